This is an optimization exercise on Yosys and OpenROAD, whose aim is small area, not a production implementation. RTL that was checked went through simulation tests only; none was proved equivalent to the original. Order is by start time. A run may have started before the one above it ended, and the first run may already hold edits. Not every run is shown, and edits may drop behaviour that the tests do not exercise. Function not checked in runs 1 to 4 and 11 to 13: the RTL went through the layout flow alone.

[design/flow/run.sh]
#!/bin/bash
# synth_recipe.tcl (not shown) runs the flow's synth.tcl, then flattens the netlist and writes it again
# the make line also repeats each setting of config.mk as NAME=value (left out here)
make -C /OpenROAD-flow-scripts/flow DESIGN_CONFIG=/design/flow/config.mk WORK_HOME=/design/flow/orfs CLKGATE_MAP_FILE= SYNTH_SCRIPT=/design/flow/synth_recipe.tcl finish
[design/flow/config.mk]
export PLATFORM = sky130hd
export DESIGN_NAME = fir
export DESIGN_NICKNAME = fir
export VERILOG_FILES = /design/flow/design.v
export SDC_FILE = /design/flow/constraint.sdc
export NUM_CORES = 4
export LEC_CHECK = 0
export CAP_MARGIN = 20
export CORE_MARGIN = 2
export CORE_UTILIZATION = 40
export SLEW_MARGIN = 20
[design/flow/constraint.sdc]
create_clock -name core_clock -period 6.0 [get_ports {clk}]
set_input_delay 1.2000 -clock core_clock [delete_from_list [all_inputs] [get_ports {clk}]]
set_output_delay 1.2000 -clock core_clock [all_outputs]
set_load 0.01 [all_outputs]
[design/flow/design.v]
`timescale 1ms / 1us
module fix_mult ( clk,rst_n,in_a,in_b,y_out );  
  input clk,rst_n;
  input [15:0]   in_a,in_b;  
  output[31:0]   y_out;      
  reg[31:0]   y_out;          
  reg[15:0]   x1,x2,x3,x4;    
  reg         x5;             
  reg[29:0]   x6;             
  reg[31:0]   x7;             
 always@ (posedge clk )
	 begin
		if(!rst_n )               
			begin
			x1<=16'b0;
			x2<=16'b0;
			x3<=16'b0;
			x4<=16'b0;
			x5<=1'b0;
			x6<=30'b0;
			x7<=32'b0;
			y_out<=32'b0;
			end
		else
			 begin
			 x1<=in_a;              
			 x2<=in_b;
			 x3<=(x1[15]==0)?x1:{x1[15],~x1[14:0]+1'b1};      
			 x4<=(x2[15]==0)?x2:{x2[15],~x2[14:0]+1'b1};      
			 x5<=x3[15]^x4[15];                               
			 x6<=x3[14:0]*x4[14:0];                           
			 x7<={x5,x6,1'b0};                                
			 y_out<=(x7[31]==0)?x7:{x7[31],~x7[30:0]+1'b1};   
			 end
	 end
endmodule
`timescale 1ms / 1us
module fir(
	out,
	x,
	clk,
	rest
	);                  
output[34:0] out;
input rest;
input[15:0] x;                               
input clk;
reg  signed [15:0] x1,x2,x3,x4,x5,x6,x7,x8;  
reg  signed [15:0] s1,s2,s3,s4;              
wire signed [31:0] y1,y2,y3,y4,y5,y6,y7,y8;  
reg signed  [34:0] out;                      
reg signed  [33:0] out1,out2;                
  parameter [15:0] coeff1 = 16'd5;           
  parameter [15:0] coeff2 = 16'd60; 
  parameter [15:0] coeff3 = 16'd257; 
  parameter [15:0] coeff4 = 16'd476; 
  parameter [15:0] coeff5 = 16'd476; 
  parameter [15:0] coeff6 = 16'd257; 
  parameter [15:0] coeff7 = 16'd60; 
  parameter [15:0] coeff8 = 16'd5; 
always@(posedge clk)
      if(!rest)                             
		begin
		    x1<=16'd0;
			  x2<=16'd0;
			  x3<=16'd0;
			  x4<=16'd0;
			  x5<=16'd0;
			  x6<=16'd0;
			  x7<=16'd0;
			  x8<=16'd0;
			  s1<=16'd0;
			  s2<=16'd0;
        s3<=16'd0;
        s4<=16'd0;
        out1<=34'd0;
        out2<=34'd0;
        out<=35'd0;
		end
		else
      begin                   
           x1  <=  x;                      
           x2  <=  x1;
           x3  <=  x2;
           x4  <=  x3;
           x5  <=  x4;
           x6  <=  x5;
           x7  <=  x6;
           x8  <=  x7;
           s1  <=x1+x8;                   
           s2  <=x2+x7;
           s3  <=x3+x6;
           s4  <=x4+x5;
			     out1   <=  y1+y2;
           out2   <=  y3+y4;
           out    <= out1+out2;
      end
		fix_mult mult1(.clk(clk),.rst_n(rest),.in_a(coeff1),.in_b(s1),.y_out(y1));   
		fix_mult mult2(.clk(clk),.rst_n(rest),.in_a(coeff2),.in_b(s2),.y_out(y2));
		fix_mult mult3(.clk(clk),.rst_n(rest),.in_a(coeff3),.in_b(s3),.y_out(y3));
		fix_mult mult4(.clk(clk),.rst_n(rest),.in_a(coeff4),.in_b(s4),.y_out(y4));   
endmodule
==> key figures, run 1 <==
Floorplanning
  • Die area: 91,700 um^2
  • IO Pins: 53
  • Die Ht: 303 um
  • Core area: 88,500 um^2
  • Die width: 303 um
  • Initial Util: 40.4%
  • Standard-cell rows: 109

Min path
  • Min-delay worst type: reg -> reg

Timing
  • Setup TNS: 0 ps
  • Final setup viols: 0
  • Final Max Tran Viols: 0
  • Worst-Margin Slew: 1000 ps
  • Hold Vio Cnt, Final: 0
  • Achievable Freq: 178 MHz
  • Slew HR: 32.7%
  • Fin crit share: 93.6%
  • Worst Skew: 22.6 ps
  • RSZ-0062 raised after global routing: false
  • Min cycle time layout: 5620 ps

Worst setup path
  • Setup crit start: mult4.x4[4]
  • Startpoint types: flip-flop
  • Cell mode on critical path: inv_1
  • Worst reg2reg path startpoint: mult4.x4[4]
  • FF-to-FF End: mult4.x6[25]
  • Kind of end point of the critical path: flip-flop
  • Stages on the worst setup path: 24
  • Buf/Inv on CP: 5
  • Crit path max-delay family: adder cells
  • Crit path required time: 6540 ps
  • Critical path class: reg -> reg
  • Max incr delay on CP: 540 ps
  • Critical-path top delay cell: fa_1
  • Peak fanout along the critical path: 6
  • CP endpoint: mult4.x6[25]
  • Reg-to-reg setup timing slack: 380 ps
  • Critical Path AT: 6160 ps
  • CP cell instances: xor2_1, nand2_1, inv_1, ha_1, or2_2, inv_1, fa_1, inv_1, ha_1, ha_1, inv_1, fa_1, fa_1, inv_1, ha_1, or2_2, nand2_1, o21ai_0, a31o_2, a21oi_2, o31ai_1, a221o_1, a31oi_1, mux2i_1
  • Reg2Reg Depth: 24

Yosys
  • Primary FF master, synth: dfxtp_1
  • Synth warn: 2
  • Post-Synthesis Cells: 3,719
  • Synth cell types: 69
  • Post-synth EDFFs: 0
  • Synth Cell Area: 35,700 um^2
  • Async SR Flop Fraction: 0%
  • Register area share after synthesis: 40.9%
  • Syn_area_per_cell: 9.61 um^2
  • Yosys reg bits: 730

Finish
  • Final net count: 4,262
  • Area of the multi-input gates: 19,800 um^2
  • Area grow syn2layout: 11.9%
  • FILL cells: 8,512
  • Reg area: 14,600 um^2
  • Antenna cells: 0
  • Ratio of cells with drive above 1 in the final layout: 4.39%

Drt
  • Wl on met1: 32,600 um
  • Via Count: 23,400
  • Met3 wire len: 1650 um
  • Drt pass-1 iters: 23
  • Initial DRC count: 885
  • WL met2: 30,700 um
  • DR top layer: met4
  • Final ANT Viol Nets: 0
  • # DRC: 0
  • Drt wl/cell: 13.4 um
  • Vias per Instance: 4.71
  • Final WL: 66,400 um

Placement
  • Placer Congestion: 0.817
  • # port buffers: 51
  • DP HPWL: 50,500 um

Clock tree
  • Clock root cell: clkbuf_16
  • Skew-Pair Late Insertion Delay: 620 ps
  • Clock sinks: 730
  • Htree depth: 3
  • CTS tree: done
  • Clock-pin slew on the worst setup and hold paths: 60 ps
  • Total CTS buffers: 77
  • Clock Tree Buf Depth: 3

Global route
  • First-pass GRT wire length: 112,000 um
  • Largest net degree at the start of global routing: 240
  • Number of global-route vias before repair: 22,700
  • Initial antenna violation count: 0
  • Remaining Overflow, GRT: 0
  • All-Layer GR Usage: 14.7%

Outcome
  • Status: finished clean

Run
  • Max-Cap Viols: 0
==> per-layer routing <==
layer  vias to the layer above  global-route usage, %
li1                      12500                      -
met1                     10600                   19.3
met2                       238                   25.1
met3                        99                   2.31
met4                         0                   3.92
met5                         -                      0
==> logic make-up (layout without fill, tap and decap cells) <==
family,count (synthesis),count (layout),share of synthesized area (%)
XOR/XNOR,288,288,7.06
adder cells (fa/ha/maj),506,506,19.3
buffers and inverters,351,434,3.70
multiplexers,17,17,0.476
AND/OR/NAND/NOR,1234,1234,17.9
flip-flops,730,730,40.9
AO/OA/AOI/OAI,592,592,10.7
other,1,1,0.0105
==> cell usage in the layout, fill, tap and decap left out, drive strengths merged, types with 9 or more instances in the layout <==
cell type,n
or3,21
clkbuf,112
mux2i,17
xnor2,124
nand4,13
nor3,53
a21oi,153
a21boi,18
o21ai,132
o41ai,17
fa,76
a211oi,12
clkinv,16
a31oi,33
nand2,184
o21a,22
ha,430
or2,17
o31ai,41
nand3,33
or4,22
xor2,164
clkdlybuf4s50,50
a41oi,9
o21bai,22
inv,237
dfxtp,730
nor2b,36
nor2,339
and3,40
and2,421
o31a,17
nand2b,32
a21o,75
==> worst register-to-register path: cells and delay by family (launching register included) <==
kind | cells | cell delay [ps]
xor+xnor | 1 | 160
compound gates | 6 | 1340
fa+ha+maj | 7 | 2310
buf+inv | 5 | 330
flops | 1 | 360
mux | 1 | 210
simple gates | 4 | 850
==> flip-flops by register name, summed over array words and instances (netlist names), 20 cells and up <==
signal / cells
mult3.x7: 25
mult3.y_out: 31
mult2.x7: 23
mult1.x7: 21
mult2.y_out: 29
out: 34
mult2.x6: 22
mult3.x6: 24
mult1.x6: 20
mult1.y_out: 31
mult4.y_out: 29
mult4.x7: 26
out1: 32
out2: 32
mult4.x6: 25
==> repair_timing <==
item	CTS	global route
setup endpoints to repair	0	4
gates resized for setup	0	3
setup buffers	0	0
endpoints found under the hold margin	0	0
hold buffers	0	0
==> final cells by class <==
class                   count  share of cell area (%)
multi-input cells        2638                    49.5
flip-flops and latches    730                    36.5
clock buffers             112                    5.55
well taps                1165                    3.64
inverters                 235                    2.22
repair buffers             56                    1.45
clock inverters            31                    1.09
==> worst min-delay path by stage <==
stage / from / end / slack [ps] / cells past startpoint
floorplan: mult3.x4[14] / mult3.x6[23] / 410 / 2
global placement: mult4.x6[2] / mult4.x7[3] / 410 / 1
detailed placement: s2[13] / mult2.x2[13] / 420 / 1
CTS: s4[7] / mult4.x2[7] / 420 / 1
global route: s4[7] / mult4.x2[7] / 440 / 1
finish: s4[7] / mult4.x2[7] / 420 / 1
==> synthesized netlist by cell type (21+ instances only) <==
| master | count | area share, % |
|---|---|---|
| dfxtp_1 | 730 | 41 |
| ha_1 | 430 | 15 |
| and2_1 | 421 | 7.4 |
| nor2_1 | 339 | 3.6 |
| inv_1 | 234 | 2.5 |
| nand2_1 | 184 | 1.9 |
| xor2_1 | 164 | 4.0 |
| a21oi_1 | 153 | 2.1 |
| o21ai_0 | 131 | 1.8 |
| xnor2_1 | 124 | 3.0 |
| clkbuf_1 | 114 | 1.2 |
| fa_1 | 76 | 4.3 |
| a21o_1 | 75 | 1.6 |
| nor3_1 | 53 | 0.74 |
| o31ai_1 | 41 | 0.86 |
| and3_1 | 40 | 0.70 |
| nor2b_1 | 36 | 0.63 |
| a31oi_1 | 33 | 0.58 |
| nand3_1 | 33 | 0.46 |
| nand2b_1 | 31 | 0.54 |
| o21a_1 | 22 | 0.46 |
| o21bai_1 | 22 | 0.46 |
| or3_1 | 21 | 0.37 |
==> per-stage QoR <==
step           util (%)  hold slack [ps]  worst slack (ps)  instances  instance area, um^2
6_report           45.2              425               381       4967                40000
2_1_floorplan         -              410               223       3719                35700
5_1_grt            45.2              438              49.2       4967                40000
3_5_place_dp       42.2              417               181       4824                37300
4_1_cts            45.2              424               164       4967                40000
3_3_place_gp       42.2              414               308       4824                37300
Power of run 1 is not shown: the default activity estimate is doubtful for this run.
==> run 2, diff against run 1 <==
==> design/flow/design.v (replaced) <==
module fix_mult (s0, s1, s2, s3, l);
input  [15:0] s0, s1, s2, s3;
output [25:0] l;
wire w0 = s0[2] ^ s0[0] ^ ~s1[0];
wire w1 = (s0[2] & s0[0]) | (s0[2] & ~s1[0]) | (s0[0] & ~s1[0]);
wire w2 = s2[2] ^ ~s3[0] ^ w0;
wire w3 = (s2[2] & ~s3[0]) | (s2[2] & w0) | (~s3[0] & w0);
wire w4 = ~(s0[3] ^ s0[1]);
wire w5 = s0[3] | s0[1];
wire w6 = w4 ^ ~s1[1] ^ s2[3];
wire w7 = (w4 & ~s1[1]) | (w4 & s2[3]) | (~s1[1] & s2[3]);
wire w8 = ~s3[1] ^ w1 ^ w6;
wire w9 = (~s3[1] & w1) | (~s3[1] & w6) | (w1 & w6);
wire w10 = s0[4] ^ s0[2] ^ w5;
wire w11 = (s0[4] & s0[2]) | (s0[4] & w5) | (s0[2] & w5);
wire w12 = w10 ^ ~s1[2] ^ s2[4];
wire w13 = (w10 & ~s1[2]) | (w10 & s2[4]) | (~s1[2] & s2[4]);
wire w14 = ~s3[2] ^ w7 ^ w12;
wire w15 = (~s3[2] & w7) | (~s3[2] & w12) | (w7 & w12);
wire w16 = ~(s0[5] ^ s0[3]);
wire w17 = s0[5] | s0[3];
wire w18 = w16 ^ w11 ^ ~s1[3];
wire w19 = (w16 & w11) | (w16 & ~s1[3]) | (w11 & ~s1[3]);
wire w20 = s2[5] ^ ~s3[0] ^ ~s3[3];
wire w21 = (s2[5] & ~s3[0]) | (s2[5] & ~s3[3]) | (~s3[0] & ~s3[3]);
wire w22 = w13 ^ w18 ^ w20;
wire w23 = (w13 & w18) | (w13 & w20) | (w18 & w20);
wire w24 = s0[6] ^ s0[4] ^ w17;
wire w25 = (s0[6] & s0[4]) | (s0[6] & w17) | (s0[4] & w17);
wire w26 = w24 ^ s1[0] ^ ~s1[4];
wire w27 = (w24 & s1[0]) | (w24 & ~s1[4]) | (s1[0] & ~s1[4]);
wire w28 = s2[6] ^ ~s3[1] ^ ~s3[4];
wire w29 = (s2[6] & ~s3[1]) | (s2[6] & ~s3[4]) | (~s3[1] & ~s3[4]);
wire w30 = w19 ^ w21 ^ w26;
wire w31 = (w19 & w21) | (w19 & w26) | (w21 & w26);
wire w32 = w28 ^ w23 ^ w30;
wire w33 = (w28 & w23) | (w28 & w30) | (w23 & w30);
wire w34 = s0[7] ^ s0[5] ^ w25;
wire w35 = (s0[7] & s0[5]) | (s0[7] & w25) | (s0[5] & w25);
wire w36 = w34 ^ s1[1] ^ ~s1[5];
wire w37 = (w34 & s1[1]) | (w34 & ~s1[5]) | (s1[1] & ~s1[5]);
wire w38 = s2[7] ^ ~s3[2] ^ ~s3[5];
wire w39 = (s2[7] & ~s3[2]) | (s2[7] & ~s3[5]) | (~s3[2] & ~s3[5]);
wire w40 = w27 ^ w29 ^ w36;
wire w41 = (w27 & w29) | (w27 & w36) | (w29 & w36);
wire w42 = w38 ^ w31 ^ w40;
wire w43 = (w38 & w31) | (w38 & w40) | (w31 & w40);
wire w44 = s0[8] ^ s0[6] ^ w35;
wire w45 = (s0[8] & s0[6]) | (s0[8] & w35) | (s0[6] & w35);
wire w46 = s1[2] ^ ~s1[6] ^ s2[8];
wire w47 = (s1[2] & ~s1[6]) | (s1[2] & s2[8]) | (~s1[6] & s2[8]);
wire w48 = s2[0] ^ ~s3[3] ^ ~s3[6];
wire w49 = (s2[0] & ~s3[3]) | (s2[0] & ~s3[6]) | (~s3[3] & ~s3[6]);
wire w50 = w44 ^ w37 ^ w39;
wire w51 = (w44 & w37) | (w44 & w39) | (w37 & w39);
wire w52 = w46 ^ w48 ^ w41;
wire w53 = (w46 & w48) | (w46 & w41) | (w48 & w41);
wire w54 = w50 ^ w43 ^ w52;
wire w55 = (w50 & w43) | (w50 & w52) | (w43 & w52);
wire w56 = s0[9] ^ s0[7] ^ s1[3];
wire w57 = (s0[9] & s0[7]) | (s0[9] & s1[3]) | (s0[7] & s1[3]);
wire w58 = ~s1[7] ^ s2[9] ^ s2[1];
wire w59 = (~s1[7] & s2[9]) | (~s1[7] & s2[1]) | (s2[9] & s2[1]);
wire w60 = s3[0] ^ ~s3[4] ^ ~s3[7];
wire w61 = (s3[0] & ~s3[4]) | (s3[0] & ~s3[7]) | (~s3[4] & ~s3[7]);
wire w62 = w45 ^ w47 ^ w49;
wire w63 = (w45 & w47) | (w45 & w49) | (w47 & w49);
wire w64 = w56 ^ w58 ^ w60;
wire w65 = (w56 & w58) | (w56 & w60) | (w58 & w60);
wire w66 = w51 ^ w62 ^ w64;
wire w67 = (w51 & w62) | (w51 & w64) | (w62 & w64);
wire w68 = w53 ^ w66 ^ w55;
wire w69 = (w53 & w66) | (w53 & w55) | (w66 & w55);
wire w70 = s0[10] ^ s0[8] ^ s1[4];
wire w71 = (s0[10] & s0[8]) | (s0[10] & s1[4]) | (s0[8] & s1[4]);
wire w72 = ~s1[8] ^ s2[10] ^ s2[2];
wire w73 = (~s1[8] & s2[10]) | (~s1[8] & s2[2]) | (s2[10] & s2[2]);
wire w74 = s3[1] ^ ~s3[5] ^ ~s3[8];
wire w75 = (s3[1] & ~s3[5]) | (s3[1] & ~s3[8]) | (~s3[5] & ~s3[8]);
wire w76 = w57 ^ w59 ^ w61;
wire w77 = (w57 & w59) | (w57 & w61) | (w59 & w61);
wire w78 = w70 ^ w72 ^ w74;
wire w79 = (w70 & w72) | (w70 & w74) | (w72 & w74);
wire w80 = w63 ^ w65 ^ w76;
wire w81 = (w63 & w65) | (w63 & w76) | (w65 & w76);
wire w82 = w78 ^ w67 ^ w80;
wire w83 = (w78 & w67) | (w78 & w80) | (w67 & w80);
wire w84 = s0[11] ^ s0[9] ^ s1[5];
wire w85 = (s0[11] & s0[9]) | (s0[11] & s1[5]) | (s0[9] & s1[5]);
wire w86 = ~s1[9] ^ s2[11] ^ s2[3];
wire w87 = (~s1[9] & s2[11]) | (~s1[9] & s2[3]) | (s2[11] & s2[3]);
wire w88 = s3[2] ^ ~s3[6] ^ ~s3[9];
wire w89 = (s3[2] & ~s3[6]) | (s3[2] & ~s3[9]) | (~s3[6] & ~s3[9]);
wire w90 = w71 ^ w73 ^ w75;
wire w91 = (w71 & w73) | (w71 & w75) | (w73 & w75);
wire w92 = w84 ^ w86 ^ w88;
wire w93 = (w84 & w86) | (w84 & w88) | (w86 & w88);
wire w94 = w77 ^ w79 ^ w90;
wire w95 = (w77 & w79) | (w77 & w90) | (w79 & w90);
wire w96 = w92 ^ w81 ^ w94;
wire w97 = (w92 & w81) | (w92 & w94) | (w81 & w94);
wire w98 = s0[12] ^ s0[10] ^ s1[6];
wire w99 = (s0[12] & s0[10]) | (s0[12] & s1[6]) | (s0[10] & s1[6]);
wire w100 = ~s1[10] ^ s2[12] ^ s2[4];
wire w101 = (~s1[10] & s2[12]) | (~s1[10] & s2[4]) | (s2[12] & s2[4]);
wire w102 = s3[3] ^ ~s3[7] ^ ~s3[10];
wire w103 = (s3[3] & ~s3[7]) | (s3[3] & ~s3[10]) | (~s3[7] & ~s3[10]);
wire w104 = w85 ^ w87 ^ w89;
wire w105 = (w85 & w87) | (w85 & w89) | (w87 & w89);
wire w106 = w98 ^ w100 ^ w102;
wire w107 = (w98 & w100) | (w98 & w102) | (w100 & w102);
wire w108 = w91 ^ w93 ^ w104;
wire w109 = (w91 & w93) | (w91 & w104) | (w93 & w104);
wire w110 = w106 ^ w95 ^ w108;
wire w111 = (w106 & w95) | (w106 & w108) | (w95 & w108);
wire w112 = s0[13] ^ s0[11] ^ s1[7];
wire w113 = (s0[13] & s0[11]) | (s0[13] & s1[7]) | (s0[11] & s1[7]);
wire w114 = ~s1[11] ^ s2[13] ^ s2[5];
wire w115 = (~s1[11] & s2[13]) | (~s1[11] & s2[5]) | (s2[13] & s2[5]);
wire w116 = s3[4] ^ ~s3[8] ^ ~s3[11];
wire w117 = (s3[4] & ~s3[8]) | (s3[4] & ~s3[11]) | (~s3[8] & ~s3[11]);
wire w118 = w99 ^ w101 ^ w103;
wire w119 = (w99 & w101) | (w99 & w103) | (w101 & w103);
wire w120 = w112 ^ w114 ^ w116;
wire w121 = (w112 & w114) | (w112 & w116) | (w114 & w116);
wire w122 = w105 ^ w107 ^ w118;
wire w123 = (w105 & w107) | (w105 & w118) | (w107 & w118);
wire w124 = w120 ^ w109 ^ w122;
wire w125 = (w120 & w109) | (w120 & w122) | (w109 & w122);
wire w126 = s0[14] ^ s0[12] ^ s1[8];
wire w127 = (s0[14] & s0[12]) | (s0[14] & s1[8]) | (s0[12] & s1[8]);
wire w128 = ~s1[12] ^ s2[14] ^ s2[6];
wire w129 = (~s1[12] & s2[14]) | (~s1[12] & s2[6]) | (s2[14] & s2[6]);
wire w130 = s3[5] ^ ~s3[9] ^ ~s3[12];
wire w131 = (s3[5] & ~s3[9]) | (s3[5] & ~s3[12]) | (~s3[9] & ~s3[12]);
wire w132 = w113 ^ w115 ^ w117;
wire w133 = (w113 & w115) | (w113 & w117) | (w115 & w117);
wire w134 = w126 ^ w128 ^ w130;
wire w135 = (w126 & w128) | (w126 & w130) | (w128 & w130);
wire w136 = w119 ^ w121 ^ w132;
wire w137 = (w119 & w121) | (w119 & w132) | (w121 & w132);
wire w138 = w134 ^ w123 ^ w136;
wire w139 = (w134 & w123) | (w134 & w136) | (w123 & w136);
wire w140 = ~s0[15] ^ s0[13] ^ s1[9];
wire w141 = (~s0[15] & s0[13]) | (~s0[15] & s1[9]) | (s0[13] & s1[9]);
wire w142 = ~s1[13] ^ s2[7] ^ s3[6];
wire w143 = (~s1[13] & s2[7]) | (~s1[13] & s3[6]) | (s2[7] & s3[6]);
wire w144 = ~s3[10] ^ ~s3[13] ^ ~s2[15];
wire w145 = (~s3[10] & ~s3[13]) | (~s3[10] & ~s2[15]) | (~s3[13] & ~s2[15]);
wire w146 = w127 ^ w129 ^ w131;
wire w147 = (w127 & w129) | (w127 & w131) | (w129 & w131);
wire w148 = w140 ^ w142 ^ w133;
wire w149 = (w140 & w142) | (w140 & w133) | (w142 & w133);
wire w150 = w135 ^ w144 ^ w146;
wire w151 = (w135 & w144) | (w135 & w146) | (w144 & w146);
wire w152 = w137 ^ w148 ^ w150;
wire w153 = (w137 & w148) | (w137 & w150) | (w148 & w150);
wire w154 = ~(s0[14] ^ s1[10]);
wire w155 = s0[14] | s1[10];
wire w156 = ~s1[14] ^ s2[8] ^ s3[7];
wire w157 = (~s1[14] & s2[8]) | (~s1[14] & s3[7]) | (s2[8] & s3[7]);
wire w158 = ~s3[11] ^ ~s3[14] ^ w141;
wire w159 = (~s3[11] & ~s3[14]) | (~s3[11] & w141) | (~s3[14] & w141);
wire w160 = w143 ^ w154 ^ w156;
wire w161 = (w143 & w154) | (w143 & w156) | (w154 & w156);
wire w162 = w145 ^ w147 ^ w158;
wire w163 = (w145 & w147) | (w145 & w158) | (w147 & w158);
wire w164 = w160 ^ w149 ^ w151;
wire w165 = (w160 & w149) | (w160 & w151) | (w149 & w151);
wire w166 = w162 ^ w153 ^ w164;
wire w167 = (w162 & w153) | (w162 & w164) | (w153 & w164);
wire w168 = ~s0[15] ^ s1[11] ^ s2[9];
wire w169 = (~s0[15] & s1[11]) | (~s0[15] & s2[9]) | (s1[11] & s2[9]);
wire w170 = s3[8] ^ ~s3[12] ^ s1[15];
wire w171 = (s3[8] & ~s3[12]) | (s3[8] & s1[15]) | (~s3[12] & s1[15]);
wire w172 = s3[15] ^ w155 ^ w157;
wire w173 = (s3[15] & w155) | (s3[15] & w157) | (w155 & w157);
wire w174 = w168 ^ w159 ^ w161;
wire w175 = (w168 & w159) | (w168 & w161) | (w159 & w161);
wire w176 = w170 ^ w172 ^ w163;
wire w177 = (w170 & w172) | (w170 & w163) | (w172 & w163);
wire w178 = w174 ^ w165 ^ w176;
wire w179 = (w174 & w165) | (w174 & w176) | (w165 & w176);
wire w180 = s1[12] ^ s2[10] ^ s3[9];
wire w181 = (s1[12] & s2[10]) | (s1[12] & s3[9]) | (s2[10] & s3[9]);
wire w182 = ~s3[13] ^ w169 ^ w180;
wire w183 = (~s3[13] & w169) | (~s3[13] & w180) | (w169 & w180);
wire w184 = w171 ^ w173 ^ w182;
wire w185 = (w171 & w173) | (w171 & w182) | (w173 & w182);
wire w186 = w175 ^ w184 ^ w177;
wire w187 = (w175 & w184) | (w175 & w177) | (w184 & w177);
wire w188 = ~(s1[13] ^ s2[11]);
wire w189 = s1[13] | s2[11];
wire w190 = s3[10] ^ ~s3[14] ^ w181;
wire w191 = (s3[10] & ~s3[14]) | (s3[10] & w181) | (~s3[14] & w181);
wire w192 = w188 ^ w183 ^ w190;
wire w193 = (w188 & w183) | (w188 & w190) | (w183 & w190);
wire w194 = w185 ^ w192 ^ w187;
wire w195 = (w185 & w192) | (w185 & w187) | (w192 & w187);
wire w196 = s1[14] ^ s2[12] ^ s3[11];
wire w197 = (s1[14] & s2[12]) | (s1[14] & s3[11]) | (s2[12] & s3[11]);
wire w198 = s3[15] ^ w189 ^ w196;
wire w199 = (s3[15] & w189) | (s3[15] & w196) | (w189 & w196);
wire w200 = w191 ^ w198 ^ w193;
wire w201 = (w191 & w198) | (w191 & w193) | (w198 & w193);
wire w202 = s2[13] ^ s3[12] ^ ~s1[15];
wire w203 = (s2[13] & s3[12]) | (s2[13] & ~s1[15]) | (s3[12] & ~s1[15]);
wire w204 = w197 ^ w199 ^ w202;
wire w205 = (w197 & w199) | (w197 & w202) | (w199 & w202);
wire w206 = ~(s2[14] ^ s3[13]);
wire w207 = s2[14] | s3[13];
wire w208 = w206 ^ w203 ^ w205;
wire w209 = (w206 & w203) | (w206 & w205) | (w203 & w205);
wire w210 = s3[14] ^ ~s2[15] ^ w207;
wire w211 = (s3[14] & ~s2[15]) | (s3[14] & w207) | (~s2[15] & w207);
wire [25:0] cpa_a = {1'b1, ~s3[15], w209, w208, w201, w195, w194, w179, w167, w166, w139, w125, w111, w97, w83, w69, w68, w54, w33, w32, w15, w9, w3, w2, s0[1], s0[0]};
wire [25:0] cpa_b = {1'b0, w211, w210, 1'b0, w204, w200, 1'b0, w186, w178, 1'b0, w152, w138, w124, w110, w96, w82, 1'b0, 1'b0, w42, 1'b0, w22, w14, w8, 1'b0, s2[1], s2[0]};
assign l = cpa_a + cpa_b;
endmodule
module fir(
	out,
	x,
	clk,
	rest
	);
output [34:0] out;
input         rest;
input  [15:0] x;
input         clk;
reg  [15:0] r0, r1, r2, r3, r4, r5, r6, r7, r8, r9, r10, r11, r12, r13;
reg  [15:0] p;           
reg  [3:0]  n;           
reg  [25:0] l;           
reg  [2:0]  q;           
wire [3:0] hi = {4{l[25]}} - {1'b0, q};
assign out = {hi, {4{l[25]}}, l, 1'b0};
wire v6  = rest && n > 4'd6;
wire v13p = rest && n > 4'd13;
wire v8  = n > 4'd8;
wire v9  = n > 4'd9;
wire v10 = n > 4'd10;
wire v11 = n > 4'd11;
wire v12 = n > 4'd12;
wire v13 = n > 4'd13;
wire [15:0] m6  = r6  & {16{v6}};
wire [15:0] m13p = r13 & {16{v13p}};
wire [15:0] m8  = r8  & {16{v8}};
wire [15:0] m9  = r9  & {16{v9}};
wire [15:0] m10 = r10 & {16{v10}};
wire [15:0] m11 = r11 & {16{v11}};
wire [15:0] m12 = r12 & {16{v12}};
wire [15:0] m13 = r13 & {16{v13}};
wire [15:0] t1 = m8 + m13;
wire [15:0] t2 = m9 + m12;
wire [15:0] t3 = m10 + m11;
wire [15:0] pn = m6 + m13p;
wire z1 = t1[15] & ~|t1[14:0];
wire z2 = t2[15] & ~|t2[14:0];
wire z3 = t3[15] & ~|t3[14:0];
wire z0 = p[15] & ~|p[14:0];
wire [15:0] s0 = {p[15] & ~z0, p[14:0]};
wire [15:0] s1 = {t1[15] & ~z1, t1[14:0]};
wire [15:0] s2 = {t2[15] & ~z2, t2[14:0]};
wire [15:0] s3 = {t3[15] & ~z3, t3[14:0]};
wire [2:0] qn = z0 + z1 + z2 + z3;
wire [25:0] ln;
fix_mult core (.s0(s0), .s1(s1), .s2(s2), .s3(s3), .l(ln));
always @(posedge clk) begin
	r0  <= x;
	r1  <= r0;
	r2  <= r1;
	r3  <= r2;
	r4  <= r3;
	r5  <= r4;
	r6  <= r5;
	r7  <= r6;
	r8  <= r7;
	r9  <= r8;
	r10 <= r9;
	r11 <= r10;
	r12 <= r11;
	r13 <= r12;
	p   <= pn;
	l   <= ln & {26{rest}};
	q   <= qn & {3{rest}};
	if (!rest)
		n <= 4'd0;
	else if (n != 4'd14)
		n <= n + 4'd1;
end
endmodule
==> run 2 against run 1 <==
Against the previous run:
- now fails the layout checks on negative setup slack
- global-route usage rose by 3.6 points
- critical path depth up 6
- synthesized cell count is 66% lower
- worst hold slack got worse by 130 ps
- non-clock buffer count is 212 higher
- setup slack got worse by 590 ps
- critical endpoint is now l[24]
- largest cell class unchanged
- highest routed layer unchanged
==> key figures, run 2 <==
Yosys
  • Syn_area_per_cell: 10.5 um^2
  • Register area share after synthesis: 41.0%
  • Yosys reg bits: 273
  • Synth top area share: 41.0%
  • Post-synth EDFFs: 0
  • Synth warn: 1
  • Post-Synthesis Cells: 1,269
  • Dominant cells by area after synthesis: dfxtp_1, fa_1, ha_1
  • Most frequent cell after synthesis: dfxtp_1
  • Async SR Flop Fraction: 0%
  • Primary FF master, synth: dfxtp_1
  • Commonest cells in the netlist: dfxtp_1, inv_1, fa_1
  • Synth cell types: 77
  • Synth Cell Area: 13,300 um^2
  • Area leader, netlist: dfxtp_1

Timing
  • Slew HR: 59.9%
  • Achievable Freq: 161 MHz
  • Worst Skew: 33.9 ps
  • Final worst slack: -208 ps
  • Final Max Tran Viols: 0
  • Min cycle time layout: 6210 ps
  • Final setup viols: 11
  • RSZ-0062 raised after global routing: true
  • Fin crit share: 103%
  • Setup TNS: -1310 ps
  • Worst-Margin Slew: 592 ps
  • Hold Vio Cnt, Final: 0

Drt
  • Initial DRC count: 325
  • Drt wl/cell: 15.7 um
  • Final ANT Viol Nets: 0
  • Drt pass-1 iters: 7
  • Via Count: 9,556
  • # DRC: 0
  • Final WL: 31,600 um
  • Vias per Instance: 4.75

Clock tree
  • Clock sinks: 273
  • Cts hold-fix bufs: 0
  • CTS tree: done
  • Htree depth: 1
  • Clock root cell: clkbuf_16
  • Total CTS buffers: 29
  • Clock Tree Buf Depth: 3
  • Clock-pin slew on the worst setup and hold paths: 60 ps
  • Skew-Pair Late Insertion Delay: 580 ps

Finish
  • Biggest register: l
  • Area grow syn2layout: 34.6%
  • Post-Route Utilization: 54.8%
  • FILL cells: 2,858
  • Max FFs per register: 26
  • Final net count: 1,766
  • Most frequent cells in the layout: dfxtp_1, buf_4, inv_1
  • Final Non-Filler Cells: 2,013
  • Commonest non-fill, non-tap cell in the layout: dfxtp_1
  • Ratio of cells with drive above 1 in the final layout: 27.8%

Placement
  • Post-place setup slack: -390 ps
  • Placer Congestion: 0.853
  • Placed cell count: 1,924
  • DP HPWL: 24,300 um
  • # port buffers: 51

Floorplanning
  • Core area: 32,700 um^2
  • Die width: 186 um
  • IO Pins: 53
  • Initial Util: 40.7%
  • Standard-cell rows: 66
  • Die Ht: 186 um
  • Die area: 34,800 um^2

Outcome
  • Status: finished with violations
  • Layout Check Fails: negative setup slack

Worst setup path
  • FF-to-FF End: l[24]
  • Critical-path top delay cell: fa_1
  • Critical path class: reg -> reg
  • Cell mode on critical path: buf_4
  • Kind of end point of the critical path: flip-flop
  • Reg2Reg Depth: 30
  • Critical Path AT: 6660 ps
  • Reg-to-reg setup timing slack: -210 ps
  • Crit path required time: 6450 ps
  • Max incr delay on CP: 530 ps
  • Worst reg2reg path startpoint: n[1]
  • Startpoint types: flip-flop
  • Peak fanout along the critical path: 5

Global route
  • Number of global-route vias before repair: 10,200
  • First-pass GRT wire length: 51,000 um
  • Remaining Overflow, GRT: 0
  • All-Layer GR Usage: 18.3%
  • Initial antenna violation count: 1
  • Largest net degree at the start of global routing: 28

Min path
  • Hold path depth: 0
  • Min-Delay Startpoint: r4[6]
  • Hold Path End: r5[6]
  • Min-delay worst type: reg -> reg

Run
  • Max-Cap Viols: 0
[run 2: cell count changes after synthesis, sizes merged, moves of 32 or more]
cell	delta
dfxtp	-457
ha	-337
and2	-323
nor2	-266
nand2	-143
xor2	-135
a21oi	-115
o21ai	-101
clkbuf	-98
xnor2	-82
a21o	-62
inv	-62
o31ai	-36
fa	+32
[run 2: cell families (layout without fill, tap and decap cells)]
| logic type | count (synthesis) | after routing | synth area share [%] |
|---|---|---|---|
| compound gates | 157 | 157 | 8.06 |
| xor+xnor | 71 | 71 | 4.72 |
| fa+ha+maj | 201 | 201 | 25.0 |
| buf+inv | 195 | 496 | 5.64 |
| flops | 273 | 273 | 41.0 |
| mux | 3 | 3 | 0.225 |
| other cells | 1 | 2 | 0.0281 |
| simple gates | 368 | 368 | 15.3 |
[run 2: metal layers]
metal  up-vias  wire, um  track usage, %
li1       4710         -               -
met1      4617     13700            22.4
met2       169     15500            32.6
met3        60      1200            2.37
met4         0      1130            7.42
met5         -         0               0
[run 2: area by class of cell]
type                       count  area (um^2)  area share, %
timing repair buffer         268         2190           12.2
inverter                     174          663           3.70
tap                          442          553           3.08
clock inverter                16          188           1.05
antenna                        1         2.50         0.0140
sequential                   273         5470           30.5
multi-input combinational    801         8040           44.8
clock buffer                  38          831           4.63
[run 2: worst max-delay path: cells and delay by family, from the launching register on]
kind / cells / cell delay (ps)
AOI/OAI and AO/OA: 5 / 1060
DFF: 1 / 370
adders and majority gates: 6 / 2010
xor gates and xnor gates: 2 / 230
and+or+nand+nor: 8 / 1390
buffers and inverters: 9 / 1000
[run 2: how the worst max path moves through the flow]
stage,from,to,cells past startpoint
2_1_floorplan,n[1],l[22],26
3_3_place_gp,n[1],l[24],27
3_5_place_dp,n[1],l[24],27
4_1_cts,n[0],l[24],26
5_1_grt,n[1],l[21],28
6_report,n[1],l[24],30
[run 2: stage by stage]
step | hold WS (ps) | cell area (um^2)
6_report | 293 | 17900
5_1_grt | 326 | 17900
4_1_cts | 321 | 17600
3_5_place_dp | 312 | 15800
3_3_place_gp | 310 | 15800
2_1_floorplan | 310 | 13400
[run 2: timing repair]
action                                  in CTS  in global routing
gates cloned                                 1                  0
gates resized for setup                    115                 61
pin swaps                                   64                 56
endpoints found under the setup margin      12                 13
buffers inserted                            27                  7
Power of run 2 is not shown: the default activity estimate is doubtful for this run.
==> run 3, diff against run 2 <==
==> design/flow/design.v (replaced) <==
module fix_mult (s0, s1, s2, s3, lo, hi, c);
input  [15:0] s0, s1, s2, s3;
output [12:0] lo;
output [12:0] hi;
output c;
wire w0, w1;
fa u1 (.a(s0[2]), .b(s0[0]), .c(s2[2]), .s(w0), .co(w1));
wire w2 = ~w0;
wire w3, w4;
fa u2 (.a(s1[0]), .b(s3[0]), .c(w2), .s(w3), .co(w4));
wire w5 = s0[3] ^ s0[1];
wire w6 = s0[3] | s0[1];
wire w7, w8;
fa u3 (.a(w5), .b(s1[1]), .c(s3[1]), .s(w7), .co(w8));
wire w9 = ~w7;
wire w10, w11;
fa u4 (.a(s2[3]), .b(w1), .c(w9), .s(w10), .co(w11));
wire w12, w13;
fa u5 (.a(s0[4]), .b(s0[2]), .c(w6), .s(w12), .co(w13));
wire w14 = ~s1[2];
wire w15, w16;
fa u6 (.a(w12), .b(w14), .c(s2[4]), .s(w15), .co(w16));
wire w17 = ~w15;
wire w18, w19;
fa u7 (.a(s3[2]), .b(w8), .c(w17), .s(w18), .co(w19));
wire w20 = s0[5] ^ s0[3];
wire w21 = s0[5] | s0[3];
wire w22, w23;
fa u8 (.a(w20), .b(s1[3]), .c(s3[0]), .s(w22), .co(w23));
wire w24 = ~s3[3];
wire w25, w26;
fa u9 (.a(w13), .b(s2[5]), .c(w24), .s(w25), .co(w26));
wire w27 = ~w22;
wire w28, w29;
fa u10 (.a(w27), .b(w16), .c(w25), .s(w28), .co(w29));
wire w30, w31;
fa u11 (.a(s0[6]), .b(s0[4]), .c(w21), .s(w30), .co(w31));
wire w32, w33;
fa u12 (.a(w30), .b(s1[0]), .c(s2[6]), .s(w32), .co(w33));
wire w34, w35;
fa u13 (.a(s1[4]), .b(s3[1]), .c(s3[4]), .s(w34), .co(w35));
wire w36 = ~w32;
wire w37, w38;
fa u14 (.a(w23), .b(w36), .c(w34), .s(w37), .co(w38));
wire w39 = ~w37;
wire w40, w41;
fa u15 (.a(w26), .b(w39), .c(w29), .s(w40), .co(w41));
wire w42, w43;
fa u16 (.a(s0[7]), .b(s0[5]), .c(w31), .s(w42), .co(w43));
wire w44, w45;
fa u17 (.a(w42), .b(s1[1]), .c(s2[7]), .s(w44), .co(w45));
wire w46, w47;
fa u18 (.a(s1[5]), .b(s3[2]), .c(s3[5]), .s(w46), .co(w47));
wire w48 = ~w35;
wire w49, w50;
fa u19 (.a(w33), .b(w48), .c(w44), .s(w49), .co(w50));
wire w51 = ~w49;
wire w52, w53;
fa u20 (.a(w46), .b(w38), .c(w51), .s(w52), .co(w53));
wire w54, w55;
fa u21 (.a(s0[8]), .b(s0[6]), .c(w43), .s(w54), .co(w55));
wire w56, w57;
fa u22 (.a(w54), .b(s1[2]), .c(s2[8]), .s(w56), .co(w57));
wire w58, w59;
fa u23 (.a(s1[6]), .b(s3[3]), .c(s3[6]), .s(w58), .co(w59));
wire w60, w61;
fa u24 (.a(s2[0]), .b(w45), .c(w56), .s(w60), .co(w61));
wire w62 = ~w60;
wire w63, w64;
fa u25 (.a(w47), .b(w58), .c(w62), .s(w63), .co(w64));
wire w65 = ~w50;
wire w66, w67;
fa u26 (.a(w65), .b(w63), .c(w53), .s(w66), .co(w67));
wire w68, w69;
fa u27 (.a(s0[9]), .b(s0[7]), .c(w55), .s(w68), .co(w69));
wire w70, w71;
fa u28 (.a(s1[3]), .b(s2[9]), .c(s2[1]), .s(w70), .co(w71));
wire w72, w73;
fa u29 (.a(s1[7]), .b(s3[4]), .c(s3[7]), .s(w72), .co(w73));
wire w74, w75;
fa u30 (.a(s3[0]), .b(w68), .c(w57), .s(w74), .co(w75));
wire w76 = ~w70;
wire w77, w78;
fa u31 (.a(w59), .b(w76), .c(w72), .s(w77), .co(w78));
wire w79 = ~w77;
wire w80, w81;
fa u32 (.a(w61), .b(w74), .c(w79), .s(w80), .co(w81));
wire w82 = ~w80;
wire w83, w84;
fa u33 (.a(w64), .b(w82), .c(w67), .s(w83), .co(w84));
wire w85, w86;
fa u34 (.a(s0[10]), .b(s0[8]), .c(s1[4]), .s(w85), .co(w86));
wire w87, w88;
fa u35 (.a(s2[10]), .b(s2[2]), .c(s3[1]), .s(w87), .co(w88));
wire w89, w90;
fa u36 (.a(s1[8]), .b(s3[5]), .c(s3[8]), .s(w89), .co(w90));
wire w91, w92;
fa u37 (.a(w69), .b(w71), .c(w85), .s(w91), .co(w92));
wire w93 = ~w87;
wire w94, w95;
fa u38 (.a(w73), .b(w93), .c(w89), .s(w94), .co(w95));
wire w96 = ~w78;
wire w97, w98;
fa u39 (.a(w75), .b(w91), .c(w96), .s(w97), .co(w98));
wire w99 = ~w94;
wire w100, w101;
fa u40 (.a(w99), .b(w81), .c(w97), .s(w100), .co(w101));
wire w102, w103;
fa u41 (.a(s0[11]), .b(s0[9]), .c(s1[5]), .s(w102), .co(w103));
wire w104, w105;
fa u42 (.a(s2[11]), .b(s2[3]), .c(s3[2]), .s(w104), .co(w105));
wire w106, w107;
fa u43 (.a(s1[9]), .b(s3[6]), .c(s3[9]), .s(w106), .co(w107));
wire w108, w109;
fa u44 (.a(w86), .b(w88), .c(w102), .s(w108), .co(w109));
wire w110 = ~w104;
wire w111, w112;
fa u45 (.a(w90), .b(w110), .c(w106), .s(w111), .co(w112));
wire w113 = ~w95;
wire w114, w115;
fa u46 (.a(w92), .b(w108), .c(w113), .s(w114), .co(w115));
wire w116 = ~w111;
wire w117, w118;
fa u47 (.a(w116), .b(w98), .c(w114), .s(w117), .co(w118));
wire w119, w120;
fa u48 (.a(s0[12]), .b(s0[10]), .c(s1[6]), .s(w119), .co(w120));
wire w121, w122;
fa u49 (.a(s2[12]), .b(s2[4]), .c(s3[3]), .s(w121), .co(w122));
wire w123, w124;
fa u50 (.a(s1[10]), .b(s3[7]), .c(s3[10]), .s(w123), .co(w124));
wire w125, w126;
fa u51 (.a(w103), .b(w105), .c(w119), .s(w125), .co(w126));
wire w127 = ~w121;
wire w128, w129;
fa u52 (.a(w107), .b(w127), .c(w123), .s(w128), .co(w129));
wire w130 = ~w112;
wire w131, w132;
fa u53 (.a(w109), .b(w125), .c(w130), .s(w131), .co(w132));
wire w133 = ~w128;
wire w134, w135;
fa u54 (.a(w133), .b(w115), .c(w131), .s(w134), .co(w135));
wire w136, w137;
fa u55 (.a(s0[13]), .b(s0[11]), .c(s1[7]), .s(w136), .co(w137));
wire w138, w139;
fa u56 (.a(s2[13]), .b(s2[5]), .c(s3[4]), .s(w138), .co(w139));
wire w140, w141;
fa u57 (.a(s1[11]), .b(s3[8]), .c(s3[11]), .s(w140), .co(w141));
wire w142, w143;
fa u58 (.a(w120), .b(w122), .c(w136), .s(w142), .co(w143));
wire w144 = ~w138;
wire w145, w146;
fa u59 (.a(w124), .b(w144), .c(w140), .s(w145), .co(w146));
wire w147 = ~w129;
wire w148, w149;
fa u60 (.a(w126), .b(w142), .c(w147), .s(w148), .co(w149));
wire w150 = ~w145;
wire w151, w152;
fa u61 (.a(w150), .b(w132), .c(w148), .s(w151), .co(w152));
wire w153, w154;
fa u62 (.a(s0[14]), .b(s0[12]), .c(s1[8]), .s(w153), .co(w154));
wire w155, w156;
fa u63 (.a(s2[14]), .b(s2[6]), .c(s3[5]), .s(w155), .co(w156));
wire w157, w158;
fa u64 (.a(s1[12]), .b(s3[9]), .c(s3[12]), .s(w157), .co(w158));
wire w159, w160;
fa u65 (.a(w137), .b(w139), .c(w153), .s(w159), .co(w160));
wire w161 = ~w155;
wire w162, w163;
fa u66 (.a(w141), .b(w161), .c(w157), .s(w162), .co(w163));
wire w164 = ~w146;
wire w165, w166;
fa u67 (.a(w143), .b(w159), .c(w164), .s(w165), .co(w166));
wire w167 = ~w162;
wire w168, w169;
fa u68 (.a(w167), .b(w149), .c(w165), .s(w168), .co(w169));
wire w170, w171;
fa u69 (.a(s0[13]), .b(s1[9]), .c(s2[7]), .s(w170), .co(w171));
wire w172, w173;
fa u70 (.a(s0[15]), .b(s1[13]), .c(s3[10]), .s(w172), .co(w173));
wire w174, w175;
fa u71 (.a(s3[6]), .b(w154), .c(w156), .s(w174), .co(w175));
wire w176, w177;
fa u72 (.a(s3[13]), .b(w158), .c(w172), .s(w176), .co(w177));
wire w178, w179;
fa u73 (.a(w170), .b(w160), .c(w174), .s(w178), .co(w179));
wire w180, w181;
fa u74 (.a(s2[15]), .b(w176), .c(w163), .s(w180), .co(w181));
wire w182 = ~w180;
wire w183, w184;
fa u75 (.a(w178), .b(w182), .c(w166), .s(w183), .co(w184));
wire w185 = s0[14] ^ s1[10];
wire w186 = s0[14] | s1[10];
wire w187, w188;
fa u76 (.a(s1[14]), .b(s3[11]), .c(s3[14]), .s(w187), .co(w188));
wire w189, w190;
fa u77 (.a(s2[8]), .b(s3[7]), .c(w171), .s(w189), .co(w190));
wire w191, w192;
fa u78 (.a(w173), .b(w185), .c(w187), .s(w191), .co(w192));
wire w193 = ~w177;
wire w194, w195;
fa u79 (.a(w175), .b(w193), .c(w189), .s(w194), .co(w195));
wire w196 = ~w179;
wire w197, w198;
fa u80 (.a(w191), .b(w196), .c(w181), .s(w197), .co(w198));
wire w199 = ~w197;
wire w200, w201;
fa u81 (.a(w194), .b(w199), .c(w184), .s(w200), .co(w201));
wire w202, w203;
fa u82 (.a(s1[11]), .b(s2[9]), .c(s3[8]), .s(w202), .co(w203));
wire w204 = ~w186;
wire w205, w206;
fa u83 (.a(s0[15]), .b(s3[12]), .c(w204), .s(w205), .co(w206));
wire w207, w208;
fa u84 (.a(w202), .b(s1[15]), .c(s3[15]), .s(w207), .co(w208));
wire w209, w210;
fa u85 (.a(w188), .b(w205), .c(w192), .s(w209), .co(w210));
wire w211, w212;
fa u86 (.a(w190), .b(w207), .c(w195), .s(w211), .co(w212));
wire w213 = ~w211;
wire w214, w215;
fa u87 (.a(w209), .b(w213), .c(w198), .s(w214), .co(w215));
wire w216, w217;
fa u88 (.a(s1[12]), .b(s2[10]), .c(s3[9]), .s(w216), .co(w217));
wire w218 = ~s3[13];
wire w219, w220;
fa u89 (.a(w218), .b(w203), .c(w216), .s(w219), .co(w220));
wire w221 = ~w206;
wire w222, w223;
fa u90 (.a(w221), .b(w208), .c(w219), .s(w222), .co(w223));
wire w224 = ~w210;
wire w225, w226;
fa u91 (.a(w224), .b(w222), .c(w212), .s(w225), .co(w226));
wire w227 = s1[13] ^ s2[11];
wire w228 = s1[13] | s2[11];
wire w229 = ~s3[14];
wire w230, w231;
fa u92 (.a(s3[10]), .b(w229), .c(w217), .s(w230), .co(w231));
wire w232 = ~w227;
wire w233, w234;
fa u93 (.a(w232), .b(w220), .c(w230), .s(w233), .co(w234));
wire w235, w236;
fa u94 (.a(w223), .b(w233), .c(w226), .s(w235), .co(w236));
wire w237, w238;
fa u95 (.a(s1[14]), .b(s2[12]), .c(s3[11]), .s(w237), .co(w238));
wire w239, w240;
fa u96 (.a(w228), .b(w237), .c(s3[15]), .s(w239), .co(w240));
wire w241, w242;
fa u97 (.a(w231), .b(w239), .c(w234), .s(w241), .co(w242));
wire w243, w244;
fa u98 (.a(s2[13]), .b(s3[12]), .c(w238), .s(w243), .co(w244));
wire w245 = ~s1[15];
wire w246, w247;
fa u99 (.a(w245), .b(w243), .c(w240), .s(w246), .co(w247));
wire w248 = s2[14] ^ s3[13];
wire w249 = s2[14] | s3[13];
wire w250 = ~w248;
wire w251, w252;
fa u100 (.a(w250), .b(w244), .c(w247), .s(w251), .co(w252));
wire w253 = ~s2[15];
wire w254, w255;
fa u101 (.a(s3[14]), .b(w249), .c(w253), .s(w254), .co(w255));
wire cpl_p0 = s0[0] ^ s2[0];
wire cpl_g0 = s0[0] & s2[0];
wire cpl_p1 = s0[1] ^ s2[1];
wire cpl_g1 = s0[1] & s2[1];
wire cpl_p2 = ~w3 ^ 1'b0;
wire cpl_g2 = ~w3 & 1'b0;
wire cpl_p3 = ~w4 ^ w10;
wire cpl_g3 = ~w4 & w10;
wire cpl_p4 = w11 ^ ~w18;
wire cpl_g4 = w11 & ~w18;
wire cpl_p5 = ~w19 ^ w28;
wire cpl_g5 = ~w19 & w28;
wire cpl_p6 = w40 ^ 1'b0;
wire cpl_g6 = w40 & 1'b0;
wire cpl_p7 = w41 ^ ~w52;
wire cpl_g7 = w41 & ~w52;
wire cpl_p8 = ~w66 ^ 1'b0;
wire cpl_g8 = ~w66 & 1'b0;
wire cpl_p9 = ~w83 ^ 1'b0;
wire cpl_g9 = ~w83 & 1'b0;
wire cpl_p10 = ~w84 ^ w100;
wire cpl_g10 = ~w84 & w100;
wire cpl_p11 = w101 ^ w117;
wire cpl_g11 = w101 & w117;
wire cpl_p12 = w118 ^ w134;
wire cpl_g12 = w118 & w134;
wire cpl_G1 = cpl_g1 | (cpl_p1 & cpl_g0);
wire cpl_G2 = cpl_g3 | (cpl_p3 & cpl_g2);
wire cpl_P2 = cpl_p3 & cpl_p2;
wire cpl_G3 = cpl_g5 | (cpl_p5 & cpl_g4);
wire cpl_P3 = cpl_p5 & cpl_p4;
wire cpl_G4 = cpl_g7 | (cpl_p7 & cpl_g6);
wire cpl_P4 = cpl_p7 & cpl_p6;
wire cpl_G5 = cpl_g9 | (cpl_p9 & cpl_g8);
wire cpl_P5 = cpl_p9 & cpl_p8;
wire cpl_G6 = cpl_g11 | (cpl_p11 & cpl_g10);
wire cpl_P6 = cpl_p11 & cpl_p10;
wire cpl_G7 = cpl_G2 | (cpl_P2 & cpl_G1);
wire cpl_G8 = cpl_G4 | (cpl_P4 & cpl_G3);
wire cpl_P8 = cpl_P4 & cpl_P3;
wire cpl_G9 = cpl_G6 | (cpl_P6 & cpl_G5);
wire cpl_P9 = cpl_P6 & cpl_P5;
wire cpl_G10 = cpl_G8 | (cpl_P8 & cpl_G7);
wire cpl_G11 = cpl_G9 | (cpl_P9 & cpl_G10);
wire cpl_G12 = cpl_G3 | (cpl_P3 & cpl_G7);
wire cpl_G13 = cpl_G5 | (cpl_P5 & cpl_G10);
wire cpl_G14 = cpl_g2 | (cpl_p2 & cpl_G1);
wire cpl_G15 = cpl_g4 | (cpl_p4 & cpl_G7);
wire cpl_G16 = cpl_g6 | (cpl_p6 & cpl_G12);
wire cpl_G17 = cpl_g8 | (cpl_p8 & cpl_G10);
wire cpl_G18 = cpl_g10 | (cpl_p10 & cpl_G13);
wire cpl_G19 = cpl_g12 | (cpl_p12 & cpl_G11);
wire [12:0] cpl = {cpl_p12 ^ cpl_G11, cpl_p11 ^ cpl_G18, cpl_p10 ^ cpl_G13, cpl_p9 ^ cpl_G17, cpl_p8 ^ cpl_G10, cpl_p7 ^ cpl_G16, cpl_p6 ^ cpl_G12, cpl_p5 ^ cpl_G15, cpl_p4 ^ cpl_G7, cpl_p3 ^ cpl_G14, cpl_p2 ^ cpl_G1, cpl_p1 ^ cpl_g0, cpl_p0};
wire cpl_co = cpl_G19;
wire cph_p0 = w135 ^ w151;
wire cph_g0 = w135 & w151;
wire cph_p1 = w152 ^ w168;
wire cph_g1 = w152 & w168;
wire cph_p2 = w169 ^ w183;
wire cph_g2 = w169 & w183;
wire cph_p3 = w200 ^ 1'b0;
wire cph_g3 = w200 & 1'b0;
wire cph_p4 = w201 ^ ~w214;
wire cph_g4 = w201 & ~w214;
wire cph_p5 = ~w215 ^ w225;
wire cph_g5 = ~w215 & w225;
wire cph_p6 = w235 ^ 1'b0;
wire cph_g6 = w235 & 1'b0;
wire cph_p7 = w236 ^ w241;
wire cph_g7 = w236 & w241;
wire cph_p8 = w242 ^ w246;
wire cph_g8 = w242 & w246;
wire cph_p9 = w251 ^ 1'b0;
wire cph_g9 = w251 & 1'b0;
wire cph_p10 = w252 ^ w254;
wire cph_g10 = w252 & w254;
wire cph_p11 = ~s3[15] ^ w255;
wire cph_g11 = ~s3[15] & w255;
wire cph_p12 = 1'b1 ^ 1'b0;
wire cph_g12 = 1'b1 & 1'b0;
wire cph_G1 = cph_g1 | (cph_p1 & cph_g0);
wire cph_G2 = cph_g3 | (cph_p3 & cph_g2);
wire cph_P2 = cph_p3 & cph_p2;
wire cph_G3 = cph_g5 | (cph_p5 & cph_g4);
wire cph_P3 = cph_p5 & cph_p4;
wire cph_G4 = cph_g7 | (cph_p7 & cph_g6);
wire cph_P4 = cph_p7 & cph_p6;
wire cph_G5 = cph_g9 | (cph_p9 & cph_g8);
wire cph_P5 = cph_p9 & cph_p8;
wire cph_G6 = cph_g11 | (cph_p11 & cph_g10);
wire cph_P6 = cph_p11 & cph_p10;
wire cph_G7 = cph_G2 | (cph_P2 & cph_G1);
wire cph_G8 = cph_G4 | (cph_P4 & cph_G3);
wire cph_P8 = cph_P4 & cph_P3;
wire cph_G9 = cph_G6 | (cph_P6 & cph_G5);
wire cph_P9 = cph_P6 & cph_P5;
wire cph_G10 = cph_G8 | (cph_P8 & cph_G7);
wire cph_G11 = cph_G9 | (cph_P9 & cph_G10);
wire cph_G12 = cph_G3 | (cph_P3 & cph_G7);
wire cph_G13 = cph_G5 | (cph_P5 & cph_G10);
wire cph_G14 = cph_g2 | (cph_p2 & cph_G1);
wire cph_G15 = cph_g4 | (cph_p4 & cph_G7);
wire cph_G16 = cph_g6 | (cph_p6 & cph_G12);
wire cph_G17 = cph_g8 | (cph_p8 & cph_G10);
wire cph_G18 = cph_g10 | (cph_p10 & cph_G13);
wire cph_G19 = cph_g12 | (cph_p12 & cph_G11);
wire [12:0] cph = {cph_p12 ^ cph_G11, cph_p11 ^ cph_G18, cph_p10 ^ cph_G13, cph_p9 ^ cph_G17, cph_p8 ^ cph_G10, cph_p7 ^ cph_G16, cph_p6 ^ cph_G12, cph_p5 ^ cph_G15, cph_p4 ^ cph_G7, cph_p3 ^ cph_G14, cph_p2 ^ cph_G1, cph_p1 ^ cph_g0, cph_p0};
wire cph_co = cph_G19;
assign lo = cpl;
assign hi = cph;
assign c = cpl_co;
endmodule
module fa (a, b, c, s, co);
input  a, b, c;
output s, co;
assign s  = a ^ b ^ c;
assign co = (a & b) | (a & c) | (b & c);
endmodule
module fir(
	out,
	x,
	clk,
	rest
	);
output [34:0] out;
input         rest;
input  [15:0] x;
input         clk;
reg  [15:0] r0, r1, r2, r3, r4, r5, r6, r7, r8, r9, r10, r11, r12, r13;
reg  [15:0] p;
reg  [2:0]  n;           
reg         z;           
reg  [2:0]  q;           
reg  [12:0] llo;
reg  [12:0] lhi;        
reg         lc;
wire [25:0] l = {lhi + {12'd0, lc}, llo};
wire [3:0] hi = {4{l[25]}} - {1'b0, q};
assign out = {hi, {4{l[25]}}, l, 1'b0} & {35{~z}};
wire [15:0] d7  = (rest && n == 3'd7) ? r6 : 16'd0;
wire [15:0] d14 = rest ? r13 : 16'd0;
wire t1_p0 = r8[0] ^ r13[0];
wire t1_g0 = r8[0] & r13[0];
wire t1_p1 = r8[1] ^ r13[1];
wire t1_g1 = r8[1] & r13[1];
wire t1_p2 = r8[2] ^ r13[2];
wire t1_g2 = r8[2] & r13[2];
wire t1_p3 = r8[3] ^ r13[3];
wire t1_g3 = r8[3] & r13[3];
wire t1_p4 = r8[4] ^ r13[4];
wire t1_g4 = r8[4] & r13[4];
wire t1_p5 = r8[5] ^ r13[5];
wire t1_g5 = r8[5] & r13[5];
wire t1_p6 = r8[6] ^ r13[6];
wire t1_g6 = r8[6] & r13[6];
wire t1_p7 = r8[7] ^ r13[7];
wire t1_g7 = r8[7] & r13[7];
wire t1_p8 = r8[8] ^ r13[8];
wire t1_g8 = r8[8] & r13[8];
wire t1_p9 = r8[9] ^ r13[9];
wire t1_g9 = r8[9] & r13[9];
wire t1_p10 = r8[10] ^ r13[10];
wire t1_g10 = r8[10] & r13[10];
wire t1_p11 = r8[11] ^ r13[11];
wire t1_g11 = r8[11] & r13[11];
wire t1_p12 = r8[12] ^ r13[12];
wire t1_g12 = r8[12] & r13[12];
wire t1_p13 = r8[13] ^ r13[13];
wire t1_g13 = r8[13] & r13[13];
wire t1_p14 = r8[14] ^ r13[14];
wire t1_g14 = r8[14] & r13[14];
wire t1_p15 = r8[15] ^ r13[15];
wire t1_g15 = r8[15] & r13[15];
wire t1_G1 = t1_g1 | (t1_p1 & t1_g0);
wire t1_G2 = t1_g3 | (t1_p3 & t1_g2);
wire t1_P2 = t1_p3 & t1_p2;
wire t1_G3 = t1_g5 | (t1_p5 & t1_g4);
wire t1_P3 = t1_p5 & t1_p4;
wire t1_G4 = t1_g7 | (t1_p7 & t1_g6);
wire t1_P4 = t1_p7 & t1_p6;
wire t1_G5 = t1_g9 | (t1_p9 & t1_g8);
wire t1_P5 = t1_p9 & t1_p8;
wire t1_G6 = t1_g11 | (t1_p11 & t1_g10);
wire t1_P6 = t1_p11 & t1_p10;
wire t1_G7 = t1_g13 | (t1_p13 & t1_g12);
wire t1_P7 = t1_p13 & t1_p12;
wire t1_G8 = t1_g15 | (t1_p15 & t1_g14);
wire t1_P8 = t1_p15 & t1_p14;
wire t1_G9 = t1_G2 | (t1_P2 & t1_G1);
wire t1_G10 = t1_G4 | (t1_P4 & t1_G3);
wire t1_P10 = t1_P4 & t1_P3;
wire t1_G11 = t1_G6 | (t1_P6 & t1_G5);
wire t1_P11 = t1_P6 & t1_P5;
wire t1_G12 = t1_G8 | (t1_P8 & t1_G7);
wire t1_P12 = t1_P8 & t1_P7;
wire t1_G13 = t1_G10 | (t1_P10 & t1_G9);
wire t1_G14 = t1_G12 | (t1_P12 & t1_G11);
wire t1_P14 = t1_P12 & t1_P11;
wire t1_G15 = t1_G14 | (t1_P14 & t1_G13);
wire t1_G16 = t1_G11 | (t1_P11 & t1_G13);
wire t1_G17 = t1_G3 | (t1_P3 & t1_G9);
wire t1_G18 = t1_G5 | (t1_P5 & t1_G13);
wire t1_G19 = t1_G7 | (t1_P7 & t1_G16);
wire t1_G20 = t1_g2 | (t1_p2 & t1_G1);
wire t1_G21 = t1_g4 | (t1_p4 & t1_G9);
wire t1_G22 = t1_g6 | (t1_p6 & t1_G17);
wire t1_G23 = t1_g8 | (t1_p8 & t1_G13);
wire t1_G24 = t1_g10 | (t1_p10 & t1_G18);
wire t1_G25 = t1_g12 | (t1_p12 & t1_G16);
wire t1_G26 = t1_g14 | (t1_p14 & t1_G19);
wire [15:0] t1 = {t1_p15 ^ t1_G26, t1_p14 ^ t1_G19, t1_p13 ^ t1_G25, t1_p12 ^ t1_G16, t1_p11 ^ t1_G24, t1_p10 ^ t1_G18, t1_p9 ^ t1_G23, t1_p8 ^ t1_G13, t1_p7 ^ t1_G22, t1_p6 ^ t1_G17, t1_p5 ^ t1_G21, t1_p4 ^ t1_G9, t1_p3 ^ t1_G20, t1_p2 ^ t1_G1, t1_p1 ^ t1_g0, t1_p0};
wire t1_co = t1_G15;
wire t2_p0 = r9[0] ^ r12[0];
wire t2_g0 = r9[0] & r12[0];
wire t2_p1 = r9[1] ^ r12[1];
wire t2_g1 = r9[1] & r12[1];
wire t2_p2 = r9[2] ^ r12[2];
wire t2_g2 = r9[2] & r12[2];
wire t2_p3 = r9[3] ^ r12[3];
wire t2_g3 = r9[3] & r12[3];
wire t2_p4 = r9[4] ^ r12[4];
wire t2_g4 = r9[4] & r12[4];
wire t2_p5 = r9[5] ^ r12[5];
wire t2_g5 = r9[5] & r12[5];
wire t2_p6 = r9[6] ^ r12[6];
wire t2_g6 = r9[6] & r12[6];
wire t2_p7 = r9[7] ^ r12[7];
wire t2_g7 = r9[7] & r12[7];
wire t2_p8 = r9[8] ^ r12[8];
wire t2_g8 = r9[8] & r12[8];
wire t2_p9 = r9[9] ^ r12[9];
wire t2_g9 = r9[9] & r12[9];
wire t2_p10 = r9[10] ^ r12[10];
wire t2_g10 = r9[10] & r12[10];
wire t2_p11 = r9[11] ^ r12[11];
wire t2_g11 = r9[11] & r12[11];
wire t2_p12 = r9[12] ^ r12[12];
wire t2_g12 = r9[12] & r12[12];
wire t2_p13 = r9[13] ^ r12[13];
wire t2_g13 = r9[13] & r12[13];
wire t2_p14 = r9[14] ^ r12[14];
wire t2_g14 = r9[14] & r12[14];
wire t2_p15 = r9[15] ^ r12[15];
wire t2_g15 = r9[15] & r12[15];
wire t2_G1 = t2_g1 | (t2_p1 & t2_g0);
wire t2_G2 = t2_g3 | (t2_p3 & t2_g2);
wire t2_P2 = t2_p3 & t2_p2;
wire t2_G3 = t2_g5 | (t2_p5 & t2_g4);
wire t2_P3 = t2_p5 & t2_p4;
wire t2_G4 = t2_g7 | (t2_p7 & t2_g6);
wire t2_P4 = t2_p7 & t2_p6;
wire t2_G5 = t2_g9 | (t2_p9 & t2_g8);
wire t2_P5 = t2_p9 & t2_p8;
wire t2_G6 = t2_g11 | (t2_p11 & t2_g10);
wire t2_P6 = t2_p11 & t2_p10;
wire t2_G7 = t2_g13 | (t2_p13 & t2_g12);
wire t2_P7 = t2_p13 & t2_p12;
wire t2_G8 = t2_g15 | (t2_p15 & t2_g14);
wire t2_P8 = t2_p15 & t2_p14;
wire t2_G9 = t2_G2 | (t2_P2 & t2_G1);
wire t2_G10 = t2_G4 | (t2_P4 & t2_G3);
wire t2_P10 = t2_P4 & t2_P3;
wire t2_G11 = t2_G6 | (t2_P6 & t2_G5);
wire t2_P11 = t2_P6 & t2_P5;
wire t2_G12 = t2_G8 | (t2_P8 & t2_G7);
wire t2_P12 = t2_P8 & t2_P7;
wire t2_G13 = t2_G10 | (t2_P10 & t2_G9);
wire t2_G14 = t2_G12 | (t2_P12 & t2_G11);
wire t2_P14 = t2_P12 & t2_P11;
wire t2_G15 = t2_G14 | (t2_P14 & t2_G13);
wire t2_G16 = t2_G11 | (t2_P11 & t2_G13);
wire t2_G17 = t2_G3 | (t2_P3 & t2_G9);
wire t2_G18 = t2_G5 | (t2_P5 & t2_G13);
wire t2_G19 = t2_G7 | (t2_P7 & t2_G16);
wire t2_G20 = t2_g2 | (t2_p2 & t2_G1);
wire t2_G21 = t2_g4 | (t2_p4 & t2_G9);
wire t2_G22 = t2_g6 | (t2_p6 & t2_G17);
wire t2_G23 = t2_g8 | (t2_p8 & t2_G13);
wire t2_G24 = t2_g10 | (t2_p10 & t2_G18);
wire t2_G25 = t2_g12 | (t2_p12 & t2_G16);
wire t2_G26 = t2_g14 | (t2_p14 & t2_G19);
wire [15:0] t2 = {t2_p15 ^ t2_G26, t2_p14 ^ t2_G19, t2_p13 ^ t2_G25, t2_p12 ^ t2_G16, t2_p11 ^ t2_G24, t2_p10 ^ t2_G18, t2_p9 ^ t2_G23, t2_p8 ^ t2_G13, t2_p7 ^ t2_G22, t2_p6 ^ t2_G17, t2_p5 ^ t2_G21, t2_p4 ^ t2_G9, t2_p3 ^ t2_G20, t2_p2 ^ t2_G1, t2_p1 ^ t2_g0, t2_p0};
wire t2_co = t2_G15;
wire t3_p0 = r10[0] ^ r11[0];
wire t3_g0 = r10[0] & r11[0];
wire t3_p1 = r10[1] ^ r11[1];
wire t3_g1 = r10[1] & r11[1];
wire t3_p2 = r10[2] ^ r11[2];
wire t3_g2 = r10[2] & r11[2];
wire t3_p3 = r10[3] ^ r11[3];
wire t3_g3 = r10[3] & r11[3];
wire t3_p4 = r10[4] ^ r11[4];
wire t3_g4 = r10[4] & r11[4];
wire t3_p5 = r10[5] ^ r11[5];
wire t3_g5 = r10[5] & r11[5];
wire t3_p6 = r10[6] ^ r11[6];
wire t3_g6 = r10[6] & r11[6];
wire t3_p7 = r10[7] ^ r11[7];
wire t3_g7 = r10[7] & r11[7];
wire t3_p8 = r10[8] ^ r11[8];
wire t3_g8 = r10[8] & r11[8];
wire t3_p9 = r10[9] ^ r11[9];
wire t3_g9 = r10[9] & r11[9];
wire t3_p10 = r10[10] ^ r11[10];
wire t3_g10 = r10[10] & r11[10];
wire t3_p11 = r10[11] ^ r11[11];
wire t3_g11 = r10[11] & r11[11];
wire t3_p12 = r10[12] ^ r11[12];
wire t3_g12 = r10[12] & r11[12];
wire t3_p13 = r10[13] ^ r11[13];
wire t3_g13 = r10[13] & r11[13];
wire t3_p14 = r10[14] ^ r11[14];
wire t3_g14 = r10[14] & r11[14];
wire t3_p15 = r10[15] ^ r11[15];
wire t3_g15 = r10[15] & r11[15];
wire t3_G1 = t3_g1 | (t3_p1 & t3_g0);
wire t3_G2 = t3_g3 | (t3_p3 & t3_g2);
wire t3_P2 = t3_p3 & t3_p2;
wire t3_G3 = t3_g5 | (t3_p5 & t3_g4);
wire t3_P3 = t3_p5 & t3_p4;
wire t3_G4 = t3_g7 | (t3_p7 & t3_g6);
wire t3_P4 = t3_p7 & t3_p6;
wire t3_G5 = t3_g9 | (t3_p9 & t3_g8);
wire t3_P5 = t3_p9 & t3_p8;
wire t3_G6 = t3_g11 | (t3_p11 & t3_g10);
wire t3_P6 = t3_p11 & t3_p10;
wire t3_G7 = t3_g13 | (t3_p13 & t3_g12);
wire t3_P7 = t3_p13 & t3_p12;
wire t3_G8 = t3_g15 | (t3_p15 & t3_g14);
wire t3_P8 = t3_p15 & t3_p14;
wire t3_G9 = t3_G2 | (t3_P2 & t3_G1);
wire t3_G10 = t3_G4 | (t3_P4 & t3_G3);
wire t3_P10 = t3_P4 & t3_P3;
wire t3_G11 = t3_G6 | (t3_P6 & t3_G5);
wire t3_P11 = t3_P6 & t3_P5;
wire t3_G12 = t3_G8 | (t3_P8 & t3_G7);
wire t3_P12 = t3_P8 & t3_P7;
wire t3_G13 = t3_G10 | (t3_P10 & t3_G9);
wire t3_G14 = t3_G12 | (t3_P12 & t3_G11);
wire t3_P14 = t3_P12 & t3_P11;
wire t3_G15 = t3_G14 | (t3_P14 & t3_G13);
wire t3_G16 = t3_G11 | (t3_P11 & t3_G13);
wire t3_G17 = t3_G3 | (t3_P3 & t3_G9);
wire t3_G18 = t3_G5 | (t3_P5 & t3_G13);
wire t3_G19 = t3_G7 | (t3_P7 & t3_G16);
wire t3_G20 = t3_g2 | (t3_p2 & t3_G1);
wire t3_G21 = t3_g4 | (t3_p4 & t3_G9);
wire t3_G22 = t3_g6 | (t3_p6 & t3_G17);
wire t3_G23 = t3_g8 | (t3_p8 & t3_G13);
wire t3_G24 = t3_g10 | (t3_p10 & t3_G18);
wire t3_G25 = t3_g12 | (t3_p12 & t3_G16);
wire t3_G26 = t3_g14 | (t3_p14 & t3_G19);
wire [15:0] t3 = {t3_p15 ^ t3_G26, t3_p14 ^ t3_G19, t3_p13 ^ t3_G25, t3_p12 ^ t3_G16, t3_p11 ^ t3_G24, t3_p10 ^ t3_G18, t3_p9 ^ t3_G23, t3_p8 ^ t3_G13, t3_p7 ^ t3_G22, t3_p6 ^ t3_G17, t3_p5 ^ t3_G21, t3_p4 ^ t3_G9, t3_p3 ^ t3_G20, t3_p2 ^ t3_G1, t3_p1 ^ t3_g0, t3_p0};
wire t3_co = t3_G15;
wire pn_p0 = d7[0] ^ d14[0];
wire pn_g0 = d7[0] & d14[0];
wire pn_p1 = d7[1] ^ d14[1];
wire pn_g1 = d7[1] & d14[1];
wire pn_p2 = d7[2] ^ d14[2];
wire pn_g2 = d7[2] & d14[2];
wire pn_p3 = d7[3] ^ d14[3];
wire pn_g3 = d7[3] & d14[3];
wire pn_p4 = d7[4] ^ d14[4];
wire pn_g4 = d7[4] & d14[4];
wire pn_p5 = d7[5] ^ d14[5];
wire pn_g5 = d7[5] & d14[5];
wire pn_p6 = d7[6] ^ d14[6];
wire pn_g6 = d7[6] & d14[6];
wire pn_p7 = d7[7] ^ d14[7];
wire pn_g7 = d7[7] & d14[7];
wire pn_p8 = d7[8] ^ d14[8];
wire pn_g8 = d7[8] & d14[8];
wire pn_p9 = d7[9] ^ d14[9];
wire pn_g9 = d7[9] & d14[9];
wire pn_p10 = d7[10] ^ d14[10];
wire pn_g10 = d7[10] & d14[10];
wire pn_p11 = d7[11] ^ d14[11];
wire pn_g11 = d7[11] & d14[11];
wire pn_p12 = d7[12] ^ d14[12];
wire pn_g12 = d7[12] & d14[12];
wire pn_p13 = d7[13] ^ d14[13];
wire pn_g13 = d7[13] & d14[13];
wire pn_p14 = d7[14] ^ d14[14];
wire pn_g14 = d7[14] & d14[14];
wire pn_p15 = d7[15] ^ d14[15];
wire pn_g15 = d7[15] & d14[15];
wire pn_G1 = pn_g1 | (pn_p1 & pn_g0);
wire pn_G2 = pn_g3 | (pn_p3 & pn_g2);
wire pn_P2 = pn_p3 & pn_p2;
wire pn_G3 = pn_g5 | (pn_p5 & pn_g4);
wire pn_P3 = pn_p5 & pn_p4;
wire pn_G4 = pn_g7 | (pn_p7 & pn_g6);
wire pn_P4 = pn_p7 & pn_p6;
wire pn_G5 = pn_g9 | (pn_p9 & pn_g8);
wire pn_P5 = pn_p9 & pn_p8;
wire pn_G6 = pn_g11 | (pn_p11 & pn_g10);
wire pn_P6 = pn_p11 & pn_p10;
wire pn_G7 = pn_g13 | (pn_p13 & pn_g12);
wire pn_P7 = pn_p13 & pn_p12;
wire pn_G8 = pn_g15 | (pn_p15 & pn_g14);
wire pn_P8 = pn_p15 & pn_p14;
wire pn_G9 = pn_G2 | (pn_P2 & pn_G1);
wire pn_G10 = pn_G4 | (pn_P4 & pn_G3);
wire pn_P10 = pn_P4 & pn_P3;
wire pn_G11 = pn_G6 | (pn_P6 & pn_G5);
wire pn_P11 = pn_P6 & pn_P5;
wire pn_G12 = pn_G8 | (pn_P8 & pn_G7);
wire pn_P12 = pn_P8 & pn_P7;
wire pn_G13 = pn_G10 | (pn_P10 & pn_G9);
wire pn_G14 = pn_G12 | (pn_P12 & pn_G11);
wire pn_P14 = pn_P12 & pn_P11;
wire pn_G15 = pn_G14 | (pn_P14 & pn_G13);
wire pn_G16 = pn_G11 | (pn_P11 & pn_G13);
wire pn_G17 = pn_G3 | (pn_P3 & pn_G9);
wire pn_G18 = pn_G5 | (pn_P5 & pn_G13);
wire pn_G19 = pn_G7 | (pn_P7 & pn_G16);
wire pn_G20 = pn_g2 | (pn_p2 & pn_G1);
wire pn_G21 = pn_g4 | (pn_p4 & pn_G9);
wire pn_G22 = pn_g6 | (pn_p6 & pn_G17);
wire pn_G23 = pn_g8 | (pn_p8 & pn_G13);
wire pn_G24 = pn_g10 | (pn_p10 & pn_G18);
wire pn_G25 = pn_g12 | (pn_p12 & pn_G16);
wire pn_G26 = pn_g14 | (pn_p14 & pn_G19);
wire [15:0] pn = {pn_p15 ^ pn_G26, pn_p14 ^ pn_G19, pn_p13 ^ pn_G25, pn_p12 ^ pn_G16, pn_p11 ^ pn_G24, pn_p10 ^ pn_G18, pn_p9 ^ pn_G23, pn_p8 ^ pn_G13, pn_p7 ^ pn_G22, pn_p6 ^ pn_G17, pn_p5 ^ pn_G21, pn_p4 ^ pn_G9, pn_p3 ^ pn_G20, pn_p2 ^ pn_G1, pn_p1 ^ pn_g0, pn_p0};
wire pn_co = pn_G15;
wire z0 = p[15]  & ~|p[14:0];
wire z1 = t1[15] & ~|t1[14:0];
wire z2 = t2[15] & ~|t2[14:0];
wire z3 = t3[15] & ~|t3[14:0];
wire [15:0] s0 = {p[15]  & ~z0, p[14:0]};
wire [15:0] s1 = {t1[15] & ~z1, t1[14:0]};
wire [15:0] s2 = {t2[15] & ~z2, t2[14:0]};
wire [15:0] s3 = {t3[15] & ~z3, t3[14:0]};
wire [2:0] qn = z0 + z1 + z2 + z3;
wire [12:0] lon;
wire [12:0] hin;
wire cn;
fix_mult core (.s0(s0), .s1(s1), .s2(s2), .s3(s3), .lo(lon), .hi(hin), .c(cn));
always @(posedge clk) begin
	r0  <= x;
	r1  <= r0;
	r2  <= r1;
	r3  <= r2;
	r4  <= r3;
	r5  <= r4;
	r6  <= r5;
	r7  <= d7;
	r8  <= rest ? r7  : 16'd0;
	r9  <= rest ? r8  : 16'd0;
	r10 <= rest ? r9  : 16'd0;
	r11 <= rest ? r10 : 16'd0;
	r12 <= rest ? r11 : 16'd0;
	r13 <= rest ? r12 : 16'd0;
	p   <= pn;
	z   <= ~rest;
	q   <= qn;
	llo <= lon;
	lhi <= hin;
	lc  <= cn;
	if (!rest)
		n <= 3'd0;
	else if (n != 3'd7)
		n <= n + 3'd1;
end
endmodule
--- a/design/flow/config.mk
+++ b/design/flow/config.mk
@@ -9,3 +9,6 @@
 export CORE_MARGIN = 2
-export CORE_UTILIZATION = 40
+export CORE_UTILIZATION = 65
+export CTS_BUF_LIST = sky130_fd_sc_hd__clkbuf_4
 export SLEW_MARGIN = 20
+export SYNTH_HIERARCHICAL = 1
+export SYNTH_MINIMUM_KEEP_SIZE = 0
==> run 3 against run 2 <==
Against the previous run:
- the layout still fails its checks (negative setup slack)
- final cell count down 26%
- synthesized cell count down 18%
- worst hold slack better by 24 ps
- die area down 42%
- setup slack better by 120 ps
- global-route usage up 7.1 points
- design area down 18%
- first-iteration DRC count up 4.6%
- wire length down 23%
- critical endpoint is now lhi[11]
==> key figures, run 3 <==
Outcome
  • Status: finished with violations
  • Layout Check Fails: negative setup slack

Yosys
  • Post-synth EDFFs: 0
  • Adder-Cell Fraction of Synth Area: 31.7%
  • Post-synthesis mux area share: 0.161%
  • Post-Synth Simple-Gate Area: 11.0%
  • Post-Synthesis Cells: 1,043
  • Synth Cell Area: 12,400 um^2
  • Most frequent cell after synthesis: dfxtp_1
  • Yosys reg bits: 274
  • Async SR Flop Fraction: 0%
  • Synth warn: 7
  • Main combinational cell family by area after synthesis: adder cells
  • Register area share after synthesis: 44.1%
  • Primary FF master, synth: dfxtp_1
  • Dominant cells by area after synthesis: dfxtp_1, fa_1, ha_1
  • Synth top area share: 44.1%
  • Synth cell types: 47
  • XOR/XNOR Fraction of Synth Area: 3.80%
  • Syn_area_per_cell: 11.9 um^2
  • Synth Area in Compound Gates: 4.29%
  • Area leader, netlist: dfxtp_1
  • Commonest cells in the netlist: dfxtp_1, fa_1, inv_1

Finish
  • Area grow syn2layout: 18.3%
  • Commonest non-fill, non-tap cell in the layout: dfxtp_1
  • Final net count: 1,461
  • FILL cells: 1,229
  • Final Non-Filler Cells: 1,487
  • Antenna cells: 0
  • Ratio of cells with drive above 1 in the final layout: 18.8%
  • Most frequent cells in the layout: dfxtp_1, inv_1, fa_1

Global route
  • Initial antenna violation count: 0
  • All-Layer GR Usage: 25.4%
  • Number of global-route vias before repair: 8,161
  • First-pass GRT wire length: 39,400 um
  • Remaining Overflow, GRT: 0
  • Largest net degree at the start of global routing: 96

Placement
  • DP HPWL: 18,000 um
  • Placed cell count: 1,361
  • Placer Congestion: 0.925
  • # port buffers: 51

Clock tree
  • Htree depth: 3
  • Total CTS buffers: 68
  • Clock-pin slew on the worst setup and hold paths: 70 ps
  • Cts hold-fix bufs: 0
  • CTS tree: done
  • Skew-Pair Late Insertion Delay: 680 ps
  • Clock root cell: clkbuf_4
  • Clock Tree Buf Depth: 3
  • Clock sinks: 274

Timing
  • Final worst slack: -88.5 ps
  • Slew HR: 45.1%
  • Worst Skew: 56.8 ps
  • Final Max Tran Viols: 0
  • Min cycle time layout: 6090 ps
  • Worst-Margin Slew: 822 ps
  • RSZ-0062 raised after global routing: true
  • Hold Vio Cnt, Final: 0
  • Achievable Freq: 164 MHz
  • Fin crit share: 101%
  • Final setup viols: 4

Drt
  • Drt wl/cell: 16.3 um
  • Via Count: 7,602
  • Initial DRC count: 340
  • Final WL: 24,200 um
  • Final ANT Viol Nets: 0
  • Vias per Instance: 5.11
  • Drt pass-1 iters: 4
  • # DRC: 0

Floorplanning
  • Initial Util: 66.5%
  • Standard-cell rows: 50
  • Die width: 142 um
  • Core area: 18,700 um^2
  • IO Pins: 53
  • Die Ht: 142 um
  • Die area: 20,200 um^2

Min path
  • Min-delay worst type: reg -> reg

Worst setup path
  • Critical Path AT: 6600 ps
  • Startpoint types: flip-flop
  • Crit path required time: 6510 ps
  • Kind of end point of the critical path: flip-flop
  • Critical path class: reg -> reg
  • Peak fanout along the critical path: 4

Run
  • Max-Cap Viols: 0
run 3: cell count changes in the layout (fill, tap and decap cells not counted), moves of 13 or more:
cell / change
fa_1: +38
nor3_1: -14
ha_4: -20
clkbuf_4: +93
xnor2_1: -13
buf_4: -130
inv_1: -37
clkbuf_16: -30
nand2_1: -15
and3_1: -23
run 3: worst max-delay path, stage by stage (launching register included):
cell,delay [ps]
dfxtp_1,310
ha_2,190
fa_2,390
a211oi_2,210
o21a_1,170
a21o_1,180
o21ai_2,80
o31a_1,310
fa_2,520
fa_2,380
fa_2,360
fa_2,410
fa_2,520
inv_1,50
fa_1,400
inv_2,80
ha_4,220
a2111oi_4,360
o31ai_2,130
and2_4,160
fa_2,330
xor2_1,170
run 3: path summary, 6_finish.rpt:
path	startpoint	endpoint	slack (ps)	cells after the start
min reg2reg	r2[3]	r3[3]	320	0
max	r9[0]	lhi[11]	-90	21
min	r2[3]	r3[3]	320	0
max reg2reg	r9[0]	lhi[11]	-90	21
run 3: repair_timing:
action | CTS | global route
endpoints found under the setup margin | 4 | 9
resized for setup | 26 | 14
setup buffers | 15 | 2
pin swaps | 19 | 17
run 3: logic make-up (layout without fill, tap and decap cells):
| logic type | count (synthesis) | after routing |
|---|---|---|
| xor gates and xnor gates | 54 | 54 |
| muxes | 2 | 2 |
| DFF | 274 | 274 |
| adders and majority gates | 229 | 229 |
| other | 1 | 1 |
| buffers and inverters | 152 | 362 |
| and+or+nand+nor | 250 | 250 |
| AOI/OAI and AO/OA | 81 | 81 |
run 3: layout make-up:
| cell class | instances | area, um^2 | share of cell area (%) |
|---|---|---|---|
| timing repair buffer | 127 | 1090 | 7.39 |
| inverter | 126 | 473 | 3.21 |
| clock inverter | 16 | 133 | 0.902 |
| tap | 234 | 293 | 1.99 |
| sequential | 274 | 5490 | 37.3 |
| multi-input combinational | 617 | 6540 | 44.5 |
| clock buffer | 93 | 698 | 4.75 |
run 3: through the flow:
| stage | setup TNS [ps] | setup slack (ps) | util (%) | instance area (um^2) | hold slack [ps] |
|---|---|---|---|---|---|
| after floorplan | 0 | 0.883 | - | 12500 | 310 |
| after detailed placement | -867 | -280 | 72.8 | 13600 | 312 |
| after global routing | -1320 | -313 | 78.6 | 14700 | 311 |
| after global placement | -536 | -225 | 72.8 | 13600 | 310 |
| after CTS | -221 | -82.7 | 78.3 | 14600 | 308 |
| final | -184 | -88.5 | 78.6 | 14700 | 317 |
run 3: layer usage:
metal	GRT usage, %	vias to the layer above	wire length (um)
met4	8.96	0	556
met2	43.9	205	12000
met3	6.80	48	1390
li1	-	3674	-
met1	31.0	3675	10300
met5	0	-	0
run 3: per-module statistics from Yosys (local to each module, per instance):
module / cells / flops+latches / cell area [um^2] / copies in the design
fir: 793 / 274 / 9350 / 1
fix_mult: 149 / 0 / 1060 / 1
fa: 1 / 0 / 20.0 / 101
Power of run 3 is not shown: the default activity estimate is doubtful for this run.
==> run 4, diff against run 3 <==
--- a/design/flow/config.mk
+++ b/design/flow/config.mk
@@ -9,4 +9,3 @@
 export CORE_MARGIN = 2
-export CORE_UTILIZATION = 65
-export CTS_BUF_LIST = sky130_fd_sc_hd__clkbuf_4
+export CORE_UTILIZATION = 40
 export SLEW_MARGIN = 20
==> run 4 against run 3 <==
Against the previous run:
- still fails the layout checks on negative setup slack
- final cell count up 7.5%
- clock skew down 42 ps
- synthesized cell count is the same
- non-clock buffer count is 5 higher
- synthesized area did not move
- clock-buffer cell count down 51
- worst hold slack improved by 5.1 ps
- critical endpoint unchanged
- highest routed layer unchanged
==> key figures, run 4 <==
Worst setup path
  • Critical path class: reg -> reg
  • Startpoint types: flip-flop
  • CP cell instances: ha_4, fa_2, a21o_1, a21oi_2, o21a_1, o21ai_2, a211o_1, fa_2, xnor2_4, inv_2, fa_1, fa_1, fa_2, fa_2, inv_2, fa_2, ha_4, a2111oi_4, o31ai_2, and2_1, fa_2, xor2_1
  • Kind of end point of the critical path: flip-flop
  • Max incr delay on CP: 530 ps
  • Critical Path AT: 6530 ps
  • Crit path required time: 6450 ps
  • Critical-path top delay cell: fa_2
  • Peak fanout along the critical path: 2
  • Cell mode on critical path: fa_2

Floorplanning
  • Die Ht: 180 um
  • Initial Util: 40.6%
  • Die area: 32,500 um^2
  • Die width: 180 um
  • Core area: 30,600 um^2
  • IO Pins: 53
  • Standard-cell rows: 64

Yosys
  • Post-Synthesis Cells: 1,043
  • Synth Cell Area: 12,400 um^2
  • Yosys reg bits: 274
  • Post-synth EDFFs: 0
  • Async SR Flop Fraction: 0%
  • Area leader, netlist: dfxtp_1
  • Syn_area_per_cell: 11.9 um^2
  • Commonest cells in the netlist: dfxtp_1, fa_1, inv_1
  • Main combinational cell family by area after synthesis: adder cells
  • Post-Synth Simple-Gate Area: 11.0%
  • Most frequent cell after synthesis: dfxtp_1
  • Register area share after synthesis: 44.1%
  • Adder-Cell Fraction of Synth Area: 31.7%
  • Synth cell types: 47
  • Synth Area in Compound Gates: 4.29%
  • Dominant cells by area after synthesis: dfxtp_1, fa_1, ha_1
  • Post-synthesis mux area share: 0.161%
  • Synth top area share: 44.1%
  • Synth warn: 7
  • XOR/XNOR Fraction of Synth Area: 3.80%
  • Primary FF master, synth: dfxtp_1

Finish
  • Antenna cells: 0
  • Final net count: 1,427
  • Post-Route Utilization: 49.6%
  • Final Non-Filler Cells: 1,599
  • Ratio of cells with drive above 1 in the final layout: 16.0%
  • Commonest non-fill, non-tap cell in the layout: dfxtp_1
  • Area grow syn2layout: 22.1%
  • Most frequent cells in the layout: dfxtp_1, inv_1, fa_1

Run
  • Max-Cap Viols: 0

Drt
  • Vias per Instance: 4.51
  • Via Count: 7,208
  • Drt pass-1 iters: 4
  • Final WL: 23,500 um
  • Initial DRC count: 306
  • # DRC: 0
  • Final ANT Viol Nets: 0
  • Drt wl/cell: 14.7 um

Placement
  • # port buffers: 51
  • Placed cell count: 1,526
  • Post-place setup slack: -360 ps
  • DP HPWL: 18,400 um
  • Placer Congestion: 0.858

Global route
  • Number of global-route vias before repair: 7,547
  • All-Layer GR Usage: 15.0%
  • Largest net degree at the start of global routing: 78
  • Remaining Overflow, GRT: 0
  • First-pass GRT wire length: 39,000 um
  • Initial antenna violation count: 0

Timing
  • Hold Vio Cnt, Final: 0
  • RSZ-0062 raised after global routing: true
  • Worst Skew: 15.2 ps
  • Min cycle time layout: 6080 ps
  • Final setup viols: 4
  • Final Max Tran Viols: 0
  • Worst-Margin Slew: 684 ps
  • Slew HR: 54.2%
  • Setup TNS: -181 ps
  • Final worst slack: -79.0 ps
  • Achievable Freq: 165 MHz
  • Fin crit share: 101%

Clock tree
  • Skew-Pair Late Insertion Delay: 560 ps
  • Clock-pin slew on the worst setup and hold paths: 60 ps
  • Clock Tree Buf Depth: 3
  • Clock sinks: 274
  • Clock root cell: clkbuf_16
  • Total CTS buffers: 29
  • Htree depth: 1
  • CTS tree: done
  • Cts hold-fix bufs: 0

Outcome
  • Status: finished with violations
  • Layout Check Fails: negative setup slack

Min path
  • Min-delay worst type: reg -> reg
[run 4: cell count changes in the layout (fill, tap and decap cells not counted), moves of 3 or more]
cell | before | now
clkbuf_4 | 93 | 0
clkbuf_8 | 0 | 9
clkinv_1 | 9 | 0
clkbuf_16 | 0 | 29
buf_4 | 73 | 81
clkinv_2 | 1 | 4
buf_6 | 3 | 0
clkbuf_1 | 0 | 4
[run 4: repair_timing]
action,in CTS,in global routing
endpoints found under the hold margin,0,0
buffers inserted,17,2
cloned,0,0
endpoints found under the setup margin,4,7
resized for setup,26,18
pin swaps,23,11
[run 4: final cells by class]
cell class / count / area [um^2]
Clock buffer: 42 / 865
Clock inverter: 12 / 161
Fill cell: 2769 / 15400
Inverter: 126 / 473
Multi-Input combinational cell: 617 / 6590
Sequential cell: 274 / 5490
Tap cell: 396 / 495
Timing Repair Buffer: 132 / 1110
[run 4: layer usage]
layer / part of all wire (%) / global-route usage (%) / up-vias
li1: - / - / 3579
met1: 46 / 20.0 / 3422
met2: 45 / 24.8 / 151
met3: 4.8 / 2.53 / 56
met4: 4.0 / 5.03 / 0
met5: 0 / 0 / -
[run 4: final timing paths]
| kind | endpoint | cells past startpoint | slack [ps] | startpoint |
|---|---|---|---|---|
| worst min register to register | r3[2] | 0 | 320 | r2[2] |
| worst min-delay path | r3[2] | 0 | 320 | r2[2] |
| worst max-delay path | lhi[11] | 22 | -80 | r8[0] |
| worst max register to register | lhi[11] | 22 | -80 | r8[0] |
[run 4: critical path: cells and delay by family (launching register included)]
| kind | cells | cell delay, ps |
|---|---|---|
| adders and majority gates | 10 | 3650 |
| AOI/OAI and AO/OA | 7 | 1350 |
| DFF | 1 | 340 |
| xor gates and xnor gates | 2 | 340 |
| and+or+nand+nor | 1 | 180 |
| buffers and inverters | 2 | 110 |
[run 4: kinds of logic (layout without fill, tap and decap cells)]
family	count (synthesis)	in the layout
xor gates and xnor gates	54	54
other	1	1
buffers and inverters	152	312
muxes	2	2
DFF	274	274
AOI/OAI and AO/OA	81	81
adders and majority gates	229	229
and+or+nand+nor	250	250
[run 4: Yosys stat by module, one instance, submodules excluded]
module    cells inside  copies in the design  cell area (um^2)
fix_mult           149                     1              1060
fir                793                     1              9350
fa                   1                   101              20.0
[run 4: through the flow]
stage / cell area, um^2 / hold slack [ps]
final: 15200 / 322
after global routing: 15200 / 327
after CTS: 15100 / 324
after detailed placement: 13800 / 312
after global placement: 13800 / 310
after floorplan: 12500 / 310
Power of run 4 is not shown: the default activity estimate is doubtful for this run.
==> run 5, diff against run 4 <==
==> design/flow/design.v (replaced) <==
module fix_mult (s0, s1, s2, s3, z0, z1, z2, z3, a, b);
input  [15:0] s0, s1, s2, s3;
input  z0, z1, z2, z3;
output [25:0] a;
output [25:0] b;
wire w0 = ~s0[2];
wire w1, w2;
fa u1 (.a(w0), .b(s1[0]), .c(s3[0]), .s(w1), .co(w2));
wire w3 = ~w1;
wire w4, w5;
fa u2 (.a(s0[0]), .b(w3), .c(s2[2]), .s(w4), .co(w5));
wire w6 = s0[3] ^ s0[1];
wire w7 = s0[3] | s0[1];
wire w8, w9;
fa u3 (.a(w6), .b(w2), .c(s1[1]), .s(w8), .co(w9));
wire w10 = ~s2[3];
wire w11, w12;
fa u4 (.a(s3[1]), .b(w10), .c(w8), .s(w11), .co(w12));
wire w13, w14;
fa u5 (.a(s0[4]), .b(s0[2]), .c(w7), .s(w13), .co(w14));
wire w15 = ~w13;
wire w16, w17;
fa u6 (.a(w15), .b(s1[2]), .c(s3[2]), .s(w16), .co(w17));
wire w18 = ~s2[4];
wire w19, w20;
fa u7 (.a(w18), .b(w9), .c(w16), .s(w19), .co(w20));
wire w21 = s0[5] ^ s0[3];
wire w22 = s0[5] | s0[3];
wire w23 = ~w14;
wire w24, w25;
fa u8 (.a(s3[0]), .b(w21), .c(w23), .s(w24), .co(w25));
wire w26, w27;
fa u9 (.a(s1[3]), .b(s3[3]), .c(w24), .s(w26), .co(w27));
wire w28 = ~s2[5];
wire w29, w30;
fa u10 (.a(w28), .b(w17), .c(w26), .s(w29), .co(w30));
wire w31, w32;
fa u11 (.a(s0[6]), .b(s0[4]), .c(w22), .s(w31), .co(w32));
wire w33 = ~s3[1];
wire w34, w35;
fa u12 (.a(s1[0]), .b(w31), .c(w33), .s(w34), .co(w35));
wire w36, w37;
fa u13 (.a(w25), .b(s1[4]), .c(s3[4]), .s(w36), .co(w37));
wire w38 = ~s2[6];
wire w39, w40;
fa u14 (.a(w38), .b(w27), .c(w36), .s(w39), .co(w40));
wire w41 = ~w34;
wire w42, w43;
fa u15 (.a(w41), .b(w30), .c(w39), .s(w42), .co(w43));
wire w44, w45;
fa u16 (.a(s0[7]), .b(s0[5]), .c(w32), .s(w44), .co(w45));
wire w46 = ~s3[2];
wire w47, w48;
fa u17 (.a(s1[1]), .b(w46), .c(w44), .s(w47), .co(w48));
wire w49 = ~w35;
wire w50, w51;
fa u18 (.a(s1[5]), .b(s3[5]), .c(w49), .s(w50), .co(w51));
wire w52 = ~w37;
wire w53, w54;
fa u19 (.a(s2[7]), .b(w52), .c(w47), .s(w53), .co(w54));
wire w55 = ~w53;
wire w56, w57;
fa u20 (.a(w50), .b(w40), .c(w55), .s(w56), .co(w57));
wire w58, w59;
fa u21 (.a(s0[8]), .b(s0[6]), .c(s2[0]), .s(w58), .co(w59));
wire w60, w61;
fa u22 (.a(w58), .b(s1[2]), .c(w45), .s(w60), .co(w61));
wire w62, w63;
fa u23 (.a(s3[3]), .b(s1[6]), .c(s3[6]), .s(w62), .co(w63));
wire w64, w65;
fa u24 (.a(w48), .b(w60), .c(s2[8]), .s(w64), .co(w65));
wire w66 = ~w51;
wire w67, w68;
fa u25 (.a(w66), .b(w54), .c(w64), .s(w67), .co(w68));
wire w69 = ~w67;
wire w70, w71;
fa u26 (.a(w62), .b(w69), .c(w57), .s(w70), .co(w71));
wire w72, w73;
fa u27 (.a(s0[9]), .b(s0[7]), .c(s3[0]), .s(w72), .co(w73));
wire w74, w75;
fa u28 (.a(w59), .b(w72), .c(s2[1]), .s(w74), .co(w75));
wire w76 = ~s3[4];
wire w77, w78;
fa u29 (.a(s1[3]), .b(w76), .c(w74), .s(w77), .co(w78));
wire w79 = ~w61;
wire w80, w81;
fa u30 (.a(w79), .b(s1[7]), .c(s3[7]), .s(w80), .co(w81));
wire w82 = ~w63;
wire w83, w84;
fa u31 (.a(s2[9]), .b(w82), .c(w77), .s(w83), .co(w84));
wire w85 = ~w80;
wire w86, w87;
fa u32 (.a(w65), .b(w85), .c(w83), .s(w86), .co(w87));
wire w88 = ~w71;
wire w89, w90;
fa u33 (.a(w68), .b(w86), .c(w88), .s(w89), .co(w90));
wire w91, w92;
fa u34 (.a(s0[10]), .b(s0[8]), .c(w73), .s(w91), .co(w92));
wire w93, w94;
fa u35 (.a(s3[1]), .b(s2[2]), .c(s1[4]), .s(w93), .co(w94));
wire w95 = ~s3[5];
wire w96, w97;
fa u36 (.a(w91), .b(w75), .c(w95), .s(w96), .co(w97));
wire w98 = ~w93;
wire w99, w100;
fa u37 (.a(s1[8]), .b(s3[8]), .c(w98), .s(w99), .co(w100));
wire w101, w102;
fa u38 (.a(w78), .b(s2[10]), .c(w96), .s(w101), .co(w102));
wire w103 = ~w81;
wire w104, w105;
fa u39 (.a(w103), .b(w84), .c(w101), .s(w104), .co(w105));
wire w106 = ~w99;
wire w107, w108;
fa u40 (.a(w106), .b(w87), .c(w104), .s(w107), .co(w108));
wire w109, w110;
fa u41 (.a(s0[11]), .b(s0[9]), .c(s3[2]), .s(w109), .co(w110));
wire w111, w112;
fa u42 (.a(s2[3]), .b(w92), .c(s1[5]), .s(w111), .co(w112));
wire w113 = ~s3[6];
wire w114, w115;
fa u43 (.a(w113), .b(w109), .c(w94), .s(w114), .co(w115));
wire w116 = ~s1[9];
wire w117, w118;
fa u44 (.a(w116), .b(w97), .c(w111), .s(w117), .co(w118));
wire w119 = ~s3[9];
wire w120, w121;
fa u45 (.a(w119), .b(s2[11]), .c(w114), .s(w120), .co(w121));
wire w122 = ~w100;
wire w123, w124;
fa u46 (.a(w122), .b(w102), .c(w117), .s(w123), .co(w124));
wire w125, w126;
fa u47 (.a(w120), .b(w105), .c(w123), .s(w125), .co(w126));
wire w127, w128;
fa u48 (.a(s0[12]), .b(s0[10]), .c(s3[3]), .s(w127), .co(w128));
wire w129, w130;
fa u49 (.a(s2[4]), .b(w110), .c(s1[6]), .s(w129), .co(w130));
wire w131 = ~s3[7];
wire w132, w133;
fa u50 (.a(w131), .b(w127), .c(w112), .s(w132), .co(w133));
wire w134 = ~w129;
wire w135, w136;
fa u51 (.a(s1[10]), .b(s3[10]), .c(w134), .s(w135), .co(w136));
wire w137, w138;
fa u52 (.a(w115), .b(s2[12]), .c(w132), .s(w137), .co(w138));
wire w139 = ~w135;
wire w140, w141;
fa u53 (.a(w118), .b(w139), .c(w121), .s(w140), .co(w141));
wire w142, w143;
fa u54 (.a(w137), .b(w124), .c(w140), .s(w142), .co(w143));
wire w144, w145;
fa u55 (.a(s0[13]), .b(s0[11]), .c(s3[4]), .s(w144), .co(w145));
wire w146, w147;
fa u56 (.a(s2[5]), .b(w128), .c(s1[7]), .s(w146), .co(w147));
wire w148 = ~s3[8];
wire w149, w150;
fa u57 (.a(w148), .b(w144), .c(w130), .s(w149), .co(w150));
wire w151 = ~s1[11];
wire w152, w153;
fa u58 (.a(w151), .b(w146), .c(s2[13]), .s(w152), .co(w153));
wire w154 = ~s3[11];
wire w155, w156;
fa u59 (.a(w154), .b(w133), .c(w149), .s(w155), .co(w156));
wire w157 = ~w136;
wire w158, w159;
fa u60 (.a(w157), .b(w152), .c(w138), .s(w158), .co(w159));
wire w160, w161;
fa u61 (.a(w155), .b(w141), .c(w158), .s(w160), .co(w161));
wire w162, w163;
fa u62 (.a(s0[14]), .b(s0[12]), .c(s3[5]), .s(w162), .co(w163));
wire w164, w165;
fa u63 (.a(s2[6]), .b(w145), .c(s1[8]), .s(w164), .co(w165));
wire w166 = ~s3[9];
wire w167, w168;
fa u64 (.a(w166), .b(w162), .c(w147), .s(w167), .co(w168));
wire w169 = ~s2[14];
wire w170, w171;
fa u65 (.a(s1[12]), .b(w169), .c(s3[12]), .s(w170), .co(w171));
wire w172, w173;
fa u66 (.a(w164), .b(w150), .c(w167), .s(w172), .co(w173));
wire w174 = ~w170;
wire w175, w176;
fa u67 (.a(w153), .b(w174), .c(w156), .s(w175), .co(w176));
wire w177, w178;
fa u68 (.a(w172), .b(w159), .c(w175), .s(w177), .co(w178));
wire w179 = ~s0[15];
wire w180, w181;
fa u69 (.a(w179), .b(s0[13]), .c(z0), .s(w180), .co(w181));
wire w182, w183;
fa u70 (.a(w180), .b(s3[6]), .c(s2[7]), .s(w182), .co(w183));
wire w184 = ~s3[10];
wire w185, w186;
fa u71 (.a(w163), .b(s1[9]), .c(w184), .s(w185), .co(w186));
wire w187 = ~w182;
wire w188, w189;
fa u72 (.a(w187), .b(s1[13]), .c(s3[13]), .s(w188), .co(w189));
wire w190 = ~s2[15];
wire w191, w192;
fa u73 (.a(w165), .b(w190), .c(w168), .s(w191), .co(w192));
wire w193 = ~w185;
wire w194, w195;
fa u74 (.a(w193), .b(w171), .c(w188), .s(w194), .co(w195));
wire w196, w197;
fa u75 (.a(w173), .b(w191), .c(w176), .s(w196), .co(w197));
wire w198, w199;
fa u76 (.a(z2), .b(w178), .c(w196), .s(w198), .co(w199));
wire w200 = s0[14] ^ w181;
wire w201 = s0[14] | w181;
wire w202 = ~w200;
wire w203, w204;
fa u77 (.a(w202), .b(s3[7]), .c(s2[8]), .s(w203), .co(w204));
wire w205, w206;
fa u78 (.a(s3[11]), .b(s1[14]), .c(s3[14]), .s(w205), .co(w206));
wire w207, w208;
fa u79 (.a(s1[10]), .b(w183), .c(w203), .s(w207), .co(w208));
wire w209 = ~w186;
wire w210, w211;
fa u80 (.a(w209), .b(w189), .c(w205), .s(w210), .co(w211));
wire w212 = ~w207;
wire w213, w214;
fa u81 (.a(w212), .b(w195), .c(w210), .s(w213), .co(w214));
wire w215 = ~w213;
wire w216, w217;
fa u82 (.a(w192), .b(w215), .c(w197), .s(w216), .co(w217));
wire w218 = ~s0[15];
wire w219, w220;
fa u83 (.a(w218), .b(z0), .c(w201), .s(w219), .co(w220));
wire w221, w222;
fa u84 (.a(s3[8]), .b(w219), .c(s2[9]), .s(w221), .co(w222));
wire w223 = ~s3[12];
wire w224, w225;
fa u85 (.a(s1[11]), .b(w223), .c(w204), .s(w224), .co(w225));
wire w226, w227;
fa u86 (.a(s1[15]), .b(s3[15]), .c(w221), .s(w226), .co(w227));
wire w228 = ~w206;
wire w229, w230;
fa u87 (.a(w228), .b(w208), .c(w224), .s(w229), .co(w230));
wire w231 = ~w211;
wire w232, w233;
fa u88 (.a(w226), .b(w231), .c(w229), .s(w232), .co(w233));
wire w234, w235;
fa u89 (.a(z1), .b(z3), .c(w214), .s(w234), .co(w235));
wire w236 = ~w234;
wire w237, w238;
fa u90 (.a(w232), .b(w236), .c(w217), .s(w237), .co(w238));
wire w239 = w220 ^ s3[9];
wire w240 = w220 | s3[9];
wire w241 = ~s3[13];
wire w242, w243;
fa u91 (.a(s2[10]), .b(s1[12]), .c(w241), .s(w242), .co(w243));
wire w244 = ~w239;
wire w245, w246;
fa u92 (.a(w222), .b(w244), .c(w225), .s(w245), .co(w246));
wire w247, w248;
fa u93 (.a(w242), .b(w227), .c(w230), .s(w247), .co(w248));
wire w249, w250;
fa u94 (.a(w245), .b(w233), .c(w247), .s(w249), .co(w250));
wire w251 = ~w235;
wire w252, w253;
fa u95 (.a(w251), .b(w249), .c(w238), .s(w252), .co(w253));
wire w254, w255;
fa u96 (.a(s3[10]), .b(s2[11]), .c(w240), .s(w254), .co(w255));
wire w256 = ~s3[14];
wire w257, w258;
fa u97 (.a(s1[13]), .b(w256), .c(w254), .s(w257), .co(w258));
wire w259, w260;
fa u98 (.a(w243), .b(w246), .c(w257), .s(w259), .co(w260));
wire w261, w262;
fa u99 (.a(w248), .b(w259), .c(w250), .s(w261), .co(w262));
wire w263 = s3[11] ^ s1[14];
wire w264 = s3[11] | s1[14];
wire w265, w266;
fa u100 (.a(s2[12]), .b(s3[15]), .c(w255), .s(w265), .co(w266));
wire w267 = ~w263;
wire w268, w269;
fa u101 (.a(w267), .b(w258), .c(w265), .s(w268), .co(w269));
wire w270 = ~z3;
wire w271, w272;
fa u102 (.a(w270), .b(w260), .c(w268), .s(w271), .co(w272));
wire w273 = s2[13] ^ s3[12];
wire w274 = s2[13] | s3[12];
wire w275 = ~w264;
wire w276, w277;
fa u103 (.a(s1[15]), .b(w275), .c(w273), .s(w276), .co(w277));
wire w278 = ~w276;
wire w279, w280;
fa u104 (.a(w266), .b(w278), .c(z1), .s(w279), .co(w280));
wire w281, w282;
fa u105 (.a(w269), .b(w279), .c(w272), .s(w281), .co(w282));
wire w283, w284;
fa u106 (.a(s2[14]), .b(s3[13]), .c(w274), .s(w283), .co(w284));
wire w285 = ~w277;
wire w286, w287;
fa u107 (.a(w283), .b(w285), .c(w280), .s(w286), .co(w287));
wire w288 = ~s2[15];
wire w289, w290;
fa u108 (.a(s3[14]), .b(w288), .c(w284), .s(w289), .co(w290));
wire w291, w292;
fa u109 (.a(z2), .b(w289), .c(w287), .s(w291), .co(w292));
wire w293 = ~s3[15];
wire w294, w295;
fa u110 (.a(w293), .b(w290), .c(z3), .s(w294), .co(w295));
wire cp0_p0 = s0[0] ^ s2[0];
wire cp0_g0 = s0[0] & s2[0];
wire cp0_p1 = s0[1] ^ s2[1];
wire cp0_g1 = s0[1] & s2[1];
wire cp0_p2 = w4 ^ 1'b0;
wire cp0_g2 = w4 & 1'b0;
wire cp0_p3 = w5 ^ ~w11;
wire cp0_g3 = w5 & ~w11;
wire cp0_p4 = ~w12 ^ ~w19;
wire cp0_g4 = ~w12 & ~w19;
wire cp0_p5 = ~w20 ^ ~w29;
wire cp0_g5 = ~w20 & ~w29;
wire cp0_p6 = ~w42 ^ 1'b0;
wire cp0_g6 = ~w42 & 1'b0;
wire cp0_p7 = ~w43 ^ ~w56;
wire cp0_g7 = ~w43 & ~w56;
wire cp0_p8 = ~w70 ^ 1'b0;
wire cp0_g8 = ~w70 & 1'b0;
wire cp0_G1 = cp0_g1 | (cp0_p1 & cp0_g0);
wire cp0_G2 = cp0_g3 | (cp0_p3 & cp0_g2);
wire cp0_P2 = cp0_p3 & cp0_p2;
wire cp0_G3 = cp0_g5 | (cp0_p5 & cp0_g4);
wire cp0_P3 = cp0_p5 & cp0_p4;
wire cp0_G4 = cp0_g7 | (cp0_p7 & cp0_g6);
wire cp0_P4 = cp0_p7 & cp0_p6;
wire cp0_G5 = cp0_G2 | (cp0_P2 & cp0_G1);
wire cp0_G6 = cp0_G4 | (cp0_P4 & cp0_G3);
wire cp0_P6 = cp0_P4 & cp0_P3;
wire cp0_G7 = cp0_G6 | (cp0_P6 & cp0_G5);
wire cp0_G8 = cp0_G3 | (cp0_P3 & cp0_G5);
wire cp0_G9 = cp0_g2 | (cp0_p2 & cp0_G1);
wire cp0_G10 = cp0_g4 | (cp0_p4 & cp0_G5);
wire cp0_G11 = cp0_g6 | (cp0_p6 & cp0_G8);
wire cp0_G12 = cp0_g8 | (cp0_p8 & cp0_G7);
wire [8:0] cp0 = {cp0_p8 ^ cp0_G7, cp0_p7 ^ cp0_G11, cp0_p6 ^ cp0_G8, cp0_p5 ^ cp0_G10, cp0_p4 ^ cp0_G5, cp0_p3 ^ cp0_G9, cp0_p2 ^ cp0_G1, cp0_p1 ^ cp0_g0, cp0_p0};
wire cp0_co = cp0_G12;
wire cp1_p0 = w89 ^ 1'b0;
wire cp1_g0 = w89 & 1'b0;
wire cp1_p1 = w90 ^ w107;
wire cp1_g1 = w90 & w107;
wire cp1_p2 = w108 ^ w125;
wire cp1_g2 = w108 & w125;
wire cp1_p3 = w126 ^ w142;
wire cp1_g3 = w126 & w142;
wire cp1_p4 = w143 ^ w160;
wire cp1_g4 = w143 & w160;
wire cp1_p5 = w161 ^ w177;
wire cp1_g5 = w161 & w177;
wire cp1_p6 = ~w194 ^ w198;
wire cp1_g6 = ~w194 & w198;
wire cp1_p7 = w199 ^ w216;
wire cp1_g7 = w199 & w216;
wire cp1_G1 = cp1_g1 | (cp1_p1 & cp1_g0);
wire cp1_G2 = cp1_g3 | (cp1_p3 & cp1_g2);
wire cp1_P2 = cp1_p3 & cp1_p2;
wire cp1_G3 = cp1_g5 | (cp1_p5 & cp1_g4);
wire cp1_P3 = cp1_p5 & cp1_p4;
wire cp1_G4 = cp1_g7 | (cp1_p7 & cp1_g6);
wire cp1_P4 = cp1_p7 & cp1_p6;
wire cp1_G5 = cp1_G2 | (cp1_P2 & cp1_G1);
wire cp1_G6 = cp1_G4 | (cp1_P4 & cp1_G3);
wire cp1_P6 = cp1_P4 & cp1_P3;
wire cp1_G7 = cp1_G6 | (cp1_P6 & cp1_G5);
wire cp1_G8 = cp1_G3 | (cp1_P3 & cp1_G5);
wire cp1_G9 = cp1_g2 | (cp1_p2 & cp1_G1);
wire cp1_G10 = cp1_g4 | (cp1_p4 & cp1_G5);
wire cp1_G11 = cp1_g6 | (cp1_p6 & cp1_G8);
wire [7:0] cp1 = {cp1_p7 ^ cp1_G11, cp1_p6 ^ cp1_G8, cp1_p5 ^ cp1_G10, cp1_p4 ^ cp1_G5, cp1_p3 ^ cp1_G9, cp1_p2 ^ cp1_G1, cp1_p1 ^ cp1_g0, cp1_p0};
wire cp1_co = cp1_G7;
assign a = {1'b1, w292, w291, w282, w281, w262, w253, w252, w237, cp1[7], cp1[6], cp1[5], cp1[4], cp1[3], cp1[2], cp1[1], cp1[0], cp0[8], cp0[7], cp0[6], cp0[5], cp0[4], cp0[3], cp0[2], cp0[1], cp0[0]};
assign b = {w295, w294, 1'b0, w286, 1'b0, w271, w261, 1'b0, cp1_co, 1'b0, 1'b0, 1'b0, 1'b0, 1'b0, 1'b0, 1'b0, cp0_co, 1'b0, 1'b0, 1'b0, 1'b0, 1'b0, 1'b0, 1'b0, 1'b0, 1'b0};
endmodule
module fa (a, b, c, s, co);
input  a, b, c;
output s, co;
assign s  = a ^ b ^ c;
assign co = (a & b) | (a & c) | (b & c);
endmodule
module fir(
	out,
	x,
	clk,
	rest
	);
output [34:0] out;
input         rest;
input  [15:0] x;
input         clk;
reg  [15:0] r0, r1, r2, r3, r4, r5, r6, r7, r8, r9, r10, r11, r12, r13;
reg  [15:0] p;
reg  [2:0]  n;           
reg         z;           
reg  [2:0]  q;           
reg  [24:0] ra;
reg  [6:0] rb;
wire [25:0] l = {1'b1, ra[24], ra[23], ra[22], ra[21], ra[20], ra[19], ra[18], ra[17], ra[16], ra[15], ra[14], ra[13], ra[12], ra[11], ra[10], ra[9], ra[8], ra[7], ra[6], ra[5], ra[4], ra[3], ra[2], ra[1], ra[0]}
              + {rb[6], rb[5], 1'b0, rb[4], 1'b0, rb[3], rb[2], 1'b0, rb[1], 1'b0, 1'b0, 1'b0, 1'b0, 1'b0, 1'b0, 1'b0, rb[0], 1'b0, 1'b0, 1'b0, 1'b0, 1'b0, 1'b0, 1'b0, 1'b0, 1'b0};
wire [3:0] hi = {4{l[25]}} - {1'b0, q};
assign out = {hi, {4{l[25]}}, l, 1'b0} & {35{~z}};
wire [15:0] d7  = (rest && n == 3'd7) ? r6 : 16'd0;
wire [15:0] d14 = rest ? ~r13 : 16'd0;
wire t1_p0 = r8[0] ^ ~r13[0];
wire t1_g0 = r8[0] & ~r13[0];
wire t1_p1 = r8[1] ^ ~r13[1];
wire t1_g1 = r8[1] & ~r13[1];
wire t1_p2 = r8[2] ^ ~r13[2];
wire t1_g2 = r8[2] & ~r13[2];
wire t1_p3 = r8[3] ^ ~r13[3];
wire t1_g3 = r8[3] & ~r13[3];
wire t1_p4 = r8[4] ^ ~r13[4];
wire t1_g4 = r8[4] & ~r13[4];
wire t1_p5 = r8[5] ^ ~r13[5];
wire t1_g5 = r8[5] & ~r13[5];
wire t1_p6 = r8[6] ^ ~r13[6];
wire t1_g6 = r8[6] & ~r13[6];
wire t1_p7 = r8[7] ^ ~r13[7];
wire t1_g7 = r8[7] & ~r13[7];
wire t1_p8 = r8[8] ^ ~r13[8];
wire t1_g8 = r8[8] & ~r13[8];
wire t1_p9 = r8[9] ^ ~r13[9];
wire t1_g9 = r8[9] & ~r13[9];
wire t1_p10 = r8[10] ^ ~r13[10];
wire t1_g10 = r8[10] & ~r13[10];
wire t1_p11 = r8[11] ^ ~r13[11];
wire t1_g11 = r8[11] & ~r13[11];
wire t1_p12 = r8[12] ^ ~r13[12];
wire t1_g12 = r8[12] & ~r13[12];
wire t1_p13 = r8[13] ^ ~r13[13];
wire t1_g13 = r8[13] & ~r13[13];
wire t1_p14 = r8[14] ^ ~r13[14];
wire t1_g14 = r8[14] & ~r13[14];
wire t1_p15 = r8[15] ^ ~r13[15];
wire t1_g15 = r8[15] & ~r13[15];
wire t1_G1 = t1_g1 | (t1_p1 & t1_g0);
wire t1_G2 = t1_g3 | (t1_p3 & t1_g2);
wire t1_P2 = t1_p3 & t1_p2;
wire t1_G3 = t1_g5 | (t1_p5 & t1_g4);
wire t1_P3 = t1_p5 & t1_p4;
wire t1_G4 = t1_g7 | (t1_p7 & t1_g6);
wire t1_P4 = t1_p7 & t1_p6;
wire t1_G5 = t1_g9 | (t1_p9 & t1_g8);
wire t1_P5 = t1_p9 & t1_p8;
wire t1_G6 = t1_g11 | (t1_p11 & t1_g10);
wire t1_P6 = t1_p11 & t1_p10;
wire t1_G7 = t1_g13 | (t1_p13 & t1_g12);
wire t1_P7 = t1_p13 & t1_p12;
wire t1_G8 = t1_g15 | (t1_p15 & t1_g14);
wire t1_P8 = t1_p15 & t1_p14;
wire t1_G9 = t1_G2 | (t1_P2 & t1_G1);
wire t1_G10 = t1_G4 | (t1_P4 & t1_G3);
wire t1_P10 = t1_P4 & t1_P3;
wire t1_G11 = t1_G6 | (t1_P6 & t1_G5);
wire t1_P11 = t1_P6 & t1_P5;
wire t1_G12 = t1_G8 | (t1_P8 & t1_G7);
wire t1_P12 = t1_P8 & t1_P7;
wire t1_G13 = t1_G10 | (t1_P10 & t1_G9);
wire t1_G14 = t1_G12 | (t1_P12 & t1_G11);
wire t1_P14 = t1_P12 & t1_P11;
wire t1_G15 = t1_G14 | (t1_P14 & t1_G13);
wire t1_G16 = t1_G11 | (t1_P11 & t1_G13);
wire t1_G17 = t1_G3 | (t1_P3 & t1_G9);
wire t1_G18 = t1_G5 | (t1_P5 & t1_G13);
wire t1_G19 = t1_G7 | (t1_P7 & t1_G16);
wire t1_G20 = t1_g2 | (t1_p2 & t1_G1);
wire t1_G21 = t1_g4 | (t1_p4 & t1_G9);
wire t1_G22 = t1_g6 | (t1_p6 & t1_G17);
wire t1_G23 = t1_g8 | (t1_p8 & t1_G13);
wire t1_G24 = t1_g10 | (t1_p10 & t1_G18);
wire t1_G25 = t1_g12 | (t1_p12 & t1_G16);
wire t1_G26 = t1_g14 | (t1_p14 & t1_G19);
wire [15:0] t1 = {t1_p15 ^ t1_G26, t1_p14 ^ t1_G19, t1_p13 ^ t1_G25, t1_p12 ^ t1_G16, t1_p11 ^ t1_G24, t1_p10 ^ t1_G18, t1_p9 ^ t1_G23, t1_p8 ^ t1_G13, t1_p7 ^ t1_G22, t1_p6 ^ t1_G17, t1_p5 ^ t1_G21, t1_p4 ^ t1_G9, t1_p3 ^ t1_G20, t1_p2 ^ t1_G1, t1_p1 ^ t1_g0, t1_p0};
wire t1_co = t1_G15;
wire t2_p0 = ~r9[0] ^ r12[0];
wire t2_g0 = ~r9[0] & r12[0];
wire t2_p1 = ~r9[1] ^ r12[1];
wire t2_g1 = ~r9[1] & r12[1];
wire t2_p2 = ~r9[2] ^ r12[2];
wire t2_g2 = ~r9[2] & r12[2];
wire t2_p3 = ~r9[3] ^ r12[3];
wire t2_g3 = ~r9[3] & r12[3];
wire t2_p4 = ~r9[4] ^ r12[4];
wire t2_g4 = ~r9[4] & r12[4];
wire t2_p5 = ~r9[5] ^ r12[5];
wire t2_g5 = ~r9[5] & r12[5];
wire t2_p6 = ~r9[6] ^ r12[6];
wire t2_g6 = ~r9[6] & r12[6];
wire t2_p7 = ~r9[7] ^ r12[7];
wire t2_g7 = ~r9[7] & r12[7];
wire t2_p8 = ~r9[8] ^ r12[8];
wire t2_g8 = ~r9[8] & r12[8];
wire t2_p9 = ~r9[9] ^ r12[9];
wire t2_g9 = ~r9[9] & r12[9];
wire t2_p10 = ~r9[10] ^ r12[10];
wire t2_g10 = ~r9[10] & r12[10];
wire t2_p11 = ~r9[11] ^ r12[11];
wire t2_g11 = ~r9[11] & r12[11];
wire t2_p12 = ~r9[12] ^ r12[12];
wire t2_g12 = ~r9[12] & r12[12];
wire t2_p13 = ~r9[13] ^ r12[13];
wire t2_g13 = ~r9[13] & r12[13];
wire t2_p14 = ~r9[14] ^ r12[14];
wire t2_g14 = ~r9[14] & r12[14];
wire t2_p15 = ~r9[15] ^ r12[15];
wire t2_g15 = ~r9[15] & r12[15];
wire t2_G1 = t2_g1 | (t2_p1 & t2_g0);
wire t2_G2 = t2_g3 | (t2_p3 & t2_g2);
wire t2_P2 = t2_p3 & t2_p2;
wire t2_G3 = t2_g5 | (t2_p5 & t2_g4);
wire t2_P3 = t2_p5 & t2_p4;
wire t2_G4 = t2_g7 | (t2_p7 & t2_g6);
wire t2_P4 = t2_p7 & t2_p6;
wire t2_G5 = t2_g9 | (t2_p9 & t2_g8);
wire t2_P5 = t2_p9 & t2_p8;
wire t2_G6 = t2_g11 | (t2_p11 & t2_g10);
wire t2_P6 = t2_p11 & t2_p10;
wire t2_G7 = t2_g13 | (t2_p13 & t2_g12);
wire t2_P7 = t2_p13 & t2_p12;
wire t2_G8 = t2_g15 | (t2_p15 & t2_g14);
wire t2_P8 = t2_p15 & t2_p14;
wire t2_G9 = t2_G2 | (t2_P2 & t2_G1);
wire t2_G10 = t2_G4 | (t2_P4 & t2_G3);
wire t2_P10 = t2_P4 & t2_P3;
wire t2_G11 = t2_G6 | (t2_P6 & t2_G5);
wire t2_P11 = t2_P6 & t2_P5;
wire t2_G12 = t2_G8 | (t2_P8 & t2_G7);
wire t2_P12 = t2_P8 & t2_P7;
wire t2_G13 = t2_G10 | (t2_P10 & t2_G9);
wire t2_G14 = t2_G12 | (t2_P12 & t2_G11);
wire t2_P14 = t2_P12 & t2_P11;
wire t2_G15 = t2_G14 | (t2_P14 & t2_G13);
wire t2_G16 = t2_G11 | (t2_P11 & t2_G13);
wire t2_G17 = t2_G3 | (t2_P3 & t2_G9);
wire t2_G18 = t2_G5 | (t2_P5 & t2_G13);
wire t2_G19 = t2_G7 | (t2_P7 & t2_G16);
wire t2_G20 = t2_g2 | (t2_p2 & t2_G1);
wire t2_G21 = t2_g4 | (t2_p4 & t2_G9);
wire t2_G22 = t2_g6 | (t2_p6 & t2_G17);
wire t2_G23 = t2_g8 | (t2_p8 & t2_G13);
wire t2_G24 = t2_g10 | (t2_p10 & t2_G18);
wire t2_G25 = t2_g12 | (t2_p12 & t2_G16);
wire t2_G26 = t2_g14 | (t2_p14 & t2_G19);
wire [15:0] t2 = {t2_p15 ^ t2_G26, t2_p14 ^ t2_G19, t2_p13 ^ t2_G25, t2_p12 ^ t2_G16, t2_p11 ^ t2_G24, t2_p10 ^ t2_G18, t2_p9 ^ t2_G23, t2_p8 ^ t2_G13, t2_p7 ^ t2_G22, t2_p6 ^ t2_G17, t2_p5 ^ t2_G21, t2_p4 ^ t2_G9, t2_p3 ^ t2_G20, t2_p2 ^ t2_G1, t2_p1 ^ t2_g0, t2_p0};
wire t2_co = t2_G15;
wire t3_p0 = r10[0] ^ ~r11[0];
wire t3_g0 = r10[0] & ~r11[0];
wire t3_p1 = r10[1] ^ ~r11[1];
wire t3_g1 = r10[1] & ~r11[1];
wire t3_p2 = r10[2] ^ ~r11[2];
wire t3_g2 = r10[2] & ~r11[2];
wire t3_p3 = r10[3] ^ ~r11[3];
wire t3_g3 = r10[3] & ~r11[3];
wire t3_p4 = r10[4] ^ ~r11[4];
wire t3_g4 = r10[4] & ~r11[4];
wire t3_p5 = r10[5] ^ ~r11[5];
wire t3_g5 = r10[5] & ~r11[5];
wire t3_p6 = r10[6] ^ ~r11[6];
wire t3_g6 = r10[6] & ~r11[6];
wire t3_p7 = r10[7] ^ ~r11[7];
wire t3_g7 = r10[7] & ~r11[7];
wire t3_p8 = r10[8] ^ ~r11[8];
wire t3_g8 = r10[8] & ~r11[8];
wire t3_p9 = r10[9] ^ ~r11[9];
wire t3_g9 = r10[9] & ~r11[9];
wire t3_p10 = r10[10] ^ ~r11[10];
wire t3_g10 = r10[10] & ~r11[10];
wire t3_p11 = r10[11] ^ ~r11[11];
wire t3_g11 = r10[11] & ~r11[11];
wire t3_p12 = r10[12] ^ ~r11[12];
wire t3_g12 = r10[12] & ~r11[12];
wire t3_p13 = r10[13] ^ ~r11[13];
wire t3_g13 = r10[13] & ~r11[13];
wire t3_p14 = r10[14] ^ ~r11[14];
wire t3_g14 = r10[14] & ~r11[14];
wire t3_p15 = r10[15] ^ ~r11[15];
wire t3_g15 = r10[15] & ~r11[15];
wire t3_G1 = t3_g1 | (t3_p1 & t3_g0);
wire t3_G2 = t3_g3 | (t3_p3 & t3_g2);
wire t3_P2 = t3_p3 & t3_p2;
wire t3_G3 = t3_g5 | (t3_p5 & t3_g4);
wire t3_P3 = t3_p5 & t3_p4;
wire t3_G4 = t3_g7 | (t3_p7 & t3_g6);
wire t3_P4 = t3_p7 & t3_p6;
wire t3_G5 = t3_g9 | (t3_p9 & t3_g8);
wire t3_P5 = t3_p9 & t3_p8;
wire t3_G6 = t3_g11 | (t3_p11 & t3_g10);
wire t3_P6 = t3_p11 & t3_p10;
wire t3_G7 = t3_g13 | (t3_p13 & t3_g12);
wire t3_P7 = t3_p13 & t3_p12;
wire t3_G8 = t3_g15 | (t3_p15 & t3_g14);
wire t3_P8 = t3_p15 & t3_p14;
wire t3_G9 = t3_G2 | (t3_P2 & t3_G1);
wire t3_G10 = t3_G4 | (t3_P4 & t3_G3);
wire t3_P10 = t3_P4 & t3_P3;
wire t3_G11 = t3_G6 | (t3_P6 & t3_G5);
wire t3_P11 = t3_P6 & t3_P5;
wire t3_G12 = t3_G8 | (t3_P8 & t3_G7);
wire t3_P12 = t3_P8 & t3_P7;
wire t3_G13 = t3_G10 | (t3_P10 & t3_G9);
wire t3_G14 = t3_G12 | (t3_P12 & t3_G11);
wire t3_P14 = t3_P12 & t3_P11;
wire t3_G15 = t3_G14 | (t3_P14 & t3_G13);
wire t3_G16 = t3_G11 | (t3_P11 & t3_G13);
wire t3_G17 = t3_G3 | (t3_P3 & t3_G9);
wire t3_G18 = t3_G5 | (t3_P5 & t3_G13);
wire t3_G19 = t3_G7 | (t3_P7 & t3_G16);
wire t3_G20 = t3_g2 | (t3_p2 & t3_G1);
wire t3_G21 = t3_g4 | (t3_p4 & t3_G9);
wire t3_G22 = t3_g6 | (t3_p6 & t3_G17);
wire t3_G23 = t3_g8 | (t3_p8 & t3_G13);
wire t3_G24 = t3_g10 | (t3_p10 & t3_G18);
wire t3_G25 = t3_g12 | (t3_p12 & t3_G16);
wire t3_G26 = t3_g14 | (t3_p14 & t3_G19);
wire [15:0] t3 = {t3_p15 ^ t3_G26, t3_p14 ^ t3_G19, t3_p13 ^ t3_G25, t3_p12 ^ t3_G16, t3_p11 ^ t3_G24, t3_p10 ^ t3_G18, t3_p9 ^ t3_G23, t3_p8 ^ t3_G13, t3_p7 ^ t3_G22, t3_p6 ^ t3_G17, t3_p5 ^ t3_G21, t3_p4 ^ t3_G9, t3_p3 ^ t3_G20, t3_p2 ^ t3_G1, t3_p1 ^ t3_g0, t3_p0};
wire t3_co = t3_G15;
wire pn_p0 = d7[0] ^ d14[0];
wire pn_g0 = d7[0] & d14[0];
wire pn_p1 = d7[1] ^ d14[1];
wire pn_g1 = d7[1] & d14[1];
wire pn_p2 = d7[2] ^ d14[2];
wire pn_g2 = d7[2] & d14[2];
wire pn_p3 = d7[3] ^ d14[3];
wire pn_g3 = d7[3] & d14[3];
wire pn_p4 = d7[4] ^ d14[4];
wire pn_g4 = d7[4] & d14[4];
wire pn_p5 = d7[5] ^ d14[5];
wire pn_g5 = d7[5] & d14[5];
wire pn_p6 = d7[6] ^ d14[6];
wire pn_g6 = d7[6] & d14[6];
wire pn_p7 = d7[7] ^ d14[7];
wire pn_g7 = d7[7] & d14[7];
wire pn_p8 = d7[8] ^ d14[8];
wire pn_g8 = d7[8] & d14[8];
wire pn_p9 = d7[9] ^ d14[9];
wire pn_g9 = d7[9] & d14[9];
wire pn_p10 = d7[10] ^ d14[10];
wire pn_g10 = d7[10] & d14[10];
wire pn_p11 = d7[11] ^ d14[11];
wire pn_g11 = d7[11] & d14[11];
wire pn_p12 = d7[12] ^ d14[12];
wire pn_g12 = d7[12] & d14[12];
wire pn_p13 = d7[13] ^ d14[13];
wire pn_g13 = d7[13] & d14[13];
wire pn_p14 = d7[14] ^ d14[14];
wire pn_g14 = d7[14] & d14[14];
wire pn_p15 = d7[15] ^ d14[15];
wire pn_g15 = d7[15] & d14[15];
wire pn_G1 = pn_g1 | (pn_p1 & pn_g0);
wire pn_G2 = pn_g3 | (pn_p3 & pn_g2);
wire pn_P2 = pn_p3 & pn_p2;
wire pn_G3 = pn_g5 | (pn_p5 & pn_g4);
wire pn_P3 = pn_p5 & pn_p4;
wire pn_G4 = pn_g7 | (pn_p7 & pn_g6);
wire pn_P4 = pn_p7 & pn_p6;
wire pn_G5 = pn_g9 | (pn_p9 & pn_g8);
wire pn_P5 = pn_p9 & pn_p8;
wire pn_G6 = pn_g11 | (pn_p11 & pn_g10);
wire pn_P6 = pn_p11 & pn_p10;
wire pn_G7 = pn_g13 | (pn_p13 & pn_g12);
wire pn_P7 = pn_p13 & pn_p12;
wire pn_G8 = pn_g15 | (pn_p15 & pn_g14);
wire pn_P8 = pn_p15 & pn_p14;
wire pn_G9 = pn_G2 | (pn_P2 & pn_G1);
wire pn_G10 = pn_G4 | (pn_P4 & pn_G3);
wire pn_P10 = pn_P4 & pn_P3;
wire pn_G11 = pn_G6 | (pn_P6 & pn_G5);
wire pn_P11 = pn_P6 & pn_P5;
wire pn_G12 = pn_G8 | (pn_P8 & pn_G7);
wire pn_P12 = pn_P8 & pn_P7;
wire pn_G13 = pn_G10 | (pn_P10 & pn_G9);
wire pn_G14 = pn_G12 | (pn_P12 & pn_G11);
wire pn_P14 = pn_P12 & pn_P11;
wire pn_G15 = pn_G14 | (pn_P14 & pn_G13);
wire pn_G16 = pn_G11 | (pn_P11 & pn_G13);
wire pn_G17 = pn_G3 | (pn_P3 & pn_G9);
wire pn_G18 = pn_G5 | (pn_P5 & pn_G13);
wire pn_G19 = pn_G7 | (pn_P7 & pn_G16);
wire pn_G20 = pn_g2 | (pn_p2 & pn_G1);
wire pn_G21 = pn_g4 | (pn_p4 & pn_G9);
wire pn_G22 = pn_g6 | (pn_p6 & pn_G17);
wire pn_G23 = pn_g8 | (pn_p8 & pn_G13);
wire pn_G24 = pn_g10 | (pn_p10 & pn_G18);
wire pn_G25 = pn_g12 | (pn_p12 & pn_G16);
wire pn_G26 = pn_g14 | (pn_p14 & pn_G19);
wire [15:0] pn = {pn_p15 ^ pn_G26, pn_p14 ^ pn_G19, pn_p13 ^ pn_G25, pn_p12 ^ pn_G16, pn_p11 ^ pn_G24, pn_p10 ^ pn_G18, pn_p9 ^ pn_G23, pn_p8 ^ pn_G13, pn_p7 ^ pn_G22, pn_p6 ^ pn_G17, pn_p5 ^ pn_G21, pn_p4 ^ pn_G9, pn_p3 ^ pn_G20, pn_p2 ^ pn_G1, pn_p1 ^ pn_g0, pn_p0};
wire pn_co = pn_G15;
wire z0 = p[15]  & ~|p[14:0];
wire z1 = t1[15] & ~|t1[14:0];
wire z2 = t2[15] & ~|t2[14:0];
wire z3 = t3[15] & ~|t3[14:0];
wire [2:0] qn = z0 + z1 + z2 + z3;
wire [25:0] an, bn;
fix_mult core (.s0(p), .s1(t1), .s2(t2), .s3(t3), .z0(z0), .z1(z1), .z2(z2), .z3(z3), .a(an), .b(bn));
always @(posedge clk) begin
	r0  <= x;
	r1  <= r0;
	r2  <= r1;
	r3  <= r2;
	r4  <= r3;
	r5  <= r4;
	r6  <= r5;
	r7  <= ~d7;
	r8  <= rest ? ~r7  : 16'd0;
	r9  <= ~(rest ? r8  : 16'd0);
	r10 <= rest ? ~r9  : 16'd0;
	r11 <= ~(rest ? r10 : 16'd0);
	r12 <= rest ? ~r11 : 16'd0;
	r13 <= ~(rest ? r12 : 16'd0);
	p   <= pn;
	z   <= ~rest;
	q   <= qn;
	ra  <= {an[24], an[23], an[22], an[21], an[20], an[19], an[18], an[17], an[16], an[15], an[14], an[13], an[12], an[11], an[10], an[9], an[8], an[7], an[6], an[5], an[4], an[3], an[2], an[1], an[0]};
	rb  <= {bn[25], bn[24], bn[22], bn[20], bn[19], bn[17], bn[9]};
	if (!rest)
		n <= 3'd0;
	else if (n != 3'd7)
		n <= n + 3'd1;
end
endmodule
--- a/design/flow/config.mk
+++ b/design/flow/config.mk
@@ -9,3 +9,3 @@
 export CORE_MARGIN = 2
-export CORE_UTILIZATION = 40
+export CORE_UTILIZATION = 65
 export SLEW_MARGIN = 20
==> run 5 against run 4 <==
Against the previous run:
- the run now finishes clean
- die area is 35% lower
- synthesized area is 4.1% higher
- maximum frequency is 6.7% higher
- sequential share of layout area is 2.1 points higher
- core utilization is 25 points higher
- setup slack better by 380 ps
==> key figures, run 5 <==
Timing
  • Final hold slack: 322 ps
  • Final worst slack: 303 ps
  • Setup TNS: 0 ps
  • Slew HR: 58.1%
  • Final setup viols: 0
  • Worst Skew: 9.86 ps
  • Hold Vio Cnt, Final: 0
  • Achievable Freq: 176 MHz
  • Fin crit share: 95.0%
  • Final Max Tran Viols: 0
  • Min cycle time layout: 5700 ps
  • RSZ-0062 raised after global routing: false
  • Worst-Margin Slew: 624 ps

Finish
  • Biggest register: ra
  • Area grow syn2layout: 12.8%
  • Final net count: 1,486
  • Antenna cells: 0
  • Design Area, Final: 14,600 um^2
  • Most frequent cells in the layout: dfxtp_1, inv_1, fa_1
  • Commonest non-fill, non-tap cell in the layout: dfxtp_1
  • Ratio of cells with drive above 1 in the final layout: 6.63%
  • Max FFs per register: 25
  • FILL cells: 1,388

Placement
  • Post-place setup slack: 359 ps
  • # port buffers: 51
  • Dpl cell area: 13,700 um^2
  • DP HPWL: 20,000 um
  • Placer Congestion: 0.913

Worst setup path
  • Crit path max-delay family: adder cells
  • Critical path class: reg -> reg
  • Max incr delay on CP: 570 ps
  • Critical-path top delay cell: fa_1
  • Peak fanout along the critical path: 4
  • Cell mode on critical path: fa_1
  • Reg2Reg Depth: 18
  • Crit path required time: 6410 ps
  • Startpoint types: flip-flop
  • Critical Path AT: 6110 ps
  • Buf/Inv on CP: 4
  • CP cell instances: inv_1, ha_1, inv_1, fa_1, nor2b_1, o21ai_0, and2_1, o21ai_0, fa_1, fa_1, inv_1, fa_1, fa_1, fa_1, fa_1, inv_1, fa_1, fa_1
  • Kind of end point of the critical path: flip-flop
  • Stages on the worst setup path: 18

Drt
  • Final WL: 26,100 um
  • Drt pass-1 iters: 4
  • # DRC: 0
  • Initial DRC count: 335
  • Final ANT Viol Nets: 0
  • Drt wl/cell: 17.2 um
  • Via Count: 7,727
  • Vias per Instance: 5.09

Global route
  • Remaining Overflow, GRT: 0
  • GRT busiest layer: met2
  • M3 GR Usage: 3.74%
  • All-Layer GR Usage: 26.0%
  • Number of global-route vias before repair: 8,475
  • Met1 usage: 32.8%
  • M2 GR Usage: 45.6%
  • Largest net degree at the start of global routing: 53
  • First-pass GRT wire length: 42,900 um
  • Initial antenna violation count: 0

Run
  • Max-Cap Viols: 0

Clock tree
  • Clock-pin slew on the worst setup and hold paths: 70 ps
  • Skew-Pair Late Insertion Delay: 540 ps
  • Cts repair resizes: 0
  • CTS tree: done
  • Total CTS buffers: 27
  • Cts hold-fix bufs: 0
  • Clock Tree Buf Depth: 3
  • Number of post-CTS setup repair buffers: 0
  • Clock root cell: clkbuf_16
  • Htree depth: 1
  • Clock sinks: 279

Yosys
  • Syn_area_per_cell: 11.0 um^2
  • Post-Synthesis Cells: 1,173
  • Synth Cell Area: 12,900 um^2
  • Synth warn: 7

Floorplanning
  • Die Ht: 145 um
  • Initial Util: 66.3%
  • Die area: 21,100 um^2
  • IO Pins: 53
  • Core area: 19,500 um^2
  • Die width: 145 um
  • Standard-cell rows: 51

Outcome
  • Status: finished clean

Min path
  • Min-delay worst type: reg -> reg
  • Hold path depth: 0
-- run 5: changes by cell type in the layout (fill, tap and decap cells not counted), moves of 8 or more --
cell / previous run / this run
and2_1: 93 / 4
inv_1: 123 / 204
nand2_1: 22 / 89
buf_4: 81 / 20
nor2_1: 53 / 105
fa_1: 122 / 149
fa_2: 22 / 0
and3_1: 14 / 6
-- run 5: final timing paths --
| path | from | slack, ps | end |
|---|---|---|---|
| min reg2reg | r4[4] | 320 | r5[4] |
| max | r11[0] | 300 | ra[18] |
| min | r4[4] | 320 | r5[4] |
| max reg2reg | r11[0] | 300 | ra[18] |
-- run 5: worst reg2reg max path: stages, from the launching register on --
cell,delay (ps)
dfxtp_1,320
inv_1,60
ha_1,130
inv_1,50
fa_1,400
nor2b_1,130
o21ai_0,120
and2_1,200
o21ai_0,250
fa_1,540
fa_1,570
inv_1,70
fa_1,450
fa_1,500
fa_1,400
fa_1,490
inv_1,50
fa_1,410
fa_1,430
-- run 5: stage by stage --
step | instances | utilization (%)
CTS | 1517 | 74.8
floorplan | 1173 | -
global placement | 1468 | 70.1
finish | 1517 | 74.8
global route | 1517 | 74.8
detailed placement | 1468 | 70.1
-- run 5: cell type report --
type / instances / area [um^2] / area share, %
Tap cell: 265 / 332 / 2.27
Timing Repair Buffer: 71 / 656 / 4.49
Clock inverter: 13 / 145 / 0.994
Clock buffer: 36 / 769 / 5.27
Multi-Input combinational cell: 648 / 6340 / 43.4
Sequential cell: 279 / 5590 / 38.3
Inverter: 205 / 769 / 5.27
-- run 5: layer usage --
layer	vias up	share of wire (%)
met5	-	0
met2	175	49
li1	3709	-
met1	3770	43
met4	0	4.0
met3	73	4.0
Power of run 5 is not shown: the default activity estimate is doubtful for this run.
==> run 6, diff against run 5 <==
==> design/flow/design.v (replaced) <==
module fix_mult (s0, s1, s2, s3, z0, z1, z2, z3, a, b);
input  [15:0] s0, s1, s2, s3;
input  z0, z1, z2, z3;
output [25:0] a;
output [25:0] b;
wire [15:0] ns0 = ~s0;
wire nz0 = ~z0;
wire [15:0] ns1 = ~s1;
wire nz1 = ~z1;
wire [15:0] ns2 = ~s2;
wire nz2 = ~z2;
wire [15:0] ns3 = ~s3;
wire nz3 = ~z3;
wire w0, w1;
fa u1 (.a(s0[2]), .b(s0[0]), .c(ns1[0]), .s(w0), .co(w1));
wire w2, w3;
fa u2 (.a(ns3[0]), .b(w0), .c(s2[2]), .s(w2), .co(w3));
wire w4 = s0[3] ^ s0[1];
wire w5 = s0[3] | s0[1];
wire w6, w7;
fa u3 (.a(w1), .b(ns1[1]), .c(ns3[1]), .s(w6), .co(w7));
wire w8 = ~w4;
wire w9, w10;
fa u4 (.a(w8), .b(s2[3]), .c(w3), .s(w9), .co(w10));
wire w11, w12;
fa u5 (.a(s0[4]), .b(s0[2]), .c(w5), .s(w11), .co(w12));
wire w13, w14;
fa u6 (.a(w11), .b(ns1[2]), .c(ns3[2]), .s(w13), .co(w14));
wire w15, w16;
fa u7 (.a(s2[4]), .b(w7), .c(w13), .s(w15), .co(w16));
wire w17 = s0[5] ^ s0[3];
wire w18 = s0[5] | s0[3];
wire w19 = ~w17;
wire w20, w21;
fa u8 (.a(ns3[0]), .b(w19), .c(w12), .s(w20), .co(w21));
wire w22, w23;
fa u9 (.a(w20), .b(ns1[3]), .c(ns3[3]), .s(w22), .co(w23));
wire w24, w25;
fa u10 (.a(s2[5]), .b(w14), .c(w22), .s(w24), .co(w25));
wire w26, w27;
fa u11 (.a(s0[6]), .b(s0[4]), .c(w18), .s(w26), .co(w27));
wire w28, w29;
fa u12 (.a(s1[0]), .b(w26), .c(ns3[1]), .s(w28), .co(w29));
wire w30, w31;
fa u13 (.a(w21), .b(ns1[4]), .c(ns3[4]), .s(w30), .co(w31));
wire w32, w33;
fa u14 (.a(s2[6]), .b(w28), .c(w23), .s(w32), .co(w33));
wire w34, w35;
fa u15 (.a(w30), .b(w25), .c(w32), .s(w34), .co(w35));
wire w36, w37;
fa u16 (.a(s0[7]), .b(s0[5]), .c(w27), .s(w36), .co(w37));
wire w38, w39;
fa u17 (.a(s1[1]), .b(ns3[2]), .c(w36), .s(w38), .co(w39));
wire w40, w41;
fa u18 (.a(w29), .b(ns1[5]), .c(ns3[5]), .s(w40), .co(w41));
wire w42, w43;
fa u19 (.a(s2[7]), .b(w38), .c(w31), .s(w42), .co(w43));
wire w44, w45;
fa u20 (.a(w40), .b(w33), .c(w42), .s(w44), .co(w45));
wire w46, w47;
fa u21 (.a(s0[8]), .b(s0[6]), .c(s2[0]), .s(w46), .co(w47));
wire w48, w49;
fa u22 (.a(w46), .b(s1[2]), .c(w37), .s(w48), .co(w49));
wire w50, w51;
fa u23 (.a(ns3[3]), .b(ns1[6]), .c(ns3[6]), .s(w50), .co(w51));
wire w52, w53;
fa u24 (.a(w39), .b(w48), .c(s2[8]), .s(w52), .co(w53));
wire w54, w55;
fa u25 (.a(w41), .b(w50), .c(w43), .s(w54), .co(w55));
wire w56, w57;
fa u26 (.a(w52), .b(w45), .c(w54), .s(w56), .co(w57));
wire w58, w59;
fa u27 (.a(s0[9]), .b(s0[7]), .c(s3[0]), .s(w58), .co(w59));
wire w60, w61;
fa u28 (.a(w47), .b(w58), .c(s2[1]), .s(w60), .co(w61));
wire w62, w63;
fa u29 (.a(s1[3]), .b(ns3[4]), .c(w60), .s(w62), .co(w63));
wire w64, w65;
fa u30 (.a(w49), .b(ns1[7]), .c(ns3[7]), .s(w64), .co(w65));
wire w66, w67;
fa u31 (.a(s2[9]), .b(w62), .c(w51), .s(w66), .co(w67));
wire w68, w69;
fa u32 (.a(w53), .b(w64), .c(w66), .s(w68), .co(w69));
wire w70, w71;
fa u33 (.a(w55), .b(w68), .c(w57), .s(w70), .co(w71));
wire w72, w73;
fa u34 (.a(s0[10]), .b(s0[8]), .c(w59), .s(w72), .co(w73));
wire w74, w75;
fa u35 (.a(s3[1]), .b(s2[2]), .c(s1[4]), .s(w74), .co(w75));
wire w76, w77;
fa u36 (.a(w72), .b(w61), .c(ns3[5]), .s(w76), .co(w77));
wire w78, w79;
fa u37 (.a(w74), .b(ns1[8]), .c(ns3[8]), .s(w78), .co(w79));
wire w80, w81;
fa u38 (.a(w63), .b(s2[10]), .c(w76), .s(w80), .co(w81));
wire w82, w83;
fa u39 (.a(w65), .b(w78), .c(w67), .s(w82), .co(w83));
wire w84, w85;
fa u40 (.a(w80), .b(w69), .c(w82), .s(w84), .co(w85));
wire w86, w87;
fa u41 (.a(s0[11]), .b(s0[9]), .c(s3[2]), .s(w86), .co(w87));
wire w88, w89;
fa u42 (.a(s2[3]), .b(w73), .c(s1[5]), .s(w88), .co(w89));
wire w90, w91;
fa u43 (.a(w86), .b(ns3[6]), .c(w75), .s(w90), .co(w91));
wire w92, w93;
fa u44 (.a(w88), .b(w77), .c(ns1[9]), .s(w92), .co(w93));
wire w94, w95;
fa u45 (.a(ns3[9]), .b(s2[11]), .c(w90), .s(w94), .co(w95));
wire w96, w97;
fa u46 (.a(w79), .b(w81), .c(w92), .s(w96), .co(w97));
wire w98, w99;
fa u47 (.a(w94), .b(w83), .c(w96), .s(w98), .co(w99));
wire w100, w101;
fa u48 (.a(s0[12]), .b(s0[10]), .c(s3[3]), .s(w100), .co(w101));
wire w102, w103;
fa u49 (.a(s2[4]), .b(w87), .c(s1[6]), .s(w102), .co(w103));
wire w104, w105;
fa u50 (.a(w100), .b(ns3[7]), .c(w89), .s(w104), .co(w105));
wire w106, w107;
fa u51 (.a(w102), .b(ns1[10]), .c(ns3[10]), .s(w106), .co(w107));
wire w108, w109;
fa u52 (.a(w91), .b(s2[12]), .c(w104), .s(w108), .co(w109));
wire w110, w111;
fa u53 (.a(w93), .b(w106), .c(w95), .s(w110), .co(w111));
wire w112, w113;
fa u54 (.a(w108), .b(w97), .c(w110), .s(w112), .co(w113));
wire w114, w115;
fa u55 (.a(s0[13]), .b(s0[11]), .c(s3[4]), .s(w114), .co(w115));
wire w116, w117;
fa u56 (.a(s2[5]), .b(w101), .c(s1[7]), .s(w116), .co(w117));
wire w118, w119;
fa u57 (.a(w114), .b(ns3[8]), .c(w103), .s(w118), .co(w119));
wire w120, w121;
fa u58 (.a(w116), .b(s2[13]), .c(ns1[11]), .s(w120), .co(w121));
wire w122, w123;
fa u59 (.a(ns3[11]), .b(w105), .c(w118), .s(w122), .co(w123));
wire w124, w125;
fa u60 (.a(w107), .b(w120), .c(w109), .s(w124), .co(w125));
wire w126, w127;
fa u61 (.a(w122), .b(w111), .c(w124), .s(w126), .co(w127));
wire w128, w129;
fa u62 (.a(s0[14]), .b(s0[12]), .c(s3[5]), .s(w128), .co(w129));
wire w130, w131;
fa u63 (.a(s2[6]), .b(w115), .c(s1[8]), .s(w130), .co(w131));
wire w132, w133;
fa u64 (.a(w128), .b(ns3[9]), .c(w117), .s(w132), .co(w133));
wire w134, w135;
fa u65 (.a(s2[14]), .b(w130), .c(ns1[12]), .s(w134), .co(w135));
wire w136, w137;
fa u66 (.a(ns3[12]), .b(w119), .c(w132), .s(w136), .co(w137));
wire w138, w139;
fa u67 (.a(w121), .b(w134), .c(w123), .s(w138), .co(w139));
wire w140, w141;
fa u68 (.a(w136), .b(w125), .c(w138), .s(w140), .co(w141));
wire w142, w143;
fa u69 (.a(s0[13]), .b(ns0[15]), .c(z0), .s(w142), .co(w143));
wire w144, w145;
fa u70 (.a(w142), .b(s3[6]), .c(s2[7]), .s(w144), .co(w145));
wire w146, w147;
fa u71 (.a(w129), .b(s1[9]), .c(ns3[10]), .s(w146), .co(w147));
wire w148, w149;
fa u72 (.a(w144), .b(w131), .c(ns1[13]), .s(w148), .co(w149));
wire w150, w151;
fa u73 (.a(ns3[13]), .b(ns2[15]), .c(w133), .s(w150), .co(w151));
wire w152, w153;
fa u74 (.a(w146), .b(w135), .c(w148), .s(w152), .co(w153));
wire w154, w155;
fa u75 (.a(w137), .b(w150), .c(w152), .s(w154), .co(w155));
wire w156, w157;
fa u76 (.a(w139), .b(z2), .c(w154), .s(w156), .co(w157));
wire w158 = s0[14] ^ w143;
wire w159 = s0[14] | w143;
wire w160 = ~w158;
wire w161, w162;
fa u77 (.a(w160), .b(s3[7]), .c(s2[8]), .s(w161), .co(w162));
wire w163, w164;
fa u78 (.a(s1[10]), .b(w145), .c(ns3[11]), .s(w163), .co(w164));
wire w165, w166;
fa u79 (.a(w161), .b(ns1[14]), .c(ns3[14]), .s(w165), .co(w166));
wire w167, w168;
fa u80 (.a(w147), .b(w163), .c(w149), .s(w167), .co(w168));
wire w169, w170;
fa u81 (.a(w165), .b(w151), .c(w153), .s(w169), .co(w170));
wire w171, w172;
fa u82 (.a(w167), .b(w155), .c(w169), .s(w171), .co(w172));
wire w173, w174;
fa u83 (.a(ns0[15]), .b(z0), .c(w159), .s(w173), .co(w174));
wire w175, w176;
fa u84 (.a(s3[8]), .b(w173), .c(s2[9]), .s(w175), .co(w176));
wire w177, w178;
fa u85 (.a(s1[11]), .b(w162), .c(ns3[12]), .s(w177), .co(w178));
wire w179, w180;
fa u86 (.a(s1[15]), .b(s3[15]), .c(w175), .s(w179), .co(w180));
wire w181, w182;
fa u87 (.a(w164), .b(w166), .c(w177), .s(w181), .co(w182));
wire w183, w184;
fa u88 (.a(w179), .b(w168), .c(w181), .s(w183), .co(w184));
wire w185, w186;
fa u89 (.a(nz1), .b(nz3), .c(w170), .s(w185), .co(w186));
wire w187, w188;
fa u90 (.a(w183), .b(w172), .c(w185), .s(w187), .co(w188));
wire w189 = w174 ^ s3[9];
wire w190 = w174 | s3[9];
wire w191, w192;
fa u91 (.a(s2[10]), .b(s1[12]), .c(ns3[13]), .s(w191), .co(w192));
wire w193 = ~w189;
wire w194, w195;
fa u92 (.a(w176), .b(w193), .c(w178), .s(w194), .co(w195));
wire w196, w197;
fa u93 (.a(w191), .b(w180), .c(w182), .s(w196), .co(w197));
wire w198, w199;
fa u94 (.a(w194), .b(w184), .c(w196), .s(w198), .co(w199));
wire w200, w201;
fa u95 (.a(w186), .b(w198), .c(w188), .s(w200), .co(w201));
wire w202, w203;
fa u96 (.a(s3[10]), .b(s2[11]), .c(w190), .s(w202), .co(w203));
wire w204, w205;
fa u97 (.a(s1[13]), .b(ns3[14]), .c(w202), .s(w204), .co(w205));
wire w206, w207;
fa u98 (.a(w192), .b(w195), .c(w204), .s(w206), .co(w207));
wire w208, w209;
fa u99 (.a(w197), .b(w206), .c(w199), .s(w208), .co(w209));
wire w210 = s3[11] ^ s1[14];
wire w211 = s3[11] | s1[14];
wire w212, w213;
fa u100 (.a(s2[12]), .b(s3[15]), .c(w203), .s(w212), .co(w213));
wire w214 = ~w210;
wire w215, w216;
fa u101 (.a(w214), .b(w205), .c(w212), .s(w215), .co(w216));
wire w217, w218;
fa u102 (.a(nz3), .b(w207), .c(w215), .s(w217), .co(w218));
wire w219 = s2[13] ^ s3[12];
wire w220 = s2[13] | s3[12];
wire w221 = ~w219;
wire w222, w223;
fa u103 (.a(ns1[15]), .b(w211), .c(w221), .s(w222), .co(w223));
wire w224, w225;
fa u104 (.a(w213), .b(w222), .c(z1), .s(w224), .co(w225));
wire w226, w227;
fa u105 (.a(w216), .b(w224), .c(w218), .s(w226), .co(w227));
wire w228, w229;
fa u106 (.a(s2[14]), .b(s3[13]), .c(w220), .s(w228), .co(w229));
wire w230, w231;
fa u107 (.a(w228), .b(w223), .c(w225), .s(w230), .co(w231));
wire w232, w233;
fa u108 (.a(s3[14]), .b(ns2[15]), .c(w229), .s(w232), .co(w233));
wire w234, w235;
fa u109 (.a(z2), .b(w232), .c(w231), .s(w234), .co(w235));
wire w236, w237;
fa u110 (.a(ns3[15]), .b(w233), .c(z3), .s(w236), .co(w237));
wire cp0_p0 = s0[0] ^ s2[0];
wire cp0_g0 = s0[0] & s2[0];
wire cp0_p1 = s0[1] ^ s2[1];
wire cp0_g1 = s0[1] & s2[1];
wire cp0_p2 = w2 ^ 1'b0;
wire cp0_g2 = w2 & 1'b0;
wire cp0_p3 = w6 ^ w9;
wire cp0_g3 = w6 & w9;
wire cp0_p4 = w10 ^ w15;
wire cp0_g4 = w10 & w15;
wire cp0_p5 = w16 ^ w24;
wire cp0_g5 = w16 & w24;
wire cp0_p6 = w34 ^ 1'b0;
wire cp0_g6 = w34 & 1'b0;
wire cp0_p7 = w35 ^ w44;
wire cp0_g7 = w35 & w44;
wire cp0_p8 = w56 ^ 1'b0;
wire cp0_g8 = w56 & 1'b0;
wire cp0_G1 = cp0_g1 | (cp0_p1 & cp0_g0);
wire cp0_G2 = cp0_g3 | (cp0_p3 & cp0_g2);
wire cp0_P2 = cp0_p3 & cp0_p2;
wire cp0_G3 = cp0_g5 | (cp0_p5 & cp0_g4);
wire cp0_P3 = cp0_p5 & cp0_p4;
wire cp0_G4 = cp0_g7 | (cp0_p7 & cp0_g6);
wire cp0_P4 = cp0_p7 & cp0_p6;
wire cp0_G5 = cp0_G2 | (cp0_P2 & cp0_G1);
wire cp0_G6 = cp0_G4 | (cp0_P4 & cp0_G3);
wire cp0_P6 = cp0_P4 & cp0_P3;
wire cp0_G7 = cp0_G6 | (cp0_P6 & cp0_G5);
wire cp0_G8 = cp0_G3 | (cp0_P3 & cp0_G5);
wire cp0_G9 = cp0_g2 | (cp0_p2 & cp0_G1);
wire cp0_G10 = cp0_g4 | (cp0_p4 & cp0_G5);
wire cp0_G11 = cp0_g6 | (cp0_p6 & cp0_G8);
wire cp0_G12 = cp0_g8 | (cp0_p8 & cp0_G7);
wire [8:0] cp0 = {cp0_p8 ^ cp0_G7, cp0_p7 ^ cp0_G11, cp0_p6 ^ cp0_G8, cp0_p5 ^ cp0_G10, cp0_p4 ^ cp0_G5, cp0_p3 ^ cp0_G9, cp0_p2 ^ cp0_G1, cp0_p1 ^ cp0_g0, cp0_p0};
wire cp0_co = cp0_G12;
wire cp1_p0 = w70 ^ 1'b0;
wire cp1_g0 = w70 & 1'b0;
wire cp1_p1 = w71 ^ w84;
wire cp1_g1 = w71 & w84;
wire cp1_p2 = w85 ^ w98;
wire cp1_g2 = w85 & w98;
wire cp1_p3 = w99 ^ w112;
wire cp1_g3 = w99 & w112;
wire cp1_p4 = w113 ^ w126;
wire cp1_g4 = w113 & w126;
wire cp1_p5 = w127 ^ w140;
wire cp1_g5 = w127 & w140;
wire cp1_p6 = w141 ^ w156;
wire cp1_g6 = w141 & w156;
wire cp1_p7 = w157 ^ w171;
wire cp1_g7 = w157 & w171;
wire cp1_G1 = cp1_g1 | (cp1_p1 & cp1_g0);
wire cp1_G2 = cp1_g3 | (cp1_p3 & cp1_g2);
wire cp1_P2 = cp1_p3 & cp1_p2;
wire cp1_G3 = cp1_g5 | (cp1_p5 & cp1_g4);
wire cp1_P3 = cp1_p5 & cp1_p4;
wire cp1_G4 = cp1_g7 | (cp1_p7 & cp1_g6);
wire cp1_P4 = cp1_p7 & cp1_p6;
wire cp1_G5 = cp1_G2 | (cp1_P2 & cp1_G1);
wire cp1_G6 = cp1_G4 | (cp1_P4 & cp1_G3);
wire cp1_P6 = cp1_P4 & cp1_P3;
wire cp1_G7 = cp1_G6 | (cp1_P6 & cp1_G5);
wire cp1_G8 = cp1_G3 | (cp1_P3 & cp1_G5);
wire cp1_G9 = cp1_g2 | (cp1_p2 & cp1_G1);
wire cp1_G10 = cp1_g4 | (cp1_p4 & cp1_G5);
wire cp1_G11 = cp1_g6 | (cp1_p6 & cp1_G8);
wire [7:0] cp1 = {cp1_p7 ^ cp1_G11, cp1_p6 ^ cp1_G8, cp1_p5 ^ cp1_G10, cp1_p4 ^ cp1_G5, cp1_p3 ^ cp1_G9, cp1_p2 ^ cp1_G1, cp1_p1 ^ cp1_g0, cp1_p0};
wire cp1_co = cp1_G7;
assign a = {1'b1, w235, w234, w227, w226, w209, w201, w200, w187, cp1[7], cp1[6], cp1[5], cp1[4], cp1[3], cp1[2], cp1[1], cp1[0], cp0[8], cp0[7], cp0[6], cp0[5], cp0[4], cp0[3], cp0[2], cp0[1], cp0[0]};
assign b = {w237, w236, 1'b0, w230, 1'b0, w217, w208, 1'b0, cp1_co, 1'b0, 1'b0, 1'b0, 1'b0, 1'b0, 1'b0, 1'b0, cp0_co, 1'b0, 1'b0, 1'b0, 1'b0, 1'b0, 1'b0, 1'b0, 1'b0, 1'b0};
endmodule
module fa (a, b, c, s, co);
input  a, b, c;
output s, co;
assign s  = a ^ b ^ c;
assign co = (a & b) | (a & c) | (b & c);
endmodule
module fir(
	out,
	x,
	clk,
	rest
	);
output [34:0] out;
input         rest;
input  [15:0] x;
input         clk;
reg  [15:0] r0, r1, r2, r3, r4, r5, r6, r7, r8, r9, r10, r11, r12, r13;
reg  [15:0] p;
reg  [2:0]  n;           
reg         z;           
reg  [2:0]  q;           
reg  [24:0] ra;
reg  [6:0] rb;
wire [25:0] l = {1'b1, ra[24], ra[23], ra[22], ra[21], ra[20], ra[19], ra[18], ra[17], ra[16], ra[15], ra[14], ra[13], ra[12], ra[11], ra[10], ra[9], ra[8], ra[7], ra[6], ra[5], ra[4], ra[3], ra[2], ra[1], ra[0]}
              + {rb[6], rb[5], 1'b0, rb[4], 1'b0, rb[3], rb[2], 1'b0, rb[1], 1'b0, 1'b0, 1'b0, 1'b0, 1'b0, 1'b0, 1'b0, rb[0], 1'b0, 1'b0, 1'b0, 1'b0, 1'b0, 1'b0, 1'b0, 1'b0, 1'b0};
wire [3:0] hi = {4{l[25]}} - {1'b0, q};
assign out = {hi, {4{l[25]}}, l, 1'b0} & {35{~z}};
wire [15:0] d7  = (rest && n == 3'd7) ? r6 : 16'd0;
wire [15:0] d14 = rest ? r13 : 16'd0;
wire t1_p0 = r8[0] ^ r13[0];
wire t1_g0 = r8[0] & r13[0];
wire t1_p1 = r8[1] ^ r13[1];
wire t1_g1 = r8[1] & r13[1];
wire t1_p2 = r8[2] ^ r13[2];
wire t1_g2 = r8[2] & r13[2];
wire t1_p3 = r8[3] ^ r13[3];
wire t1_g3 = r8[3] & r13[3];
wire t1_p4 = r8[4] ^ r13[4];
wire t1_g4 = r8[4] & r13[4];
wire t1_p5 = r8[5] ^ r13[5];
wire t1_g5 = r8[5] & r13[5];
wire t1_p6 = r8[6] ^ r13[6];
wire t1_g6 = r8[6] & r13[6];
wire t1_p7 = r8[7] ^ r13[7];
wire t1_g7 = r8[7] & r13[7];
wire t1_p8 = r8[8] ^ r13[8];
wire t1_g8 = r8[8] & r13[8];
wire t1_p9 = r8[9] ^ r13[9];
wire t1_g9 = r8[9] & r13[9];
wire t1_p10 = r8[10] ^ r13[10];
wire t1_g10 = r8[10] & r13[10];
wire t1_p11 = r8[11] ^ r13[11];
wire t1_g11 = r8[11] & r13[11];
wire t1_p12 = r8[12] ^ r13[12];
wire t1_g12 = r8[12] & r13[12];
wire t1_p13 = r8[13] ^ r13[13];
wire t1_g13 = r8[13] & r13[13];
wire t1_p14 = r8[14] ^ r13[14];
wire t1_g14 = r8[14] & r13[14];
wire t1_p15 = r8[15] ^ r13[15];
wire t1_g15 = r8[15] & r13[15];
wire t1_G1 = t1_g1 | (t1_p1 & t1_g0);
wire t1_G2 = t1_g3 | (t1_p3 & t1_g2);
wire t1_P2 = t1_p3 & t1_p2;
wire t1_G3 = t1_g5 | (t1_p5 & t1_g4);
wire t1_P3 = t1_p5 & t1_p4;
wire t1_G4 = t1_g7 | (t1_p7 & t1_g6);
wire t1_P4 = t1_p7 & t1_p6;
wire t1_G5 = t1_g9 | (t1_p9 & t1_g8);
wire t1_P5 = t1_p9 & t1_p8;
wire t1_G6 = t1_g11 | (t1_p11 & t1_g10);
wire t1_P6 = t1_p11 & t1_p10;
wire t1_G7 = t1_g13 | (t1_p13 & t1_g12);
wire t1_P7 = t1_p13 & t1_p12;
wire t1_G8 = t1_g15 | (t1_p15 & t1_g14);
wire t1_P8 = t1_p15 & t1_p14;
wire t1_G9 = t1_G2 | (t1_P2 & t1_G1);
wire t1_G10 = t1_G4 | (t1_P4 & t1_G3);
wire t1_P10 = t1_P4 & t1_P3;
wire t1_G11 = t1_G6 | (t1_P6 & t1_G5);
wire t1_P11 = t1_P6 & t1_P5;
wire t1_G12 = t1_G8 | (t1_P8 & t1_G7);
wire t1_P12 = t1_P8 & t1_P7;
wire t1_G13 = t1_G10 | (t1_P10 & t1_G9);
wire t1_G14 = t1_G12 | (t1_P12 & t1_G11);
wire t1_P14 = t1_P12 & t1_P11;
wire t1_G15 = t1_G14 | (t1_P14 & t1_G13);
wire t1_G16 = t1_G11 | (t1_P11 & t1_G13);
wire t1_G17 = t1_G3 | (t1_P3 & t1_G9);
wire t1_G18 = t1_G5 | (t1_P5 & t1_G13);
wire t1_G19 = t1_G7 | (t1_P7 & t1_G16);
wire t1_G20 = t1_g2 | (t1_p2 & t1_G1);
wire t1_G21 = t1_g4 | (t1_p4 & t1_G9);
wire t1_G22 = t1_g6 | (t1_p6 & t1_G17);
wire t1_G23 = t1_g8 | (t1_p8 & t1_G13);
wire t1_G24 = t1_g10 | (t1_p10 & t1_G18);
wire t1_G25 = t1_g12 | (t1_p12 & t1_G16);
wire t1_G26 = t1_g14 | (t1_p14 & t1_G19);
wire [15:0] t1 = {t1_p15 ^ t1_G26, t1_p14 ^ t1_G19, t1_p13 ^ t1_G25, t1_p12 ^ t1_G16, t1_p11 ^ t1_G24, t1_p10 ^ t1_G18, t1_p9 ^ t1_G23, t1_p8 ^ t1_G13, t1_p7 ^ t1_G22, t1_p6 ^ t1_G17, t1_p5 ^ t1_G21, t1_p4 ^ t1_G9, t1_p3 ^ t1_G20, t1_p2 ^ t1_G1, t1_p1 ^ t1_g0, t1_p0};
wire t1_co = t1_G15;
wire t2n_x0 = r9[0] ^ r12[0];
wire t2n_s0 = t2n_x0 ^ 1'b1;
wire t2n_g0 = (r9[0] & r12[0]) | (t2n_x0 & 1'b1);
wire t2n_p0 = 1'b0;
wire t2n_p1 = r9[1] ^ r12[1];
wire t2n_g1 = r9[1] & r12[1];
wire t2n_p2 = r9[2] ^ r12[2];
wire t2n_g2 = r9[2] & r12[2];
wire t2n_p3 = r9[3] ^ r12[3];
wire t2n_g3 = r9[3] & r12[3];
wire t2n_p4 = r9[4] ^ r12[4];
wire t2n_g4 = r9[4] & r12[4];
wire t2n_p5 = r9[5] ^ r12[5];
wire t2n_g5 = r9[5] & r12[5];
wire t2n_p6 = r9[6] ^ r12[6];
wire t2n_g6 = r9[6] & r12[6];
wire t2n_p7 = r9[7] ^ r12[7];
wire t2n_g7 = r9[7] & r12[7];
wire t2n_p8 = r9[8] ^ r12[8];
wire t2n_g8 = r9[8] & r12[8];
wire t2n_p9 = r9[9] ^ r12[9];
wire t2n_g9 = r9[9] & r12[9];
wire t2n_p10 = r9[10] ^ r12[10];
wire t2n_g10 = r9[10] & r12[10];
wire t2n_p11 = r9[11] ^ r12[11];
wire t2n_g11 = r9[11] & r12[11];
wire t2n_p12 = r9[12] ^ r12[12];
wire t2n_g12 = r9[12] & r12[12];
wire t2n_p13 = r9[13] ^ r12[13];
wire t2n_g13 = r9[13] & r12[13];
wire t2n_p14 = r9[14] ^ r12[14];
wire t2n_g14 = r9[14] & r12[14];
wire t2n_p15 = r9[15] ^ r12[15];
wire t2n_g15 = r9[15] & r12[15];
wire t2n_G1 = t2n_g1 | (t2n_p1 & t2n_g0);
wire t2n_G2 = t2n_g3 | (t2n_p3 & t2n_g2);
wire t2n_P2 = t2n_p3 & t2n_p2;
wire t2n_G3 = t2n_g5 | (t2n_p5 & t2n_g4);
wire t2n_P3 = t2n_p5 & t2n_p4;
wire t2n_G4 = t2n_g7 | (t2n_p7 & t2n_g6);
wire t2n_P4 = t2n_p7 & t2n_p6;
wire t2n_G5 = t2n_g9 | (t2n_p9 & t2n_g8);
wire t2n_P5 = t2n_p9 & t2n_p8;
wire t2n_G6 = t2n_g11 | (t2n_p11 & t2n_g10);
wire t2n_P6 = t2n_p11 & t2n_p10;
wire t2n_G7 = t2n_g13 | (t2n_p13 & t2n_g12);
wire t2n_P7 = t2n_p13 & t2n_p12;
wire t2n_G8 = t2n_g15 | (t2n_p15 & t2n_g14);
wire t2n_P8 = t2n_p15 & t2n_p14;
wire t2n_G9 = t2n_G2 | (t2n_P2 & t2n_G1);
wire t2n_G10 = t2n_G4 | (t2n_P4 & t2n_G3);
wire t2n_P10 = t2n_P4 & t2n_P3;
wire t2n_G11 = t2n_G6 | (t2n_P6 & t2n_G5);
wire t2n_P11 = t2n_P6 & t2n_P5;
wire t2n_G12 = t2n_G8 | (t2n_P8 & t2n_G7);
wire t2n_P12 = t2n_P8 & t2n_P7;
wire t2n_G13 = t2n_G10 | (t2n_P10 & t2n_G9);
wire t2n_G14 = t2n_G12 | (t2n_P12 & t2n_G11);
wire t2n_P14 = t2n_P12 & t2n_P11;
wire t2n_G15 = t2n_G14 | (t2n_P14 & t2n_G13);
wire t2n_G16 = t2n_G11 | (t2n_P11 & t2n_G13);
wire t2n_G17 = t2n_G3 | (t2n_P3 & t2n_G9);
wire t2n_G18 = t2n_G5 | (t2n_P5 & t2n_G13);
wire t2n_G19 = t2n_G7 | (t2n_P7 & t2n_G16);
wire t2n_G20 = t2n_g2 | (t2n_p2 & t2n_G1);
wire t2n_G21 = t2n_g4 | (t2n_p4 & t2n_G9);
wire t2n_G22 = t2n_g6 | (t2n_p6 & t2n_G17);
wire t2n_G23 = t2n_g8 | (t2n_p8 & t2n_G13);
wire t2n_G24 = t2n_g10 | (t2n_p10 & t2n_G18);
wire t2n_G25 = t2n_g12 | (t2n_p12 & t2n_G16);
wire t2n_G26 = t2n_g14 | (t2n_p14 & t2n_G19);
wire [15:0] t2n = {t2n_p15 ^ t2n_G26, t2n_p14 ^ t2n_G19, t2n_p13 ^ t2n_G25, t2n_p12 ^ t2n_G16, t2n_p11 ^ t2n_G24, t2n_p10 ^ t2n_G18, t2n_p9 ^ t2n_G23, t2n_p8 ^ t2n_G13, t2n_p7 ^ t2n_G22, t2n_p6 ^ t2n_G17, t2n_p5 ^ t2n_G21, t2n_p4 ^ t2n_G9, t2n_p3 ^ t2n_G20, t2n_p2 ^ t2n_G1, t2n_p1 ^ t2n_g0, t2n_s0};
wire t2n_co = t2n_G15;
wire t3_p0 = r10[0] ^ r11[0];
wire t3_g0 = r10[0] & r11[0];
wire t3_p1 = r10[1] ^ r11[1];
wire t3_g1 = r10[1] & r11[1];
wire t3_p2 = r10[2] ^ r11[2];
wire t3_g2 = r10[2] & r11[2];
wire t3_p3 = r10[3] ^ r11[3];
wire t3_g3 = r10[3] & r11[3];
wire t3_p4 = r10[4] ^ r11[4];
wire t3_g4 = r10[4] & r11[4];
wire t3_p5 = r10[5] ^ r11[5];
wire t3_g5 = r10[5] & r11[5];
wire t3_p6 = r10[6] ^ r11[6];
wire t3_g6 = r10[6] & r11[6];
wire t3_p7 = r10[7] ^ r11[7];
wire t3_g7 = r10[7] & r11[7];
wire t3_p8 = r10[8] ^ r11[8];
wire t3_g8 = r10[8] & r11[8];
wire t3_p9 = r10[9] ^ r11[9];
wire t3_g9 = r10[9] & r11[9];
wire t3_p10 = r10[10] ^ r11[10];
wire t3_g10 = r10[10] & r11[10];
wire t3_p11 = r10[11] ^ r11[11];
wire t3_g11 = r10[11] & r11[11];
wire t3_p12 = r10[12] ^ r11[12];
wire t3_g12 = r10[12] & r11[12];
wire t3_p13 = r10[13] ^ r11[13];
wire t3_g13 = r10[13] & r11[13];
wire t3_p14 = r10[14] ^ r11[14];
wire t3_g14 = r10[14] & r11[14];
wire t3_p15 = r10[15] ^ r11[15];
wire t3_g15 = r10[15] & r11[15];
wire t3_G1 = t3_g1 | (t3_p1 & t3_g0);
wire t3_G2 = t3_g3 | (t3_p3 & t3_g2);
wire t3_P2 = t3_p3 & t3_p2;
wire t3_G3 = t3_g5 | (t3_p5 & t3_g4);
wire t3_P3 = t3_p5 & t3_p4;
wire t3_G4 = t3_g7 | (t3_p7 & t3_g6);
wire t3_P4 = t3_p7 & t3_p6;
wire t3_G5 = t3_g9 | (t3_p9 & t3_g8);
wire t3_P5 = t3_p9 & t3_p8;
wire t3_G6 = t3_g11 | (t3_p11 & t3_g10);
wire t3_P6 = t3_p11 & t3_p10;
wire t3_G7 = t3_g13 | (t3_p13 & t3_g12);
wire t3_P7 = t3_p13 & t3_p12;
wire t3_G8 = t3_g15 | (t3_p15 & t3_g14);
wire t3_P8 = t3_p15 & t3_p14;
wire t3_G9 = t3_G2 | (t3_P2 & t3_G1);
wire t3_G10 = t3_G4 | (t3_P4 & t3_G3);
wire t3_P10 = t3_P4 & t3_P3;
wire t3_G11 = t3_G6 | (t3_P6 & t3_G5);
wire t3_P11 = t3_P6 & t3_P5;
wire t3_G12 = t3_G8 | (t3_P8 & t3_G7);
wire t3_P12 = t3_P8 & t3_P7;
wire t3_G13 = t3_G10 | (t3_P10 & t3_G9);
wire t3_G14 = t3_G12 | (t3_P12 & t3_G11);
wire t3_P14 = t3_P12 & t3_P11;
wire t3_G15 = t3_G14 | (t3_P14 & t3_G13);
wire t3_G16 = t3_G11 | (t3_P11 & t3_G13);
wire t3_G17 = t3_G3 | (t3_P3 & t3_G9);
wire t3_G18 = t3_G5 | (t3_P5 & t3_G13);
wire t3_G19 = t3_G7 | (t3_P7 & t3_G16);
wire t3_G20 = t3_g2 | (t3_p2 & t3_G1);
wire t3_G21 = t3_g4 | (t3_p4 & t3_G9);
wire t3_G22 = t3_g6 | (t3_p6 & t3_G17);
wire t3_G23 = t3_g8 | (t3_p8 & t3_G13);
wire t3_G24 = t3_g10 | (t3_p10 & t3_G18);
wire t3_G25 = t3_g12 | (t3_p12 & t3_G16);
wire t3_G26 = t3_g14 | (t3_p14 & t3_G19);
wire [15:0] t3 = {t3_p15 ^ t3_G26, t3_p14 ^ t3_G19, t3_p13 ^ t3_G25, t3_p12 ^ t3_G16, t3_p11 ^ t3_G24, t3_p10 ^ t3_G18, t3_p9 ^ t3_G23, t3_p8 ^ t3_G13, t3_p7 ^ t3_G22, t3_p6 ^ t3_G17, t3_p5 ^ t3_G21, t3_p4 ^ t3_G9, t3_p3 ^ t3_G20, t3_p2 ^ t3_G1, t3_p1 ^ t3_g0, t3_p0};
wire t3_co = t3_G15;
wire pn_p0 = d7[0] ^ d14[0];
wire pn_g0 = d7[0] & d14[0];
wire pn_p1 = d7[1] ^ d14[1];
wire pn_g1 = d7[1] & d14[1];
wire pn_p2 = d7[2] ^ d14[2];
wire pn_g2 = d7[2] & d14[2];
wire pn_p3 = d7[3] ^ d14[3];
wire pn_g3 = d7[3] & d14[3];
wire pn_p4 = d7[4] ^ d14[4];
wire pn_g4 = d7[4] & d14[4];
wire pn_p5 = d7[5] ^ d14[5];
wire pn_g5 = d7[5] & d14[5];
wire pn_p6 = d7[6] ^ d14[6];
wire pn_g6 = d7[6] & d14[6];
wire pn_p7 = d7[7] ^ d14[7];
wire pn_g7 = d7[7] & d14[7];
wire pn_p8 = d7[8] ^ d14[8];
wire pn_g8 = d7[8] & d14[8];
wire pn_p9 = d7[9] ^ d14[9];
wire pn_g9 = d7[9] & d14[9];
wire pn_p10 = d7[10] ^ d14[10];
wire pn_g10 = d7[10] & d14[10];
wire pn_p11 = d7[11] ^ d14[11];
wire pn_g11 = d7[11] & d14[11];
wire pn_p12 = d7[12] ^ d14[12];
wire pn_g12 = d7[12] & d14[12];
wire pn_p13 = d7[13] ^ d14[13];
wire pn_g13 = d7[13] & d14[13];
wire pn_p14 = d7[14] ^ d14[14];
wire pn_g14 = d7[14] & d14[14];
wire pn_p15 = d7[15] ^ d14[15];
wire pn_g15 = d7[15] & d14[15];
wire pn_G1 = pn_g1 | (pn_p1 & pn_g0);
wire pn_G2 = pn_g3 | (pn_p3 & pn_g2);
wire pn_P2 = pn_p3 & pn_p2;
wire pn_G3 = pn_g5 | (pn_p5 & pn_g4);
wire pn_P3 = pn_p5 & pn_p4;
wire pn_G4 = pn_g7 | (pn_p7 & pn_g6);
wire pn_P4 = pn_p7 & pn_p6;
wire pn_G5 = pn_g9 | (pn_p9 & pn_g8);
wire pn_P5 = pn_p9 & pn_p8;
wire pn_G6 = pn_g11 | (pn_p11 & pn_g10);
wire pn_P6 = pn_p11 & pn_p10;
wire pn_G7 = pn_g13 | (pn_p13 & pn_g12);
wire pn_P7 = pn_p13 & pn_p12;
wire pn_G8 = pn_g15 | (pn_p15 & pn_g14);
wire pn_P8 = pn_p15 & pn_p14;
wire pn_G9 = pn_G2 | (pn_P2 & pn_G1);
wire pn_G10 = pn_G4 | (pn_P4 & pn_G3);
wire pn_P10 = pn_P4 & pn_P3;
wire pn_G11 = pn_G6 | (pn_P6 & pn_G5);
wire pn_P11 = pn_P6 & pn_P5;
wire pn_G12 = pn_G8 | (pn_P8 & pn_G7);
wire pn_P12 = pn_P8 & pn_P7;
wire pn_G13 = pn_G10 | (pn_P10 & pn_G9);
wire pn_G14 = pn_G12 | (pn_P12 & pn_G11);
wire pn_P14 = pn_P12 & pn_P11;
wire pn_G15 = pn_G14 | (pn_P14 & pn_G13);
wire pn_G16 = pn_G11 | (pn_P11 & pn_G13);
wire pn_G17 = pn_G3 | (pn_P3 & pn_G9);
wire pn_G18 = pn_G5 | (pn_P5 & pn_G13);
wire pn_G19 = pn_G7 | (pn_P7 & pn_G16);
wire pn_G20 = pn_g2 | (pn_p2 & pn_G1);
wire pn_G21 = pn_g4 | (pn_p4 & pn_G9);
wire pn_G22 = pn_g6 | (pn_p6 & pn_G17);
wire pn_G23 = pn_g8 | (pn_p8 & pn_G13);
wire pn_G24 = pn_g10 | (pn_p10 & pn_G18);
wire pn_G25 = pn_g12 | (pn_p12 & pn_G16);
wire pn_G26 = pn_g14 | (pn_p14 & pn_G19);
wire [15:0] pn = {pn_p15 ^ pn_G26, pn_p14 ^ pn_G19, pn_p13 ^ pn_G25, pn_p12 ^ pn_G16, pn_p11 ^ pn_G24, pn_p10 ^ pn_G18, pn_p9 ^ pn_G23, pn_p8 ^ pn_G13, pn_p7 ^ pn_G22, pn_p6 ^ pn_G17, pn_p5 ^ pn_G21, pn_p4 ^ pn_G9, pn_p3 ^ pn_G20, pn_p2 ^ pn_G1, pn_p1 ^ pn_g0, pn_p0};
wire pn_co = pn_G15;
wire [15:0] t2 = ~t2n;    
wire z0 = p[15]  & ~|p[14:0];
wire z1 = t1[15] & ~|t1[14:0];
wire z2 = t2[15] & ~|t2[14:0];
wire z3 = t3[15] & ~|t3[14:0];
wire [2:0] qn = z0 + z1 + z2 + z3;
wire [25:0] an, bn;
fix_mult core (.s0(p), .s1(t1), .s2(t2), .s3(t3), .z0(z0), .z1(z1), .z2(z2), .z3(z3), .a(an), .b(bn));
always @(posedge clk) begin
	r0  <= x;
	r1  <= r0;
	r2  <= r1;
	r3  <= r2;
	r4  <= r3;
	r5  <= r4;
	r6  <= r5;
	r7  <= ~d7;
	r8  <= rest ? ~r7  : 16'd0;
	r9  <= ~(rest ? r8  : 16'd0);
	r10 <= rest ? ~r9  : 16'd0;
	r11 <= rest ? r10  : 16'd0;
	r12 <= ~(rest ? r11 : 16'd0);
	r13 <= rest ? ~r12 : 16'd0;
	p   <= pn;
	z   <= ~rest;
	q   <= qn;
	ra  <= {an[24], an[23], an[22], an[21], an[20], an[19], an[18], an[17], an[16], an[15], an[14], an[13], an[12], an[11], an[10], an[9], an[8], an[7], an[6], an[5], an[4], an[3], an[2], an[1], an[0]};
	rb  <= {bn[25], bn[24], bn[22], bn[20], bn[19], bn[17], bn[9]};
	if (!rest)
		n <= 3'd0;
	else if (n != 3'd7)
		n <= n + 3'd1;
end
endmodule
--- a/design/flow/config.mk
+++ b/design/flow/config.mk
@@ -10,2 +10,5 @@
 export CORE_UTILIZATION = 65
+export CTS_BUF_LIST = sky130_fd_sc_hd__clkbuf_8
+export CTS_CLUSTER_DIAMETER = 150
+export CTS_CLUSTER_SIZE = 16
 export SLEW_MARGIN = 20
==> run 6 against run 5 <==
Against the previous run:
- still clean on timing, DRC and antenna
- global-route usage is 2.8 points lower
- synthesized cell count is 7.0% lower
- critical path depth stayed put
- register-to-register slack better by 97 ps
- clock-buffer cell count is 15 lower
- final cell count is 7.6% lower
- core utilization is 3.9 points lower
- clock skew is 18 ps higher
- non-clock buffer count is 7 lower
- critical path type unchanged
- highest routed layer unchanged
==> key figures, run 6 <==
Outcome
  • Status: finished clean

Placement
  • # port buffers: 51
  • DP HPWL: 18,100 um
  • Placer Congestion: 0.957

Clock tree
  • Cts hold-fix bufs: 0
  • Cts repair resizes: 0
  • Htree depth: 1
  • Total CTS buffers: 21
  • CTS tree: done
  • Clock Tree Buf Depth: 3
  • Clock root cell: clkbuf_8
  • Number of post-CTS setup repair buffers: 0
  • Skew-Pair Late Insertion Delay: 530 ps
  • Clock-pin slew on the worst setup and hold paths: 100 ps
  • Clock sinks: 279

Timing
  • Setup TNS: 0 ps
  • Hold Vio Cnt, Final: 0
  • RSZ-0062 raised after global routing: false
  • Worst Skew: 28.1 ps
  • Min cycle time layout: 5600 ps
  • Slew HR: 57.6%
  • Fin crit share: 93.3%
  • Final setup viols: 0
  • Achievable Freq: 179 MHz
  • Worst-Margin Slew: 631 ps
  • Final Max Tran Viols: 0

Drt
  • Vias per Instance: 5.00
  • Drt pass-1 iters: 4
  • Via Count: 6,998
  • Final ANT Viol Nets: 0
  • Final WL: 22,300 um
  • Initial DRC count: 324
  • # DRC: 0
  • Drt wl/cell: 15.9 um

Worst setup path
  • Startpoint types: flip-flop
  • Peak fanout along the critical path: 4
  • Critical path class: reg -> reg
  • Reg-to-reg setup timing slack: 400 ps
  • Reg2Reg Depth: 18
  • FF-to-FF End: ra[15]
  • Worst reg2reg path startpoint: r12[0]
  • Kind of end point of the critical path: flip-flop
  • Crit path required time: 6480 ps
  • Critical Path AT: 6080 ps

Global route
  • Number of global-route vias before repair: 7,344
  • M3 GR Usage: 2.97%
  • M2 GR Usage: 39.7%
  • First-pass GRT wire length: 36,700 um
  • Largest net degree at the start of global routing: 51
  • Remaining Overflow, GRT: 0
  • Initial antenna violation count: 0
  • GRT busiest layer: met2
  • All-Layer GR Usage: 23.1%
  • Met1 usage: 30.8%

Floorplanning
  • Die Ht: 144 um
  • Die area: 20,700 um^2
  • Core area: 19,300 um^2
  • IO Pins: 53
  • Die width: 144 um
  • Standard-cell rows: 51
  • Initial Util: 65.7%

Run
  • Max-Cap Viols: 0

Finish
  • Max FFs per register: 25
  • Post-Route Utilization: 70.8%
  • Commonest non-fill, non-tap cell in the layout: dfxtp_1
  • Most frequent cells in the layout: dfxtp_1, fa_1, inv_1
  • Area grow syn2layout: 7.83%
  • Antenna cells: 0
  • Final net count: 1,391
  • Ratio of cells with drive above 1 in the final layout: 4.40%
  • FILL cells: 1,425
  • Biggest register: ra

Yosys
  • Syn_area_per_cell: 11.6 um^2
  • Post-Synthesis Cells: 1,091
  • Synth warn: 7
  • Synth Cell Area: 12,700 um^2

Min path
  • Hold Path End: r1[12]
  • Hold path depth: 0
  • Min-delay worst type: reg -> reg
  • Min-Delay Startpoint: r0[12]
[run 6: final cells by class]
type	instances	area, um^2	area share [%]
Clock buffer	21	289	2.11
Clock inverter	1	11.3	0.0822
Inverter	146	548	4.00
Multi-Input combinational cell	625	6330	46.2
Sequential cell	279	5590	40.8
Tap cell	265	332	2.42
Timing Repair Buffer	64	603	4.40
[run 6: stage by stage]
stage	hold slack [ps]	cells	instance area, um^2	setup slack, ps
final	316	1401	13700	400
after floorplan	310	1091	12700	628
after CTS	316	1401	13700	411
after global routing	327	1401	13700	95.7
after global placement	310	1379	13400	477
after detailed placement	312	1379	13400	416
[run 6: worst max-delay path by stage]
stage / from / to / slack [ps]
after floorplan: r10[0] / ra[18] / 630
after global placement: r9[0] / ra[18] / 480
after detailed placement: r10[0] / ra[15] / 420
after CTS: r12[0] / ra[18] / 410
after global routing: r10[0] / ra[16] / 100
final: r12[0] / ra[15] / 400
[run 6: layer usage]
| layer | wire, um | vias to the layer above |
|---|---|---|
| met5 | 0 | - |
| met4 | 530 | 0 |
| met3 | 1080 | 35 |
| met2 | 10900 | 140 |
| met1 | 9820 | 3350 |
| li1 | - | 3473 |
[run 6: critical path, cell delays in order (launching register included)]
cell and delay (ps):
dfxtp_1 350, inv_1 50, ha_1 180, fa_1 410
nor2b_1 120, o21ai_0 120, a21oi_1 290, a311o_1 340
a21boi_0 160, fa_1 400, xor2_1 450, fa_1 540
fa_1 440, fa_1 470, ha_1 340, a21o_1 210
o21ba_2 230, fa_1 400, inv_1 60
Power of run 6 is not shown: the default activity estimate is doubtful for this run.
==> run 7, diff against run 6 <==
--- a/design/flow/config.mk
+++ b/design/flow/config.mk
@@ -9,3 +9,3 @@
 export CORE_MARGIN = 2
-export CORE_UTILIZATION = 65
+export CORE_UTILIZATION = 78
 export CTS_BUF_LIST = sky130_fd_sc_hd__clkbuf_8
==> run 7 against run 6 <==
Against the previous run:
- via count up 14%
- non-clock buffer count down 1
- largest cell class unchanged
- clock-buffer cell count unchanged
- synthesized area unchanged
- core utilization up 15 points
- flip-flop and latch count unchanged
==> key figures, run 7 <==
Outcome
  • Status: finished clean

Worst setup path
  • Setup crit start: r8[0]
  • Critical path class: reg -> reg
  • Critical Path AT: 6120 ps
  • Reg-to-reg setup timing slack: 290 ps
  • Peak fanout along the critical path: 3
  • Crit path required time: 6410 ps
  • Worst reg2reg path startpoint: r8[0]
  • Startpoint types: flip-flop
  • Kind of end point of the critical path: flip-flop

Timing
  • Achievable Freq: 175 MHz
  • Final setup viols: 0
  • Hold Vio Cnt, Final: 0
  • Final Max Tran Viols: 0
  • Worst Skew: 16.9 ps
  • Min cycle time layout: 5710 ps
  • RSZ-0062 raised after global routing: false
  • Setup TNS: 0 ps
  • Slew HR: 30.4%
  • Worst-Margin Slew: 1040 ps
  • Fin crit share: 95.2%

Floorplanning
  • IO Pins: 53
  • Standard-cell rows: 46
  • Die Ht: 132 um
  • Die area: 17,300 um^2
  • Die width: 132 um
  • Initial Util: 80.0%
  • Core area: 15,900 um^2

Finish
  • Biggest register: ra
  • Commonest non-fill, non-tap cell in the layout: dfxtp_1
  • Area grow syn2layout: 7.32%
  • Area of the multi-input gates: 6330 um^2
  • Final net count: 1,390
  • Max FFs per register: 25
  • Antenna cells: 0
  • FILL cells: 741
  • Reg area: 5590 um^2
  • Most frequent cells in the layout: dfxtp_1, fa_1, inv_1
  • Ratio of cells with drive above 1 in the final layout: 4.41%

Drt
  • Final WL: 29,700 um
  • Initial DRC count: 703
  • Via Count: 7,946
  • Drt pass-1 iters: 6
  • # DRC: 0
  • Final ANT Viol Nets: 0
  • Vias per Instance: 5.88
  • Drt wl/cell: 22.0 um

Placement
  • DP HPWL: 21,700 um
  • Placer Congestion: 0.961
  • # port buffers: 51

Run
  • Max-Cap Viols: 0

Clock tree
  • Clock-pin slew on the worst setup and hold paths: 100 ps
  • Htree depth: 1
  • Clock Tree Buf Depth: 3
  • CTS tree: done
  • Clock sinks: 279
  • Total CTS buffers: 21
  • Skew-Pair Late Insertion Delay: 530 ps
  • Clock root cell: clkbuf_8

Yosys
  • Synth Cell Area: 12,700 um^2
  • Post-Synthesis Cells: 1,091
  • Syn_area_per_cell: 11.6 um^2
  • Synth warn: 7

Global route
  • First-pass GRT wire length: 46,600 um
  • All-Layer GR Usage: 35.2%
  • Remaining Overflow, GRT: 0
  • Largest net degree at the start of global routing: 58
  • Number of global-route vias before repair: 8,622
  • Initial antenna violation count: 0

Min path
  • Min-Delay Startpoint: r2[4]
  • Min-delay worst type: reg -> reg
[run 7: critical path, cell delays in order, from the launching register on]
cell and delay (ps):
dfxtp_1 330, ha_1 200, fa_1 410, a21o_1 190, a21oi_2 290, o21a_1 260, o21ai_0 170, fa_1 640
fa_1 470, fa_1 440, fa_1 490, fa_1 400, fa_1 430, fa_1 440, fa_1 440
[run 7: final timing paths]
kind / to / cells after the start
worst max-delay path: ra[18] / 14
worst min-delay path: r3[4] / 0
worst max register to register: ra[18] / 14
worst min register to register: r3[4] / 0
[run 7: layout make-up]
type / count / area share, %
clock buffer: 21 / 2.12
clock inverter: 1 / 0.0826
inverter: 146 / 4.02
multi-input combinational: 625 / 46.5
sequential: 279 / 41.0
tap: 216 / 1.98
timing repair buffer: 63 / 4.37
[run 7: per-layer routing]
| metal | wire (um) | track usage [%] | vias up |
|---|---|---|---|
| li1 | - | - | 3478 |
| met1 | 11300 | 42.7 | 3896 |
| met2 | 14900 | 62.4 | 431 |
| met3 | 1870 | 4.67 | 141 |
| met4 | 1710 | 17.0 | 0 |
| met5 | 0 | 0 | - |
[run 7: per-stage QoR]
stage               hold slack, ps  util (%)  instance area, um^2  setup WS [ps]  std cells
floorplan                      310         -                12700            628       1091
finish                         315      85.8                13600            286       1351
global placement               310      83.9                13300            495       1329
detailed placement             312      83.9                13300            338       1329
CTS                            322      85.8                13600            225       1351
global route                   316      85.8                13600           19.3       1351
[run 7: repair_timing]
action,in CTS,in global routing
hold buffers,0,0
setup buffers,0,0
resized for setup,0,1
setup endpoints to repair,0,3
Power of run 7 is not shown: the default activity estimate is doubtful for this run.
==> run 8, diff against run 7 <==
==> design/flow/flow/run.sh (new file) <==
#!/bin/bash
# Own flow: the standard layout (standard.sh, all steps), except that the
# port buffers that global placement inserts (one per input and output port,
# as in the standard flow) are the library's smallest buffer, buf_1.
set -e
export BUFFER_PORTS_ARGS="-buffer_cell sky130_fd_sc_hd__buf_1"
bash standard.sh > standard.log 2>&1
==> design/flow/standard.sh (new file) <==
#!/bin/bash
# synth_recipe.tcl (not shown) runs the flow's synth.tcl, then flattens the netlist and writes it again
# the make line also repeats each setting of config.mk as NAME=value (left out here)
make -C /OpenROAD-flow-scripts/flow DESIGN_CONFIG=/design/flow/config.mk WORK_HOME=/design/flow/orfs CLKGATE_MAP_FILE= SYNTH_SCRIPT=/design/flow/synth_recipe.tcl "${@:-finish}"
--- a/design/flow/config.mk
+++ b/design/flow/config.mk
@@ -9,3 +9,3 @@
 export CORE_MARGIN = 2
-export CORE_UTILIZATION = 78
+export CORE_UTILIZATION = 65
 export CTS_BUF_LIST = sky130_fd_sc_hd__clkbuf_8
removed: design/flow/run.sh
==> run 8 against run 7 <==
Against the previous run:
- synthesized area unchanged
- wire length down 24%
- synthesized cell count unchanged
- clock skew about the same
==> key figures, run 8 <==
Clock tree
  • Skew-Pair Late Insertion Delay: 530 ps
  • Clock Tree Buf Depth: 3
  • Clock root cell: clkbuf_8
  • Clock sinks: 279
  • CTS tree: done
  • Number of post-CTS setup repair buffers: 0
  • Htree depth: 1
  • Clock-pin slew on the worst setup and hold paths: 100 ps
  • Cts repair resizes: 0
  • Cts hold-fix bufs: 0
  • Total CTS buffers: 21

Yosys
  • Syn_area_per_cell: 11.6 um^2
  • Post-Synthesis Cells: 1,091
  • Synth Cell Area: 12,700 um^2
  • Synth warn: 7

Floorplanning
  • Core area: 19,300 um^2
  • Die width: 144 um
  • IO Pins: 53
  • Initial Util: 65.7%
  • Die area: 20,700 um^2
  • Standard-cell rows: 51
  • Die Ht: 144 um

Timing
  • Fin crit share: 94.1%
  • Hold Vio Cnt, Final: 0
  • Final setup viols: 0
  • Setup TNS: 0 ps
  • Final Max Tran Viols: 0
  • Slew HR: 58.6%
  • Worst Skew: 16.7 ps
  • RSZ-0062 raised after global routing: false
  • Worst-Margin Slew: 617 ps
  • Min cycle time layout: 5650 ps
  • Achievable Freq: 177 MHz

Worst setup path
  • Critical-path top delay cell: fa_1
  • Cell mode on critical path: fa_1
  • Peak fanout along the critical path: 4
  • Critical Path AT: 6120 ps
  • CP cell instances: inv_1, ha_1, fa_1, nor2b_1, o21ai_0, and2_1, fa_1, fa_1, fa_1, fa_1, fa_1, fa_1, ha_1, a21o_1, o21ba_2, fa_1, inv_1
  • Reg2Reg Depth: 17
  • Critical path class: reg -> reg
  • Startpoint types: flip-flop
  • Reg-to-reg setup timing slack: 350 ps
  • Setup crit start: r12[0]
  • Crit path required time: 6470 ps
  • Worst reg2reg path startpoint: r12[0]
  • Max incr delay on CP: 560 ps
  • Kind of end point of the critical path: flip-flop
  • FF-to-FF End: ra[15]

Placement
  • Placer Congestion: 0.921
  • # port buffers: 51
  • Placed cell count: 1,379
  • DP HPWL: 18,200 um

Finish
  • Final net count: 1,391
  • Biggest register: ra
  • Ratio of cells with drive above 1 in the final layout: 4.40%
  • Max FFs per register: 25
  • Commonest non-fill, non-tap cell in the layout: dfxtp_1
  • Area grow syn2layout: 5.37%
  • Post-Route Utilization: 69.2%
  • Final Non-Filler Cells: 1,401
  • Antenna cells: 0
  • Most frequent cells in the layout: dfxtp_1, fa_1, inv_1

Global route
  • Number of global-route vias before repair: 7,262
  • Initial antenna violation count: 0
  • Largest net degree at the start of global routing: 52
  • First-pass GRT wire length: 36,100 um
  • All-Layer GR Usage: 23.0%
  • Remaining Overflow, GRT: 0

Drt
  • DR top layer: met4
  • Vias per Instance: 5.03
  • Final WL: 22,600 um
  • Drt pass-1 iters: 5
  • WL met2: 10,800 um
  • Initial DRC count: 307
  • Drt wl/cell: 16.1 um
  • Met3 wire len: 798 um
  • Via Count: 7,042
  • # DRC: 0
  • Wl on met1: 10,400 um
  • Final ANT Viol Nets: 0

Min path
  • Min-delay worst type: reg -> reg
  • Hold path depth: 0
  • Min-Delay Startpoint: r4[8]
  • Hold Path End: r5[8]

Run
  • Max-Cap Viols: 0

Outcome
  • Status: finished clean
==> run 8: area by class of cell <==
| class | count | area [um^2] |
|---|---|---|
| Multi-Input combinational cell | 625 | 6330 |
| Fill cell | 1491 | 5950 |
| Tap cell | 265 | 332 |
| Timing Repair Buffer | 64 | 290 |
| Clock buffer | 21 | 289 |
| Clock inverter | 1 | 11.3 |
| Inverter | 146 | 548 |
| Sequential cell | 279 | 5590 |
==> run 8: metal layers <==
layer  GRT usage (%)  up-vias
li1                -     3467
met1            30.5     3421
met2            39.6      125
met3            3.07       29
met4            7.02        0
met5               0        -
==> run 8: metrics by stage <==
stage,worst slack [ps],cell area [um^2],hold slack (ps)
2_1_floorplan,628,12700,310
3_3_place_gp,451,13100,310
3_5_place_dp,407,13100,312
4_1_cts,389,13400,325
5_1_grt,102,13400,331
6_report,354,13400,321
==> run 8: how the worst max path moves through the flow <==
stage | end | cells past startpoint
after floorplan | ra[18] | 15
after detailed placement | ra[15] | 17
after global placement | ra[18] | 17
final | ra[15] | 17
after CTS | ra[15] | 17
after global routing | ra[16] | 18
==> run 8: worst max-delay path, delay by kind of cell (launching register included) <==
kind                       cells  cell delay, ps
AOI/OAI and AO/OA              3             570
adders and majority gates     10            4240
buffers and inverters          2             110
DFF                            1             350
and+or+nand+nor                2             320
Power of run 8 is not shown: the default activity estimate is doubtful for this run.
==> run 9, diff against run 8 <==
--- a/design/flow/design.v
+++ b/design/flow/design.v
@@ -1,2 +1,3 @@
-module fix_mult (s0, s1, s2, s3, z0, z1, z2, z3, a, b);
+module fix_mult (s0, s1, s2, s3, z0, z1, z2, z3, a, b, c);
+output c;          
 input  [15:0] s0, s1, s2, s3;
@@ -269,2 +270,14 @@
 wire cp0_g8 = w56 & 1'b0;
+wire cp0_p9 = w70 ^ 1'b0;
+wire cp0_g9 = w70 & 1'b0;
+wire cp0_p10 = w71 ^ w84;
+wire cp0_g10 = w71 & w84;
+wire cp0_p11 = w85 ^ w98;
+wire cp0_g11 = w85 & w98;
+wire cp0_p12 = w99 ^ w112;
+wire cp0_g12 = w99 & w112;
+wire cp0_p13 = w113 ^ w126;
+wire cp0_g13 = w113 & w126;
+wire cp0_p14 = w127 ^ w140;
+wire cp0_g14 = w127 & w140;
 wire cp0_G1 = cp0_g1 | (cp0_p1 & cp0_g0);
@@ -276,48 +289,37 @@
 wire cp0_P4 = cp0_p7 & cp0_p6;
-wire cp0_G5 = cp0_G2 | (cp0_P2 & cp0_G1);
-wire cp0_G6 = cp0_G4 | (cp0_P4 & cp0_G3);
-wire cp0_P6 = cp0_P4 & cp0_P3;
-wire cp0_G7 = cp0_G6 | (cp0_P6 & cp0_G5);
-wire cp0_G8 = cp0_G3 | (cp0_P3 & cp0_G5);
-wire cp0_G9 = cp0_g2 | (cp0_p2 & cp0_G1);
-wire cp0_G10 = cp0_g4 | (cp0_p4 & cp0_G5);
-wire cp0_G11 = cp0_g6 | (cp0_p6 & cp0_G8);
-wire cp0_G12 = cp0_g8 | (cp0_p8 & cp0_G7);
-wire [8:0] cp0 = {cp0_p8 ^ cp0_G7, cp0_p7 ^ cp0_G11, cp0_p6 ^ cp0_G8, cp0_p5 ^ cp0_G10, cp0_p4 ^ cp0_G5, cp0_p3 ^ cp0_G9, cp0_p2 ^ cp0_G1, cp0_p1 ^ cp0_g0, cp0_p0};
-wire cp0_co = cp0_G12;
-wire cp1_p0 = w70 ^ 1'b0;
-wire cp1_g0 = w70 & 1'b0;
-wire cp1_p1 = w71 ^ w84;
-wire cp1_g1 = w71 & w84;
-wire cp1_p2 = w85 ^ w98;
-wire cp1_g2 = w85 & w98;
-wire cp1_p3 = w99 ^ w112;
-wire cp1_g3 = w99 & w112;
-wire cp1_p4 = w113 ^ w126;
-wire cp1_g4 = w113 & w126;
-wire cp1_p5 = w127 ^ w140;
-wire cp1_g5 = w127 & w140;
-wire cp1_p6 = w141 ^ w156;
-wire cp1_g6 = w141 & w156;
-wire cp1_p7 = w157 ^ w171;
-wire cp1_g7 = w157 & w171;
-wire cp1_G1 = cp1_g1 | (cp1_p1 & cp1_g0);
-wire cp1_G2 = cp1_g3 | (cp1_p3 & cp1_g2);
-wire cp1_P2 = cp1_p3 & cp1_p2;
-wire cp1_G3 = cp1_g5 | (cp1_p5 & cp1_g4);
-wire cp1_P3 = cp1_p5 & cp1_p4;
-wire cp1_G4 = cp1_g7 | (cp1_p7 & cp1_g6);
-wire cp1_P4 = cp1_p7 & cp1_p6;
-wire cp1_G5 = cp1_G2 | (cp1_P2 & cp1_G1);
-wire cp1_G6 = cp1_G4 | (cp1_P4 & cp1_G3);
-wire cp1_P6 = cp1_P4 & cp1_P3;
-wire cp1_G7 = cp1_G6 | (cp1_P6 & cp1_G5);
-wire cp1_G8 = cp1_G3 | (cp1_P3 & cp1_G5);
-wire cp1_G9 = cp1_g2 | (cp1_p2 & cp1_G1);
-wire cp1_G10 = cp1_g4 | (cp1_p4 & cp1_G5);
-wire cp1_G11 = cp1_g6 | (cp1_p6 & cp1_G8);
-wire [7:0] cp1 = {cp1_p7 ^ cp1_G11, cp1_p6 ^ cp1_G8, cp1_p5 ^ cp1_G10, cp1_p4 ^ cp1_G5, cp1_p3 ^ cp1_G9, cp1_p2 ^ cp1_G1, cp1_p1 ^ cp1_g0, cp1_p0};
-wire cp1_co = cp1_G7;
-assign a = {1'b1, w235, w234, w227, w226, w209, w201, w200, w187, cp1[7], cp1[6], cp1[5], cp1[4], cp1[3], cp1[2], cp1[1], cp1[0], cp0[8], cp0[7], cp0[6], cp0[5], cp0[4], cp0[3], cp0[2], cp0[1], cp0[0]};
-assign b = {w237, w236, 1'b0, w230, 1'b0, w217, w208, 1'b0, cp1_co, 1'b0, 1'b0, 1'b0, 1'b0, 1'b0, 1'b0, 1'b0, cp0_co, 1'b0, 1'b0, 1'b0, 1'b0, 1'b0, 1'b0, 1'b0, 1'b0, 1'b0};
+wire cp0_G5 = cp0_g9 | (cp0_p9 & cp0_g8);
+wire cp0_P5 = cp0_p9 & cp0_p8;
+wire cp0_G6 = cp0_g11 | (cp0_p11 & cp0_g10);
+wire cp0_P6 = cp0_p11 & cp0_p10;
+wire cp0_G7 = cp0_g13 | (cp0_p13 & cp0_g12);
+wire cp0_P7 = cp0_p13 & cp0_p12;
+wire cp0_G8 = cp0_G2 | (cp0_P2 & cp0_G1);
+wire cp0_G9 = cp0_G4 | (cp0_P4 & cp0_G3);
+wire cp0_P9 = cp0_P4 & cp0_P3;
+wire cp0_G10 = cp0_G6 | (cp0_P6 & cp0_G5);
+wire cp0_P10 = cp0_P6 & cp0_P5;
+wire cp0_G11 = cp0_G9 | (cp0_P9 & cp0_G8);
+wire cp0_G12 = cp0_G10 | (cp0_P10 & cp0_G11);
+wire cp0_G13 = cp0_G3 | (cp0_P3 & cp0_G8);
+wire cp0_G14 = cp0_G5 | (cp0_P5 & cp0_G11);
+wire cp0_G15 = cp0_G7 | (cp0_P7 & cp0_G12);
+wire cp0_fs2, cp0_G16;
+fa cp0_f2 (.a(w2), .b(1'b0), .c(cp0_G1), .s(cp0_fs2), .co(cp0_G16));
+wire cp0_fs4, cp0_G17;
+fa cp0_f4 (.a(w10), .b(w15), .c(cp0_G8), .s(cp0_fs4), .co(cp0_G17));
+wire cp0_fs6, cp0_G18;
+fa cp0_f6 (.a(w34), .b(1'b0), .c(cp0_G13), .s(cp0_fs6), .co(cp0_G18));
+wire cp0_fs8, cp0_G19;
+fa cp0_f8 (.a(w56), .b(1'b0), .c(cp0_G11), .s(cp0_fs8), .co(cp0_G19));
+wire cp0_fs10, cp0_G20;
+fa cp0_f10 (.a(w71), .b(w84), .c(cp0_G14), .s(cp0_fs10), .co(cp0_G20));
+wire cp0_fs12, cp0_G21;
+fa cp0_f12 (.a(w99), .b(w112), .c(cp0_G12), .s(cp0_fs12), .co(cp0_G21));
+wire cp0_fs14, cp0_G22;
+fa cp0_f14 (.a(w127), .b(w140), .c(cp0_G15), .s(cp0_fs14), .co(cp0_G22));
+wire [14:0] cp0 = {cp0_fs14, cp0_p13 ^ cp0_G21, cp0_fs12, cp0_p11 ^ cp0_G20, cp0_fs10, cp0_p9 ^ cp0_G19, cp0_fs8, cp0_p7 ^ cp0_G18, cp0_fs6, cp0_p5 ^ cp0_G17, cp0_fs4, cp0_p3 ^ cp0_G16, cp0_fs2, cp0_p1 ^ cp0_g0, cp0_p0};
+wire cp0_co = cp0_G22;
+assign a = {1'b1, w235, w234, w227, w226, w209, w201, w200, w187, w157, w141, cp0[14], cp0[13], cp0[12], cp0[11], cp0[10], cp0[9], cp0[8], cp0[7], cp0[6], cp0[5], cp0[4], cp0[3], cp0[2], cp0[1], cp0[0]};
+assign b = {w237, w236, 1'b0, w230, 1'b0, w217, w208, 1'b0, 1'b0, w171, w156, 1'b0, 1'b0, 1'b0, 1'b0, 1'b0, 1'b0, 1'b0, 1'b0, 1'b0, 1'b0, 1'b0, 1'b0, 1'b0, 1'b0, 1'b0};
+assign c = cp0_co;
 endmodule
@@ -346,4 +348,6 @@
 reg  [6:0] rb;
+reg         rc;
 wire [25:0] l = {1'b1, ra[24], ra[23], ra[22], ra[21], ra[20], ra[19], ra[18], ra[17], ra[16], ra[15], ra[14], ra[13], ra[12], ra[11], ra[10], ra[9], ra[8], ra[7], ra[6], ra[5], ra[4], ra[3], ra[2], ra[1], ra[0]}
-              + {rb[6], rb[5], 1'b0, rb[4], 1'b0, rb[3], rb[2], 1'b0, rb[1], 1'b0, 1'b0, 1'b0, 1'b0, 1'b0, 1'b0, 1'b0, rb[0], 1'b0, 1'b0, 1'b0, 1'b0, 1'b0, 1'b0, 1'b0, 1'b0, 1'b0};
+              + {rb[6], rb[5], 1'b0, rb[4], 1'b0, rb[3], rb[2], 1'b0, 1'b0, rb[1], rb[0], 1'b0, 1'b0, 1'b0, 1'b0, 1'b0, 1'b0, 1'b0, 1'b0, 1'b0, 1'b0, 1'b0, 1'b0, 1'b0, 1'b0, 1'b0}
+              + {rc, 15'd0};
 wire [3:0] hi = {4{l[25]}} - {1'b0, q};
@@ -414,10 +418,17 @@
 wire t1_G19 = t1_G7 | (t1_P7 & t1_G16);
-wire t1_G20 = t1_g2 | (t1_p2 & t1_G1);
-wire t1_G21 = t1_g4 | (t1_p4 & t1_G9);
-wire t1_G22 = t1_g6 | (t1_p6 & t1_G17);
-wire t1_G23 = t1_g8 | (t1_p8 & t1_G13);
-wire t1_G24 = t1_g10 | (t1_p10 & t1_G18);
-wire t1_G25 = t1_g12 | (t1_p12 & t1_G16);
-wire t1_G26 = t1_g14 | (t1_p14 & t1_G19);
-wire [15:0] t1 = {t1_p15 ^ t1_G26, t1_p14 ^ t1_G19, t1_p13 ^ t1_G25, t1_p12 ^ t1_G16, t1_p11 ^ t1_G24, t1_p10 ^ t1_G18, t1_p9 ^ t1_G23, t1_p8 ^ t1_G13, t1_p7 ^ t1_G22, t1_p6 ^ t1_G17, t1_p5 ^ t1_G21, t1_p4 ^ t1_G9, t1_p3 ^ t1_G20, t1_p2 ^ t1_G1, t1_p1 ^ t1_g0, t1_p0};
+wire t1_fs2, t1_G20;
+fa t1_f2 (.a(r8[2]), .b(r13[2]), .c(t1_G1), .s(t1_fs2), .co(t1_G20));
+wire t1_fs4, t1_G21;
+fa t1_f4 (.a(r8[4]), .b(r13[4]), .c(t1_G9), .s(t1_fs4), .co(t1_G21));
+wire t1_fs6, t1_G22;
+fa t1_f6 (.a(r8[6]), .b(r13[6]), .c(t1_G17), .s(t1_fs6), .co(t1_G22));
+wire t1_fs8, t1_G23;
+fa t1_f8 (.a(r8[8]), .b(r13[8]), .c(t1_G13), .s(t1_fs8), .co(t1_G23));
+wire t1_fs10, t1_G24;
+fa t1_f10 (.a(r8[10]), .b(r13[10]), .c(t1_G18), .s(t1_fs10), .co(t1_G24));
+wire t1_fs12, t1_G25;
+fa t1_f12 (.a(r8[12]), .b(r13[12]), .c(t1_G16), .s(t1_fs12), .co(t1_G25));
+wire t1_fs14, t1_G26;
+fa t1_f14 (.a(r8[14]), .b(r13[14]), .c(t1_G19), .s(t1_fs14), .co(t1_G26));
+wire [15:0] t1 = {t1_p15 ^ t1_G26, t1_fs14, t1_p13 ^ t1_G25, t1_fs12, t1_p11 ^ t1_G24, t1_fs10, t1_p9 ^ t1_G23, t1_fs8, t1_p7 ^ t1_G22, t1_fs6, t1_p5 ^ t1_G21, t1_fs4, t1_p3 ^ t1_G20, t1_fs2, t1_p1 ^ t1_g0, t1_p0};
 wire t1_co = t1_G15;
@@ -487,10 +498,17 @@
 wire t2n_G19 = t2n_G7 | (t2n_P7 & t2n_G16);
-wire t2n_G20 = t2n_g2 | (t2n_p2 & t2n_G1);
-wire t2n_G21 = t2n_g4 | (t2n_p4 & t2n_G9);
-wire t2n_G22 = t2n_g6 | (t2n_p6 & t2n_G17);
-wire t2n_G23 = t2n_g8 | (t2n_p8 & t2n_G13);
-wire t2n_G24 = t2n_g10 | (t2n_p10 & t2n_G18);
-wire t2n_G25 = t2n_g12 | (t2n_p12 & t2n_G16);
-wire t2n_G26 = t2n_g14 | (t2n_p14 & t2n_G19);
-wire [15:0] t2n = {t2n_p15 ^ t2n_G26, t2n_p14 ^ t2n_G19, t2n_p13 ^ t2n_G25, t2n_p12 ^ t2n_G16, t2n_p11 ^ t2n_G24, t2n_p10 ^ t2n_G18, t2n_p9 ^ t2n_G23, t2n_p8 ^ t2n_G13, t2n_p7 ^ t2n_G22, t2n_p6 ^ t2n_G17, t2n_p5 ^ t2n_G21, t2n_p4 ^ t2n_G9, t2n_p3 ^ t2n_G20, t2n_p2 ^ t2n_G1, t2n_p1 ^ t2n_g0, t2n_s0};
+wire t2n_fs2, t2n_G20;
+fa t2n_f2 (.a(r9[2]), .b(r12[2]), .c(t2n_G1), .s(t2n_fs2), .co(t2n_G20));
+wire t2n_fs4, t2n_G21;
+fa t2n_f4 (.a(r9[4]), .b(r12[4]), .c(t2n_G9), .s(t2n_fs4), .co(t2n_G21));
+wire t2n_fs6, t2n_G22;
+fa t2n_f6 (.a(r9[6]), .b(r12[6]), .c(t2n_G17), .s(t2n_fs6), .co(t2n_G22));
+wire t2n_fs8, t2n_G23;
+fa t2n_f8 (.a(r9[8]), .b(r12[8]), .c(t2n_G13), .s(t2n_fs8), .co(t2n_G23));
+wire t2n_fs10, t2n_G24;
+fa t2n_f10 (.a(r9[10]), .b(r12[10]), .c(t2n_G18), .s(t2n_fs10), .co(t2n_G24));
+wire t2n_fs12, t2n_G25;
+fa t2n_f12 (.a(r9[12]), .b(r12[12]), .c(t2n_G16), .s(t2n_fs12), .co(t2n_G25));
+wire t2n_fs14, t2n_G26;
+fa t2n_f14 (.a(r9[14]), .b(r12[14]), .c(t2n_G19), .s(t2n_fs14), .co(t2n_G26));
+wire [15:0] t2n = {t2n_p15 ^ t2n_G26, t2n_fs14, t2n_p13 ^ t2n_G25, t2n_fs12, t2n_p11 ^ t2n_G24, t2n_fs10, t2n_p9 ^ t2n_G23, t2n_fs8, t2n_p7 ^ t2n_G22, t2n_fs6, t2n_p5 ^ t2n_G21, t2n_fs4, t2n_p3 ^ t2n_G20, t2n_fs2, t2n_p1 ^ t2n_g0, t2n_s0};
 wire t2n_co = t2n_G15;
@@ -558,10 +576,17 @@
 wire t3_G19 = t3_G7 | (t3_P7 & t3_G16);
-wire t3_G20 = t3_g2 | (t3_p2 & t3_G1);
-wire t3_G21 = t3_g4 | (t3_p4 & t3_G9);
-wire t3_G22 = t3_g6 | (t3_p6 & t3_G17);
-wire t3_G23 = t3_g8 | (t3_p8 & t3_G13);
-wire t3_G24 = t3_g10 | (t3_p10 & t3_G18);
-wire t3_G25 = t3_g12 | (t3_p12 & t3_G16);
-wire t3_G26 = t3_g14 | (t3_p14 & t3_G19);
-wire [15:0] t3 = {t3_p15 ^ t3_G26, t3_p14 ^ t3_G19, t3_p13 ^ t3_G25, t3_p12 ^ t3_G16, t3_p11 ^ t3_G24, t3_p10 ^ t3_G18, t3_p9 ^ t3_G23, t3_p8 ^ t3_G13, t3_p7 ^ t3_G22, t3_p6 ^ t3_G17, t3_p5 ^ t3_G21, t3_p4 ^ t3_G9, t3_p3 ^ t3_G20, t3_p2 ^ t3_G1, t3_p1 ^ t3_g0, t3_p0};
+wire t3_fs2, t3_G20;
+fa t3_f2 (.a(r10[2]), .b(r11[2]), .c(t3_G1), .s(t3_fs2), .co(t3_G20));
+wire t3_fs4, t3_G21;
+fa t3_f4 (.a(r10[4]), .b(r11[4]), .c(t3_G9), .s(t3_fs4), .co(t3_G21));
+wire t3_fs6, t3_G22;
+fa t3_f6 (.a(r10[6]), .b(r11[6]), .c(t3_G17), .s(t3_fs6), .co(t3_G22));
+wire t3_fs8, t3_G23;
+fa t3_f8 (.a(r10[8]), .b(r11[8]), .c(t3_G13), .s(t3_fs8), .co(t3_G23));
+wire t3_fs10, t3_G24;
+fa t3_f10 (.a(r10[10]), .b(r11[10]), .c(t3_G18), .s(t3_fs10), .co(t3_G24));
+wire t3_fs12, t3_G25;
+fa t3_f12 (.a(r10[12]), .b(r11[12]), .c(t3_G16), .s(t3_fs12), .co(t3_G25));
+wire t3_fs14, t3_G26;
+fa t3_f14 (.a(r10[14]), .b(r11[14]), .c(t3_G19), .s(t3_fs14), .co(t3_G26));
+wire [15:0] t3 = {t3_p15 ^ t3_G26, t3_fs14, t3_p13 ^ t3_G25, t3_fs12, t3_p11 ^ t3_G24, t3_fs10, t3_p9 ^ t3_G23, t3_fs8, t3_p7 ^ t3_G22, t3_fs6, t3_p5 ^ t3_G21, t3_fs4, t3_p3 ^ t3_G20, t3_fs2, t3_p1 ^ t3_g0, t3_p0};
 wire t3_co = t3_G15;
@@ -629,10 +654,17 @@
 wire pn_G19 = pn_G7 | (pn_P7 & pn_G16);
-wire pn_G20 = pn_g2 | (pn_p2 & pn_G1);
-wire pn_G21 = pn_g4 | (pn_p4 & pn_G9);
-wire pn_G22 = pn_g6 | (pn_p6 & pn_G17);
-wire pn_G23 = pn_g8 | (pn_p8 & pn_G13);
-wire pn_G24 = pn_g10 | (pn_p10 & pn_G18);
-wire pn_G25 = pn_g12 | (pn_p12 & pn_G16);
-wire pn_G26 = pn_g14 | (pn_p14 & pn_G19);
-wire [15:0] pn = {pn_p15 ^ pn_G26, pn_p14 ^ pn_G19, pn_p13 ^ pn_G25, pn_p12 ^ pn_G16, pn_p11 ^ pn_G24, pn_p10 ^ pn_G18, pn_p9 ^ pn_G23, pn_p8 ^ pn_G13, pn_p7 ^ pn_G22, pn_p6 ^ pn_G17, pn_p5 ^ pn_G21, pn_p4 ^ pn_G9, pn_p3 ^ pn_G20, pn_p2 ^ pn_G1, pn_p1 ^ pn_g0, pn_p0};
+wire pn_fs2, pn_G20;
+fa pn_f2 (.a(d7[2]), .b(d14[2]), .c(pn_G1), .s(pn_fs2), .co(pn_G20));
+wire pn_fs4, pn_G21;
+fa pn_f4 (.a(d7[4]), .b(d14[4]), .c(pn_G9), .s(pn_fs4), .co(pn_G21));
+wire pn_fs6, pn_G22;
+fa pn_f6 (.a(d7[6]), .b(d14[6]), .c(pn_G17), .s(pn_fs6), .co(pn_G22));
+wire pn_fs8, pn_G23;
+fa pn_f8 (.a(d7[8]), .b(d14[8]), .c(pn_G13), .s(pn_fs8), .co(pn_G23));
+wire pn_fs10, pn_G24;
+fa pn_f10 (.a(d7[10]), .b(d14[10]), .c(pn_G18), .s(pn_fs10), .co(pn_G24));
+wire pn_fs12, pn_G25;
+fa pn_f12 (.a(d7[12]), .b(d14[12]), .c(pn_G16), .s(pn_fs12), .co(pn_G25));
+wire pn_fs14, pn_G26;
+fa pn_f14 (.a(d7[14]), .b(d14[14]), .c(pn_G19), .s(pn_fs14), .co(pn_G26));
+wire [15:0] pn = {pn_p15 ^ pn_G26, pn_fs14, pn_p13 ^ pn_G25, pn_fs12, pn_p11 ^ pn_G24, pn_fs10, pn_p9 ^ pn_G23, pn_fs8, pn_p7 ^ pn_G22, pn_fs6, pn_p5 ^ pn_G21, pn_fs4, pn_p3 ^ pn_G20, pn_fs2, pn_p1 ^ pn_g0, pn_p0};
 wire pn_co = pn_G15;
@@ -645,3 +677,4 @@
 wire [25:0] an, bn;
-fix_mult core (.s0(p), .s1(t1), .s2(t2), .s3(t3), .z0(z0), .z1(z1), .z2(z2), .z3(z3), .a(an), .b(bn));
+wire cn;
+fix_mult core (.s0(p), .s1(t1), .s2(t2), .s3(t3), .z0(z0), .z1(z1), .z2(z2), .z3(z3), .a(an), .b(bn), .c(cn));
 always @(posedge clk) begin
@@ -665,3 +698,4 @@
 	ra  <= {an[24], an[23], an[22], an[21], an[20], an[19], an[18], an[17], an[16], an[15], an[14], an[13], an[12], an[11], an[10], an[9], an[8], an[7], an[6], an[5], an[4], an[3], an[2], an[1], an[0]};
-	rb  <= {bn[25], bn[24], bn[22], bn[20], bn[19], bn[17], bn[9]};
+	rb  <= {bn[25], bn[24], bn[22], bn[20], bn[19], bn[16], bn[15]};
+	rc  <= cn;
 	if (!rest)
==> run 9 against run 8 <==
Against the previous run:
- wire length is 2.8% lower
- global-route usage is 0.24 points lower
- non-clock buffer count is 1 lower
- via count is 4.8% lower
- maximum frequency is 1.6% higher
- sequential share of layout area is 0.63 points higher
- core utilization is 0.82 points higher
- design area is 1.1% lower
- die area is 0.78% lower
- register-to-register slack better by 90 ps
- clock-buffer cell count stayed put
- critical endpoint is now ra[18]
==> key figures, run 9 <==
Clock tree
  • Total CTS buffers: 21
  • Clock-pin slew on the worst setup and hold paths: 100 ps
  • Cts hold-fix bufs: 0
  • Clock root cell: clkbuf_8
  • Htree depth: 1
  • CTS tree: done
  • Clock Tree Buf Depth: 3
  • Cts repair resizes: 0
  • Skew-Pair Late Insertion Delay: 560 ps
  • Number of post-CTS setup repair buffers: 0
  • Clock sinks: 280

Worst setup path
  • Critical Path AT: 6000 ps
  • Cell mode on critical path: fa_1
  • Reg2Reg Depth: 16
  • CP cell instances: inv_1, ha_1, inv_1, fa_1, a21o_1, nand2_1, o21ai_0, fa_1, xnor2_1, fa_1, fa_1, fa_1, fa_1, fa_1, fa_1, fa_1
  • Peak fanout along the critical path: 3
  • Max incr delay on CP: 570 ps
  • Worst reg2reg path startpoint: r12[0]
  • Startpoint types: flip-flop
  • FF-to-FF End: ra[18]
  • Setup crit start: r12[0]
  • Critical-path top delay cell: fa_1
  • Crit path required time: 6440 ps
  • CP endpoint: ra[18]
  • Critical path class: reg -> reg
  • Kind of end point of the critical path: flip-flop
  • Reg-to-reg setup timing slack: 440 ps

Outcome
  • Status: finished clean

Global route
  • Remaining Overflow, GRT: 0
  • Number of global-route vias before repair: 7,031
  • Initial antenna violation count: 0
  • All-Layer GR Usage: 22.7%
  • Largest net degree at the start of global routing: 54
  • First-pass GRT wire length: 35,800 um

Placement
  • # port buffers: 51
  • Placer Congestion: 0.946
  • DP HPWL: 17,600 um

Finish
  • Max FFs per register: 25
  • Ratio of cells with drive above 1 in the final layout: 5.23%
  • Most frequent cells in the layout: dfxtp_1, fa_1, inv_1
  • Biggest register: ra
  • Antenna cells: 0
  • FILL cells: 1,420
  • Area grow syn2layout: 5.01%
  • Final net count: 1,327
  • Commonest non-fill, non-tap cell in the layout: dfxtp_1

Timing
  • Worst-Margin Slew: 994 ps
  • Setup TNS: 0 ps
  • RSZ-0062 raised after global routing: false
  • Achievable Freq: 180 MHz
  • Fin crit share: 92.7%
  • Hold Vio Cnt, Final: 0
  • Final setup viols: 0
  • Worst Skew: 20.9 ps
  • Min cycle time layout: 5560 ps
  • Slew HR: 33.7%
  • Final Max Tran Viols: 0

Floorplanning
  • Core area: 18,900 um^2
  • Die Ht: 143 um
  • Die width: 143 um
  • IO Pins: 53
  • Die area: 20,500 um^2
  • Initial Util: 66.7%
  • Standard-cell rows: 50

Drt
  • Drt pass-1 iters: 4
  • Vias per Instance: 5.04
  • Initial DRC count: 285
  • # DRC: 0
  • Final WL: 22,000 um
  • Drt wl/cell: 16.5 um
  • Via Count: 6,706
  • Final ANT Viol Nets: 0

Yosys
  • Post-Synthesis Cells: 1,030
  • Synth warn: 7
  • Synth Cell Area: 12,600 um^2
  • Syn_area_per_cell: 12.2 um^2

Min path
  • Min-delay worst type: reg -> reg

Run
  • Max-Cap Viols: 0
run 9: metrics by stage:
step           worst slack [ps]  util, %  cell area, um^2  hold slack [ps]  instances
2_1_floorplan               638        -            12600              310       1032
3_3_place_gp                520     68.4            12900              310       1308
3_5_place_dp                470     68.4            12900              312       1308
4_1_cts                     460     70.0            13200              315       1331
5_1_grt                     207     70.0            13200              311       1331
6_report                    440     70.0            13200              314       1331
run 9: area by class of cell:
cell class / instances / area (um^2) / area share, %
Inverter: 108 / 405 / 3.06
Timing Repair Buffer: 63 / 283 / 2.14
Clock inverter: 2 / 16.3 / 0.123
Multi-Input combinational cell: 597 / 6310 / 47.7
Sequential cell: 280 / 5610 / 42.4
Tap cell: 260 / 325 / 2.46
Clock buffer: 21 / 289 / 2.18
run 9: routing by layer:
layer | up-vias | part of all wire (%) | track usage, %
li1 | 3286 | - | -
met1 | 3269 | 47 | 31.5
met2 | 115 | 47 | 38.0
met3 | 36 | 3.1 | 3.19
met4 | 0 | 2.7 | 6.35
met5 | - | 0 | 0
run 9: how the worst min path moves through the flow:
stage          startpoint    end  slack [ps]  depth (start not counted)
6_report            r3[1]  r4[1]         310                          0
5_1_grt             r3[1]  r4[1]         310                          0
4_1_cts             r3[1]  r4[1]         310                          0
3_5_place_dp        r2[0]  r3[0]         310                          0
3_3_place_gp        r4[0]  r5[0]         310                          0
2_1_floorplan       r0[0]  r1[0]         310                          0
run 9: critical path: cells and delay by family (launching register included):
| kind | cells | cell delay [ps] |
|---|---|---|
| AO/OA/AOI/OAI | 2 | 420 |
| AND/OR/NAND/NOR | 1 | 90 |
| XOR/XNOR | 1 | 330 |
| buffers and inverters | 2 | 90 |
| adder cells (fa/ha/maj) | 10 | 4170 |
| flip-flops | 1 | 320 |
Power of run 9 is not shown: the default activity estimate is doubtful for this run.
==> run 10, diff against run 9 <==
==> design/flow/run.sh (new file) <==
#!/bin/bash
# synth_recipe.tcl (not shown) runs the flow's synth.tcl, then flattens the netlist and writes it again
# the make line also repeats each setting of config.mk as NAME=value (left out here)
make -C /OpenROAD-flow-scripts/flow DESIGN_CONFIG=/design/flow/config.mk WORK_HOME=/design/flow/orfs CLKGATE_MAP_FILE= SYNTH_SCRIPT=/design/flow/synth_recipe.tcl finish
removed: design/flow/flow/run.sh
removed: design/flow/standard.sh
==> run 10 against run 9 <==
Against the previous run:
- global-route usage up 0.56 points
- non-clock buffer count fell by 2
- still clean
- synthesized area unchanged
- register-to-register slack about the same
- core utilization grew 1.5 points
==> key figures, run 10 <==
Worst setup path
  • Peak fanout along the critical path: 3
  • Cell mode on critical path: fa_1
  • Crit path required time: 6430 ps
  • CP cell instances: ha_1, inv_1, fa_1, nor2b_1, o21ai_0, o21ai_0, a31o_2, fa_1, fa_1, fa_1, fa_1, fa_1, fa_1, fa_1, fa_1
  • Worst reg2reg path startpoint: r8[0]
  • Reg2Reg Depth: 15
  • Crit path max-delay family: adder cells
  • Startpoint types: flip-flop
  • Setup crit start: r8[0]
  • Max incr delay on CP: 540 ps
  • Critical path class: reg -> reg
  • Reg-to-reg setup timing slack: 440 ps
  • FF-to-FF End: ra[18]
  • Critical-path top delay cell: fa_1
  • Kind of end point of the critical path: flip-flop
  • Stages on the worst setup path: 15
  • Buf/Inv on CP: 1
  • Critical Path AT: 5990 ps
  • CP endpoint: ra[18]

Drt
  • Drt wl/cell: 16.7 um
  • Final ANT Viol Nets: 0
  • Vias per Instance: 5.15
  • Initial DRC count: 280
  • DR top layer: met4
  • WL met2: 10,600 um
  • Final WL: 22,200 um
  • Drt pass-1 iters: 4
  • Met3 wire len: 943 um
  • # DRC: 0
  • Wl on met1: 10,100 um
  • Via Count: 6,839

Floorplanning
  • Standard-cell rows: 50
  • Core area: 18,900 um^2
  • Die area: 20,500 um^2
  • Die Ht: 143 um
  • Initial Util: 66.7%
  • Die width: 143 um
  • IO Pins: 53

Finish
  • Max FFs per register: 25
  • Ratio of cells with drive above 1 in the final layout: 4.96%
  • Most frequent cells in the layout: dfxtp_1, fa_1, inv_1
  • Commonest non-fill, non-tap cell in the layout: dfxtp_1
  • Final Non-Filler Cells: 1,328
  • Antenna cells: 0
  • Biggest register: ra
  • FILL cells: 1,379
  • Area grow syn2layout: 7.32%
  • Final net count: 1,325

Global route
  • Remaining Overflow, GRT: 0
  • All-Layer GR Usage: 23.3%
  • Number of global-route vias before repair: 7,249
  • First-pass GRT wire length: 36,600 um
  • Largest net degree at the start of global routing: 54
  • Initial antenna violation count: 0

Timing
  • Min cycle time layout: 5560 ps
  • Slew HR: 32.2%
  • RSZ-0062 raised after global routing: false
  • Worst Skew: 27.0 ps
  • Hold Vio Cnt, Final: 0
  • Worst-Margin Slew: 1020 ps
  • Final Max Tran Viols: 0
  • Fin crit share: 92.6%
  • Final setup viols: 0
  • Achievable Freq: 180 MHz
  • Setup TNS: 0 ps

Clock tree
  • Clock root cell: clkbuf_8
  • Clock-pin slew on the worst setup and hold paths: 100 ps
  • Cts repair resizes: 0
  • Number of post-CTS setup repair buffers: 0
  • Clock sinks: 280
  • Clock Tree Buf Depth: 3
  • Cts hold-fix bufs: 0
  • Skew-Pair Late Insertion Delay: 540 ps
  • Total CTS buffers: 21
  • CTS tree: done
  • Htree depth: 1

Yosys
  • Syn_area_per_cell: 12.2 um^2
  • Post-Synthesis Cells: 1,030
  • Synth warn: 7
  • Synth Cell Area: 12,600 um^2

Run
  • Max-Cap Viols: 0

Placement
  • Placed cell count: 1,306
  • # port buffers: 51
  • DP HPWL: 17,700 um
  • Placer Congestion: 0.916

Outcome
  • Status: finished clean

Min path
  • Min-delay worst type: reg -> reg
==> run 10: worst min-delay path by stage <==
stage | start | endpoint | slack [ps] | cells after the start
finish | r4[4] | r5[4] | 320 | 0
global route | r0[7] | r1[7] | 320 | 0
CTS | r0[7] | r1[7] | 320 | 0
detailed placement | r4[4] | r5[4] | 310 | 0
global placement | r3[0] | r4[0] | 310 | 0
floorplan | r0[0] | r1[0] | 310 | 0
==> run 10: cell type report <==
type	count	area, um^2	area share, %
inverter	108	405	3.00
clock buffer	21	289	2.14
timing repair buffer	61	581	4.29
clock inverter	1	8.76	0.0648
multi-input combinational	597	6310	46.7
sequential	280	5610	41.4
tap	260	325	2.41
==> run 10: routing by layer <==
layer	vias up	GRT usage [%]
li1	3282	-
met1	3387	31.2
met2	138	39.3
met3	32	3.79
met4	0	7.48
met5	-	0
==> run 10: metrics by stage <==
step / setup WS, ps / util [%] / area, um^2 / hold WS [ps]
floorplan: 638 / - / 12600 / 310
global placement: 528 / 70.0 / 13200 / 310
global route: 116 / 71.6 / 13500 / 321
detailed placement: 428 / 70.0 / 13200 / 312
finish: 441 / 71.6 / 13500 / 316
CTS: 440 / 71.6 / 13500 / 318
Power of run 10 is not shown: the default activity estimate is doubtful for this run.
==> run 11, diff against run 10 <==
--- a/design/flow/design.v
+++ b/design/flow/design.v
@@ -1,3 +1,2 @@
-module fix_mult (s0, s1, s2, s3, z0, z1, z2, z3, a, b, c);
-output c;          
+module fix_mult (s0, s1, s2, s3, z0, z1, z2, z3, a, b);
 input  [15:0] s0, s1, s2, s3;
@@ -282,2 +281,6 @@
 wire cp0_g14 = w127 & w140;
+wire cp0_p15 = w141 ^ w156;
+wire cp0_g15 = w141 & w156;
+wire cp0_p16 = w157 ^ w171;
+wire cp0_g16 = w157 & w171;
 wire cp0_G1 = cp0_g1 | (cp0_p1 & cp0_g0);
@@ -295,31 +298,39 @@
 wire cp0_P7 = cp0_p13 & cp0_p12;
-wire cp0_G8 = cp0_G2 | (cp0_P2 & cp0_G1);
-wire cp0_G9 = cp0_G4 | (cp0_P4 & cp0_G3);
-wire cp0_P9 = cp0_P4 & cp0_P3;
-wire cp0_G10 = cp0_G6 | (cp0_P6 & cp0_G5);
-wire cp0_P10 = cp0_P6 & cp0_P5;
-wire cp0_G11 = cp0_G9 | (cp0_P9 & cp0_G8);
-wire cp0_G12 = cp0_G10 | (cp0_P10 & cp0_G11);
-wire cp0_G13 = cp0_G3 | (cp0_P3 & cp0_G8);
-wire cp0_G14 = cp0_G5 | (cp0_P5 & cp0_G11);
-wire cp0_G15 = cp0_G7 | (cp0_P7 & cp0_G12);
-wire cp0_fs2, cp0_G16;
-fa cp0_f2 (.a(w2), .b(1'b0), .c(cp0_G1), .s(cp0_fs2), .co(cp0_G16));
-wire cp0_fs4, cp0_G17;
-fa cp0_f4 (.a(w10), .b(w15), .c(cp0_G8), .s(cp0_fs4), .co(cp0_G17));
-wire cp0_fs6, cp0_G18;
-fa cp0_f6 (.a(w34), .b(1'b0), .c(cp0_G13), .s(cp0_fs6), .co(cp0_G18));
-wire cp0_fs8, cp0_G19;
-fa cp0_f8 (.a(w56), .b(1'b0), .c(cp0_G11), .s(cp0_fs8), .co(cp0_G19));
-wire cp0_fs10, cp0_G20;
-fa cp0_f10 (.a(w71), .b(w84), .c(cp0_G14), .s(cp0_fs10), .co(cp0_G20));
-wire cp0_fs12, cp0_G21;
-fa cp0_f12 (.a(w99), .b(w112), .c(cp0_G12), .s(cp0_fs12), .co(cp0_G21));
-wire cp0_fs14, cp0_G22;
-fa cp0_f14 (.a(w127), .b(w140), .c(cp0_G15), .s(cp0_fs14), .co(cp0_G22));
-wire [14:0] cp0 = {cp0_fs14, cp0_p13 ^ cp0_G21, cp0_fs12, cp0_p11 ^ cp0_G20, cp0_fs10, cp0_p9 ^ cp0_G19, cp0_fs8, cp0_p7 ^ cp0_G18, cp0_fs6, cp0_p5 ^ cp0_G17, cp0_fs4, cp0_p3 ^ cp0_G16, cp0_fs2, cp0_p1 ^ cp0_g0, cp0_p0};
-wire cp0_co = cp0_G22;
-assign a = {1'b1, w235, w234, w227, w226, w209, w201, w200, w187, w157, w141, cp0[14], cp0[13], cp0[12], cp0[11], cp0[10], cp0[9], cp0[8], cp0[7], cp0[6], cp0[5], cp0[4], cp0[3], cp0[2], cp0[1], cp0[0]};
-assign b = {w237, w236, 1'b0, w230, 1'b0, w217, w208, 1'b0, 1'b0, w171, w156, 1'b0, 1'b0, 1'b0, 1'b0, 1'b0, 1'b0, 1'b0, 1'b0, 1'b0, 1'b0, 1'b0, 1'b0, 1'b0, 1'b0, 1'b0};
-assign c = cp0_co;
+wire cp0_G8 = cp0_g15 | (cp0_p15 & cp0_g14);
+wire cp0_P8 = cp0_p15 & cp0_p14;
+wire cp0_G9 = cp0_G2 | (cp0_P2 & cp0_G1);
+wire cp0_G10 = cp0_G4 | (cp0_P4 & cp0_G3);
+wire cp0_P10 = cp0_P4 & cp0_P3;
+wire cp0_G11 = cp0_G6 | (cp0_P6 & cp0_G5);
+wire cp0_P11 = cp0_P6 & cp0_P5;
+wire cp0_G12 = cp0_G8 | (cp0_P8 & cp0_G7);
+wire cp0_P12 = cp0_P8 & cp0_P7;
+wire cp0_G13 = cp0_G10 | (cp0_P10 & cp0_G9);
+wire cp0_G14 = cp0_G12 | (cp0_P12 & cp0_G11);
+wire cp0_P14 = cp0_P12 & cp0_P11;
+wire cp0_G15 = cp0_G14 | (cp0_P14 & cp0_G13);
+wire cp0_G16 = cp0_G11 | (cp0_P11 & cp0_G13);
+wire cp0_G17 = cp0_G3 | (cp0_P3 & cp0_G9);
+wire cp0_G18 = cp0_G5 | (cp0_P5 & cp0_G13);
+wire cp0_G19 = cp0_G7 | (cp0_P7 & cp0_G16);
+wire cp0_fs2, cp0_G20;
+fa cp0_f2 (.a(w2), .b(1'b0), .c(cp0_G1), .s(cp0_fs2), .co(cp0_G20));
+wire cp0_fs4, cp0_G21;
+fa cp0_f4 (.a(w10), .b(w15), .c(cp0_G9), .s(cp0_fs4), .co(cp0_G21));
+wire cp0_fs6, cp0_G22;
+fa cp0_f6 (.a(w34), .b(1'b0), .c(cp0_G17), .s(cp0_fs6), .co(cp0_G22));
+wire cp0_fs8, cp0_G23;
+fa cp0_f8 (.a(w56), .b(1'b0), .c(cp0_G13), .s(cp0_fs8), .co(cp0_G23));
+wire cp0_fs10, cp0_G24;
+fa cp0_f10 (.a(w71), .b(w84), .c(cp0_G18), .s(cp0_fs10), .co(cp0_G24));
+wire cp0_fs12, cp0_G25;
+fa cp0_f12 (.a(w99), .b(w112), .c(cp0_G16), .s(cp0_fs12), .co(cp0_G25));
+wire cp0_fs14, cp0_G26;
+fa cp0_f14 (.a(w127), .b(w140), .c(cp0_G19), .s(cp0_fs14), .co(cp0_G26));
+wire cp0_fs16, cp0_G27;
+fa cp0_f16 (.a(w157), .b(w171), .c(cp0_G15), .s(cp0_fs16), .co(cp0_G27));
+wire [16:0] cp0 = {cp0_fs16, cp0_p15 ^ cp0_G26, cp0_fs14, cp0_p13 ^ cp0_G25, cp0_fs12, cp0_p11 ^ cp0_G24, cp0_fs10, cp0_p9 ^ cp0_G23, cp0_fs8, cp0_p7 ^ cp0_G22, cp0_fs6, cp0_p5 ^ cp0_G21, cp0_fs4, cp0_p3 ^ cp0_G20, cp0_fs2, cp0_p1 ^ cp0_g0, cp0_p0};
+wire cp0_co = cp0_G27;
+assign a = {1'b1, w235, w234, w227, w226, w209, w201, w200, w187, cp0[16], cp0[15], cp0[14], cp0[13], cp0[12], cp0[11], cp0[10], cp0[9], cp0[8], cp0[7], cp0[6], cp0[5], cp0[4], cp0[3], cp0[2], cp0[1], cp0[0]};
+assign b = {w237, w236, 1'b0, w230, 1'b0, w217, w208, 1'b0, cp0_co, 1'b0, 1'b0, 1'b0, 1'b0, 1'b0, 1'b0, 1'b0, 1'b0, 1'b0, 1'b0, 1'b0, 1'b0, 1'b0, 1'b0, 1'b0, 1'b0, 1'b0};
 endmodule
@@ -347,7 +358,5 @@
 reg  [24:0] ra;
-reg  [6:0] rb;
-reg         rc;
+reg  [5:0] rb;
 wire [25:0] l = {1'b1, ra[24], ra[23], ra[22], ra[21], ra[20], ra[19], ra[18], ra[17], ra[16], ra[15], ra[14], ra[13], ra[12], ra[11], ra[10], ra[9], ra[8], ra[7], ra[6], ra[5], ra[4], ra[3], ra[2], ra[1], ra[0]}
-              + {rb[6], rb[5], 1'b0, rb[4], 1'b0, rb[3], rb[2], 1'b0, 1'b0, rb[1], rb[0], 1'b0, 1'b0, 1'b0, 1'b0, 1'b0, 1'b0, 1'b0, 1'b0, 1'b0, 1'b0, 1'b0, 1'b0, 1'b0, 1'b0, 1'b0}
-              + {rc, 15'd0};
+              + {rb[5], rb[4], 1'b0, rb[3], 1'b0, rb[2], rb[1], 1'b0, rb[0], 1'b0, 1'b0, 1'b0, 1'b0, 1'b0, 1'b0, 1'b0, 1'b0, 1'b0, 1'b0, 1'b0, 1'b0, 1'b0, 1'b0, 1'b0, 1'b0, 1'b0};
 wire [3:0] hi = {4{l[25]}} - {1'b0, q};
@@ -677,4 +686,3 @@
 wire [25:0] an, bn;
-wire cn;
-fix_mult core (.s0(p), .s1(t1), .s2(t2), .s3(t3), .z0(z0), .z1(z1), .z2(z2), .z3(z3), .a(an), .b(bn), .c(cn));
+fix_mult core (.s0(p), .s1(t1), .s2(t2), .s3(t3), .z0(z0), .z1(z1), .z2(z2), .z3(z3), .a(an), .b(bn));
 always @(posedge clk) begin
@@ -698,4 +706,3 @@
 	ra  <= {an[24], an[23], an[22], an[21], an[20], an[19], an[18], an[17], an[16], an[15], an[14], an[13], an[12], an[11], an[10], an[9], an[8], an[7], an[6], an[5], an[4], an[3], an[2], an[1], an[0]};
-	rb  <= {bn[25], bn[24], bn[22], bn[20], bn[19], bn[16], bn[15]};
-	rc  <= cn;
+	rb  <= {bn[25], bn[24], bn[22], bn[20], bn[19], bn[17]};
 	if (!rest)
==> design/flow/flow/run.sh (new file) <==
#!/bin/bash
# Own flow: the standard layout (standard.sh, all steps), except that the
# port buffers that global placement inserts (one per input and output port,
# as in the standard flow) are the library's smallest buffer, buf_1.
set -e
export BUFFER_PORTS_ARGS="-buffer_cell sky130_fd_sc_hd__buf_1"
bash standard.sh > standard.log 2>&1
==> design/flow/standard.sh (new file) <==
#!/bin/bash
# synth_recipe.tcl (not shown) runs the flow's synth.tcl, then flattens the netlist and writes it again
# the make line also repeats each setting of config.mk as NAME=value (left out here)
make -C /OpenROAD-flow-scripts/flow DESIGN_CONFIG=/design/flow/config.mk WORK_HOME=/design/flow/orfs CLKGATE_MAP_FILE= SYNTH_SCRIPT=/design/flow/synth_recipe.tcl "${@:-finish}"
removed: design/flow/run.sh
==> run 11 against run 10 <==
Against the previous run:
- via count is 0.57% lower
- worst hold slack better by 2.2 ps
- non-clock buffer count is 6 higher
- synthesized area is 0.91% lower
- clock-buffer cell count stayed put
- synthesized cell count is 0.19% lower
- wire length is 0.51% lower
- final cell count is 1.5% lower
- die area is 0.89% lower
- register-to-register slack worse by 220 ps
- critical path depth is 4 higher
- largest cell class unchanged
==> key figures, run 11 <==
Outcome
  • Status: finished clean

Placement
  • DP HPWL: 17,600 um
  • Dpl cell area: 12,800 um^2
  • # port buffers: 51
  • Placer Congestion: 0.942
  • Post-place setup slack: 53.9 ps

Global route
  • First-pass GRT wire length: 36,100 um
  • Number of global-route vias before repair: 7,067
  • Initial antenna violation count: 0
  • Largest net degree at the start of global routing: 58
  • Remaining Overflow, GRT: 0
  • All-Layer GR Usage: 23.1%

Finish
  • Area grow syn2layout: 5.43%
  • Most frequent cells in the layout: dfxtp_1, fa_1, inv_1
  • Ratio of cells with drive above 1 in the final layout: 5.59%
  • Final net count: 1,328
  • Antenna cells: 0
  • Design Area, Final: 13,200 um^2
  • FILL cells: 1,395
  • Commonest non-fill, non-tap cell in the layout: dfxtp_1
  • Biggest register: ra
  • Max FFs per register: 25

Clock tree
  • Htree depth: 1
  • Clock-pin slew on the worst setup and hold paths: 100 ps
  • Clock sinks: 278
  • Total CTS buffers: 21
  • Clock root cell: clkbuf_8
  • CTS tree: done
  • Clock Tree Buf Depth: 3
  • Skew-Pair Late Insertion Delay: 530 ps
  • Cts hold-fix bufs: 0

Timing
  • Final worst slack: 222 ps
  • Final Max Tran Viols: 0
  • Slew HR: 34.3%
  • Setup TNS: 0 ps
  • Achievable Freq: 173 MHz
  • Fin crit share: 96.3%
  • Worst Skew: 15.6 ps
  • Final hold slack: 318 ps
  • Hold Vio Cnt, Final: 0
  • Min cycle time layout: 5780 ps
  • Worst-Margin Slew: 984 ps
  • Final setup viols: 0
  • RSZ-0062 raised after global routing: false

Worst setup path
  • Worst reg2reg path startpoint: r12[0]
  • Reg2Reg Depth: 19
  • Peak fanout along the critical path: 2
  • Critical Path AT: 6210 ps
  • Reg-to-reg setup timing slack: 220 ps
  • Critical path class: reg -> reg
  • Kind of end point of the critical path: flip-flop
  • FF-to-FF End: ra[15]
  • Startpoint types: flip-flop
  • Crit path required time: 6430 ps

Floorplanning
  • IO Pins: 53
  • Die area: 20,300 um^2
  • Die Ht: 143 um
  • Core area: 18,800 um^2
  • Die width: 143 um
  • Initial Util: 66.5%
  • Standard-cell rows: 50

Drt
  • Via Count: 6,800
  • Drt wl/cell: 16.9 um
  • Final WL: 22,100 um
  • Vias per Instance: 5.20
  • # DRC: 0
  • Drt pass-1 iters: 4
  • Final ANT Viol Nets: 0
  • Initial DRC count: 310

Min path
  • Hold path depth: 0
  • Min-Delay Startpoint: r3[3]
  • Hold Path End: r4[3]
  • Min-delay worst type: reg -> reg

Yosys
  • Syn_area_per_cell: 12.1 um^2
  • Post-Synthesis Cells: 1,028
  • Synth Cell Area: 12,500 um^2
  • Synth warn: 7

Run
  • Max-Cap Viols: 0
==> run 11: how the worst max path moves through the flow <==
stage	start	endpoint	slack (ps)	depth (start not counted)
final	r12[0]	ra[15]	220	19
after CTS	r12[0]	ra[16]	60	19
after global placement	r9[0]	ra[16]	170	19
after floorplan	r9[0]	ra[16]	320	20
after detailed placement	r12[0]	ra[16]	50	19
after global routing	r9[0]	ra[16]	10	19
==> run 11: layout make-up <==
| cell class | instances | area (um^2) | area share, % |
|---|---|---|---|
| Clock buffer | 21 | 289 | 2.20 |
| Clock inverter | 1 | 11.3 | 0.0855 |
| Inverter | 113 | 424 | 3.22 |
| Multi-Input combinational cell | 594 | 6270 | 47.6 |
| Sequential cell | 278 | 5570 | 42.3 |
| Tap cell | 234 | 293 | 2.22 |
| Timing Repair Buffer | 67 | 313 | 2.38 |
==> run 11: critical path, cell delays in order (launching register included) <==
cell	delay, ps
dfxtp_1	330
inv_1	50
ha_1	150
inv_1	50
fa_1	400
a21o_1	170
nand2_1	100
nand2b_1	80
fa_1	550
inv_1	140
fa_1	520
fa_1	580
fa_1	440
fa_1	500
ha_1	320
and3_1	210
a311o_1	360
a21o_1	190
fa_1	380
xor2_1	150
==> run 11: stage by stage <==
step | std cells | utilization [%]
6_report | 1308 | 70.1
5_1_grt | 1308 | 70.1
3_5_place_dp | 1285 | 68.3
2_1_floorplan | 1030 | -
3_3_place_gp | 1285 | 68.3
4_1_cts | 1307 | 69.9
==> run 11: routing by layer <==
metal	GRT usage (%)	wire, um	vias up
met2	38.0	10200	142
met4	7.76	740	0
met1	31.8	10200	3309
li1	-	-	3307
met3	3.63	959	42
met5	0	0	-
==> run 11: repair_timing <==
action | 4_1_cts | 5_1_grt
buffers inserted | 0 | 1
endpoints found under the hold margin | 0 | 0
gates resized for setup | 0 | 9
setup endpoints to repair | 0 | 3
Power of run 11 is not shown: the default activity estimate is doubtful for this run.
==> run 12, diff against run 11 <==
--- a/design/flow/design.v
+++ b/design/flow/design.v
@@ -1,2 +1,3 @@
-module fix_mult (s0, s1, s2, s3, z0, z1, z2, z3, a, b);
+module fix_mult (s0, s1, s2, s3, z0, z1, z2, z3, a, b, c);
+output c;          
 input  [15:0] s0, s1, s2, s3;
@@ -281,6 +282,2 @@
 wire cp0_g14 = w127 & w140;
-wire cp0_p15 = w141 ^ w156;
-wire cp0_g15 = w141 & w156;
-wire cp0_p16 = w157 ^ w171;
-wire cp0_g16 = w157 & w171;
 wire cp0_G1 = cp0_g1 | (cp0_p1 & cp0_g0);
@@ -298,39 +295,31 @@
 wire cp0_P7 = cp0_p13 & cp0_p12;
-wire cp0_G8 = cp0_g15 | (cp0_p15 & cp0_g14);
-wire cp0_P8 = cp0_p15 & cp0_p14;
-wire cp0_G9 = cp0_G2 | (cp0_P2 & cp0_G1);
-wire cp0_G10 = cp0_G4 | (cp0_P4 & cp0_G3);
-wire cp0_P10 = cp0_P4 & cp0_P3;
-wire cp0_G11 = cp0_G6 | (cp0_P6 & cp0_G5);
-wire cp0_P11 = cp0_P6 & cp0_P5;
-wire cp0_G12 = cp0_G8 | (cp0_P8 & cp0_G7);
-wire cp0_P12 = cp0_P8 & cp0_P7;
-wire cp0_G13 = cp0_G10 | (cp0_P10 & cp0_G9);
-wire cp0_G14 = cp0_G12 | (cp0_P12 & cp0_G11);
-wire cp0_P14 = cp0_P12 & cp0_P11;
-wire cp0_G15 = cp0_G14 | (cp0_P14 & cp0_G13);
-wire cp0_G16 = cp0_G11 | (cp0_P11 & cp0_G13);
-wire cp0_G17 = cp0_G3 | (cp0_P3 & cp0_G9);
-wire cp0_G18 = cp0_G5 | (cp0_P5 & cp0_G13);
-wire cp0_G19 = cp0_G7 | (cp0_P7 & cp0_G16);
-wire cp0_fs2, cp0_G20;
-fa cp0_f2 (.a(w2), .b(1'b0), .c(cp0_G1), .s(cp0_fs2), .co(cp0_G20));
-wire cp0_fs4, cp0_G21;
-fa cp0_f4 (.a(w10), .b(w15), .c(cp0_G9), .s(cp0_fs4), .co(cp0_G21));
-wire cp0_fs6, cp0_G22;
-fa cp0_f6 (.a(w34), .b(1'b0), .c(cp0_G17), .s(cp0_fs6), .co(cp0_G22));
-wire cp0_fs8, cp0_G23;
-fa cp0_f8 (.a(w56), .b(1'b0), .c(cp0_G13), .s(cp0_fs8), .co(cp0_G23));
-wire cp0_fs10, cp0_G24;
-fa cp0_f10 (.a(w71), .b(w84), .c(cp0_G18), .s(cp0_fs10), .co(cp0_G24));
-wire cp0_fs12, cp0_G25;
-fa cp0_f12 (.a(w99), .b(w112), .c(cp0_G16), .s(cp0_fs12), .co(cp0_G25));
-wire cp0_fs14, cp0_G26;
-fa cp0_f14 (.a(w127), .b(w140), .c(cp0_G19), .s(cp0_fs14), .co(cp0_G26));
-wire cp0_fs16, cp0_G27;
-fa cp0_f16 (.a(w157), .b(w171), .c(cp0_G15), .s(cp0_fs16), .co(cp0_G27));
-wire [16:0] cp0 = {cp0_fs16, cp0_p15 ^ cp0_G26, cp0_fs14, cp0_p13 ^ cp0_G25, cp0_fs12, cp0_p11 ^ cp0_G24, cp0_fs10, cp0_p9 ^ cp0_G23, cp0_fs8, cp0_p7 ^ cp0_G22, cp0_fs6, cp0_p5 ^ cp0_G21, cp0_fs4, cp0_p3 ^ cp0_G20, cp0_fs2, cp0_p1 ^ cp0_g0, cp0_p0};
-wire cp0_co = cp0_G27;
-assign a = {1'b1, w235, w234, w227, w226, w209, w201, w200, w187, cp0[16], cp0[15], cp0[14], cp0[13], cp0[12], cp0[11], cp0[10], cp0[9], cp0[8], cp0[7], cp0[6], cp0[5], cp0[4], cp0[3], cp0[2], cp0[1], cp0[0]};
-assign b = {w237, w236, 1'b0, w230, 1'b0, w217, w208, 1'b0, cp0_co, 1'b0, 1'b0, 1'b0, 1'b0, 1'b0, 1'b0, 1'b0, 1'b0, 1'b0, 1'b0, 1'b0, 1'b0, 1'b0, 1'b0, 1'b0, 1'b0, 1'b0};
+wire cp0_G8 = cp0_G2 | (cp0_P2 & cp0_G1);
+wire cp0_G9 = cp0_G4 | (cp0_P4 & cp0_G3);
+wire cp0_P9 = cp0_P4 & cp0_P3;
+wire cp0_G10 = cp0_G6 | (cp0_P6 & cp0_G5);
+wire cp0_P10 = cp0_P6 & cp0_P5;
+wire cp0_G11 = cp0_G9 | (cp0_P9 & cp0_G8);
+wire cp0_G12 = cp0_G10 | (cp0_P10 & cp0_G11);
+wire cp0_G13 = cp0_G3 | (cp0_P3 & cp0_G8);
+wire cp0_G14 = cp0_G5 | (cp0_P5 & cp0_G11);
+wire cp0_G15 = cp0_G7 | (cp0_P7 & cp0_G12);
+wire cp0_fs2, cp0_G16;
+fa cp0_f2 (.a(w2), .b(1'b0), .c(cp0_G1), .s(cp0_fs2), .co(cp0_G16));
+wire cp0_fs4, cp0_G17;
+fa cp0_f4 (.a(w10), .b(w15), .c(cp0_G8), .s(cp0_fs4), .co(cp0_G17));
+wire cp0_fs6, cp0_G18;
+fa cp0_f6 (.a(w34), .b(1'b0), .c(cp0_G13), .s(cp0_fs6), .co(cp0_G18));
+wire cp0_fs8, cp0_G19;
+fa cp0_f8 (.a(w56), .b(1'b0), .c(cp0_G11), .s(cp0_fs8), .co(cp0_G19));
+wire cp0_fs10, cp0_G20;
+fa cp0_f10 (.a(w71), .b(w84), .c(cp0_G14), .s(cp0_fs10), .co(cp0_G20));
+wire cp0_fs12, cp0_G21;
+fa cp0_f12 (.a(w99), .b(w112), .c(cp0_G12), .s(cp0_fs12), .co(cp0_G21));
+wire cp0_fs14, cp0_G22;
+fa cp0_f14 (.a(w127), .b(w140), .c(cp0_G15), .s(cp0_fs14), .co(cp0_G22));
+wire [14:0] cp0 = {cp0_fs14, cp0_p13 ^ cp0_G21, cp0_fs12, cp0_p11 ^ cp0_G20, cp0_fs10, cp0_p9 ^ cp0_G19, cp0_fs8, cp0_p7 ^ cp0_G18, cp0_fs6, cp0_p5 ^ cp0_G17, cp0_fs4, cp0_p3 ^ cp0_G16, cp0_fs2, cp0_p1 ^ cp0_g0, cp0_p0};
+wire cp0_co = cp0_G22;
+assign a = {1'b1, w235, w234, w227, w226, w209, w201, w200, w187, w157, w141, cp0[14], cp0[13], cp0[12], cp0[11], cp0[10], cp0[9], cp0[8], cp0[7], cp0[6], cp0[5], cp0[4], cp0[3], cp0[2], cp0[1], cp0[0]};
+assign b = {w237, w236, 1'b0, w230, 1'b0, w217, w208, 1'b0, 1'b0, w171, w156, 1'b0, 1'b0, 1'b0, 1'b0, 1'b0, 1'b0, 1'b0, 1'b0, 1'b0, 1'b0, 1'b0, 1'b0, 1'b0, 1'b0, 1'b0};
+assign c = cp0_co;
 endmodule
@@ -358,5 +347,7 @@
 reg  [24:0] ra;
-reg  [5:0] rb;
+reg  [6:0] rb;
+reg         rc;
 wire [25:0] l = {1'b1, ra[24], ra[23], ra[22], ra[21], ra[20], ra[19], ra[18], ra[17], ra[16], ra[15], ra[14], ra[13], ra[12], ra[11], ra[10], ra[9], ra[8], ra[7], ra[6], ra[5], ra[4], ra[3], ra[2], ra[1], ra[0]}
-              + {rb[5], rb[4], 1'b0, rb[3], 1'b0, rb[2], rb[1], 1'b0, rb[0], 1'b0, 1'b0, 1'b0, 1'b0, 1'b0, 1'b0, 1'b0, 1'b0, 1'b0, 1'b0, 1'b0, 1'b0, 1'b0, 1'b0, 1'b0, 1'b0, 1'b0};
+              + {rb[6], rb[5], 1'b0, rb[4], 1'b0, rb[3], rb[2], 1'b0, 1'b0, rb[1], rb[0], 1'b0, 1'b0, 1'b0, 1'b0, 1'b0, 1'b0, 1'b0, 1'b0, 1'b0, 1'b0, 1'b0, 1'b0, 1'b0, 1'b0, 1'b0}
+              + {rc, 15'd0};
 wire [3:0] hi = {4{l[25]}} - {1'b0, q};
@@ -364,239 +355,241 @@
 wire [15:0] d7  = (rest && n == 3'd7) ? r6 : 16'd0;
-wire [15:0] d14 = rest ? r13 : 16'd0;
-wire t1_p0 = r8[0] ^ r13[0];
-wire t1_g0 = r8[0] & r13[0];
-wire t1_p1 = r8[1] ^ r13[1];
-wire t1_g1 = r8[1] & r13[1];
-wire t1_p2 = r8[2] ^ r13[2];
-wire t1_g2 = r8[2] & r13[2];
-wire t1_p3 = r8[3] ^ r13[3];
-wire t1_g3 = r8[3] & r13[3];
-wire t1_p4 = r8[4] ^ r13[4];
-wire t1_g4 = r8[4] & r13[4];
-wire t1_p5 = r8[5] ^ r13[5];
-wire t1_g5 = r8[5] & r13[5];
-wire t1_p6 = r8[6] ^ r13[6];
-wire t1_g6 = r8[6] & r13[6];
-wire t1_p7 = r8[7] ^ r13[7];
-wire t1_g7 = r8[7] & r13[7];
-wire t1_p8 = r8[8] ^ r13[8];
-wire t1_g8 = r8[8] & r13[8];
-wire t1_p9 = r8[9] ^ r13[9];
-wire t1_g9 = r8[9] & r13[9];
-wire t1_p10 = r8[10] ^ r13[10];
-wire t1_g10 = r8[10] & r13[10];
-wire t1_p11 = r8[11] ^ r13[11];
-wire t1_g11 = r8[11] & r13[11];
-wire t1_p12 = r8[12] ^ r13[12];
-wire t1_g12 = r8[12] & r13[12];
-wire t1_p13 = r8[13] ^ r13[13];
-wire t1_g13 = r8[13] & r13[13];
-wire t1_p14 = r8[14] ^ r13[14];
-wire t1_g14 = r8[14] & r13[14];
-wire t1_p15 = r8[15] ^ r13[15];
-wire t1_g15 = r8[15] & r13[15];
-wire t1_G1 = t1_g1 | (t1_p1 & t1_g0);
-wire t1_G2 = t1_g3 | (t1_p3 & t1_g2);
-wire t1_P2 = t1_p3 & t1_p2;
-wire t1_G3 = t1_g5 | (t1_p5 & t1_g4);
-wire t1_P3 = t1_p5 & t1_p4;
-wire t1_G4 = t1_g7 | (t1_p7 & t1_g6);
-wire t1_P4 = t1_p7 & t1_p6;
-wire t1_G5 = t1_g9 | (t1_p9 & t1_g8);
-wire t1_P5 = t1_p9 & t1_p8;
-wire t1_G6 = t1_g11 | (t1_p11 & t1_g10);
-wire t1_P6 = t1_p11 & t1_p10;
-wire t1_G7 = t1_g13 | (t1_p13 & t1_g12);
-wire t1_P7 = t1_p13 & t1_p12;
-wire t1_G8 = t1_g15 | (t1_p15 & t1_g14);
-wire t1_P8 = t1_p15 & t1_p14;
-wire t1_G9 = t1_G2 | (t1_P2 & t1_G1);
-wire t1_G10 = t1_G4 | (t1_P4 & t1_G3);
-wire t1_P10 = t1_P4 & t1_P3;
-wire t1_G11 = t1_G6 | (t1_P6 & t1_G5);
-wire t1_P11 = t1_P6 & t1_P5;
-wire t1_G12 = t1_G8 | (t1_P8 & t1_G7);
-wire t1_P12 = t1_P8 & t1_P7;
-wire t1_G13 = t1_G10 | (t1_P10 & t1_G9);
-wire t1_G14 = t1_G12 | (t1_P12 & t1_G11);
-wire t1_P14 = t1_P12 & t1_P11;
-wire t1_G15 = t1_G14 | (t1_P14 & t1_G13);
-wire t1_G16 = t1_G11 | (t1_P11 & t1_G13);
-wire t1_G17 = t1_G3 | (t1_P3 & t1_G9);
-wire t1_G18 = t1_G5 | (t1_P5 & t1_G13);
-wire t1_G19 = t1_G7 | (t1_P7 & t1_G16);
-wire t1_fs2, t1_G20;
-fa t1_f2 (.a(r8[2]), .b(r13[2]), .c(t1_G1), .s(t1_fs2), .co(t1_G20));
-wire t1_fs4, t1_G21;
-fa t1_f4 (.a(r8[4]), .b(r13[4]), .c(t1_G9), .s(t1_fs4), .co(t1_G21));
-wire t1_fs6, t1_G22;
-fa t1_f6 (.a(r8[6]), .b(r13[6]), .c(t1_G17), .s(t1_fs6), .co(t1_G22));
-wire t1_fs8, t1_G23;
-fa t1_f8 (.a(r8[8]), .b(r13[8]), .c(t1_G13), .s(t1_fs8), .co(t1_G23));
-wire t1_fs10, t1_G24;
-fa t1_f10 (.a(r8[10]), .b(r13[10]), .c(t1_G18), .s(t1_fs10), .co(t1_G24));
-wire t1_fs12, t1_G25;
-fa t1_f12 (.a(r8[12]), .b(r13[12]), .c(t1_G16), .s(t1_fs12), .co(t1_G25));
-wire t1_fs14, t1_G26;
-fa t1_f14 (.a(r8[14]), .b(r13[14]), .c(t1_G19), .s(t1_fs14), .co(t1_G26));
-wire [15:0] t1 = {t1_p15 ^ t1_G26, t1_fs14, t1_p13 ^ t1_G25, t1_fs12, t1_p11 ^ t1_G24, t1_fs10, t1_p9 ^ t1_G23, t1_fs8, t1_p7 ^ t1_G22, t1_fs6, t1_p5 ^ t1_G21, t1_fs4, t1_p3 ^ t1_G20, t1_fs2, t1_p1 ^ t1_g0, t1_p0};
-wire t1_co = t1_G15;
-wire t2n_x0 = r9[0] ^ r12[0];
-wire t2n_s0 = t2n_x0 ^ 1'b1;
-wire t2n_g0 = (r9[0] & r12[0]) | (t2n_x0 & 1'b1);
-wire t2n_p0 = 1'b0;
-wire t2n_p1 = r9[1] ^ r12[1];
-wire t2n_g1 = r9[1] & r12[1];
-wire t2n_p2 = r9[2] ^ r12[2];
-wire t2n_g2 = r9[2] & r12[2];
-wire t2n_p3 = r9[3] ^ r12[3];
-wire t2n_g3 = r9[3] & r12[3];
-wire t2n_p4 = r9[4] ^ r12[4];
-wire t2n_g4 = r9[4] & r12[4];
-wire t2n_p5 = r9[5] ^ r12[5];
-wire t2n_g5 = r9[5] & r12[5];
-wire t2n_p6 = r9[6] ^ r12[6];
-wire t2n_g6 = r9[6] & r12[6];
-wire t2n_p7 = r9[7] ^ r12[7];
-wire t2n_g7 = r9[7] & r12[7];
-wire t2n_p8 = r9[8] ^ r12[8];
-wire t2n_g8 = r9[8] & r12[8];
-wire t2n_p9 = r9[9] ^ r12[9];
-wire t2n_g9 = r9[9] & r12[9];
-wire t2n_p10 = r9[10] ^ r12[10];
-wire t2n_g10 = r9[10] & r12[10];
-wire t2n_p11 = r9[11] ^ r12[11];
-wire t2n_g11 = r9[11] & r12[11];
-wire t2n_p12 = r9[12] ^ r12[12];
-wire t2n_g12 = r9[12] & r12[12];
-wire t2n_p13 = r9[13] ^ r12[13];
-wire t2n_g13 = r9[13] & r12[13];
-wire t2n_p14 = r9[14] ^ r12[14];
-wire t2n_g14 = r9[14] & r12[14];
-wire t2n_p15 = r9[15] ^ r12[15];
-wire t2n_g15 = r9[15] & r12[15];
-wire t2n_G1 = t2n_g1 | (t2n_p1 & t2n_g0);
-wire t2n_G2 = t2n_g3 | (t2n_p3 & t2n_g2);
-wire t2n_P2 = t2n_p3 & t2n_p2;
-wire t2n_G3 = t2n_g5 | (t2n_p5 & t2n_g4);
-wire t2n_P3 = t2n_p5 & t2n_p4;
-wire t2n_G4 = t2n_g7 | (t2n_p7 & t2n_g6);
-wire t2n_P4 = t2n_p7 & t2n_p6;
-wire t2n_G5 = t2n_g9 | (t2n_p9 & t2n_g8);
-wire t2n_P5 = t2n_p9 & t2n_p8;
-wire t2n_G6 = t2n_g11 | (t2n_p11 & t2n_g10);
-wire t2n_P6 = t2n_p11 & t2n_p10;
-wire t2n_G7 = t2n_g13 | (t2n_p13 & t2n_g12);
-wire t2n_P7 = t2n_p13 & t2n_p12;
-wire t2n_G8 = t2n_g15 | (t2n_p15 & t2n_g14);
-wire t2n_P8 = t2n_p15 & t2n_p14;
-wire t2n_G9 = t2n_G2 | (t2n_P2 & t2n_G1);
-wire t2n_G10 = t2n_G4 | (t2n_P4 & t2n_G3);
-wire t2n_P10 = t2n_P4 & t2n_P3;
-wire t2n_G11 = t2n_G6 | (t2n_P6 & t2n_G5);
-wire t2n_P11 = t2n_P6 & t2n_P5;
-wire t2n_G12 = t2n_G8 | (t2n_P8 & t2n_G7);
-wire t2n_P12 = t2n_P8 & t2n_P7;
-wire t2n_G13 = t2n_G10 | (t2n_P10 & t2n_G9);
-wire t2n_G14 = t2n_G12 | (t2n_P12 & t2n_G11);
-wire t2n_P14 = t2n_P12 & t2n_P11;
-wire t2n_G15 = t2n_G14 | (t2n_P14 & t2n_G13);
-wire t2n_G16 = t2n_G11 | (t2n_P11 & t2n_G13);
-wire t2n_G17 = t2n_G3 | (t2n_P3 & t2n_G9);
-wire t2n_G18 = t2n_G5 | (t2n_P5 & t2n_G13);
-wire t2n_G19 = t2n_G7 | (t2n_P7 & t2n_G16);
-wire t2n_fs2, t2n_G20;
-fa t2n_f2 (.a(r9[2]), .b(r12[2]), .c(t2n_G1), .s(t2n_fs2), .co(t2n_G20));
-wire t2n_fs4, t2n_G21;
-fa t2n_f4 (.a(r9[4]), .b(r12[4]), .c(t2n_G9), .s(t2n_fs4), .co(t2n_G21));
-wire t2n_fs6, t2n_G22;
-fa t2n_f6 (.a(r9[6]), .b(r12[6]), .c(t2n_G17), .s(t2n_fs6), .co(t2n_G22));
-wire t2n_fs8, t2n_G23;
-fa t2n_f8 (.a(r9[8]), .b(r12[8]), .c(t2n_G13), .s(t2n_fs8), .co(t2n_G23));
-wire t2n_fs10, t2n_G24;
-fa t2n_f10 (.a(r9[10]), .b(r12[10]), .c(t2n_G18), .s(t2n_fs10), .co(t2n_G24));
-wire t2n_fs12, t2n_G25;
-fa t2n_f12 (.a(r9[12]), .b(r12[12]), .c(t2n_G16), .s(t2n_fs12), .co(t2n_G25));
-wire t2n_fs14, t2n_G26;
-fa t2n_f14 (.a(r9[14]), .b(r12[14]), .c(t2n_G19), .s(t2n_fs14), .co(t2n_G26));
-wire [15:0] t2n = {t2n_p15 ^ t2n_G26, t2n_fs14, t2n_p13 ^ t2n_G25, t2n_fs12, t2n_p11 ^ t2n_G24, t2n_fs10, t2n_p9 ^ t2n_G23, t2n_fs8, t2n_p7 ^ t2n_G22, t2n_fs6, t2n_p5 ^ t2n_G21, t2n_fs4, t2n_p3 ^ t2n_G20, t2n_fs2, t2n_p1 ^ t2n_g0, t2n_s0};
-wire t2n_co = t2n_G15;
-wire t3_p0 = r10[0] ^ r11[0];
-wire t3_g0 = r10[0] & r11[0];
-wire t3_p1 = r10[1] ^ r11[1];
-wire t3_g1 = r10[1] & r11[1];
-wire t3_p2 = r10[2] ^ r11[2];
-wire t3_g2 = r10[2] & r11[2];
-wire t3_p3 = r10[3] ^ r11[3];
-wire t3_g3 = r10[3] & r11[3];
-wire t3_p4 = r10[4] ^ r11[4];
-wire t3_g4 = r10[4] & r11[4];
-wire t3_p5 = r10[5] ^ r11[5];
-wire t3_g5 = r10[5] & r11[5];
-wire t3_p6 = r10[6] ^ r11[6];
-wire t3_g6 = r10[6] & r11[6];
-wire t3_p7 = r10[7] ^ r11[7];
-wire t3_g7 = r10[7] & r11[7];
-wire t3_p8 = r10[8] ^ r11[8];
-wire t3_g8 = r10[8] & r11[8];
-wire t3_p9 = r10[9] ^ r11[9];
-wire t3_g9 = r10[9] & r11[9];
-wire t3_p10 = r10[10] ^ r11[10];
-wire t3_g10 = r10[10] & r11[10];
-wire t3_p11 = r10[11] ^ r11[11];
-wire t3_g11 = r10[11] & r11[11];
-wire t3_p12 = r10[12] ^ r11[12];
-wire t3_g12 = r10[12] & r11[12];
-wire t3_p13 = r10[13] ^ r11[13];
-wire t3_g13 = r10[13] & r11[13];
-wire t3_p14 = r10[14] ^ r11[14];
-wire t3_g14 = r10[14] & r11[14];
-wire t3_p15 = r10[15] ^ r11[15];
-wire t3_g15 = r10[15] & r11[15];
-wire t3_G1 = t3_g1 | (t3_p1 & t3_g0);
-wire t3_G2 = t3_g3 | (t3_p3 & t3_g2);
-wire t3_P2 = t3_p3 & t3_p2;
-wire t3_G3 = t3_g5 | (t3_p5 & t3_g4);
-wire t3_P3 = t3_p5 & t3_p4;
-wire t3_G4 = t3_g7 | (t3_p7 & t3_g6);
-wire t3_P4 = t3_p7 & t3_p6;
-wire t3_G5 = t3_g9 | (t3_p9 & t3_g8);
-wire t3_P5 = t3_p9 & t3_p8;
-wire t3_G6 = t3_g11 | (t3_p11 & t3_g10);
-wire t3_P6 = t3_p11 & t3_p10;
-wire t3_G7 = t3_g13 | (t3_p13 & t3_g12);
-wire t3_P7 = t3_p13 & t3_p12;
-wire t3_G8 = t3_g15 | (t3_p15 & t3_g14);
-wire t3_P8 = t3_p15 & t3_p14;
-wire t3_G9 = t3_G2 | (t3_P2 & t3_G1);
-wire t3_G10 = t3_G4 | (t3_P4 & t3_G3);
-wire t3_P10 = t3_P4 & t3_P3;
-wire t3_G11 = t3_G6 | (t3_P6 & t3_G5);
-wire t3_P11 = t3_P6 & t3_P5;
-wire t3_G12 = t3_G8 | (t3_P8 & t3_G7);
-wire t3_P12 = t3_P8 & t3_P7;
-wire t3_G13 = t3_G10 | (t3_P10 & t3_G9);
-wire t3_G14 = t3_G12 | (t3_P12 & t3_G11);
-wire t3_P14 = t3_P12 & t3_P11;
-wire t3_G15 = t3_G14 | (t3_P14 & t3_G13);
-wire t3_G16 = t3_G11 | (t3_P11 & t3_G13);
-wire t3_G17 = t3_G3 | (t3_P3 & t3_G9);
-wire t3_G18 = t3_G5 | (t3_P5 & t3_G13);
-wire t3_G19 = t3_G7 | (t3_P7 & t3_G16);
-wire t3_fs2, t3_G20;
-fa t3_f2 (.a(r10[2]), .b(r11[2]), .c(t3_G1), .s(t3_fs2), .co(t3_G20));
-wire t3_fs4, t3_G21;
-fa t3_f4 (.a(r10[4]), .b(r11[4]), .c(t3_G9), .s(t3_fs4), .co(t3_G21));
-wire t3_fs6, t3_G22;
-fa t3_f6 (.a(r10[6]), .b(r11[6]), .c(t3_G17), .s(t3_fs6), .co(t3_G22));
-wire t3_fs8, t3_G23;
-fa t3_f8 (.a(r10[8]), .b(r11[8]), .c(t3_G13), .s(t3_fs8), .co(t3_G23));
-wire t3_fs10, t3_G24;
-fa t3_f10 (.a(r10[10]), .b(r11[10]), .c(t3_G18), .s(t3_fs10), .co(t3_G24));
-wire t3_fs12, t3_G25;
-fa t3_f12 (.a(r10[12]), .b(r11[12]), .c(t3_G16), .s(t3_fs12), .co(t3_G25));
-wire t3_fs14, t3_G26;
-fa t3_f14 (.a(r10[14]), .b(r11[14]), .c(t3_G19), .s(t3_fs14), .co(t3_G26));
-wire [15:0] t3 = {t3_p15 ^ t3_G26, t3_fs14, t3_p13 ^ t3_G25, t3_fs12, t3_p11 ^ t3_G24, t3_fs10, t3_p9 ^ t3_G23, t3_fs8, t3_p7 ^ t3_G22, t3_fs6, t3_p5 ^ t3_G21, t3_fs4, t3_p3 ^ t3_G20, t3_fs2, t3_p1 ^ t3_g0, t3_p0};
-wire t3_co = t3_G15;
+wire [15:0] d14 = rest ? ~r13 : 16'd0;
+wire t1n_x0 = r8[0] ^ r13[0];
+wire t1n_s0 = t1n_x0 ^ 1'b1;
+wire t1n_g0 = (r8[0] & r13[0]) | (t1n_x0 & 1'b1);
+wire t1n_p0 = 1'b0;
+wire t1n_p1 = r8[1] ^ r13[1];
+wire t1n_g1 = r8[1] & r13[1];
+wire t1n_p2 = r8[2] ^ r13[2];
+wire t1n_g2 = r8[2] & r13[2];
+wire t1n_p3 = r8[3] ^ r13[3];
+wire t1n_g3 = r8[3] & r13[3];
+wire t1n_p4 = r8[4] ^ r13[4];
+wire t1n_g4 = r8[4] & r13[4];
+wire t1n_p5 = r8[5] ^ r13[5];
+wire t1n_g5 = r8[5] & r13[5];
+wire t1n_p6 = r8[6] ^ r13[6];
+wire t1n_g6 = r8[6] & r13[6];
+wire t1n_p7 = r8[7] ^ r13[7];
+wire t1n_g7 = r8[7] & r13[7];
+wire t1n_p8 = r8[8] ^ r13[8];
+wire t1n_g8 = r8[8] & r13[8];
+wire t1n_p9 = r8[9] ^ r13[9];
+wire t1n_g9 = r8[9] & r13[9];
+wire t1n_p10 = r8[10] ^ r13[10];
+wire t1n_g10 = r8[10] & r13[10];
+wire t1n_p11 = r8[11] ^ r13[11];
+wire t1n_g11 = r8[11] & r13[11];
+wire t1n_p12 = r8[12] ^ r13[12];
+wire t1n_g12 = r8[12] & r13[12];
+wire t1n_p13 = r8[13] ^ r13[13];
+wire t1n_g13 = r8[13] & r13[13];
+wire t1n_p14 = r8[14] ^ r13[14];
+wire t1n_g14 = r8[14] & r13[14];
+wire t1n_p15 = r8[15] ^ r13[15];
+wire t1n_g15 = r8[15] & r13[15];
+wire t1n_G1 = t1n_g1 | (t1n_p1 & t1n_g0);
+wire t1n_G2 = t1n_g3 | (t1n_p3 & t1n_g2);
+wire t1n_P2 = t1n_p3 & t1n_p2;
+wire t1n_G3 = t1n_g5 | (t1n_p5 & t1n_g4);
+wire t1n_P3 = t1n_p5 & t1n_p4;
+wire t1n_G4 = t1n_g7 | (t1n_p7 & t1n_g6);
+wire t1n_P4 = t1n_p7 & t1n_p6;
+wire t1n_G5 = t1n_g9 | (t1n_p9 & t1n_g8);
+wire t1n_P5 = t1n_p9 & t1n_p8;
+wire t1n_G6 = t1n_g11 | (t1n_p11 & t1n_g10);
+wire t1n_P6 = t1n_p11 & t1n_p10;
+wire t1n_G7 = t1n_g13 | (t1n_p13 & t1n_g12);
+wire t1n_P7 = t1n_p13 & t1n_p12;
+wire t1n_G8 = t1n_g15 | (t1n_p15 & t1n_g14);
+wire t1n_P8 = t1n_p15 & t1n_p14;
+wire t1n_G9 = t1n_G2 | (t1n_P2 & t1n_G1);
+wire t1n_G10 = t1n_G4 | (t1n_P4 & t1n_G3);
+wire t1n_P10 = t1n_P4 & t1n_P3;
+wire t1n_G11 = t1n_G6 | (t1n_P6 & t1n_G5);
+wire t1n_P11 = t1n_P6 & t1n_P5;
+wire t1n_G12 = t1n_G8 | (t1n_P8 & t1n_G7);
+wire t1n_P12 = t1n_P8 & t1n_P7;
+wire t1n_G13 = t1n_G10 | (t1n_P10 & t1n_G9);
+wire t1n_G14 = t1n_G12 | (t1n_P12 & t1n_G11);
+wire t1n_P14 = t1n_P12 & t1n_P11;
+wire t1n_G15 = t1n_G14 | (t1n_P14 & t1n_G13);
+wire t1n_G16 = t1n_G11 | (t1n_P11 & t1n_G13);
+wire t1n_G17 = t1n_G3 | (t1n_P3 & t1n_G9);
+wire t1n_G18 = t1n_G5 | (t1n_P5 & t1n_G13);
+wire t1n_G19 = t1n_G7 | (t1n_P7 & t1n_G16);
+wire t1n_fs2, t1n_G20;
+fa t1n_f2 (.a(r8[2]), .b(r13[2]), .c(t1n_G1), .s(t1n_fs2), .co(t1n_G20));
+wire t1n_fs4, t1n_G21;
+fa t1n_f4 (.a(r8[4]), .b(r13[4]), .c(t1n_G9), .s(t1n_fs4), .co(t1n_G21));
+wire t1n_fs6, t1n_G22;
+fa t1n_f6 (.a(r8[6]), .b(r13[6]), .c(t1n_G17), .s(t1n_fs6), .co(t1n_G22));
+wire t1n_fs8, t1n_G23;
+fa t1n_f8 (.a(r8[8]), .b(r13[8]), .c(t1n_G13), .s(t1n_fs8), .co(t1n_G23));
+wire t1n_fs10, t1n_G24;
+fa t1n_f10 (.a(r8[10]), .b(r13[10]), .c(t1n_G18), .s(t1n_fs10), .co(t1n_G24));
+wire t1n_fs12, t1n_G25;
+fa t1n_f12 (.a(r8[12]), .b(r13[12]), .c(t1n_G16), .s(t1n_fs12), .co(t1n_G25));
+wire t1n_fs14, t1n_G26;
+fa t1n_f14 (.a(r8[14]), .b(r13[14]), .c(t1n_G19), .s(t1n_fs14), .co(t1n_G26));
+wire [15:0] t1n = {t1n_p15 ^ t1n_G26, t1n_fs14, t1n_p13 ^ t1n_G25, t1n_fs12, t1n_p11 ^ t1n_G24, t1n_fs10, t1n_p9 ^ t1n_G23, t1n_fs8, t1n_p7 ^ t1n_G22, t1n_fs6, t1n_p5 ^ t1n_G21, t1n_fs4, t1n_p3 ^ t1n_G20, t1n_fs2, t1n_p1 ^ t1n_g0, t1n_s0};
+wire t1n_co = t1n_G15;
+wire t2_p0 = r9[0] ^ r12[0];
+wire t2_g0 = r9[0] & r12[0];
+wire t2_p1 = r9[1] ^ r12[1];
+wire t2_g1 = r9[1] & r12[1];
+wire t2_p2 = r9[2] ^ r12[2];
+wire t2_g2 = r9[2] & r12[2];
+wire t2_p3 = r9[3] ^ r12[3];
+wire t2_g3 = r9[3] & r12[3];
+wire t2_p4 = r9[4] ^ r12[4];
+wire t2_g4 = r9[4] & r12[4];
+wire t2_p5 = r9[5] ^ r12[5];
+wire t2_g5 = r9[5] & r12[5];
+wire t2_p6 = r9[6] ^ r12[6];
+wire t2_g6 = r9[6] & r12[6];
+wire t2_p7 = r9[7] ^ r12[7];
+wire t2_g7 = r9[7] & r12[7];
+wire t2_p8 = r9[8] ^ r12[8];
+wire t2_g8 = r9[8] & r12[8];
+wire t2_p9 = r9[9] ^ r12[9];
+wire t2_g9 = r9[9] & r12[9];
+wire t2_p10 = r9[10] ^ r12[10];
+wire t2_g10 = r9[10] & r12[10];
+wire t2_p11 = r9[11] ^ r12[11];
+wire t2_g11 = r9[11] & r12[11];
+wire t2_p12 = r9[12] ^ r12[12];
+wire t2_g12 = r9[12] & r12[12];
+wire t2_p13 = r9[13] ^ r12[13];
+wire t2_g13 = r9[13] & r12[13];
+wire t2_p14 = r9[14] ^ r12[14];
+wire t2_g14 = r9[14] & r12[14];
+wire t2_p15 = r9[15] ^ r12[15];
+wire t2_g15 = r9[15] & r12[15];
+wire t2_G1 = t2_g1 | (t2_p1 & t2_g0);
+wire t2_G2 = t2_g3 | (t2_p3 & t2_g2);
+wire t2_P2 = t2_p3 & t2_p2;
+wire t2_G3 = t2_g5 | (t2_p5 & t2_g4);
+wire t2_P3 = t2_p5 & t2_p4;
+wire t2_G4 = t2_g7 | (t2_p7 & t2_g6);
+wire t2_P4 = t2_p7 & t2_p6;
+wire t2_G5 = t2_g9 | (t2_p9 & t2_g8);
+wire t2_P5 = t2_p9 & t2_p8;
+wire t2_G6 = t2_g11 | (t2_p11 & t2_g10);
+wire t2_P6 = t2_p11 & t2_p10;
+wire t2_G7 = t2_g13 | (t2_p13 & t2_g12);
+wire t2_P7 = t2_p13 & t2_p12;
+wire t2_G8 = t2_g15 | (t2_p15 & t2_g14);
+wire t2_P8 = t2_p15 & t2_p14;
+wire t2_G9 = t2_G2 | (t2_P2 & t2_G1);
+wire t2_G10 = t2_G4 | (t2_P4 & t2_G3);
+wire t2_P10 = t2_P4 & t2_P3;
+wire t2_G11 = t2_G6 | (t2_P6 & t2_G5);
+wire t2_P11 = t2_P6 & t2_P5;
+wire t2_G12 = t2_G8 | (t2_P8 & t2_G7);
+wire t2_P12 = t2_P8 & t2_P7;
+wire t2_G13 = t2_G10 | (t2_P10 & t2_G9);
+wire t2_G14 = t2_G12 | (t2_P12 & t2_G11);
+wire t2_P14 = t2_P12 & t2_P11;
+wire t2_G15 = t2_G14 | (t2_P14 & t2_G13);
+wire t2_G16 = t2_G11 | (t2_P11 & t2_G13);
+wire t2_G17 = t2_G3 | (t2_P3 & t2_G9);
+wire t2_G18 = t2_G5 | (t2_P5 & t2_G13);
+wire t2_G19 = t2_G7 | (t2_P7 & t2_G16);
+wire t2_fs2, t2_G20;
+fa t2_f2 (.a(r9[2]), .b(r12[2]), .c(t2_G1), .s(t2_fs2), .co(t2_G20));
+wire t2_fs4, t2_G21;
+fa t2_f4 (.a(r9[4]), .b(r12[4]), .c(t2_G9), .s(t2_fs4), .co(t2_G21));
+wire t2_fs6, t2_G22;
+fa t2_f6 (.a(r9[6]), .b(r12[6]), .c(t2_G17), .s(t2_fs6), .co(t2_G22));
+wire t2_fs8, t2_G23;
+fa t2_f8 (.a(r9[8]), .b(r12[8]), .c(t2_G13), .s(t2_fs8), .co(t2_G23));
+wire t2_fs10, t2_G24;
+fa t2_f10 (.a(r9[10]), .b(r12[10]), .c(t2_G18), .s(t2_fs10), .co(t2_G24));
+wire t2_fs12, t2_G25;
+fa t2_f12 (.a(r9[12]), .b(r12[12]), .c(t2_G16), .s(t2_fs12), .co(t2_G25));
+wire t2_fs14, t2_G26;
+fa t2_f14 (.a(r9[14]), .b(r12[14]), .c(t2_G19), .s(t2_fs14), .co(t2_G26));
+wire [15:0] t2 = {t2_p15 ^ t2_G26, t2_fs14, t2_p13 ^ t2_G25, t2_fs12, t2_p11 ^ t2_G24, t2_fs10, t2_p9 ^ t2_G23, t2_fs8, t2_p7 ^ t2_G22, t2_fs6, t2_p5 ^ t2_G21, t2_fs4, t2_p3 ^ t2_G20, t2_fs2, t2_p1 ^ t2_g0, t2_p0};
+wire t2_co = t2_G15;
+wire t3n_x0 = r10[0] ^ r11[0];
+wire t3n_s0 = t3n_x0 ^ 1'b1;
+wire t3n_g0 = (r10[0] & r11[0]) | (t3n_x0 & 1'b1);
+wire t3n_p0 = 1'b0;
+wire t3n_p1 = r10[1] ^ r11[1];
+wire t3n_g1 = r10[1] & r11[1];
+wire t3n_p2 = r10[2] ^ r11[2];
+wire t3n_g2 = r10[2] & r11[2];
+wire t3n_p3 = r10[3] ^ r11[3];
+wire t3n_g3 = r10[3] & r11[3];
+wire t3n_p4 = r10[4] ^ r11[4];
+wire t3n_g4 = r10[4] & r11[4];
+wire t3n_p5 = r10[5] ^ r11[5];
+wire t3n_g5 = r10[5] & r11[5];
+wire t3n_p6 = r10[6] ^ r11[6];
+wire t3n_g6 = r10[6] & r11[6];
+wire t3n_p7 = r10[7] ^ r11[7];
+wire t3n_g7 = r10[7] & r11[7];
+wire t3n_p8 = r10[8] ^ r11[8];
+wire t3n_g8 = r10[8] & r11[8];
+wire t3n_p9 = r10[9] ^ r11[9];
+wire t3n_g9 = r10[9] & r11[9];
+wire t3n_p10 = r10[10] ^ r11[10];
+wire t3n_g10 = r10[10] & r11[10];
+wire t3n_p11 = r10[11] ^ r11[11];
+wire t3n_g11 = r10[11] & r11[11];
+wire t3n_p12 = r10[12] ^ r11[12];
+wire t3n_g12 = r10[12] & r11[12];
+wire t3n_p13 = r10[13] ^ r11[13];
+wire t3n_g13 = r10[13] & r11[13];
+wire t3n_p14 = r10[14] ^ r11[14];
+wire t3n_g14 = r10[14] & r11[14];
+wire t3n_p15 = r10[15] ^ r11[15];
+wire t3n_g15 = r10[15] & r11[15];
+wire t3n_G1 = t3n_g1 | (t3n_p1 & t3n_g0);
+wire t3n_G2 = t3n_g3 | (t3n_p3 & t3n_g2);
+wire t3n_P2 = t3n_p3 & t3n_p2;
+wire t3n_G3 = t3n_g5 | (t3n_p5 & t3n_g4);
+wire t3n_P3 = t3n_p5 & t3n_p4;
+wire t3n_G4 = t3n_g7 | (t3n_p7 & t3n_g6);
+wire t3n_P4 = t3n_p7 & t3n_p6;
+wire t3n_G5 = t3n_g9 | (t3n_p9 & t3n_g8);
+wire t3n_P5 = t3n_p9 & t3n_p8;
+wire t3n_G6 = t3n_g11 | (t3n_p11 & t3n_g10);
+wire t3n_P6 = t3n_p11 & t3n_p10;
+wire t3n_G7 = t3n_g13 | (t3n_p13 & t3n_g12);
+wire t3n_P7 = t3n_p13 & t3n_p12;
+wire t3n_G8 = t3n_g15 | (t3n_p15 & t3n_g14);
+wire t3n_P8 = t3n_p15 & t3n_p14;
+wire t3n_G9 = t3n_G2 | (t3n_P2 & t3n_G1);
+wire t3n_G10 = t3n_G4 | (t3n_P4 & t3n_G3);
+wire t3n_P10 = t3n_P4 & t3n_P3;
+wire t3n_G11 = t3n_G6 | (t3n_P6 & t3n_G5);
+wire t3n_P11 = t3n_P6 & t3n_P5;
+wire t3n_G12 = t3n_G8 | (t3n_P8 & t3n_G7);
+wire t3n_P12 = t3n_P8 & t3n_P7;
+wire t3n_G13 = t3n_G10 | (t3n_P10 & t3n_G9);
+wire t3n_G14 = t3n_G12 | (t3n_P12 & t3n_G11);
+wire t3n_P14 = t3n_P12 & t3n_P11;
+wire t3n_G15 = t3n_G14 | (t3n_P14 & t3n_G13);
+wire t3n_G16 = t3n_G11 | (t3n_P11 & t3n_G13);
+wire t3n_G17 = t3n_G3 | (t3n_P3 & t3n_G9);
+wire t3n_G18 = t3n_G5 | (t3n_P5 & t3n_G13);
+wire t3n_G19 = t3n_G7 | (t3n_P7 & t3n_G16);
+wire t3n_fs2, t3n_G20;
+fa t3n_f2 (.a(r10[2]), .b(r11[2]), .c(t3n_G1), .s(t3n_fs2), .co(t3n_G20));
+wire t3n_fs4, t3n_G21;
+fa t3n_f4 (.a(r10[4]), .b(r11[4]), .c(t3n_G9), .s(t3n_fs4), .co(t3n_G21));
+wire t3n_fs6, t3n_G22;
+fa t3n_f6 (.a(r10[6]), .b(r11[6]), .c(t3n_G17), .s(t3n_fs6), .co(t3n_G22));
+wire t3n_fs8, t3n_G23;
+fa t3n_f8 (.a(r10[8]), .b(r11[8]), .c(t3n_G13), .s(t3n_fs8), .co(t3n_G23));
+wire t3n_fs10, t3n_G24;
+fa t3n_f10 (.a(r10[10]), .b(r11[10]), .c(t3n_G18), .s(t3n_fs10), .co(t3n_G24));
+wire t3n_fs12, t3n_G25;
+fa t3n_f12 (.a(r10[12]), .b(r11[12]), .c(t3n_G16), .s(t3n_fs12), .co(t3n_G25));
+wire t3n_fs14, t3n_G26;
+fa t3n_f14 (.a(r10[14]), .b(r11[14]), .c(t3n_G19), .s(t3n_fs14), .co(t3n_G26));
+wire [15:0] t3n = {t3n_p15 ^ t3n_G26, t3n_fs14, t3n_p13 ^ t3n_G25, t3n_fs12, t3n_p11 ^ t3n_G24, t3n_fs10, t3n_p9 ^ t3n_G23, t3n_fs8, t3n_p7 ^ t3n_G22, t3n_fs6, t3n_p5 ^ t3n_G21, t3n_fs4, t3n_p3 ^ t3n_G20, t3n_fs2, t3n_p1 ^ t3n_g0, t3n_s0};
+wire t3n_co = t3n_G15;
 wire pn_p0 = d7[0] ^ d14[0];
@@ -679,3 +672,4 @@
 wire pn_co = pn_G15;
-wire [15:0] t2 = ~t2n;    
+wire [15:0] t1 = ~t1n;    
+wire [15:0] t3 = ~t3n;    
 wire z0 = p[15]  & ~|p[14:0];
@@ -686,3 +680,4 @@
 wire [25:0] an, bn;
-fix_mult core (.s0(p), .s1(t1), .s2(t2), .s3(t3), .z0(z0), .z1(z1), .z2(z2), .z3(z3), .a(an), .b(bn));
+wire cn;
+fix_mult core (.s0(p), .s1(t1), .s2(t2), .s3(t3), .z0(z0), .z1(z1), .z2(z2), .z3(z3), .a(an), .b(bn), .c(cn));
 always @(posedge clk) begin
@@ -695,9 +690,9 @@
 	r6  <= r5;
-	r7  <= ~d7;
-	r8  <= rest ? ~r7  : 16'd0;
-	r9  <= ~(rest ? r8  : 16'd0);
-	r10 <= rest ? ~r9  : 16'd0;
-	r11 <= rest ? r10  : 16'd0;
-	r12 <= ~(rest ? r11 : 16'd0);
-	r13 <= rest ? ~r12 : 16'd0;
+	r7  <= d7;
+	r8  <= ~(rest ? r7  : 16'd0);
+	r9  <= rest ? ~r8  : 16'd0;
+	r10 <= ~(rest ? r9  : 16'd0);
+	r11 <= ~(rest ? ~r10 : 16'd0);
+	r12 <= rest ? ~r11 : 16'd0;
+	r13 <= ~(rest ? r12 : 16'd0);
 	p   <= pn;
@@ -706,3 +701,4 @@
 	ra  <= {an[24], an[23], an[22], an[21], an[20], an[19], an[18], an[17], an[16], an[15], an[14], an[13], an[12], an[11], an[10], an[9], an[8], an[7], an[6], an[5], an[4], an[3], an[2], an[1], an[0]};
-	rb  <= {bn[25], bn[24], bn[22], bn[20], bn[19], bn[17]};
+	rb  <= {bn[25], bn[24], bn[22], bn[20], bn[19], bn[16], bn[15]};
+	rc  <= cn;
 	if (!rest)
==> run 12 against run 11 <==
Against the previous run:
- still clean
- die area is 0.54% higher
- via count is 0.28% lower
- core utilization is 0.31 points lower
- sequential share of layout area is 0.35 points higher
- first-iteration DRC count is 0.32% higher
- wire length is 1.2% lower
- critical endpoint is now ra[18]
==> key figures, run 12 <==
Global route
  • Number of global-route vias before repair: 7,203
  • Initial antenna violation count: 0
  • Remaining Overflow, GRT: 0
  • M3 GR Usage: 3.12%
  • All-Layer GR Usage: 22.9%
  • First-pass GRT wire length: 36,000 um
  • GRT busiest layer: met2
  • Largest net degree at the start of global routing: 66
  • M2 GR Usage: 38.7%
  • Met1 usage: 30.9%

Finish
  • Most frequent cells in the layout: dfxtp_1, fa_1, inv_1
  • Post-Route Utilization: 69.8%
  • Commonest non-fill, non-tap cell in the layout: dfxtp_1
  • Area grow syn2layout: 4.73%
  • Ratio of cells with drive above 1 in the final layout: 4.79%
  • FILL cells: 1,393
  • Final net count: 1,322
  • Max FFs per register: 25
  • Biggest register: ra
  • Antenna cells: 0

Drt
  • Final ANT Viol Nets: 0
  • Via Count: 6,781
  • Initial DRC count: 311
  • Drt pass-1 iters: 5
  • # DRC: 0
  • Vias per Instance: 5.12
  • Drt wl/cell: 16.5 um
  • Final WL: 21,800 um

Worst setup path
  • Cell mode on critical path: fa_1
  • Crit path required time: 6400 ps
  • Max incr delay on CP: 570 ps
  • Startpoint types: flip-flop
  • Critical Path AT: 6030 ps
  • Crit path max-delay family: adder cells
  • Reg2Reg Depth: 15
  • CP cell instances: ha_1, inv_1, fa_1, nor2b_1, o21ai_0, o21ai_0, fa_1, xor2_1, fa_1, fa_1, fa_1, fa_1, fa_1, fa_1, fa_1
  • Critical-path top delay cell: fa_1
  • Critical path class: reg -> reg
  • Kind of end point of the critical path: flip-flop
  • Buf/Inv on CP: 1
  • Peak fanout along the critical path: 3
  • Stages on the worst setup path: 15
  • Reg-to-reg setup timing slack: 370 ps

Min path
  • Hold path depth: 0
  • Min-delay worst type: reg -> reg

Placement
  • Placer Congestion: 0.931
  • # port buffers: 51
  • DP HPWL: 17,500 um

Timing
  • Worst Skew: 25.8 ps
  • Final setup viols: 0
  • Worst-Margin Slew: 759 ps
  • Achievable Freq: 178 MHz
  • RSZ-0062 raised after global routing: false
  • Setup TNS: 0 ps
  • Hold Vio Cnt, Final: 0
  • Final hold slack: 316 ps
  • Fin crit share: 93.8%
  • Final Max Tran Viols: 0
  • Slew HR: 49.0%
  • Min cycle time layout: 5630 ps

Clock tree
  • Cts repair resizes: 0
  • Htree depth: 1
  • Clock sinks: 280
  • Cts hold-fix bufs: 0
  • Number of post-CTS setup repair buffers: 0
  • CTS tree: done
  • Clock root cell: clkbuf_8
  • Clock Tree Buf Depth: 3
  • Skew-Pair Late Insertion Delay: 530 ps
  • Total CTS buffers: 21
  • Clock-pin slew on the worst setup and hold paths: 100 ps

Yosys
  • Post-Synthesis Cells: 1,030
  • Synth warn: 7
  • Syn_area_per_cell: 12.2 um^2
  • Synth Cell Area: 12,600 um^2

Floorplanning
  • IO Pins: 53
  • Die area: 20,400 um^2
  • Die Ht: 143 um
  • Core area: 18,800 um^2
  • Initial Util: 66.7%
  • Standard-cell rows: 50
  • Die width: 143 um

Outcome
  • Status: finished clean

Run
  • Max-Cap Viols: 0
[run 12: final timing paths]
| path | from | end |
|---|---|---|
| max reg2reg | r12[0] | ra[18] |
| min | r3[2] | r4[2] |
| max | r12[0] | ra[18] |
| min reg2reg | r3[2] | r4[2] |
[run 12: through the flow]
step                area (um^2)  setup slack, ps  instances
finish                    13200              372       1325
CTS                       13200              405       1325
floorplan                 12600              606       1032
global route              13200             20.0       1325
global placement          12900              487       1303
detailed placement        12900              430       1303
[run 12: cell type report]
type | instances | area (um^2) | share of cell area [%]
sequential | 280 | 5610 | 42.6
clock buffer | 21 | 289 | 2.20
clock inverter | 1 | 8.76 | 0.0666
multi-input combinational | 597 | 6260 | 47.6
inverter | 106 | 398 | 3.03
timing repair buffer | 60 | 260 | 1.98
tap | 260 | 325 | 2.47
[run 12: per-layer routing]
layer  vias to the layer above  routed length (um)  share of wire [%]
met5                         -                   0                  0
met4                         0                 614                2.8
met3                        47                1090                5.0
met2                       167               10400                 48
met1                      3290                9730                 45
li1                       3277                   -                  -
Power of run 12 is not shown: the default activity estimate is doubtful for this run.
==> run 13, diff against run 12 <==
--- a/design/flow/design.v
+++ b/design/flow/design.v
@@ -14,2 +14,8 @@
 wire nz3 = ~z3;
+wire qs0p = ~s0[15] | z0;    
+wire qs1p = ~s1[15] | z1;    
+wire qs1n = s1[15] & ~z1;    
+wire qs2p = ~s2[15] | z2;    
+wire qs3p = ~s3[15] | z3;    
+wire qs3n = s3[15] & ~z3;    
 wire w0, w1;
@@ -157,97 +163,76 @@
 wire w142, w143;
-fa u69 (.a(s0[13]), .b(ns0[15]), .c(z0), .s(w142), .co(w143));
+fa u69 (.a(s0[13]), .b(qs0p), .c(s3[6]), .s(w142), .co(w143));
 wire w144, w145;
-fa u70 (.a(w142), .b(s3[6]), .c(s2[7]), .s(w144), .co(w145));
+fa u70 (.a(s2[7]), .b(w129), .c(s1[9]), .s(w144), .co(w145));
 wire w146, w147;
-fa u71 (.a(w129), .b(s1[9]), .c(ns3[10]), .s(w146), .co(w147));
+fa u71 (.a(w142), .b(ns3[10]), .c(w131), .s(w146), .co(w147));
 wire w148, w149;
-fa u72 (.a(w144), .b(w131), .c(ns1[13]), .s(w148), .co(w149));
+fa u72 (.a(ns1[13]), .b(ns3[13]), .c(w144), .s(w148), .co(w149));
 wire w150, w151;
-fa u73 (.a(ns3[13]), .b(ns2[15]), .c(w133), .s(w150), .co(w151));
+fa u73 (.a(w133), .b(w146), .c(w135), .s(w150), .co(w151));
 wire w152, w153;
-fa u74 (.a(w146), .b(w135), .c(w148), .s(w152), .co(w153));
+fa u74 (.a(w148), .b(w137), .c(w150), .s(w152), .co(w153));
 wire w154, w155;
-fa u75 (.a(w137), .b(w150), .c(w152), .s(w154), .co(w155));
-wire w156, w157;
-fa u76 (.a(w139), .b(z2), .c(w154), .s(w156), .co(w157));
-wire w158 = s0[14] ^ w143;
-wire w159 = s0[14] | w143;
-wire w160 = ~w158;
-wire w161, w162;
-fa u77 (.a(w160), .b(s3[7]), .c(s2[8]), .s(w161), .co(w162));
+fa u75 (.a(w139), .b(qs2p), .c(w152), .s(w154), .co(w155));
+wire w156 = s0[14] ^ s3[7];
+wire w157 = s0[14] | s3[7];
+wire w158, w159;
+fa u76 (.a(s2[8]), .b(w143), .c(s1[10]), .s(w158), .co(w159));
+wire w160, w161;
+fa u77 (.a(ns3[11]), .b(ns1[14]), .c(ns3[14]), .s(w160), .co(w161));
+wire w162 = ~w156;
 wire w163, w164;
-fa u78 (.a(s1[10]), .b(w145), .c(ns3[11]), .s(w163), .co(w164));
+fa u78 (.a(w162), .b(w145), .c(w158), .s(w163), .co(w164));
 wire w165, w166;
-fa u79 (.a(w161), .b(ns1[14]), .c(ns3[14]), .s(w165), .co(w166));
+fa u79 (.a(w147), .b(w160), .c(w149), .s(w165), .co(w166));
 wire w167, w168;
-fa u80 (.a(w147), .b(w163), .c(w149), .s(w167), .co(w168));
+fa u80 (.a(w163), .b(w151), .c(w165), .s(w167), .co(w168));
 wire w169, w170;
-fa u81 (.a(w165), .b(w151), .c(w153), .s(w169), .co(w170));
+fa u81 (.a(w153), .b(w167), .c(w155), .s(w169), .co(w170));
 wire w171, w172;
-fa u82 (.a(w167), .b(w155), .c(w169), .s(w171), .co(w172));
+fa u82 (.a(qs0p), .b(s3[8]), .c(s2[9]), .s(w171), .co(w172));
 wire w173, w174;
-fa u83 (.a(ns0[15]), .b(z0), .c(w159), .s(w173), .co(w174));
+fa u83 (.a(w157), .b(s1[11]), .c(ns3[12]), .s(w173), .co(w174));
 wire w175, w176;
-fa u84 (.a(s3[8]), .b(w173), .c(s2[9]), .s(w175), .co(w176));
+fa u84 (.a(w171), .b(w159), .c(w161), .s(w175), .co(w176));
 wire w177, w178;
-fa u85 (.a(s1[11]), .b(w162), .c(ns3[12]), .s(w177), .co(w178));
+fa u85 (.a(w173), .b(w164), .c(w175), .s(w177), .co(w178));
 wire w179, w180;
-fa u86 (.a(s1[15]), .b(s3[15]), .c(w175), .s(w179), .co(w180));
+fa u86 (.a(w166), .b(qs1n), .c(qs3n), .s(w179), .co(w180));
 wire w181, w182;
-fa u87 (.a(w164), .b(w166), .c(w177), .s(w181), .co(w182));
+fa u87 (.a(w177), .b(w168), .c(w179), .s(w181), .co(w182));
 wire w183, w184;
-fa u88 (.a(w179), .b(w168), .c(w181), .s(w183), .co(w184));
+fa u88 (.a(s3[9]), .b(s2[10]), .c(s1[12]), .s(w183), .co(w184));
 wire w185, w186;
-fa u89 (.a(nz1), .b(nz3), .c(w170), .s(w185), .co(w186));
+fa u89 (.a(ns3[13]), .b(w172), .c(w183), .s(w185), .co(w186));
 wire w187, w188;
-fa u90 (.a(w183), .b(w172), .c(w185), .s(w187), .co(w188));
-wire w189 = w174 ^ s3[9];
-wire w190 = w174 | s3[9];
-wire w191, w192;
-fa u91 (.a(s2[10]), .b(s1[12]), .c(ns3[13]), .s(w191), .co(w192));
-wire w193 = ~w189;
-wire w194, w195;
-fa u92 (.a(w176), .b(w193), .c(w178), .s(w194), .co(w195));
+fa u90 (.a(w174), .b(w176), .c(w185), .s(w187), .co(w188));
+wire w189, w190;
+fa u91 (.a(w178), .b(w187), .c(w180), .s(w189), .co(w190));
+wire w191 = s3[10] ^ s2[11];
+wire w192 = s3[10] | s2[11];
+wire w193, w194;
+fa u92 (.a(s1[13]), .b(ns3[14]), .c(w184), .s(w193), .co(w194));
+wire w195 = ~w191;
 wire w196, w197;
-fa u93 (.a(w191), .b(w180), .c(w182), .s(w196), .co(w197));
+fa u93 (.a(w195), .b(w186), .c(w193), .s(w196), .co(w197));
 wire w198, w199;
-fa u94 (.a(w194), .b(w184), .c(w196), .s(w198), .co(w199));
+fa u94 (.a(w188), .b(w196), .c(w190), .s(w198), .co(w199));
 wire w200, w201;
-fa u95 (.a(w186), .b(w198), .c(w188), .s(w200), .co(w201));
+fa u95 (.a(s3[11]), .b(s1[14]), .c(s2[12]), .s(w200), .co(w201));
 wire w202, w203;
-fa u96 (.a(s3[10]), .b(s2[11]), .c(w190), .s(w202), .co(w203));
+fa u96 (.a(w192), .b(w200), .c(w194), .s(w202), .co(w203));
 wire w204, w205;
-fa u97 (.a(s1[13]), .b(ns3[14]), .c(w202), .s(w204), .co(w205));
+fa u97 (.a(w197), .b(w202), .c(qs3n), .s(w204), .co(w205));
 wire w206, w207;
-fa u98 (.a(w192), .b(w195), .c(w204), .s(w206), .co(w207));
+fa u98 (.a(s2[13]), .b(s3[12]), .c(w201), .s(w206), .co(w207));
 wire w208, w209;
-fa u99 (.a(w197), .b(w206), .c(w199), .s(w208), .co(w209));
-wire w210 = s3[11] ^ s1[14];
-wire w211 = s3[11] | s1[14];
-wire w212, w213;
-fa u100 (.a(s2[12]), .b(s3[15]), .c(w203), .s(w212), .co(w213));
-wire w214 = ~w210;
+fa u99 (.a(w206), .b(w203), .c(qs1p), .s(w208), .co(w209));
+wire w210 = s2[14] ^ s3[13];
+wire w211 = s2[14] | s3[13];
+wire w212 = ~w210;
+wire w213, w214;
+fa u100 (.a(w212), .b(w207), .c(w209), .s(w213), .co(w214));
 wire w215, w216;
-fa u101 (.a(w214), .b(w205), .c(w212), .s(w215), .co(w216));
-wire w217, w218;
-fa u102 (.a(nz3), .b(w207), .c(w215), .s(w217), .co(w218));
-wire w219 = s2[13] ^ s3[12];
-wire w220 = s2[13] | s3[12];
-wire w221 = ~w219;
-wire w222, w223;
-fa u103 (.a(ns1[15]), .b(w211), .c(w221), .s(w222), .co(w223));
-wire w224, w225;
-fa u104 (.a(w213), .b(w222), .c(z1), .s(w224), .co(w225));
-wire w226, w227;
-fa u105 (.a(w216), .b(w224), .c(w218), .s(w226), .co(w227));
-wire w228, w229;
-fa u106 (.a(s2[14]), .b(s3[13]), .c(w220), .s(w228), .co(w229));
-wire w230, w231;
-fa u107 (.a(w228), .b(w223), .c(w225), .s(w230), .co(w231));
-wire w232, w233;
-fa u108 (.a(s3[14]), .b(ns2[15]), .c(w229), .s(w232), .co(w233));
-wire w234, w235;
-fa u109 (.a(z2), .b(w232), .c(w231), .s(w234), .co(w235));
-wire w236, w237;
-fa u110 (.a(ns3[15]), .b(w233), .c(z3), .s(w236), .co(w237));
+fa u101 (.a(s3[14]), .b(w211), .c(qs2p), .s(w215), .co(w216));
 wire cp0_p0 = s0[0] ^ s2[0];
@@ -282,2 +267,6 @@
 wire cp0_g14 = w127 & w140;
+wire cp0_p15 = w141 ^ w154;
+wire cp0_g15 = w141 & w154;
+wire cp0_p16 = w169 ^ 1'b0;
+wire cp0_g16 = w169 & 1'b0;
 wire cp0_G1 = cp0_g1 | (cp0_p1 & cp0_g0);
@@ -295,30 +284,39 @@
 wire cp0_P7 = cp0_p13 & cp0_p12;
-wire cp0_G8 = cp0_G2 | (cp0_P2 & cp0_G1);
-wire cp0_G9 = cp0_G4 | (cp0_P4 & cp0_G3);
-wire cp0_P9 = cp0_P4 & cp0_P3;
-wire cp0_G10 = cp0_G6 | (cp0_P6 & cp0_G5);
-wire cp0_P10 = cp0_P6 & cp0_P5;
-wire cp0_G11 = cp0_G9 | (cp0_P9 & cp0_G8);
-wire cp0_G12 = cp0_G10 | (cp0_P10 & cp0_G11);
-wire cp0_G13 = cp0_G3 | (cp0_P3 & cp0_G8);
-wire cp0_G14 = cp0_G5 | (cp0_P5 & cp0_G11);
-wire cp0_G15 = cp0_G7 | (cp0_P7 & cp0_G12);
-wire cp0_fs2, cp0_G16;
-fa cp0_f2 (.a(w2), .b(1'b0), .c(cp0_G1), .s(cp0_fs2), .co(cp0_G16));
-wire cp0_fs4, cp0_G17;
-fa cp0_f4 (.a(w10), .b(w15), .c(cp0_G8), .s(cp0_fs4), .co(cp0_G17));
-wire cp0_fs6, cp0_G18;
-fa cp0_f6 (.a(w34), .b(1'b0), .c(cp0_G13), .s(cp0_fs6), .co(cp0_G18));
-wire cp0_fs8, cp0_G19;
-fa cp0_f8 (.a(w56), .b(1'b0), .c(cp0_G11), .s(cp0_fs8), .co(cp0_G19));
-wire cp0_fs10, cp0_G20;
-fa cp0_f10 (.a(w71), .b(w84), .c(cp0_G14), .s(cp0_fs10), .co(cp0_G20));
-wire cp0_fs12, cp0_G21;
-fa cp0_f12 (.a(w99), .b(w112), .c(cp0_G12), .s(cp0_fs12), .co(cp0_G21));
-wire cp0_fs14, cp0_G22;
-fa cp0_f14 (.a(w127), .b(w140), .c(cp0_G15), .s(cp0_fs14), .co(cp0_G22));
-wire [14:0] cp0 = {cp0_fs14, cp0_p13 ^ cp0_G21, cp0_fs12, cp0_p11 ^ cp0_G20, cp0_fs10, cp0_p9 ^ cp0_G19, cp0_fs8, cp0_p7 ^ cp0_G18, cp0_fs6, cp0_p5 ^ cp0_G17, cp0_fs4, cp0_p3 ^ cp0_G16, cp0_fs2, cp0_p1 ^ cp0_g0, cp0_p0};
-wire cp0_co = cp0_G22;
-assign a = {1'b1, w235, w234, w227, w226, w209, w201, w200, w187, w157, w141, cp0[14], cp0[13], cp0[12], cp0[11], cp0[10], cp0[9], cp0[8], cp0[7], cp0[6], cp0[5], cp0[4], cp0[3], cp0[2], cp0[1], cp0[0]};
-assign b = {w237, w236, 1'b0, w230, 1'b0, w217, w208, 1'b0, 1'b0, w171, w156, 1'b0, 1'b0, 1'b0, 1'b0, 1'b0, 1'b0, 1'b0, 1'b0, 1'b0, 1'b0, 1'b0, 1'b0, 1'b0, 1'b0, 1'b0};
+wire cp0_G8 = cp0_g15 | (cp0_p15 & cp0_g14);
+wire cp0_P8 = cp0_p15 & cp0_p14;
+wire cp0_G9 = cp0_G2 | (cp0_P2 & cp0_G1);
+wire cp0_G10 = cp0_G4 | (cp0_P4 & cp0_G3);
+wire cp0_P10 = cp0_P4 & cp0_P3;
+wire cp0_G11 = cp0_G6 | (cp0_P6 & cp0_G5);
+wire cp0_P11 = cp0_P6 & cp0_P5;
+wire cp0_G12 = cp0_G8 | (cp0_P8 & cp0_G7);
+wire cp0_P12 = cp0_P8 & cp0_P7;
+wire cp0_G13 = cp0_G10 | (cp0_P10 & cp0_G9);
+wire cp0_G14 = cp0_G12 | (cp0_P12 & cp0_G11);
+wire cp0_P14 = cp0_P12 & cp0_P11;
+wire cp0_G15 = cp0_G14 | (cp0_P14 & cp0_G13);
+wire cp0_G16 = cp0_G11 | (cp0_P11 & cp0_G13);
+wire cp0_G17 = cp0_G3 | (cp0_P3 & cp0_G9);
+wire cp0_G18 = cp0_G5 | (cp0_P5 & cp0_G13);
+wire cp0_G19 = cp0_G7 | (cp0_P7 & cp0_G16);
+wire cp0_fs2, cp0_G20;
+fa cp0_f2 (.a(w2), .b(1'b0), .c(cp0_G1), .s(cp0_fs2), .co(cp0_G20));
+wire cp0_fs4, cp0_G21;
+fa cp0_f4 (.a(w10), .b(w15), .c(cp0_G9), .s(cp0_fs4), .co(cp0_G21));
+wire cp0_fs6, cp0_G22;
+fa cp0_f6 (.a(w34), .b(1'b0), .c(cp0_G17), .s(cp0_fs6), .co(cp0_G22));
+wire cp0_fs8, cp0_G23;
+fa cp0_f8 (.a(w56), .b(1'b0), .c(cp0_G13), .s(cp0_fs8), .co(cp0_G23));
+wire cp0_fs10, cp0_G24;
+fa cp0_f10 (.a(w71), .b(w84), .c(cp0_G18), .s(cp0_fs10), .co(cp0_G24));
+wire cp0_fs12, cp0_G25;
+fa cp0_f12 (.a(w99), .b(w112), .c(cp0_G16), .s(cp0_fs12), .co(cp0_G25));
+wire cp0_fs14, cp0_G26;
+fa cp0_f14 (.a(w127), .b(w140), .c(cp0_G19), .s(cp0_fs14), .co(cp0_G26));
+wire cp0_fs16, cp0_G27;
+fa cp0_f16 (.a(w169), .b(1'b0), .c(cp0_G15), .s(cp0_fs16), .co(cp0_G27));
+wire [16:0] cp0 = {cp0_fs16, cp0_p15 ^ cp0_G26, cp0_fs14, cp0_p13 ^ cp0_G25, cp0_fs12, cp0_p11 ^ cp0_G24, cp0_fs10, cp0_p9 ^ cp0_G23, cp0_fs8, cp0_p7 ^ cp0_G22, cp0_fs6, cp0_p5 ^ cp0_G21, cp0_fs4, cp0_p3 ^ cp0_G20, cp0_fs2, cp0_p1 ^ cp0_g0, cp0_p0};
+wire cp0_co = cp0_G27;
+assign a = {1'b1, qs3p, w214, w213, w205, w199, w198, w182, w170, cp0[16], cp0[15], cp0[14], cp0[13], cp0[12], cp0[11], cp0[10], cp0[9], cp0[8], cp0[7], cp0[6], cp0[5], cp0[4], cp0[3], cp0[2], cp0[1], cp0[0]};
+assign b = {1'b0, w216, w215, 1'b0, w208, w204, 1'b0, w189, w181, 1'b0, 1'b0, 1'b0, 1'b0, 1'b0, 1'b0, 1'b0, 1'b0, 1'b0, 1'b0, 1'b0, 1'b0, 1'b0, 1'b0, 1'b0, 1'b0, 1'b0};
 assign c = cp0_co;
@@ -347,7 +345,7 @@
 reg  [24:0] ra;
-reg  [6:0] rb;
+reg  [5:0] rb;
 reg         rc;
 wire [25:0] l = {1'b1, ra[24], ra[23], ra[22], ra[21], ra[20], ra[19], ra[18], ra[17], ra[16], ra[15], ra[14], ra[13], ra[12], ra[11], ra[10], ra[9], ra[8], ra[7], ra[6], ra[5], ra[4], ra[3], ra[2], ra[1], ra[0]}
-              + {rb[6], rb[5], 1'b0, rb[4], 1'b0, rb[3], rb[2], 1'b0, 1'b0, rb[1], rb[0], 1'b0, 1'b0, 1'b0, 1'b0, 1'b0, 1'b0, 1'b0, 1'b0, 1'b0, 1'b0, 1'b0, 1'b0, 1'b0, 1'b0, 1'b0}
-              + {rc, 15'd0};
+              + {1'b0, rb[5], rb[4], 1'b0, rb[3], rb[2], 1'b0, rb[1], rb[0], 1'b0, 1'b0, 1'b0, 1'b0, 1'b0, 1'b0, 1'b0, 1'b0, 1'b0, 1'b0, 1'b0, 1'b0, 1'b0, 1'b0, 1'b0, 1'b0, 1'b0}
+              + {rc, 17'd0};
 wire [3:0] hi = {4{l[25]}} - {1'b0, q};
@@ -701,3 +699,3 @@
 	ra  <= {an[24], an[23], an[22], an[21], an[20], an[19], an[18], an[17], an[16], an[15], an[14], an[13], an[12], an[11], an[10], an[9], an[8], an[7], an[6], an[5], an[4], an[3], an[2], an[1], an[0]};
-	rb  <= {bn[25], bn[24], bn[22], bn[20], bn[19], bn[16], bn[15]};
+	rb  <= {bn[24], bn[23], bn[21], bn[20], bn[18], bn[17]};
 	rc  <= cn;
==> run 13 against run 12 <==
Against the previous run:
- flip-flop and latch count down 1
- core utilization is 0.14 points higher
- highest routed layer unchanged
- still clean on timing, DRC and antenna
- synthesized cell count shrank 1.6%
==> key figures, run 13 <==
Worst setup path
  • Max incr delay on CP: 560 ps
  • CP cell instances: inv_1, ha_1, inv_1, fa_1, a21o_1, nand2_1, nand2b_1, fa_1, xnor2_1, fa_1, fa_1, fa_1, fa_1, ha_1, a21oi_1, a21oi_2, a2111oi_2, nor2_1, fa_1, xor2_1
  • Critical path class: reg -> reg
  • Critical-path top delay cell: fa_1
  • Peak fanout along the critical path: 4
  • Critical Path AT: 6250 ps
  • Cell mode on critical path: fa_1
  • Startpoint types: flip-flop
  • Kind of end point of the critical path: flip-flop
  • Crit path required time: 6450 ps

Clock tree
  • Skew-Pair Late Insertion Delay: 560 ps
  • Clock root cell: clkbuf_8
  • Clock Tree Buf Depth: 3
  • Htree depth: 1
  • Clock sinks: 279
  • Cts hold-fix bufs: 0
  • Clock-pin slew on the worst setup and hold paths: 100 ps
  • Total CTS buffers: 21
  • CTS tree: done

Drt
  • Drt wl/cell: 16.6 um
  • Final ANT Viol Nets: 0
  • Final WL: 21,500 um
  • Via Count: 6,660
  • Vias per Instance: 5.15
  • # DRC: 0
  • Initial DRC count: 327
  • Drt pass-1 iters: 4

Min path
  • Min-delay worst type: reg -> reg

Timing
  • RSZ-0062 raised after global routing: false
  • Final setup viols: 0
  • Setup TNS: 0 ps
  • Fin crit share: 96.6%
  • Worst-Margin Slew: 967 ps
  • Achievable Freq: 172 MHz
  • Final hold slack: 314 ps
  • Worst Skew: 28.8 ps
  • Final Max Tran Viols: 0
  • Min cycle time layout: 5800 ps
  • Slew HR: 35.4%
  • Hold Vio Cnt, Final: 0

Global route
  • First-pass GRT wire length: 35,500 um
  • Number of global-route vias before repair: 6,903
  • Remaining Overflow, GRT: 0
  • Initial antenna violation count: 0
  • Largest net degree at the start of global routing: 74
  • All-Layer GR Usage: 22.7%

Finish
  • Commonest non-fill, non-tap cell in the layout: dfxtp_1
  • Antenna cells: 0
  • Biggest register: ra
  • Ratio of cells with drive above 1 in the final layout: 7.65%
  • Final net count: 1,308
  • Area of the multi-input gates: 6210 um^2
  • FILL cells: 1,399
  • Area grow syn2layout: 5.65%
  • Max FFs per register: 25
  • Most frequent cells in the layout: dfxtp_1, fa_1, inv_1
  • Reg area: 5590 um^2

Floorplanning
  • Standard-cell rows: 50
  • Die area: 20,200 um^2
  • Initial Util: 66.2%
  • Die width: 142 um
  • Core area: 18,700 um^2
  • Die Ht: 142 um
  • IO Pins: 53

Placement
  • Placer Congestion: 0.967
  • DP HPWL: 17,100 um
  • # port buffers: 51

Yosys
  • Synth Cell Area: 12,400 um^2
  • Syn_area_per_cell: 12.2 um^2
  • Synth warn: 7
  • Post-Synthesis Cells: 1,014

Run
  • Max-Cap Viols: 0

Outcome
  • Status: finished clean
[run 13: final cells by class]
class | count | area share, %
tap | 234 | 2.24
timing repair buffer | 66 | 2.33
multi-input combinational | 588 | 47.5
clock buffer | 21 | 2.21
clock inverter | 2 | 0.143
inverter | 103 | 2.95
sequential | 279 | 42.7
[run 13: timing repair]
action | CTS | global route
setup endpoints to repair | 0 | 4
setup buffers | 0 | 2
hold endpoints to repair | 0 | 0
resized for setup | 0 | 20
[run 13: worst max-delay path, delay by kind of cell, from the launching register on]
| family | cells | cell delay [ps] |
|---|---|---|
| adders and majority gates | 9 | 3620 |
| AOI/OAI and AO/OA | 4 | 860 |
| xor gates and xnor gates | 2 | 520 |
| DFF | 1 | 320 |
| and+or+nand+nor | 3 | 290 |
| buffers and inverters | 2 | 100 |
[run 13: per-stage QoR]
stage | instance area, um^2 | util, % | instances | setup slack (ps)
final | 13100 | 70.0 | 1293 | 203
after global routing | 13100 | 70.0 | 1293 | 4.51
after CTS | 13000 | 69.6 | 1291 | 107
after detailed placement | 12700 | 67.9 | 1268 | 142
after global placement | 12700 | 67.9 | 1268 | 222
after floorplan | 12400 | - | 1017 | 383
[run 13: final timing paths]
check | endpoint | from | depth (start not counted) | slack (ps)
min reg2reg | r1[6] | r0[6] | 0 | 310
max | ra[15] | r8[0] | 20 | 200
max reg2reg | ra[15] | r8[0] | 20 | 200
min | r1[6] | r0[6] | 0 | 310
[run 13: layer usage]
layer | vias to the layer above | GRT usage (%) | wire (um)
met5 | - | 0 | 0
met4 | 0 | 5.79 | 461
met3 | 26 | 3.53 | 972
met1 | 3225 | 31.6 | 9910
li1 | 3263 | - | -
met2 | 146 | 37.8 | 10200
Power of run 13 is not shown: the default activity estimate is doubtful for this run.
==> run 14, diff against run 13 <==
--- a/design/flow/design.v
+++ b/design/flow/design.v
@@ -267,6 +267,2 @@
 wire cp0_g14 = w127 & w140;
-wire cp0_p15 = w141 ^ w154;
-wire cp0_g15 = w141 & w154;
-wire cp0_p16 = w169 ^ 1'b0;
-wire cp0_g16 = w169 & 1'b0;
 wire cp0_G1 = cp0_g1 | (cp0_p1 & cp0_g0);
@@ -284,39 +280,30 @@
 wire cp0_P7 = cp0_p13 & cp0_p12;
-wire cp0_G8 = cp0_g15 | (cp0_p15 & cp0_g14);
-wire cp0_P8 = cp0_p15 & cp0_p14;
-wire cp0_G9 = cp0_G2 | (cp0_P2 & cp0_G1);
-wire cp0_G10 = cp0_G4 | (cp0_P4 & cp0_G3);
-wire cp0_P10 = cp0_P4 & cp0_P3;
-wire cp0_G11 = cp0_G6 | (cp0_P6 & cp0_G5);
-wire cp0_P11 = cp0_P6 & cp0_P5;
-wire cp0_G12 = cp0_G8 | (cp0_P8 & cp0_G7);
-wire cp0_P12 = cp0_P8 & cp0_P7;
-wire cp0_G13 = cp0_G10 | (cp0_P10 & cp0_G9);
-wire cp0_G14 = cp0_G12 | (cp0_P12 & cp0_G11);
-wire cp0_P14 = cp0_P12 & cp0_P11;
-wire cp0_G15 = cp0_G14 | (cp0_P14 & cp0_G13);
-wire cp0_G16 = cp0_G11 | (cp0_P11 & cp0_G13);
-wire cp0_G17 = cp0_G3 | (cp0_P3 & cp0_G9);
-wire cp0_G18 = cp0_G5 | (cp0_P5 & cp0_G13);
-wire cp0_G19 = cp0_G7 | (cp0_P7 & cp0_G16);
-wire cp0_fs2, cp0_G20;
-fa cp0_f2 (.a(w2), .b(1'b0), .c(cp0_G1), .s(cp0_fs2), .co(cp0_G20));
-wire cp0_fs4, cp0_G21;
-fa cp0_f4 (.a(w10), .b(w15), .c(cp0_G9), .s(cp0_fs4), .co(cp0_G21));
-wire cp0_fs6, cp0_G22;
-fa cp0_f6 (.a(w34), .b(1'b0), .c(cp0_G17), .s(cp0_fs6), .co(cp0_G22));
-wire cp0_fs8, cp0_G23;
-fa cp0_f8 (.a(w56), .b(1'b0), .c(cp0_G13), .s(cp0_fs8), .co(cp0_G23));
-wire cp0_fs10, cp0_G24;
-fa cp0_f10 (.a(w71), .b(w84), .c(cp0_G18), .s(cp0_fs10), .co(cp0_G24));
-wire cp0_fs12, cp0_G25;
-fa cp0_f12 (.a(w99), .b(w112), .c(cp0_G16), .s(cp0_fs12), .co(cp0_G25));
-wire cp0_fs14, cp0_G26;
-fa cp0_f14 (.a(w127), .b(w140), .c(cp0_G19), .s(cp0_fs14), .co(cp0_G26));
-wire cp0_fs16, cp0_G27;
-fa cp0_f16 (.a(w169), .b(1'b0), .c(cp0_G15), .s(cp0_fs16), .co(cp0_G27));
-wire [16:0] cp0 = {cp0_fs16, cp0_p15 ^ cp0_G26, cp0_fs14, cp0_p13 ^ cp0_G25, cp0_fs12, cp0_p11 ^ cp0_G24, cp0_fs10, cp0_p9 ^ cp0_G23, cp0_fs8, cp0_p7 ^ cp0_G22, cp0_fs6, cp0_p5 ^ cp0_G21, cp0_fs4, cp0_p3 ^ cp0_G20, cp0_fs2, cp0_p1 ^ cp0_g0, cp0_p0};
-wire cp0_co = cp0_G27;
-assign a = {1'b1, qs3p, w214, w213, w205, w199, w198, w182, w170, cp0[16], cp0[15], cp0[14], cp0[13], cp0[12], cp0[11], cp0[10], cp0[9], cp0[8], cp0[7], cp0[6], cp0[5], cp0[4], cp0[3], cp0[2], cp0[1], cp0[0]};
-assign b = {1'b0, w216, w215, 1'b0, w208, w204, 1'b0, w189, w181, 1'b0, 1'b0, 1'b0, 1'b0, 1'b0, 1'b0, 1'b0, 1'b0, 1'b0, 1'b0, 1'b0, 1'b0, 1'b0, 1'b0, 1'b0, 1'b0, 1'b0};
+wire cp0_G8 = cp0_G2 | (cp0_P2 & cp0_G1);
+wire cp0_G9 = cp0_G4 | (cp0_P4 & cp0_G3);
+wire cp0_P9 = cp0_P4 & cp0_P3;
+wire cp0_G10 = cp0_G6 | (cp0_P6 & cp0_G5);
+wire cp0_P10 = cp0_P6 & cp0_P5;
+wire cp0_G11 = cp0_G9 | (cp0_P9 & cp0_G8);
+wire cp0_G12 = cp0_G10 | (cp0_P10 & cp0_G11);
+wire cp0_G13 = cp0_G3 | (cp0_P3 & cp0_G8);
+wire cp0_G14 = cp0_G5 | (cp0_P5 & cp0_G11);
+wire cp0_G15 = cp0_G7 | (cp0_P7 & cp0_G12);
+wire cp0_fs2, cp0_G16;
+fa cp0_f2 (.a(w2), .b(1'b0), .c(cp0_G1), .s(cp0_fs2), .co(cp0_G16));
+wire cp0_fs4, cp0_G17;
+fa cp0_f4 (.a(w10), .b(w15), .c(cp0_G8), .s(cp0_fs4), .co(cp0_G17));
+wire cp0_fs6, cp0_G18;
+fa cp0_f6 (.a(w34), .b(1'b0), .c(cp0_G13), .s(cp0_fs6), .co(cp0_G18));
+wire cp0_fs8, cp0_G19;
+fa cp0_f8 (.a(w56), .b(1'b0), .c(cp0_G11), .s(cp0_fs8), .co(cp0_G19));
+wire cp0_fs10, cp0_G20;
+fa cp0_f10 (.a(w71), .b(w84), .c(cp0_G14), .s(cp0_fs10), .co(cp0_G20));
+wire cp0_fs12, cp0_G21;
+fa cp0_f12 (.a(w99), .b(w112), .c(cp0_G12), .s(cp0_fs12), .co(cp0_G21));
+wire cp0_fs14, cp0_G22;
+fa cp0_f14 (.a(w127), .b(w140), .c(cp0_G15), .s(cp0_fs14), .co(cp0_G22));
+wire [14:0] cp0 = {cp0_fs14, cp0_p13 ^ cp0_G21, cp0_fs12, cp0_p11 ^ cp0_G20, cp0_fs10, cp0_p9 ^ cp0_G19, cp0_fs8, cp0_p7 ^ cp0_G18, cp0_fs6, cp0_p5 ^ cp0_G17, cp0_fs4, cp0_p3 ^ cp0_G16, cp0_fs2, cp0_p1 ^ cp0_g0, cp0_p0};
+wire cp0_co = cp0_G22;
+assign a = {1'b1, qs3p, w214, w213, w205, w199, w198, w182, w170, w169, w141, cp0[14], cp0[13], cp0[12], cp0[11], cp0[10], cp0[9], cp0[8], cp0[7], cp0[6], cp0[5], cp0[4], cp0[3], cp0[2], cp0[1], cp0[0]};
+assign b = {1'b0, w216, w215, 1'b0, w208, w204, 1'b0, w189, w181, 1'b0, w154, 1'b0, 1'b0, 1'b0, 1'b0, 1'b0, 1'b0, 1'b0, 1'b0, 1'b0, 1'b0, 1'b0, 1'b0, 1'b0, 1'b0, 1'b0};
 assign c = cp0_co;
@@ -345,7 +332,7 @@
 reg  [24:0] ra;
-reg  [5:0] rb;
+reg  [6:0] rb;
 reg         rc;
 wire [25:0] l = {1'b1, ra[24], ra[23], ra[22], ra[21], ra[20], ra[19], ra[18], ra[17], ra[16], ra[15], ra[14], ra[13], ra[12], ra[11], ra[10], ra[9], ra[8], ra[7], ra[6], ra[5], ra[4], ra[3], ra[2], ra[1], ra[0]}
-              + {1'b0, rb[5], rb[4], 1'b0, rb[3], rb[2], 1'b0, rb[1], rb[0], 1'b0, 1'b0, 1'b0, 1'b0, 1'b0, 1'b0, 1'b0, 1'b0, 1'b0, 1'b0, 1'b0, 1'b0, 1'b0, 1'b0, 1'b0, 1'b0, 1'b0}
-              + {rc, 17'd0};
+              + {1'b0, rb[6], rb[5], 1'b0, rb[4], rb[3], 1'b0, rb[2], rb[1], 1'b0, rb[0], 1'b0, 1'b0, 1'b0, 1'b0, 1'b0, 1'b0, 1'b0, 1'b0, 1'b0, 1'b0, 1'b0, 1'b0, 1'b0, 1'b0, 1'b0}
+              + {rc, 15'd0};
 wire [3:0] hi = {4{l[25]}} - {1'b0, q};
@@ -699,3 +686,3 @@
 	ra  <= {an[24], an[23], an[22], an[21], an[20], an[19], an[18], an[17], an[16], an[15], an[14], an[13], an[12], an[11], an[10], an[9], an[8], an[7], an[6], an[5], an[4], an[3], an[2], an[1], an[0]};
-	rb  <= {bn[24], bn[23], bn[21], bn[20], bn[18], bn[17]};
+	rb  <= {bn[24], bn[23], bn[21], bn[20], bn[18], bn[17], bn[15]};
 	rc  <= cn;
==> run 14 against run 13 <==
Against the previous run:
- sequential share of layout area grew 0.51 points
- core utilization fell by 0.58 points
- global-route usage rose by 0.22 points
- maximum frequency rose by 1.4%
- critical endpoint is now ra[14]
==> key figures, run 14 <==
Worst setup path
  • Max incr delay on CP: 540 ps
  • CP endpoint: ra[14]
  • Setup crit start: r8[0]
  • Buf/Inv on CP: 3
  • Critical path class: reg -> reg
  • FF-to-FF End: ra[14]
  • Cell mode on critical path: fa_1
  • Worst reg2reg path startpoint: r8[0]
  • Crit path required time: 6420 ps
  • Peak fanout along the critical path: 4
  • Reg2Reg Depth: 18
  • Critical Path AT: 6140 ps
  • Kind of end point of the critical path: flip-flop
  • Reg-to-reg setup timing slack: 280 ps
  • Critical-path top delay cell: fa_1
  • Crit path max-delay family: adder cells
  • CP cell instances: inv_1, ha_1, inv_1, fa_1, a21o_1, a41oi_1, o221ai_1, a31o_2, fa_1, xnor2_1, inv_1, fa_1, fa_1, fa_1, ha_1, nor2_1, a311oi_2, fa_1
  • Stages on the worst setup path: 18
  • Startpoint types: flip-flop

Clock tree
  • Cts repair resizes: 0
  • Clock-pin slew on the worst setup and hold paths: 110 ps
  • Total CTS buffers: 21
  • Cts hold-fix bufs: 0
  • Number of post-CTS setup repair buffers: 0
  • Clock sinks: 280
  • Clock root cell: clkbuf_8
  • Skew-Pair Late Insertion Delay: 530 ps
  • Htree depth: 1
  • Clock Tree Buf Depth: 3
  • CTS tree: done

Global route
  • First-pass GRT wire length: 36,100 um
  • Initial antenna violation count: 0
  • All-Layer GR Usage: 22.9%
  • Largest net degree at the start of global routing: 70
  • Number of global-route vias before repair: 7,215
  • Remaining Overflow, GRT: 0

Placement
  • Placer Congestion: 0.914
  • Post-place setup slack: 288 ps
  • DP HPWL: 17,300 um
  • # port buffers: 51

Floorplanning
  • Die width: 142 um
  • Die area: 20,200 um^2
  • Standard-cell rows: 50
  • Core area: 18,700 um^2
  • Initial Util: 66.4%
  • IO Pins: 53
  • Die Ht: 142 um

Yosys
  • Post-Synthesis Cells: 1,029
  • Synth Cell Area: 12,400 um^2
  • Synth warn: 7
  • Syn_area_per_cell: 12.1 um^2

Finish
  • Final net count: 1,312
  • Biggest register: ra
  • Ratio of cells with drive above 1 in the final layout: 4.23%
  • Max FFs per register: 25
  • Most frequent cells in the layout: dfxtp_1, fa_1, inv_1
  • Antenna cells: 0
  • Post-Route Utilization: 69.4%
  • Area grow syn2layout: 4.46%
  • Commonest non-fill, non-tap cell in the layout: dfxtp_1

Drt
  • # DRC: 0
  • Vias per Instance: 5.31
  • Drt wl/cell: 16.6 um
  • Final WL: 21,600 um
  • Via Count: 6,885
  • Final ANT Viol Nets: 0
  • Drt pass-1 iters: 5
  • Initial DRC count: 381

Timing
  • Fin crit share: 95.3%
  • Worst Skew: 22.4 ps
  • Achievable Freq: 175 MHz
  • Hold Vio Cnt, Final: 0
  • Final setup viols: 0
  • Slew HR: 51.5%
  • RSZ-0062 raised after global routing: false
  • Final hold slack: 322 ps
  • Final Max Tran Viols: 0
  • Final worst slack: 282 ps
  • Setup TNS: 0 ps
  • Min cycle time layout: 5720 ps
  • Worst-Margin Slew: 728 ps

Run
  • Max-Cap Viols: 0

Outcome
  • Status: finished clean

Min path
  • Min-delay worst type: reg -> reg
run 14: final cells by class:
| type | count | area, um^2 |
|---|---|---|
| clock inverter | 1 | 8.76 |
| timing repair buffer | 59 | 253 |
| multi-input combinational | 603 | 6160 |
| sequential | 280 | 5610 |
| inverter | 99 | 372 |
| fill | 1420 | 5720 |
| tap | 234 | 293 |
| clock buffer | 21 | 289 |
run 14: worst min path at each step:
| stage | slack (ps) | start | cells past startpoint | end |
|---|---|---|---|---|
| after floorplan | 310 | r0[0] | 0 | r1[0] |
| after global placement | 310 | r5[12] | 0 | r6[12] |
| after detailed placement | 310 | r2[10] | 0 | r3[10] |
| after CTS | 320 | r3[0] | 0 | r4[0] |
| after global routing | 330 | r3[2] | 0 | r4[2] |
| final | 320 | r3[0] | 0 | r4[0] |
run 14: routing by layer:
| metal | track usage, % | vias up | share of wire, % |
|---|---|---|---|
| li1 | - | 3295 | - |
| met1 | 31.2 | 3373 | 45 |
| met2 | 38.8 | 178 | 47 |
| met3 | 3.53 | 39 | 5.2 |
| met4 | 6.42 | 0 | 2.2 |
| met5 | 0 | - | 0 |
run 14: per-stage QoR:
step	instance area, um^2	cells
6_report	13000	1297
3_5_place_dp	12700	1275
3_3_place_gp	12700	1275
5_1_grt	13000	1297
4_1_cts	13000	1297
2_1_floorplan	12400	1031
Power of run 14 is not shown: the default activity estimate is doubtful for this run.
==> run 15, diff against run 14 <==
--- a/design/flow/config.mk
+++ b/design/flow/config.mk
@@ -9,3 +9,3 @@
 export CORE_MARGIN = 2
-export CORE_UTILIZATION = 65
+export CORE_UTILIZATION = 55
 export CTS_BUF_LIST = sky130_fd_sc_hd__clkbuf_8
==> run 15 against run 14 <==
Against the previous run:
- core utilization down 10 points
- clock-buffer cell count unchanged
- global-route usage down 3.6 points
- non-clock buffer count up 2
- largest cell class unchanged
==> key figures, run 15 <==
Floorplanning
  • Standard-cell rows: 54
  • Initial Util: 56.4%
  • Core area: 22,000 um^2
  • Die width: 154 um
  • Die area: 23,800 um^2
  • IO Pins: 53
  • Die Ht: 154 um

Drt
  • WL met2: 10,000 um
  • Final ANT Viol Nets: 0
  • DR top layer: met4
  • Wl on met1: 10,300 um
  • Initial DRC count: 295
  • # DRC: 0
  • Final WL: 21,800 um
  • Drt pass-1 iters: 4
  • Drt wl/cell: 16.2 um
  • Met3 wire len: 923 um
  • Vias per Instance: 4.97
  • Via Count: 6,694

Finish
  • Most frequent cells in the layout: dfxtp_1, fa_1, inv_1
  • Area grow syn2layout: 5.17%
  • Max FFs per register: 25
  • Reg area: 5610 um^2
  • FILL cells: 1,896
  • Final Non-Filler Cells: 1,346
  • Commonest non-fill, non-tap cell in the layout: dfxtp_1
  • Ratio of cells with drive above 1 in the final layout: 4.60%
  • Area of the multi-input gates: 6170 um^2
  • Antenna cells: 0
  • Final net count: 1,314
  • Biggest register: ra

Clock tree
  • Total CTS buffers: 21
  • CTS tree: done
  • Htree depth: 1
  • Skew-Pair Late Insertion Delay: 570 ps
  • Clock-pin slew on the worst setup and hold paths: 100 ps
  • Clock sinks: 280
  • Clock root cell: clkbuf_8
  • Clock Tree Buf Depth: 3

Timing
  • Min cycle time layout: 5690 ps
  • RSZ-0062 raised after global routing: false
  • Fin crit share: 94.8%
  • Setup TNS: 0 ps
  • Slew HR: 55.1%
  • Hold Vio Cnt, Final: 0
  • Worst-Margin Slew: 673 ps
  • Final setup viols: 0
  • Worst Skew: 34.8 ps
  • Final hold slack: 310 ps
  • Final Max Tran Viols: 0
  • Achievable Freq: 176 MHz

Worst setup path
  • Critical path class: reg -> reg
  • CP cell instances: inv_1, ha_1, inv_1, fa_1, a21o_1, a41oi_1, o221ai_1, a31o_2, fa_1, xnor2_1, inv_1, fa_1, fa_1, fa_1, ha_1, nor2_1, a311oi_2, fa_1
  • Startpoint types: flip-flop
  • Kind of end point of the critical path: flip-flop
  • Reg-to-reg setup timing slack: 310 ps
  • Crit path required time: 6440 ps
  • Peak fanout along the critical path: 4
  • Critical Path AT: 6130 ps
  • Crit path max-delay family: adder cells
  • Buf/Inv on CP: 3
  • Critical-path top delay cell: fa_1
  • Cell mode on critical path: fa_1
  • Max incr delay on CP: 540 ps

Global route
  • Remaining Overflow, GRT: 0
  • All-Layer GR Usage: 19.3%
  • First-pass GRT wire length: 36,300 um
  • Initial antenna violation count: 0
  • Largest net degree at the start of global routing: 57
  • Number of global-route vias before repair: 7,018

Yosys
  • Post-Synthesis Cells: 1,029
  • Synth warn: 7
  • Synth Cell Area: 12,400 um^2
  • Syn_area_per_cell: 12.1 um^2

Run
  • Max-Cap Viols: 0

Placement
  • # port buffers: 51
  • Placer Congestion: 0.919
  • Placed cell count: 1,323
  • DP HPWL: 17,100 um

Outcome
  • Status: finished clean

Min path
  • Min-delay worst type: reg -> reg
run 15: changes by cell type in the layout (fill, tap and decap cells not counted), sizes merged:
cell,before,now
buf,58,60
clkinvlp,0,1
run 15: per-layer routing:
layer / vias to the layer above / track usage [%]
met3: 33 / 2.94
met1: 3232 / 26.5
met4: 0 / 4.76
met2: 129 / 32.5
met5: - / 0
li1: 3300 / -
run 15: final timing paths:
path          from  endpoint  cells after the start
max          r8[0]    ra[14]                     18
min          r5[7]     r6[7]                      0
max reg2reg  r8[0]    ra[14]                     18
min reg2reg  r5[7]     r6[7]                      0
run 15: final cells by class:
cell class / instances / share of cell area [%]
Multi-Input combinational cell: 603 / 47.2
Sequential cell: 280 / 42.9
Inverter: 99 / 2.84
Tap cell: 280 / 2.68
Clock buffer: 21 / 2.21
Timing Repair Buffer: 61 / 2.05
Clock inverter: 2 / 0.124
run 15: what timing repair did:
item | in CTS | in global routing
hold endpoints to repair | 0 | 0
endpoints found under the setup margin | 0 | 1
hold buffers | 0 | 0
resized for setup | 0 | 1
buffers inserted | 0 | 0
run 15: worst reg2reg max path: cells and delay by family (launching register included):
family                   cells  cell delay, ps
AO/OA/AOI/OAI                5            1430
XOR/XNOR                     1             430
adder cells (fa/ha/maj)      8            3120
buffers and inverters        3             230
flip-flops                   1             320
AND/OR/NAND/NOR              1              60
run 15: through the flow:
step           util (%)  setup WS, ps  cell area [um^2]
2_1_floorplan         -           695             12400
3_3_place_gp       57.9           347             12800
3_5_place_dp       57.9           269             12800
4_1_cts            59.3           277             13100
5_1_grt            59.3          7.89             13100
6_report           59.3           310             13100
Power of run 15 is not shown: the default activity estimate is doubtful for this run.
==> run 16, diff against run 15 <==
--- a/design/flow/config.mk
+++ b/design/flow/config.mk
@@ -9,3 +9,3 @@
 export CORE_MARGIN = 2
-export CORE_UTILIZATION = 55
+export CORE_UTILIZATION = 78
 export CTS_BUF_LIST = sky130_fd_sc_hd__clkbuf_8
==> run 16 against run 15 <==
Against the previous run:
- synthesized area is the same
- global-route usage grew 11 points
- design area shrank 0.67%
- clock-buffer cell count is the same
- via count grew 5.7%
- setup slack gained 33 ps
- die area shrank 29%
- final cell count shrank 4.8%
- register-to-register slack gained 30 ps
- maximum frequency grew 0.58%
- synthesized cell count is the same
- non-clock buffer count is the same
- highest routed layer unchanged
==> key figures, run 16 <==
Finish
  • Max FFs per register: 25
  • Biggest register: ra
  • Final net count: 1,314
  • Antenna cells: 0
  • Commonest non-fill, non-tap cell in the layout: dfxtp_1
  • Ratio of cells with drive above 1 in the final layout: 4.41%
  • Most frequent cells in the layout: dfxtp_1, fa_1, inv_1
  • Area grow syn2layout: 4.46%

Clock tree
  • Number of post-CTS setup repair buffers: 0
  • Clock Tree Buf Depth: 3
  • Htree depth: 1
  • Clock-pin slew on the worst setup and hold paths: 100 ps
  • Total CTS buffers: 21
  • Cts hold-fix bufs: 0
  • Clock root cell: clkbuf_8
  • Clock sinks: 280
  • Skew-Pair Late Insertion Delay: 530 ps
  • Cts repair resizes: 0
  • CTS tree: done

Placement
  • DP HPWL: 18,700 um
  • Placer Congestion: 0.943
  • # port buffers: 51

Global route
  • Met1 usage: 38.5%
  • Initial antenna violation count: 0
  • Number of global-route vias before repair: 7,597
  • Remaining Overflow, GRT: 0
  • M2 GR Usage: 52.9%
  • Largest net degree at the start of global routing: 69
  • All-Layer GR Usage: 29.9%
  • GRT busiest layer: met2
  • First-pass GRT wire length: 38,500 um
  • M3 GR Usage: 4.88%

Yosys
  • Syn_area_per_cell: 12.1 um^2
  • Post-Synthesis Cells: 1,029
  • Synth Cell Area: 12,400 um^2
  • Synth warn: 7

Outcome
  • Status: finished clean

Worst setup path
  • Critical Path AT: 6090 ps
  • Startpoint types: flip-flop
  • Cell mode on critical path: fa_1
  • Max incr delay on CP: 540 ps
  • CP cell instances: inv_1, ha_1, inv_1, fa_1, a21o_1, a41oi_1, o221ai_1, a31o_2, fa_1, xnor2_1, inv_1, fa_1, fa_1, fa_1, ha_1, nor2_1, a311oi_2, fa_1
  • Critical path class: reg -> reg
  • Peak fanout along the critical path: 4
  • Buf/Inv on CP: 3
  • Crit path required time: 6430 ps
  • Reg-to-reg setup timing slack: 340 ps
  • Kind of end point of the critical path: flip-flop
  • Crit path max-delay family: adder cells
  • Critical-path top delay cell: fa_1

Floorplanning
  • Standard-cell rows: 46
  • Initial Util: 79.1%
  • Die width: 130 um
  • Die area: 17,000 um^2
  • Die Ht: 130 um
  • IO Pins: 53
  • Core area: 15,700 um^2

Timing
  • Hold Vio Cnt, Final: 0
  • Fin crit share: 94.3%
  • Worst Skew: 35.4 ps
  • Achievable Freq: 177 MHz
  • Worst-Margin Slew: 750 ps
  • Slew HR: 50.0%
  • RSZ-0062 raised after global routing: false
  • Final Max Tran Viols: 0
  • Setup TNS: 0 ps
  • Final setup viols: 0
  • Min cycle time layout: 5660 ps

Run
  • Max-Cap Viols: 0

Drt
  • Initial DRC count: 434
  • Final WL: 24,200 um
  • Final ANT Viol Nets: 0
  • # DRC: 0
  • Drt pass-1 iters: 5
  • Via Count: 7,073
  • Vias per Instance: 5.52
  • Drt wl/cell: 18.9 um

Min path
  • Min-delay worst type: reg -> reg
run 16: cell type report:
cell class	count	area, um^2
multi-input cells	603	6160
flip-flops and latches	280	5610
fillers	849	2730
inverters	99	372
clock buffers	21	289
repair buffers	61	275
well taps	216	270
clock inverters	1	8.76
run 16: worst register-to-register path, cell delays in order (launching register included):
cell and delay [ps]:
dfxtp_1 330, inv_1 60, ha_1 130, inv_1 40, fa_1 400, a21o_1 220, a41oi_1 300, o221ai_1 310
a31o_2 340, fa_1 370, xnor2_1 420, inv_1 110, fa_1 470, fa_1 540, fa_1 420, ha_1 320
nor2_1 60, a311oi_2 270, fa_1 440
run 16: path summary, 6_finish.rpt:
path              startpoint     end  cells past startpoint
setup / recovery       r8[0]  ra[14]                     18
setup reg to reg       r8[0]  ra[14]                     18
hold / removal         r2[0]   r3[0]                      0
hold reg to reg        r2[0]   r3[0]                      0
run 16: layer usage:
layer,vias to the layer above,part of all wire (%)
met1,3504,41
met5,-,0
met2,224,51
li1,3296,-
met3,49,5.5
met4,0,2.3
run 16: through the flow:
stage	std cells	setup WS [ps]	hold WS [ps]	utilization, %	instance area (um^2)
after global routing	1281	129	331	82.6	13000
after CTS	1280	413	330	82.5	13000
after global placement	1258	432	311	80.6	12700
after floorplan	1031	695	310	-	12400
final	1281	343	329	82.6	13000
after detailed placement	1258	378	312	80.6	12700
Power of run 16 is not shown: the default activity estimate is doubtful for this run.
==> run 17, diff against run 16 <==
--- a/design/flow/design.v
+++ b/design/flow/design.v
@@ -1,4 +1,5 @@
-module fix_mult (s0, s1, s2, s3, z0, z1, z2, z3, a, b, c);
+module fix_mult (s0, s1, s2, s3, ns1, ns3, z0, z1, z2, z3, a, b, c);
 output c;          
 input  [15:0] s0, s1, s2, s3;
+input  [15:0] ns1, ns3;    
 input  z0, z1, z2, z3;
@@ -8,3 +9,2 @@
 wire nz0 = ~z0;
-wire [15:0] ns1 = ~s1;
 wire nz1 = ~z1;
@@ -12,3 +12,2 @@
 wire nz2 = ~z2;
-wire [15:0] ns3 = ~s3;
 wire nz3 = ~z3;
@@ -666,3 +665,3 @@
 wire cn;
-fix_mult core (.s0(p), .s1(t1), .s2(t2), .s3(t3), .z0(z0), .z1(z1), .z2(z2), .z3(z3), .a(an), .b(bn), .c(cn));
+fix_mult core (.s0(p), .s1(t1), .s2(t2), .s3(t3), .ns1(t1n), .ns3(t3n), .z0(z0), .z1(z1), .z2(z2), .z3(z3), .a(an), .b(bn), .c(cn));
 always @(posedge clk) begin
--- a/design/flow/config.mk
+++ b/design/flow/config.mk
@@ -9,3 +9,3 @@
 export CORE_MARGIN = 2
-export CORE_UTILIZATION = 78
+export CORE_UTILIZATION = 65
 export CTS_BUF_LIST = sky130_fd_sc_hd__clkbuf_8
==> run 17 against run 16 <==
Against the previous run:
- core utilization fell by 13 points
- design area about the same
- maximum frequency is 0.63% higher
- largest cell class unchanged
==> key figures, run 17 <==
Worst setup path
  • Critical path class: reg -> reg
  • Max incr delay on CP: 550 ps
  • Kind of end point of the critical path: flip-flop
  • Peak fanout along the critical path: 4
  • Crit path required time: 6420 ps
  • Critical-path top delay cell: fa_1
  • Startpoint types: flip-flop
  • CP cell instances: inv_1, ha_1, inv_1, fa_1, a21o_1, a41oi_1, o221ai_1, a31o_2, fa_1, xor2_1, fa_1, fa_1, fa_1, ha_1, or3_1, o21ai_0, a31oi_1, fa_1
  • Critical Path AT: 6040 ps
  • Cell mode on critical path: fa_1

Clock tree
  • Cts repair resizes: 0
  • Number of post-CTS setup repair buffers: 0
  • Cts hold-fix bufs: 0
  • Clock sinks: 280
  • Htree depth: 1
  • Clock-pin slew on the worst setup and hold paths: 100 ps
  • Clock Tree Buf Depth: 3
  • Skew-Pair Late Insertion Delay: 530 ps
  • CTS tree: done
  • Total CTS buffers: 21
  • Clock root cell: clkbuf_8

Finish
  • Ratio of cells with drive above 1 in the final layout: 4.92%
  • Area grow syn2layout: 4.90%
  • Area of the multi-input gates: 6150 um^2
  • FILL cells: 1,412
  • Biggest register: ra
  • Most frequent cells in the layout: dfxtp_1, fa_1, ha_1
  • Final net count: 1,305
  • Antenna cells: 0
  • Max FFs per register: 25
  • Reg area: 5610 um^2
  • Commonest non-fill, non-tap cell in the layout: dfxtp_1

Drt
  • Drt pass-1 iters: 4
  • Vias per Instance: 5.27
  • Final ANT Viol Nets: 0
  • Final WL: 22,400 um
  • Via Count: 6,797
  • Initial DRC count: 282
  • # DRC: 0
  • Drt wl/cell: 17.3 um

Global route
  • Remaining Overflow, GRT: 0
  • First-pass GRT wire length: 36,200 um
  • Largest net degree at the start of global routing: 40
  • All-Layer GR Usage: 23.4%
  • Initial antenna violation count: 0
  • Number of global-route vias before repair: 7,074

Placement
  • # port buffers: 51
  • Placer Congestion: 0.919
  • DP HPWL: 17,900 um
  • Post-place setup slack: 377 ps

Outcome
  • Status: finished clean

Timing
  • Fin crit share: 93.7%
  • Slew HR: 50.8%
  • Hold Vio Cnt, Final: 0
  • Min cycle time layout: 5620 ps
  • Worst Skew: 28.2 ps
  • Achievable Freq: 178 MHz
  • Setup TNS: 0 ps
  • RSZ-0062 raised after global routing: false
  • Worst-Margin Slew: 738 ps
  • Final hold slack: 322 ps
  • Final worst slack: 378 ps
  • Final setup viols: 0
  • Final Max Tran Viols: 0

Floorplanning
  • Standard-cell rows: 50
  • Initial Util: 66.1%
  • IO Pins: 53
  • Die width: 142 um
  • Core area: 18,700 um^2
  • Die area: 20,200 um^2
  • Die Ht: 142 um

Run
  • Max-Cap Viols: 0

Yosys
  • Post-Synthesis Cells: 1,015
  • Syn_area_per_cell: 12.2 um^2
  • Synth Cell Area: 12,400 um^2
  • Synth warn: 7

Min path
  • Min-delay worst type: reg -> reg
run 17: area by class of cell:
| type | instances | area share [%] |
|---|---|---|
| Timing Repair Buffer | 66 | 2.35 |
| Tap cell | 234 | 2.26 |
| Sequential cell | 280 | 43.2 |
| Inverter | 86 | 2.49 |
| Multi-Input combinational cell | 602 | 47.4 |
| Clock buffer | 21 | 2.23 |
| Clock inverter | 1 | 0.0675 |
run 17: worst paths after layout:
| kind | startpoint | to | slack [ps] | cells after the start |
|---|---|---|---|---|
| worst min-delay path | r3[1] | r4[1] | 320 | 0 |
| worst max-delay path | r8[0] | ra[14] | 380 | 18 |
| worst min register to register | r3[1] | r4[1] | 320 | 0 |
| worst max register to register | r8[0] | ra[14] | 380 | 18 |
run 17: metrics by stage:
step | util (%) | std cells | cell area, um^2
after CTS | 69.4 | 1290 | 13000
after global placement | 67.8 | 1268 | 12700
final | 69.4 | 1290 | 13000
after global routing | 69.4 | 1290 | 13000
after floorplan | - | 1017 | 12400
after detailed placement | 67.8 | 1268 | 12700
run 17: critical path, delay by kind of cell, from the launching register on:
family                   cells  cell delay [ps]
adder cells (fa/ha/maj)      8             3040
AO/OA/AOI/OAI                6             1330
buffers and inverters        2               90
XOR/XNOR                     1              400
AND/OR/NAND/NOR              1              330
flip-flops                   1              320
run 17: metal layers:
metal | share of wire (%) | vias up | wire [um] | GRT usage, %
met3 | 3.7 | 39 | 838 | 2.73
li1 | - | 3272 | - | -
met2 | 49 | 137 | 10900 | 40.1
met4 | 2.3 | 0 | 514 | 5.89
met5 | 0 | - | 0 | 0
met1 | 45 | 3349 | 10200 | 32.2
Power of run 17 is not shown: the default activity estimate is doubtful for this run.
==> run 18, diff against run 17 <==
--- a/design/flow/design.v
+++ b/design/flow/design.v
@@ -1,310 +1 @@
-module fix_mult (s0, s1, s2, s3, ns1, ns3, z0, z1, z2, z3, a, b, c);
-output c;          
-input  [15:0] s0, s1, s2, s3;
-input  [15:0] ns1, ns3;    
-input  z0, z1, z2, z3;
-output [25:0] a;
-output [25:0] b;
-wire [15:0] ns0 = ~s0;
-wire nz0 = ~z0;
-wire nz1 = ~z1;
-wire [15:0] ns2 = ~s2;
-wire nz2 = ~z2;
-wire nz3 = ~z3;
-wire qs0p = ~s0[15] | z0;    
-wire qs1p = ~s1[15] | z1;    
-wire qs1n = s1[15] & ~z1;    
-wire qs2p = ~s2[15] | z2;    
-wire qs3p = ~s3[15] | z3;    
-wire qs3n = s3[15] & ~z3;    
-wire w0, w1;
-fa u1 (.a(s0[2]), .b(s0[0]), .c(ns1[0]), .s(w0), .co(w1));
-wire w2, w3;
-fa u2 (.a(ns3[0]), .b(w0), .c(s2[2]), .s(w2), .co(w3));
-wire w4 = s0[3] ^ s0[1];
-wire w5 = s0[3] | s0[1];
-wire w6, w7;
-fa u3 (.a(w1), .b(ns1[1]), .c(ns3[1]), .s(w6), .co(w7));
-wire w8 = ~w4;
-wire w9, w10;
-fa u4 (.a(w8), .b(s2[3]), .c(w3), .s(w9), .co(w10));
-wire w11, w12;
-fa u5 (.a(s0[4]), .b(s0[2]), .c(w5), .s(w11), .co(w12));
-wire w13, w14;
-fa u6 (.a(w11), .b(ns1[2]), .c(ns3[2]), .s(w13), .co(w14));
-wire w15, w16;
-fa u7 (.a(s2[4]), .b(w7), .c(w13), .s(w15), .co(w16));
-wire w17 = s0[5] ^ s0[3];
-wire w18 = s0[5] | s0[3];
-wire w19 = ~w17;
-wire w20, w21;
-fa u8 (.a(ns3[0]), .b(w19), .c(w12), .s(w20), .co(w21));
-wire w22, w23;
-fa u9 (.a(w20), .b(ns1[3]), .c(ns3[3]), .s(w22), .co(w23));
-wire w24, w25;
-fa u10 (.a(s2[5]), .b(w14), .c(w22), .s(w24), .co(w25));
-wire w26, w27;
-fa u11 (.a(s0[6]), .b(s0[4]), .c(w18), .s(w26), .co(w27));
-wire w28, w29;
-fa u12 (.a(s1[0]), .b(w26), .c(ns3[1]), .s(w28), .co(w29));
-wire w30, w31;
-fa u13 (.a(w21), .b(ns1[4]), .c(ns3[4]), .s(w30), .co(w31));
-wire w32, w33;
-fa u14 (.a(s2[6]), .b(w28), .c(w23), .s(w32), .co(w33));
-wire w34, w35;
-fa u15 (.a(w30), .b(w25), .c(w32), .s(w34), .co(w35));
-wire w36, w37;
-fa u16 (.a(s0[7]), .b(s0[5]), .c(w27), .s(w36), .co(w37));
-wire w38, w39;
-fa u17 (.a(s1[1]), .b(ns3[2]), .c(w36), .s(w38), .co(w39));
-wire w40, w41;
-fa u18 (.a(w29), .b(ns1[5]), .c(ns3[5]), .s(w40), .co(w41));
-wire w42, w43;
-fa u19 (.a(s2[7]), .b(w38), .c(w31), .s(w42), .co(w43));
-wire w44, w45;
-fa u20 (.a(w40), .b(w33), .c(w42), .s(w44), .co(w45));
-wire w46, w47;
-fa u21 (.a(s0[8]), .b(s0[6]), .c(s2[0]), .s(w46), .co(w47));
-wire w48, w49;
-fa u22 (.a(w46), .b(s1[2]), .c(w37), .s(w48), .co(w49));
-wire w50, w51;
-fa u23 (.a(ns3[3]), .b(ns1[6]), .c(ns3[6]), .s(w50), .co(w51));
-wire w52, w53;
-fa u24 (.a(w39), .b(w48), .c(s2[8]), .s(w52), .co(w53));
-wire w54, w55;
-fa u25 (.a(w41), .b(w50), .c(w43), .s(w54), .co(w55));
-wire w56, w57;
-fa u26 (.a(w52), .b(w45), .c(w54), .s(w56), .co(w57));
-wire w58, w59;
-fa u27 (.a(s0[9]), .b(s0[7]), .c(s3[0]), .s(w58), .co(w59));
-wire w60, w61;
-fa u28 (.a(w47), .b(w58), .c(s2[1]), .s(w60), .co(w61));
-wire w62, w63;
-fa u29 (.a(s1[3]), .b(ns3[4]), .c(w60), .s(w62), .co(w63));
-wire w64, w65;
-fa u30 (.a(w49), .b(ns1[7]), .c(ns3[7]), .s(w64), .co(w65));
-wire w66, w67;
-fa u31 (.a(s2[9]), .b(w62), .c(w51), .s(w66), .co(w67));
-wire w68, w69;
-fa u32 (.a(w53), .b(w64), .c(w66), .s(w68), .co(w69));
-wire w70, w71;
-fa u33 (.a(w55), .b(w68), .c(w57), .s(w70), .co(w71));
-wire w72, w73;
-fa u34 (.a(s0[10]), .b(s0[8]), .c(w59), .s(w72), .co(w73));
-wire w74, w75;
-fa u35 (.a(s3[1]), .b(s2[2]), .c(s1[4]), .s(w74), .co(w75));
-wire w76, w77;
-fa u36 (.a(w72), .b(w61), .c(ns3[5]), .s(w76), .co(w77));
-wire w78, w79;
-fa u37 (.a(w74), .b(ns1[8]), .c(ns3[8]), .s(w78), .co(w79));
-wire w80, w81;
-fa u38 (.a(w63), .b(s2[10]), .c(w76), .s(w80), .co(w81));
-wire w82, w83;
-fa u39 (.a(w65), .b(w78), .c(w67), .s(w82), .co(w83));
-wire w84, w85;
-fa u40 (.a(w80), .b(w69), .c(w82), .s(w84), .co(w85));
-wire w86, w87;
-fa u41 (.a(s0[11]), .b(s0[9]), .c(s3[2]), .s(w86), .co(w87));
-wire w88, w89;
-fa u42 (.a(s2[3]), .b(w73), .c(s1[5]), .s(w88), .co(w89));
-wire w90, w91;
-fa u43 (.a(w86), .b(ns3[6]), .c(w75), .s(w90), .co(w91));
-wire w92, w93;
-fa u44 (.a(w88), .b(w77), .c(ns1[9]), .s(w92), .co(w93));
-wire w94, w95;
-fa u45 (.a(ns3[9]), .b(s2[11]), .c(w90), .s(w94), .co(w95));
-wire w96, w97;
-fa u46 (.a(w79), .b(w81), .c(w92), .s(w96), .co(w97));
-wire w98, w99;
-fa u47 (.a(w94), .b(w83), .c(w96), .s(w98), .co(w99));
-wire w100, w101;
-fa u48 (.a(s0[12]), .b(s0[10]), .c(s3[3]), .s(w100), .co(w101));
-wire w102, w103;
-fa u49 (.a(s2[4]), .b(w87), .c(s1[6]), .s(w102), .co(w103));
-wire w104, w105;
-fa u50 (.a(w100), .b(ns3[7]), .c(w89), .s(w104), .co(w105));
-wire w106, w107;
-fa u51 (.a(w102), .b(ns1[10]), .c(ns3[10]), .s(w106), .co(w107));
-wire w108, w109;
-fa u52 (.a(w91), .b(s2[12]), .c(w104), .s(w108), .co(w109));
-wire w110, w111;
-fa u53 (.a(w93), .b(w106), .c(w95), .s(w110), .co(w111));
-wire w112, w113;
-fa u54 (.a(w108), .b(w97), .c(w110), .s(w112), .co(w113));
-wire w114, w115;
-fa u55 (.a(s0[13]), .b(s0[11]), .c(s3[4]), .s(w114), .co(w115));
-wire w116, w117;
-fa u56 (.a(s2[5]), .b(w101), .c(s1[7]), .s(w116), .co(w117));
-wire w118, w119;
-fa u57 (.a(w114), .b(ns3[8]), .c(w103), .s(w118), .co(w119));
-wire w120, w121;
-fa u58 (.a(w116), .b(s2[13]), .c(ns1[11]), .s(w120), .co(w121));
-wire w122, w123;
-fa u59 (.a(ns3[11]), .b(w105), .c(w118), .s(w122), .co(w123));
-wire w124, w125;
-fa u60 (.a(w107), .b(w120), .c(w109), .s(w124), .co(w125));
-wire w126, w127;
-fa u61 (.a(w122), .b(w111), .c(w124), .s(w126), .co(w127));
-wire w128, w129;
-fa u62 (.a(s0[14]), .b(s0[12]), .c(s3[5]), .s(w128), .co(w129));
-wire w130, w131;
-fa u63 (.a(s2[6]), .b(w115), .c(s1[8]), .s(w130), .co(w131));
-wire w132, w133;
-fa u64 (.a(w128), .b(ns3[9]), .c(w117), .s(w132), .co(w133));
-wire w134, w135;
-fa u65 (.a(s2[14]), .b(w130), .c(ns1[12]), .s(w134), .co(w135));
-wire w136, w137;
-fa u66 (.a(ns3[12]), .b(w119), .c(w132), .s(w136), .co(w137));
-wire w138, w139;
-fa u67 (.a(w121), .b(w134), .c(w123), .s(w138), .co(w139));
-wire w140, w141;
-fa u68 (.a(w136), .b(w125), .c(w138), .s(w140), .co(w141));
-wire w142, w143;
-fa u69 (.a(s0[13]), .b(qs0p), .c(s3[6]), .s(w142), .co(w143));
-wire w144, w145;
-fa u70 (.a(s2[7]), .b(w129), .c(s1[9]), .s(w144), .co(w145));
-wire w146, w147;
-fa u71 (.a(w142), .b(ns3[10]), .c(w131), .s(w146), .co(w147));
-wire w148, w149;
-fa u72 (.a(ns1[13]), .b(ns3[13]), .c(w144), .s(w148), .co(w149));
-wire w150, w151;
-fa u73 (.a(w133), .b(w146), .c(w135), .s(w150), .co(w151));
-wire w152, w153;
-fa u74 (.a(w148), .b(w137), .c(w150), .s(w152), .co(w153));
-wire w154, w155;
-fa u75 (.a(w139), .b(qs2p), .c(w152), .s(w154), .co(w155));
-wire w156 = s0[14] ^ s3[7];
-wire w157 = s0[14] | s3[7];
-wire w158, w159;
-fa u76 (.a(s2[8]), .b(w143), .c(s1[10]), .s(w158), .co(w159));
-wire w160, w161;
-fa u77 (.a(ns3[11]), .b(ns1[14]), .c(ns3[14]), .s(w160), .co(w161));
-wire w162 = ~w156;
-wire w163, w164;
-fa u78 (.a(w162), .b(w145), .c(w158), .s(w163), .co(w164));
-wire w165, w166;
-fa u79 (.a(w147), .b(w160), .c(w149), .s(w165), .co(w166));
-wire w167, w168;
-fa u80 (.a(w163), .b(w151), .c(w165), .s(w167), .co(w168));
-wire w169, w170;
-fa u81 (.a(w153), .b(w167), .c(w155), .s(w169), .co(w170));
-wire w171, w172;
-fa u82 (.a(qs0p), .b(s3[8]), .c(s2[9]), .s(w171), .co(w172));
-wire w173, w174;
-fa u83 (.a(w157), .b(s1[11]), .c(ns3[12]), .s(w173), .co(w174));
-wire w175, w176;
-fa u84 (.a(w171), .b(w159), .c(w161), .s(w175), .co(w176));
-wire w177, w178;
-fa u85 (.a(w173), .b(w164), .c(w175), .s(w177), .co(w178));
-wire w179, w180;
-fa u86 (.a(w166), .b(qs1n), .c(qs3n), .s(w179), .co(w180));
-wire w181, w182;
-fa u87 (.a(w177), .b(w168), .c(w179), .s(w181), .co(w182));
-wire w183, w184;
-fa u88 (.a(s3[9]), .b(s2[10]), .c(s1[12]), .s(w183), .co(w184));
-wire w185, w186;
-fa u89 (.a(ns3[13]), .b(w172), .c(w183), .s(w185), .co(w186));
-wire w187, w188;
-fa u90 (.a(w174), .b(w176), .c(w185), .s(w187), .co(w188));
-wire w189, w190;
-fa u91 (.a(w178), .b(w187), .c(w180), .s(w189), .co(w190));
-wire w191 = s3[10] ^ s2[11];
-wire w192 = s3[10] | s2[11];
-wire w193, w194;
-fa u92 (.a(s1[13]), .b(ns3[14]), .c(w184), .s(w193), .co(w194));
-wire w195 = ~w191;
-wire w196, w197;
-fa u93 (.a(w195), .b(w186), .c(w193), .s(w196), .co(w197));
-wire w198, w199;
-fa u94 (.a(w188), .b(w196), .c(w190), .s(w198), .co(w199));
-wire w200, w201;
-fa u95 (.a(s3[11]), .b(s1[14]), .c(s2[12]), .s(w200), .co(w201));
-wire w202, w203;
-fa u96 (.a(w192), .b(w200), .c(w194), .s(w202), .co(w203));
-wire w204, w205;
-fa u97 (.a(w197), .b(w202), .c(qs3n), .s(w204), .co(w205));
-wire w206, w207;
-fa u98 (.a(s2[13]), .b(s3[12]), .c(w201), .s(w206), .co(w207));
-wire w208, w209;
-fa u99 (.a(w206), .b(w203), .c(qs1p), .s(w208), .co(w209));
-wire w210 = s2[14] ^ s3[13];
-wire w211 = s2[14] | s3[13];
-wire w212 = ~w210;
-wire w213, w214;
-fa u100 (.a(w212), .b(w207), .c(w209), .s(w213), .co(w214));
-wire w215, w216;
-fa u101 (.a(s3[14]), .b(w211), .c(qs2p), .s(w215), .co(w216));
-wire cp0_p0 = s0[0] ^ s2[0];
-wire cp0_g0 = s0[0] & s2[0];
-wire cp0_p1 = s0[1] ^ s2[1];
-wire cp0_g1 = s0[1] & s2[1];
-wire cp0_p2 = w2 ^ 1'b0;
-wire cp0_g2 = w2 & 1'b0;
-wire cp0_p3 = w6 ^ w9;
-wire cp0_g3 = w6 & w9;
-wire cp0_p4 = w10 ^ w15;
-wire cp0_g4 = w10 & w15;
-wire cp0_p5 = w16 ^ w24;
-wire cp0_g5 = w16 & w24;
-wire cp0_p6 = w34 ^ 1'b0;
-wire cp0_g6 = w34 & 1'b0;
-wire cp0_p7 = w35 ^ w44;
-wire cp0_g7 = w35 & w44;
-wire cp0_p8 = w56 ^ 1'b0;
-wire cp0_g8 = w56 & 1'b0;
-wire cp0_p9 = w70 ^ 1'b0;
-wire cp0_g9 = w70 & 1'b0;
-wire cp0_p10 = w71 ^ w84;
-wire cp0_g10 = w71 & w84;
-wire cp0_p11 = w85 ^ w98;
-wire cp0_g11 = w85 & w98;
-wire cp0_p12 = w99 ^ w112;
-wire cp0_g12 = w99 & w112;
-wire cp0_p13 = w113 ^ w126;
-wire cp0_g13 = w113 & w126;
-wire cp0_p14 = w127 ^ w140;
-wire cp0_g14 = w127 & w140;
-wire cp0_G1 = cp0_g1 | (cp0_p1 & cp0_g0);
-wire cp0_G2 = cp0_g3 | (cp0_p3 & cp0_g2);
-wire cp0_P2 = cp0_p3 & cp0_p2;
-wire cp0_G3 = cp0_g5 | (cp0_p5 & cp0_g4);
-wire cp0_P3 = cp0_p5 & cp0_p4;
-wire cp0_G4 = cp0_g7 | (cp0_p7 & cp0_g6);
-wire cp0_P4 = cp0_p7 & cp0_p6;
-wire cp0_G5 = cp0_g9 | (cp0_p9 & cp0_g8);
-wire cp0_P5 = cp0_p9 & cp0_p8;
-wire cp0_G6 = cp0_g11 | (cp0_p11 & cp0_g10);
-wire cp0_P6 = cp0_p11 & cp0_p10;
-wire cp0_G7 = cp0_g13 | (cp0_p13 & cp0_g12);
-wire cp0_P7 = cp0_p13 & cp0_p12;
-wire cp0_G8 = cp0_G2 | (cp0_P2 & cp0_G1);
-wire cp0_G9 = cp0_G4 | (cp0_P4 & cp0_G3);
-wire cp0_P9 = cp0_P4 & cp0_P3;
-wire cp0_G10 = cp0_G6 | (cp0_P6 & cp0_G5);
-wire cp0_P10 = cp0_P6 & cp0_P5;
-wire cp0_G11 = cp0_G9 | (cp0_P9 & cp0_G8);
-wire cp0_G12 = cp0_G10 | (cp0_P10 & cp0_G11);
-wire cp0_G13 = cp0_G3 | (cp0_P3 & cp0_G8);
-wire cp0_G14 = cp0_G5 | (cp0_P5 & cp0_G11);
-wire cp0_G15 = cp0_G7 | (cp0_P7 & cp0_G12);
-wire cp0_fs2, cp0_G16;
-fa cp0_f2 (.a(w2), .b(1'b0), .c(cp0_G1), .s(cp0_fs2), .co(cp0_G16));
-wire cp0_fs4, cp0_G17;
-fa cp0_f4 (.a(w10), .b(w15), .c(cp0_G8), .s(cp0_fs4), .co(cp0_G17));
-wire cp0_fs6, cp0_G18;
-fa cp0_f6 (.a(w34), .b(1'b0), .c(cp0_G13), .s(cp0_fs6), .co(cp0_G18));
-wire cp0_fs8, cp0_G19;
-fa cp0_f8 (.a(w56), .b(1'b0), .c(cp0_G11), .s(cp0_fs8), .co(cp0_G19));
-wire cp0_fs10, cp0_G20;
-fa cp0_f10 (.a(w71), .b(w84), .c(cp0_G14), .s(cp0_fs10), .co(cp0_G20));
-wire cp0_fs12, cp0_G21;
-fa cp0_f12 (.a(w99), .b(w112), .c(cp0_G12), .s(cp0_fs12), .co(cp0_G21));
-wire cp0_fs14, cp0_G22;
-fa cp0_f14 (.a(w127), .b(w140), .c(cp0_G15), .s(cp0_fs14), .co(cp0_G22));
-wire [14:0] cp0 = {cp0_fs14, cp0_p13 ^ cp0_G21, cp0_fs12, cp0_p11 ^ cp0_G20, cp0_fs10, cp0_p9 ^ cp0_G19, cp0_fs8, cp0_p7 ^ cp0_G18, cp0_fs6, cp0_p5 ^ cp0_G17, cp0_fs4, cp0_p3 ^ cp0_G16, cp0_fs2, cp0_p1 ^ cp0_g0, cp0_p0};
-wire cp0_co = cp0_G22;
-assign a = {1'b1, qs3p, w214, w213, w205, w199, w198, w182, w170, w169, w141, cp0[14], cp0[13], cp0[12], cp0[11], cp0[10], cp0[9], cp0[8], cp0[7], cp0[6], cp0[5], cp0[4], cp0[3], cp0[2], cp0[1], cp0[0]};
-assign b = {1'b0, w216, w215, 1'b0, w208, w204, 1'b0, w189, w181, 1'b0, w154, 1'b0, 1'b0, 1'b0, 1'b0, 1'b0, 1'b0, 1'b0, 1'b0, 1'b0, 1'b0, 1'b0, 1'b0, 1'b0, 1'b0, 1'b0};
-assign c = cp0_co;
-endmodule
 module fa (a, b, c, s, co);
@@ -664,4 +355,306 @@
 wire [25:0] an, bn;
+wire [15:0] s0 = p, s1 = t1, s2 = t2, s3 = t3;
+wire [15:0] ns1 = t1n, ns3 = t3n;
 wire cn;
-fix_mult core (.s0(p), .s1(t1), .s2(t2), .s3(t3), .ns1(t1n), .ns3(t3n), .z0(z0), .z1(z1), .z2(z2), .z3(z3), .a(an), .b(bn), .c(cn));
+wire [15:0] ns0 = ~s0;
+wire nz0 = ~z0;
+wire nz1 = ~z1;
+wire [15:0] ns2 = ~s2;
+wire nz2 = ~z2;
+wire nz3 = ~z3;
+wire qs0p = ~s0[15] | z0;    
+wire qs1p = ~s1[15] | z1;    
+wire qs1n = s1[15] & ~z1;    
+wire qs2p = ~s2[15] | z2;    
+wire qs3p = ~s3[15] | z3;    
+wire qs3n = s3[15] & ~z3;    
+wire w0, w1;
+fa u1 (.a(s0[2]), .b(s0[0]), .c(ns1[0]), .s(w0), .co(w1));
+wire w2, w3;
+fa u2 (.a(ns3[0]), .b(w0), .c(s2[2]), .s(w2), .co(w3));
+wire w4 = s0[3] ^ s0[1];
+wire w5 = s0[3] | s0[1];
+wire w6, w7;
+fa u3 (.a(w1), .b(ns1[1]), .c(ns3[1]), .s(w6), .co(w7));
+wire w8 = ~w4;
+wire w9, w10;
+fa u4 (.a(w8), .b(s2[3]), .c(w3), .s(w9), .co(w10));
+wire w11, w12;
+fa u5 (.a(s0[4]), .b(s0[2]), .c(w5), .s(w11), .co(w12));
+wire w13, w14;
+fa u6 (.a(w11), .b(ns1[2]), .c(ns3[2]), .s(w13), .co(w14));
+wire w15, w16;
+fa u7 (.a(s2[4]), .b(w7), .c(w13), .s(w15), .co(w16));
+wire w17 = s0[5] ^ s0[3];
+wire w18 = s0[5] | s0[3];
+wire w19 = ~w17;
+wire w20, w21;
+fa u8 (.a(ns3[0]), .b(w19), .c(w12), .s(w20), .co(w21));
+wire w22, w23;
+fa u9 (.a(w20), .b(ns1[3]), .c(ns3[3]), .s(w22), .co(w23));
+wire w24, w25;
+fa u10 (.a(s2[5]), .b(w14), .c(w22), .s(w24), .co(w25));
+wire w26, w27;
+fa u11 (.a(s0[6]), .b(s0[4]), .c(w18), .s(w26), .co(w27));
+wire w28, w29;
+fa u12 (.a(s1[0]), .b(w26), .c(ns3[1]), .s(w28), .co(w29));
+wire w30, w31;
+fa u13 (.a(w21), .b(ns1[4]), .c(ns3[4]), .s(w30), .co(w31));
+wire w32, w33;
+fa u14 (.a(s2[6]), .b(w28), .c(w23), .s(w32), .co(w33));
+wire w34, w35;
+fa u15 (.a(w30), .b(w25), .c(w32), .s(w34), .co(w35));
+wire w36, w37;
+fa u16 (.a(s0[7]), .b(s0[5]), .c(w27), .s(w36), .co(w37));
+wire w38, w39;
+fa u17 (.a(s1[1]), .b(ns3[2]), .c(w36), .s(w38), .co(w39));
+wire w40, w41;
+fa u18 (.a(w29), .b(ns1[5]), .c(ns3[5]), .s(w40), .co(w41));
+wire w42, w43;
+fa u19 (.a(s2[7]), .b(w38), .c(w31), .s(w42), .co(w43));
+wire w44, w45;
+fa u20 (.a(w40), .b(w33), .c(w42), .s(w44), .co(w45));
+wire w46, w47;
+fa u21 (.a(s0[8]), .b(s0[6]), .c(s2[0]), .s(w46), .co(w47));
+wire w48, w49;
+fa u22 (.a(w46), .b(s1[2]), .c(w37), .s(w48), .co(w49));
+wire w50, w51;
+fa u23 (.a(ns3[3]), .b(ns1[6]), .c(ns3[6]), .s(w50), .co(w51));
+wire w52, w53;
+fa u24 (.a(w39), .b(w48), .c(s2[8]), .s(w52), .co(w53));
+wire w54, w55;
+fa u25 (.a(w41), .b(w50), .c(w43), .s(w54), .co(w55));
+wire w56, w57;
+fa u26 (.a(w52), .b(w45), .c(w54), .s(w56), .co(w57));
+wire w58, w59;
+fa u27 (.a(s0[9]), .b(s0[7]), .c(s3[0]), .s(w58), .co(w59));
+wire w60, w61;
+fa u28 (.a(w47), .b(w58), .c(s2[1]), .s(w60), .co(w61));
+wire w62, w63;
+fa u29 (.a(s1[3]), .b(ns3[4]), .c(w60), .s(w62), .co(w63));
+wire w64, w65;
+fa u30 (.a(w49), .b(ns1[7]), .c(ns3[7]), .s(w64), .co(w65));
+wire w66, w67;
+fa u31 (.a(s2[9]), .b(w62), .c(w51), .s(w66), .co(w67));
+wire w68, w69;
+fa u32 (.a(w53), .b(w64), .c(w66), .s(w68), .co(w69));
+wire w70, w71;
+fa u33 (.a(w55), .b(w68), .c(w57), .s(w70), .co(w71));
+wire w72, w73;
+fa u34 (.a(s0[10]), .b(s0[8]), .c(w59), .s(w72), .co(w73));
+wire w74, w75;
+fa u35 (.a(s3[1]), .b(s2[2]), .c(s1[4]), .s(w74), .co(w75));
+wire w76, w77;
+fa u36 (.a(w72), .b(w61), .c(ns3[5]), .s(w76), .co(w77));
+wire w78, w79;
+fa u37 (.a(w74), .b(ns1[8]), .c(ns3[8]), .s(w78), .co(w79));
+wire w80, w81;
+fa u38 (.a(w63), .b(s2[10]), .c(w76), .s(w80), .co(w81));
+wire w82, w83;
+fa u39 (.a(w65), .b(w78), .c(w67), .s(w82), .co(w83));
+wire w84, w85;
+fa u40 (.a(w80), .b(w69), .c(w82), .s(w84), .co(w85));
+wire w86, w87;
+fa u41 (.a(s0[11]), .b(s0[9]), .c(s3[2]), .s(w86), .co(w87));
+wire w88, w89;
+fa u42 (.a(s2[3]), .b(w73), .c(s1[5]), .s(w88), .co(w89));
+wire w90, w91;
+fa u43 (.a(w86), .b(ns3[6]), .c(w75), .s(w90), .co(w91));
+wire w92, w93;
+fa u44 (.a(w88), .b(w77), .c(ns1[9]), .s(w92), .co(w93));
+wire w94, w95;
+fa u45 (.a(ns3[9]), .b(s2[11]), .c(w90), .s(w94), .co(w95));
+wire w96, w97;
+fa u46 (.a(w79), .b(w81), .c(w92), .s(w96), .co(w97));
+wire w98, w99;
+fa u47 (.a(w94), .b(w83), .c(w96), .s(w98), .co(w99));
+wire w100, w101;
+fa u48 (.a(s0[12]), .b(s0[10]), .c(s3[3]), .s(w100), .co(w101));
+wire w102, w103;
+fa u49 (.a(s2[4]), .b(w87), .c(s1[6]), .s(w102), .co(w103));
+wire w104, w105;
+fa u50 (.a(w100), .b(ns3[7]), .c(w89), .s(w104), .co(w105));
+wire w106, w107;
+fa u51 (.a(w102), .b(ns1[10]), .c(ns3[10]), .s(w106), .co(w107));
+wire w108, w109;
+fa u52 (.a(w91), .b(s2[12]), .c(w104), .s(w108), .co(w109));
+wire w110, w111;
+fa u53 (.a(w93), .b(w106), .c(w95), .s(w110), .co(w111));
+wire w112, w113;
+fa u54 (.a(w108), .b(w97), .c(w110), .s(w112), .co(w113));
+wire w114, w115;
+fa u55 (.a(s0[13]), .b(s0[11]), .c(s3[4]), .s(w114), .co(w115));
+wire w116, w117;
+fa u56 (.a(s2[5]), .b(w101), .c(s1[7]), .s(w116), .co(w117));
+wire w118, w119;
+fa u57 (.a(w114), .b(ns3[8]), .c(w103), .s(w118), .co(w119));
+wire w120, w121;
+fa u58 (.a(w116), .b(s2[13]), .c(ns1[11]), .s(w120), .co(w121));
+wire w122, w123;
+fa u59 (.a(ns3[11]), .b(w105), .c(w118), .s(w122), .co(w123));
+wire w124, w125;
+fa u60 (.a(w107), .b(w120), .c(w109), .s(w124), .co(w125));
+wire w126, w127;
+fa u61 (.a(w122), .b(w111), .c(w124), .s(w126), .co(w127));
+wire w128, w129;
+fa u62 (.a(s0[14]), .b(s0[12]), .c(s3[5]), .s(w128), .co(w129));
+wire w130, w131;
+fa u63 (.a(s2[6]), .b(w115), .c(s1[8]), .s(w130), .co(w131));
+wire w132, w133;
+fa u64 (.a(w128), .b(ns3[9]), .c(w117), .s(w132), .co(w133));
+wire w134, w135;
+fa u65 (.a(s2[14]), .b(w130), .c(ns1[12]), .s(w134), .co(w135));
+wire w136, w137;
+fa u66 (.a(ns3[12]), .b(w119), .c(w132), .s(w136), .co(w137));
+wire w138, w139;
+fa u67 (.a(w121), .b(w134), .c(w123), .s(w138), .co(w139));
+wire w140, w141;
+fa u68 (.a(w136), .b(w125), .c(w138), .s(w140), .co(w141));
+wire w142, w143;
+fa u69 (.a(s0[13]), .b(qs0p), .c(s3[6]), .s(w142), .co(w143));
+wire w144, w145;
+fa u70 (.a(s2[7]), .b(w129), .c(s1[9]), .s(w144), .co(w145));
+wire w146, w147;
+fa u71 (.a(w142), .b(ns3[10]), .c(w131), .s(w146), .co(w147));
+wire w148, w149;
+fa u72 (.a(ns1[13]), .b(ns3[13]), .c(w144), .s(w148), .co(w149));
+wire w150, w151;
+fa u73 (.a(w133), .b(w146), .c(w135), .s(w150), .co(w151));
+wire w152, w153;
+fa u74 (.a(w148), .b(w137), .c(w150), .s(w152), .co(w153));
+wire w154, w155;
+fa u75 (.a(w139), .b(qs2p), .c(w152), .s(w154), .co(w155));
+wire w156 = s0[14] ^ s3[7];
+wire w157 = s0[14] | s3[7];
+wire w158, w159;
+fa u76 (.a(s2[8]), .b(w143), .c(s1[10]), .s(w158), .co(w159));
+wire w160, w161;
+fa u77 (.a(ns3[11]), .b(ns1[14]), .c(ns3[14]), .s(w160), .co(w161));
+wire w162 = ~w156;
+wire w163, w164;
+fa u78 (.a(w162), .b(w145), .c(w158), .s(w163), .co(w164));
+wire w165, w166;
+fa u79 (.a(w147), .b(w160), .c(w149), .s(w165), .co(w166));
+wire w167, w168;
+fa u80 (.a(w163), .b(w151), .c(w165), .s(w167), .co(w168));
+wire w169, w170;
+fa u81 (.a(w153), .b(w167), .c(w155), .s(w169), .co(w170));
+wire w171, w172;
+fa u82 (.a(qs0p), .b(s3[8]), .c(s2[9]), .s(w171), .co(w172));
+wire w173, w174;
+fa u83 (.a(w157), .b(s1[11]), .c(ns3[12]), .s(w173), .co(w174));
+wire w175, w176;
+fa u84 (.a(w171), .b(w159), .c(w161), .s(w175), .co(w176));
+wire w177, w178;
+fa u85 (.a(w173), .b(w164), .c(w175), .s(w177), .co(w178));
+wire w179, w180;
+fa u86 (.a(w166), .b(qs1n), .c(qs3n), .s(w179), .co(w180));
+wire w181, w182;
+fa u87 (.a(w177), .b(w168), .c(w179), .s(w181), .co(w182));
+wire w183, w184;
+fa u88 (.a(s3[9]), .b(s2[10]), .c(s1[12]), .s(w183), .co(w184));
+wire w185, w186;
+fa u89 (.a(ns3[13]), .b(w172), .c(w183), .s(w185), .co(w186));
+wire w187, w188;
+fa u90 (.a(w174), .b(w176), .c(w185), .s(w187), .co(w188));
+wire w189, w190;
+fa u91 (.a(w178), .b(w187), .c(w180), .s(w189), .co(w190));
+wire w191 = s3[10] ^ s2[11];
+wire w192 = s3[10] | s2[11];
+wire w193, w194;
+fa u92 (.a(s1[13]), .b(ns3[14]), .c(w184), .s(w193), .co(w194));
+wire w195 = ~w191;
+wire w196, w197;
+fa u93 (.a(w195), .b(w186), .c(w193), .s(w196), .co(w197));
+wire w198, w199;
+fa u94 (.a(w188), .b(w196), .c(w190), .s(w198), .co(w199));
+wire w200, w201;
+fa u95 (.a(s3[11]), .b(s1[14]), .c(s2[12]), .s(w200), .co(w201));
+wire w202, w203;
+fa u96 (.a(w192), .b(w200), .c(w194), .s(w202), .co(w203));
+wire w204, w205;
+fa u97 (.a(w197), .b(w202), .c(qs3n), .s(w204), .co(w205));
+wire w206, w207;
+fa u98 (.a(s2[13]), .b(s3[12]), .c(w201), .s(w206), .co(w207));
+wire w208, w209;
+fa u99 (.a(w206), .b(w203), .c(qs1p), .s(w208), .co(w209));
+wire w210 = s2[14] ^ s3[13];
+wire w211 = s2[14] | s3[13];
+wire w212 = ~w210;
+wire w213, w214;
+fa u100 (.a(w212), .b(w207), .c(w209), .s(w213), .co(w214));
+wire w215, w216;
+fa u101 (.a(s3[14]), .b(w211), .c(qs2p), .s(w215), .co(w216));
+wire cp0_p0 = s0[0] ^ s2[0];
+wire cp0_g0 = s0[0] & s2[0];
+wire cp0_p1 = s0[1] ^ s2[1];
+wire cp0_g1 = s0[1] & s2[1];
+wire cp0_p2 = w2 ^ 1'b0;
+wire cp0_g2 = w2 & 1'b0;
+wire cp0_p3 = w6 ^ w9;
+wire cp0_g3 = w6 & w9;
+wire cp0_p4 = w10 ^ w15;
+wire cp0_g4 = w10 & w15;
+wire cp0_p5 = w16 ^ w24;
+wire cp0_g5 = w16 & w24;
+wire cp0_p6 = w34 ^ 1'b0;
+wire cp0_g6 = w34 & 1'b0;
+wire cp0_p7 = w35 ^ w44;
+wire cp0_g7 = w35 & w44;
+wire cp0_p8 = w56 ^ 1'b0;
+wire cp0_g8 = w56 & 1'b0;
+wire cp0_p9 = w70 ^ 1'b0;
+wire cp0_g9 = w70 & 1'b0;
+wire cp0_p10 = w71 ^ w84;
+wire cp0_g10 = w71 & w84;
+wire cp0_p11 = w85 ^ w98;
+wire cp0_g11 = w85 & w98;
+wire cp0_p12 = w99 ^ w112;
+wire cp0_g12 = w99 & w112;
+wire cp0_p13 = w113 ^ w126;
+wire cp0_g13 = w113 & w126;
+wire cp0_p14 = w127 ^ w140;
+wire cp0_g14 = w127 & w140;
+wire cp0_G1 = cp0_g1 | (cp0_p1 & cp0_g0);
+wire cp0_G2 = cp0_g3 | (cp0_p3 & cp0_g2);
+wire cp0_P2 = cp0_p3 & cp0_p2;
+wire cp0_G3 = cp0_g5 | (cp0_p5 & cp0_g4);
+wire cp0_P3 = cp0_p5 & cp0_p4;
+wire cp0_G4 = cp0_g7 | (cp0_p7 & cp0_g6);
+wire cp0_P4 = cp0_p7 & cp0_p6;
+wire cp0_G5 = cp0_g9 | (cp0_p9 & cp0_g8);
+wire cp0_P5 = cp0_p9 & cp0_p8;
+wire cp0_G6 = cp0_g11 | (cp0_p11 & cp0_g10);
+wire cp0_P6 = cp0_p11 & cp0_p10;
+wire cp0_G7 = cp0_g13 | (cp0_p13 & cp0_g12);
+wire cp0_P7 = cp0_p13 & cp0_p12;
+wire cp0_G8 = cp0_G2 | (cp0_P2 & cp0_G1);
+wire cp0_G9 = cp0_G4 | (cp0_P4 & cp0_G3);
+wire cp0_P9 = cp0_P4 & cp0_P3;
+wire cp0_G10 = cp0_G6 | (cp0_P6 & cp0_G5);
+wire cp0_P10 = cp0_P6 & cp0_P5;
+wire cp0_G11 = cp0_G9 | (cp0_P9 & cp0_G8);
+wire cp0_G12 = cp0_G10 | (cp0_P10 & cp0_G11);
+wire cp0_G13 = cp0_G3 | (cp0_P3 & cp0_G8);
+wire cp0_G14 = cp0_G5 | (cp0_P5 & cp0_G11);
+wire cp0_G15 = cp0_G7 | (cp0_P7 & cp0_G12);
+wire cp0_fs2, cp0_G16;
+fa cp0_f2 (.a(w2), .b(1'b0), .c(cp0_G1), .s(cp0_fs2), .co(cp0_G16));
+wire cp0_fs4, cp0_G17;
+fa cp0_f4 (.a(w10), .b(w15), .c(cp0_G8), .s(cp0_fs4), .co(cp0_G17));
+wire cp0_fs6, cp0_G18;
+fa cp0_f6 (.a(w34), .b(1'b0), .c(cp0_G13), .s(cp0_fs6), .co(cp0_G18));
+wire cp0_fs8, cp0_G19;
+fa cp0_f8 (.a(w56), .b(1'b0), .c(cp0_G11), .s(cp0_fs8), .co(cp0_G19));
+wire cp0_fs10, cp0_G20;
+fa cp0_f10 (.a(w71), .b(w84), .c(cp0_G14), .s(cp0_fs10), .co(cp0_G20));
+wire cp0_fs12, cp0_G21;
+fa cp0_f12 (.a(w99), .b(w112), .c(cp0_G12), .s(cp0_fs12), .co(cp0_G21));
+wire cp0_fs14, cp0_G22;
+fa cp0_f14 (.a(w127), .b(w140), .c(cp0_G15), .s(cp0_fs14), .co(cp0_G22));
+wire [14:0] cp0 = {cp0_fs14, cp0_p13 ^ cp0_G21, cp0_fs12, cp0_p11 ^ cp0_G20, cp0_fs10, cp0_p9 ^ cp0_G19, cp0_fs8, cp0_p7 ^ cp0_G18, cp0_fs6, cp0_p5 ^ cp0_G17, cp0_fs4, cp0_p3 ^ cp0_G16, cp0_fs2, cp0_p1 ^ cp0_g0, cp0_p0};
+wire cp0_co = cp0_G22;
+assign an = {1'b1, qs3p, w214, w213, w205, w199, w198, w182, w170, w169, w141, cp0[14], cp0[13], cp0[12], cp0[11], cp0[10], cp0[9], cp0[8], cp0[7], cp0[6], cp0[5], cp0[4], cp0[3], cp0[2], cp0[1], cp0[0]};
+assign bn = {1'b0, w216, w215, 1'b0, w208, w204, 1'b0, w189, w181, 1'b0, w154, 1'b0, 1'b0, 1'b0, 1'b0, 1'b0, 1'b0, 1'b0, 1'b0, 1'b0, 1'b0, 1'b0, 1'b0, 1'b0, 1'b0, 1'b0};
+assign cn = cp0_co;
 always @(posedge clk) begin
==> run 18 against run 17 <==
Against the previous run:
- still clean on timing, DRC and antenna
- register-to-register slack lost 20 ps
- global-route usage is 0.12 points higher
- flip-flop and latch count did not move
- maximum frequency down 0.40%
- clock skew fell by 5.0 ps
- setup slack got worse by 22 ps
- design area shrank 1.3%
- critical path depth up 1
- final cell count decreased by 1.6%
- first-iteration DRC count increased by 16%
- critical path type unchanged
- largest cell class unchanged
==> key figures, run 18 <==
Outcome
  • Status: finished clean

Finish
  • Biggest register: ra
  • Ratio of cells with drive above 1 in the final layout: 4.13%
  • FILL cells: 1,310
  • Final net count: 1,290
  • Post-Route Utilization: 70.8%
  • Design Area, Final: 12,800 um^2
  • Reg area: 5610 um^2
  • Antenna cells: 0
  • Max FFs per register: 25
  • Area grow syn2layout: 6.19%
  • Most frequent cells in the layout: dfxtp_1, fa_1, ha_1
  • Commonest non-fill, non-tap cell in the layout: dfxtp_1
  • Area of the multi-input gates: 6120 um^2

Clock tree
  • Clock root cell: clkbuf_8
  • CTS tree: done
  • Clock sinks: 280
  • Htree depth: 1
  • Clock Tree Buf Depth: 3
  • Cts repair resizes: 0
  • Clock-pin slew on the worst setup and hold paths: 110 ps
  • Total CTS buffers: 21
  • Skew-Pair Late Insertion Delay: 530 ps
  • Cts hold-fix bufs: 0
  • Number of post-CTS setup repair buffers: 0

Min path
  • Hold path depth: 0
  • Min-Delay Startpoint: r1[2]
  • Min-delay worst type: reg -> reg
  • Hold Path End: r2[2]

Floorplanning
  • Core area: 18,100 um^2
  • Die width: 140 um
  • IO Pins: 53
  • Die area: 19,700 um^2
  • Standard-cell rows: 49
  • Initial Util: 66.7%
  • Die Ht: 140 um

Yosys
  • Synth cell types: 43
  • Register area share after synthesis: 46.5%
  • Synth top area share: 46.5%
  • Yosys reg bits: 280
  • Synth warn: 7
  • Syn_area_per_cell: 12.3 um^2
  • Primary FF master, synth: dfxtp_1
  • Synth Cell Area: 12,100 um^2
  • Area leader, netlist: dfxtp_1
  • Post-synth EDFFs: 0
  • Dominant cells by area after synthesis: dfxtp_1, fa_1, ha_1
  • Async SR Flop Fraction: 0%
  • Commonest cells in the netlist: dfxtp_1, fa_1, ha_1
  • Post-Synthesis Cells: 980
  • Most frequent cell after synthesis: dfxtp_1

Worst setup path
  • Max incr delay on CP: 530 ps
  • FF-to-FF End: ra[13]
  • Peak fanout along the critical path: 3
  • Worst reg2reg path startpoint: r10[0]
  • Cell mode on critical path: fa_1
  • Critical Path AT: 6070 ps
  • Reg2Reg Depth: 19
  • Kind of end point of the critical path: flip-flop
  • Reg-to-reg setup timing slack: 360 ps
  • Crit path required time: 6420 ps
  • Startpoint types: flip-flop
  • CP cell instances: inv_1, ha_1, inv_1, fa_1, a21o_1, a21o_1, fa_1, xnor2_1, inv_1, fa_1, fa_1, fa_1, fa_1, ha_1, and4_1, a21boi_1, inv_1, fa_1, xor2_1
  • Critical path class: reg -> reg
  • Critical-path top delay cell: fa_1

Drt
  • Drt pass-1 iters: 4
  • Drt wl/cell: 17.4 um
  • Final WL: 22,100 um
  • Final ANT Viol Nets: 0
  • Initial DRC count: 328
  • Via Count: 6,743
  • Vias per Instance: 5.31
  • # DRC: 0

Global route
  • Number of global-route vias before repair: 7,073
  • GRT busiest layer: met2
  • Met1 usage: 31.9%
  • Initial antenna violation count: 0
  • Remaining Overflow, GRT: 0
  • All-Layer GR Usage: 23.5%
  • First-pass GRT wire length: 36,100 um
  • M3 GR Usage: 3.32%
  • Largest net degree at the start of global routing: 83
  • M2 GR Usage: 39.9%

Timing
  • Achievable Freq: 177 MHz
  • Hold Vio Cnt, Final: 0
  • Setup TNS: 0 ps
  • Worst Skew: 23.2 ps
  • Final Max Tran Viols: 0
  • Final setup viols: 0
  • RSZ-0062 raised after global routing: false
  • Slew HR: 35.6%
  • Fin crit share: 94.1%
  • Worst-Margin Slew: 964 ps
  • Min cycle time layout: 5640 ps

Placement
  • DP HPWL: 17,500 um
  • Dpl cell area: 12,500 um^2
  • Placer Congestion: 0.872
  • # port buffers: 51

Run
  • Max-Cap Viols: 0
run 18: changes by cell type in the layout (fill, tap and decap cells not counted), moves of 9 or more:
cell     change
o21ai_0      -9
nand3_1     +13
inv_1       -24
nand2_1     +10
o21ai_1     +10
a21oi_1     +10
run 18: Yosys stat by module, one instance, submodules excluded:
module	copies in the design	flip-flops and latches	cells	area, um^2
fa	136	0	1	20.0
fir	1	280	844	9340
run 18: cells by family (layout without fill, tap and decap cells):
kind of cell               count (synthesis)  count (layout)  share of synthesized area, %
adders and majority gates                230             230                          32.8
DFF                                      280             280                          46.5
xor gates and xnor gates                  46              46                          3.47
buffers and inverters                     87             145                          2.87
and+or+nand+nor                          253             253                          9.88
other                                      1               4                        0.0311
AOI/OAI and AO/OA                         80              80                          4.18
muxes                                      3               3                         0.259
run 18: stage by stage:
step	hold slack, ps	cells	setup WS [ps]
after global routing	328	1270	127
after CTS	319	1270	346
final	323	1270	356
after global placement	310	1248	542
after floorplan	310	983	840
after detailed placement	312	1248	356
run 18: critical path, delay by kind of cell (launching register included):
kind,cells,cell delay [ps]
flip-flops,1,320
adder cells (fa/ha/maj),9,3520
XOR/XNOR,2,530
buffers and inverters,4,370
AO/OA/AOI/OAI,3,590
AND/OR/NAND/NOR,1,210
run 18: per-layer routing:
layer  share of wire [%]  wire length [um]
met1                  46             10100
met2                  47             10400
met5                   0                 0
met3                 4.6              1020
met4                 2.8               608
run 18: worst max-delay path by stage:
stage                     startpoint      to  slack, ps  cells after the start
final                         r10[0]  ra[13]        360                     19
after global routing          r10[0]  ra[13]        130                     19
after CTS                     r10[0]  ra[13]        350                     19
after detailed placement      r10[0]  ra[13]        360                     19
after global placement        r10[0]  ra[13]        540                     19
after floorplan                r8[0]  ra[13]        840                     18
run 18: layout make-up:
type | instances | share of cell area (%)
clock buffer | 21 | 2.26
clock inverter | 1 | 0.0684
inverter | 63 | 1.86
multi-input combinational | 616 | 47.8
sequential | 280 | 43.8
tap | 229 | 2.24
timing repair buffer | 60 | 2.03
Power of run 18 is not shown: the default activity estimate is doubtful for this run.
==> run 19, diff against run 18 <==
--- a/design/flow/design.v
+++ b/design/flow/design.v
@@ -24,5 +24,54 @@
 reg         rc;
-wire [25:0] l = {1'b1, ra[24], ra[23], ra[22], ra[21], ra[20], ra[19], ra[18], ra[17], ra[16], ra[15], ra[14], ra[13], ra[12], ra[11], ra[10], ra[9], ra[8], ra[7], ra[6], ra[5], ra[4], ra[3], ra[2], ra[1], ra[0]}
-              + {1'b0, rb[6], rb[5], 1'b0, rb[4], rb[3], 1'b0, rb[2], rb[1], 1'b0, rb[0], 1'b0, 1'b0, 1'b0, 1'b0, 1'b0, 1'b0, 1'b0, 1'b0, 1'b0, 1'b0, 1'b0, 1'b0, 1'b0, 1'b0, 1'b0}
-              + {rc, 15'd0};
+wire lu_x0 = ra[15] ^ rb[0];
+wire lu_s0 = lu_x0 ^ rc;
+wire lu_g0 = (ra[15] & rb[0]) | (lu_x0 & rc);
+wire lu_p0 = 1'b0;
+wire lu_p1 = ra[16] ^ 1'b0;
+wire lu_g1 = ra[16] & 1'b0;
+wire lu_p2 = ra[17] ^ rb[1];
+wire lu_g2 = ra[17] & rb[1];
+wire lu_p3 = ra[18] ^ rb[2];
+wire lu_g3 = ra[18] & rb[2];
+wire lu_p4 = ra[19] ^ 1'b0;
+wire lu_g4 = ra[19] & 1'b0;
+wire lu_p5 = ra[20] ^ rb[3];
+wire lu_g5 = ra[20] & rb[3];
+wire lu_p6 = ra[21] ^ rb[4];
+wire lu_g6 = ra[21] & rb[4];
+wire lu_p7 = ra[22] ^ 1'b0;
+wire lu_g7 = ra[22] & 1'b0;
+wire lu_p8 = ra[23] ^ rb[5];
+wire lu_g8 = ra[23] & rb[5];
+wire lu_p9 = ra[24] ^ rb[6];
+wire lu_g9 = ra[24] & rb[6];
+wire lu_p10 = 1'b1 ^ 1'b0;
+wire lu_g10 = 1'b1 & 1'b0;
+wire lu_G1 = lu_g1 | (lu_p1 & lu_g0);
+wire lu_G2 = lu_g3 | (lu_p3 & lu_g2);
+wire lu_P2 = lu_p3 & lu_p2;
+wire lu_G3 = lu_g5 | (lu_p5 & lu_g4);
+wire lu_P3 = lu_p5 & lu_p4;
+wire lu_G4 = lu_g7 | (lu_p7 & lu_g6);
+wire lu_P4 = lu_p7 & lu_p6;
+wire lu_G5 = lu_g9 | (lu_p9 & lu_g8);
+wire lu_P5 = lu_p9 & lu_p8;
+wire lu_G6 = lu_G2 | (lu_P2 & lu_G1);
+wire lu_G7 = lu_G4 | (lu_P4 & lu_G3);
+wire lu_P7 = lu_P4 & lu_P3;
+wire lu_G8 = lu_G7 | (lu_P7 & lu_G6);
+wire lu_G9 = lu_G3 | (lu_P3 & lu_G6);
+wire lu_G10 = lu_G5 | (lu_P5 & lu_G8);
+wire lu_fs2, lu_G11;
+fa lu_f2 (.a(ra[17]), .b(rb[1]), .c(lu_G1), .s(lu_fs2), .co(lu_G11));
+wire lu_fs4, lu_G12;
+fa lu_f4 (.a(ra[19]), .b(1'b0), .c(lu_G6), .s(lu_fs4), .co(lu_G12));
+wire lu_fs6, lu_G13;
+fa lu_f6 (.a(ra[21]), .b(rb[4]), .c(lu_G9), .s(lu_fs6), .co(lu_G13));
+wire lu_fs8, lu_G14;
+fa lu_f8 (.a(ra[23]), .b(rb[5]), .c(lu_G8), .s(lu_fs8), .co(lu_G14));
+wire lu_fs10, lu_G15;
+fa lu_f10 (.a(1'b1), .b(1'b0), .c(lu_G10), .s(lu_fs10), .co(lu_G15));
+wire [10:0] lu = {lu_fs10, lu_p9 ^ lu_G14, lu_fs8, lu_p7 ^ lu_G13, lu_fs6, lu_p5 ^ lu_G12, lu_fs4, lu_p3 ^ lu_G11, lu_fs2, lu_p1 ^ lu_g0, lu_s0};
+wire lu_co = lu_G15;
+wire [25:0] l = {lu, ra[14], ra[13], ra[12], ra[11], ra[10], ra[9], ra[8], ra[7], ra[6], ra[5], ra[4], ra[3], ra[2], ra[1], ra[0]};
 wire [3:0] hi = {4{l[25]}} - {1'b0, q};
==> run 19 against run 18 <==
Against the previous run:
- clock skew up 10 ps
- core utilization is 0.24 points lower
- flip-flop and latch count did not move
- via count grew 1.9%
- synthesized cell count shrank 1.5%
- sequential share of layout area up 0.30 points
- register-to-register slack improved by 130 ps
- clock-buffer cell count did not move
- design area decreased by 0.68%
- setup slack better by 130 ps
- critical path type unchanged
- critical endpoint is now ra[14]
- largest cell class unchanged
- highest routed layer unchanged
==> key figures, run 19 <==
Drt
  • Via Count: 6,870
  • Drt pass-1 iters: 5
  • Final WL: 24,300 um
  • # DRC: 0
  • Initial DRC count: 356
  • Final ANT Viol Nets: 0
  • Vias per Instance: 5.46
  • Drt wl/cell: 19.3 um

Clock tree
  • Number of post-CTS setup repair buffers: 0
  • Total CTS buffers: 21
  • Skew-Pair Late Insertion Delay: 530 ps
  • Clock-pin slew on the worst setup and hold paths: 100 ps
  • Clock sinks: 280
  • Clock Tree Buf Depth: 3
  • Cts repair resizes: 0
  • Cts hold-fix bufs: 0
  • Htree depth: 1
  • CTS tree: done
  • Clock root cell: clkbuf_8

Timing
  • Worst-Margin Slew: 1020 ps
  • Final Max Tran Viols: 0
  • Final hold slack: 320 ps
  • Worst Skew: 33.5 ps
  • Achievable Freq: 181 MHz
  • Min cycle time layout: 5520 ps
  • RSZ-0062 raised after global routing: false
  • Slew HR: 32.2%
  • Setup TNS: 0 ps
  • Fin crit share: 92.0%
  • Final setup viols: 0
  • Hold Vio Cnt, Final: 0

Floorplanning
  • Core area: 18,000 um^2
  • Die width: 140 um
  • Initial Util: 66.3%
  • Standard-cell rows: 49
  • Die area: 19,500 um^2
  • IO Pins: 53
  • Die Ht: 140 um

Worst setup path
  • Setup crit start: r10[0]
  • Worst reg2reg path startpoint: r10[0]
  • Critical Path AT: 5930 ps
  • Startpoint types: flip-flop
  • Crit path required time: 6410 ps
  • Reg-to-reg setup timing slack: 480 ps
  • Critical path class: reg -> reg
  • Kind of end point of the critical path: flip-flop
  • Reg2Reg Depth: 18
  • CP endpoint: ra[14]
  • FF-to-FF End: ra[14]
  • Peak fanout along the critical path: 3

Placement
  • Placer Congestion: 0.971
  • # port buffers: 51
  • Placed cell count: 1,237
  • DP HPWL: 19,200 um
  • Dpl cell area: 12,400 um^2

Outcome
  • Status: finished clean

Yosys
  • Syn_area_per_cell: 12.4 um^2
  • Post-synth EDFFs: 0
  • Synth cell types: 39
  • Post-Synthesis Cells: 965
  • Primary FF master, synth: dfxtp_1
  • Synth top area share: 46.9%
  • Async SR Flop Fraction: 0%
  • Synth Cell Area: 12,000 um^2
  • Dominant cells by area after synthesis: dfxtp_1, fa_1, ha_1
  • Register area share after synthesis: 46.9%
  • Yosys reg bits: 280
  • Synth warn: 7
  • Area leader, netlist: dfxtp_1
  • Commonest cells in the netlist: dfxtp_1, fa_1, nand2_1
  • Most frequent cell after synthesis: dfxtp_1

Finish
  • Antenna cells: 0
  • Area grow syn2layout: 6.35%
  • Design Area, Final: 12,700 um^2
  • Commonest non-fill, non-tap cell in the layout: dfxtp_1
  • Area of the multi-input gates: 6010 um^2
  • Max FFs per register: 25
  • Reg area: 5610 um^2
  • Ratio of cells with drive above 1 in the final layout: 3.79%
  • Most frequent cells in the layout: dfxtp_1, fa_1, nand2_1
  • Final net count: 1,278
  • Biggest register: ra
  • FILL cells: 1,249
  • Final Non-Filler Cells: 1,259

Min path
  • Min-delay worst type: reg -> reg

Global route
  • All-Layer GR Usage: 26.2%
  • Remaining Overflow, GRT: 0
  • Initial antenna violation count: 0
  • Largest net degree at the start of global routing: 83
  • First-pass GRT wire length: 39,700 um
  • Number of global-route vias before repair: 7,680

Run
  • Max-Cap Viols: 0
-- run 19: changes by cell type after synthesis, sizes merged, moves of 7 or more --
| cell | previous run | this run |
|---|---|---|
| nand2 | 74 | 82 |
| a31oi | 2 | 10 |
| nor2 | 81 | 67 |
| buf | 6 | 13 |
| clkbuf | 18 | 11 |
| a21o | 20 | 5 |
-- run 19: cell families after synthesis --
family	count (synthesis)	share of synthesized area, %
other	2	0.0628
DFF	280	46.9
and+or+nand+nor	245	9.69
xor gates and xnor gates	43	3.15
buffers and inverters	90	3.07
muxes	2	0.167
AOI/OAI and AO/OA	74	3.68
adders and majority gates	229	33.3
-- run 19: final cells by class --
class / instances / area share, %
sequential: 280 / 44.1
clock buffer: 21 / 2.27
inverter: 66 / 1.95
multi-input combinational: 600 / 47.2
tap: 229 / 2.25
clock inverter: 1 / 0.0689
timing repair buffer: 62 / 2.16
-- run 19: metal layers --
layer	track usage, %	vias to the layer above	part of all wire (%)	wire length (um)
met5	0	-	0	0
met4	9.26	0	3.7	898
met3	3.72	54	4.4	1080
met2	45.0	177	49	11900
met1	34.4	3446	43	10500
li1	-	3193	-	-
-- run 19: worst min-delay path by stage --
stage / start / endpoint / slack [ps] / depth (start not counted)
2_1_floorplan: r0[0] / r1[0] / 310 / 0
3_3_place_gp: r5[0] / r6[0] / 310 / 0
3_5_place_dp: r0[13] / r1[13] / 310 / 0
4_1_cts: r0[0] / r1[0] / 320 / 0
5_1_grt: r4[1] / r5[1] / 320 / 0
6_report: r4[1] / r5[1] / 320 / 0
-- run 19: critical path: stages, from the launching register on --
cell and delay [ps]:
dfxtp_1 320, inv_1 70, ha_1 150, inv_1 50
fa_1 400, fa_1 390, xnor2_1 440, inv_1 180
fa_1 410, fa_1 410, fa_1 430, fa_1 420
fa_1 440, ha_1 300, nand2_1 40, nor2_1 70
o21ai_0 110, a311oi_1 300, fa_1 470
-- run 19: per-stage QoR --
stage / setup WS [ps] / util (%)
after detailed placement: 485 / 68.9
after global placement: 534 / 68.9
after floorplan: 936 / -
after CTS: 489 / 70.6
after global routing: 231 / 70.6
final: 482 / 70.6
-- run 19: Yosys stat by module, one instance, submodules excluded --
| module | times used | flops+latches |
|---|---|---|
| fa | 141 | 0 |
| fir | 1 | 280 |
Power of run 19 is not shown: the default activity estimate is doubtful for this run.
==> run 20, diff against run 19 <==
--- a/design/flow/config.mk
+++ b/design/flow/config.mk
@@ -12,3 +12,3 @@
 export CTS_CLUSTER_DIAMETER = 150
-export CTS_CLUSTER_SIZE = 16
+export CTS_CLUSTER_SIZE = 14
 export SLEW_MARGIN = 20
==> run 20 against run 19 <==
Against the previous run:
- flip-flop and latch count unchanged
- design area is 0.15% higher
- die area stayed put
- synthesized area did not move
- critical path depth stayed put
- synthesized cell count unchanged
- via count decreased by 0.57%
- global-route usage is 0.45 points lower
- clock skew grew 5.7 ps
- non-clock buffer count unchanged
==> key figures, run 20 <==
Outcome
  • Status: finished clean

Global route
  • Initial antenna violation count: 0
  • All-Layer GR Usage: 25.7%
  • M3 GR Usage: 3.75%
  • Number of global-route vias before repair: 7,567
  • Remaining Overflow, GRT: 0
  • M2 GR Usage: 44.2%
  • Largest net degree at the start of global routing: 83
  • First-pass GRT wire length: 39,100 um
  • Met1 usage: 34.1%
  • GRT busiest layer: met2

Drt
  • Drt wl/cell: 19.1 um
  • Via Count: 6,831
  • Final ANT Viol Nets: 0
  • Final WL: 24,100 um
  • # DRC: 0
  • Drt pass-1 iters: 5
  • Vias per Instance: 5.42
  • Initial DRC count: 317

Floorplanning
  • IO Pins: 53
  • Core area: 18,000 um^2
  • Standard-cell rows: 49
  • Die width: 140 um
  • Initial Util: 66.3%
  • Die Ht: 140 um
  • Die area: 19,500 um^2

Timing
  • Achievable Freq: 180 MHz
  • Final setup viols: 0
  • Final Max Tran Viols: 0
  • RSZ-0062 raised after global routing: false
  • Fin crit share: 92.3%
  • Worst Skew: 39.2 ps
  • Hold Vio Cnt, Final: 0
  • Min cycle time layout: 5540 ps
  • Setup TNS: 0 ps
  • Worst-Margin Slew: 1010 ps
  • Slew HR: 32.6%

Clock tree
  • Total CTS buffers: 23
  • Htree depth: 1
  • Number of post-CTS setup repair buffers: 0
  • Clock Tree Buf Depth: 3
  • Cts hold-fix bufs: 0
  • Skew-Pair Late Insertion Delay: 550 ps
  • Clock-pin slew on the worst setup and hold paths: 100 ps
  • Clock root cell: clkbuf_8
  • CTS tree: done
  • Cts repair resizes: 0
  • Clock sinks: 280

Yosys
  • Dominant cells by area after synthesis: dfxtp_1, fa_1, ha_1
  • Synth warn: 7
  • Async SR Flop Fraction: 0%
  • Synth cell types: 39
  • Area leader, netlist: dfxtp_1
  • Most frequent cell after synthesis: dfxtp_1
  • Yosys reg bits: 280
  • Post-Synthesis Cells: 965
  • Syn_area_per_cell: 12.4 um^2
  • Commonest cells in the netlist: dfxtp_1, fa_1, nand2_1
  • Synth Cell Area: 12,000 um^2
  • Register area share after synthesis: 46.9%
  • Post-synth EDFFs: 0
  • Synth top area share: 46.9%
  • Primary FF master, synth: dfxtp_1

Worst setup path
  • Kind of end point of the critical path: flip-flop
  • Critical path class: reg -> reg
  • Peak fanout along the critical path: 3
  • Startpoint types: flip-flop
  • Crit path required time: 6410 ps
  • Critical Path AT: 5950 ps

Min path
  • Min-delay worst type: reg -> reg

Finish
  • Antenna cells: 0
  • Biggest register: ra
  • Most frequent cells in the layout: dfxtp_1, fa_1, nand2_1
  • Area grow syn2layout: 6.51%
  • Max FFs per register: 25
  • Final net count: 1,280
  • FILL cells: 1,255
  • Ratio of cells with drive above 1 in the final layout: 3.88%
  • Commonest non-fill, non-tap cell in the layout: dfxtp_1

Placement
  • # port buffers: 51
  • Placer Congestion: 0.971
  • DP HPWL: 19,200 um

Run
  • Max-Cap Viols: 0
[run 20: logic make-up after synthesis]
group / count (synthesis) / share of synthesized area (%)
xor+xnor: 43 / 3.15
mux: 2 / 0.167
fa+ha+maj: 229 / 33.3
other cells: 2 / 0.0628
flops: 280 / 46.9
compound gates: 74 / 3.68
simple gates: 245 / 9.69
buf+inv: 90 / 3.07
[run 20: path summary, 6_finish.rpt]
kind	startpoint	endpoint	slack (ps)	cells past startpoint
min	r2[7]	r3[7]	320	0
min reg2reg	r2[7]	r3[7]	320	0
max	r10[0]	ra[14]	460	18
max reg2reg	r10[0]	ra[14]	460	18
[run 20: per-layer routing]
layer	up-vias	routed length [um]
met5	-	0
met4	0	718
met3	48	1230
met2	205	11800
met1	3380	10300
li1	3198	-
[run 20: modules after synthesis, one instance, submodules excluded]
| module | times used | cells |
|---|---|---|
| fa | 141 | 1 |
| fir | 1 | 824 |
[run 20: metrics by stage]
stage               hold WS, ps  cells  utilization (%)  area, um^2  setup WS (ps)
floorplan                   310    970                -       12000            936
global placement            309   1237             68.9       12400            534
detailed placement          312   1237             68.9       12400            485
CTS                         327   1260             70.7       12700            457
global route                324   1260             70.7       12700            198
finish                      319   1260             70.7       12700            459
[run 20: critical path: stages, from the launching register on]
cell	delay, ps
dfxtp_1	310
inv_1	70
ha_1	150
inv_1	50
fa_1	400
fa_1	390
xnor2_1	450
inv_1	190
fa_1	410
fa_1	410
fa_1	430
fa_1	420
fa_1	440
ha_1	300
nand2_1	40
nor2_1	70
o21ai_0	110
a311oi_1	300
fa_1	470
[run 20: final cells by class]
class | count | area [um^2] | share of cell area (%)
clock buffer | 23 | 317 | 2.49
inverter | 66 | 248 | 1.94
multi-input combinational | 600 | 6010 | 47.2
sequential | 280 | 5610 | 44.0
tap | 229 | 287 | 2.25
timing repair buffer | 62 | 275 | 2.16
Power of run 20 is not shown: the default activity estimate is doubtful for this run.

[what the ideal ports hide]
In the flow no input, the clock included, has a driving cell. The finished layouts below were timed again as built, in two steps. Step 1: set_driving_cell puts a clkbuf_16 on clk and a buf_2 on each other input, an assumption about the parent block. Step 2 adds t to the input delays and takes it off the output delays; t is the mean of the earliest and latest rising clock arrival at the registers after step 1. Input paths then give back, and output paths get back, about the clock's delay inside the block. Slacks: ideal / step 1 / step 2; pairs: ideal / step 1.
run	t (ns)	setup slack, ns	worst setup path after step 2
run 1	0.674	0.381 / 0.381 / 0.381	register to register
run 2	0.617	-0.208 / -0.208 / -0.208	register to register
run 3	0.685	-0.088 / -0.088 / -0.088	register to register
run 4	0.599	-0.079 / -0.079 / -0.079	register to register
run 5	0.583	0.303 / 0.303 / 0.303	register to register
run 6	0.560	0.400 / 0.400 / 0.400	register to register
run 7	0.562	0.286 / 0.286 / 0.286	register to register
run 8	0.559	0.354 / 0.354 / 0.354	register to register
run 9	0.580	0.440 / 0.440 / 0.440	register to register
run 10	0.562	0.441 / 0.441 / 0.441	register to register
run 11	0.555	0.222 / 0.222 / 0.222	register to register
run 12	0.557	0.372 / 0.372 / 0.372	register to register
run 13	0.587	0.203 / 0.203 / 0.203	register to register
run 14	0.552	0.282 / 0.282 / 0.282	register to register
run 15	0.589	0.310 / 0.310 / 0.310	register to register
run 16	0.558	0.343 / 0.343 / 0.343	register to register
run 17	0.552	0.378 / 0.378 / 0.378	register to register
run 18	0.557	0.356 / 0.356 / 0.356	register to register
run 19	0.557	0.482 / 0.482 / 0.482	register to register
run 20	0.565	0.459 / 0.459 / 0.459	register to register
